From an optimization exercise on the open Yosys and OpenROAD flow, aimed at small area and a short achievable clock period; shortcuts taken in it are not production practice. In this exercise RTL edits were held to simulation tests only and were not proved equivalent to the original. Runs are listed by start time; runs that overlapped did not see each other's results, and the first one shown may already differ from the original design. The series may have gaps, and a smaller design here may also do less where the tests do not look.

### flow/run.sh
#!/bin/bash
# synth_recipe.tcl (not shown) runs the flow's synth.tcl, then flattens the netlist and writes it again
# the make line also repeats each setting of config.mk as NAME=value (left out here)
make -C /OpenROAD-flow-scripts/flow DESIGN_CONFIG=/design/flow/config.mk WORK_HOME=/design/flow/orfs CLKGATE_MAP_FILE= SYNTH_SCRIPT=/design/flow/synth_recipe.tcl finish
### flow/config.mk
export PLATFORM = sky130hd
export DESIGN_NAME = processor
export DESIGN_NICKNAME = processor
export VERILOG_FILES = /design/flow/design.v
export SDC_FILE = /design/flow/constraint.sdc
export NUM_CORES = 4
export LEC_CHECK = 0
export CAP_MARGIN = 20
export CORE_MARGIN = 2
export CORE_UTILIZATION = 40
export SLEW_MARGIN = 20
### flow/constraint.sdc
create_clock -name core_clock -period 42.0 [get_ports {clk}]
set_input_delay 8.4000 -clock core_clock [delete_from_list [all_inputs] [get_ports {clk}]]
set_output_delay 8.4000 -clock core_clock [all_outputs]
set_load 0.01 [all_outputs]
### flow/design.v
module processor(clk, rst, i_dataValid, i_packet,
                 o_answer);
                 input clk; 
                 input rst;
                 input i_dataValid;
                 input [31:0] i_packet;
                 output reg [31:0] o_answer;
                 localparam p_initSum = 32'd50;
                 wire iw_direction;
                 wire [30:0] iw_val;
                 assign iw_direction = i_packet[31];
                 assign iw_val = i_packet[30:0];
                 reg signed [31:0] ir_counter;
                 reg signed [31:0] ir_newCounter;
                 reg [31:0] ir_zerosInStep;
                 reg signed [32:0] ir_numA, ir_numB;
                 always @(*) begin 
                    if (!iw_direction) begin
                        ir_newCounter = ir_counter - iw_val;
                        ir_numA = {ir_counter[31], ir_counter} - 33'sd1;
                        ir_numB = {ir_newCounter[31], ir_newCounter} - 33'sd1;
                        ir_zerosInStep = ((ir_numA - (ir_numA[32] ? 33'sd99 : 33'sd0)) / 33'sd100)
                                       - ((ir_numB - (ir_numB[32] ? 33'sd99 : 33'sd0)) / 33'sd100);
                    end else begin
                        ir_newCounter = ir_counter + iw_val;
                        ir_numA = {ir_newCounter[31], ir_newCounter};
                        ir_numB = {ir_counter[31], ir_counter};
                        ir_zerosInStep = ((ir_numA - (ir_numA[32] ? 33'sd99 : 33'sd0)) / 33'sd100)
                                       - ((ir_numB - (ir_numB[32] ? 33'sd99 : 33'sd0)) / 33'sd100);
                    end
                 end
                 always @(posedge clk) begin 
                    if (rst) begin 
                        ir_counter <= p_initSum;
                        o_answer <= 0;
                    end else if (i_dataValid) begin 
                        ir_counter <= ir_newCounter;
                        o_answer <= o_answer + ir_zerosInStep;
                    end
                 end
endmodule
==> results by group, run 1 <==
Layout
  – Layout Cells excl Fill: between 7000 and 8000
  – Number of nets in the layout: between 6000 and 7000
  – Share of layout cells above drive strength 1: between 10% and 20%
  – Relative area change from synthesis to final layout: 11.2%
  – Post-layout instance area: between 0.04 and 0.05 mm²

GRT
  – Maximum number of pins on one net before global-route repair: 70
  – Overall overflow remaining after global route: 0
  – Via count of the first global-routing pass: about 46000
  – First-pass GRT wire length: 258000 µm
  – All-layer global routing usage: about 28%
  – Number of antenna violations at the first check in global routing: 0

Drt
  – Final wirelength: 169000 µm
  – Routed Antenna Nets: 0
  – Number of DRC markers after the initial detailed-route iteration: between 5000 and 6000
  – Routed via count: between 50000 and 60000
  – Average routed wire per standard cell: ~21 µm
  – Count of TritonRoute iterations in the first routing pass: 8
  – Drt via density: approximately 6.5
  – DRC: 0

Clock network
  – Clock Tree Buf Depth: 2
  – Count of clock tree sinks: 64
  – Clock tree from TritonCTS: done
  – Clock transition at the registers of the reported paths: around 0.060 ns
  – Root buffer cell: clkbuf_16
  – H-tree Lvls: 3
  – Total CTS buffers: 9
  – Worst-Skew Late Latency: 0.36 ns

Placed design
  – Dpl cells: 7921
  – Final HPWL from detailed placement: 137000 µm
  – Final GP Congestion: between 1 and 1.5
  – # port buffers: 66
  – Post-Place Cell Area: ~0.047 mm²

Timing
  – Worst setup skew after layout: about 0.0085 ns
  – Setup Viol. Count Final: 0
  – Sum Neg Setup Slack: 0 ns
  – Worst slew margin: roughly 24%
  – Final hold violation count: 0
  – Max Slew Vio Count: 0
  – Final worst-path cycle share: a little over nine tenths
  – Worst hold margin: between 0.5 and 0.6 ns
  – Highest attainable clock frequency: ~0.025 GHz
  – Slew at the pin closest to its max-slew limit: 1.13 ns
  – Min Clock Period, post-route: roughly 40 ns

Logic synthesis
  – Most common flop cell mapped by yosys: dfxtp_1
  – Sequential share of the synthesized area: 2.95%
  – Synthesized instance count: around 6400
  – Fraction of registers with async set or reset after synthesis: 0%
  – EDFF count, synth: 0
  – Unique masters post-synth: between 150 and 200
  – Flops & latches, synth: 64
  – Post-synthesis area per instance: approximately 6.7 µm²
  – Total standard cell area after synthesis: about 0.043 mm²
  – Synth warnings: 1

Die
  – Initial Utilization: between 40 and 50%
  – Die span in x: ~330 µm
  – Standard cell core area: approximately 0.11 mm²
  – Vert. Die Dim: 333 µm
  – Full die area: 0.111 mm²
  – Cell row count: 120
  – Total I/O pin count: 67

Hold path
  – Type of the most critical hold path: reg2reg

Outcome
  – Status: timing/DRC/antenna clean

Worst setup path
  – Worst path arrival time: just over 40 ns
  – Setup slack of the most critical reg-to-reg path: roughly 7.2 ns
  – Crit path max fanout: 13
  – Sort of element at the start of the critical path: primary input
  – Slowest CP cell: xnor2_1
  – Max stage delay on crit path: ~0.63 ns
  – Kind of end point of the critical path: flop
  – Critical setup path kind: in2reg
  – Required time at the worst-slack endpoint: 42.29 ns

Job
  – Max-capacitance violation count: 0
[worst paths after layout]
kind,start,to,cells after the start
min,o_answer[9],o_answer[9],2
max,i_packet[8],o_answer[31],147
min reg2reg,o_answer[9],o_answer[9],2
max reg2reg,ir_counter[0],o_answer[31],129
[metrics by stage]
step | util [%] | setup slack [ns]
6_report | 45.0 | 1.94
5_1_grt | 45.0 | -0.121
4_1_cts | 43.7 | 0.777
3_5_place_dp | 43.4 | 0.641
3_3_place_gp | 43.4 | 0.882
2_1_floorplan | - | 4.27
[logic make-up (layout without fill, tap and decap cells)]
kind of cell             Yosys count  after routing  synth area share, %
buffers and inverters            472            613                 4.67
XOR/XNOR                         648            648                 13.5
AO/OA/AOI/OAI                   2377           2377                 39.5
flip-flops                        64             64                 2.95
AND/OR/NAND/NOR                 2496           2496                 29.2
adder cells (fa/ha/maj)          218            218                 6.30
multiplexers                     159            159                 3.87
other                              0              2                    0
[what timing repair did]
item	in CTS	in global routing
buffers inserted	0	41
hold buffers	0	0
setup endpoints to repair	0	14
resized for setup	0	194
[state kept, by name, indices dropped and copies added, names as in the netlist]
register / count
o_answer: 32
ir_counter: 32
[final cells by class]
cell class / count / area (µm²)
inverter: 234 / 882
antenna: 2 / 5.00
clock buffer: 10 / 239
clock inverter: 6 / 73.8
multi-input combinational: 5898 / 41200
tap: 1403 / 1760
sequential: 64 / 1280
timing repair buffer: 363 / 2880
fill: 11200 / 59100
[Yosys cell counts, types with 64 or more instances]
library cell | number | area (µm²)
nor3_1 | 229 | 1150
a211oi_1 | 118 | 886
and2_1 | 130 | 813
a31oi_1 | 131 | 820
dfxtp_1 | 64 | 1280
mux2i_1 | 107 | 1070
clkbuf_1 | 124 | 465
nand4_1 | 88 | 551
nor2_1 | 637 | 2390
inv_1 | 226 | 848
ha_1 | 184 | 2300
a21oi_1 | 455 | 2280
a21o_1 | 106 | 796
o21ai_0 | 346 | 1730
nand3_1 | 233 | 1170
o21a_1 | 96 | 721
and3_1 | 106 | 663
or3_1 | 84 | 526
o211ai_1 | 95 | 713
xor2_1 | 176 | 1540
xnor2_1 | 453 | 3970
o21ai_1 | 70 | 350
nor4_1 | 68 | 425
o31ai_1 | 93 | 698
nand2_1 | 527 | 1980
[critical path, delay by kind of cell]
family                     cells  cell delay [ns]
buffers and inverters         14             2.52
and+or+nand+nor               48             9.84
adders and majority gates      7             2.27
AOI/OAI and AO/OA             74            16.19
xor gates and xnor gates       4             1.10
[metal layers]
metal  share of wire [%]  track usage, %  vias up
met3                 7.0            3.14      336
met5                   0               0        -
met4                 5.1            13.3        0
li1                    -               -    24900
met2                  44            44.5     2062
met1                  44            38.4    24500
[cell usage in the layout, fill, tap and decap left out, types with 127 or more instances in the layout]
cell type,count
nor2_1,629
nand2_1,526
xnor2_1,445
a21oi_1,441
o21ai_0,339
buf_4,296
nand3_1,227
inv_1,224
nor3_1,217
ha_1,174
xor2_1,173
and2_1,129
a31oi_1,127
Power of run 1 is not shown: default switching activity piles up to over one toggle a cycle in this logic, so the estimate is an artifact.
==> run 2, diff against run 1 <==
==> flow/design.v (replaced) <==
module processor(clk, rst, i_dataValid, i_packet, o_answer);
  input clk;
  input rst;
  input i_dataValid;
  input [31:0] i_packet;
  output reg [31:0] o_answer;
  reg [6:0] rf;
  reg f;
  wire g = i_dataValid & ~rst;             
  wire dir = i_packet[31];
  wire [30:0] v = i_packet[30:0] & {31{g}};
  wire [31:0] a = o_answer & {32{~rst}};
  wire [6:0] rneg = (rf == 7'd0) ? 7'd0 : 7'd100 - rf;
  wire [6:0] rin = (dir ^ f) ? rneg : rf;
  wire [9:0] c0 = v[11:2];
  wire [9:0] c1 = v[21:12];
  wire [8:0] c2 = v[30:22];
  wire [9:0] c1n = ~c1;
  wire [8:0] c2n = ~c2;
  wire [2:0] uq = v[1:0] + rin[1:0];
  wire cc = uq[2];
  wire ns_1, nc_2;
  fa uns_1 (.a(c0[1]), .b(c1n[1]), .c(c2[1]), .s(ns_1), .co(nc_2));
  wire ns_3, nc_4;
  ha uns_3 (.a(c0[2]), .b(c1n[2]), .s(ns_3), .co(nc_4));
  wire ns_5, nc_6;
  fa uns_5 (.a(c0[0]), .b(c1n[0]), .c(c2[0]), .s(ns_5), .co(nc_6));
  wire ns_7, nc_8;
  fa uns_7 (.a(ns_1), .b(rin[3]), .c(c0[8]), .s(ns_7), .co(nc_8));
  wire ns_9, nc_10;
  fa uns_9 (.a(c0[7]), .b(c1n[8]), .c(c1n[7]), .s(ns_9), .co(nc_10));
  wire ns_11, nc_12;
  fa uns_11 (.a(ns_3), .b(c2[2]), .c(rin[4]), .s(ns_11), .co(nc_12));
  wire ns_13, nc_14;
  fa uns_13 (.a(c0[9]), .b(c0[8]), .c(c1n[9]), .s(ns_13), .co(nc_14));
  wire ns_15, nc_16;
  ha uns_15 (.a(c1n[8]), .b(c2[8]), .s(ns_15), .co(nc_16));
  wire ns_17, nc_18;
  fa uns_17 (.a(c0[3]), .b(c1n[3]), .c(c2[3]), .s(ns_17), .co(nc_18));
  wire ns_19, nc_20;
  fa uns_19 (.a(rin[5]), .b(c0[9]), .c(c1n[9]), .s(ns_19), .co(nc_20));
  wire ns_21, nc_22;
  fa uns_21 (.a(ns_5), .b(rin[2]), .c(cc), .s(ns_21), .co(nc_22));
  wire ns_23, nc_24;
  fa uns_23 (.a(ns_7), .b(ns_9), .c(c2[8]), .s(ns_23), .co(nc_24));
  wire ns_25, nc_26;
  ha uns_25 (.a(c2[7]), .b(1'b1), .s(ns_25), .co(nc_26));
  wire ns_27, nc_28;
  fa uns_27 (.a(ns_11), .b(ns_13), .c(ns_15), .s(ns_27), .co(nc_28));
  wire ns_29, nc_30;
  fa uns_29 (.a(nc_2), .b(nc_8), .c(nc_10), .s(ns_29), .co(nc_30));
  wire ns_31, nc_32;
  fa uns_31 (.a(ns_17), .b(ns_19), .c(nc_4), .s(ns_31), .co(nc_32));
  wire ns_33, nc_34;
  fa uns_33 (.a(nc_12), .b(nc_14), .c(nc_16), .s(ns_33), .co(nc_34));
  wire ns_35, nc_36;
  fa uns_35 (.a(c0[4]), .b(c1n[4]), .c(c2[4]), .s(ns_35), .co(nc_36));
  wire ns_37, nc_38;
  fa uns_37 (.a(rin[6]), .b(nc_18), .c(nc_20), .s(ns_37), .co(nc_38));
  wire ns_39, nc_40;
  ha uns_39 (.a(c0[5]), .b(c1n[5]), .s(ns_39), .co(nc_40));
  wire ns_41, nc_42;
  ha uns_41 (.a(ns_21), .b(c0[7]), .s(ns_41), .co(nc_42));
  wire ns_43, nc_44;
  fa uns_43 (.a(ns_23), .b(ns_25), .c(nc_6), .s(ns_43), .co(nc_44));
  wire ns_45, nc_46;
  fa uns_45 (.a(ns_27), .b(ns_29), .c(nc_24), .s(ns_45), .co(nc_46));
  wire ns_47, nc_48;
  fa uns_47 (.a(ns_31), .b(ns_33), .c(nc_28), .s(ns_47), .co(nc_48));
  wire ns_49, nc_50;
  fa uns_49 (.a(ns_35), .b(ns_37), .c(nc_32), .s(ns_49), .co(nc_50));
  wire ns_51, nc_52;
  fa uns_51 (.a(ns_39), .b(c2[5]), .c(nc_36), .s(ns_51), .co(nc_52));
  wire ns_53, nc_54;
  fa uns_53 (.a(c0[6]), .b(c1n[6]), .c(c2[6]), .s(ns_53), .co(nc_54));
  wire ns_55, nc_56;
  ha uns_55 (.a(ns_41), .b(c1n[7]), .s(ns_55), .co(nc_56));
  wire ns_57, nc_58;
  fa uns_57 (.a(ns_43), .b(nc_22), .c(nc_42), .s(ns_57), .co(nc_58));
  wire ns_59, nc_60;
  fa uns_59 (.a(ns_45), .b(nc_26), .c(nc_44), .s(ns_59), .co(nc_60));
  wire ns_61, nc_62;
  fa uns_61 (.a(ns_47), .b(nc_30), .c(nc_46), .s(ns_61), .co(nc_62));
  wire ns_63, nc_64;
  fa uns_63 (.a(ns_49), .b(nc_34), .c(nc_48), .s(ns_63), .co(nc_64));
  wire ns_65, nc_66;
  fa uns_65 (.a(ns_51), .b(nc_38), .c(nc_50), .s(ns_65), .co(nc_66));
  wire ns_67, nc_68;
  fa uns_67 (.a(ns_53), .b(nc_40), .c(nc_52), .s(ns_67), .co(nc_68));
  wire [8:0] fp;
  wire ng_69 = ns_55 & c2[7];
  wire np_78 = ns_55 ^ c2[7];
  wire ng_70 = ns_57 & nc_56;
  wire np_79 = ns_57 ^ nc_56;
  wire ng_71 = ns_59 & nc_58;
  wire np_80 = ns_59 ^ nc_58;
  wire ng_72 = ns_61 & nc_60;
  wire np_81 = ns_61 ^ nc_60;
  wire ng_73 = ns_63 & nc_62;
  wire np_82 = ns_63 ^ nc_62;
  wire ng_74 = ns_65 & nc_64;
  wire np_83 = ns_65 ^ nc_64;
  wire ng_75 = ns_67 & nc_66;
  wire np_84 = ns_67 ^ nc_66;
  wire ng_76 = nc_54 & nc_68;
  wire np_85 = nc_54 ^ nc_68;
  wire ng_77 = 1'b0 & 1'b0;
  wire np_86 = 1'b0 ^ 1'b0;
  wire nG_87 = ng_70 | (np_79 & ng_69);
  wire nP_88 = np_79 & np_78;
  wire nG_89 = ng_72 | (np_81 & ng_71);
  wire nP_90 = np_81 & np_80;
  wire nG_91 = ng_74 | (np_83 & ng_73);
  wire nP_92 = np_83 & np_82;
  wire nG_93 = ng_76 | (np_85 & ng_75);
  wire nP_94 = np_85 & np_84;
  wire nG_95 = ng_71 | (np_80 & nG_87);
  wire nP_96 = np_80 & nP_88;
  wire nG_97 = nG_89 | (nP_90 & nG_87);
  wire nP_98 = nP_90 & nP_88;
  wire nG_99 = ng_75 | (np_84 & nG_91);
  wire nP_100 = np_84 & nP_92;
  wire nG_101 = nG_93 | (nP_94 & nG_91);
  wire nP_102 = nP_94 & nP_92;
  wire nG_103 = ng_73 | (np_82 & nG_97);
  wire nP_104 = np_82 & nP_98;
  wire nG_105 = nG_91 | (nP_92 & nG_97);
  wire nP_106 = nP_92 & nP_98;
  wire nG_107 = nG_99 | (nP_100 & nG_97);
  wire nP_108 = nP_100 & nP_98;
  wire nG_109 = nG_101 | (nP_102 & nG_97);
  wire nP_110 = nP_102 & nP_98;
  wire nG_111 = ng_77 | (np_86 & nG_109);
  wire nP_112 = np_86 & nP_110;
  assign fp[0] = np_78;
  assign fp[1] = np_79 ^ ng_69;
  assign fp[2] = np_80 ^ nG_87;
  assign fp[3] = np_81 ^ nG_95;
  assign fp[4] = np_82 ^ nG_97;
  assign fp[5] = np_83 ^ nG_103;
  assign fp[6] = np_84 ^ nG_105;
  assign fp[7] = np_85 ^ nG_107;
  assign fp[8] = np_86 ^ nG_109;
  wire [7:0] gg = {fp[8:5], 3'd0} - {4'd0, fp[8:5]} + {3'd0, fp[4:0]};
  wire [2:0] qg = gg / 8'd25;
  wire [4:0] rg = gg % 8'd25;
  wire [6:0] m = {rg, uq[1:0]};
  wire ns_113, nc_114;
  ha uns_113 (.a(a[2]), .b(c0[9]), .s(ns_113), .co(nc_114));
  wire ns_115, nc_116;
  ha uns_115 (.a(a[3]), .b(c0[8]), .s(ns_115), .co(nc_116));
  wire ns_117, nc_118;
  fa uns_117 (.a(a[0]), .b(c0[7]), .c(c1n[7]), .s(ns_117), .co(nc_118));
  wire ns_119, nc_120;
  fa uns_119 (.a(a[1]), .b(c0[8]), .c(c1n[8]), .s(ns_119), .co(nc_120));
  wire ns_121, nc_122;
  ha uns_121 (.a(c2[8]), .b(fp[6]), .s(ns_121), .co(nc_122));
  wire ns_123, nc_124;
  fa uns_123 (.a(ns_113), .b(c0[7]), .c(c1n[9]), .s(ns_123), .co(nc_124));
  wire ns_125, nc_126;
  fa uns_125 (.a(c1n[7]), .b(c2[7]), .c(fp[7]), .s(ns_125), .co(nc_126));
  wire ns_127, nc_128;
  ha uns_127 (.a(qg[2]), .b(c1[2]), .s(ns_127), .co(nc_128));
  wire ns_129, nc_130;
  fa uns_129 (.a(ns_115), .b(c1n[8]), .c(c2[8]), .s(ns_129), .co(nc_130));
  wire ns_131, nc_132;
  fa uns_131 (.a(fp[8]), .b(c1[3]), .c(c1[0]), .s(ns_131), .co(nc_132));
  wire ns_133, nc_134;
  fa uns_133 (.a(c2n[0]), .b(c2n[3]), .c(nc_114), .s(ns_133), .co(nc_134));
  wire ns_135, nc_136;
  fa uns_135 (.a(a[4]), .b(c0[9]), .c(c1n[9]), .s(ns_135), .co(nc_136));
  wire ns_137, nc_138;
  fa uns_137 (.a(c1[4]), .b(c1[1]), .c(c2n[1]), .s(ns_137), .co(nc_138));
  wire ns_139, nc_140;
  ha uns_139 (.a(c2n[4]), .b(nc_116), .s(ns_139), .co(nc_140));
  wire ns_141, nc_142;
  fa uns_141 (.a(a[5]), .b(c1[5]), .c(c1[2]), .s(ns_141), .co(nc_142));
  wire ns_143, nc_144;
  fa uns_143 (.a(c1[0]), .b(c2n[0]), .c(c2n[2]), .s(ns_143), .co(nc_144));
  wire ns_145, nc_146;
  fa uns_145 (.a(a[6]), .b(c1[6]), .c(c1[3]), .s(ns_145), .co(nc_146));
  wire ns_147, nc_148;
  ha uns_147 (.a(c1[1]), .b(c2n[1]), .s(ns_147), .co(nc_148));
  wire ns_149, nc_150;
  fa uns_149 (.a(a[7]), .b(c1[7]), .c(c1[4]), .s(ns_149), .co(nc_150));
  wire ns_151, nc_152;
  ha uns_151 (.a(c1[2]), .b(c2n[2]), .s(ns_151), .co(nc_152));
  wire ns_153, nc_154;
  fa uns_153 (.a(a[8]), .b(c1[8]), .c(c1[5]), .s(ns_153), .co(nc_154));
  wire ns_155, nc_156;
  ha uns_155 (.a(c1[3]), .b(c2n[3]), .s(ns_155), .co(nc_156));
  wire ns_157, nc_158;
  fa uns_157 (.a(a[9]), .b(c1[9]), .c(c1[6]), .s(ns_157), .co(nc_158));
  wire ns_159, nc_160;
  ha uns_159 (.a(c1[4]), .b(c2n[4]), .s(ns_159), .co(nc_160));
  wire ns_161, nc_162;
  fa uns_161 (.a(a[10]), .b(c1[7]), .c(c1[5]), .s(ns_161), .co(nc_162));
  wire ns_163, nc_164;
  ha uns_163 (.a(c2[0]), .b(c2n[5]), .s(ns_163), .co(nc_164));
  wire ns_165, nc_166;
  fa uns_165 (.a(a[11]), .b(c1[8]), .c(c1[6]), .s(ns_165), .co(nc_166));
  wire ns_167, nc_168;
  ha uns_167 (.a(c2[1]), .b(c2n[6]), .s(ns_167), .co(nc_168));
  wire ns_169, nc_170;
  ha uns_169 (.a(a[12]), .b(c1[9]), .s(ns_169), .co(nc_170));
  wire ns_171, nc_172;
  ha uns_171 (.a(a[13]), .b(c1[8]), .s(ns_171), .co(nc_172));
  wire ns_173, nc_174;
  fa uns_173 (.a(ns_117), .b(c2[7]), .c(fp[5]), .s(ns_173), .co(nc_174));
  wire ns_175, nc_176;
  fa uns_175 (.a(ns_119), .b(ns_121), .c(qg[1]), .s(ns_175), .co(nc_176));
  wire ns_177, nc_178;
  ha uns_177 (.a(c1[1]), .b(c2n[1]), .s(ns_177), .co(nc_178));
  wire ns_179, nc_180;
  fa uns_179 (.a(ns_123), .b(ns_125), .c(ns_127), .s(ns_179), .co(nc_180));
  wire ns_181, nc_182;
  fa uns_181 (.a(c2n[2]), .b(nc_120), .c(nc_122), .s(ns_181), .co(nc_182));
  wire ns_183, nc_184;
  fa uns_183 (.a(ns_129), .b(ns_131), .c(ns_133), .s(ns_183), .co(nc_184));
  wire ns_185, nc_186;
  fa uns_185 (.a(nc_124), .b(nc_126), .c(nc_128), .s(ns_185), .co(nc_186));
  wire ns_187, nc_188;
  fa uns_187 (.a(ns_135), .b(ns_137), .c(ns_139), .s(ns_187), .co(nc_188));
  wire ns_189, nc_190;
  fa uns_189 (.a(nc_130), .b(nc_132), .c(nc_134), .s(ns_189), .co(nc_190));
  wire ns_191, nc_192;
  fa uns_191 (.a(ns_141), .b(ns_143), .c(c2n[5]), .s(ns_191), .co(nc_192));
  wire ns_193, nc_194;
  fa uns_193 (.a(nc_136), .b(nc_138), .c(nc_140), .s(ns_193), .co(nc_194));
  wire ns_195, nc_196;
  fa uns_195 (.a(ns_145), .b(ns_147), .c(c2n[3]), .s(ns_195), .co(nc_196));
  wire ns_197, nc_198;
  fa uns_197 (.a(c2n[6]), .b(nc_142), .c(nc_144), .s(ns_197), .co(nc_198));
  wire ns_199, nc_200;
  fa uns_199 (.a(ns_149), .b(ns_151), .c(c2n[4]), .s(ns_199), .co(nc_200));
  wire ns_201, nc_202;
  fa uns_201 (.a(c2n[7]), .b(nc_146), .c(nc_148), .s(ns_201), .co(nc_202));
  wire ns_203, nc_204;
  fa uns_203 (.a(ns_153), .b(ns_155), .c(c2n[5]), .s(ns_203), .co(nc_204));
  wire ns_205, nc_206;
  fa uns_205 (.a(c2n[8]), .b(nc_150), .c(nc_152), .s(ns_205), .co(nc_206));
  wire ns_207, nc_208;
  fa uns_207 (.a(ns_157), .b(ns_159), .c(c2n[6]), .s(ns_207), .co(nc_208));
  wire ns_209, nc_210;
  fa uns_209 (.a(1'b1), .b(nc_154), .c(nc_156), .s(ns_209), .co(nc_210));
  wire ns_211, nc_212;
  fa uns_211 (.a(ns_161), .b(ns_163), .c(c2n[7]), .s(ns_211), .co(nc_212));
  wire ns_213, nc_214;
  fa uns_213 (.a(1'b1), .b(nc_158), .c(nc_160), .s(ns_213), .co(nc_214));
  wire ns_215, nc_216;
  fa uns_215 (.a(ns_165), .b(ns_167), .c(c2n[8]), .s(ns_215), .co(nc_216));
  wire ns_217, nc_218;
  fa uns_217 (.a(1'b1), .b(nc_162), .c(nc_164), .s(ns_217), .co(nc_218));
  wire ns_219, nc_220;
  fa uns_219 (.a(ns_169), .b(c1[7]), .c(c2[2]), .s(ns_219), .co(nc_220));
  wire ns_221, nc_222;
  fa uns_221 (.a(c2n[7]), .b(nc_166), .c(nc_168), .s(ns_221), .co(nc_222));
  wire ns_223, nc_224;
  fa uns_223 (.a(ns_171), .b(c2[0]), .c(c2[3]), .s(ns_223), .co(nc_224));
  wire ns_225, nc_226;
  fa uns_225 (.a(c2n[8]), .b(1'b1), .c(nc_170), .s(ns_225), .co(nc_226));
  wire ns_227, nc_228;
  fa uns_227 (.a(a[14]), .b(c1[9]), .c(c2[1]), .s(ns_227), .co(nc_228));
  wire ns_229, nc_230;
  ha uns_229 (.a(c2[4]), .b(nc_172), .s(ns_229), .co(nc_230));
  wire ns_231, nc_232;
  fa uns_231 (.a(a[15]), .b(c2[0]), .c(c2[2]), .s(ns_231), .co(nc_232));
  wire ns_233, nc_234;
  ha uns_233 (.a(c2[5]), .b(1'b1), .s(ns_233), .co(nc_234));
  wire ns_235, nc_236;
  fa uns_235 (.a(a[16]), .b(c2[1]), .c(c2[3]), .s(ns_235), .co(nc_236));
  wire ns_237, nc_238;
  ha uns_237 (.a(c2[6]), .b(1'b1), .s(ns_237), .co(nc_238));
  wire ns_239, nc_240;
  fa uns_239 (.a(a[17]), .b(c2[2]), .c(c2[4]), .s(ns_239), .co(nc_240));
  wire ns_241, nc_242;
  ha uns_241 (.a(c2[7]), .b(1'b1), .s(ns_241), .co(nc_242));
  wire ns_243, nc_244;
  fa uns_243 (.a(a[18]), .b(c2[3]), .c(c2[5]), .s(ns_243), .co(nc_244));
  wire ns_245, nc_246;
  ha uns_245 (.a(c2[8]), .b(1'b1), .s(ns_245), .co(nc_246));
  wire ns_247, nc_248;
  fa uns_247 (.a(a[19]), .b(c2[4]), .c(c2[6]), .s(ns_247), .co(nc_248));
  wire ns_249, nc_250;
  ha uns_249 (.a(a[20]), .b(c2[5]), .s(ns_249), .co(nc_250));
  wire ns_251, nc_252;
  ha uns_251 (.a(a[21]), .b(c2[6]), .s(ns_251), .co(nc_252));
  wire ns_253, nc_254;
  ha uns_253 (.a(ns_173), .b(qg[0]), .s(ns_253), .co(nc_254));
  wire ns_255, nc_256;
  fa uns_255 (.a(ns_175), .b(ns_177), .c(nc_118), .s(ns_255), .co(nc_256));
  wire ns_257, nc_258;
  fa uns_257 (.a(ns_179), .b(ns_181), .c(nc_176), .s(ns_257), .co(nc_258));
  wire ns_259, nc_260;
  fa uns_259 (.a(ns_183), .b(ns_185), .c(nc_180), .s(ns_259), .co(nc_260));
  wire ns_261, nc_262;
  fa uns_261 (.a(ns_187), .b(ns_189), .c(nc_184), .s(ns_261), .co(nc_262));
  wire ns_263, nc_264;
  fa uns_263 (.a(ns_191), .b(ns_193), .c(nc_188), .s(ns_263), .co(nc_264));
  wire ns_265, nc_266;
  fa uns_265 (.a(ns_195), .b(ns_197), .c(nc_192), .s(ns_265), .co(nc_266));
  wire ns_267, nc_268;
  fa uns_267 (.a(ns_199), .b(ns_201), .c(nc_196), .s(ns_267), .co(nc_268));
  wire ns_269, nc_270;
  fa uns_269 (.a(ns_203), .b(ns_205), .c(nc_200), .s(ns_269), .co(nc_270));
  wire ns_271, nc_272;
  fa uns_271 (.a(ns_207), .b(ns_209), .c(nc_204), .s(ns_271), .co(nc_272));
  wire ns_273, nc_274;
  fa uns_273 (.a(ns_211), .b(ns_213), .c(nc_208), .s(ns_273), .co(nc_274));
  wire ns_275, nc_276;
  fa uns_275 (.a(ns_215), .b(ns_217), .c(nc_212), .s(ns_275), .co(nc_276));
  wire ns_277, nc_278;
  fa uns_277 (.a(ns_219), .b(ns_221), .c(nc_216), .s(ns_277), .co(nc_278));
  wire ns_279, nc_280;
  fa uns_279 (.a(ns_223), .b(ns_225), .c(nc_220), .s(ns_279), .co(nc_280));
  wire ns_281, nc_282;
  fa uns_281 (.a(ns_227), .b(ns_229), .c(nc_224), .s(ns_281), .co(nc_282));
  wire ns_283, nc_284;
  fa uns_283 (.a(ns_231), .b(ns_233), .c(nc_228), .s(ns_283), .co(nc_284));
  wire ns_285, nc_286;
  fa uns_285 (.a(ns_235), .b(ns_237), .c(nc_232), .s(ns_285), .co(nc_286));
  wire ns_287, nc_288;
  fa uns_287 (.a(ns_239), .b(ns_241), .c(nc_236), .s(ns_287), .co(nc_288));
  wire ns_289, nc_290;
  fa uns_289 (.a(ns_243), .b(ns_245), .c(nc_240), .s(ns_289), .co(nc_290));
  wire ns_291, nc_292;
  fa uns_291 (.a(ns_247), .b(1'b1), .c(nc_244), .s(ns_291), .co(nc_292));
  wire ns_293, nc_294;
  fa uns_293 (.a(ns_249), .b(c2[7]), .c(1'b1), .s(ns_293), .co(nc_294));
  wire ns_295, nc_296;
  fa uns_295 (.a(ns_251), .b(c2[8]), .c(1'b1), .s(ns_295), .co(nc_296));
  wire ns_297, nc_298;
  fa uns_297 (.a(a[22]), .b(c2[7]), .c(1'b1), .s(ns_297), .co(nc_298));
  wire ns_299, nc_300;
  ha uns_299 (.a(a[23]), .b(c2[8]), .s(ns_299), .co(nc_300));
  wire ns_301, nc_302;
  ha uns_301 (.a(ns_253), .b(c1[0]), .s(ns_301), .co(nc_302));
  wire ns_303, nc_304;
  fa uns_303 (.a(ns_255), .b(nc_174), .c(nc_254), .s(ns_303), .co(nc_304));
  wire ns_305, nc_306;
  fa uns_305 (.a(ns_257), .b(nc_178), .c(nc_256), .s(ns_305), .co(nc_306));
  wire ns_307, nc_308;
  fa uns_307 (.a(ns_259), .b(nc_182), .c(nc_258), .s(ns_307), .co(nc_308));
  wire ns_309, nc_310;
  fa uns_309 (.a(ns_261), .b(nc_186), .c(nc_260), .s(ns_309), .co(nc_310));
  wire ns_311, nc_312;
  fa uns_311 (.a(ns_263), .b(nc_190), .c(nc_262), .s(ns_311), .co(nc_312));
  wire ns_313, nc_314;
  fa uns_313 (.a(ns_265), .b(nc_194), .c(nc_264), .s(ns_313), .co(nc_314));
  wire ns_315, nc_316;
  fa uns_315 (.a(ns_267), .b(nc_198), .c(nc_266), .s(ns_315), .co(nc_316));
  wire ns_317, nc_318;
  fa uns_317 (.a(ns_269), .b(nc_202), .c(nc_268), .s(ns_317), .co(nc_318));
  wire ns_319, nc_320;
  fa uns_319 (.a(ns_271), .b(nc_206), .c(nc_270), .s(ns_319), .co(nc_320));
  wire ns_321, nc_322;
  fa uns_321 (.a(ns_273), .b(nc_210), .c(nc_272), .s(ns_321), .co(nc_322));
  wire ns_323, nc_324;
  fa uns_323 (.a(ns_275), .b(nc_214), .c(nc_274), .s(ns_323), .co(nc_324));
  wire ns_325, nc_326;
  fa uns_325 (.a(ns_277), .b(nc_218), .c(nc_276), .s(ns_325), .co(nc_326));
  wire ns_327, nc_328;
  fa uns_327 (.a(ns_279), .b(nc_222), .c(nc_278), .s(ns_327), .co(nc_328));
  wire ns_329, nc_330;
  fa uns_329 (.a(ns_281), .b(nc_226), .c(nc_280), .s(ns_329), .co(nc_330));
  wire ns_331, nc_332;
  fa uns_331 (.a(ns_283), .b(nc_230), .c(nc_282), .s(ns_331), .co(nc_332));
  wire ns_333, nc_334;
  fa uns_333 (.a(ns_285), .b(nc_234), .c(nc_284), .s(ns_333), .co(nc_334));
  wire ns_335, nc_336;
  fa uns_335 (.a(ns_287), .b(nc_238), .c(nc_286), .s(ns_335), .co(nc_336));
  wire ns_337, nc_338;
  fa uns_337 (.a(ns_289), .b(nc_242), .c(nc_288), .s(ns_337), .co(nc_338));
  wire ns_339, nc_340;
  fa uns_339 (.a(ns_291), .b(nc_246), .c(nc_290), .s(ns_339), .co(nc_340));
  wire ns_341, nc_342;
  fa uns_341 (.a(ns_293), .b(nc_248), .c(nc_292), .s(ns_341), .co(nc_342));
  wire ns_343, nc_344;
  fa uns_343 (.a(ns_295), .b(nc_250), .c(nc_294), .s(ns_343), .co(nc_344));
  wire ns_345, nc_346;
  fa uns_345 (.a(ns_297), .b(nc_252), .c(nc_296), .s(ns_345), .co(nc_346));
  wire ns_347, nc_348;
  fa uns_347 (.a(ns_299), .b(1'b1), .c(nc_298), .s(ns_347), .co(nc_348));
  wire ns_349, nc_350;
  fa uns_349 (.a(a[24]), .b(1'b1), .c(nc_300), .s(ns_349), .co(nc_350));
  wire ns_351, nc_352;
  ha uns_351 (.a(a[25]), .b(1'b1), .s(ns_351), .co(nc_352));
  wire ns_353, nc_354;
  ha uns_353 (.a(a[26]), .b(1'b1), .s(ns_353), .co(nc_354));
  wire ns_355, nc_356;
  ha uns_355 (.a(a[27]), .b(1'b1), .s(ns_355), .co(nc_356));
  wire ns_357, nc_358;
  ha uns_357 (.a(a[28]), .b(1'b1), .s(ns_357), .co(nc_358));
  wire ns_359, nc_360;
  ha uns_359 (.a(a[29]), .b(1'b1), .s(ns_359), .co(nc_360));
  wire ns_361, nc_362;
  ha uns_361 (.a(a[30]), .b(1'b1), .s(ns_361), .co(nc_362));
  wire ns_363, nc_364;
  ha uns_363 (.a(a[31]), .b(1'b1), .s(ns_363), .co(nc_364));
  wire [31:0] sum;
  wire ng_365 = ns_301 & c2n[0];
  wire np_397 = ns_301 ^ c2n[0];
  wire ng_366 = ns_303 & nc_302;
  wire np_398 = ns_303 ^ nc_302;
  wire ng_367 = ns_305 & nc_304;
  wire np_399 = ns_305 ^ nc_304;
  wire ng_368 = ns_307 & nc_306;
  wire np_400 = ns_307 ^ nc_306;
  wire ng_369 = ns_309 & nc_308;
  wire np_401 = ns_309 ^ nc_308;
  wire ng_370 = ns_311 & nc_310;
  wire np_402 = ns_311 ^ nc_310;
  wire ng_371 = ns_313 & nc_312;
  wire np_403 = ns_313 ^ nc_312;
  wire ng_372 = ns_315 & nc_314;
  wire np_404 = ns_315 ^ nc_314;
  wire ng_373 = ns_317 & nc_316;
  wire np_405 = ns_317 ^ nc_316;
  wire ng_374 = ns_319 & nc_318;
  wire np_406 = ns_319 ^ nc_318;
  wire ng_375 = ns_321 & nc_320;
  wire np_407 = ns_321 ^ nc_320;
  wire ng_376 = ns_323 & nc_322;
  wire np_408 = ns_323 ^ nc_322;
  wire ng_377 = ns_325 & nc_324;
  wire np_409 = ns_325 ^ nc_324;
  wire ng_378 = ns_327 & nc_326;
  wire np_410 = ns_327 ^ nc_326;
  wire ng_379 = ns_329 & nc_328;
  wire np_411 = ns_329 ^ nc_328;
  wire ng_380 = ns_331 & nc_330;
  wire np_412 = ns_331 ^ nc_330;
  wire ng_381 = ns_333 & nc_332;
  wire np_413 = ns_333 ^ nc_332;
  wire ng_382 = ns_335 & nc_334;
  wire np_414 = ns_335 ^ nc_334;
  wire ng_383 = ns_337 & nc_336;
  wire np_415 = ns_337 ^ nc_336;
  wire ng_384 = ns_339 & nc_338;
  wire np_416 = ns_339 ^ nc_338;
  wire ng_385 = ns_341 & nc_340;
  wire np_417 = ns_341 ^ nc_340;
  wire ng_386 = ns_343 & nc_342;
  wire np_418 = ns_343 ^ nc_342;
  wire ng_387 = ns_345 & nc_344;
  wire np_419 = ns_345 ^ nc_344;
  wire ng_388 = ns_347 & nc_346;
  wire np_420 = ns_347 ^ nc_346;
  wire ng_389 = ns_349 & nc_348;
  wire np_421 = ns_349 ^ nc_348;
  wire ng_390 = ns_351 & nc_350;
  wire np_422 = ns_351 ^ nc_350;
  wire ng_391 = ns_353 & nc_352;
  wire np_423 = ns_353 ^ nc_352;
  wire ng_392 = ns_355 & nc_354;
  wire np_424 = ns_355 ^ nc_354;
  wire ng_393 = ns_357 & nc_356;
  wire np_425 = ns_357 ^ nc_356;
  wire ng_394 = ns_359 & nc_358;
  wire np_426 = ns_359 ^ nc_358;
  wire ng_395 = ns_361 & nc_360;
  wire np_427 = ns_361 ^ nc_360;
  wire ng_396 = ns_363 & nc_362;
  wire np_428 = ns_363 ^ nc_362;
  wire nG_429 = ng_366 | (np_398 & ng_365);
  wire nP_430 = np_398 & np_397;
  wire nG_431 = ng_368 | (np_400 & ng_367);
  wire nP_432 = np_400 & np_399;
  wire nG_433 = ng_370 | (np_402 & ng_369);
  wire nP_434 = np_402 & np_401;
  wire nG_435 = ng_372 | (np_404 & ng_371);
  wire nP_436 = np_404 & np_403;
  wire nG_437 = ng_374 | (np_406 & ng_373);
  wire nP_438 = np_406 & np_405;
  wire nG_439 = ng_376 | (np_408 & ng_375);
  wire nP_440 = np_408 & np_407;
  wire nG_441 = ng_378 | (np_410 & ng_377);
  wire nP_442 = np_410 & np_409;
  wire nG_443 = ng_380 | (np_412 & ng_379);
  wire nP_444 = np_412 & np_411;
  wire nG_445 = ng_382 | (np_414 & ng_381);
  wire nP_446 = np_414 & np_413;
  wire nG_447 = ng_384 | (np_416 & ng_383);
  wire nP_448 = np_416 & np_415;
  wire nG_449 = ng_386 | (np_418 & ng_385);
  wire nP_450 = np_418 & np_417;
  wire nG_451 = ng_388 | (np_420 & ng_387);
  wire nP_452 = np_420 & np_419;
  wire nG_453 = ng_390 | (np_422 & ng_389);
  wire nP_454 = np_422 & np_421;
  wire nG_455 = ng_392 | (np_424 & ng_391);
  wire nP_456 = np_424 & np_423;
  wire nG_457 = ng_394 | (np_426 & ng_393);
  wire nP_458 = np_426 & np_425;
  wire nG_459 = ng_396 | (np_428 & ng_395);
  wire nP_460 = np_428 & np_427;
  wire nG_461 = ng_367 | (np_399 & nG_429);
  wire nP_462 = np_399 & nP_430;
  wire nG_463 = nG_431 | (nP_432 & nG_429);
  wire nP_464 = nP_432 & nP_430;
  wire nG_465 = ng_371 | (np_403 & nG_433);
  wire nP_466 = np_403 & nP_434;
  wire nG_467 = nG_435 | (nP_436 & nG_433);
  wire nP_468 = nP_436 & nP_434;
  wire nG_469 = ng_375 | (np_407 & nG_437);
  wire nP_470 = np_407 & nP_438;
  wire nG_471 = nG_439 | (nP_440 & nG_437);
  wire nP_472 = nP_440 & nP_438;
  wire nG_473 = ng_379 | (np_411 & nG_441);
  wire nP_474 = np_411 & nP_442;
  wire nG_475 = nG_443 | (nP_444 & nG_441);
  wire nP_476 = nP_444 & nP_442;
  wire nG_477 = ng_383 | (np_415 & nG_445);
  wire nP_478 = np_415 & nP_446;
  wire nG_479 = nG_447 | (nP_448 & nG_445);
  wire nP_480 = nP_448 & nP_446;
  wire nG_481 = ng_387 | (np_419 & nG_449);
  wire nP_482 = np_419 & nP_450;
  wire nG_483 = nG_451 | (nP_452 & nG_449);
  wire nP_484 = nP_452 & nP_450;
  wire nG_485 = ng_391 | (np_423 & nG_453);
  wire nP_486 = np_423 & nP_454;
  wire nG_487 = nG_455 | (nP_456 & nG_453);
  wire nP_488 = nP_456 & nP_454;
  wire nG_489 = ng_395 | (np_427 & nG_457);
  wire nP_490 = np_427 & nP_458;
  wire nG_491 = nG_459 | (nP_460 & nG_457);
  wire nP_492 = nP_460 & nP_458;
  wire nG_493 = ng_369 | (np_401 & nG_463);
  wire nP_494 = np_401 & nP_464;
  wire nG_495 = nG_433 | (nP_434 & nG_463);
  wire nP_496 = nP_434 & nP_464;
  wire nG_497 = nG_465 | (nP_466 & nG_463);
  wire nP_498 = nP_466 & nP_464;
  wire nG_499 = nG_467 | (nP_468 & nG_463);
  wire nP_500 = nP_468 & nP_464;
  wire nG_501 = ng_377 | (np_409 & nG_471);
  wire nP_502 = np_409 & nP_472;
  wire nG_503 = nG_441 | (nP_442 & nG_471);
  wire nP_504 = nP_442 & nP_472;
  wire nG_505 = nG_473 | (nP_474 & nG_471);
  wire nP_506 = nP_474 & nP_472;
  wire nG_507 = nG_475 | (nP_476 & nG_471);
  wire nP_508 = nP_476 & nP_472;
  wire nG_509 = ng_385 | (np_417 & nG_479);
  wire nP_510 = np_417 & nP_480;
  wire nG_511 = nG_449 | (nP_450 & nG_479);
  wire nP_512 = nP_450 & nP_480;
  wire nG_513 = nG_481 | (nP_482 & nG_479);
  wire nP_514 = nP_482 & nP_480;
  wire nG_515 = nG_483 | (nP_484 & nG_479);
  wire nP_516 = nP_484 & nP_480;
  wire nG_517 = ng_393 | (np_425 & nG_487);
  wire nP_518 = np_425 & nP_488;
  wire nG_519 = nG_457 | (nP_458 & nG_487);
  wire nP_520 = nP_458 & nP_488;
  wire nG_521 = nG_489 | (nP_490 & nG_487);
  wire nP_522 = nP_490 & nP_488;
  wire nG_523 = nG_491 | (nP_492 & nG_487);
  wire nP_524 = nP_492 & nP_488;
  wire nG_525 = ng_373 | (np_405 & nG_499);
  wire nP_526 = np_405 & nP_500;
  wire nG_527 = nG_437 | (nP_438 & nG_499);
  wire nP_528 = nP_438 & nP_500;
  wire nG_529 = nG_469 | (nP_470 & nG_499);
  wire nP_530 = nP_470 & nP_500;
  wire nG_531 = nG_471 | (nP_472 & nG_499);
  wire nP_532 = nP_472 & nP_500;
  wire nG_533 = nG_501 | (nP_502 & nG_499);
  wire nP_534 = nP_502 & nP_500;
  wire nG_535 = nG_503 | (nP_504 & nG_499);
  wire nP_536 = nP_504 & nP_500;
  wire nG_537 = nG_505 | (nP_506 & nG_499);
  wire nP_538 = nP_506 & nP_500;
  wire nG_539 = nG_507 | (nP_508 & nG_499);
  wire nP_540 = nP_508 & nP_500;
  wire nG_541 = ng_389 | (np_421 & nG_515);
  wire nP_542 = np_421 & nP_516;
  wire nG_543 = nG_453 | (nP_454 & nG_515);
  wire nP_544 = nP_454 & nP_516;
  wire nG_545 = nG_485 | (nP_486 & nG_515);
  wire nP_546 = nP_486 & nP_516;
  wire nG_547 = nG_487 | (nP_488 & nG_515);
  wire nP_548 = nP_488 & nP_516;
  wire nG_549 = nG_517 | (nP_518 & nG_515);
  wire nP_550 = nP_518 & nP_516;
  wire nG_551 = nG_519 | (nP_520 & nG_515);
  wire nP_552 = nP_520 & nP_516;
  wire nG_553 = nG_521 | (nP_522 & nG_515);
  wire nP_554 = nP_522 & nP_516;
  wire nG_555 = nG_523 | (nP_524 & nG_515);
  wire nP_556 = nP_524 & nP_516;
  wire nG_557 = ng_381 | (np_413 & nG_539);
  wire nP_558 = np_413 & nP_540;
  wire nG_559 = nG_445 | (nP_446 & nG_539);
  wire nP_560 = nP_446 & nP_540;
  wire nG_561 = nG_477 | (nP_478 & nG_539);
  wire nP_562 = nP_478 & nP_540;
  wire nG_563 = nG_479 | (nP_480 & nG_539);
  wire nP_564 = nP_480 & nP_540;
  wire nG_565 = nG_509 | (nP_510 & nG_539);
  wire nP_566 = nP_510 & nP_540;
  wire nG_567 = nG_511 | (nP_512 & nG_539);
  wire nP_568 = nP_512 & nP_540;
  wire nG_569 = nG_513 | (nP_514 & nG_539);
  wire nP_570 = nP_514 & nP_540;
  wire nG_571 = nG_515 | (nP_516 & nG_539);
  wire nP_572 = nP_516 & nP_540;
  wire nG_573 = nG_541 | (nP_542 & nG_539);
  wire nP_574 = nP_542 & nP_540;
  wire nG_575 = nG_543 | (nP_544 & nG_539);
  wire nP_576 = nP_544 & nP_540;
  wire nG_577 = nG_545 | (nP_546 & nG_539);
  wire nP_578 = nP_546 & nP_540;
  wire nG_579 = nG_547 | (nP_548 & nG_539);
  wire nP_580 = nP_548 & nP_540;
  wire nG_581 = nG_549 | (nP_550 & nG_539);
  wire nP_582 = nP_550 & nP_540;
  wire nG_583 = nG_551 | (nP_552 & nG_539);
  wire nP_584 = nP_552 & nP_540;
  wire nG_585 = nG_553 | (nP_554 & nG_539);
  wire nP_586 = nP_554 & nP_540;
  wire nG_587 = nG_555 | (nP_556 & nG_539);
  wire nP_588 = nP_556 & nP_540;
  assign sum[0] = np_397;
  assign sum[1] = np_398 ^ ng_365;
  assign sum[2] = np_399 ^ nG_429;
  assign sum[3] = np_400 ^ nG_461;
  assign sum[4] = np_401 ^ nG_463;
  assign sum[5] = np_402 ^ nG_493;
  assign sum[6] = np_403 ^ nG_495;
  assign sum[7] = np_404 ^ nG_497;
  assign sum[8] = np_405 ^ nG_499;
  assign sum[9] = np_406 ^ nG_525;
  assign sum[10] = np_407 ^ nG_527;
  assign sum[11] = np_408 ^ nG_529;
  assign sum[12] = np_409 ^ nG_531;
  assign sum[13] = np_410 ^ nG_533;
  assign sum[14] = np_411 ^ nG_535;
  assign sum[15] = np_412 ^ nG_537;
  assign sum[16] = np_413 ^ nG_539;
  assign sum[17] = np_414 ^ nG_557;
  assign sum[18] = np_415 ^ nG_559;
  assign sum[19] = np_416 ^ nG_561;
  assign sum[20] = np_417 ^ nG_563;
  assign sum[21] = np_418 ^ nG_565;
  assign sum[22] = np_419 ^ nG_567;
  assign sum[23] = np_420 ^ nG_569;
  assign sum[24] = np_421 ^ nG_571;
  assign sum[25] = np_422 ^ nG_573;
  assign sum[26] = np_423 ^ nG_575;
  assign sum[27] = np_424 ^ nG_577;
  assign sum[28] = np_425 ^ nG_579;
  assign sum[29] = np_426 ^ nG_581;
  assign sum[30] = np_427 ^ nG_583;
  assign sum[31] = np_428 ^ nG_585;
  always @(posedge clk) begin
    o_answer <= sum;
    rf <= rst ? 7'd50 : m;
    f <= dir;
  end
endmodule
module fa(input a, input b, input c, output s, output co);
  assign s = a ^ b ^ c;
  assign co = (a & b) | (a & c) | (b & c);
endmodule
module ha(input a, input b, output s, output co);
  assign s = a ^ b;
  assign co = a & b;
endmodule
--- a/flow/config.mk
+++ b/flow/config.mk
@@ -7,5 +7,6 @@
 export LEC_CHECK = 0
 export CAP_MARGIN = 20
 export CORE_MARGIN = 2
-export CORE_UTILIZATION = 40
+export CORE_UTILIZATION = 60
 export SLEW_MARGIN = 20
+export SYNTH_HIERARCHICAL = 1
==> run 2 against run 1 <==
Compared with the run above: critical path type unchanged; utilization increased by 25 points; highest routed layer unchanged; hold slack improved by 0.33 ns; flip-flop and latch count decreased by 24; die area decreased by 88%.
==> results by group, run 2 <==
Timing
  – Final worst-path cycle share: ~55%
  – Max Slew Vio Count: 0
  – Setup Viol. Count Final: 0
  – RSZ-0062 raised after global routing: no
  – Slew at the pin closest to its max-slew limit: ~0.94 ns
  – Min Clock Period, post-route: about 23 ns
  – Highest attainable clock frequency: approximately 0.043 GHz
  – Final hold violation count: 0
  – Worst slew margin: 37.2%
  – Sum Neg Setup Slack: 0 ns
  – Worst setup skew after layout: between 0.006 and 0.007 ns

Drt
  – DRC: 0
  – Routed Antenna Nets: 0
  – Drt via density: roughly 5.7
  – Routed via count: ~5300
  – Final wirelength: around 16000 µm
  – Number of DRC markers after the initial detailed-route iteration: 312
  – Average routed wire per standard cell: 17.5 µm
  – Count of TritonRoute iterations in the first routing pass: 4

Logic synthesis
  – Most frequent cell after synthesis: fa_1
  – Most common flop cell mapped by yosys: dfxtp_1
  – Total standard cell area after synthesis: ~0.0073 mm²
  – Post-synthesis area per instance: around 10 µm²
  – Top area cells in the synthesized netlist: fa_1, ha_1, dfxtp_1, nor2b_1, inv_1
  – Most common library cells after synthesis: fa_1, ha_1, inv_1
  – Fraction of registers with async set or reset after synthesis: 0%
  – Unique masters post-synth: 77
  – EDFF count, synth: 0
  – Synth warnings: 7
  – Top-area cell type share of the netlist area: ~36%
  – Flops & latches, synth: 40
  – Synthesized instance count: between 700 and 800
  – Yosys top cell by area: fa_1
  – Sequential share of the synthesized area: between 10% and 20%

Die
  – Initial Utilization: 61.0%
  – Vert. Die Dim: between 100 and 150 µm
  – Full die area: roughly 0.013 mm²
  – Total I/O pin count: 67
  – Cell row count: 40
  – Standard cell core area: 0.0120 mm²
  – Die span in x: between 100 and 150 µm

Clock network
  – Clock transition at the registers of the reported paths: roughly 0.060 ns
  – Post-cts sizing count: 0
  – Setup Buffers After CTS: 0
  – Clock tree from TritonCTS: done
  – Count of clock tree sinks: 40
  – Worst-Skew Late Latency: about 0.31 ns
  – Cts hold-fix bufs: 0
  – Root buffer cell: clkbuf_16
  – Clock Tree Buf Depth: 2
  – H-tree Lvls: 2
  – Total CTS buffers: 5

GRT
  – Maximum number of pins on one net before global-route repair: 39
  – Met1 demand-to-capacity share in global routing: between 30 and 40%
  – Via count of the first global-routing pass: around 5700
  – Number of antenna violations at the first check in global routing: 0
  – Met3 Resource Use GR: around 5.0%
  – Global routing met2 resource utilization: between 40% and 50%
  – Overall overflow remaining after global route: 0
  – Busiest metal layer after global routing: met2
  – First-pass GRT wire length: between 20000 and 30000 µm
  – All-layer global routing usage: between 20 and 30%

Worst setup path
  – Slowest CP cell: xor2_1
  – Worst path arrival time: about 23 ns
  – Crit path max fanout: 38
  – Cell with the most instances on the worst path: fa_1
  – Crit path buffers/inverters: 7
  – Cell class contributing the biggest share of worst-path delay: adder cells
  – Max stage delay on crit path: between 0.7 and 0.8 ns
  – Required time at the worst-slack endpoint: ~42 ns
  – Kind of end point of the critical path: flop
  – Sort of element at the start of the critical path: primary input
  – Critical setup path kind: in2reg

Layout
  – Flip-flop count of the largest register, all copies and words added: 32
  – Relative area change from synthesis to final layout: 14.1%
  – Most common library cell in the layout ignoring fill and taps: fa_1
  – FILL cells: 932
  – Top Registers: o_answer x32, rf x7, f x1
  – Share of layout cells above drive strength 1: about 5.2%
  – Register with the most flip-flops: o_answer
  – Number of nets in the layout: between 1000 and 1500
  – Diode insertion count for antenna repair: 0
  – Commonest cells after routing, fill and taps aside: fa_1, ha_1, inv_1, clkdlybuf4s50_1

Outcome
  – Status: timing/DRC/antenna clean

Hold path
  – Type of the most critical hold path: reg2reg

Placed design
  – Final GP Congestion: 0.889
  – Final HPWL from detailed placement: 14200 µm
  – # port buffers: 66

Job
  – Max-capacitance violation count: 0
## run 2: changes by cell type in the layout (fill, tap and decap cells not counted), sizes merged, moves of 297 or more
cell,change
a21oi,-453
buf,-297
nand2,-488
nor2,-608
o21ai,-410
xnor2,-443
## run 2: tightest hold or removal path: cells and delay by family (launching register included)
family,cells,cell delay (ns)
AO/OA/AOI/OAI,1,0.17
adder cells (fa/ha/maj),1,0.14
buffers and inverters,1,0.07
flip-flops,1,0.34
AND/OR/NAND/NOR,1,0.11
## run 2: routing by layer
layer / vias up / wire, µm
met5: - / 0
met4: 0 / 287
met3: 16 / 813
met2: 119 / 7920
met1: 2646 / 7420
li1: 2533 / -
## run 2: path summary, 6_finish.rpt
check,startpoint,end,slack [ns],depth (start not counted)
worst max-delay path,rst,o_answer[31],18.81,57
worst min-delay path,rf[0],rf[0],0.87,4
worst max register to register,f,o_answer[31],27.42,52
worst min register to register,rf[0],rf[0],0.87,4
## run 2: cell type report
| cell class | instances | area [µm²] | area share (%) |
|---|---|---|---|
| Clock buffer | 5 | 125 | 1.50 |
| Tap cell | 147 | 184 | 2.21 |
| Timing Repair Buffer | 68 | 676 | 8.11 |
| Clock inverter | 3 | 23.8 | 0.285 |
| Sequential cell | 40 | 801 | 9.61 |
| Multi-Input combinational cell | 603 | 6250 | 75.0 |
| Inverter | 71 | 269 | 3.23 |
## run 2: per-stage QoR
stage / hold WS, ns / instances / setup slack (ns) / utilization (%) / instance area [µm²]
floorplan: 0.735 / 729 / 20.61 / - / 7380
global placement: 0.800 / 929 / 18.95 / 68.4 / 8180
detailed placement: 0.872 / 929 / 18.52 / 68.4 / 8180
CTS: 0.887 / 937 / 18.81 / 69.6 / 8330
global route: 0.940 / 937 / 17.78 / 69.6 / 8330
finish: 0.867 / 937 / 18.81 / 69.6 / 8330
## run 2: logic make-up (layout without fill, tap and decap cells)
group / after synthesis / in the layout / share of synthesized area (%)
adder cells (fa/ha/maj): 223 / 223 / 51.9
AND/OR/NAND/NOR: 197 / 197 / 14.3
AO/OA/AOI/OAI: 117 / 117 / 12.4
buffers and inverters: 86 / 147 / 4.51
flip-flops: 40 / 40 / 11.0
XOR/XNOR: 38 / 38 / 4.66
multiplexers: 6 / 6 / 1.18
other: 1 / 22 / 0.0514
## run 2: per-module statistics from Yosys, one instance, submodules excluded
module / times used / flops+latches / area, µm² / cells
ha: 37 / 0 / 12.5 / 1
processor: 1 / 40 / 4370 / 548
fa: 123 / 0 / 20.0 / 1
Power of run 2 is left out for the same reason.
## Run 3: large edit since run 2, in outline
flow/design.v: 670 -> 855 lines; modules unchanged: 2
  processor: edited, 662 -> 838 lines, shown in part
  ao21: new, 3 lines
  an2: new, 3 lines
  xr2: new, 3 lines
==> module processor, changes in run 3, first 38 of 1426 lines <==
@@ -17,643 +17,819 @@
   wire [8:0] c2 = v[30:22];
   wire [9:0] c1n = ~c1;
   wire [8:0] c2n = ~c2;
-  wire [2:0] uq = v[1:0] + rin[1:0];
+  wire [2:0] uq = {1'b0, v[1:0]} + {1'b0, rin[1:0]};
   wire cc = uq[2];
   wire ns_1, nc_2;
-  fa uns_1 (.a(c0[1]), .b(c1n[1]), .c(c2[1]), .s(ns_1), .co(nc_2));
+  fa uns_1 (.a(c0[0]), .b(c1n[0]), .c(c2[0]), .s(ns_1), .co(nc_2));
   wire ns_3, nc_4;
-  ha uns_3 (.a(c0[2]), .b(c1n[2]), .s(ns_3), .co(nc_4));
+  fa uns_3 (.a(c0[7]), .b(c1n[7]), .c(c2[7]), .s(ns_3), .co(nc_4));
   wire ns_5, nc_6;
-  fa uns_5 (.a(c0[0]), .b(c1n[0]), .c(c2[0]), .s(ns_5), .co(nc_6));
-  wire ns_7, nc_8;
-  fa uns_7 (.a(ns_1), .b(rin[3]), .c(c0[8]), .s(ns_7), .co(nc_8));
+  fa uns_5 (.a(rin[2]), .b(cc), .c(ns_1), .s(ns_5), .co(nc_6));
+  wire ns_7 = ~(c0[1] ^ c1n[1]);
+  wire nc_8 = c0[1] | c1n[1];
   wire ns_9, nc_10;
-  fa uns_9 (.a(c0[7]), .b(c1n[8]), .c(c1n[7]), .s(ns_9), .co(nc_10));
+  fa uns_9 (.a(c2[1]), .b(c0[8]), .c(c0[7]), .s(ns_9), .co(nc_10));
   wire ns_11, nc_12;
-  fa uns_11 (.a(ns_3), .b(c2[2]), .c(rin[4]), .s(ns_11), .co(nc_12));
+  fa uns_11 (.a(c1n[8]), .b(c1n[7]), .c(c2[8]), .s(ns_11), .co(nc_12));
   wire ns_13, nc_14;
-  fa uns_13 (.a(c0[9]), .b(c0[8]), .c(c1n[9]), .s(ns_13), .co(nc_14));
+  fa uns_13 (.a(c2[7]), .b(rin[3]), .c(ns_7), .s(ns_13), .co(nc_14));
   wire ns_15, nc_16;
-  ha uns_15 (.a(c1n[8]), .b(c2[8]), .s(ns_15), .co(nc_16));
+  fa uns_15 (.a(nc_2), .b(nc_4), .c(ns_9), .s(ns_15), .co(nc_16));
   wire ns_17, nc_18;
-  fa uns_17 (.a(c0[3]), .b(c1n[3]), .c(c2[3]), .s(ns_17), .co(nc_18));
+  fa uns_17 (.a(ns_11), .b(ns_13), .c(nc_6), .s(ns_17), .co(nc_18));
   wire ns_19, nc_20;
-  fa uns_19 (.a(rin[5]), .b(c0[9]), .c(c1n[9]), .s(ns_19), .co(nc_20));
+  fa uns_19 (.a(c0[2]), .b(c1n[2]), .c(c2[2]), .s(ns_19), .co(nc_20));
==> module ao21 as of run 3 <==
module ao21(input a, input b, input c, output y);
  assign y = a | (b & c);
endmodule
==> module an2 as of run 3 <==
module an2(input a, input b, output y);
  assign y = a & b;
endmodule
==> module xr2 as of run 3 <==
module xr2(input a, input b, output y);
  assign y = a ^ b;
endmodule
==> run 3 against run 2 <==
Compared with the run above: flip-flop and latch count stayed put; register-to-register slack gained 6.5 ns; global-route usage decreased by 0.37 points; via count is 2.9% lower; still clean; critical endpoint unchanged; first-iteration DRC count up 5.8%; die area shrank 2.8%.
==> results by group, run 3 <==
Layout
  – Top Registers: o_answer x32, rf x7, f x1
  – Flip-flop count of the largest register, all copies and words added: 32
  – Number of nets in the layout: slightly above 1000
  – Register with the most flip-flops: o_answer
  – Diode insertion count for antenna repair: 0
  – Commonest cells after routing, fill and taps aside: fa_1, ha_1, a21o_1, inv_1, and2_1
  – Most common library cell in the layout ignoring fill and taps: fa_1
  – Multi-input gate area: roughly 0.0060 mm²
  – FILL cells: about 920
  – Sequential standard cell area: 801 µm²
  – Share of layout cells above drive strength 1: ~3%
  – Relative area change from synthesis to final layout: 13.5%
  – Post-layout instance area: a little over 0.008 mm²

Logic synthesis
  – Most frequent cell after synthesis: fa_1
  – Multiplexer fraction of the synthesized cell area: 1.11%
  – Most common library cells after synthesis: fa_1, ha_1, a21o_1
  – Total standard cell area after synthesis: ~0.0071 mm²
  – Top-area cell type share of the netlist area: a little under a third
  – Fraction of registers with async set or reset after synthesis: 0%
  – Yosys top cell by area: fa_1
  – Synthesized instance count: about 700
  – Flops & latches, synth: 40
  – Sequential share of the synthesized area: 11.3%
  – Area share of fa/ha/maj cells after synthesis: 47.7%
  – Largest family of logic cells by synthesized area: adder cells
  – Synth warnings: 7
  – Post-synthesis share of cell area spent on and, or, nand and nor gates: around 15%
  – Unique masters post-synth: 46
  – Xor/xnor cell area share of the yosys netlist: between 6 and 7%
  – Post-synthesis area per instance: between 9 and 10 µm²
  – EDFF count, synth: 0
  – Compound-Gate Fraction of Synth Area: between 10% and 20%
  – Most common flop cell mapped by yosys: dfxtp_1
  – Top area cells in the synthesized netlist: fa_1, ha_1, dfxtp_1, a21o_1, and2_1

Die
  – Standard cell core area: about 0.011 mm²
  – Initial Utilization: between 60% and 70%
  – Vert. Die Dim: between 100 and 150 µm
  – Cell row count: 39
  – Die span in x: between 100 and 150 µm
  – Total I/O pin count: 67
  – Full die area: roughly 0.013 mm²

Clock network
  – Setup Buffers After CTS: 0
  – H-tree Lvls: 2
  – Cts hold-fix bufs: 0
  – Clock Tree Buf Depth: 2
  – Clock transition at the registers of the reported paths: roughly 0.060 ns
  – Root buffer cell: clkbuf_16
  – Count of clock tree sinks: 40
  – Worst-Skew Late Latency: 0.30 ns
  – Post-cts sizing count: 0
  – Total CTS buffers: 5
  – Clock tree from TritonCTS: done

Outcome
  – Status: timing/DRC/antenna clean

Worst setup path
  – Timing startpoint of the critical path: rst
  – FF-to-FF path depth: 29
  – Terminus of the critical flop-to-flop path: o_answer[31]
  – Required time at the worst-slack endpoint: 42.23 ns
  – Worst path arrival time: about 18 ns
  – Worst flop-to-flop path startpoint: f
  – Kind of end point of the critical path: flop
  – Sort of element at the start of the critical path: primary input
  – Critical setup path kind: in2reg
  – End of the critical path: o_answer[31]
  – Crit path max fanout: 40
  – Setup slack of the most critical reg-to-reg path: roughly 34 ns

Timing
  – Slew at the pin closest to its max-slew limit: just over 1 ns
  – Sum Neg Setup Slack: 0 ns
  – Worst slew margin: a little under a third
  – Final worst-path cycle share: 41.6%
  – Min Clock Period, post-route: between 15 and 20 ns
  – Final hold violation count: 0
  – Max Slew Vio Count: 0
  – Setup Viol. Count Final: 0
  – Highest attainable clock frequency: about 0.057 GHz
  – Worst setup skew after layout: 0.00673 ns
  – RSZ-0062 raised after global routing: no

Drt
  – DRC: 0
  – Routed via count: 5159
  – Count of TritonRoute iterations in the first routing pass: 4
  – Routed Antenna Nets: 0
  – Number of DRC markers after the initial detailed-route iteration: between 300 and 400
  – Drt via density: approximately 5.6
  – Final wirelength: between 15000 and 20000 µm
  – Average routed wire per standard cell: around 18 µm

Placed design
  – Final HPWL from detailed placement: approximately 14000 µm
  – Final GP Congestion: 0.884
  – Post-Place Cell Area: around 0.008 mm²
  – # port buffers: 66

GRT
  – Via count of the first global-routing pass: between 5000 and 6000
  – Busiest metal layer after global routing: met2
  – Global routing met2 resource utilization: between 40% and 50%
  – First-pass GRT wire length: about 27000 µm
  – Met3 Resource Use GR: 4.55%
  – Met1 demand-to-capacity share in global routing: a little over a third
  – Maximum number of pins on one net before global-route repair: between 40 and 50
  – Overall overflow remaining after global route: 0
  – All-layer global routing usage: a little over a quarter
  – Number of antenna violations at the first check in global routing: 0

Hold path
  – Type of the most critical hold path: reg2reg
  – Start point of the worst hold path: o_answer[31]

Job
  – Max-capacitance violation count: 0
[run 3: cell types whose count changed after synthesis, moves of 20 or more]
cell      before  now
a21o_1         7   95
and2_1        17   67
xor2_1        13   42
nor2b_1       43   18
fa_1         133  109
nand2b_1       8   29
nor2_1        38   18
[run 3: kinds of logic after synthesis]
kind of cell | count (synthesis)
buffers and inverters | 86
muxes | 6
AOI/OAI and AO/OA | 147
and+or+nand+nor | 184
adders and majority gates | 205
xor gates and xnor gates | 49
DFF | 40
[run 3: worst min-delay path by stage]
stage / end / slack [ns] / cells after the start
6_report: o_answer[31] / 0.66 / 3
5_1_grt: o_answer[31] / 0.69 / 3
4_1_cts: o_answer[31] / 0.64 / 3
3_5_place_dp: o_answer[31] / 0.63 / 3
3_3_place_gp: o_answer[31] / 0.59 / 3
2_1_floorplan: o_answer[31] / 0.62 / 3
[run 3: critical path, cell delays in order]
cell and delay (ns):
clkdlybuf4s50_1 0.40, buf_4 0.25, nor2b_2 0.84, nand2_1 0.42, inv_1 0.29, fa_1 0.45, fa_1 0.40, fa_1 0.42
fa_1 0.44, ha_1 0.34, and2_1 0.17, a21o_1 0.23, a21o_1 0.18, xor2_1 0.58, inv_1 0.30, ha_1 0.49
nand2b_1 0.20, a21oi_1 0.10, a211oi_1 0.25, a21oi_1 0.09, ha_1 0.33, nor2b_1 0.04, o21ai_0 0.13, a21oi_1 0.19
nor2_2 0.46, a21o_1 0.86, a21o_1 0.23, xor2_1 0.14
[run 3: modules after synthesis, one instance, submodules excluded]
module     cells inside  times used
processor           363           1
ha                    1          62
fa                    1         107
an2                   1          55
xr2                   1          39
ao21                  1          91
[run 3: layout make-up]
type / count / share of cell area [%]
repair buffers: 69 / 8.49
flip-flops and latches: 40 / 9.95
multi-input cells: 591 / 74.0
clock inverters: 3 / 0.529
inverters: 70 / 3.27
well taps: 143 / 2.22
clock buffers: 5 / 1.56
[run 3: stage by stage]
| step | util [%] | worst slack, ns | hold slack, ns | instances |
|---|---|---|---|---|
| after floorplan | - | 26.71 | 0.620 | 717 |
| after global placement | 68.7 | 24.71 | 0.593 | 913 |
| after detailed placement | 68.7 | 24.35 | 0.631 | 913 |
| after CTS | 70.2 | 24.65 | 0.643 | 921 |
| after global routing | 70.2 | 23.85 | 0.690 | 921 |
| final | 70.2 | 24.55 | 0.662 | 921 |
[run 3: layer usage]
metal,share of wire [%],vias up,routed length [µm]
met3,3.8,38,616
met5,0,-,0
li1,-,2485,-
met4,3.8,0,614
met1,44,2511,7120
met2,48,125,7830
Power of run 3 is left out for the same reason.
==> run 4, diff against run 3 <==
==> flow/flow/run.sh (new file) <==
#!/bin/bash
# Standard layout, with plain buf_1 cells (instead of the default delay buffers) as the
# buffers that every input and output port gets.
set -euo pipefail
export BUFFER_PORTS_ARGS="-buffer_cell sky130_fd_sc_hd__buf_1"
bash standard.sh > standard.log 2>&1
==> flow/standard.sh (new file) <==
#!/bin/bash
# synth_recipe.tcl (not shown) runs the flow's synth.tcl, then flattens the netlist and writes it again
# the make line also repeats each setting of config.mk as NAME=value (left out here)
make -C /OpenROAD-flow-scripts/flow DESIGN_CONFIG=/design/flow/config.mk WORK_HOME=/design/flow/orfs CLKGATE_MAP_FILE= SYNTH_SCRIPT=/design/flow/synth_recipe.tcl "${@:-finish}"
removed: flow/run.sh
==> run 4 against run 3 <==
Compared with the run above: clock-buffer cell count did not move; clock skew rose by 0.0056 ns; flip-flop and latch count did not move; die area did not move; critical path type unchanged; still clean; first-iteration DRC count fell by 15%; synthesized cell count did not move; cell count did not move; highest routed layer unchanged; cell area fell by 5.1%; critical endpoint is now o_answer[11].
==> results by group, run 4 <==
Die
  – Standard cell core area: between 0.01 and 0.015 mm²
  – Vert. Die Dim: between 100 and 150 µm
  – Initial Utilization: 61.8%
  – Cell row count: 39
  – Total I/O pin count: 67
  – Full die area: 0.0127 mm²
  – Die span in x: about 110 µm

Worst setup path
  – Critical setup path kind: in2reg
  – Kind of end point of the critical path: flop
  – Required time at the worst-slack endpoint: roughly 42 ns
  – Crit path max fanout: 40
  – Worst flop-to-flop path startpoint: f
  – Setup slack of the most critical reg-to-reg path: approximately 34 ns
  – Sort of element at the start of the critical path: primary input
  – Terminus of the critical flop-to-flop path: o_answer[11]
  – Worst path arrival time: 17.17 ns
  – FF-to-FF path depth: 26

GRT
  – All-layer global routing usage: approximately 27%
  – Number of antenna violations at the first check in global routing: 0
  – Maximum number of pins on one net before global-route repair: roughly 40
  – Via count of the first global-routing pass: between 5000 and 6000
  – First-pass GRT wire length: 27100 µm
  – Overall overflow remaining after global route: 0

Clock network
  – Cts hold-fix bufs: 0
  – Count of clock tree sinks: 40
  – Total CTS buffers: 5
  – Post-cts sizing count: 0
  – Setup Buffers After CTS: 0
  – Clock tree from TritonCTS: done
  – Worst-Skew Late Latency: ~0.30 ns
  – Clock Tree Buf Depth: 2
  – H-tree Lvls: 2
  – Root buffer cell: clkbuf_16
  – Clock transition at the registers of the reported paths: 0.07 ns

Drt
  – DRC: 0
  – Number of DRC markers after the initial detailed-route iteration: between 200 and 300
  – Routed via count: roughly 5100
  – Count of TritonRoute iterations in the first routing pass: 6
  – Drt via density: roughly 5.5
  – Routed Antenna Nets: 0
  – Average routed wire per standard cell: approximately 17 µm
  – Final wirelength: around 16000 µm

Logic synthesis
  – Post-synthesis area per instance: between 9 and 10 µm²
  – Fraction of registers with async set or reset after synthesis: 0%
  – Top area cells in the synthesized netlist: fa_1, ha_1, dfxtp_1, a21o_1, and2_1
  – Unique masters post-synth: 46
  – Synth warnings: 7
  – Yosys top cell by area: fa_1
  – Synthesized instance count: approximately 700
  – Top-area cell type share of the netlist area: between 30% and 40%
  – Flops & latches, synth: 40
  – Most frequent cell after synthesis: fa_1
  – EDFF count, synth: 0
  – Sequential share of the synthesized area: between 10% and 20%
  – Most common library cells after synthesis: fa_1, ha_1, a21o_1
  – Most common flop cell mapped by yosys: dfxtp_1
  – Total standard cell area after synthesis: a little over 0.007 mm²

Outcome
  – Status: timing/DRC/antenna clean

Timing
  – Sum Neg Setup Slack: 0 ns
  – Min Clock Period, post-route: around 17 ns
  – Setup Viol. Count Final: 0
  – Final worst-path cycle share: between 40% and 50%
  – Worst slew margin: 33.4%
  – RSZ-0062 raised after global routing: no
  – Max Slew Vio Count: 0
  – Highest attainable clock frequency: between 0.05 and 0.06 GHz
  – Final hold violation count: 0
  – Worst setup skew after layout: 0.0123 ns
  – Slew at the pin closest to its max-slew limit: 0.995 ns

Layout
  – FILL cells: about 960
  – Top Registers: o_answer x32, rf x7, f x1
  – Multi-input gate area: just under 0.006 mm²
  – Share of layout cells above drive strength 1: under 10%
  – Number of nets in the layout: between 1000 and 1500
  – Diode insertion count for antenna repair: 0
  – Most common library cell in the layout ignoring fill and taps: fa_1
  – Commonest cells after routing, fill and taps aside: fa_1, ha_1, a21o_1, inv_1, and2_1
  – Relative area change from synthesis to final layout: 7.73%
  – Flip-flop count of the largest register, all copies and words added: 32
  – Register with the most flip-flops: o_answer
  – Sequential standard cell area: around 800 µm²

Hold path
  – Type of the most critical hold path: reg2reg
  – Endpoint of the worst hold-timing path: o_answer[31]
  – Worst Hold Path Cells: 3
  – Start point of the worst hold path: o_answer[31]

Job
  – Max-capacitance violation count: 0

Placed design
  – # port buffers: 66
  – Final GP Congestion: roughly 0.94
  – Final HPWL from detailed placement: approximately 14000 µm
-- run 4: cell counts after synthesis --
Identical to the previous run, type by type.
-- run 4: worst max-delay path, cell delays in order --
cell and delay [ns]:
buf_1 0.07, buf_4 0.25, nor2b_2 0.82, nand2_1 0.43, inv_1 0.43, fa_1 0.26
fa_1 0.43, fa_1 0.40, fa_1 0.44, ha_1 0.35, and2_1 0.17, a21o_1 0.23
a21o_1 0.19, xor2_1 0.61, inv_1 0.29, ha_1 0.47, nand2b_1 0.22, a21oi_1 0.11
a211oi_1 0.21, a21oi_1 0.07, ha_1 0.32, nor2b_1 0.04, o21ai_0 0.14, a21oi_1 0.19
nor2_2 0.41, a21o_1 0.83, a21o_1 0.22, xor2_1 0.16
-- run 4: final cells by class --
type / instances / area share [%]
clock inverters: 3 / 0.606
multi-input cells: 591 / 77.9
inverters: 70 / 3.44
clock buffers: 5 / 1.64
repair buffers: 69 / 3.54
well taps: 143 / 2.34
flip-flops and latches: 40 / 10.5
-- run 4: cell families after synthesis --
family,count (synthesis),synth area share [%]
AO/OA/AOI/OAI,147,14.5
XOR/XNOR,49,6.05
adder cells (fa/ha/maj),205,47.7
buffers and inverters,86,4.77
flip-flops,40,11.3
multiplexers,6,1.11
AND/OR/NAND/NOR,184,14.5
-- run 4: metal layers --
layer / wire (µm) / GRT usage [%]
met1: 7050 / 36.0
met5: 0 / 0
met4: 454 / 8.86
met3: 609 / 4.66
met2: 7790 / 45.9
-- run 4: per-module statistics from Yosys (local to each module, per instance) --
module,flops+latches,cells inside,cell area [µm²]
an2,0,1,6.26
ao21,0,1,7.51
fa,0,1,20.0
ha,0,1,12.5
processor,40,363,2800
xr2,0,1,8.76
-- run 4: worst max-delay path by stage --
stage	start	end	slack [ns]	cells after the start
final	rst	o_answer[11]	25.06	28
after floorplan	i_dataValid	o_answer[10]	26.71	24
after global routing	rst	o_answer[11]	24.27	26
after global placement	rst	o_answer[24]	25.00	27
after CTS	rst	o_answer[11]	25.02	28
after detailed placement	rst	o_answer[11]	24.72	27
-- run 4: metrics by stage --
step                instance area, µm²  util (%)  hold WS, ns  setup WS (ns)  cells
floorplan                         7090         -        0.620          26.71    717
global placement                  7460      65.1        0.592          25.00    913
detailed placement                7460      65.1        0.607          24.72    913
CTS                               7640      66.6        0.619          25.02    921
global route                      7640      66.6        0.645          24.27    921
finish                            7640      66.6        0.614          25.06    921
Power of run 4 is left out for the same reason.
==> run 5, diff against run 4 <==
==> flow/flow/run.sh (replaced) <==
#!/bin/bash
# Standard layout, with plain buf_1 cells as the buffers that every input and output port gets,
# and timing repair asked to keep 28 ns of setup slack (a 14 ns path) so that the resizer
# buffers and sizes the critical path instead of leaving minimum-size gates on it.
set -euo pipefail
export BUFFER_PORTS_ARGS="-buffer_cell sky130_fd_sc_hd__buf_1"
export SETUP_SLACK_MARGIN=28
bash standard.sh > standard.log 2>&1
==> run 5 against run 4 <==
Compared with the run above: cell count up 7.8%; clock skew down 0.0033 ns; non-clock buffer count up 67; flip-flop and latch count unchanged; via count up 13%; global-route usage up 5.5 points; synthesized cell count unchanged; die area unchanged; hold slack better by 0.022 ns; first-iteration DRC count up 19%; still clean on timing, DRC and antenna; cell area up 18%; clock-buffer cell count unchanged.
==> results by group, run 5 <==
Layout
  – Register with the most flip-flops: o_answer
  – Multi-input gate area: around 0.0066 mm²
  – Sequential standard cell area: between 800 and 900 µm²
  – Top Registers: o_answer x32, rf x7, f x1
  – Layout Cells excl Fill: around 990
  – Share of layout cells above drive strength 1: approximately 22%
  – FILL cells: 757
  – Diode insertion count for antenna repair: 0
  – Number of nets in the layout: between 1000 and 1500
  – Flip-flop count of the largest register, all copies and words added: 32
  – Commonest cells after routing, fill and taps aside: fa_1, a21o_1, ha_1, buf_1, and2_1
  – Relative area change from synthesis to final layout: 27.1%
  – Most common library cell in the layout ignoring fill and taps: fa_1

Placed design
  – Worst slack, placed: roughly 26 ns
  – Final HPWL from detailed placement: ~14000 µm
  – # port buffers: 66
  – Final GP Congestion: ~0.91
  – Dpl cells: roughly 910

Die
  – Die span in x: between 100 and 150 µm
  – Total I/O pin count: between 60 and 70
  – Initial Utilization: 61.8%
  – Vert. Die Dim: about 110 µm
  – Cell row count: 39
  – Full die area: approximately 0.013 mm²
  – Standard cell core area: 0.0115 mm²

Logic synthesis
  – Unique masters post-synth: 46
  – Top area cells in the synthesized netlist: fa_1, ha_1, dfxtp_1, a21o_1, and2_1
  – Most common flop cell mapped by yosys: dfxtp_1
  – Fraction of registers with async set or reset after synthesis: 0%
  – Total standard cell area after synthesis: approximately 0.0071 mm²
  – Most common library cells after synthesis: fa_1, ha_1, a21o_1
  – Flops & latches, synth: 40
  – Sequential share of the synthesized area: approximately 11%
  – Post-synthesis area per instance: 9.89 µm²
  – Yosys top cell by area: fa_1
  – Top-area cell type share of the netlist area: approximately 31%
  – Synth warnings: 7
  – Most frequent cell after synthesis: fa_1
  – EDFF count, synth: 0
  – Synthesized instance count: slightly above 700

Worst setup path
  – Max stage delay on crit path: approximately 0.57 ns
  – Crit path max fanout: 7
  – Critical setup path kind: in2reg
  – FF-to-FF path depth: 27
  – Required time at the worst-slack endpoint: 42.19 ns
  – Worst path arrival time: 14.58 ns
  – Setup slack of the most critical reg-to-reg path: 35.58 ns
  – Slowest CP cell: fa_2
  – Terminus of the critical flop-to-flop path: o_answer[9]
  – Kind of end point of the critical path: flop
  – Sort of element at the start of the critical path: primary input
  – Worst flop-to-flop path startpoint: rf[0]

Timing
  – RSZ-0062 raised after global routing: yes
  – Worst setup skew after layout: a little over 0.009 ns
  – Final hold violation count: 0
  – Highest attainable clock frequency: 0.0695 GHz
  – Max Slew Vio Count: 0
  – Min Clock Period, post-route: 14.39 ns
  – Final worst-path cycle share: 34.3%
  – Setup Viol. Count Final: 0
  – Final worst-path setup slack: between 20 and 30 ns
  – Worst slew margin: a little under two thirds
  – Sum Neg Setup Slack: 0 ns
  – Slew at the pin closest to its max-slew limit: between 0.5 and 0.6 ns

GRT
  – Maximum number of pins on one net before global-route repair: 30
  – All-layer global routing usage: between 30% and 40%
  – Overall overflow remaining after global route: 0
  – Number of antenna violations at the first check in global routing: 0
  – First-pass GRT wire length: 31800 µm
  – Via count of the first global-routing pass: around 6000

Clock network
  – Clock tree from TritonCTS: done
  – H-tree Lvls: 2
  – Clock Tree Buf Depth: 2
  – Count of clock tree sinks: 40
  – Clock transition at the registers of the reported paths: ~0.070 ns
  – Cts hold-fix bufs: 0
  – Root buffer cell: clkbuf_16
  – Worst-Skew Late Latency: 0.31 ns
  – Total CTS buffers: 5

Drt
  – Routed via count: 5736
  – DRC: 0
  – Average routed wire per standard cell: 20.0 µm
  – Final wirelength: 19800 µm
  – Routed Antenna Nets: 0
  – Drt via density: 5.78
  – Count of TritonRoute iterations in the first routing pass: 5
  – Number of DRC markers after the initial detailed-route iteration: approximately 330

Outcome
  – Status: timing/DRC/antenna clean

Job
  – Max-capacitance violation count: 0

Hold path
  – Endpoint of the worst hold-timing path: o_answer[31]
  – Start point of the worst hold path: o_answer[31]
  – Worst Hold Path Cells: 3
  – Type of the most critical hold path: reg2reg
==> run 5: cell counts after synthesis <==
No cell type changed its count.
==> run 5: worst max-delay path by stage <==
| stage | start | to | slack [ns] | cells after the start |
|---|---|---|---|---|
| 5_1_grt | rst | o_answer[9] | 27.45 | 30 |
| 3_5_place_dp | rst | o_answer[26] | 25.96 | 26 |
| 2_1_floorplan | i_dataValid | o_answer[10] | 27.75 | 24 |
| 3_3_place_gp | rst | o_answer[23] | 26.07 | 26 |
| 4_1_cts | rst | o_answer[9] | 27.71 | 31 |
| 6_report | rst | o_answer[9] | 27.61 | 31 |
==> run 5: repair_timing <==
action / in CTS / in global routing
cloned: 10 / 0
resized for setup: 67 / 30
endpoints found under the setup margin: 37 / 37
pin swaps: 55 / 28
buffers inserted: 47 / 16
==> run 5: stage by stage <==
stage               util, %  instance area [µm²]  hold slack, ns
finish                 78.5                 9010           0.636
global route           78.5                 9010           0.662
CTS                    76.4                 8760           0.619
detailed placement     67.6                 7760           0.608
global placement       67.6                 7760           0.591
floorplan                 -                 7450           0.624
==> run 5: cells by family (layout without fill, tap and decap cells) <==
kind of cell | Yosys count | count (layout) | share of synthesized area, %
XOR/XNOR | 49 | 50 | 6.05
buffers and inverters | 86 | 214 | 4.77
multiplexers | 6 | 6 | 1.11
flip-flops | 40 | 40 | 11.3
adder cells (fa/ha/maj) | 205 | 205 | 47.7
AO/OA/AOI/OAI | 147 | 150 | 14.5
AND/OR/NAND/NOR | 184 | 185 | 14.5
==> run 5: layer usage <==
layer / global-route usage, % / share of wire, %
met3: 7.28 / 6.7
met4: 12.6 / 4.3
met5: 0 / 0
met1: 42.6 / 40
met2: 53.8 / 48
==> run 5: final cells by class <==
| class | count | share of cell area (%) |
|---|---|---|
| inverters | 70 | 3.24 |
| clock buffers | 5 | 1.39 |
| repair buffers | 136 | 10.8 |
| flip-flops and latches | 40 | 8.89 |
| clock inverters | 3 | 0.514 |
| multi-input cells | 596 | 73.2 |
| well taps | 143 | 1.99 |
==> run 5: Yosys stat by module (local to each module, per instance) <==
module,cell area [µm²],cells inside,times used,flip-flops and latches
an2,6.26,1,55,0
xr2,8.76,1,39,0
processor,2800,363,1,40
fa,20.0,1,107,0
ao21,7.51,1,91,0
ha,12.5,1,62,0
==> run 5: worst max-delay path, delay by kind of cell <==
kind	cells	cell delay [ns]
AO/OA/AOI/OAI	10	1.85
buffers and inverters	7	0.81
adder cells (fa/ha/maj)	7	2.36
XOR/XNOR	2	0.43
AND/OR/NAND/NOR	5	0.68
Power of run 5 is left out for the same reason.
==> run 6, diff against run 5 <==
--- a/flow/design.v
+++ b/flow/design.v
@@ -6,10 +6,14 @@
   output reg [31:0] o_answer;
   reg [6:0] rf;
   reg f;
-  wire g = i_dataValid & ~rst;             
   wire dir = i_packet[31];
-  wire [30:0] v = i_packet[30:0] & {31{g}};
-  wire [31:0] a = o_answer & {32{~rst}};
+  wire [30:0] v;
+  gate8 ug0 (.d(i_packet[7:0]), .vld(i_dataValid), .rst(rst), .q(v[7:0]));
+  gate8 ug1 (.d(i_packet[15:8]), .vld(i_dataValid), .rst(rst), .q(v[15:8]));
+  gate8 ug2 (.d(i_packet[23:16]), .vld(i_dataValid), .rst(rst), .q(v[23:16]));
+  gate8 ug3 (.d({1'b0, i_packet[30:24]}), .vld(i_dataValid), .rst(rst), .q({nc_unused, v[30:24]}));
+  wire nc_unused;
+  wire [31:0] a = o_answer;
   wire [6:0] rneg = (rf == 7'd0) ? 7'd0 : 7'd100 - rf;
   wire [6:0] rin = (dir ^ f) ? rneg : rf;
   wire [9:0] c0 = v[11:2];
@@ -160,42 +164,8 @@
   wire no_109;
   xr2 uno_109 (.a(np_78), .b(nG_99), .y(no_109));
   wire [8:0] fp = {nG_101, no_109, no_108, no_107, no_106, no_105, no_104, no_103, np_64};
-  wire [4:0] fF = fp[8:4];
-  reg [4:0] qf, rr, th;
-  always @(*) begin
-    case (fF)
-      5'd0: begin qf = 5'd0; rr = 5'd0; th = 5'd25; end
-      5'd1: begin qf = 5'd0; rr = 5'd16; th = 5'd9; end
-      5'd2: begin qf = 5'd1; rr = 5'd7; th = 5'd18; end
-      5'd3: begin qf = 5'd1; rr = 5'd23; th = 5'd2; end
-      5'd4: begin qf = 5'd2; rr = 5'd14; th = 5'd11; end
-      5'd5: begin qf = 5'd3; rr = 5'd5; th = 5'd20; end
-      5'd6: begin qf = 5'd3; rr = 5'd21; th = 5'd4; end
-      5'd7: begin qf = 5'd4; rr = 5'd12; th = 5'd13; end
-      5'd8: begin qf = 5'd5; rr = 5'd3; th = 5'd22; end
-      5'd9: begin qf = 5'd5; rr = 5'd19; th = 5'd6; end
-      5'd10: begin qf = 5'd6; rr = 5'd10; th = 5'd15; end
-      5'd11: begin qf = 5'd7; rr = 5'd1; th = 5'd24; end
-      5'd12: begin qf = 5'd7; rr = 5'd17; th = 5'd8; end
-      5'd13: begin qf = 5'd8; rr = 5'd8; th = 5'd17; end
-      5'd14: begin qf = 5'd8; rr = 5'd24; th = 5'd1; end
-      5'd15: begin qf = 5'd9; rr = 5'd15; th = 5'd10; end
-      5'd16: begin qf = 5'd10; rr = 5'd6; th = 5'd19; end
-      5'd17: begin qf = 5'd10; rr = 5'd22; th = 5'd3; end
-      5'd18: begin qf = 5'd11; rr = 5'd13; th = 5'd12; end
-      5'd19: begin qf = 5'd12; rr = 5'd4; th = 5'd21; end
-      5'd20: begin qf = 5'd12; rr = 5'd20; th = 5'd5; end
-      5'd21: begin qf = 5'd13; rr = 5'd11; th = 5'd14; end
-      5'd22: begin qf = 5'd14; rr = 5'd2; th = 5'd23; end
-      5'd23: begin qf = 5'd14; rr = 5'd18; th = 5'd7; end
-      5'd24: begin qf = 5'd15; rr = 5'd9; th = 5'd16; end
-      5'd25: begin qf = 5'd16; rr = 5'd0; th = 5'd25; end
-      5'd26: begin qf = 5'd16; rr = 5'd16; th = 5'd9; end
-      5'd27: begin qf = 5'd17; rr = 5'd7; th = 5'd18; end
-      5'd28: begin qf = 5'd17; rr = 5'd23; th = 5'd2; end
-      default: begin qf = 5'd0; rr = 5'd0; th = 5'd0; end
-    endcase
-  end
+  wire [4:0] qf, rr, th;
+  ftab utab (.f(fp[8:4]), .qf(qf), .rr(rr), .th(th));
   wire [5:0] s = {1'b0, rr} + {2'b0, fp[3:0]};
   wire k = {1'b0, fp[3:0]} >= th;        
   wire [4:0] ry = k ? s[4:0] + 5'd7 : s[4:0];
@@ -831,11 +801,32 @@
   ao21 unG_572 (.a(nG_495), .b(nP_496), .c(nG_380), .y(nG_572));
   wire [31:0] sum = {no_571, no_569, no_567, no_565, no_563, no_561, no_559, no_557, no_555, no_553, no_551, no_549, no_547, no_545, no_543, no_541, no_539, no_537, no_535, no_533, no_531, no_529, no_527, no_525, no_523, no_521, no_379, no_377, no_375, no_373, no_371, no_369};
   always @(posedge clk) begin
-    o_answer <= sum;
+    o_answer <= rst ? 32'd0 : sum;
     rf <= rst ? 7'd50 : m;
     f <= dir;
   end
 endmodule
+module ftab(input [4:0] f, output [4:0] qf, output [4:0] rr, output [4:0] th);
+  assign qf[0] = (f == 5'd2) | (f == 5'd3) | (f == 5'd5) | (f == 5'd6) | (f == 5'd8) | (f == 5'd9) | (f == 5'd11) | (f == 5'd12) | (f == 5'd15) | (f == 5'd18) | (f == 5'd21) | (f == 5'd24) | (f == 5'd27) | (f == 5'd28) | (f == 5'd30) | (f == 5'd31);
+  assign qf[1] = (f == 5'd4) | (f == 5'd5) | (f == 5'd6) | (f == 5'd10) | (f == 5'd11) | (f == 5'd12) | (f == 5'd16) | (f == 5'd17) | (f == 5'd18) | (f == 5'd22) | (f == 5'd23) | (f == 5'd24) | (f == 5'd29) | (f == 5'd30) | (f == 5'd31);
+  assign qf[2] = (f == 5'd7) | (f == 5'd8) | (f == 5'd9) | (f == 5'd10) | (f == 5'd11) | (f == 5'd12) | (f == 5'd19) | (f == 5'd20) | (f == 5'd21) | (f == 5'd22) | (f == 5'd23) | (f == 5'd24);
+  assign qf[3] = (f == 5'd13) | (f == 5'd14) | (f == 5'd15) | (f == 5'd16) | (f == 5'd17) | (f == 5'd18) | (f == 5'd19) | (f == 5'd20) | (f == 5'd21) | (f == 5'd22) | (f == 5'd23) | (f == 5'd24);
+  assign qf[4] = (f == 5'd25) | (f == 5'd26) | (f == 5'd27) | (f == 5'd28) | (f == 5'd29) | (f == 5'd30) | (f == 5'd31);
+  assign rr[0] = (f == 5'd2) | (f == 5'd3) | (f == 5'd5) | (f == 5'd6) | (f == 5'd8) | (f == 5'd9) | (f == 5'd11) | (f == 5'd12) | (f == 5'd15) | (f == 5'd18) | (f == 5'd21) | (f == 5'd24) | (f == 5'd27) | (f == 5'd28) | (f == 5'd30) | (f == 5'd31);
+  assign rr[1] = (f == 5'd2) | (f == 5'd3) | (f == 5'd4) | (f == 5'd8) | (f == 5'd9) | (f == 5'd10) | (f == 5'd15) | (f == 5'd16) | (f == 5'd17) | (f == 5'd21) | (f == 5'd22) | (f == 5'd23) | (f == 5'd27) | (f == 5'd28) | (f == 5'd29);
+  assign rr[2] = (f == 5'd2) | (f == 5'd3) | (f == 5'd4) | (f == 5'd5) | (f == 5'd6) | (f == 5'd7) | (f == 5'd15) | (f == 5'd16) | (f == 5'd17) | (f == 5'd18) | (f == 5'd19) | (f == 5'd20) | (f == 5'd27) | (f == 5'd28) | (f == 5'd29) | (f == 5'd30) | (f == 5'd31);
+  assign rr[3] = (f == 5'd4) | (f == 5'd7) | (f == 5'd10) | (f == 5'd13) | (f == 5'd14) | (f == 5'd15) | (f == 5'd18) | (f == 5'd21) | (f == 5'd24) | (f == 5'd29);
+  assign rr[4] = (f == 5'd1) | (f == 5'd3) | (f == 5'd6) | (f == 5'd9) | (f == 5'd12) | (f == 5'd14) | (f == 5'd17) | (f == 5'd20) | (f == 5'd23) | (f == 5'd26) | (f == 5'd28) | (f == 5'd31);
+  assign th[0] = (f == 5'd0) | (f == 5'd1) | (f == 5'd4) | (f == 5'd7) | (f == 5'd10) | (f == 5'd13) | (f == 5'd14) | (f == 5'd16) | (f == 5'd17) | (f == 5'd19) | (f == 5'd20) | (f == 5'd22) | (f == 5'd23) | (f == 5'd25) | (f == 5'd26) | (f == 5'd29);
+  assign th[1] = (f == 5'd2) | (f == 5'd3) | (f == 5'd4) | (f == 5'd8) | (f == 5'd9) | (f == 5'd10) | (f == 5'd15) | (f == 5'd16) | (f == 5'd17) | (f == 5'd21) | (f == 5'd22) | (f == 5'd23) | (f == 5'd27) | (f == 5'd28) | (f == 5'd29);
+  assign th[2] = (f == 5'd5) | (f == 5'd6) | (f == 5'd7) | (f == 5'd8) | (f == 5'd9) | (f == 5'd10) | (f == 5'd18) | (f == 5'd19) | (f == 5'd20) | (f == 5'd21) | (f == 5'd22) | (f == 5'd23) | (f == 5'd30) | (f == 5'd31);
+  assign th[3] = (f == 5'd0) | (f == 5'd1) | (f == 5'd4) | (f == 5'd7) | (f == 5'd10) | (f == 5'd11) | (f == 5'd12) | (f == 5'd15) | (f == 5'd18) | (f == 5'd21) | (f == 5'd25) | (f == 5'd26) | (f == 5'd29);
+  assign th[4] = (f == 5'd0) | (f == 5'd2) | (f == 5'd5) | (f == 5'd8) | (f == 5'd11) | (f == 5'd13) | (f == 5'd16) | (f == 5'd19) | (f == 5'd22) | (f == 5'd24) | (f == 5'd25) | (f == 5'd27) | (f == 5'd30);
+endmodule
+module gate8(input [7:0] d, input vld, input rst, output [7:0] q);
+  wire g = vld & ~rst;
+  assign q = d & {8{g}};
+endmodule
 module fa(input a, input b, input c, output s, output co);
   assign s = a ^ b ^ c;
   assign co = (a & b) | (a & c) | (b & c);
==> flow/flow/run.sh (replaced) <==
#!/bin/bash
# Standard layout, with plain buf_1 cells (instead of the default delay buffers) as the
# buffers that every input and output port gets.
set -euo pipefail
export BUFFER_PORTS_ARGS="-buffer_cell sky130_fd_sc_hd__buf_1"
bash standard.sh > standard.log 2>&1
==> run 6 against run 5 <==
Compared with the run above: cell count fell by 6.9%; non-clock buffer count decreased by 65; critical path depth down 8; clock-buffer cell count did not move; clock skew fell by 0.0051 ns; flip-flop and latch count unchanged; wire length decreased by 20%; utilization fell by 13 points; cell area down 14%; fmax is 11% lower; first-iteration DRC count down 12%; critical path type unchanged.
==> results by group, run 6 <==
Drt
  – Routed Antenna Nets: 0
  – Number of DRC markers after the initial detailed-route iteration: 295
  – Final wirelength: 16000 µm
  – Count of TritonRoute iterations in the first routing pass: 4
  – Routed via count: a little over 5000
  – Drt via density: 5.58
  – Average routed wire per standard cell: approximately 17 µm
  – DRC: 0

Timing
  – Worst slew margin: 28.6%
  – Slew at the pin closest to its max-slew limit: roughly 1.1 ns
  – Worst setup skew after layout: 0.00391 ns
  – Final hold violation count: 0
  – Min Clock Period, post-route: 16.20 ns
  – Highest attainable clock frequency: 0.0617 GHz
  – Max Slew Vio Count: 0
  – Final worst-path cycle share: roughly 39%
  – RSZ-0062 raised after global routing: no
  – Sum Neg Setup Slack: 0 ns
  – Setup Viol. Count Final: 0

Placed design
  – Final HPWL from detailed placement: approximately 13000 µm
  – Final GP Congestion: approximately 0.84
  – # port buffers: 66

Worst setup path
  – Cell class contributing the biggest share of worst-path delay: adder cells
  – Worst path arrival time: 16.44 ns
  – Required time at the worst-slack endpoint: roughly 42 ns
  – Worst-path cell chain: buf_1 -> and3b_1 -> inv_1 -> fa_1 -> fa_1 -> fa_1 -> fa_1 -> fa_1 -> ha_1 -> and2_1 -> and2_1 -> a21o_1 -> maj3_2 -> or3b_1 -> and3_1 -> ha_1 -> nor2b_1 -> o21ai_1 -> a22o_1 -> a21o_1 -> a21o_1 -> xor2_1 -> nor2b_1
  – Terminus of the critical flop-to-flop path: o_answer[19]
  – Crit path buffers/inverters: 2
  – Timing startpoint of the critical path: i_dataValid
  – End of the critical path: o_answer[19]
  – Worst flop-to-flop path startpoint: f
  – Sort of element at the start of the critical path: primary input
  – Setup slack of the most critical reg-to-reg path: approximately 34 ns
  – Slowest CP cell: a21o_1
  – Crit path max fanout: 31
  – Kind of end point of the critical path: flop
  – Cell with the most instances on the worst path: fa_1
  – FF-to-FF path depth: 28
  – Critical setup path kind: in2reg
  – Critical path depth: 23
  – Max stage delay on crit path: around 0.86 ns

Die
  – Initial Utilization: approximately three fifths
  – Full die area: approximately 0.013 mm²
  – Total I/O pin count: 67
  – Die span in x: around 110 µm
  – Cell row count: 40
  – Vert. Die Dim: approximately 110 µm
  – Standard cell core area: about 0.012 mm²

Logic synthesis
  – Synthesized instance count: ~700
  – Post-synthesis area per instance: 10.1 µm²
  – Synth warnings: 7
  – Total standard cell area after synthesis: slightly above 0.007 mm²

Layout
  – Commonest cells after routing, fill and taps aside: fa_1, a21o_1, ha_1, inv_1, buf_1
  – Most common library cell in the layout ignoring fill and taps: fa_1
  – Top Registers: o_answer x32, rf x7, f x1
  – Register with the most flip-flops: o_answer
  – Share of layout cells above drive strength 1: 3.47%
  – Relative area change from synthesis to final layout: 7.43%
  – Diode insertion count for antenna repair: 0
  – Flip-flop count of the largest register, all copies and words added: 32
  – Number of nets in the layout: 1008

Outcome
  – Status: timing/DRC/antenna clean

GRT
  – Number of antenna violations at the first check in global routing: 0
  – First-pass GRT wire length: about 28000 µm
  – Overall overflow remaining after global route: 0
  – All-layer global routing usage: between 20 and 30%
  – Maximum number of pins on one net before global-route repair: between 70 and 80
  – Via count of the first global-routing pass: roughly 5500

Clock network
  – Clock transition at the registers of the reported paths: approximately 0.07 ns
  – Clock tree from TritonCTS: done
  – Clock Tree Buf Depth: 2
  – Cts hold-fix bufs: 0
  – Post-cts sizing count: 0
  – Root buffer cell: clkbuf_16
  – H-tree Lvls: 2
  – Setup Buffers After CTS: 0
  – Total CTS buffers: 5
  – Worst-Skew Late Latency: about 0.30 ns
  – Count of clock tree sinks: 40

Job
  – Max-capacitance violation count: 0

Hold path
  – Type of the most critical hold path: reg2reg
  – Start point of the worst hold path: o_answer[31]
-- run 6: cell count changes in the layout (fill, tap and decap cells not counted), sizes merged, moves of 5 or more --
| cell | before | now |
|---|---|---|
| nor2 | 20 | 12 |
| ha | 96 | 88 |
| a21oi | 23 | 12 |
| buf | 134 | 70 |
| nor2b | 19 | 37 |
| nand2 | 35 | 11 |
| inv | 70 | 81 |
| and3 | 1 | 6 |
| and3b | 0 | 32 |
| nand2b | 29 | 5 |
| and2 | 67 | 55 |
-- run 6: worst min-delay path by stage --
| stage | slack (ns) | to | depth (start not counted) |
|---|---|---|---|
| after floorplan | 0.69 | rf[0] | 4 |
| after global placement | 0.68 | o_answer[31] | 4 |
| after detailed placement | 0.70 | o_answer[31] | 4 |
| after CTS | 0.72 | o_answer[31] | 4 |
| after global routing | 0.78 | o_answer[31] | 4 |
| final | 0.71 | o_answer[31] | 4 |
-- run 6: area by class of cell --
type,count,area [µm²]
multi-input cells,578,6000
inverters,80,300
flip-flops and latches,40,801
clock inverters,3,46.3
well taps,147,184
repair buffers,71,287
fillers,1004,4120
clock buffers,5,125
-- run 6: per-stage QoR --
stage               setup WS, ns  cell area [µm²]  utilization [%]  hold slack (ns)  instances
finish                     25.80             7740             65.3            0.707        924
global route               25.22             7740             65.3            0.778        924
CTS                        25.89             7740             65.3            0.716        924
detailed placement         25.62             7570             63.9            0.700        916
global placement           25.81             7570             63.9            0.680        916
floorplan                  27.36             7210                -            0.690        717
-- run 6: metal layers --
| layer | up-vias | GRT usage [%] | wire [µm] |
|---|---|---|---|
| li1 | 2515 | - | - |
| met1 | 2559 | 37.9 | 7480 |
| met2 | 70 | 45.9 | 7800 |
| met3 | 16 | 4.09 | 480 |
| met4 | 0 | 5.45 | 190 |
| met5 | - | 0 | 0 |
-- run 6: worst min-delay path, delay by kind of cell, from the launching register on --
kind | cells | cell delay, ns
flops | 1 | 0.32
simple gates | 1 | 0.12
fa+ha+maj | 1 | 0.12
xor+xnor | 1 | 0.05
buf+inv | 1 | 0.05
Power of run 6 is left out for the same reason.
==> run 7: too many edits to list; what changed since run 6 <==
flow/design.v: 846 -> 823 lines; modules unchanged: 6
  processor: edited, 808 -> 789 lines, shown in part
  ftab: edited, 17 -> 7 lines
  xn2: new, 3 lines
  or2m: new, 3 lines
==> module processor, changes in run 7, first 51 of 1270 lines <==
@@ -4,7 +4,8 @@
   input i_dataValid;
   input [31:0] i_packet;
   output reg [31:0] o_answer;
-  reg [6:0] rf;
+  reg [8:0] fpr;
+  reg [1:0] uqr;
   reg f;
   wire dir = i_packet[31];
   wire [30:0] v;
@@ -14,6 +15,11 @@
   gate8 ug3 (.d({1'b0, i_packet[30:24]}), .vld(i_dataValid), .rst(rst), .q({nc_unused, v[30:24]}));
   wire nc_unused;
   wire [31:0] a = o_answer;
+  wire [4:0] rr;
+  ftab utab (.f(fpr[8:4]), .rr(rr));
+  wire [5:0] s = {1'b0, rr} + {2'b0, fpr[3:0]};
+  wire [4:0] ry = (s >= 6'd25) ? s[4:0] + 5'd7 : s[4:0];
+  wire [6:0] rf = {ry, uqr};
   wire [6:0] rneg = (rf == 7'd0) ? 7'd0 : 7'd100 - rf;
   wire [6:0] rin = (dir ^ f) ? rneg : rf;
   wire [9:0] c0 = v[11:2];
@@ -29,8 +35,9 @@
   fa uns_3 (.a(c0[7]), .b(c1n[7]), .c(c2[7]), .s(ns_3), .co(nc_4));
   wire ns_5, nc_6;
   fa uns_5 (.a(rin[2]), .b(cc), .c(ns_1), .s(ns_5), .co(nc_6));
-  wire ns_7 = ~(c0[1] ^ c1n[1]);
-  wire nc_8 = c0[1] | c1n[1];
+  wire ns_7, nc_8;
+  xn2 uns_7 (.a(c0[1]), .b(c1n[1]), .y(ns_7));
+  or2m unc_8 (.a(c0[1]), .b(c1n[1]), .y(nc_8));
   wire ns_9, nc_10;
   fa uns_9 (.a(c2[1]), .b(c0[8]), .c(c0[7]), .s(ns_9), .co(nc_10));
   wire ns_11, nc_12;
@@ -101,54 +108,30 @@
   ha unp_76 (.a(nc_58), .b(ns_61), .s(np_76), .co(ng_75));
   wire ng_77, np_78;
   ha unp_78 (.a(nc_60), .b(nc_62), .s(np_78), .co(ng_77));
-  wire nG_79;
-  ao21 unG_79 (.a(ng_65), .b(np_66), .c(ng_63), .y(nG_79));
-  wire nP_80;
-  an2 unP_80 (.a(np_66), .b(np_64), .y(nP_80));
-  wire nG_81;
-  ao21 unG_81 (.a(ng_69), .b(np_70), .c(ng_67), .y(nG_81));
-  wire nP_82;
-  an2 unP_82 (.a(np_70), .b(np_68), .y(nP_82));
-  wire nG_83;
-  ao21 unG_83 (.a(ng_73), .b(np_74), .c(ng_71), .y(nG_83));
-  wire nP_84;
-  an2 unP_84 (.a(np_74), .b(np_72), .y(nP_84));
-  wire nG_85;
==> module ftab as of run 7 <==
module ftab(input [4:0] f, output [4:0] rr);
  assign rr[0] = (f == 5'd2) | (f == 5'd3) | (f == 5'd5) | (f == 5'd6) | (f == 5'd8) | (f == 5'd9) | (f == 5'd11) | (f == 5'd12) | (f == 5'd15) | (f == 5'd18) | (f == 5'd21) | (f == 5'd24) | (f == 5'd27) | (f == 5'd28) | (f == 5'd30) | (f == 5'd31);
  assign rr[1] = (f == 5'd2) | (f == 5'd3) | (f == 5'd4) | (f == 5'd8) | (f == 5'd9) | (f == 5'd10) | (f == 5'd15) | (f == 5'd16) | (f == 5'd17) | (f == 5'd21) | (f == 5'd22) | (f == 5'd23) | (f == 5'd27) | (f == 5'd28) | (f == 5'd29);
  assign rr[2] = (f == 5'd2) | (f == 5'd3) | (f == 5'd4) | (f == 5'd5) | (f == 5'd6) | (f == 5'd7) | (f == 5'd15) | (f == 5'd16) | (f == 5'd17) | (f == 5'd18) | (f == 5'd19) | (f == 5'd20) | (f == 5'd27) | (f == 5'd28) | (f == 5'd29) | (f == 5'd30) | (f == 5'd31);
  assign rr[3] = (f == 5'd4) | (f == 5'd7) | (f == 5'd10) | (f == 5'd13) | (f == 5'd14) | (f == 5'd15) | (f == 5'd18) | (f == 5'd21) | (f == 5'd24) | (f == 5'd29);
  assign rr[4] = (f == 5'd1) | (f == 5'd3) | (f == 5'd6) | (f == 5'd9) | (f == 5'd12) | (f == 5'd14) | (f == 5'd17) | (f == 5'd20) | (f == 5'd23) | (f == 5'd26) | (f == 5'd28) | (f == 5'd31);
endmodule
==> module xn2 as of run 7 <==
module xn2(input a, input b, output y);
  assign y = ~(a ^ b);
endmodule
==> module or2m as of run 7 <==
module or2m(input a, input b, output y);
  assign y = a | b;
endmodule
==> run 7 against run 6 <==
Compared with the run above: die area shrank 0.63%; cell count down 9.0%; largest cell class unchanged; synthesized area shrank 0.66%; global-route usage is 0.17 points higher; register-to-register slack got worse by 2.3 ns; utilization up 1.5 points; setup slack better by 0.61 ns; wire length up 0.13%; clock skew is 0.0066 ns higher; via count decreased by 4.8%; sequential share of layout area rose by 1.1 points.
==> results by group, run 7 <==
Timing
  – Final worst-path cycle share: between 30% and 40%
  – Worst setup skew after layout: between 0.01 and 0.015 ns
  – Setup Viol. Count Final: 0
  – Slew at the pin closest to its max-slew limit: 0.656 ns
  – Max Slew Vio Count: 0
  – Final hold violation count: 0
  – Highest attainable clock frequency: between 0.06 and 0.07 GHz
  – Sum Neg Setup Slack: 0 ns
  – Worst hold margin: around 0.73 ns
  – Min Clock Period, post-route: 15.59 ns
  – Worst slew margin: between 50% and 60%
  – RSZ-0062 raised after global routing: no

Clock network
  – Clock Tree Buf Depth: 2
  – Clock transition at the registers of the reported paths: about 0.070 ns
  – Clock tree from TritonCTS: done
  – Setup Buffers After CTS: 0
  – Root buffer cell: clkbuf_16
  – Count of clock tree sinks: between 40 and 50
  – H-tree Lvls: 2
  – Total CTS buffers: 5
  – Cts hold-fix bufs: 0
  – Post-cts sizing count: 0
  – Worst-Skew Late Latency: roughly 0.31 ns

Placed design
  – Final GP Congestion: about 0.9
  – Final HPWL from detailed placement: approximately 13000 µm
  – Post-Place Cell Area: 0.00752 mm²
  – Dpl cells: about 830
  – # port buffers: 66

Layout
  – Most common library cell in the layout ignoring fill and taps: fa_1
  – Post-layout instance area: slightly below 0.008 mm²
  – Diode insertion count for antenna repair: 0
  – Commonest cells after routing, fill and taps aside: fa_1, ha_1, buf_1, xor2_1, dfxtp_1
  – Share of layout cells above drive strength 1: slightly above 5%
  – Register with the most flip-flops: o_answer
  – Layout Cells excl Fill: around 840
  – Top Registers: o_answer x32, fpr x9, uqr x2
  – Flip-flop count of the largest register, all copies and words added: 32
  – Relative area change from synthesis to final layout: 7.46%
  – Number of nets in the layout: between 900 and 1000

Worst setup path
  – Critical path depth: 25
  – Sort of element at the start of the critical path: primary input
  – Timing startpoint of the critical path: i_packet[31]
  – Kind of end point of the critical path: flop
  – End of the critical path: o_answer[31]
  – Crit path buffers/inverters: 1
  – Worst path arrival time: 15.77 ns
  – Critical setup path kind: in2reg
  – Required time at the worst-slack endpoint: ~42 ns
  – FF-to-FF path depth: 33
  – Max stage delay on crit path: 0.51 ns
  – Cell class contributing the biggest share of worst-path delay: adder cells
  – Setup slack of the most critical reg-to-reg path: 31.81 ns
  – Crit path max fanout: 8
  – Worst flop-to-flop path startpoint: fpr[5]
  – Slowest CP cell: fa_1
  – Terminus of the critical flop-to-flop path: o_answer[31]
  – Cell with the most instances on the worst path: fa_1

Drt
  – Routed Antenna Nets: 0
  – Final wirelength: between 15000 and 20000 µm
  – Drt via density: just under 6
  – Number of DRC markers after the initial detailed-route iteration: between 200 and 300
  – Routed via count: around 5000
  – DRC: 0
  – Count of TritonRoute iterations in the first routing pass: 15
  – Average routed wire per standard cell: approximately 19 µm

GRT
  – All-layer global routing usage: 27.4%
  – Via count of the first global-routing pass: 5247
  – Number of antenna violations at the first check in global routing: 0
  – Maximum number of pins on one net before global-route repair: 55
  – First-pass GRT wire length: around 27000 µm
  – Overall overflow remaining after global route: 0

Die
  – Initial Utilization: around 62%
  – Total I/O pin count: between 60 and 70
  – Standard cell core area: around 0.012 mm²
  – Vert. Die Dim: between 100 and 150 µm
  – Cell row count: 39
  – Die span in x: 113 µm
  – Full die area: approximately 0.013 mm²

Job
  – Max-capacitance violation count: 0

Hold path
  – Type of the most critical hold path: reg2reg

Logic synthesis
  – Total standard cell area after synthesis: a little over 0.007 mm²
  – Post-synthesis area per instance: roughly 11 µm²
  – Synthesized instance count: 633
  – Synth warnings: 7

Outcome
  – Status: timing/DRC/antenna clean
[run 7: changes by cell type in the layout (fill, tap and decap cells not counted), sizes merged, moves of 6 or more]
cell / previous run / this run
fa: 109 / 131
and2: 55 / 7
or2: 2 / 25
xnor2: 6 / 19
a21o: 96 / 35
nand2: 11 / 17
inv: 81 / 36
ha: 88 / 79
nor2: 12 / 4
[run 7: layout make-up]
cell class	count	area [µm²]
Multi-Input combinational cell	543	6070
Fill cell	927	3820
Sequential cell	44	881
Timing Repair Buffer	68	264
Tap cell	143	179
Inverter	35	131
Clock buffer	5	125
Clock inverter	3	46.3
[run 7: tightest hold or removal path, cell delays in order, from the launching register on]
cell	delay [ns]
dfxtp_1	0.34
and2_1	0.13
ha_1	0.11
nor2b_1	0.11
[run 7: how the worst min path moves through the flow]
| stage | startpoint | end | slack (ns) | cells past startpoint |
|---|---|---|---|---|
| finish | uqr[0] | uqr[0] | 0.73 | 3 |
| global route | o_answer[31] | o_answer[31] | 0.79 | 4 |
| global placement | uqr[0] | uqr[0] | 0.67 | 3 |
| CTS | uqr[0] | uqr[0] | 0.74 | 3 |
| detailed placement | uqr[0] | uqr[0] | 0.71 | 3 |
| floorplan | uqr[0] | uqr[0] | 0.65 | 3 |
[run 7: routing by layer]
| layer | vias up | GRT usage [%] | part of all wire [%] |
|---|---|---|---|
| met1 | 2490 | 37.7 | 46 |
| met5 | - | 0 | 0 |
| met4 | 0 | 6.26 | 1.5 |
| met3 | 15 | 6.05 | 5.0 |
| met2 | 97 | 44.9 | 47 |
| li1 | 2312 | - | - |
[run 7: stage by stage]
stage,setup WS [ns],util [%]
floorplan,26.89,-
global placement,26.21,65.3
detailed placement,26.07,65.3
CTS,26.38,66.8
global route,25.95,66.8
finish,26.41,66.8
Power of run 7 is left out for the same reason.
==> run 8, diff against run 7 <==
==> flow/flow/run.sh (replaced) <==
#!/bin/bash
# Standard layout, with plain buf_1 cells as the buffers that every input and output port gets,
# and timing repair asked to keep 27 ns of setup slack (a 15 ns path) so that the resizer
# buffers and sizes the critical path instead of leaving minimum-size gates on it.
set -euo pipefail
export BUFFER_PORTS_ARGS="-buffer_cell sky130_fd_sc_hd__buf_1"
export SETUP_SLACK_MARGIN=27
bash standard.sh > standard.log 2>&1
==> run 8 against run 7 <==
Compared with the run above: cell area up 3.7%; utilization up 2.5 points; synthesized cell count unchanged; largest cell class unchanged.
==> results by group, run 8 <==
GRT
  – Number of antenna violations at the first check in global routing: 0
  – All-layer global routing usage: approximately 28%
  – Overall overflow remaining after global route: 0
  – Maximum number of pins on one net before global-route repair: between 40 and 50
  – Via count of the first global-routing pass: between 5000 and 6000
  – First-pass GRT wire length: 27300 µm

Layout
  – Register with the most flip-flops: o_answer
  – Commonest cells after routing, fill and taps aside: fa_1, ha_1, buf_1, dfxtp_1
  – Flip-flop count of the largest register, all copies and words added: 32
  – Most common library cell in the layout ignoring fill and taps: fa_1
  – Diode insertion count for antenna repair: 0
  – Share of layout cells above drive strength 1: approximately 11%
  – Relative area change from synthesis to final layout: 11.4%
  – Number of nets in the layout: approximately 950
  – Post-layout instance area: between 0.007 and 0.008 mm²
  – Top Registers: o_answer x32, fpr x9, uqr x2

Drt
  – Drt via density: approximately 5.8
  – Average routed wire per standard cell: about 19 µm
  – Count of TritonRoute iterations in the first routing pass: 21
  – Routed via count: roughly 5000
  – DRC: 0
  – Final wirelength: about 16000 µm
  – Routed Antenna Nets: 0
  – Number of DRC markers after the initial detailed-route iteration: slightly above 200

Timing
  – Highest attainable clock frequency: slightly below 0.07 GHz
  – Sum Neg Setup Slack: 0 ns
  – Setup Viol. Count Final: 0
  – Max Slew Vio Count: 0
  – Worst slew margin: between 50% and 60%
  – Final hold violation count: 0
  – Final worst-path cycle share: 35.3%
  – Worst setup skew after layout: 0.00611 ns
  – Slew at the pin closest to its max-slew limit: 0.616 ns
  – Min Clock Period, post-route: approximately 15 ns
  – RSZ-0062 raised after global routing: yes

Job
  – Max-capacitance violation count: 0

Worst setup path
  – Cell class contributing the biggest share of worst-path delay: adder cells
  – Sort of element at the start of the critical path: primary input
  – Kind of end point of the critical path: flop
  – Max stage delay on crit path: 0.57 ns
  – FF-to-FF path depth: 33
  – Crit path buffers/inverters: 1
  – Crit path max fanout: 3
  – Setup slack of the most critical reg-to-reg path: around 32 ns
  – Critical setup path kind: in2reg
  – Worst path arrival time: roughly 15 ns
  – Required time at the worst-slack endpoint: ~42 ns
  – Worst flop-to-flop path startpoint: fpr[5]
  – Cell with the most instances on the worst path: ha_4
  – Slowest CP cell: fa_1
  – Terminus of the critical flop-to-flop path: o_answer[31]

Clock network
  – Clock Tree Buf Depth: 2
  – Worst-Skew Late Latency: between 0.3 and 0.4 ns
  – Clock transition at the registers of the reported paths: ~0.070 ns
  – Total CTS buffers: 5
  – H-tree Lvls: 2
  – Cts hold-fix bufs: 0
  – Root buffer cell: clkbuf_16
  – Clock tree from TritonCTS: done
  – Count of clock tree sinks: between 40 and 50

Logic synthesis
  – Synthesized instance count: between 600 and 700
  – Synth warnings: 7
  – Post-synthesis area per instance: roughly 11 µm²
  – Total standard cell area after synthesis: a little over 0.007 mm²

Die
  – Standard cell core area: around 0.012 mm²
  – Cell row count: 39
  – Full die area: roughly 0.013 mm²
  – Initial Utilization: slightly above 60%
  – Die span in x: 113 µm
  – Vert. Die Dim: between 100 and 150 µm
  – Total I/O pin count: between 60 and 70

Hold path
  – Type of the most critical hold path: reg2reg
  – Worst Hold Path Cells: 4
  – Start point of the worst hold path: o_answer[31]
  – Endpoint of the worst hold-timing path: o_answer[31]

Outcome
  – Status: timing/DRC/antenna clean

Placed design
  – Final GP Congestion: 0.906
  – # port buffers: 66
  – Final HPWL from detailed placement: about 14000 µm
  – Post-Place Cell Area: about 0.0075 mm²
run 8: layout make-up:
class / count / area (µm²)
multi-input cells: 543 / 6200
clock buffers: 5 / 125
well taps: 143 / 179
repair buffers: 80 / 418
fillers: 897 / 3540
flip-flops and latches: 44 / 881
inverters: 35 / 131
clock inverters: 3 / 46.3
run 8: routing by layer:
metal	share of wire, %	global-route usage (%)
met1	46	38.9
met2	48	45.4
met3	5.0	5.25
met4	1.2	5.37
met5	0	0
run 8: worst max-delay path by stage:
stage,cells after the start,startpoint,slack (ns),endpoint
5_1_grt,25,i_packet[31],26.94,o_answer[31]
6_report,25,i_packet[31],27.17,o_answer[31]
3_3_place_gp,21,i_dataValid,25.97,o_answer[31]
4_1_cts,21,rst,27.01,o_answer[31]
3_5_place_dp,21,i_dataValid,25.89,o_answer[31]
2_1_floorplan,24,i_packet[31],27.01,o_answer[31]
run 8: metrics by stage:
stage / hold slack, ns / std cells / util [%] / setup WS, ns
2_1_floorplan: 0.646 / 633 / - / 27.01
3_3_place_gp: 0.676 / 832 / 65.3 / 25.97
3_5_place_dp: 0.677 / 832 / 65.3 / 25.89
4_1_cts: 0.699 / 843 / 67.5 / 27.01
5_1_grt: 0.743 / 853 / 69.3 / 26.94
6_report: 0.704 / 853 / 69.3 / 27.17
run 8: repair_timing:
item	CTS	global route
pin swaps	5	26
gates cloned	0	1
setup endpoints to repair	28	15
setup buffers	3	9
resized for setup	17	29
hold endpoints to repair	0	0
run 8: worst min-delay path: stages, from the launching register on:
cell     delay, ns
dfxtp_1       0.31
inv_1         0.05
ha_1          0.12
xor2_1        0.06
nor2b_1       0.12
Power of run 8 is left out for the same reason.
==> run 9, diff against run 8 <==
--- a/flow/design.v
+++ b/flow/design.v
@@ -4,24 +4,25 @@
   input i_dataValid;
   input [31:0] i_packet;
   output reg [31:0] o_answer;
-  reg [8:0] fpr;
-  reg [1:0] uqr;
+  reg [6:0] rf;
   reg f;
   wire dir = i_packet[31];
   wire [30:0] v;
-  gate8 ug0 (.d(i_packet[7:0]), .vld(i_dataValid), .rst(rst), .q(v[7:0]));
-  gate8 ug1 (.d(i_packet[15:8]), .vld(i_dataValid), .rst(rst), .q(v[15:8]));
-  gate8 ug2 (.d(i_packet[23:16]), .vld(i_dataValid), .rst(rst), .q(v[23:16]));
-  gate8 ug3 (.d({1'b0, i_packet[30:24]}), .vld(i_dataValid), .rst(rst), .q({nc_unused, v[30:24]}));
+  wire [3:0] g;
+  gctl uc0 (.vld(i_dataValid), .rst(rst), .g(g[0]));
+  gctl uc1 (.vld(i_dataValid), .rst(rst), .g(g[1]));
+  gctl uc2 (.vld(i_dataValid), .rst(rst), .g(g[2]));
+  gctl uc3 (.vld(i_dataValid), .rst(rst), .g(g[3]));
+  gate8 ug0 (.d(i_packet[7:0]), .g(g[0]), .q(v[7:0]));
+  gate8 ug1 (.d(i_packet[15:8]), .g(g[1]), .q(v[15:8]));
+  gate8 ug2 (.d(i_packet[23:16]), .g(g[2]), .q(v[23:16]));
+  gate8 ug3 (.d({1'b0, i_packet[30:24]}), .g(g[3]), .q({nc_unused, v[30:24]}));
   wire nc_unused;
   wire [31:0] a = o_answer;
-  wire [4:0] rr;
-  ftab utab (.f(fpr[8:4]), .rr(rr));
-  wire [5:0] s = {1'b0, rr} + {2'b0, fpr[3:0]};
-  wire [4:0] ry = (s >= 6'd25) ? s[4:0] + 5'd7 : s[4:0];
-  wire [6:0] rf = {ry, uqr};
   wire [6:0] rneg = (rf == 7'd0) ? 7'd0 : 7'd100 - rf;
-  wire [6:0] rin = (dir ^ f) ? rneg : rf;
+  wire [6:0] rin1 = f ? rf : rneg;        
+  wire [6:0] rin0 = f ? rneg : rf;        
+  wire [6:0] rin = dir ? rin1 : rin0;
   wire [9:0] c0 = v[11:2];
   wire [9:0] c1 = v[21:12];
   wire [8:0] c2 = v[30:22];
@@ -147,6 +148,11 @@
   wire no_109;
   xr2 uno_109 (.a(np_78), .b(nG_99), .y(no_109));
   wire [8:0] fp = {nG_101, no_109, no_108, no_107, no_106, no_105, no_104, no_103, np_64};
+  wire [4:0] rr;
+  ftab utab (.f(fp[8:4]), .rr(rr));
+  wire [5:0] s = {1'b0, rr} + {2'b0, fp[3:0]};
+  wire [4:0] ry = (s >= 6'd25) ? s[4:0] + 5'd7 : s[4:0];
+  wire [6:0] m = {ry, uq[1:0]};
   wire ns_110, nc_111;
   fa uns_110 (.a(ns_3), .b(ns_5), .c(ns_41), .s(ns_110), .co(nc_111));
   wire ns_112, nc_113;
@@ -782,8 +788,7 @@
   wire [31:0] sum = {no_694, no_693, no_692, no_691, no_690, no_689, no_688, no_687, no_686, no_685, no_684, no_683, no_682, no_681, no_680, no_679, no_678, no_677, no_676, no_675, no_674, no_673, no_672, no_671, no_670, no_669, no_668, no_667, no_666, no_665, no_664, no_663};
   always @(posedge clk) begin
     o_answer <= rst ? 32'd0 : sum;
-    fpr <= rst ? 9'd12 : fp;               
-    uqr <= rst ? 2'd2 : uq[1:0];
+    rf <= rst ? 7'd50 : m;
     f <= dir;
   end
 endmodule
@@ -794,8 +799,10 @@
   assign rr[3] = (f == 5'd4) | (f == 5'd7) | (f == 5'd10) | (f == 5'd13) | (f == 5'd14) | (f == 5'd15) | (f == 5'd18) | (f == 5'd21) | (f == 5'd24) | (f == 5'd29);
   assign rr[4] = (f == 5'd1) | (f == 5'd3) | (f == 5'd6) | (f == 5'd9) | (f == 5'd12) | (f == 5'd14) | (f == 5'd17) | (f == 5'd20) | (f == 5'd23) | (f == 5'd26) | (f == 5'd28) | (f == 5'd31);
 endmodule
-module gate8(input [7:0] d, input vld, input rst, output [7:0] q);
-  wire g = vld & ~rst;
+module gctl(input vld, input rst, output g);
+  assign g = vld & ~rst;
+endmodule
+module gate8(input [7:0] d, input g, output [7:0] q);
   assign q = d & {8{g}};
 endmodule
 module fa(input a, input b, input c, output s, output co);
==> flow/flow/run.sh (replaced) <==
#!/bin/bash
# Standard layout, with plain buf_1 cells (instead of the default delay buffers) as the
# buffers that every input and output port gets.
set -euo pipefail
export BUFFER_PORTS_ARGS="-buffer_cell sky130_fd_sc_hd__buf_1"
bash standard.sh > standard.log 2>&1
==> run 9 against run 8 <==
Compared with the run above: non-clock buffer count down 13; global-route usage down 1.1 points; sequential share of layout area is 0.35 points lower; die area decreased by 2.5%; clock-buffer cell count unchanged; via count shrank 2.2%; critical path depth is 2 higher; register-to-register slack gained 1.6 ns; critical path type unchanged; largest cell class unchanged; synthesized cell count is 1.7% higher.
==> results by group, run 9 <==
Drt
  – DRC: 0
  – Average routed wire per standard cell: approximately 18 µm
  – Routed via count: 4866
  – Number of DRC markers after the initial detailed-route iteration: roughly 330
  – Routed Antenna Nets: 0
  – Count of TritonRoute iterations in the first routing pass: 5
  – Final wirelength: roughly 15000 µm
  – Drt via density: around 5.7

Worst setup path
  – Worst flop-to-flop path startpoint: f
  – Cell class contributing the biggest share of worst-path delay: adder cells
  – Required time at the worst-slack endpoint: ~42 ns
  – Crit path max fanout: 43
  – Cell with the most instances on the worst path: fa_1
  – Terminus of the critical flop-to-flop path: rf[3]
  – Worst path arrival time: about 16 ns
  – Max stage delay on crit path: just over 0.8 ns
  – Setup slack of the most critical reg-to-reg path: ~34 ns
  – Kind of end point of the critical path: flop
  – Crit path buffers/inverters: 4
  – Slowest CP cell: xor2_1
  – FF-to-FF path depth: 28
  – Critical setup path kind: in2reg
  – Sort of element at the start of the critical path: primary input

Die
  – Full die area: 0.0125 mm²
  – Die span in x: between 100 and 150 µm
  – Total I/O pin count: 67
  – Cell row count: 39
  – Vert. Die Dim: around 110 µm
  – Standard cell core area: ~0.011 mm²
  – Initial Utilization: 61.3%

Layout
  – Commonest cells after routing, fill and taps aside: fa_1, ha_1, buf_1, inv_1
  – Diode insertion count for antenna repair: 0
  – Post-layout instance area: approximately 0.0075 mm²
  – Relative area change from synthesis to final layout: 7.39%
  – Number of nets in the layout: 951
  – Final design utilization: approximately 66%
  – Top Registers: o_answer x32, rf x7, f x1
  – Register with the most flip-flops: o_answer
  – Share of layout cells above drive strength 1: 3.96%
  – Most common library cell in the layout ignoring fill and taps: fa_1
  – Flip-flop count of the largest register, all copies and words added: 32

Timing
  – Setup Viol. Count Final: 0
  – Min Clock Period, post-route: 16.15 ns
  – Sum Neg Setup Slack: 0 ns
  – Slew at the pin closest to its max-slew limit: 1.01 ns
  – Max Slew Vio Count: 0
  – Worst setup skew after layout: between 0.01 and 0.015 ns
  – Final worst-path cycle share: around two fifths
  – Worst slew margin: between 30% and 40%
  – Final worst-path setup slack: ~26 ns
  – RSZ-0062 raised after global routing: no
  – Final hold violation count: 0
  – Highest attainable clock frequency: around 0.062 GHz

Logic synthesis
  – Synth warnings: 7
  – Post-synthesis area per instance: ~11 µm²
  – Synthesized instance count: between 600 and 700
  – Total standard cell area after synthesis: approximately 0.0070 mm²

Clock network
  – Root buffer cell: clkbuf_16
  – Post-cts sizing count: 0
  – Clock Tree Buf Depth: 2
  – Total CTS buffers: 5
  – Worst-Skew Late Latency: around 0.30 ns
  – Clock transition at the registers of the reported paths: 0.07 ns
  – Cts hold-fix bufs: 0
  – Clock tree from TritonCTS: done
  – H-tree Lvls: 2
  – Count of clock tree sinks: 40
  – Setup Buffers After CTS: 0

Placed design
  – Final GP Congestion: roughly 0.9
  – Worst slack, placed: ~25 ns
  – Post-Place Cell Area: about 0.0073 mm²
  – # port buffers: 66
  – Final HPWL from detailed placement: ~13000 µm

GRT
  – Overall overflow remaining after global route: 0
  – Number of antenna violations at the first check in global routing: 0
  – Via count of the first global-routing pass: between 5000 and 6000
  – All-layer global routing usage: between 20% and 30%
  – First-pass GRT wire length: ~26000 µm
  – Maximum number of pins on one net before global-route repair: 44

Outcome
  – Status: timing/DRC/antenna clean

Hold path
  – Type of the most critical hold path: reg2reg
  – Endpoint of the worst hold-timing path: o_answer[31]
  – Start point of the worst hold path: o_answer[31]
  – Worst Hold Path Cells: 4

Job
  – Max-capacitance violation count: 0
-- run 9: worst min-delay path, delay by kind of cell (launching register included) --
| kind | cells | cell delay [ns] |
|---|---|---|
| xor gates and xnor gates | 1 | 0.06 |
| adders and majority gates | 1 | 0.12 |
| buffers and inverters | 1 | 0.05 |
| DFF | 1 | 0.32 |
| and+or+nand+nor | 1 | 0.12 |
-- run 9: routing by layer --
metal  GRT usage, %  vias to the layer above  share of wire (%)
li1               -                     2301                  -
met1           36.7                     2407                 45
met2           43.2                      138                 47
met3           5.88                       20                5.6
met4           6.26                        0                1.8
met5              0                        -                  0
-- run 9: final cells by class --
type / count / area [µm²]
Clock buffer: 5 / 125
Clock inverter: 3 / 23.8
Fill cell: 931 / 3880
Inverter: 41 / 154
Multi-Input combinational cell: 551 / 5950
Sequential cell: 40 / 801
Tap cell: 143 / 179
Timing Repair Buffer: 67 / 256
-- run 9: through the flow --
step           hold slack [ns]  instances
2_1_floorplan            0.684        644
3_3_place_gp             0.680        842
3_5_place_dp             0.703        842
4_1_cts                  0.719        850
5_1_grt                  0.761        850
6_report                 0.708        850
-- run 9: how the worst max path moves through the flow --
stage                     slack [ns]        start     to  cells after the start
after floorplan                27.07  i_dataValid  rf[4]                     27
after global placement         25.83          rst  rf[4]                     27
after detailed placement       25.40          rst  rf[4]                     27
after CTS                      25.69          rst  rf[3]                     27
after global routing           25.33          rst  rf[2]                     27
final                          25.85          rst  rf[3]                     27
Power of run 9 is left out for the same reason.
==> run 10, diff against run 9 <==
==> flow/flow/run.sh (replaced) <==
#!/bin/bash
# Standard layout, with plain buf_1 cells as the buffers that every input and output port gets,
# and timing repair asked to keep 27 ns of setup slack (a 15 ns path) so that the resizer
# buffers and sizes the critical path instead of leaving minimum-size gates on it.
set -euo pipefail
export BUFFER_PORTS_ARGS="-buffer_cell sky130_fd_sc_hd__buf_1"
export SETUP_SLACK_MARGIN=27
bash standard.sh > standard.log 2>&1
==> run 10 against run 9 <==
Compared with the run above: flip-flop and latch count unchanged; setup slack gained 1.3 ns; utilization grew 3.8 points; largest cell class unchanged; non-clock buffer count is 22 higher; hold slack about the same; synthesized cell count did not move; synthesized area is the same; critical path depth increased by 2; first-iteration DRC count grew 2.4%; fmax grew 8.8%; die area stayed put; via count up 3.1%.
==> results by group, run 10 <==
Outcome
  – Status: timing/DRC/antenna clean

Logic synthesis
  – Post-synthesis area per instance: between 10 and 15 µm²
  – Synthesized instance count: between 600 and 700
  – Total standard cell area after synthesis: between 0.006 and 0.007 mm²
  – Synth warnings: 7

Clock network
  – Clock tree from TritonCTS: done
  – Count of clock tree sinks: 40
  – H-tree Lvls: 2
  – Clock Tree Buf Depth: 2
  – Clock transition at the registers of the reported paths: 0.07 ns
  – Root buffer cell: clkbuf_16
  – Total CTS buffers: 5
  – Worst-Skew Late Latency: 0.30 ns

Layout
  – Commonest cells after routing, fill and taps aside: fa_1, ha_1, buf_1, dfxtp_1, inv_1
  – Register with the most flip-flops: o_answer
  – Most common library cell in the layout ignoring fill and taps: fa_1
  – Number of nets in the layout: a little under 1000
  – FILL cells: around 900
  – Flip-flop count of the largest register, all copies and words added: 32
  – Relative area change from synthesis to final layout: 13.5%
  – Diode insertion count for antenna repair: 0
  – Share of layout cells above drive strength 1: between 10% and 20%
  – Top Registers: o_answer x32, rf x7, f x1

Placed design
  – Final GP Congestion: 0.874
  – Final HPWL from detailed placement: 13100 µm
  – # port buffers: 66

Worst setup path
  – Setup slack of the most critical reg-to-reg path: approximately 35 ns
  – Required time at the worst-slack endpoint: around 42 ns
  – Sort of element at the start of the critical path: primary input
  – FF-to-FF path depth: 30
  – Terminus of the critical flop-to-flop path: rf[2]
  – Critical setup path kind: in2reg
  – Crit path max fanout: 8
  – Worst flop-to-flop path startpoint: rf[4]
  – Kind of end point of the critical path: flop
  – Worst path arrival time: 15.03 ns
  – Max stage delay on crit path: 0.58 ns
  – Slowest CP cell: fa_2
  – Cell with the most instances on the worst path: fa_2

Drt
  – Drt via density: ~5.8
  – Final wirelength: about 16000 µm
  – Count of TritonRoute iterations in the first routing pass: 6
  – DRC: 0
  – Number of DRC markers after the initial detailed-route iteration: 339
  – Routed via count: between 5000 and 6000
  – Routed Antenna Nets: 0
  – Average routed wire per standard cell: 18.5 µm

Hold path
  – Start point of the worst hold path: o_answer[31]
  – Type of the most critical hold path: reg2reg
  – Worst Hold Path Cells: 4
  – Endpoint of the worst hold-timing path: o_answer[31]

Job
  – Max-capacitance violation count: 0

GRT
  – Via count of the first global-routing pass: 5206
  – First-pass GRT wire length: 26100 µm
  – Maximum number of pins on one net before global-route repair: 44
  – Number of antenna violations at the first check in global routing: 0
  – Overall overflow remaining after global route: 0
  – All-layer global routing usage: between 20% and 30%

Timing
  – Worst setup skew after layout: around 0.013 ns
  – Slew at the pin closest to its max-slew limit: ~0.88 ns
  – Setup Viol. Count Final: 0
  – Max Slew Vio Count: 0
  – Sum Neg Setup Slack: 0 ns
  – Min Clock Period, post-route: around 15 ns
  – Final hold violation count: 0
  – Final worst-path cycle share: between 30% and 40%
  – Worst slew margin: about two fifths
  – Worst hold margin: 0.709 ns
  – Highest attainable clock frequency: around 0.067 GHz
  – RSZ-0062 raised after global routing: no

Die
  – Standard cell core area: around 0.011 mm²
  – Cell row count: 39
  – Full die area: between 0.01 and 0.015 mm²
  – Die span in x: 112 µm
  – Total I/O pin count: 67
  – Vert. Die Dim: between 100 and 150 µm
  – Initial Utilization: around three fifths
==> run 10: final cells by class <==
| class | count | area, µm² | share of cell area [%] |
|---|---|---|---|
| clock buffers | 5 | 125 | 1.58 |
| flip-flops and latches | 40 | 801 | 10.1 |
| multi-input cells | 551 | 6150 | 77.7 |
| well taps | 143 | 179 | 2.26 |
| repair buffers | 89 | 472 | 5.96 |
| clock inverters | 3 | 23.8 | 0.300 |
| inverters | 41 | 161 | 2.04 |
==> run 10: worst max-delay path by stage <==
stage	from	slack, ns	end
6_report	rst	27.15	rf[2]
5_1_grt	rst	26.92	rf[2]
4_1_cts	rst	27.02	rf[3]
3_5_place_dp	rst	25.40	rf[4]
3_3_place_gp	rst	25.83	rf[4]
2_1_floorplan	i_dataValid	27.07	rf[4]
==> run 10: worst max-delay path: cells and delay by family <==
kind            cells  cell delay (ns)
compound gates      8             1.79
xor+xnor            1             0.17
fa+ha+maj           9             3.31
buf+inv             6             0.80
simple gates        5             0.53
==> run 10: metal layers <==
metal  vias to the layer above  GRT usage [%]  wire length [µm]
met4                         0           6.75               273
met2                       129           43.8              7770
met1                      2534           36.8              7270
li1                       2335              -                 -
met3                        18           6.10               861
met5                         -              0                 0
==> run 10: stage by stage <==
step | util, % | setup slack (ns) | cell area, µm² | cells
after global placement | 64.4 | 25.83 | 7320 | 842
after CTS | 67.3 | 27.02 | 7650 | 859
final | 69.6 | 27.15 | 7920 | 872
after detailed placement | 64.5 | 25.40 | 7330 | 842
after floorplan | - | 27.07 | 6970 | 644
after global routing | 69.6 | 26.92 | 7920 | 872
==> run 10: what timing repair did <==
action | CTS | global route
resized for setup | 30 | 34
setup buffers | 9 | 11
cloned | 0 | 2
pin swaps | 10 | 13
hold buffers | 0 | 0
setup endpoints to repair | 6 | 13
Power of run 10 is left out for the same reason.
==> run 11, diff against run 10 <==
==> flow/flow/run.sh (replaced) <==
#!/bin/bash
# Standard layout, with plain buf_1 cells as the buffers that every input and output port gets,
# and timing repair asked to keep 25 ns of setup slack (a 17 ns path) so that the resizer
# buffers and sizes the critical path instead of leaving minimum-size gates on it.
set -euo pipefail
export BUFFER_PORTS_ARGS="-buffer_cell sky130_fd_sc_hd__buf_1"
export SETUP_SLACK_MARGIN=25
bash standard.sh > standard.log 2>&1
==> run 11 against run 10 <==
Compared with the run above: critical endpoint is now rf[3]; fmax is 8.1% lower; cell area is 5.4% lower; synthesized cell count stayed put; sequential share of layout area is 0.58 points higher; setup slack worse by 1.3 ns; largest cell class unchanged; highest routed layer unchanged.
==> results by group, run 11 <==
Outcome
  – Status: timing/DRC/antenna clean

Worst setup path
  – Slowest CP cell: xor2_1
  – Worst flop-to-flop path startpoint: f
  – Terminus of the critical flop-to-flop path: rf[3]
  – End of the critical path: rf[3]
  – Crit path max fanout: between 40 and 50
  – Worst path arrival time: between 15 and 20 ns
  – Critical setup path kind: in2reg
  – Max stage delay on crit path: 0.81 ns
  – Setup slack of the most critical reg-to-reg path: ~34 ns
  – Sort of element at the start of the critical path: primary input
  – Required time at the worst-slack endpoint: about 42 ns
  – Crit path buffers/inverters: 4
  – Cell with the most instances on the worst path: fa_1
  – Timing startpoint of the critical path: rst
  – FF-to-FF path depth: 28
  – Critical path depth: 27
  – Cell class contributing the biggest share of worst-path delay: adder cells
  – Kind of end point of the critical path: flop

GRT
  – Number of antenna violations at the first check in global routing: 0
  – Maximum number of pins on one net before global-route repair: 44
  – All-layer global routing usage: roughly a quarter
  – Via count of the first global-routing pass: around 5100
  – Overall overflow remaining after global route: 0
  – First-pass GRT wire length: 25700 µm

Clock network
  – Post-cts sizing count: 0
  – Total CTS buffers: 5
  – Root buffer cell: clkbuf_16
  – Clock tree from TritonCTS: done
  – Setup Buffers After CTS: 0
  – Count of clock tree sinks: 40
  – Cts hold-fix bufs: 0
  – Clock Tree Buf Depth: 2
  – Clock transition at the registers of the reported paths: around 0.070 ns
  – Worst-Skew Late Latency: 0.30 ns
  – H-tree Lvls: 2

Placed design
  – # port buffers: 66
  – Final HPWL from detailed placement: roughly 13000 µm
  – Final GP Congestion: slightly below 0.9

Hold path
  – Type of the most critical hold path: reg2reg

Logic synthesis
  – Post-synthesis area per instance: roughly 11 µm²
  – Synth warnings: 7
  – Total standard cell area after synthesis: 0.00697 mm²
  – Synthesized instance count: approximately 640

Timing
  – Min Clock Period, post-route: 16.15 ns
  – Final hold violation count: 0
  – Final worst-path cycle share: approximately 38%
  – Worst slew margin: approximately 32%
  – Max Slew Vio Count: 0
  – Sum Neg Setup Slack: 0 ns
  – Highest attainable clock frequency: 0.0619 GHz
  – Worst setup skew after layout: around 0.012 ns
  – Slew at the pin closest to its max-slew limit: slightly above 1 ns
  – RSZ-0062 raised after global routing: no
  – Setup Viol. Count Final: 0

Layout
  – Commonest cells after routing, fill and taps aside: fa_1, ha_1, buf_1, inv_1
  – Top Registers: o_answer x32, rf x7, f x1
  – Number of nets in the layout: 951
  – Diode insertion count for antenna repair: 0
  – Relative area change from synthesis to final layout: 7.39%
  – Register with the most flip-flops: o_answer
  – Share of layout cells above drive strength 1: ~4.0%
  – Most common library cell in the layout ignoring fill and taps: fa_1
  – Flip-flop count of the largest register, all copies and words added: 32
  – FILL cells: a little over 900

Drt
  – Number of DRC markers after the initial detailed-route iteration: around 330
  – Routed via count: approximately 4900
  – Count of TritonRoute iterations in the first routing pass: 5
  – Drt via density: approximately 5.7
  – Routed Antenna Nets: 0
  – DRC: 0
  – Final wirelength: between 15000 and 20000 µm
  – Average routed wire per standard cell: 17.9 µm

Job
  – Max-capacitance violation count: 0

Die
  – Initial Utilization: 61.3%
  – Vert. Die Dim: approximately 110 µm
  – Cell row count: 39
  – Die span in x: around 110 µm
  – Standard cell core area: around 0.011 mm²
  – Total I/O pin count: 67
  – Full die area: 0.0125 mm²
## run 11: cell count changes in the layout (fill, tap and decap cells not counted), sizes merged
cell / change
buf: -19
inv: +2
clkbuf: -3
clkinvlp: -2
## run 11: area by class of cell
class                   instances  area, µm²  share of cell area, %
multi-input cells             551       5950                   79.4
flip-flops and latches         40        801                   10.7
repair buffers                 67        256                   3.43
well taps                     143        179                   2.39
inverters                      41        154                   2.06
clock buffers                   5        125                   1.67
clock inverters                 3       23.8                  0.317
## run 11: worst min-delay path by stage
stage / from / to / slack [ns] / depth (start not counted)
floorplan: rf[0] / rf[0] / 0.68 / 4
global placement: o_answer[31] / o_answer[31] / 0.68 / 4
detailed placement: o_answer[31] / o_answer[31] / 0.70 / 4
CTS: o_answer[31] / o_answer[31] / 0.72 / 4
global route: o_answer[31] / o_answer[31] / 0.76 / 4
finish: o_answer[31] / o_answer[31] / 0.71 / 4
## run 11: worst register-to-register path: cells and delay by family, from the launching register on
kind	cells	cell delay [ns]
buffers and inverters	1	0.07
DFF	1	0.34
muxes	1	0.19
and+or+nand+nor	8	0.94
AOI/OAI and AO/OA	7	1.90
adders and majority gates	9	3.24
xor gates and xnor gates	2	1.31
## run 11: through the flow
step / cells / setup slack (ns) / utilization (%) / instance area, µm² / hold WS (ns)
finish: 850 / 25.85 / 65.9 / 7490 / 0.708
global route: 850 / 25.33 / 65.9 / 7490 / 0.761
CTS: 850 / 25.69 / 65.8 / 7480 / 0.719
detailed placement: 842 / 25.40 / 64.5 / 7330 / 0.703
global placement: 842 / 25.83 / 64.4 / 7320 / 0.680
floorplan: 644 / 27.07 / - / 6970 / 0.684
## run 11: metal layers
| layer | routed length (µm) | global-route usage, % |
|---|---|---|
| met2 | 7220 | 43.2 |
| met4 | 277 | 6.26 |
| met3 | 856 | 5.88 |
| met5 | 0 | 0 |
| met1 | 6870 | 36.7 |
Power of run 11 is left out for the same reason.
==> run 12, diff against run 11 <==
==> flow/flow/run.sh (replaced) <==
#!/bin/bash
# Standard layout, with plain buf_1 cells as the buffers that every input and output port gets,
# and timing repair asked to keep 29 ns of setup slack (a 13 ns path) so that the resizer
# buffers and sizes the critical path instead of leaving minimum-size gates on it.
set -euo pipefail
export BUFFER_PORTS_ARGS="-buffer_cell sky130_fd_sc_hd__buf_1"
export SETUP_SLACK_MARGIN=29
bash standard.sh > standard.log 2>&1
==> run 12 against run 11 <==
Compared with the run above: critical path type unchanged; wire length increased by 20%; setup slack improved by 1.7 ns; non-clock buffer count increased by 73; largest cell class unchanged; sequential share of layout area decreased by 1.6 points; via count increased by 8.5%; first-iteration DRC count increased by 4.8%.
==> results by group, run 12 <==
Worst setup path
  – Max stage delay on crit path: between 0.5 and 0.6 ns
  – Slowest CP cell: fa_2
  – Worst path arrival time: around 15 ns
  – Timing startpoint of the critical path: rst
  – Cell class contributing the biggest share of worst-path delay: adder cells
  – Kind of end point of the critical path: flop
  – Cell with the most instances on the worst path: fa_2
  – Crit path max fanout: 7
  – Crit path buffers/inverters: 5
  – Sort of element at the start of the critical path: primary input
  – Critical setup path kind: in2reg
  – Worst flop-to-flop path startpoint: rf[1]
  – Required time at the worst-slack endpoint: between 40 and 50 ns

Drt
  – Routed via count: between 5000 and 6000
  – Met1 routed wirelength after detailed routing: between 7000 and 8000 µm
  – Drt via density: approximately 5.7
  – Number of DRC markers after the initial detailed-route iteration: ~350
  – Met2 layer wire length in the routed design: between 9000 and 10000 µm
  – Final wirelength: between 15000 and 20000 µm
  – Routed Antenna Nets: 0
  – Uppermost layer routed: met4
  – Average routed wire per standard cell: roughly 20 µm
  – Met3 layer wire length in the routed design: about 810 µm
  – Count of TritonRoute iterations in the first routing pass: 4
  – DRC: 0

Clock network
  – Worst-Skew Late Latency: about 0.29 ns
  – Root buffer cell: clkbuf_16
  – Total CTS buffers: 5
  – Clock tree from TritonCTS: done
  – H-tree Lvls: 2
  – Clock Tree Buf Depth: 2
  – Clock transition at the registers of the reported paths: ~0.060 ns
  – Count of clock tree sinks: 40
  – Cts hold-fix bufs: 0

Timing
  – Worst setup skew after layout: 0.00648 ns
  – Min Clock Period, post-route: 14.49 ns
  – Sum Neg Setup Slack: 0 ns
  – Worst slew margin: 51.3%
  – Setup Viol. Count Final: 0
  – Final worst-path cycle share: 34.5%
  – Max Slew Vio Count: 0
  – Final hold violation count: 0
  – Slew at the pin closest to its max-slew limit: around 0.72 ns
  – Highest attainable clock frequency: about 0.07 GHz
  – RSZ-0062 raised after global routing: yes

Logic synthesis
  – Synth warnings: 7
  – Synthesized instance count: roughly 640
  – Total standard cell area after synthesis: around 0.007 mm²
  – Post-synthesis area per instance: between 10 and 15 µm²

Die
  – Die span in x: 112 µm
  – Initial Utilization: between 60% and 70%
  – Full die area: ~0.013 mm²
  – Standard cell core area: ~0.011 mm²
  – Cell row count: 39
  – Vert. Die Dim: 112 µm
  – Total I/O pin count: 67

Layout
  – Commonest cells after routing, fill and taps aside: fa_1, ha_1, buf_1, buf_4, dfxtp_1
  – Diode insertion count for antenna repair: 0
  – Number of nets in the layout: about 1000
  – Flip-flop count of the largest register, all copies and words added: 32
  – Top Registers: o_answer x32, rf x7, f x1
  – Register with the most flip-flops: o_answer
  – Share of layout cells above drive strength 1: 25.9%
  – Relative area change from synthesis to final layout: 26.0%
  – Most common library cell in the layout ignoring fill and taps: fa_1

Placed design
  – Final HPWL from detailed placement: ~13000 µm
  – # port buffers: 66
  – Final GP Congestion: 0.883

GRT
  – Number of antenna violations at the first check in global routing: 0
  – Maximum number of pins on one net before global-route repair: 22
  – Via count of the first global-routing pass: 5828
  – Overall overflow remaining after global route: 0
  – All-layer global routing usage: 30.1%
  – First-pass GRT wire length: 29100 µm

Hold path
  – Type of the most critical hold path: reg2reg
  – Start point of the worst hold path: o_answer[31]

Outcome
  – Status: timing/DRC/antenna clean

Job
  – Max-capacitance violation count: 0
==> run 12: cell type report <==
class	count	area [µm²]
clock buffers	6	139
clock inverters	2	38.8
fillers	751	2590
inverters	41	165
multi-input cells	551	6520
flip-flops and latches	40	801
well taps	143	179
repair buffers	140	946
==> run 12: through the flow <==
| stage | util (%) | std cells | worst slack, ns | hold WS [ns] | instance area, µm² |
|---|---|---|---|---|---|
| finish | 77.3 | 923 | 27.51 | 0.709 | 8780 |
| detailed placement | 66.3 | 842 | 26.20 | 0.698 | 7540 |
| floorplan | - | 644 | 27.73 | 0.684 | 7180 |
| global route | 77.3 | 923 | 27.36 | 0.764 | 8780 |
| global placement | 66.2 | 842 | 26.44 | 0.679 | 7530 |
| CTS | 72.8 | 892 | 27.57 | 0.710 | 8280 |
==> run 12: layer usage <==
| metal | up-vias | GRT usage (%) |
|---|---|---|
| li1 | 2434 | - |
| met1 | 2656 | 40.2 |
| met2 | 150 | 49.7 |
| met3 | 38 | 5.50 |
| met4 | 0 | 10.6 |
| met5 | - | 0 |
==> run 12: final timing paths <==
check                               endpoint  slack (ns)  depth (start not counted)
worst max-delay path                   rf[4]       27.51                         29
worst min register to register  o_answer[31]        0.71                          4
worst min-delay path            o_answer[31]        0.71                          4
worst max register to register         rf[4]       35.38                         31
==> run 12: timing repair <==
action                                  in CTS  in global routing
pin swaps                                   35                 41
hold endpoints to repair                     0                  0
buffers inserted                            40                 31
resized for setup                           49                 60
cloned                                       2                  0
endpoints found under the setup margin      37                 37
==> run 12: tightest hold or removal path: cells and delay by family, from the launching register on <==
| kind | cells | cell delay, ns |
|---|---|---|
| XOR/XNOR | 1 | 0.06 |
| adder cells (fa/ha/maj) | 1 | 0.13 |
| buffers and inverters | 1 | 0.05 |
| flip-flops | 1 | 0.31 |
| AND/OR/NAND/NOR | 1 | 0.12 |
Power of run 12 is left out for the same reason.
==> run 13, diff against run 12 <==
==> flow/flow/run.sh (replaced) <==
#!/bin/bash
# Standard layout, with plain buf_1 cells as the buffers that every input and output port gets,
# and timing repair asked to keep 27 ns of setup slack (a 15 ns path) so that the resizer
# buffers and sizes the critical path instead of leaving minimum-size gates on it.
set -euo pipefail
export BUFFER_PORTS_ARGS="-buffer_cell sky130_fd_sc_hd__buf_1"
export SETUP_SLACK_MARGIN=27
bash standard.sh > standard.log 2>&1
--- a/flow/config.mk
+++ b/flow/config.mk
@@ -7,6 +7,6 @@
 export LEC_CHECK = 0
 export CAP_MARGIN = 20
 export CORE_MARGIN = 2
-export CORE_UTILIZATION = 60
+export CORE_UTILIZATION = 75
 export SLEW_MARGIN = 20
 export SYNTH_HIERARCHICAL = 1
==> run 13 against run 12 <==
Compared with the run above: cell area fell by 11%; utilization is 8.5 points higher; synthesized cell count unchanged; non-clock buffer count is 52 lower; flip-flop and latch count unchanged; register-to-register slack worse by 0.55 ns; hold slack improved by 0.0078 ns; sequential share of layout area grew 1.1 points; critical endpoint unchanged.
==> results by group, run 13 <==
Outcome
  – Status: timing/DRC/antenna clean

Placed design
  – Final GP Congestion: 0.986
  – # port buffers: 66
  – Final HPWL from detailed placement: approximately 13000 µm

Layout
  – Most common library cell in the layout ignoring fill and taps: fa_1
  – Flip-flop count of the largest register, all copies and words added: 32
  – Top Registers: o_answer x32, rf x7, f x1
  – Diode insertion count for antenna repair: 0
  – Share of layout cells above drive strength 1: 12.9%
  – Commonest cells after routing, fill and taps aside: fa_1, ha_1, buf_1, dfxtp_1, inv_1
  – Register with the most flip-flops: o_answer
  – Relative area change from synthesis to final layout: 12.0%
  – Number of nets in the layout: slightly below 1000

Clock network
  – Total CTS buffers: 5
  – Worst-Skew Late Latency: approximately 0.31 ns
  – Clock Tree Buf Depth: 2
  – Count of clock tree sinks: 40
  – H-tree Lvls: 2
  – Clock transition at the registers of the reported paths: 0.10 ns
  – Root buffer cell: clkbuf_8
  – Clock tree from TritonCTS: done

Drt
  – Count of TritonRoute iterations in the first routing pass: 5
  – Final wirelength: ~17000 µm
  – Routed via count: 5233
  – Average routed wire per standard cell: just over 20 µm
  – Routed Antenna Nets: 0
  – DRC: 0
  – Number of DRC markers after the initial detailed-route iteration: 332
  – Drt via density: about 6.2

Worst setup path
  – Terminus of the critical flop-to-flop path: rf[4]
  – Max stage delay on crit path: roughly 0.57 ns
  – Kind of end point of the critical path: flop
  – Timing startpoint of the critical path: rst
  – Slowest CP cell: fa_2
  – Worst path arrival time: 15.16 ns
  – Sort of element at the start of the critical path: primary input
  – Crit path max fanout: 19
  – Crit path buffers/inverters: 4
  – Worst flop-to-flop path startpoint: rf[4]
  – Critical path depth: 25
  – Setup slack of the most critical reg-to-reg path: 34.83 ns
  – FF-to-FF path depth: 26
  – Cell with the most instances on the worst path: fa_2
  – Required time at the worst-slack endpoint: about 42 ns
  – End of the critical path: rf[4]
  – Critical setup path kind: in2reg
  – Cell class contributing the biggest share of worst-path delay: adder cells

Job
  – Max-capacitance violation count: 0

Die
  – Standard cell core area: slightly above 0.009 mm²
  – Initial Utilization: approximately 77%
  – Cell row count: 35
  – Full die area: ~0.010 mm²
  – Total I/O pin count: 67
  – Die span in x: between 100 and 150 µm
  – Vert. Die Dim: 100 µm

GRT
  – All-layer global routing usage: 34.4%
  – Via count of the first global-routing pass: ~5400
  – Overall overflow remaining after global route: 0
  – Number of antenna violations at the first check in global routing: 0
  – First-pass GRT wire length: 26400 µm
  – Maximum number of pins on one net before global-route repair: 44

Logic synthesis
  – Total standard cell area after synthesis: approximately 0.0070 mm²
  – Synthesized instance count: 644
  – Synth warnings: 7
  – Post-synthesis area per instance: 10.8 µm²

Timing
  – Final hold violation count: 0
  – Highest attainable clock frequency: 0.0669 GHz
  – Worst setup skew after layout: around 0.014 ns
  – RSZ-0062 raised after global routing: no
  – Max Slew Vio Count: 0
  – Sum Neg Setup Slack: 0 ns
  – Worst slew margin: 40.9%
  – Slew at the pin closest to its max-slew limit: approximately 0.9 ns
  – Setup Viol. Count Final: 0
  – Min Clock Period, post-route: between 10 and 15 ns
  – Final worst-path cycle share: approximately 36%

Hold path
  – Type of the most critical hold path: reg2reg
run 13: cell count changes in the layout (fill, tap and decap cells not counted), sizes merged:
cell / previous run / this run
buf: 137 / 85
bufbuf: 2 / 0
clkbuf: 7 / 8
clkinv: 1 / 0
clkinvlp: 1 / 3
run 13: per-stage QoR:
| stage | setup slack [ns] | hold WS, ns | util (%) | cell area [µm²] | cells |
|---|---|---|---|---|---|
| 2_1_floorplan | 27.07 | 0.684 | - | 6970 | 644 |
| 6_report | 27.05 | 0.717 | 85.7 | 7810 | 839 |
| 4_1_cts | 27.01 | 0.721 | 83.0 | 7560 | 826 |
| 3_5_place_dp | 25.47 | 0.702 | 80.0 | 7280 | 810 |
| 3_3_place_gp | 25.89 | 0.678 | 80.0 | 7280 | 810 |
| 5_1_grt | 26.86 | 0.781 | 85.7 | 7810 | 839 |
run 13: worst min path at each step:
stage	cells after the start	slack (ns)	endpoint	startpoint
finish	4	0.72	o_answer[31]	o_answer[31]
global route	4	0.78	o_answer[31]	o_answer[31]
CTS	4	0.72	o_answer[31]	o_answer[31]
floorplan	4	0.68	rf[0]	rf[0]
global placement	4	0.68	o_answer[31]	o_answer[31]
detailed placement	4	0.70	o_answer[31]	o_answer[31]
run 13: repair_timing:
item,in CTS,in global routing
gates cloned,0,2
pin swaps,8,12
hold buffers,0,0
gates resized for setup,30,35
endpoints found under the setup margin,6,10
setup buffers,8,11
run 13: final cells by class:
cell class	instances	area, µm²
Multi-Input combinational cell	551	6130
Inverter	41	161
Clock inverter	3	46.3
Sequential cell	40	801
Tap cell	111	139
Timing Repair Buffer	88	463
Clock buffer	5	68.8
Fill cell	511	1300
run 13: layer usage:
layer | vias to the layer above | global-route usage, % | wire length (µm)
li1 | 2332 | - | -
met1 | 2622 | 45.3 | 6910
met2 | 230 | 59.2 | 8680
met3 | 49 | 4.87 | 1070
met4 | 0 | 11.2 | 518
met5 | - | 0 | 0
run 13: tightest hold or removal path: stages, from the launching register on:
cell and delay (ns):
dfxtp_1 0.33, inv_1 0.05, ha_1 0.13, xor2_1 0.05
nor2b_1 0.11
Power of run 13 is left out for the same reason.
==> run 14, diff against run 13 <==
==> flow/flow/run.sh (replaced) <==
#!/bin/bash
# Standard layout, with plain buf_1 cells as the buffers that every input and output port gets,
# and timing repair asked to keep 26 ns of setup slack (a 16 ns path) so that the resizer
# buffers and sizes the critical path instead of leaving minimum-size gates on it.
set -euo pipefail
export BUFFER_PORTS_ARGS="-buffer_cell sky130_fd_sc_hd__buf_1"
export SETUP_SLACK_MARGIN=26
bash standard.sh > standard.log 2>&1
--- a/flow/config.mk
+++ b/flow/config.mk
@@ -7,6 +7,6 @@
 export LEC_CHECK = 0
 export CAP_MARGIN = 20
 export CORE_MARGIN = 2
-export CORE_UTILIZATION = 75
+export CORE_UTILIZATION = 60
 export SLEW_MARGIN = 20
 export SYNTH_HIERARCHICAL = 1
==> run 14 against run 13 <==
Compared with the run above: still clean; cell count grew 1.3%; utilization down 20 points; sequential share of layout area up 0.38 points; clock skew fell by 0.0017 ns; critical path depth rose by 2; setup slack got worse by 0.59 ns; wire length fell by 11%; synthesized area stayed put; clock-buffer cell count unchanged; hold slack got worse by 0.0083 ns; fmax decreased by 3.8%; largest cell class unchanged.
==> results by group, run 14 <==
Layout
  – Commonest cells after routing, fill and taps aside: fa_1, ha_1, buf_1, inv_1, dfxtp_1
  – FILL cells: 930
  – Layout Cells excl Fill: between 800 and 900
  – Top Registers: o_answer x32, rf x7, f x1
  – Share of layout cells above drive strength 1: roughly 4.8%
  – Diode insertion count for antenna repair: 0
  – Number of nets in the layout: roughly 950
  – Most common library cell in the layout ignoring fill and taps: fa_1
  – Register with the most flip-flops: o_answer
  – Relative area change from synthesis to final layout: 7.97%
  – Flip-flop count of the largest register, all copies and words added: 32

Timing
  – Slew at the pin closest to its max-slew limit: approximately 0.86 ns
  – Final worst-path cycle share: a little under two fifths
  – Final hold violation count: 0
  – Max Slew Vio Count: 0
  – Setup Viol. Count Final: 0
  – Sum Neg Setup Slack: 0 ns
  – Worst setup skew after layout: around 0.012 ns
  – Worst slew margin: 42.5%
  – Min Clock Period, post-route: 15.55 ns
  – RSZ-0062 raised after global routing: no
  – Highest attainable clock frequency: around 0.064 GHz

Drt
  – Routed via count: around 4900
  – DRC: 0
  – Routed Antenna Nets: 0
  – Drt via density: roughly 5.7
  – Final wirelength: ~15000 µm
  – Average routed wire per standard cell: between 15 and 20 µm
  – Number of DRC markers after the initial detailed-route iteration: 292
  – Count of TritonRoute iterations in the first routing pass: 5

Placed design
  – # port buffers: 66
  – Final HPWL from detailed placement: 13100 µm
  – Dpl cells: around 840
  – Final GP Congestion: between 0.8 and 0.9

Worst setup path
  – Setup slack of the most critical reg-to-reg path: about 34 ns
  – Cell class contributing the biggest share of worst-path delay: adder cells
  – Crit path max fanout: between 40 and 50
  – Cell with the most instances on the worst path: fa_1
  – Critical setup path kind: in2reg
  – Sort of element at the start of the critical path: primary input
  – Worst path arrival time: 15.72 ns
  – Crit path buffers/inverters: 3
  – Slowest CP cell: fa_1
  – Max stage delay on crit path: 0.66 ns
  – Kind of end point of the critical path: flop
  – Required time at the worst-slack endpoint: around 42 ns

Die
  – Die span in x: ~110 µm
  – Cell row count: 39
  – Initial Utilization: between 60% and 70%
  – Vert. Die Dim: roughly 110 µm
  – Full die area: 0.0125 mm²
  – Total I/O pin count: 67
  – Standard cell core area: 0.0114 mm²

Outcome
  – Status: timing/DRC/antenna clean

Logic synthesis
  – Synthesized instance count: around 640
  – Post-synthesis area per instance: between 10 and 15 µm²
  – Total standard cell area after synthesis: between 0.006 and 0.007 mm²
  – Synth warnings: 7

Clock network
  – Count of clock tree sinks: 40
  – Clock tree from TritonCTS: done
  – Clock Tree Buf Depth: 2
  – Setup Buffers After CTS: 0
  – Worst-Skew Late Latency: around 0.3 ns
  – Clock transition at the registers of the reported paths: roughly 0.07 ns
  – H-tree Lvls: 2
  – Cts hold-fix bufs: 0
  – Root buffer cell: clkbuf_16
  – Total CTS buffers: 5

GRT
  – Maximum number of pins on one net before global-route repair: 44
  – All-layer global routing usage: 26.5%
  – Overall overflow remaining after global route: 0
  – Via count of the first global-routing pass: ~5000
  – First-pass GRT wire length: 25700 µm
  – Number of antenna violations at the first check in global routing: 0

Hold path
  – Type of the most critical hold path: reg2reg

Job
  – Max-capacitance violation count: 0
-- run 14: cell count changes in the layout (fill, tap and decap cells not counted), moves of 4 or more --
| cell | before | now |
|---|---|---|
| fa_2 | 9 | 0 |
| buf_4 | 19 | 0 |
| fa_1 | 122 | 131 |
| a21o_4 | 4 | 0 |
| ha_1 | 75 | 79 |
| and2_4 | 5 | 0 |
| and2_1 | 19 | 32 |
| clkbuf_8 | 5 | 0 |
| ha_2 | 4 | 0 |
| and2_2 | 10 | 2 |
-- run 14: worst paths after layout --
path | cells past startpoint | start | end
setup reg to reg | 29 | f | rf[3]
hold / removal | 4 | o_answer[31] | o_answer[31]
setup / recovery | 27 | rst | rf[3]
hold reg to reg | 4 | o_answer[31] | o_answer[31]
-- run 14: tightest hold or removal path: cells and delay by family (launching register included) --
kind | cells | cell delay, ns
XOR/XNOR | 1 | 0.06
adder cells (fa/ha/maj) | 1 | 0.12
buffers and inverters | 1 | 0.05
flip-flops | 1 | 0.32
AND/OR/NAND/NOR | 1 | 0.12
-- run 14: metrics by stage --
stage / worst slack [ns] / area, µm² / hold WS, ns / utilization (%)
finish: 26.45 / 7530 / 0.709 / 66.2
CTS: 26.01 / 7510 / 0.719 / 66.0
global route: 26.05 / 7530 / 0.761 / 66.2
detailed placement: 25.40 / 7330 / 0.703 / 64.5
global placement: 25.83 / 7320 / 0.680 / 64.4
floorplan: 27.07 / 6970 / 0.684 / -
-- run 14: layout make-up --
| cell class | count | area (µm²) | area share [%] |
|---|---|---|---|
| clock buffer | 5 | 125 | 1.66 |
| inverter | 41 | 154 | 2.04 |
| multi-input combinational | 551 | 5990 | 79.5 |
| timing repair buffer | 67 | 260 | 3.46 |
| tap | 143 | 179 | 2.38 |
| clock inverter | 3 | 23.8 | 0.316 |
| sequential | 40 | 801 | 10.6 |
-- run 14: what timing repair did --
action | in CTS | in global routing
resized for setup | 3 | 7
pin swaps | 0 | 0
endpoints found under the setup margin | 3 | 4
-- run 14: layer usage --
| layer | global-route usage, % | vias to the layer above | wire length (µm) |
|---|---|---|---|
| met2 | 43.2 | 136 | 7300 |
| met1 | 36.7 | 2421 | 6800 |
| li1 | - | 2299 | - |
| met4 | 6.26 | 0 | 274 |
| met3 | 5.88 | 18 | 894 |
| met5 | 0 | - | 0 |
Power of run 14 is left out for the same reason.
==> run 15, diff against run 14 <==
==> flow/design.v (replaced) <==
module processor(clk, rst, i_dataValid, i_packet, o_answer);
  input clk;
  input rst;
  input i_dataValid;
  input [31:0] i_packet;
  output reg [31:0] o_answer;
  reg [6:0] rf;
  reg f;
  wire dir = i_packet[31];
  wire [30:0] v;
  wire [3:0] g;
  gctl uc0 (.vld(i_dataValid), .rst(rst), .g(g[0]));
  gctl uc1 (.vld(i_dataValid), .rst(rst), .g(g[1]));
  gctl uc2 (.vld(i_dataValid), .rst(rst), .g(g[2]));
  gctl uc3 (.vld(i_dataValid), .rst(rst), .g(g[3]));
  gate8 ug0 (.d(i_packet[7:0]), .g(g[0]), .q(v[7:0]));
  gate8 ug1 (.d(i_packet[15:8]), .g(g[1]), .q(v[15:8]));
  gate8 ug2 (.d(i_packet[23:16]), .g(g[2]), .q(v[23:16]));
  gate8 ug3 (.d({1'b0, i_packet[30:24]}), .g(g[3]), .q({nc_unused, v[30:24]}));
  wire nc_unused;
  wire [31:0] a = o_answer;
  wire [6:0] rneg = (rf == 7'd0) ? 7'd0 : 7'd100 - rf;
  wire [6:0] rin1 = f ? rf : rneg;        
  wire [6:0] rin0 = f ? rneg : rf;        
  wire [6:0] rin = dir ? rin1 : rin0;
  wire [9:0] c0 = v[11:2];
  wire [9:0] c1 = v[21:12];
  wire [8:0] c2 = v[30:22];
  wire [9:0] c1n = ~c1;
  wire [8:0] c2n = ~c2;
  wire [2:0] uq = {1'b0, v[1:0]} + {1'b0, rin[1:0]};
  wire cc = uq[2];
  wire ns_1, nc_2;
  fa uns_1 (.a(c0[0]), .b(c1n[0]), .c(c2[0]), .s(ns_1), .co(nc_2));
  wire ns_3, nc_4;
  fa uns_3 (.a(c0[7]), .b(c1n[7]), .c(c2[7]), .s(ns_3), .co(nc_4));
  wire ns_5, nc_6;
  fa uns_5 (.a(rin[2]), .b(cc), .c(ns_1), .s(ns_5), .co(nc_6));
  wire ns_7, nc_8;
  xn2 uns_7 (.a(c0[1]), .b(c1n[1]), .y(ns_7));
  or2m unc_8 (.a(c0[1]), .b(c1n[1]), .y(nc_8));
  wire ns_9, nc_10;
  fa uns_9 (.a(c2[1]), .b(c0[8]), .c(c0[7]), .s(ns_9), .co(nc_10));
  wire ns_11, nc_12;
  fa uns_11 (.a(c1n[8]), .b(c1n[7]), .c(c2[8]), .s(ns_11), .co(nc_12));
  wire ns_13, nc_14;
  fa uns_13 (.a(c2[7]), .b(rin[3]), .c(ns_7), .s(ns_13), .co(nc_14));
  wire ns_15, nc_16;
  fa uns_15 (.a(nc_2), .b(nc_4), .c(ns_9), .s(ns_15), .co(nc_16));
  wire ns_17, nc_18;
  fa uns_17 (.a(ns_11), .b(ns_13), .c(nc_6), .s(ns_17), .co(nc_18));
  wire ns_19, nc_20;
  fa uns_19 (.a(c0[2]), .b(c1n[2]), .c(c2[2]), .s(ns_19), .co(nc_20));
  wire ns_21, nc_22;
  fa uns_21 (.a(c0[9]), .b(c0[8]), .c(c1n[9]), .s(ns_21), .co(nc_22));
  wire ns_23, nc_24;
  fa uns_23 (.a(c1n[8]), .b(c2[8]), .c(rin[4]), .s(ns_23), .co(nc_24));
  wire ns_25, nc_26;
  fa uns_25 (.a(nc_8), .b(nc_10), .c(nc_12), .s(ns_25), .co(nc_26));
  wire ns_27, nc_28;
  fa uns_27 (.a(ns_19), .b(ns_21), .c(ns_23), .s(ns_27), .co(nc_28));
  wire ns_29, nc_30;
  fa uns_29 (.a(nc_14), .b(nc_16), .c(ns_25), .s(ns_29), .co(nc_30));
  wire ns_31, nc_32;
  ha uns_31 (.a(ns_27), .b(nc_18), .s(ns_31), .co(nc_32));
  wire ns_33, nc_34;
  fa uns_33 (.a(c0[3]), .b(c1n[3]), .c(c2[3]), .s(ns_33), .co(nc_34));
  wire ns_35, nc_36;
  fa uns_35 (.a(c0[9]), .b(c1n[9]), .c(rin[5]), .s(ns_35), .co(nc_36));
  wire ns_37, nc_38;
  fa uns_37 (.a(nc_20), .b(nc_22), .c(ns_33), .s(ns_37), .co(nc_38));
  wire ns_39, nc_40;
  fa uns_39 (.a(nc_24), .b(ns_35), .c(nc_26), .s(ns_39), .co(nc_40));
  wire ns_41, nc_42;
  fa uns_41 (.a(ns_37), .b(nc_28), .c(nc_30), .s(ns_41), .co(nc_42));
  wire ns_43, nc_44;
  ha uns_43 (.a(ns_39), .b(nc_32), .s(ns_43), .co(nc_44));
  wire ns_45, nc_46;
  fa uns_45 (.a(c0[4]), .b(c1n[4]), .c(c2[4]), .s(ns_45), .co(nc_46));
  wire ns_47, nc_48;
  fa uns_47 (.a(rin[6]), .b(nc_34), .c(ns_45), .s(ns_47), .co(nc_48));
  wire ns_49, nc_50;
  fa uns_49 (.a(nc_36), .b(nc_38), .c(ns_47), .s(ns_49), .co(nc_50));
  wire ns_51, nc_52;
  fa uns_51 (.a(nc_40), .b(ns_49), .c(nc_42), .s(ns_51), .co(nc_52));
  wire ns_53, nc_54;
  fa uns_53 (.a(c0[5]), .b(c1n[5]), .c(c2[5]), .s(ns_53), .co(nc_54));
  wire ns_55, nc_56;
  fa uns_55 (.a(nc_46), .b(ns_53), .c(nc_48), .s(ns_55), .co(nc_56));
  wire ns_57, nc_58;
  ha uns_57 (.a(nc_50), .b(ns_55), .s(ns_57), .co(nc_58));
  wire ns_59, nc_60;
  fa uns_59 (.a(c0[6]), .b(c1n[6]), .c(c2[6]), .s(ns_59), .co(nc_60));
  wire ns_61, nc_62;
  fa uns_61 (.a(nc_54), .b(ns_59), .c(nc_56), .s(ns_61), .co(nc_62));
  wire ng_63, np_64;
  ha unp_64 (.a(ns_3), .b(ns_5), .s(np_64), .co(ng_63));
  wire ng_65, np_66;
  ha unp_66 (.a(ns_15), .b(ns_17), .s(np_66), .co(ng_65));
  wire ng_67, np_68;
  ha unp_68 (.a(ns_29), .b(ns_31), .s(np_68), .co(ng_67));
  wire ng_69, np_70;
  ha unp_70 (.a(ns_41), .b(ns_43), .s(np_70), .co(ng_69));
  wire ng_71, np_72;
  ha unp_72 (.a(nc_44), .b(ns_51), .s(np_72), .co(ng_71));
  wire ng_73, np_74;
  ha unp_74 (.a(ns_57), .b(nc_52), .s(np_74), .co(ng_73));
  wire ng_75, np_76;
  ha unp_76 (.a(nc_58), .b(ns_61), .s(np_76), .co(ng_75));
  wire ng_77, np_78;
  ha unp_78 (.a(nc_60), .b(nc_62), .s(np_78), .co(ng_77));
  wire nG_79 = ng_65 | (np_66 & ng_63);
  wire nP_80 = np_66 & np_64;
  wire nG_81 = ng_69 | (np_70 & ng_67);
  wire nP_82 = np_70 & np_68;
  wire nG_83 = ng_73 | (np_74 & ng_71);
  wire nP_84 = np_74 & np_72;
  wire nG_85 = ng_77 | (np_78 & ng_75);
  wire nP_86 = np_78 & np_76;
  wire nG_87 = ng_67 | (np_68 & nG_79);
  wire nP_88 = np_68 & nP_80;
  wire nG_89 = nG_81 | (nP_82 & nG_79);
  wire nP_90 = nP_82 & nP_80;
  wire nG_91 = ng_75 | (np_76 & nG_83);
  wire nP_92 = np_76 & nP_84;
  wire nG_93 = nG_85 | (nP_86 & nG_83);
  wire nP_94 = nP_86 & nP_84;
  wire nG_95 = ng_71 | (np_72 & nG_89);
  wire nP_96 = np_72 & nP_90;
  wire nG_97 = nG_83 | (nP_84 & nG_89);
  wire nP_98 = nP_84 & nP_90;
  wire nG_99 = nG_91 | (nP_92 & nG_89);
  wire nP_100 = nP_92 & nP_90;
  wire nG_101 = nG_93 | (nP_94 & nG_89);
  wire nP_102 = nP_94 & nP_90;
  wire no_103;
  xr2 uno_103 (.a(np_66), .b(ng_63), .y(no_103));
  wire no_104;
  xr2 uno_104 (.a(np_68), .b(nG_79), .y(no_104));
  wire no_105;
  xr2 uno_105 (.a(np_70), .b(nG_87), .y(no_105));
  wire no_106;
  xr2 uno_106 (.a(np_72), .b(nG_89), .y(no_106));
  wire no_107;
  xr2 uno_107 (.a(np_74), .b(nG_95), .y(no_107));
  wire no_108;
  xr2 uno_108 (.a(np_76), .b(nG_97), .y(no_108));
  wire no_109;
  xr2 uno_109 (.a(np_78), .b(nG_99), .y(no_109));
  wire [8:0] fp = {nG_101, no_109, no_108, no_107, no_106, no_105, no_104, no_103, np_64};
  wire [4:0] rr;
  ftab utab (.f(fp[8:4]), .rr(rr));
  wire [5:0] s = {1'b0, rr} + {2'b0, fp[3:0]};
  wire [4:0] ry = (s >= 6'd25) ? s[4:0] + 5'd7 : s[4:0];
  wire [6:0] m = {ry, uq[1:0]};
  wire ns_110 = ~no_103;
  wire ns_111, nc_112;
  fa uns_111 (.a(np_64), .b(no_103), .c(no_104), .s(ns_111), .co(nc_112));
  wire ns_113, nc_114;
  fa uns_113 (.a(no_103), .b(no_105), .c(nc_112), .s(ns_113), .co(nc_114));
  wire ns_115, nc_116;
  fa uns_115 (.a(no_104), .b(no_106), .c(nc_114), .s(ns_115), .co(nc_116));
  wire ns_117, nc_118;
  fa uns_117 (.a(no_105), .b(no_107), .c(nG_101), .s(ns_117), .co(nc_118));
  wire ns_119, nc_120;
  ha uns_119 (.a(no_106), .b(no_108), .s(ns_119), .co(nc_120));
  wire ns_121, nc_122;
  fa uns_121 (.a(a[0]), .b(c1[0]), .c(c2n[0]), .s(ns_121), .co(nc_122));
  wire ns_123, nc_124;
  fa uns_123 (.a(c0[7]), .b(c1n[7]), .c(c2[7]), .s(ns_123), .co(nc_124));
  wire ns_125, nc_126;
  fa uns_125 (.a(ns_121), .b(ns_123), .c(no_107), .s(ns_125), .co(nc_126));
  wire ns_127, nc_128;
  ha uns_127 (.a(no_109), .b(nc_120), .s(ns_127), .co(nc_128));
  wire ns_129, nc_130;
  fa uns_129 (.a(a[1]), .b(c1[1]), .c(c2n[1]), .s(ns_129), .co(nc_130));
  wire ns_131, nc_132;
  fa uns_131 (.a(c0[8]), .b(c1n[8]), .c(c2[8]), .s(ns_131), .co(nc_132));
  wire ns_133, nc_134;
  fa uns_133 (.a(nc_122), .b(nc_124), .c(ns_129), .s(ns_133), .co(nc_134));
  wire ns_135, nc_136;
  fa uns_135 (.a(ns_131), .b(ns_133), .c(nG_101), .s(ns_135), .co(nc_136));
  wire ns_137, nc_138;
  fa uns_137 (.a(no_108), .b(nc_126), .c(nc_128), .s(ns_137), .co(nc_138));
  wire ns_139, nc_140;
  fa uns_139 (.a(a[2]), .b(c1[2]), .c(c2n[2]), .s(ns_139), .co(nc_140));
  wire ns_141, nc_142;
  fa uns_141 (.a(c0[9]), .b(c0[7]), .c(c1n[9]), .s(ns_141), .co(nc_142));
  wire ns_143, nc_144;
  fa uns_143 (.a(c1n[7]), .b(c2[7]), .c(nc_130), .s(ns_143), .co(nc_144));
  wire ns_145, nc_146;
  fa uns_145 (.a(nc_132), .b(ns_139), .c(ns_141), .s(ns_145), .co(nc_146));
  wire ns_147, nc_148;
  fa uns_147 (.a(nc_134), .b(ns_143), .c(ns_145), .s(ns_147), .co(nc_148));
  wire ns_149, nc_150;
  fa uns_149 (.a(ns_147), .b(no_109), .c(nc_136), .s(ns_149), .co(nc_150));
  wire ns_151, nc_152;
  fa uns_151 (.a(a[3]), .b(c1[3]), .c(c1[0]), .s(ns_151), .co(nc_152));
  wire ns_153, nc_154;
  fa uns_153 (.a(c2n[0]), .b(c2n[3]), .c(c0[8]), .s(ns_153), .co(nc_154));
  wire ns_155, nc_156;
  fa uns_155 (.a(c1n[8]), .b(c2[8]), .c(nc_140), .s(ns_155), .co(nc_156));
  wire ns_157, nc_158;
  fa uns_157 (.a(nc_142), .b(ns_151), .c(ns_153), .s(ns_157), .co(nc_158));
  wire ns_159, nc_160;
  fa uns_159 (.a(nc_144), .b(nc_146), .c(ns_155), .s(ns_159), .co(nc_160));
  wire ns_161, nc_162;
  fa uns_161 (.a(ns_157), .b(nc_148), .c(ns_159), .s(ns_161), .co(nc_162));
  wire ns_163, nc_164;
  ha uns_163 (.a(ns_161), .b(nG_101), .s(ns_163), .co(nc_164));
  wire ns_165, nc_166;
  fa uns_165 (.a(a[4]), .b(c1[4]), .c(c1[1]), .s(ns_165), .co(nc_166));
  wire ns_167, nc_168;
  fa uns_167 (.a(c2n[1]), .b(c2n[4]), .c(c0[9]), .s(ns_167), .co(nc_168));
  wire ns_169, nc_170;
  fa uns_169 (.a(c1n[9]), .b(nc_152), .c(nc_154), .s(ns_169), .co(nc_170));
  wire ns_171, nc_172;
  fa uns_171 (.a(ns_165), .b(ns_167), .c(nc_156), .s(ns_171), .co(nc_172));
  wire ns_173, nc_174;
  fa uns_173 (.a(nc_158), .b(ns_169), .c(nc_160), .s(ns_173), .co(nc_174));
  wire ns_175, nc_176;
  fa uns_175 (.a(ns_171), .b(nc_162), .c(ns_173), .s(ns_175), .co(nc_176));
  wire ns_177, nc_178;
  fa uns_177 (.a(a[5]), .b(c1[5]), .c(c1[2]), .s(ns_177), .co(nc_178));
  wire ns_179, nc_180;
  fa uns_179 (.a(c1[0]), .b(c2n[0]), .c(c2n[2]), .s(ns_179), .co(nc_180));
  wire ns_181, nc_182;
  fa uns_181 (.a(c2n[5]), .b(nc_166), .c(nc_168), .s(ns_181), .co(nc_182));
  wire ns_183, nc_184;
  fa uns_183 (.a(ns_177), .b(ns_179), .c(nc_170), .s(ns_183), .co(nc_184));
  wire ns_185, nc_186;
  fa uns_185 (.a(ns_181), .b(nc_172), .c(ns_183), .s(ns_185), .co(nc_186));
  wire ns_187, nc_188;
  ha uns_187 (.a(nc_174), .b(ns_185), .s(ns_187), .co(nc_188));
  wire ns_189, nc_190;
  fa uns_189 (.a(a[6]), .b(c1[6]), .c(c1[3]), .s(ns_189), .co(nc_190));
  wire ns_191, nc_192;
  fa uns_191 (.a(c1[1]), .b(c2n[1]), .c(c2n[3]), .s(ns_191), .co(nc_192));
  wire ns_193, nc_194;
  fa uns_193 (.a(c2n[6]), .b(nc_178), .c(nc_180), .s(ns_193), .co(nc_194));
  wire ns_195, nc_196;
  fa uns_195 (.a(ns_189), .b(ns_191), .c(nc_182), .s(ns_195), .co(nc_196));
  wire ns_197, nc_198;
  fa uns_197 (.a(ns_193), .b(nc_184), .c(ns_195), .s(ns_197), .co(nc_198));
  wire ns_199, nc_200;
  ha uns_199 (.a(nc_186), .b(ns_197), .s(ns_199), .co(nc_200));
  wire ns_201, nc_202;
  fa uns_201 (.a(a[7]), .b(c1[7]), .c(c1[4]), .s(ns_201), .co(nc_202));
  wire ns_203, nc_204;
  fa uns_203 (.a(c1[2]), .b(c2n[2]), .c(c2n[4]), .s(ns_203), .co(nc_204));
  wire ns_205, nc_206;
  fa uns_205 (.a(c2n[7]), .b(nc_190), .c(nc_192), .s(ns_205), .co(nc_206));
  wire ns_207, nc_208;
  fa uns_207 (.a(ns_201), .b(ns_203), .c(nc_194), .s(ns_207), .co(nc_208));
  wire ns_209, nc_210;
  fa uns_209 (.a(ns_205), .b(nc_196), .c(ns_207), .s(ns_209), .co(nc_210));
  wire ns_211, nc_212;
  ha uns_211 (.a(nc_198), .b(ns_209), .s(ns_211), .co(nc_212));
  wire ns_213, nc_214;
  fa uns_213 (.a(a[8]), .b(c1[8]), .c(c1[5]), .s(ns_213), .co(nc_214));
  wire ns_215, nc_216;
  fa uns_215 (.a(c1[3]), .b(c2n[3]), .c(c2n[5]), .s(ns_215), .co(nc_216));
  wire ns_217, nc_218;
  fa uns_217 (.a(c2n[8]), .b(nc_202), .c(nc_204), .s(ns_217), .co(nc_218));
  wire ns_219, nc_220;
  fa uns_219 (.a(ns_213), .b(ns_215), .c(nc_206), .s(ns_219), .co(nc_220));
  wire ns_221, nc_222;
  fa uns_221 (.a(ns_217), .b(nc_208), .c(ns_219), .s(ns_221), .co(nc_222));
  wire ns_223, nc_224;
  ha uns_223 (.a(nc_210), .b(ns_221), .s(ns_223), .co(nc_224));
  wire ns_225, nc_226;
  xn2 uns_225 (.a(a[9]), .b(c1[9]), .y(ns_225));
  or2m unc_226 (.a(a[9]), .b(c1[9]), .y(nc_226));
  wire ns_227, nc_228;
  fa uns_227 (.a(c1[6]), .b(c1[4]), .c(c2n[4]), .s(ns_227), .co(nc_228));
  wire ns_229, nc_230;
  fa uns_229 (.a(c2n[6]), .b(ns_225), .c(nc_214), .s(ns_229), .co(nc_230));
  wire ns_231, nc_232;
  fa uns_231 (.a(nc_216), .b(ns_227), .c(nc_218), .s(ns_231), .co(nc_232));
  wire ns_233, nc_234;
  fa uns_233 (.a(ns_229), .b(nc_220), .c(ns_231), .s(ns_233), .co(nc_234));
  wire ns_235, nc_236;
  ha uns_235 (.a(nc_222), .b(ns_233), .s(ns_235), .co(nc_236));
  wire ns_237, nc_238;
  xn2 uns_237 (.a(a[10]), .b(c1[7]), .y(ns_237));
  or2m unc_238 (.a(a[10]), .b(c1[7]), .y(nc_238));
  wire ns_239, nc_240;
  fa uns_239 (.a(c1[5]), .b(c2[0]), .c(c2n[5]), .s(ns_239), .co(nc_240));
  wire ns_241, nc_242;
  fa uns_241 (.a(c2n[7]), .b(nc_226), .c(ns_237), .s(ns_241), .co(nc_242));
  wire ns_243, nc_244;
  fa uns_243 (.a(nc_228), .b(ns_239), .c(ns_241), .s(ns_243), .co(nc_244));
  wire ns_245, nc_246;
  fa uns_245 (.a(nc_230), .b(ns_243), .c(nc_232), .s(ns_245), .co(nc_246));
  wire ns_247, nc_248;
  ha uns_247 (.a(nc_234), .b(ns_245), .s(ns_247), .co(nc_248));
  wire ns_249, nc_250;
  xn2 uns_249 (.a(a[11]), .b(c1[8]), .y(ns_249));
  or2m unc_250 (.a(a[11]), .b(c1[8]), .y(nc_250));
  wire ns_251, nc_252;
  fa uns_251 (.a(c1[6]), .b(c2[1]), .c(c2n[6]), .s(ns_251), .co(nc_252));
  wire ns_253, nc_254;
  fa uns_253 (.a(c2n[8]), .b(nc_238), .c(ns_249), .s(ns_253), .co(nc_254));
  wire ns_255, nc_256;
  fa uns_255 (.a(nc_240), .b(ns_251), .c(nc_242), .s(ns_255), .co(nc_256));
  wire ns_257, nc_258;
  fa uns_257 (.a(ns_253), .b(nc_244), .c(ns_255), .s(ns_257), .co(nc_258));
  wire ns_259, nc_260;
  ha uns_259 (.a(ns_257), .b(nc_246), .s(ns_259), .co(nc_260));
  wire ns_261, nc_262;
  fa uns_261 (.a(a[12]), .b(c1[9]), .c(c1[7]), .s(ns_261), .co(nc_262));
  wire ns_263, nc_264;
  fa uns_263 (.a(c2[2]), .b(c2n[7]), .c(nc_250), .s(ns_263), .co(nc_264));
  wire ns_265, nc_266;
  fa uns_265 (.a(nc_252), .b(ns_261), .c(nc_254), .s(ns_265), .co(nc_266));
  wire ns_267, nc_268;
  fa uns_267 (.a(ns_263), .b(nc_256), .c(ns_265), .s(ns_267), .co(nc_268));
  wire ns_269, nc_270;
  ha uns_269 (.a(nc_258), .b(ns_267), .s(ns_269), .co(nc_270));
  wire ns_271, nc_272;
  xn2 uns_271 (.a(a[13]), .b(c1[8]), .y(ns_271));
  or2m unc_272 (.a(a[13]), .b(c1[8]), .y(nc_272));
  wire ns_273, nc_274;
  fa uns_273 (.a(c2[0]), .b(c2[3]), .c(c2n[8]), .s(ns_273), .co(nc_274));
  wire ns_275, nc_276;
  fa uns_275 (.a(ns_271), .b(nc_262), .c(ns_273), .s(ns_275), .co(nc_276));
  wire ns_277, nc_278;
  fa uns_277 (.a(nc_264), .b(ns_275), .c(nc_266), .s(ns_277), .co(nc_278));
  wire ns_279, nc_280;
  ha uns_279 (.a(nc_268), .b(ns_277), .s(ns_279), .co(nc_280));
  wire ns_281, nc_282;
  fa uns_281 (.a(a[14]), .b(c1[9]), .c(c2[1]), .s(ns_281), .co(nc_282));
  wire ns_283, nc_284;
  fa uns_283 (.a(c2[4]), .b(nc_272), .c(nc_274), .s(ns_283), .co(nc_284));
  wire ns_285, nc_286;
  fa uns_285 (.a(ns_281), .b(nc_276), .c(ns_283), .s(ns_285), .co(nc_286));
  wire ns_287, nc_288;
  ha uns_287 (.a(ns_285), .b(nc_278), .s(ns_287), .co(nc_288));
  wire ns_289, nc_290;
  xn2 uns_289 (.a(a[15]), .b(c2[0]), .y(ns_289));
  or2m unc_290 (.a(a[15]), .b(c2[0]), .y(nc_290));
  wire ns_291, nc_292;
  fa uns_291 (.a(c2[2]), .b(c2[5]), .c(ns_289), .s(ns_291), .co(nc_292));
  wire ns_293, nc_294;
  fa uns_293 (.a(nc_282), .b(ns_291), .c(nc_284), .s(ns_293), .co(nc_294));
  wire ns_295, nc_296;
  ha uns_295 (.a(nc_286), .b(ns_293), .s(ns_295), .co(nc_296));
  wire ns_297, nc_298;
  xn2 uns_297 (.a(a[16]), .b(c2[1]), .y(ns_297));
  or2m unc_298 (.a(a[16]), .b(c2[1]), .y(nc_298));
  wire ns_299, nc_300;
  fa uns_299 (.a(c2[3]), .b(c2[6]), .c(nc_290), .s(ns_299), .co(nc_300));
  wire ns_301, nc_302;
  fa uns_301 (.a(ns_297), .b(nc_292), .c(ns_299), .s(ns_301), .co(nc_302));
  wire ns_303, nc_304;
  ha uns_303 (.a(ns_301), .b(nc_294), .s(ns_303), .co(nc_304));
  wire ns_305, nc_306;
  xn2 uns_305 (.a(a[17]), .b(c2[2]), .y(ns_305));
  or2m unc_306 (.a(a[17]), .b(c2[2]), .y(nc_306));
  wire ns_307, nc_308;
  fa uns_307 (.a(c2[4]), .b(c2[7]), .c(nc_298), .s(ns_307), .co(nc_308));
  wire ns_309, nc_310;
  fa uns_309 (.a(ns_305), .b(nc_300), .c(ns_307), .s(ns_309), .co(nc_310));
  wire ns_311, nc_312;
  ha uns_311 (.a(nc_302), .b(ns_309), .s(ns_311), .co(nc_312));
  wire ns_313, nc_314;
  xn2 uns_313 (.a(a[18]), .b(c2[3]), .y(ns_313));
  or2m unc_314 (.a(a[18]), .b(c2[3]), .y(nc_314));
  wire ns_315, nc_316;
  fa uns_315 (.a(c2[5]), .b(c2[8]), .c(nc_306), .s(ns_315), .co(nc_316));
  wire ns_317, nc_318;
  fa uns_317 (.a(ns_313), .b(nc_308), .c(ns_315), .s(ns_317), .co(nc_318));
  wire ns_319, nc_320;
  ha uns_319 (.a(nc_310), .b(ns_317), .s(ns_319), .co(nc_320));
  wire ns_321, nc_322;
  xn2 uns_321 (.a(a[19]), .b(c2[4]), .y(ns_321));
  or2m unc_322 (.a(a[19]), .b(c2[4]), .y(nc_322));
  wire ns_323, nc_324;
  fa uns_323 (.a(c2[6]), .b(nc_314), .c(ns_321), .s(ns_323), .co(nc_324));
  wire ns_325, nc_326;
  fa uns_325 (.a(nc_316), .b(ns_323), .c(nc_318), .s(ns_325), .co(nc_326));
  wire ns_327, nc_328;
  xn2 uns_327 (.a(a[20]), .b(c2[5]), .y(ns_327));
  or2m unc_328 (.a(a[20]), .b(c2[5]), .y(nc_328));
  wire ns_329, nc_330;
  fa uns_329 (.a(c2[7]), .b(nc_322), .c(ns_327), .s(ns_329), .co(nc_330));
  wire ns_331, nc_332;
  ha uns_331 (.a(nc_324), .b(ns_329), .s(ns_331), .co(nc_332));
  wire ns_333, nc_334;
  xn2 uns_333 (.a(a[21]), .b(c2[6]), .y(ns_333));
  or2m unc_334 (.a(a[21]), .b(c2[6]), .y(nc_334));
  wire ns_335, nc_336;
  fa uns_335 (.a(c2[8]), .b(nc_328), .c(ns_333), .s(ns_335), .co(nc_336));
  wire ns_337, nc_338;
  ha uns_337 (.a(nc_330), .b(ns_335), .s(ns_337), .co(nc_338));
  wire ns_339, nc_340;
  xn2 uns_339 (.a(a[22]), .b(c2[7]), .y(ns_339));
  or2m unc_340 (.a(a[22]), .b(c2[7]), .y(nc_340));
  wire ns_341, nc_342;
  fa uns_341 (.a(nc_334), .b(ns_339), .c(nc_336), .s(ns_341), .co(nc_342));
  wire ns_343, nc_344;
  xn2 uns_343 (.a(a[23]), .b(c2[8]), .y(ns_343));
  or2m unc_344 (.a(a[23]), .b(c2[8]), .y(nc_344));
  wire ns_345, nc_346;
  ha uns_345 (.a(nc_340), .b(ns_343), .s(ns_345), .co(nc_346));
  wire ns_347, nc_348;
  xn2 uns_347 (.a(a[24]), .b(nc_344), .y(ns_347));
  or2m unc_348 (.a(a[24]), .b(nc_344), .y(nc_348));
  wire ns_349 = ~a[25];
  wire ns_350 = ~a[26];
  wire ns_351 = ~a[27];
  wire ns_352 = ~a[28];
  wire ns_353 = ~a[29];
  wire ns_354 = ~a[30];
  wire ns_355 = ~a[31];
  wire ng_356, np_357;
  ha unp_357 (.a(np_64), .b(no_105), .s(np_357), .co(ng_356));
  wire ng_358, np_359;
  ha unp_359 (.a(ns_110), .b(no_106), .s(np_359), .co(ng_358));
  wire ng_360, np_361;
  ha unp_361 (.a(ns_111), .b(no_107), .s(np_361), .co(ng_360));
  wire ng_362, np_363;
  ha unp_363 (.a(ns_113), .b(no_108), .s(np_363), .co(ng_362));
  wire ng_364, np_365;
  ha unp_365 (.a(no_109), .b(ns_115), .s(np_365), .co(ng_364));
  wire ng_366, np_367;
  ha unp_367 (.a(nc_116), .b(ns_117), .s(np_367), .co(ng_366));
  wire ng_368, np_369;
  ha unp_369 (.a(ns_119), .b(nc_118), .s(np_369), .co(ng_368));
  wire ng_370, np_371;
  ha unp_371 (.a(ns_125), .b(ns_127), .s(np_371), .co(ng_370));
  wire ng_372, np_373;
  ha unp_373 (.a(ns_135), .b(ns_137), .s(np_373), .co(ng_372));
  wire ng_374, np_375;
  ha unp_375 (.a(nc_138), .b(ns_149), .s(np_375), .co(ng_374));
  wire ng_376, np_377;
  ha unp_377 (.a(ns_163), .b(nc_150), .s(np_377), .co(ng_376));
  wire ng_378, np_379;
  ha unp_379 (.a(ns_175), .b(nc_164), .s(np_379), .co(ng_378));
  wire ng_380, np_381;
  ha unp_381 (.a(ns_187), .b(nc_176), .s(np_381), .co(ng_380));
  wire ng_382, np_383;
  ha unp_383 (.a(nc_188), .b(ns_199), .s(np_383), .co(ng_382));
  wire ng_384, np_385;
  ha unp_385 (.a(nc_200), .b(ns_211), .s(np_385), .co(ng_384));
  wire ng_386, np_387;
  ha unp_387 (.a(nc_212), .b(ns_223), .s(np_387), .co(ng_386));
  wire ng_388, np_389;
  ha unp_389 (.a(nc_224), .b(ns_235), .s(np_389), .co(ng_388));
  wire ng_390, np_391;
  ha unp_391 (.a(ns_247), .b(nc_236), .s(np_391), .co(ng_390));
  wire ng_392, np_393;
  ha unp_393 (.a(nc_248), .b(ns_259), .s(np_393), .co(ng_392));
  wire ng_394, np_395;
  ha unp_395 (.a(ns_269), .b(nc_260), .s(np_395), .co(ng_394));
  wire ng_396, np_397;
  ha unp_397 (.a(nc_270), .b(ns_279), .s(np_397), .co(ng_396));
  wire ng_398, np_399;
  ha unp_399 (.a(ns_287), .b(nc_280), .s(np_399), .co(ng_398));
  wire ng_400, np_401;
  ha unp_401 (.a(ns_295), .b(nc_288), .s(np_401), .co(ng_400));
  wire ng_402, np_403;
  ha unp_403 (.a(nc_296), .b(ns_303), .s(np_403), .co(ng_402));
  wire ng_404, np_405;
  ha unp_405 (.a(ns_311), .b(nc_304), .s(np_405), .co(ng_404));
  wire ng_406, np_407;
  ha unp_407 (.a(nc_312), .b(ns_319), .s(np_407), .co(ng_406));
  wire ng_408, np_409;
  ha unp_409 (.a(nc_320), .b(ns_325), .s(np_409), .co(ng_408));
  wire ng_410, np_411;
  ha unp_411 (.a(ns_331), .b(nc_326), .s(np_411), .co(ng_410));
  wire ng_412, np_413;
  ha unp_413 (.a(nc_332), .b(ns_337), .s(np_413), .co(ng_412));
  wire ng_414, np_415;
  ha unp_415 (.a(nc_338), .b(ns_341), .s(np_415), .co(ng_414));
  wire ng_416, np_417;
  ha unp_417 (.a(ns_345), .b(nc_342), .s(np_417), .co(ng_416));
  wire ng_418, np_419;
  ha unp_419 (.a(ns_347), .b(nc_346), .s(np_419), .co(ng_418));
  wire ng_420, np_421;
  ha unp_421 (.a(ns_349), .b(nc_348), .s(np_421), .co(ng_420));
  wire ng_422, np_423;
  ha unp_423 (.a(a[25]), .b(ns_350), .s(np_423), .co(ng_422));
  wire ng_424, np_425;
  ha unp_425 (.a(a[26]), .b(ns_351), .s(np_425), .co(ng_424));
  wire ng_426, np_427;
  ha unp_427 (.a(a[27]), .b(ns_352), .s(np_427), .co(ng_426));
  wire ng_428, np_429;
  ha unp_429 (.a(a[28]), .b(ns_353), .s(np_429), .co(ng_428));
  wire ng_430, np_431;
  ha unp_431 (.a(a[29]), .b(ns_354), .s(np_431), .co(ng_430));
  wire ng_432, np_433;
  ha unp_433 (.a(a[30]), .b(ns_355), .s(np_433), .co(ng_432));
  wire nG_434 = ng_358 | (np_359 & ng_356);
  wire nP_435 = np_359 & np_357;
  wire nG_436 = ng_362 | (np_363 & ng_360);
  wire nP_437 = np_363 & np_361;
  wire nG_438 = ng_366 | (np_367 & ng_364);
  wire nP_439 = np_367 & np_365;
  wire nG_440 = ng_370 | (np_371 & ng_368);
  wire nP_441 = np_371 & np_369;
  wire nG_442 = ng_374 | (np_375 & ng_372);
  wire nP_443 = np_375 & np_373;
  wire nG_444 = ng_378 | (np_379 & ng_376);
  wire nP_445 = np_379 & np_377;
  wire nG_446 = ng_382 | (np_383 & ng_380);
  wire nP_447 = np_383 & np_381;
  wire nG_448 = ng_386 | (np_387 & ng_384);
  wire nP_449 = np_387 & np_385;
  wire nG_450 = ng_390 | (np_391 & ng_388);
  wire nP_451 = np_391 & np_389;
  wire nG_452 = ng_394 | (np_395 & ng_392);
  wire nP_453 = np_395 & np_393;
  wire nG_454 = ng_398 | (np_399 & ng_396);
  wire nP_455 = np_399 & np_397;
  wire nG_456 = ng_402 | (np_403 & ng_400);
  wire nP_457 = np_403 & np_401;
  wire nG_458 = ng_406 | (np_407 & ng_404);
  wire nP_459 = np_407 & np_405;
  wire nG_460 = ng_410 | (np_411 & ng_408);
  wire nP_461 = np_411 & np_409;
  wire nG_462 = ng_414 | (np_415 & ng_412);
  wire nP_463 = np_415 & np_413;
  wire nG_464 = ng_418 | (np_419 & ng_416);
  wire nP_465 = np_419 & np_417;
  wire nG_466 = ng_422 | (np_423 & ng_420);
  wire nP_467 = np_423 & np_421;
  wire nG_468 = ng_426 | (np_427 & ng_424);
  wire nP_469 = np_427 & np_425;
  wire nG_470 = ng_430 | (np_431 & ng_428);
  wire nP_471 = np_431 & np_429;
  wire nG_472 = ng_360 | (np_361 & nG_434);
  wire nP_473 = np_361 & nP_435;
  wire nG_474 = nG_436 | (nP_437 & nG_434);
  wire nP_475 = nP_437 & nP_435;
  wire nG_476 = ng_368 | (np_369 & nG_438);
  wire nP_477 = np_369 & nP_439;
  wire nG_478 = nG_440 | (nP_441 & nG_438);
  wire nP_479 = nP_441 & nP_439;
  wire nG_480 = ng_376 | (np_377 & nG_442);
  wire nP_481 = np_377 & nP_443;
  wire nG_482 = nG_444 | (nP_445 & nG_442);
  wire nP_483 = nP_445 & nP_443;
  wire nG_484 = ng_384 | (np_385 & nG_446);
  wire nP_485 = np_385 & nP_447;
  wire nG_486 = nG_448 | (nP_449 & nG_446);
  wire nP_487 = nP_449 & nP_447;
  wire nG_488 = ng_392 | (np_393 & nG_450);
  wire nP_489 = np_393 & nP_451;
  wire nG_490 = nG_452 | (nP_453 & nG_450);
  wire nP_491 = nP_453 & nP_451;
  wire nG_492 = ng_400 | (np_401 & nG_454);
  wire nP_493 = np_401 & nP_455;
  wire nG_494 = nG_456 | (nP_457 & nG_454);
  wire nP_495 = nP_457 & nP_455;
  wire nG_496 = ng_408 | (np_409 & nG_458);
  wire nP_497 = np_409 & nP_459;
  wire nG_498 = nG_460 | (nP_461 & nG_458);
  wire nP_499 = nP_461 & nP_459;
  wire nG_500 = ng_416 | (np_417 & nG_462);
  wire nP_501 = np_417 & nP_463;
  wire nG_502 = nG_464 | (nP_465 & nG_462);
  wire nP_503 = nP_465 & nP_463;
  wire nG_504 = ng_424 | (np_425 & nG_466);
  wire nP_505 = np_425 & nP_467;
  wire nG_506 = nG_468 | (nP_469 & nG_466);
  wire nP_507 = nP_469 & nP_467;
  wire nG_508 = ng_432 | (np_433 & nG_470);
  wire nP_509 = np_433 & nP_471;
  wire nG_510 = ng_364 | (np_365 & nG_474);
  wire nP_511 = np_365 & nP_475;
  wire nG_512 = nG_438 | (nP_439 & nG_474);
  wire nP_513 = nP_439 & nP_475;
  wire nG_514 = nG_476 | (nP_477 & nG_474);
  wire nP_515 = nP_477 & nP_475;
  wire nG_516 = nG_478 | (nP_479 & nG_474);
  wire nP_517 = nP_479 & nP_475;
  wire nG_518 = ng_380 | (np_381 & nG_482);
  wire nP_519 = np_381 & nP_483;
  wire nG_520 = nG_446 | (nP_447 & nG_482);
  wire nP_521 = nP_447 & nP_483;
  wire nG_522 = nG_484 | (nP_485 & nG_482);
  wire nP_523 = nP_485 & nP_483;
  wire nG_524 = nG_486 | (nP_487 & nG_482);
  wire nP_525 = nP_487 & nP_483;
  wire nG_526 = ng_396 | (np_397 & nG_490);
  wire nP_527 = np_397 & nP_491;
  wire nG_528 = nG_454 | (nP_455 & nG_490);
  wire nP_529 = nP_455 & nP_491;
  wire nG_530 = nG_492 | (nP_493 & nG_490);
  wire nP_531 = nP_493 & nP_491;
  wire nG_532 = nG_494 | (nP_495 & nG_490);
  wire nP_533 = nP_495 & nP_491;
  wire nG_534 = ng_412 | (np_413 & nG_498);
  wire nP_535 = np_413 & nP_499;
  wire nG_536 = nG_462 | (nP_463 & nG_498);
  wire nP_537 = nP_463 & nP_499;
  wire nG_538 = nG_500 | (nP_501 & nG_498);
  wire nP_539 = nP_501 & nP_499;
  wire nG_540 = nG_502 | (nP_503 & nG_498);
  wire nP_541 = nP_503 & nP_499;
  wire nG_542 = ng_428 | (np_429 & nG_506);
  wire nP_543 = np_429 & nP_507;
  wire nG_544 = nG_470 | (nP_471 & nG_506);
  wire nP_545 = nP_471 & nP_507;
  wire nG_546 = nG_508 | (nP_509 & nG_506);
  wire nP_547 = nP_509 & nP_507;
  wire nG_548 = ng_372 | (np_373 & nG_516);
  wire nP_549 = np_373 & nP_517;
  wire nG_550 = nG_442 | (nP_443 & nG_516);
  wire nP_551 = nP_443 & nP_517;
  wire nG_552 = nG_480 | (nP_481 & nG_516);
  wire nP_553 = nP_481 & nP_517;
  wire nG_554 = nG_482 | (nP_483 & nG_516);
  wire nP_555 = nP_483 & nP_517;
  wire nG_556 = nG_518 | (nP_519 & nG_516);
  wire nP_557 = nP_519 & nP_517;
  wire nG_558 = nG_520 | (nP_521 & nG_516);
  wire nP_559 = nP_521 & nP_517;
  wire nG_560 = nG_522 | (nP_523 & nG_516);
  wire nP_561 = nP_523 & nP_517;
  wire nG_562 = nG_524 | (nP_525 & nG_516);
  wire nP_563 = nP_525 & nP_517;
  wire nG_564 = ng_404 | (np_405 & nG_532);
  wire nP_565 = np_405 & nP_533;
  wire nG_566 = nG_458 | (nP_459 & nG_532);
  wire nP_567 = nP_459 & nP_533;
  wire nG_568 = nG_496 | (nP_497 & nG_532);
  wire nP_569 = nP_497 & nP_533;
  wire nG_570 = nG_498 | (nP_499 & nG_532);
  wire nP_571 = nP_499 & nP_533;
  wire nG_572 = nG_534 | (nP_535 & nG_532);
  wire nP_573 = nP_535 & nP_533;
  wire nG_574 = nG_536 | (nP_537 & nG_532);
  wire nP_575 = nP_537 & nP_533;
  wire nG_576 = nG_538 | (nP_539 & nG_532);
  wire nP_577 = nP_539 & nP_533;
  wire nG_578 = nG_540 | (nP_541 & nG_532);
  wire nP_579 = nP_541 & nP_533;
  wire nG_580 = ng_388 | (np_389 & nG_562);
  wire nP_581 = np_389 & nP_563;
  wire nG_582 = nG_450 | (nP_451 & nG_562);
  wire nP_583 = nP_451 & nP_563;
  wire nG_584 = nG_488 | (nP_489 & nG_562);
  wire nP_585 = nP_489 & nP_563;
  wire nG_586 = nG_490 | (nP_491 & nG_562);
  wire nP_587 = nP_491 & nP_563;
  wire nG_588 = nG_526 | (nP_527 & nG_562);
  wire nP_589 = nP_527 & nP_563;
  wire nG_590 = nG_528 | (nP_529 & nG_562);
  wire nP_591 = nP_529 & nP_563;
  wire nG_592 = nG_530 | (nP_531 & nG_562);
  wire nP_593 = nP_531 & nP_563;
  wire nG_594 = nG_532 | (nP_533 & nG_562);
  wire nP_595 = nP_533 & nP_563;
  wire nG_596 = nG_564 | (nP_565 & nG_562);
  wire nP_597 = nP_565 & nP_563;
  wire nG_598 = nG_566 | (nP_567 & nG_562);
  wire nP_599 = nP_567 & nP_563;
  wire nG_600 = nG_568 | (nP_569 & nG_562);
  wire nP_601 = nP_569 & nP_563;
  wire nG_602 = nG_570 | (nP_571 & nG_562);
  wire nP_603 = nP_571 & nP_563;
  wire nG_604 = nG_572 | (nP_573 & nG_562);
  wire nP_605 = nP_573 & nP_563;
  wire nG_606 = nG_574 | (nP_575 & nG_562);
  wire nP_607 = nP_575 & nP_563;
  wire nG_608 = nG_576 | (nP_577 & nG_562);
  wire nP_609 = nP_577 & nP_563;
  wire nG_610 = nG_578 | (nP_579 & nG_562);
  wire nP_611 = nP_579 & nP_563;
  wire nG_612 = ng_420 | (np_421 & nG_610);
  wire nP_613 = np_421 & nP_611;
  wire nG_614 = nG_466 | (nP_467 & nG_610);
  wire nP_615 = nP_467 & nP_611;
  wire nG_616 = nG_504 | (nP_505 & nG_610);
  wire nP_617 = nP_505 & nP_611;
  wire nG_618 = nG_506 | (nP_507 & nG_610);
  wire nP_619 = nP_507 & nP_611;
  wire nG_620 = nG_542 | (nP_543 & nG_610);
  wire nP_621 = nP_543 & nP_611;
  wire nG_622 = nG_544 | (nP_545 & nG_610);
  wire nP_623 = nP_545 & nP_611;
  wire nG_624 = nG_546 | (nP_547 & nG_610);
  wire nP_625 = nP_547 & nP_611;
  wire no_626;
  xr2 uno_626 (.a(np_371), .b(nG_514), .y(no_626));
  wire no_627;
  xr2 uno_627 (.a(np_373), .b(nG_516), .y(no_627));
  wire no_628;
  xr2 uno_628 (.a(np_375), .b(nG_548), .y(no_628));
  wire no_629;
  xr2 uno_629 (.a(np_377), .b(nG_550), .y(no_629));
  wire no_630;
  xr2 uno_630 (.a(np_379), .b(nG_552), .y(no_630));
  wire no_631;
  xr2 uno_631 (.a(np_381), .b(nG_554), .y(no_631));
  wire no_632;
  xr2 uno_632 (.a(np_383), .b(nG_556), .y(no_632));
  wire no_633;
  xr2 uno_633 (.a(np_385), .b(nG_558), .y(no_633));
  wire no_634;
  xr2 uno_634 (.a(np_387), .b(nG_560), .y(no_634));
  wire no_635;
  xr2 uno_635 (.a(np_389), .b(nG_562), .y(no_635));
  wire no_636;
  xr2 uno_636 (.a(np_391), .b(nG_580), .y(no_636));
  wire no_637;
  xr2 uno_637 (.a(np_393), .b(nG_582), .y(no_637));
  wire no_638;
  xr2 uno_638 (.a(np_395), .b(nG_584), .y(no_638));
  wire no_639;
  xr2 uno_639 (.a(np_397), .b(nG_586), .y(no_639));
  wire no_640;
  xr2 uno_640 (.a(np_399), .b(nG_588), .y(no_640));
  wire no_641;
  xr2 uno_641 (.a(np_401), .b(nG_590), .y(no_641));
  wire no_642;
  xr2 uno_642 (.a(np_403), .b(nG_592), .y(no_642));
  wire no_643;
  xr2 uno_643 (.a(np_405), .b(nG_594), .y(no_643));
  wire no_644;
  xr2 uno_644 (.a(np_407), .b(nG_596), .y(no_644));
  wire no_645;
  xr2 uno_645 (.a(np_409), .b(nG_598), .y(no_645));
  wire no_646;
  xr2 uno_646 (.a(np_411), .b(nG_600), .y(no_646));
  wire no_647;
  xr2 uno_647 (.a(np_413), .b(nG_602), .y(no_647));
  wire no_648;
  xr2 uno_648 (.a(np_415), .b(nG_604), .y(no_648));
  wire no_649;
  xr2 uno_649 (.a(np_417), .b(nG_606), .y(no_649));
  wire no_650;
  xr2 uno_650 (.a(np_419), .b(nG_608), .y(no_650));
  wire no_651;
  xr2 uno_651 (.a(np_421), .b(nG_610), .y(no_651));
  wire no_652;
  xr2 uno_652 (.a(np_423), .b(nG_612), .y(no_652));
  wire no_653;
  xr2 uno_653 (.a(np_425), .b(nG_614), .y(no_653));
  wire no_654;
  xr2 uno_654 (.a(np_427), .b(nG_616), .y(no_654));
  wire no_655;
  xr2 uno_655 (.a(np_429), .b(nG_618), .y(no_655));
  wire no_656;
  xr2 uno_656 (.a(np_431), .b(nG_620), .y(no_656));
  wire no_657;
  xr2 uno_657 (.a(np_433), .b(nG_622), .y(no_657));
  wire [31:0] sum = {no_657, no_656, no_655, no_654, no_653, no_652, no_651, no_650, no_649, no_648, no_647, no_646, no_645, no_644, no_643, no_642, no_641, no_640, no_639, no_638, no_637, no_636, no_635, no_634, no_633, no_632, no_631, no_630, no_629, no_628, no_627, no_626};
  always @(posedge clk) begin
    o_answer <= rst ? 32'd0 : sum;
    rf <= rst ? 7'd50 : m;
    f <= dir;
  end
endmodule
module ftab(input [4:0] f, output [4:0] rr);
  assign rr[0] = (f == 5'd2) | (f == 5'd3) | (f == 5'd5) | (f == 5'd6) | (f == 5'd8) | (f == 5'd9) | (f == 5'd11) | (f == 5'd12) | (f == 5'd15) | (f == 5'd18) | (f == 5'd21) | (f == 5'd24) | (f == 5'd27) | (f == 5'd28) | (f == 5'd30) | (f == 5'd31);
  assign rr[1] = (f == 5'd2) | (f == 5'd3) | (f == 5'd4) | (f == 5'd8) | (f == 5'd9) | (f == 5'd10) | (f == 5'd15) | (f == 5'd16) | (f == 5'd17) | (f == 5'd21) | (f == 5'd22) | (f == 5'd23) | (f == 5'd27) | (f == 5'd28) | (f == 5'd29);
  assign rr[2] = (f == 5'd2) | (f == 5'd3) | (f == 5'd4) | (f == 5'd5) | (f == 5'd6) | (f == 5'd7) | (f == 5'd15) | (f == 5'd16) | (f == 5'd17) | (f == 5'd18) | (f == 5'd19) | (f == 5'd20) | (f == 5'd27) | (f == 5'd28) | (f == 5'd29) | (f == 5'd30) | (f == 5'd31);
  assign rr[3] = (f == 5'd4) | (f == 5'd7) | (f == 5'd10) | (f == 5'd13) | (f == 5'd14) | (f == 5'd15) | (f == 5'd18) | (f == 5'd21) | (f == 5'd24) | (f == 5'd29);
  assign rr[4] = (f == 5'd1) | (f == 5'd3) | (f == 5'd6) | (f == 5'd9) | (f == 5'd12) | (f == 5'd14) | (f == 5'd17) | (f == 5'd20) | (f == 5'd23) | (f == 5'd26) | (f == 5'd28) | (f == 5'd31);
endmodule
module gctl(input vld, input rst, output g);
  assign g = vld & ~rst;
endmodule
module gate8(input [7:0] d, input g, output [7:0] q);
  assign q = d & {8{g}};
endmodule
module fa(input a, input b, input c, output s, output co);
  assign s = a ^ b ^ c;
  assign co = (a & b) | (a & c) | (b & c);
endmodule
module ao21(input a, input b, input c, output y);
  assign y = a | (b & c);
endmodule
module xn2(input a, input b, output y);
  assign y = ~(a ^ b);
endmodule
module or2m(input a, input b, output y);
  assign y = a | b;
endmodule
module an2(input a, input b, output y);
  assign y = a & b;
endmodule
module xr2(input a, input b, output y);
  assign y = a ^ b;
endmodule
module ha(input a, input b, output s, output co);
  assign s = a ^ b;
  assign co = a & b;
endmodule
==> run 15 against run 14 <==
Compared with the run above: clock-buffer cell count is the same; still clean; flip-flop and latch count unchanged; cell count is 1.8% lower; via count fell by 2.6%; wire length fell by 3.1%; critical endpoint is now rf[4]; sequential share of layout area up 0.60 points; largest cell class unchanged; fmax down 0.15%.
==> results by group, run 15 <==
Drt
  – Routed Antenna Nets: 0
  – Final wirelength: 14800 µm
  – DRC: 0
  – Average routed wire per standard cell: 17.7 µm
  – Number of DRC markers after the initial detailed-route iteration: ~310
  – Routed via count: roughly 4700
  – Count of TritonRoute iterations in the first routing pass: 5
  – Drt via density: approximately 5.7

Timing
  – Worst slew margin: between 50% and 60%
  – Final worst-path cycle share: 37.1%
  – Min Clock Period, post-route: 15.57 ns
  – Sum Neg Setup Slack: 0 ns
  – Final hold violation count: 0
  – Slew at the pin closest to its max-slew limit: 0.692 ns
  – RSZ-0062 raised after global routing: no
  – Setup Viol. Count Final: 0
  – Worst setup skew after layout: ~0.019 ns
  – Max Slew Vio Count: 0
  – Highest attainable clock frequency: roughly 0.064 GHz

Layout
  – Register with the most flip-flops: o_answer
  – Share of layout cells above drive strength 1: about 5.5%
  – Number of nets in the layout: about 920
  – Top Registers: o_answer x32, rf x7, f x1
  – Most common library cell in the layout ignoring fill and taps: fa_1
  – Relative area change from synthesis to final layout: 7.62%
  – Commonest cells after routing, fill and taps aside: fa_1, ha_1, buf_1, inv_1, xor2_1
  – Post-layout instance area: 0.00713 mm²
  – Flip-flop count of the largest register, all copies and words added: 32
  – Diode insertion count for antenna repair: 0

Logic synthesis
  – Post-synthesis area per instance: about 11 µm²
  – Total standard cell area after synthesis: ~0.0066 mm²
  – Synthesized instance count: ~630
  – Synth warnings: 7

Die
  – Initial Utilization: about three fifths
  – Standard cell core area: ~0.011 mm²
  – Full die area: 0.0119 mm²
  – Vert. Die Dim: roughly 110 µm
  – Die span in x: 109 µm
  – Cell row count: 38
  – Total I/O pin count: 67

Placed design
  – # port buffers: 66
  – Final GP Congestion: just over 0.9
  – Post-Place Cell Area: roughly 0.0070 mm²
  – Final HPWL from detailed placement: between 10000 and 15000 µm

GRT
  – Number of antenna violations at the first check in global routing: 0
  – First-pass GRT wire length: 24000 µm
  – Overall overflow remaining after global route: 0
  – Maximum number of pins on one net before global-route repair: 44
  – Via count of the first global-routing pass: 4935
  – All-layer global routing usage: a little over a quarter

Job
  – Max-capacitance violation count: 0

Worst setup path
  – Kind of end point of the critical path: flop
  – Sort of element at the start of the critical path: primary input
  – Worst path arrival time: approximately 16 ns
  – Required time at the worst-slack endpoint: 42.20 ns
  – Crit path max fanout: 43
  – Critical setup path kind: in2reg

Clock network
  – Count of clock tree sinks: 40
  – Worst-Skew Late Latency: 0.34 ns
  – Clock tree from TritonCTS: done
  – Clock transition at the registers of the reported paths: approximately 0.1 ns
  – Total CTS buffers: 5
  – H-tree Lvls: 2
  – Clock Tree Buf Depth: 2
  – Root buffer cell: clkbuf_8
  – Setup Buffers After CTS: 0

Outcome
  – Status: timing/DRC/antenna clean

Hold path
  – Type of the most critical hold path: reg2reg
==> run 15: area by class of cell <==
type	count	area (µm²)
well taps	140	175
flip-flops and latches	40	801
inverters	41	154
multi-input cells	534	5610
clock buffers	5	68.8
repair buffers	72	298
fillers	890	3670
clock inverters	3	23.8
==> run 15: final timing paths <==
check / cells after the start / from / slack [ns] / to
setup reg to reg: 29 / f / 34.46 / rf[4]
hold reg to reg: 4 / o_answer[31] / 0.71 / o_answer[31]
setup / recovery: 28 / rst / 26.43 / rf[4]
hold / removal: 4 / o_answer[31] / 0.71 / o_answer[31]
==> run 15: critical path, cell delays in order <==
cell	delay [ns]
clkbuf_2	0.08
buf_6	0.22
nor2b_4	0.21
and2_2	0.28
inv_1	0.18
fa_1	0.46
fa_1	0.46
fa_1	0.39
fa_1	0.40
fa_1	0.45
ha_1	0.32
a21o_1	0.19
a21o_1	0.20
a21o_1	0.20
a21o_2	0.35
maj3_2	0.35
nor3b_1	0.17
a221o_1	0.15
ha_1	0.18
inv_1	0.06
fa_1	0.56
ha_1	0.21
nand2_1	0.11
nor2_2	0.13
nor3_1	0.08
a221o_1	0.39
and3_1	0.21
or3_1	0.36
==> run 15: what timing repair did <==
item                                    in CTS  in global routing
hold buffers                                 0                  0
endpoints found under the hold margin        0                  0
endpoints found under the setup margin       0                 22
resized for setup                            0                  7
==> run 15: routing by layer <==
layer	vias up	global-route usage [%]	part of all wire, %
met5	-	0	0
met4	0	8.97	2.4
met3	24	5.38	4.2
met2	116	46.2	50
met1	2367	34.8	44
li1	2242	-	-
==> run 15: stage by stage <==
stage / std cells / hold slack, ns / setup WS, ns / util (%)
6_report: 835 / 0.707 / 26.43 / 66.0
5_1_grt: 835 / 0.745 / 26.04 / 66.0
4_1_cts: 835 / 0.712 / 26.04 / 65.8
3_5_place_dp: 827 / 0.695 / 25.68 / 65.0
3_3_place_gp: 827 / 0.679 / 25.90 / 65.0
2_1_floorplan: 626 / 0.684 / 26.90 / -
Power of run 15 is left out for the same reason.
==> run 16, diff against run 15 <==
==> flow/flow/run.sh (replaced) <==
#!/bin/bash
# Standard layout, with plain buf_1 cells as the buffers that every input and output port gets,
# and timing repair asked to keep 27 ns of setup slack (a 15 ns path) so that the resizer
# buffers and sizes the critical path instead of leaving minimum-size gates on it.
set -euo pipefail
export BUFFER_PORTS_ARGS="-buffer_cell sky130_fd_sc_hd__buf_1"
export SETUP_SLACK_MARGIN=27
bash standard.sh > standard.log 2>&1
==> run 16 against run 15 <==
Compared with the run above: synthesized cell count is the same; cell area grew 9.3%; sequential share of layout area shrank 0.96 points; flip-flop and latch count is the same; critical path depth unchanged; critical path type unchanged; highest routed layer unchanged.
==> results by group, run 16 <==
Timing
  – Final worst-path setup slack: ~27 ns
  – Final hold violation count: 0
  – Setup Viol. Count Final: 0
  – Slew at the pin closest to its max-slew limit: roughly 0.74 ns
  – Min Clock Period, post-route: ~15 ns
  – Sum Neg Setup Slack: 0 ns
  – RSZ-0062 raised after global routing: yes
  – Final worst-path cycle share: 35.4%
  – Highest attainable clock frequency: about 0.067 GHz
  – Worst setup skew after layout: 0.0103 ns
  – Max Slew Vio Count: 0
  – Worst slew margin: 50.3%

Drt
  – Count of TritonRoute iterations in the first routing pass: 4
  – Routed via count: between 4000 and 5000
  – Drt via density: between 5 and 6
  – Routed Antenna Nets: 0
  – DRC: 0
  – Number of DRC markers after the initial detailed-route iteration: 290
  – Final wirelength: between 15000 and 20000 µm
  – Average routed wire per standard cell: 18.4 µm

Placed design
  – # port buffers: 66
  – Final HPWL from detailed placement: 12300 µm
  – Worst slack, placed: approximately 26 ns
  – Final GP Congestion: between 0.9 and 1

GRT
  – Via count of the first global-routing pass: about 5000
  – First-pass GRT wire length: 25600 µm
  – Overall overflow remaining after global route: 0
  – Maximum number of pins on one net before global-route repair: 23
  – All-layer global routing usage: 28.9%
  – Number of antenna violations at the first check in global routing: 0

Layout
  – Register with the most flip-flops: o_answer
  – Top Registers: o_answer x32, rf x7, f x1
  – Diode insertion count for antenna repair: 0
  – Multi-input gate area: 0.00594 mm²
  – Commonest cells after routing, fill and taps aside: fa_1, ha_1, buf_1, dfxtp_1
  – Share of layout cells above drive strength 1: between 15 and 20%
  – Relative area change from synthesis to final layout: 17.6%
  – Flip-flop count of the largest register, all copies and words added: 32
  – Number of nets in the layout: around 950
  – Sequential standard cell area: ~800 µm²
  – Most common library cell in the layout ignoring fill and taps: fa_1
  – FILL cells: around 830

Worst setup path
  – Required time at the worst-slack endpoint: about 42 ns
  – Worst path arrival time: between 15 and 20 ns
  – Critical setup path kind: in2reg
  – Sort of element at the start of the critical path: primary input
  – Crit path max fanout: 7
  – Kind of end point of the critical path: flop

Job
  – Max-capacitance violation count: 0

Logic synthesis
  – Total standard cell area after synthesis: 0.00662 mm²
  – Synth warnings: 7
  – Synthesized instance count: between 600 and 700
  – Post-synthesis area per instance: roughly 11 µm²

Clock network
  – H-tree Lvls: 2
  – Clock Tree Buf Depth: 2
  – Cts hold-fix bufs: 0
  – Count of clock tree sinks: 40
  – Worst-Skew Late Latency: about 0.32 ns
  – Clock tree from TritonCTS: done
  – Root buffer cell: clkbuf_8
  – Clock transition at the registers of the reported paths: 0.09 ns
  – Total CTS buffers: 5

Die
  – Full die area: roughly 0.012 mm²
  – Initial Utilization: a little over 60%
  – Total I/O pin count: 67
  – Cell row count: 38
  – Standard cell core area: between 0.01 and 0.015 mm²
  – Die span in x: ~110 µm
  – Vert. Die Dim: 109 µm

Outcome
  – Status: timing/DRC/antenna clean

Hold path
  – Type of the most critical hold path: reg2reg
## run 16: worst max-delay path: stages
cell	delay, ns
buf_8	0.10
buf_12	0.13
nor2b_4	0.15
and2_4	0.18
clkinvlp_4	0.16
fa_2	0.42
fa_1	0.49
fa_2	0.39
fa_2	0.37
fa_1	0.53
ha_4	0.21
a21o_1	0.17
a21o_1	0.18
a21o_1	0.22
a21o_4	0.28
fa_2	0.38
fa_2	0.58
ha_4	0.23
a21oi_4	0.15
o21ai_4	0.10
a21oi_2	0.20
o31ai_4	0.13
buf_6	0.15
a21o_1	0.17
a21o_1	0.17
a21o_1	0.16
xor2_1	0.15
nor2b_1	0.13
## run 16: through the flow
step,instances,area [µm²],hold WS (ns),util (%)
after floorplan,626,6650,0.684,-
after global placement,825,7030,0.681,65.1
after detailed placement,825,7030,0.717,65.1
after CTS,850,7420,0.739,68.8
after global routing,866,7790,0.800,72.2
final,866,7790,0.737,72.2
## run 16: final timing paths
path | from | to | slack (ns) | cells past startpoint
worst max-delay path | rst | o_answer[12] | 27.11 | 28
worst min-delay path | o_answer[31] | o_answer[31] | 0.74 | 4
worst max register to register | rf[0] | o_answer[12] | 35.01 | 30
worst min register to register | o_answer[31] | o_answer[31] | 0.74 | 4
## run 16: repair_timing
action                                  CTS  global route
pin swaps                                12            39
gates cloned                              2             0
endpoints found under the setup margin   35            22
buffers inserted                         15            16
endpoints found under the hold margin     0             0
gates resized for setup                  37            52
## run 16: area by class of cell
cell class / instances / share of cell area [%]
clock buffer: 5 / 0.884
sequential: 40 / 10.3
clock inverter: 3 / 0.305
tap: 140 / 2.25
multi-input combinational: 534 / 76.3
inverter: 41 / 2.07
timing repair buffer: 103 / 7.89
## run 16: per-layer routing
| metal | track usage (%) | vias to the layer above | wire length, µm |
|---|---|---|---|
| li1 | - | 2312 | - |
| met1 | 39.2 | 2457 | 7000 |
| met2 | 48.2 | 113 | 7780 |
| met3 | 5.56 | 22 | 784 |
| met4 | 6.78 | 0 | 355 |
| met5 | 0 | - | 0 |
Power of run 16 is left out for the same reason.
==> run 17, diff against run 16 <==
==> flow/design.v (replaced) <==
module processor(clk, rst, i_dataValid, i_packet, o_answer);
  input clk;
  input rst;
  input i_dataValid;
  input [31:0] i_packet;
  output reg [31:0] o_answer;
  reg [6:0] rf;
  reg f;
  wire dir = i_packet[31];
  wire [30:0] v;
  wire [3:0] g;
  gctl uc0 (.vld(i_dataValid), .rst(rst), .g(g[0]));
  gctl uc1 (.vld(i_dataValid), .rst(rst), .g(g[1]));
  gctl uc2 (.vld(i_dataValid), .rst(rst), .g(g[2]));
  gctl uc3 (.vld(i_dataValid), .rst(rst), .g(g[3]));
  gate8 ug0 (.d(i_packet[7:0]), .g(g[0]), .q(v[7:0]));
  gate8 ug1 (.d(i_packet[15:8]), .g(g[1]), .q(v[15:8]));
  gate8 ug2 (.d(i_packet[23:16]), .g(g[2]), .q(v[23:16]));
  gate8 ug3 (.d({1'b0, i_packet[30:24]}), .g(g[3]), .q({nc_unused, v[30:24]}));
  wire nc_unused;
  wire [31:0] a = o_answer;
  wire [6:0] rneg = (rf == 7'd0) ? 7'd0 : 7'd100 - rf;
  wire [6:0] rin1 = f ? rf : rneg;        
  wire [6:0] rin0 = f ? rneg : rf;        
  wire [6:0] rin = dir ? rin1 : rin0;
  wire [9:0] c0 = v[11:2];
  wire [9:0] c1 = v[21:12];
  wire [8:0] c2 = v[30:22];
  wire [9:0] c1n = ~c1;
  wire [8:0] c2n = ~c2;
  wire [2:0] uq = {1'b0, v[1:0]} + {1'b0, rin[1:0]};
  wire cc = uq[2];
  wire ns_1, nc_2;
  fa uns_1 (.a(c0[0]), .b(c1n[0]), .c(c2[0]), .s(ns_1), .co(nc_2));
  wire ns_3, nc_4;
  fa uns_3 (.a(c0[7]), .b(c1n[7]), .c(c2[7]), .s(ns_3), .co(nc_4));
  wire ns_5, nc_6;
  fa uns_5 (.a(rin[2]), .b(cc), .c(ns_1), .s(ns_5), .co(nc_6));
  wire ns_7, nc_8;
  xn2 uns_7 (.a(c0[1]), .b(c1n[1]), .y(ns_7));
  or2m unc_8 (.a(c0[1]), .b(c1n[1]), .y(nc_8));
  wire ns_9, nc_10;
  fa uns_9 (.a(c2[1]), .b(c0[8]), .c(c0[7]), .s(ns_9), .co(nc_10));
  wire ns_11, nc_12;
  fa uns_11 (.a(c1n[8]), .b(c1n[7]), .c(c2[8]), .s(ns_11), .co(nc_12));
  wire ns_13, nc_14;
  fa uns_13 (.a(c2[7]), .b(rin[3]), .c(ns_7), .s(ns_13), .co(nc_14));
  wire ns_15, nc_16;
  fa uns_15 (.a(nc_2), .b(nc_4), .c(ns_9), .s(ns_15), .co(nc_16));
  wire ns_17, nc_18;
  fa uns_17 (.a(ns_11), .b(ns_13), .c(nc_6), .s(ns_17), .co(nc_18));
  wire ns_19, nc_20;
  fa uns_19 (.a(c0[2]), .b(c1n[2]), .c(c2[2]), .s(ns_19), .co(nc_20));
  wire ns_21, nc_22;
  fa uns_21 (.a(c0[9]), .b(c0[8]), .c(c1n[9]), .s(ns_21), .co(nc_22));
  wire ns_23, nc_24;
  fa uns_23 (.a(c1n[8]), .b(c2[8]), .c(rin[4]), .s(ns_23), .co(nc_24));
  wire ns_25, nc_26;
  fa uns_25 (.a(nc_8), .b(nc_10), .c(nc_12), .s(ns_25), .co(nc_26));
  wire ns_27, nc_28;
  fa uns_27 (.a(ns_19), .b(ns_21), .c(ns_23), .s(ns_27), .co(nc_28));
  wire ns_29, nc_30;
  fa uns_29 (.a(nc_14), .b(nc_16), .c(ns_25), .s(ns_29), .co(nc_30));
  wire ns_31, nc_32;
  ha uns_31 (.a(ns_27), .b(nc_18), .s(ns_31), .co(nc_32));
  wire ns_33, nc_34;
  fa uns_33 (.a(c0[3]), .b(c1n[3]), .c(c2[3]), .s(ns_33), .co(nc_34));
  wire ns_35, nc_36;
  fa uns_35 (.a(c0[9]), .b(c1n[9]), .c(rin[5]), .s(ns_35), .co(nc_36));
  wire ns_37, nc_38;
  fa uns_37 (.a(nc_20), .b(nc_22), .c(ns_33), .s(ns_37), .co(nc_38));
  wire ns_39, nc_40;
  fa uns_39 (.a(nc_24), .b(ns_35), .c(nc_26), .s(ns_39), .co(nc_40));
  wire ns_41, nc_42;
  fa uns_41 (.a(ns_37), .b(nc_28), .c(nc_30), .s(ns_41), .co(nc_42));
  wire ns_43, nc_44;
  ha uns_43 (.a(ns_39), .b(nc_32), .s(ns_43), .co(nc_44));
  wire ns_45, nc_46;
  fa uns_45 (.a(c0[4]), .b(c1n[4]), .c(c2[4]), .s(ns_45), .co(nc_46));
  wire ns_47, nc_48;
  fa uns_47 (.a(rin[6]), .b(nc_34), .c(ns_45), .s(ns_47), .co(nc_48));
  wire ns_49, nc_50;
  fa uns_49 (.a(nc_36), .b(nc_38), .c(ns_47), .s(ns_49), .co(nc_50));
  wire ns_51, nc_52;
  fa uns_51 (.a(nc_40), .b(ns_49), .c(nc_42), .s(ns_51), .co(nc_52));
  wire ns_53, nc_54;
  fa uns_53 (.a(c0[5]), .b(c1n[5]), .c(c2[5]), .s(ns_53), .co(nc_54));
  wire ns_55, nc_56;
  fa uns_55 (.a(nc_46), .b(ns_53), .c(nc_48), .s(ns_55), .co(nc_56));
  wire ns_57, nc_58;
  ha uns_57 (.a(nc_50), .b(ns_55), .s(ns_57), .co(nc_58));
  wire ns_59, nc_60;
  fa uns_59 (.a(c0[6]), .b(c1n[6]), .c(c2[6]), .s(ns_59), .co(nc_60));
  wire ns_61, nc_62;
  fa uns_61 (.a(nc_54), .b(ns_59), .c(nc_56), .s(ns_61), .co(nc_62));
  wire ng_63, np_64;
  ha unp_64 (.a(ns_3), .b(ns_5), .s(np_64), .co(ng_63));
  wire ng_65, np_66;
  ha unp_66 (.a(ns_15), .b(ns_17), .s(np_66), .co(ng_65));
  wire ng_67, np_68;
  ha unp_68 (.a(ns_29), .b(ns_31), .s(np_68), .co(ng_67));
  wire ng_69, np_70;
  ha unp_70 (.a(ns_41), .b(ns_43), .s(np_70), .co(ng_69));
  wire ng_71, np_72;
  ha unp_72 (.a(nc_44), .b(ns_51), .s(np_72), .co(ng_71));
  wire ng_73, np_74;
  ha unp_74 (.a(ns_57), .b(nc_52), .s(np_74), .co(ng_73));
  wire ng_75, np_76;
  ha unp_76 (.a(nc_58), .b(ns_61), .s(np_76), .co(ng_75));
  wire ng_77, np_78;
  ha unp_78 (.a(nc_60), .b(nc_62), .s(np_78), .co(ng_77));
  wire nG_79 = ng_65 | (np_66 & ng_63);
  wire nP_80 = np_66 & np_64;
  wire nG_81 = ng_69 | (np_70 & ng_67);
  wire nP_82 = np_70 & np_68;
  wire nG_83 = ng_73 | (np_74 & ng_71);
  wire nP_84 = np_74 & np_72;
  wire nG_85 = ng_77 | (np_78 & ng_75);
  wire nP_86 = np_78 & np_76;
  wire nG_87 = ng_67 | (np_68 & nG_79);
  wire nP_88 = np_68 & nP_80;
  wire nG_89 = nG_81 | (nP_82 & nG_79);
  wire nP_90 = nP_82 & nP_80;
  wire nG_91 = ng_75 | (np_76 & nG_83);
  wire nP_92 = np_76 & nP_84;
  wire nG_93 = nG_85 | (nP_86 & nG_83);
  wire nP_94 = nP_86 & nP_84;
  wire nG_95 = ng_71 | (np_72 & nG_89);
  wire nP_96 = np_72 & nP_90;
  wire nG_97 = nG_83 | (nP_84 & nG_89);
  wire nP_98 = nP_84 & nP_90;
  wire nG_99 = nG_91 | (nP_92 & nG_89);
  wire nP_100 = nP_92 & nP_90;
  wire nG_101 = nG_93 | (nP_94 & nG_89);
  wire nP_102 = nP_94 & nP_90;
  wire no_103;
  xr2 uno_103 (.a(np_66), .b(ng_63), .y(no_103));
  wire no_104;
  xr2 uno_104 (.a(np_68), .b(nG_79), .y(no_104));
  wire no_105;
  xr2 uno_105 (.a(np_70), .b(nG_87), .y(no_105));
  wire no_106;
  xr2 uno_106 (.a(np_72), .b(nG_89), .y(no_106));
  wire no_107;
  xr2 uno_107 (.a(np_74), .b(nG_95), .y(no_107));
  wire no_108;
  xr2 uno_108 (.a(np_76), .b(nG_97), .y(no_108));
  wire no_109;
  xr2 uno_109 (.a(np_78), .b(nG_99), .y(no_109));
  wire [8:0] fp = {nG_101, no_109, no_108, no_107, no_106, no_105, no_104, no_103, np_64};
  wire [4:0] rr;
  ftab utab (.f(fp[8:4]), .rr(rr));
  wire [5:0] s = {1'b0, rr} + {2'b0, fp[3:0]};
  wire [4:0] ry = (s >= 6'd25) ? s[4:0] + 5'd7 : s[4:0];
  wire [6:0] m = {ry, uq[1:0]};
  wire ng_110, np_111;
  ha unp_111 (.a(c1[0]), .b(c2n[0]), .s(np_111), .co(ng_110));
  wire ng_112, np_113;
  ha unp_113 (.a(c1[1]), .b(c2n[1]), .s(np_113), .co(ng_112));
  wire ng_114, np_115;
  ha unp_115 (.a(c1[2]), .b(c2n[2]), .s(np_115), .co(ng_114));
  wire ng_116, np_117;
  ha unp_117 (.a(c1[3]), .b(c2n[3]), .s(np_117), .co(ng_116));
  wire ng_118, np_119;
  ha unp_119 (.a(c1[4]), .b(c2n[4]), .s(np_119), .co(ng_118));
  wire ng_120, np_121;
  ha unp_121 (.a(c1[5]), .b(c2n[5]), .s(np_121), .co(ng_120));
  wire ng_122, np_123;
  ha unp_123 (.a(c1[6]), .b(c2n[6]), .s(np_123), .co(ng_122));
  wire ng_124, np_125;
  ha unp_125 (.a(c1[7]), .b(c2n[7]), .s(np_125), .co(ng_124));
  wire ng_126, np_127;
  ha unp_127 (.a(c1[8]), .b(c2n[8]), .s(np_127), .co(ng_126));
  wire nG_128 = ng_112 | (np_113 & ng_110);
  wire nP_129 = np_113 & np_111;
  wire nG_130 = ng_116 | (np_117 & ng_114);
  wire nP_131 = np_117 & np_115;
  wire nG_132 = ng_120 | (np_121 & ng_118);
  wire nP_133 = np_121 & np_119;
  wire nG_134 = ng_124 | (np_125 & ng_122);
  wire nP_135 = np_125 & np_123;
  wire nG_136 = c1[9] & ng_126;
  wire nP_137 = c1[9] & np_127;
  wire nG_138 = ng_114 | (np_115 & nG_128);
  wire nP_139 = np_115 & nP_129;
  wire nG_140 = nG_130 | (nP_131 & nG_128);
  wire nP_141 = nP_131 & nP_129;
  wire nG_142 = ng_122 | (np_123 & nG_132);
  wire nP_143 = np_123 & nP_133;
  wire nG_144 = nG_134 | (nP_135 & nG_132);
  wire nP_145 = nP_135 & nP_133;
  wire nG_146 = ng_118 | (np_119 & nG_140);
  wire nP_147 = np_119 & nP_141;
  wire nG_148 = nG_132 | (nP_133 & nG_140);
  wire nP_149 = nP_133 & nP_141;
  wire nG_150 = nG_142 | (nP_143 & nG_140);
  wire nP_151 = nP_143 & nP_141;
  wire nG_152 = nG_144 | (nP_145 & nG_140);
  wire nP_153 = nP_145 & nP_141;
  wire nG_154 = ng_126 | (np_127 & nG_152);
  wire nP_155 = np_127 & nP_153;
  wire nG_156 = nG_136 | (nP_137 & nG_152);
  wire nP_157 = nP_137 & nP_153;
  wire no_158 = ~np_111;
  wire nG_159 = ng_110 | np_111;
  wire no_160;
  xr2 uno_160 (.a(np_113), .b(nG_159), .y(no_160));
  wire nG_161 = nG_128 | nP_129;
  wire no_162;
  xr2 uno_162 (.a(np_115), .b(nG_161), .y(no_162));
  wire nG_163 = nG_138 | nP_139;
  wire no_164;
  xr2 uno_164 (.a(np_117), .b(nG_163), .y(no_164));
  wire nG_165 = nG_140 | nP_141;
  wire no_166;
  xr2 uno_166 (.a(np_119), .b(nG_165), .y(no_166));
  wire nG_167 = nG_146 | nP_147;
  wire no_168;
  xr2 uno_168 (.a(np_121), .b(nG_167), .y(no_168));
  wire nG_169 = nG_148 | nP_149;
  wire no_170;
  xr2 uno_170 (.a(np_123), .b(nG_169), .y(no_170));
  wire nG_171 = nG_150 | nP_151;
  wire no_172;
  xr2 uno_172 (.a(np_125), .b(nG_171), .y(no_172));
  wire nG_173 = nG_152 | nP_153;
  wire no_174;
  xr2 uno_174 (.a(np_127), .b(nG_173), .y(no_174));
  wire nG_175 = nG_154 | nP_155;
  wire no_176;
  xr2 uno_176 (.a(c1[9]), .b(nG_175), .y(no_176));
  wire nG_177 = nG_156 | nP_157;
  wire ns_178 = ~no_103;
  wire ns_179, nc_180;
  fa uns_179 (.a(np_64), .b(no_103), .c(no_104), .s(ns_179), .co(nc_180));
  wire ns_181, nc_182;
  fa uns_181 (.a(no_103), .b(no_105), .c(nc_180), .s(ns_181), .co(nc_182));
  wire ns_183, nc_184;
  fa uns_183 (.a(no_104), .b(no_106), .c(nc_182), .s(ns_183), .co(nc_184));
  wire ns_185, nc_186;
  fa uns_185 (.a(no_105), .b(no_107), .c(nG_101), .s(ns_185), .co(nc_186));
  wire ns_187, nc_188;
  ha uns_187 (.a(no_106), .b(no_108), .s(ns_187), .co(nc_188));
  wire ns_189, nc_190;
  xn2 uns_189 (.a(a[0]), .b(c0[7]), .y(ns_189));
  or2m unc_190 (.a(a[0]), .b(c0[7]), .y(nc_190));
  wire ns_191, nc_192;
  fa uns_191 (.a(c1n[7]), .b(c2[7]), .c(ns_189), .s(ns_191), .co(nc_192));
  wire ns_193, nc_194;
  fa uns_193 (.a(no_158), .b(ns_191), .c(no_107), .s(ns_193), .co(nc_194));
  wire ns_195, nc_196;
  ha uns_195 (.a(no_109), .b(nc_188), .s(ns_195), .co(nc_196));
  wire ns_197, nc_198;
  xn2 uns_197 (.a(a[1]), .b(c0[8]), .y(ns_197));
  or2m unc_198 (.a(a[1]), .b(c0[8]), .y(nc_198));
  wire ns_199, nc_200;
  fa uns_199 (.a(c1n[8]), .b(c2[8]), .c(nc_190), .s(ns_199), .co(nc_200));
  wire ns_201, nc_202;
  fa uns_201 (.a(ns_197), .b(no_160), .c(nc_192), .s(ns_201), .co(nc_202));
  wire ns_203, nc_204;
  fa uns_203 (.a(ns_199), .b(ns_201), .c(nG_101), .s(ns_203), .co(nc_204));
  wire ns_205, nc_206;
  fa uns_205 (.a(no_108), .b(nc_194), .c(nc_196), .s(ns_205), .co(nc_206));
  wire ns_207, nc_208;
  xn2 uns_207 (.a(a[2]), .b(c0[9]), .y(ns_207));
  or2m unc_208 (.a(a[2]), .b(c0[9]), .y(nc_208));
  wire ns_209, nc_210;
  fa uns_209 (.a(c0[7]), .b(c1n[9]), .c(c1n[7]), .s(ns_209), .co(nc_210));
  wire ns_211, nc_212;
  fa uns_211 (.a(c2[7]), .b(nc_198), .c(ns_207), .s(ns_211), .co(nc_212));
  wire ns_213, nc_214;
  fa uns_213 (.a(ns_209), .b(nc_200), .c(ns_211), .s(ns_213), .co(nc_214));
  wire ns_215, nc_216;
  fa uns_215 (.a(no_162), .b(nc_202), .c(ns_213), .s(ns_215), .co(nc_216));
  wire ns_217, nc_218;
  fa uns_217 (.a(ns_215), .b(no_109), .c(nc_204), .s(ns_217), .co(nc_218));
  wire ns_219, nc_220;
  fa uns_219 (.a(a[3]), .b(c0[8]), .c(c1n[8]), .s(ns_219), .co(nc_220));
  wire ns_221, nc_222;
  fa uns_221 (.a(c2[8]), .b(nc_208), .c(no_158), .s(ns_221), .co(nc_222));
  wire ns_223, nc_224;
  fa uns_223 (.a(nc_210), .b(ns_219), .c(nc_212), .s(ns_223), .co(nc_224));
  wire ns_225, nc_226;
  fa uns_225 (.a(ns_221), .b(no_164), .c(nc_214), .s(ns_225), .co(nc_226));
  wire ns_227, nc_228;
  fa uns_227 (.a(ns_223), .b(nc_216), .c(ns_225), .s(ns_227), .co(nc_228));
  wire ns_229, nc_230;
  ha uns_229 (.a(ns_227), .b(nG_101), .s(ns_229), .co(nc_230));
  wire ns_231, nc_232;
  xn2 uns_231 (.a(a[4]), .b(c0[9]), .y(ns_231));
  or2m unc_232 (.a(a[4]), .b(c0[9]), .y(nc_232));
  wire ns_233, nc_234;
  fa uns_233 (.a(c1n[9]), .b(ns_231), .c(nc_220), .s(ns_233), .co(nc_234));
  wire ns_235, nc_236;
  fa uns_235 (.a(no_160), .b(nc_222), .c(ns_233), .s(ns_235), .co(nc_236));
  wire ns_237, nc_238;
  fa uns_237 (.a(no_166), .b(nc_224), .c(ns_235), .s(ns_237), .co(nc_238));
  wire ns_239, nc_240;
  fa uns_239 (.a(nc_226), .b(ns_237), .c(nc_228), .s(ns_239), .co(nc_240));
  wire ns_241, nc_242;
  fa uns_241 (.a(a[5]), .b(nc_232), .c(no_158), .s(ns_241), .co(nc_242));
  wire ns_243, nc_244;
  fa uns_243 (.a(no_162), .b(nc_234), .c(ns_241), .s(ns_243), .co(nc_244));
  wire ns_245, nc_246;
  fa uns_245 (.a(no_168), .b(nc_236), .c(ns_243), .s(ns_245), .co(nc_246));
  wire ns_247, nc_248;
  ha uns_247 (.a(nc_238), .b(ns_245), .s(ns_247), .co(nc_248));
  wire ns_249, nc_250;
  xn2 uns_249 (.a(a[6]), .b(no_160), .y(ns_249));
  or2m unc_250 (.a(a[6]), .b(no_160), .y(nc_250));
  wire ns_251, nc_252;
  fa uns_251 (.a(nc_242), .b(ns_249), .c(no_164), .s(ns_251), .co(nc_252));
  wire ns_253, nc_254;
  fa uns_253 (.a(no_170), .b(nc_244), .c(ns_251), .s(ns_253), .co(nc_254));
  wire ns_255, nc_256;
  ha uns_255 (.a(nc_246), .b(ns_253), .s(ns_255), .co(nc_256));
  wire ns_257, nc_258;
  xn2 uns_257 (.a(a[7]), .b(no_162), .y(ns_257));
  or2m unc_258 (.a(a[7]), .b(no_162), .y(nc_258));
  wire ns_259, nc_260;
  fa uns_259 (.a(nc_250), .b(no_166), .c(ns_257), .s(ns_259), .co(nc_260));
  wire ns_261, nc_262;
  fa uns_261 (.a(no_172), .b(nc_252), .c(ns_259), .s(ns_261), .co(nc_262));
  wire ns_263, nc_264;
  ha uns_263 (.a(nc_254), .b(ns_261), .s(ns_263), .co(nc_264));
  wire ns_265, nc_266;
  xn2 uns_265 (.a(a[8]), .b(no_164), .y(ns_265));
  or2m unc_266 (.a(a[8]), .b(no_164), .y(nc_266));
  wire ns_267, nc_268;
  fa uns_267 (.a(nc_258), .b(no_174), .c(no_168), .s(ns_267), .co(nc_268));
  wire ns_269, nc_270;
  fa uns_269 (.a(ns_265), .b(nc_260), .c(ns_267), .s(ns_269), .co(nc_270));
  wire ns_271, nc_272;
  ha uns_271 (.a(nc_262), .b(ns_269), .s(ns_271), .co(nc_272));
  wire ns_273, nc_274;
  fa uns_273 (.a(a[9]), .b(no_166), .c(no_170), .s(ns_273), .co(nc_274));
  wire ns_275, nc_276;
  fa uns_275 (.a(nc_266), .b(no_176), .c(nc_268), .s(ns_275), .co(nc_276));
  wire ns_277, nc_278;
  fa uns_277 (.a(ns_273), .b(nc_270), .c(ns_275), .s(ns_277), .co(nc_278));
  wire ns_279, nc_280;
  xn2 uns_279 (.a(a[10]), .b(c2[0]), .y(ns_279));
  or2m unc_280 (.a(a[10]), .b(c2[0]), .y(nc_280));
  wire ns_281, nc_282;
  fa uns_281 (.a(ns_279), .b(nG_177), .c(no_172), .s(ns_281), .co(nc_282));
  wire ns_283, nc_284;
  fa uns_283 (.a(no_168), .b(nc_274), .c(ns_281), .s(ns_283), .co(nc_284));
  wire ns_285, nc_286;
  ha uns_285 (.a(nc_276), .b(ns_283), .s(ns_285), .co(nc_286));
  wire ns_287, nc_288;
  xn2 uns_287 (.a(a[11]), .b(c2[1]), .y(ns_287));
  or2m unc_288 (.a(a[11]), .b(c2[1]), .y(nc_288));
  wire ns_289, nc_290;
  fa uns_289 (.a(nc_280), .b(ns_287), .c(no_174), .s(ns_289), .co(nc_290));
  wire ns_291, nc_292;
  fa uns_291 (.a(no_170), .b(nc_282), .c(ns_289), .s(ns_291), .co(nc_292));
  wire ns_293, nc_294;
  ha uns_293 (.a(nc_284), .b(ns_291), .s(ns_293), .co(nc_294));
  wire ns_295, nc_296;
  fa uns_295 (.a(a[12]), .b(c2[2]), .c(nc_288), .s(ns_295), .co(nc_296));
  wire ns_297, nc_298;
  fa uns_297 (.a(ns_295), .b(no_172), .c(no_176), .s(ns_297), .co(nc_298));
  wire ns_299, nc_300;
  fa uns_299 (.a(nc_290), .b(ns_297), .c(nc_292), .s(ns_299), .co(nc_300));
  wire ns_301, nc_302;
  xn2 uns_301 (.a(a[13]), .b(c2[0]), .y(ns_301));
  or2m unc_302 (.a(a[13]), .b(c2[0]), .y(nc_302));
  wire ns_303, nc_304;
  fa uns_303 (.a(c2[3]), .b(ns_301), .c(nc_296), .s(ns_303), .co(nc_304));
  wire ns_305, nc_306;
  fa uns_305 (.a(ns_303), .b(nG_177), .c(no_174), .s(ns_305), .co(nc_306));
  wire ns_307, nc_308;
  ha uns_307 (.a(ns_305), .b(nc_298), .s(ns_307), .co(nc_308));
  wire ns_309, nc_310;
  fa uns_309 (.a(a[14]), .b(c2[1]), .c(c2[4]), .s(ns_309), .co(nc_310));
  wire ns_311, nc_312;
  fa uns_311 (.a(nc_302), .b(ns_309), .c(nc_304), .s(ns_311), .co(nc_312));
  wire ns_313, nc_314;
  fa uns_313 (.a(no_176), .b(ns_311), .c(nc_306), .s(ns_313), .co(nc_314));
  wire ns_315, nc_316;
  xn2 uns_315 (.a(a[15]), .b(c2[0]), .y(ns_315));
  or2m unc_316 (.a(a[15]), .b(c2[0]), .y(nc_316));
  wire ns_317, nc_318;
  fa uns_317 (.a(c2[2]), .b(c2[5]), .c(ns_315), .s(ns_317), .co(nc_318));
  wire ns_319, nc_320;
  fa uns_319 (.a(nc_310), .b(ns_317), .c(nG_177), .s(ns_319), .co(nc_320));
  wire ns_321, nc_322;
  ha uns_321 (.a(nc_312), .b(ns_319), .s(ns_321), .co(nc_322));
  wire ns_323, nc_324;
  xn2 uns_323 (.a(a[16]), .b(c2[1]), .y(ns_323));
  or2m unc_324 (.a(a[16]), .b(c2[1]), .y(nc_324));
  wire ns_325, nc_326;
  fa uns_325 (.a(c2[3]), .b(c2[6]), .c(nc_316), .s(ns_325), .co(nc_326));
  wire ns_327, nc_328;
  fa uns_327 (.a(ns_323), .b(nc_318), .c(ns_325), .s(ns_327), .co(nc_328));
  wire ns_329, nc_330;
  ha uns_329 (.a(ns_327), .b(nc_320), .s(ns_329), .co(nc_330));
  wire ns_331, nc_332;
  xn2 uns_331 (.a(a[17]), .b(c2[2]), .y(ns_331));
  or2m unc_332 (.a(a[17]), .b(c2[2]), .y(nc_332));
  wire ns_333, nc_334;
  fa uns_333 (.a(c2[4]), .b(c2[7]), .c(nc_324), .s(ns_333), .co(nc_334));
  wire ns_335, nc_336;
  fa uns_335 (.a(ns_331), .b(nc_326), .c(ns_333), .s(ns_335), .co(nc_336));
  wire ns_337, nc_338;
  ha uns_337 (.a(nc_328), .b(ns_335), .s(ns_337), .co(nc_338));
  wire ns_339, nc_340;
  xn2 uns_339 (.a(a[18]), .b(c2[3]), .y(ns_339));
  or2m unc_340 (.a(a[18]), .b(c2[3]), .y(nc_340));
  wire ns_341, nc_342;
  fa uns_341 (.a(c2[5]), .b(c2[8]), .c(nc_332), .s(ns_341), .co(nc_342));
  wire ns_343, nc_344;
  fa uns_343 (.a(ns_339), .b(nc_334), .c(ns_341), .s(ns_343), .co(nc_344));
  wire ns_345, nc_346;
  ha uns_345 (.a(nc_336), .b(ns_343), .s(ns_345), .co(nc_346));
  wire ns_347, nc_348;
  xn2 uns_347 (.a(a[19]), .b(c2[4]), .y(ns_347));
  or2m unc_348 (.a(a[19]), .b(c2[4]), .y(nc_348));
  wire ns_349, nc_350;
  fa uns_349 (.a(c2[6]), .b(nc_340), .c(ns_347), .s(ns_349), .co(nc_350));
  wire ns_351, nc_352;
  fa uns_351 (.a(nc_342), .b(ns_349), .c(nc_344), .s(ns_351), .co(nc_352));
  wire ns_353, nc_354;
  xn2 uns_353 (.a(a[20]), .b(c2[5]), .y(ns_353));
  or2m unc_354 (.a(a[20]), .b(c2[5]), .y(nc_354));
  wire ns_355, nc_356;
  fa uns_355 (.a(c2[7]), .b(nc_348), .c(ns_353), .s(ns_355), .co(nc_356));
  wire ns_357, nc_358;
  ha uns_357 (.a(nc_350), .b(ns_355), .s(ns_357), .co(nc_358));
  wire ns_359, nc_360;
  xn2 uns_359 (.a(a[21]), .b(c2[6]), .y(ns_359));
  or2m unc_360 (.a(a[21]), .b(c2[6]), .y(nc_360));
  wire ns_361, nc_362;
  fa uns_361 (.a(c2[8]), .b(nc_354), .c(ns_359), .s(ns_361), .co(nc_362));
  wire ns_363, nc_364;
  ha uns_363 (.a(nc_356), .b(ns_361), .s(ns_363), .co(nc_364));
  wire ns_365, nc_366;
  xn2 uns_365 (.a(a[22]), .b(c2[7]), .y(ns_365));
  or2m unc_366 (.a(a[22]), .b(c2[7]), .y(nc_366));
  wire ns_367, nc_368;
  fa uns_367 (.a(nc_360), .b(ns_365), .c(nc_362), .s(ns_367), .co(nc_368));
  wire ns_369, nc_370;
  xn2 uns_369 (.a(a[23]), .b(c2[8]), .y(ns_369));
  or2m unc_370 (.a(a[23]), .b(c2[8]), .y(nc_370));
  wire ns_371, nc_372;
  ha uns_371 (.a(nc_366), .b(ns_369), .s(ns_371), .co(nc_372));
  wire ns_373, nc_374;
  xn2 uns_373 (.a(a[24]), .b(nc_370), .y(ns_373));
  or2m unc_374 (.a(a[24]), .b(nc_370), .y(nc_374));
  wire ns_375 = ~a[25];
  wire ns_376 = ~a[26];
  wire ns_377 = ~a[27];
  wire ns_378 = ~a[28];
  wire ns_379 = ~a[29];
  wire ns_380 = ~a[30];
  wire ns_381 = ~a[31];
  wire ng_382, np_383;
  ha unp_383 (.a(np_64), .b(no_105), .s(np_383), .co(ng_382));
  wire ng_384, np_385;
  ha unp_385 (.a(ns_178), .b(no_106), .s(np_385), .co(ng_384));
  wire ng_386, np_387;
  ha unp_387 (.a(ns_179), .b(no_107), .s(np_387), .co(ng_386));
  wire ng_388, np_389;
  ha unp_389 (.a(ns_181), .b(no_108), .s(np_389), .co(ng_388));
  wire ng_390, np_391;
  ha unp_391 (.a(no_109), .b(ns_183), .s(np_391), .co(ng_390));
  wire ng_392, np_393;
  ha unp_393 (.a(nc_184), .b(ns_185), .s(np_393), .co(ng_392));
  wire ng_394, np_395;
  ha unp_395 (.a(ns_187), .b(nc_186), .s(np_395), .co(ng_394));
  wire ng_396, np_397;
  ha unp_397 (.a(ns_193), .b(ns_195), .s(np_397), .co(ng_396));
  wire ng_398, np_399;
  ha unp_399 (.a(ns_203), .b(ns_205), .s(np_399), .co(ng_398));
  wire ng_400, np_401;
  ha unp_401 (.a(nc_206), .b(ns_217), .s(np_401), .co(ng_400));
  wire ng_402, np_403;
  ha unp_403 (.a(ns_229), .b(nc_218), .s(np_403), .co(ng_402));
  wire ng_404, np_405;
  ha unp_405 (.a(ns_239), .b(nc_230), .s(np_405), .co(ng_404));
  wire ng_406, np_407;
  ha unp_407 (.a(ns_247), .b(nc_240), .s(np_407), .co(ng_406));
  wire ng_408, np_409;
  ha unp_409 (.a(nc_248), .b(ns_255), .s(np_409), .co(ng_408));
  wire ng_410, np_411;
  ha unp_411 (.a(nc_256), .b(ns_263), .s(np_411), .co(ng_410));
  wire ng_412, np_413;
  ha unp_413 (.a(nc_264), .b(ns_271), .s(np_413), .co(ng_412));
  wire ng_414, np_415;
  ha unp_415 (.a(nc_272), .b(ns_277), .s(np_415), .co(ng_414));
  wire ng_416, np_417;
  ha unp_417 (.a(ns_285), .b(nc_278), .s(np_417), .co(ng_416));
  wire ng_418, np_419;
  ha unp_419 (.a(nc_286), .b(ns_293), .s(np_419), .co(ng_418));
  wire ng_420, np_421;
  ha unp_421 (.a(nc_294), .b(ns_299), .s(np_421), .co(ng_420));
  wire ng_422, np_423;
  ha unp_423 (.a(ns_307), .b(nc_300), .s(np_423), .co(ng_422));
  wire ng_424, np_425;
  ha unp_425 (.a(nc_308), .b(ns_313), .s(np_425), .co(ng_424));
  wire ng_426, np_427;
  ha unp_427 (.a(ns_321), .b(nc_314), .s(np_427), .co(ng_426));
  wire ng_428, np_429;
  ha unp_429 (.a(nc_322), .b(ns_329), .s(np_429), .co(ng_428));
  wire ng_430, np_431;
  ha unp_431 (.a(ns_337), .b(nc_330), .s(np_431), .co(ng_430));
  wire ng_432, np_433;
  ha unp_433 (.a(nc_338), .b(ns_345), .s(np_433), .co(ng_432));
  wire ng_434, np_435;
  ha unp_435 (.a(nc_346), .b(ns_351), .s(np_435), .co(ng_434));
  wire ng_436, np_437;
  ha unp_437 (.a(ns_357), .b(nc_352), .s(np_437), .co(ng_436));
  wire ng_438, np_439;
  ha unp_439 (.a(nc_358), .b(ns_363), .s(np_439), .co(ng_438));
  wire ng_440, np_441;
  ha unp_441 (.a(nc_364), .b(ns_367), .s(np_441), .co(ng_440));
  wire ng_442, np_443;
  ha unp_443 (.a(ns_371), .b(nc_368), .s(np_443), .co(ng_442));
  wire ng_444, np_445;
  ha unp_445 (.a(ns_373), .b(nc_372), .s(np_445), .co(ng_444));
  wire ng_446, np_447;
  ha unp_447 (.a(ns_375), .b(nc_374), .s(np_447), .co(ng_446));
  wire ng_448, np_449;
  ha unp_449 (.a(a[25]), .b(ns_376), .s(np_449), .co(ng_448));
  wire ng_450, np_451;
  ha unp_451 (.a(a[26]), .b(ns_377), .s(np_451), .co(ng_450));
  wire ng_452, np_453;
  ha unp_453 (.a(a[27]), .b(ns_378), .s(np_453), .co(ng_452));
  wire ng_454, np_455;
  ha unp_455 (.a(a[28]), .b(ns_379), .s(np_455), .co(ng_454));
  wire ng_456, np_457;
  ha unp_457 (.a(a[29]), .b(ns_380), .s(np_457), .co(ng_456));
  wire ng_458, np_459;
  ha unp_459 (.a(a[30]), .b(ns_381), .s(np_459), .co(ng_458));
  wire nG_460 = ng_384 | (np_385 & ng_382);
  wire nP_461 = np_385 & np_383;
  wire nG_462 = ng_388 | (np_389 & ng_386);
  wire nP_463 = np_389 & np_387;
  wire nG_464 = ng_392 | (np_393 & ng_390);
  wire nP_465 = np_393 & np_391;
  wire nG_466 = ng_396 | (np_397 & ng_394);
  wire nP_467 = np_397 & np_395;
  wire nG_468 = ng_400 | (np_401 & ng_398);
  wire nP_469 = np_401 & np_399;
  wire nG_470 = ng_404 | (np_405 & ng_402);
  wire nP_471 = np_405 & np_403;
  wire nG_472 = ng_408 | (np_409 & ng_406);
  wire nP_473 = np_409 & np_407;
  wire nG_474 = ng_412 | (np_413 & ng_410);
  wire nP_475 = np_413 & np_411;
  wire nG_476 = ng_416 | (np_417 & ng_414);
  wire nP_477 = np_417 & np_415;
  wire nG_478 = ng_420 | (np_421 & ng_418);
  wire nP_479 = np_421 & np_419;
  wire nG_480 = ng_424 | (np_425 & ng_422);
  wire nP_481 = np_425 & np_423;
  wire nG_482 = ng_428 | (np_429 & ng_426);
  wire nP_483 = np_429 & np_427;
  wire nG_484 = ng_432 | (np_433 & ng_430);
  wire nP_485 = np_433 & np_431;
  wire nG_486 = ng_436 | (np_437 & ng_434);
  wire nP_487 = np_437 & np_435;
  wire nG_488 = ng_440 | (np_441 & ng_438);
  wire nP_489 = np_441 & np_439;
  wire nG_490 = ng_444 | (np_445 & ng_442);
  wire nP_491 = np_445 & np_443;
  wire nG_492 = ng_448 | (np_449 & ng_446);
  wire nP_493 = np_449 & np_447;
  wire nG_494 = ng_452 | (np_453 & ng_450);
  wire nP_495 = np_453 & np_451;
  wire nG_496 = ng_456 | (np_457 & ng_454);
  wire nP_497 = np_457 & np_455;
  wire nG_498 = ng_386 | (np_387 & nG_460);
  wire nP_499 = np_387 & nP_461;
  wire nG_500 = nG_462 | (nP_463 & nG_460);
  wire nP_501 = nP_463 & nP_461;
  wire nG_502 = ng_394 | (np_395 & nG_464);
  wire nP_503 = np_395 & nP_465;
  wire nG_504 = nG_466 | (nP_467 & nG_464);
  wire nP_505 = nP_467 & nP_465;
  wire nG_506 = ng_402 | (np_403 & nG_468);
  wire nP_507 = np_403 & nP_469;
  wire nG_508 = nG_470 | (nP_471 & nG_468);
  wire nP_509 = nP_471 & nP_469;
  wire nG_510 = ng_410 | (np_411 & nG_472);
  wire nP_511 = np_411 & nP_473;
  wire nG_512 = nG_474 | (nP_475 & nG_472);
  wire nP_513 = nP_475 & nP_473;
  wire nG_514 = ng_418 | (np_419 & nG_476);
  wire nP_515 = np_419 & nP_477;
  wire nG_516 = nG_478 | (nP_479 & nG_476);
  wire nP_517 = nP_479 & nP_477;
  wire nG_518 = ng_426 | (np_427 & nG_480);
  wire nP_519 = np_427 & nP_481;
  wire nG_520 = nG_482 | (nP_483 & nG_480);
  wire nP_521 = nP_483 & nP_481;
  wire nG_522 = ng_434 | (np_435 & nG_484);
  wire nP_523 = np_435 & nP_485;
  wire nG_524 = nG_486 | (nP_487 & nG_484);
  wire nP_525 = nP_487 & nP_485;
  wire nG_526 = ng_442 | (np_443 & nG_488);
  wire nP_527 = np_443 & nP_489;
  wire nG_528 = nG_490 | (nP_491 & nG_488);
  wire nP_529 = nP_491 & nP_489;
  wire nG_530 = ng_450 | (np_451 & nG_492);
  wire nP_531 = np_451 & nP_493;
  wire nG_532 = nG_494 | (nP_495 & nG_492);
  wire nP_533 = nP_495 & nP_493;
  wire nG_534 = ng_458 | (np_459 & nG_496);
  wire nP_535 = np_459 & nP_497;
  wire nG_536 = ng_390 | (np_391 & nG_500);
  wire nP_537 = np_391 & nP_501;
  wire nG_538 = nG_464 | (nP_465 & nG_500);
  wire nP_539 = nP_465 & nP_501;
  wire nG_540 = nG_502 | (nP_503 & nG_500);
  wire nP_541 = nP_503 & nP_501;
  wire nG_542 = nG_504 | (nP_505 & nG_500);
  wire nP_543 = nP_505 & nP_501;
  wire nG_544 = ng_406 | (np_407 & nG_508);
  wire nP_545 = np_407 & nP_509;
  wire nG_546 = nG_472 | (nP_473 & nG_508);
  wire nP_547 = nP_473 & nP_509;
  wire nG_548 = nG_510 | (nP_511 & nG_508);
  wire nP_549 = nP_511 & nP_509;
  wire nG_550 = nG_512 | (nP_513 & nG_508);
  wire nP_551 = nP_513 & nP_509;
  wire nG_552 = ng_422 | (np_423 & nG_516);
  wire nP_553 = np_423 & nP_517;
  wire nG_554 = nG_480 | (nP_481 & nG_516);
  wire nP_555 = nP_481 & nP_517;
  wire nG_556 = nG_518 | (nP_519 & nG_516);
  wire nP_557 = nP_519 & nP_517;
  wire nG_558 = nG_520 | (nP_521 & nG_516);
  wire nP_559 = nP_521 & nP_517;
  wire nG_560 = ng_438 | (np_439 & nG_524);
  wire nP_561 = np_439 & nP_525;
  wire nG_562 = nG_488 | (nP_489 & nG_524);
  wire nP_563 = nP_489 & nP_525;
  wire nG_564 = nG_526 | (nP_527 & nG_524);
  wire nP_565 = nP_527 & nP_525;
  wire nG_566 = nG_528 | (nP_529 & nG_524);
  wire nP_567 = nP_529 & nP_525;
  wire nG_568 = ng_454 | (np_455 & nG_532);
  wire nP_569 = np_455 & nP_533;
  wire nG_570 = nG_496 | (nP_497 & nG_532);
  wire nP_571 = nP_497 & nP_533;
  wire nG_572 = nG_534 | (nP_535 & nG_532);
  wire nP_573 = nP_535 & nP_533;
  wire nG_574 = ng_398 | (np_399 & nG_542);
  wire nP_575 = np_399 & nP_543;
  wire nG_576 = nG_468 | (nP_469 & nG_542);
  wire nP_577 = nP_469 & nP_543;
  wire nG_578 = nG_506 | (nP_507 & nG_542);
  wire nP_579 = nP_507 & nP_543;
  wire nG_580 = nG_508 | (nP_509 & nG_542);
  wire nP_581 = nP_509 & nP_543;
  wire nG_582 = nG_544 | (nP_545 & nG_542);
  wire nP_583 = nP_545 & nP_543;
  wire nG_584 = nG_546 | (nP_547 & nG_542);
  wire nP_585 = nP_547 & nP_543;
  wire nG_586 = nG_548 | (nP_549 & nG_542);
  wire nP_587 = nP_549 & nP_543;
  wire nG_588 = nG_550 | (nP_551 & nG_542);
  wire nP_589 = nP_551 & nP_543;
  wire nG_590 = ng_430 | (np_431 & nG_558);
  wire nP_591 = np_431 & nP_559;
  wire nG_592 = nG_484 | (nP_485 & nG_558);
  wire nP_593 = nP_485 & nP_559;
  wire nG_594 = nG_522 | (nP_523 & nG_558);
  wire nP_595 = nP_523 & nP_559;
  wire nG_596 = nG_524 | (nP_525 & nG_558);
  wire nP_597 = nP_525 & nP_559;
  wire nG_598 = nG_560 | (nP_561 & nG_558);
  wire nP_599 = nP_561 & nP_559;
  wire nG_600 = nG_562 | (nP_563 & nG_558);
  wire nP_601 = nP_563 & nP_559;
  wire nG_602 = nG_564 | (nP_565 & nG_558);
  wire nP_603 = nP_565 & nP_559;
  wire nG_604 = nG_566 | (nP_567 & nG_558);
  wire nP_605 = nP_567 & nP_559;
  wire nG_606 = ng_414 | (np_415 & nG_588);
  wire nP_607 = np_415 & nP_589;
  wire nG_608 = nG_476 | (nP_477 & nG_588);
  wire nP_609 = nP_477 & nP_589;
  wire nG_610 = nG_514 | (nP_515 & nG_588);
  wire nP_611 = nP_515 & nP_589;
  wire nG_612 = nG_516 | (nP_517 & nG_588);
  wire nP_613 = nP_517 & nP_589;
  wire nG_614 = nG_552 | (nP_553 & nG_588);
  wire nP_615 = nP_553 & nP_589;
  wire nG_616 = nG_554 | (nP_555 & nG_588);
  wire nP_617 = nP_555 & nP_589;
  wire nG_618 = nG_556 | (nP_557 & nG_588);
  wire nP_619 = nP_557 & nP_589;
  wire nG_620 = nG_558 | (nP_559 & nG_588);
  wire nP_621 = nP_559 & nP_589;
  wire nG_622 = nG_590 | (nP_591 & nG_588);
  wire nP_623 = nP_591 & nP_589;
  wire nG_624 = nG_592 | (nP_593 & nG_588);
  wire nP_625 = nP_593 & nP_589;
  wire nG_626 = nG_594 | (nP_595 & nG_588);
  wire nP_627 = nP_595 & nP_589;
  wire nG_628 = nG_596 | (nP_597 & nG_588);
  wire nP_629 = nP_597 & nP_589;
  wire nG_630 = nG_598 | (nP_599 & nG_588);
  wire nP_631 = nP_599 & nP_589;
  wire nG_632 = nG_600 | (nP_601 & nG_588);
  wire nP_633 = nP_601 & nP_589;
  wire nG_634 = nG_602 | (nP_603 & nG_588);
  wire nP_635 = nP_603 & nP_589;
  wire nG_636 = nG_604 | (nP_605 & nG_588);
  wire nP_637 = nP_605 & nP_589;
  wire nG_638 = ng_446 | (np_447 & nG_636);
  wire nP_639 = np_447 & nP_637;
  wire nG_640 = nG_492 | (nP_493 & nG_636);
  wire nP_641 = nP_493 & nP_637;
  wire nG_642 = nG_530 | (nP_531 & nG_636);
  wire nP_643 = nP_531 & nP_637;
  wire nG_644 = nG_532 | (nP_533 & nG_636);
  wire nP_645 = nP_533 & nP_637;
  wire nG_646 = nG_568 | (nP_569 & nG_636);
  wire nP_647 = nP_569 & nP_637;
  wire nG_648 = nG_570 | (nP_571 & nG_636);
  wire nP_649 = nP_571 & nP_637;
  wire nG_650 = nG_572 | (nP_573 & nG_636);
  wire nP_651 = nP_573 & nP_637;
  wire no_652;
  xr2 uno_652 (.a(np_397), .b(nG_540), .y(no_652));
  wire no_653;
  xr2 uno_653 (.a(np_399), .b(nG_542), .y(no_653));
  wire no_654;
  xr2 uno_654 (.a(np_401), .b(nG_574), .y(no_654));
  wire no_655;
  xr2 uno_655 (.a(np_403), .b(nG_576), .y(no_655));
  wire no_656;
  xr2 uno_656 (.a(np_405), .b(nG_578), .y(no_656));
  wire no_657;
  xr2 uno_657 (.a(np_407), .b(nG_580), .y(no_657));
  wire no_658;
  xr2 uno_658 (.a(np_409), .b(nG_582), .y(no_658));
  wire no_659;
  xr2 uno_659 (.a(np_411), .b(nG_584), .y(no_659));
  wire no_660;
  xr2 uno_660 (.a(np_413), .b(nG_586), .y(no_660));
  wire no_661;
  xr2 uno_661 (.a(np_415), .b(nG_588), .y(no_661));
  wire no_662;
  xr2 uno_662 (.a(np_417), .b(nG_606), .y(no_662));
  wire no_663;
  xr2 uno_663 (.a(np_419), .b(nG_608), .y(no_663));
  wire no_664;
  xr2 uno_664 (.a(np_421), .b(nG_610), .y(no_664));
  wire no_665;
  xr2 uno_665 (.a(np_423), .b(nG_612), .y(no_665));
  wire no_666;
  xr2 uno_666 (.a(np_425), .b(nG_614), .y(no_666));
  wire no_667;
  xr2 uno_667 (.a(np_427), .b(nG_616), .y(no_667));
  wire no_668;
  xr2 uno_668 (.a(np_429), .b(nG_618), .y(no_668));
  wire no_669;
  xr2 uno_669 (.a(np_431), .b(nG_620), .y(no_669));
  wire no_670;
  xr2 uno_670 (.a(np_433), .b(nG_622), .y(no_670));
  wire no_671;
  xr2 uno_671 (.a(np_435), .b(nG_624), .y(no_671));
  wire no_672;
  xr2 uno_672 (.a(np_437), .b(nG_626), .y(no_672));
  wire no_673;
  xr2 uno_673 (.a(np_439), .b(nG_628), .y(no_673));
  wire no_674;
  xr2 uno_674 (.a(np_441), .b(nG_630), .y(no_674));
  wire no_675;
  xr2 uno_675 (.a(np_443), .b(nG_632), .y(no_675));
  wire no_676;
  xr2 uno_676 (.a(np_445), .b(nG_634), .y(no_676));
  wire no_677;
  xr2 uno_677 (.a(np_447), .b(nG_636), .y(no_677));
  wire no_678;
  xr2 uno_678 (.a(np_449), .b(nG_638), .y(no_678));
  wire no_679;
  xr2 uno_679 (.a(np_451), .b(nG_640), .y(no_679));
  wire no_680;
  xr2 uno_680 (.a(np_453), .b(nG_642), .y(no_680));
  wire no_681;
  xr2 uno_681 (.a(np_455), .b(nG_644), .y(no_681));
  wire no_682;
  xr2 uno_682 (.a(np_457), .b(nG_646), .y(no_682));
  wire no_683;
  xr2 uno_683 (.a(np_459), .b(nG_648), .y(no_683));
  wire [31:0] sum = {no_683, no_682, no_681, no_680, no_679, no_678, no_677, no_676, no_675, no_674, no_673, no_672, no_671, no_670, no_669, no_668, no_667, no_666, no_665, no_664, no_663, no_662, no_661, no_660, no_659, no_658, no_657, no_656, no_655, no_654, no_653, no_652};
  always @(posedge clk) begin
    o_answer <= rst ? 32'd0 : sum;
    rf <= rst ? 7'd50 : m;
    f <= dir;
  end
endmodule
module ftab(input [4:0] f, output [4:0] rr);
  assign rr[0] = (f == 5'd2) | (f == 5'd3) | (f == 5'd5) | (f == 5'd6) | (f == 5'd8) | (f == 5'd9) | (f == 5'd11) | (f == 5'd12) | (f == 5'd15) | (f == 5'd18) | (f == 5'd21) | (f == 5'd24) | (f == 5'd27) | (f == 5'd28) | (f == 5'd30) | (f == 5'd31);
  assign rr[1] = (f == 5'd2) | (f == 5'd3) | (f == 5'd4) | (f == 5'd8) | (f == 5'd9) | (f == 5'd10) | (f == 5'd15) | (f == 5'd16) | (f == 5'd17) | (f == 5'd21) | (f == 5'd22) | (f == 5'd23) | (f == 5'd27) | (f == 5'd28) | (f == 5'd29);
  assign rr[2] = (f == 5'd2) | (f == 5'd3) | (f == 5'd4) | (f == 5'd5) | (f == 5'd6) | (f == 5'd7) | (f == 5'd15) | (f == 5'd16) | (f == 5'd17) | (f == 5'd18) | (f == 5'd19) | (f == 5'd20) | (f == 5'd27) | (f == 5'd28) | (f == 5'd29) | (f == 5'd30) | (f == 5'd31);
  assign rr[3] = (f == 5'd4) | (f == 5'd7) | (f == 5'd10) | (f == 5'd13) | (f == 5'd14) | (f == 5'd15) | (f == 5'd18) | (f == 5'd21) | (f == 5'd24) | (f == 5'd29);
  assign rr[4] = (f == 5'd1) | (f == 5'd3) | (f == 5'd6) | (f == 5'd9) | (f == 5'd12) | (f == 5'd14) | (f == 5'd17) | (f == 5'd20) | (f == 5'd23) | (f == 5'd26) | (f == 5'd28) | (f == 5'd31);
endmodule
module gctl(input vld, input rst, output g);
  assign g = vld & ~rst;
endmodule
module gate8(input [7:0] d, input g, output [7:0] q);
  assign q = d & {8{g}};
endmodule
module fa(input a, input b, input c, output s, output co);
  assign s = a ^ b ^ c;
  assign co = (a & b) | (a & c) | (b & c);
endmodule
module ao21(input a, input b, input c, output y);
  assign y = a | (b & c);
endmodule
module xn2(input a, input b, output y);
  assign y = ~(a ^ b);
endmodule
module or2m(input a, input b, output y);
  assign y = a | b;
endmodule
module an2(input a, input b, output y);
  assign y = a & b;
endmodule
module xr2(input a, input b, output y);
  assign y = a ^ b;
endmodule
module ha(input a, input b, output s, output co);
  assign s = a ^ b;
  assign co = a & b;
endmodule
==> flow/flow/run.sh (replaced) <==
#!/bin/bash
# Standard layout, with plain buf_1 cells as the buffers that every input and output port gets,
# and timing repair asked to keep 26 ns of setup slack (a 16 ns path) so that the resizer
# buffers and sizes the critical path instead of leaving minimum-size gates on it.
set -euo pipefail
export BUFFER_PORTS_ARGS="-buffer_cell sky130_fd_sc_hd__buf_1"
export SETUP_SLACK_MARGIN=26
bash standard.sh > standard.log 2>&1
==> run 17 against run 16 <==
Compared with the run above: synthesized area decreased by 4.0%; first-iteration DRC count down 17%; flip-flop and latch count is the same; setup slack lost 0.80 ns; sequential share of layout area increased by 1.3 points; die area down 3.9%; clock-buffer cell count grew 1; global-route usage shrank 2.5 points; cell count down 4.3%; via count fell by 6.7%; cell area down 11%; fmax decreased by 5.1%.
==> results by group, run 17 <==
Hold path
  – Endpoint of the worst hold-timing path: o_answer[31]
  – Start point of the worst hold path: o_answer[31]
  – Worst Hold Path Cells: 4
  – Type of the most critical hold path: reg2reg

Logic synthesis
  – Total standard cell area after synthesis: roughly 0.0064 mm²
  – Post-synthesis area per instance: approximately 10 µm²
  – Synth warnings: 7
  – Synthesized instance count: 622

GRT
  – Maximum number of pins on one net before global-route repair: 44
  – All-layer global routing usage: around a quarter
  – Overall overflow remaining after global route: 0
  – Number of antenna violations at the first check in global routing: 0
  – Via count of the first global-routing pass: approximately 4900
  – First-pass GRT wire length: between 20000 and 25000 µm

Timing
  – Max Slew Vio Count: 0
  – Min Clock Period, post-route: between 15 and 20 ns
  – RSZ-0062 raised after global routing: no
  – Setup Viol. Count Final: 0
  – Highest attainable clock frequency: about 0.064 GHz
  – Final worst-path cycle share: ~37%
  – Final hold violation count: 0
  – Worst setup skew after layout: 0.00532 ns
  – Slew at the pin closest to its max-slew limit: between 0.6 and 0.7 ns
  – Sum Neg Setup Slack: 0 ns
  – Worst slew margin: 58.4%

Clock network
  – Clock transition at the registers of the reported paths: approximately 0.08 ns
  – Worst-Skew Late Latency: 0.31 ns
  – Clock Tree Buf Depth: 2
  – Count of clock tree sinks: 40
  – Cts hold-fix bufs: 0
  – H-tree Lvls: 2
  – Root buffer cell: clkbuf_8
  – Clock tree from TritonCTS: done
  – Total CTS buffers: 5

Layout
  – Register with the most flip-flops: o_answer
  – Diode insertion count for antenna repair: 0
  – Final design utilization: between 60% and 70%
  – Flip-flop count of the largest register, all copies and words added: 32
  – Multi-input gate area: between 0.005 and 0.006 mm²
  – Commonest cells after routing, fill and taps aside: fa_1, ha_1, buf_1, xor2_1, inv_1
  – FILL cells: about 870
  – Relative area change from synthesis to final layout: 8.74%
  – Sequential standard cell area: roughly 800 µm²
  – Share of layout cells above drive strength 1: under 10%
  – Top Registers: o_answer x32, rf x7, f x1
  – Most common library cell in the layout ignoring fill and taps: fa_1
  – Number of nets in the layout: around 900

Worst setup path
  – Terminus of the critical flop-to-flop path: o_answer[31]
  – Critical setup path kind: in2reg
  – Setup slack of the most critical reg-to-reg path: around 34 ns
  – Sort of element at the start of the critical path: primary input
  – FF-to-FF path depth: 29
  – Worst flop-to-flop path startpoint: rf[4]
  – Kind of end point of the critical path: flop
  – Worst path arrival time: 15.88 ns
  – Crit path max fanout: 43
  – Required time at the worst-slack endpoint: between 40 and 50 ns

Drt
  – Routed via count: between 4000 and 5000
  – Routed Antenna Nets: 0
  – Number of DRC markers after the initial detailed-route iteration: 242
  – Drt via density: approximately 5.5
  – DRC: 0
  – Final wirelength: 13700 µm
  – Count of TritonRoute iterations in the first routing pass: 4
  – Average routed wire per standard cell: 16.5 µm

Placed design
  – # port buffers: 66
  – Final HPWL from detailed placement: ~12000 µm
  – Final GP Congestion: a little under 0.9

Die
  – Standard cell core area: between 0.01 and 0.015 mm²
  – Vert. Die Dim: roughly 110 µm
  – Full die area: 0.0114 mm²
  – Die span in x: roughly 110 µm
  – Total I/O pin count: 67
  – Initial Utilization: about three fifths
  – Cell row count: 37

Outcome
  – Status: timing/DRC/antenna clean

Job
  – Max-capacitance violation count: 0
-- run 17: critical path, cell delays in order --
cell and delay (ns):
clkbuf_2 0.09, buf_8 0.29, nor2b_4 0.10, and2_1 0.28, fa_1 0.47, fa_1 0.46
fa_1 0.41, fa_1 0.38, fa_1 0.44, ha_1 0.31, a21o_1 0.19, a21o_1 0.20
a21o_1 0.21, a21o_4 0.30, fa_1 0.40, fa_1 0.44, ha_1 0.36, a21oi_1 0.17
o21ai_0 0.12, a221oi_1 0.32, a21bo_4 0.31, a31o_2 0.27, a31o_2 0.28, a31oi_2 0.23
o21ai_0 0.14, xor2_1 0.17, nor2b_1 0.12
-- run 17: per-layer routing --
metal	global-route usage, %	up-vias	share of wire [%]
met1	35.4	2259	46
li1	-	2224	-
met3	3.83	16	2.5
met4	6.96	0	1.8
met2	45.1	76	50
met5	0	-	0
-- run 17: how the worst max path moves through the flow --
stage	from	endpoint	slack, ns
after floorplan	i_packet[31]	o_answer[31]	26.58
after global placement	rst	o_answer[31]	25.70
after detailed placement	rst	o_answer[31]	25.52
after CTS	rst	o_answer[31]	26.00
after global routing	rst	o_answer[31]	26.01
final	rst	o_answer[31]	26.32
-- run 17: per-stage QoR --
step | area (µm²) | worst slack [ns] | std cells | hold WS, ns
after floorplan | 6350 | 26.58 | 622 | 0.684
after global placement | 6730 | 25.70 | 818 | 0.687
after detailed placement | 6730 | 25.52 | 818 | 0.690
after CTS | 6850 | 26.00 | 826 | 0.702
after global routing | 6910 | 26.01 | 829 | 0.759
final | 6910 | 26.32 | 829 | 0.696
-- run 17: cell type report --
class,instances,share of cell area (%)
clock buffer,6,1.05
clock inverter,2,0.507
inverter,46,2.50
multi-input combinational,525,77.3
sequential,40,11.6
tap,136,2.46
timing repair buffer,74,4.58
-- run 17: repair_timing --
action,CTS,global route
setup endpoints to repair,3,14
buffers inserted,0,3
pin swaps,0,1
cloned,0,0
resized for setup,4,12
Power of run 17 is left out for the same reason.
==> run 18, diff against run 17 <==
==> flow/flow/run.sh (replaced) <==
#!/bin/bash
# Standard layout, with plain buf_1 cells (instead of the default delay buffers) as the
# buffers that every input and output port gets.
set -euo pipefail
export BUFFER_PORTS_ARGS="-buffer_cell sky130_fd_sc_hd__buf_1"
bash standard.sh > standard.log 2>&1
==> run 18 against run 17 <==
Compared with the run above: largest cell class unchanged; clock skew down 0.00067 ns; clock-buffer cell count unchanged; wire length down 0.30%; highest routed layer unchanged; first-iteration DRC count down 12%; utilization down 0.69 points.
==> results by group, run 18 <==
GRT
  – Via count of the first global-routing pass: 4859
  – All-layer global routing usage: 26.4%
  – Maximum number of pins on one net before global-route repair: 44
  – Overall overflow remaining after global route: 0
  – Number of antenna violations at the first check in global routing: 0
  – First-pass GRT wire length: ~23000 µm

Layout
  – Top Registers: o_answer x32, rf x7, f x1
  – Commonest cells after routing, fill and taps aside: fa_1, ha_1, buf_1, xor2_1, inv_1
  – Diode insertion count for antenna repair: 0
  – FILL cells: about 880
  – Register with the most flip-flops: o_answer
  – Share of layout cells above drive strength 1: around 4.6%
  – Relative area change from synthesis to final layout: 7.62%
  – Most common library cell in the layout ignoring fill and taps: fa_1
  – Number of nets in the layout: around 900
  – Flip-flop count of the largest register, all copies and words added: 32

Worst setup path
  – Critical setup path kind: in2reg
  – Crit path max fanout: 43
  – Sort of element at the start of the critical path: primary input
  – Worst path arrival time: about 16 ns
  – Required time at the worst-slack endpoint: ~42 ns
  – Kind of end point of the critical path: flop

Logic synthesis
  – Total standard cell area after synthesis: 0.00635 mm²
  – Synth warnings: 7
  – Synthesized instance count: slightly above 600
  – Post-synthesis area per instance: about 10 µm²

Timing
  – Sum Neg Setup Slack: 0 ns
  – Min Clock Period, post-route: 16.12 ns
  – Worst setup skew after layout: approximately 0.0047 ns
  – Final hold violation count: 0
  – Setup Viol. Count Final: 0
  – Final worst-path cycle share: about two fifths
  – Worst slew margin: ~57%
  – Max Slew Vio Count: 0
  – RSZ-0062 raised after global routing: no
  – Slew at the pin closest to its max-slew limit: around 0.64 ns
  – Highest attainable clock frequency: 0.0620 GHz

Clock network
  – H-tree Lvls: 2
  – Cts hold-fix bufs: 0
  – Worst-Skew Late Latency: 0.31 ns
  – Clock transition at the registers of the reported paths: approximately 0.080 ns
  – Setup Buffers After CTS: 0
  – Total CTS buffers: 5
  – Clock Tree Buf Depth: 2
  – Root buffer cell: clkbuf_8
  – Clock tree from TritonCTS: done
  – Count of clock tree sinks: 40
  – Post-cts sizing count: 0

Placed design
  – # port buffers: between 60 and 70
  – Final HPWL from detailed placement: 11600 µm
  – Final GP Congestion: between 0.8 and 0.9

Die
  – Initial Utilization: between 60% and 70%
  – Die span in x: about 110 µm
  – Standard cell core area: roughly 0.010 mm²
  – Total I/O pin count: 67
  – Cell row count: 37
  – Vert. Die Dim: ~110 µm
  – Full die area: roughly 0.011 mm²

Drt
  – Routed Antenna Nets: 0
  – Count of TritonRoute iterations in the first routing pass: 4
  – Number of DRC markers after the initial detailed-route iteration: ~210
  – Drt via density: 5.53
  – Routed via count: roughly 4600
  – Final wirelength: around 14000 µm
  – DRC: 0
  – Average routed wire per standard cell: approximately 16 µm

Outcome
  – Status: timing/DRC/antenna clean

Job
  – Max-capacitance violation count: 0

Hold path
  – Type of the most critical hold path: reg2reg
run 18: cell types whose count changed in the layout (fill, tap and decap cells not counted), sizes merged:
| cell | previous run | this run |
|---|---|---|
| buf | 73 | 70 |
run 18: worst paths after layout:
| path | startpoint | endpoint | slack, ns | depth (start not counted) |
|---|---|---|---|---|
| worst max register to register | f | o_answer[31] | 33.79 | 29 |
| worst max-delay path | rst | o_answer[31] | 25.88 | 27 |
| worst min-delay path | o_answer[31] | o_answer[31] | 0.70 | 4 |
| worst min register to register | o_answer[31] | o_answer[31] | 0.70 | 4 |
run 18: layer usage:
layer,track usage (%),share of wire [%],wire (µm)
met4,6.96,1.8,240
met3,3.83,3.5,478
met1,35.4,45,6110
met5,0,0,0
met2,45.1,50,6790
run 18: critical path, stage by stage:
cell      delay [ns]
clkbuf_2        0.08
buf_4           0.29
nor2b_4         0.24
and2_1          0.41
fa_1            0.49
fa_1            0.40
fa_1            0.41
fa_1            0.38
fa_1            0.44
ha_1            0.31
a21o_1          0.19
a21o_1          0.20
a21o_1          0.20
a21o_1          0.41
fa_1            0.48
fa_1            0.44
ha_1            0.35
a21oi_1         0.16
o21ai_0         0.12
a221oi_1        0.28
a21bo_2         0.34
a31o_2          0.28
a31o_2          0.27
a31oi_1         0.25
o21ai_0         0.16
xor2_1          0.17
nor2b_1         0.12
run 18: stage by stage:
step / utilization, % / hold slack, ns / setup WS, ns / area [µm²] / instances
2_1_floorplan: - / 0.684 / 26.58 / 6350 / 622
3_3_place_gp: 65.2 / 0.687 / 25.70 / 6730 / 818
3_5_place_dp: 65.2 / 0.690 / 25.52 / 6730 / 818
4_1_cts: 66.2 / 0.702 / 25.85 / 6840 / 826
5_1_grt: 66.2 / 0.759 / 25.42 / 6840 / 826
6_report: 66.2 / 0.695 / 25.88 / 6840 / 826
run 18: final cells by class:
| type | count | area, µm² | area share [%] |
|---|---|---|---|
| clock buffers | 6 | 72.6 | 1.06 |
| clock inverters | 2 | 35.0 | 0.512 |
| inverters | 46 | 173 | 2.52 |
| multi-input cells | 525 | 5300 | 77.5 |
| flip-flops and latches | 40 | 801 | 11.7 |
| well taps | 136 | 170 | 2.49 |
| repair buffers | 71 | 287 | 4.19 |
Power of run 18 is left out for the same reason.
==> run 19, diff against run 18 <==
--- a/flow/design.v
+++ b/flow/design.v
@@ -7,17 +7,7 @@
   reg [6:0] rf;
   reg f;
   wire dir = i_packet[31];
-  wire [30:0] v;
-  wire [3:0] g;
-  gctl uc0 (.vld(i_dataValid), .rst(rst), .g(g[0]));
-  gctl uc1 (.vld(i_dataValid), .rst(rst), .g(g[1]));
-  gctl uc2 (.vld(i_dataValid), .rst(rst), .g(g[2]));
-  gctl uc3 (.vld(i_dataValid), .rst(rst), .g(g[3]));
-  gate8 ug0 (.d(i_packet[7:0]), .g(g[0]), .q(v[7:0]));
-  gate8 ug1 (.d(i_packet[15:8]), .g(g[1]), .q(v[15:8]));
-  gate8 ug2 (.d(i_packet[23:16]), .g(g[2]), .q(v[23:16]));
-  gate8 ug3 (.d({1'b0, i_packet[30:24]}), .g(g[3]), .q({nc_unused, v[30:24]}));
-  wire nc_unused;
+  wire [30:0] v = i_packet[30:0];
   wire [31:0] a = o_answer;
   wire [6:0] rneg = (rf == 7'd0) ? 7'd0 : 7'd100 - rf;
   wire [6:0] rin1 = f ? rf : rneg;        
@@ -790,9 +780,14 @@
   xr2 uno_683 (.a(np_459), .b(nG_648), .y(no_683));
   wire [31:0] sum = {no_683, no_682, no_681, no_680, no_679, no_678, no_677, no_676, no_675, no_674, no_673, no_672, no_671, no_670, no_669, no_668, no_667, no_666, no_665, no_664, no_663, no_662, no_661, no_660, no_659, no_658, no_657, no_656, no_655, no_654, no_653, no_652};
   always @(posedge clk) begin
-    o_answer <= rst ? 32'd0 : sum;
-    rf <= rst ? 7'd50 : m;
-    f <= dir;
+    if (rst) begin
+      o_answer <= 32'd0;
+      rf <= 7'd50;
+    end else if (i_dataValid) begin
+      o_answer <= sum;
+      rf <= m;
+      f <= dir;
+    end
   end
 endmodule
 module ftab(input [4:0] f, output [4:0] rr);
==> flow/flow/run.sh (replaced) <==
#!/bin/bash
# Standard layout, with plain buf_1 cells as the buffers that every input and output port gets,
# and timing repair asked to keep 26 ns of setup slack (a 16 ns path) so that the resizer
# buffers and sizes the critical path instead of leaving minimum-size gates on it.
set -euo pipefail
export BUFFER_PORTS_ARGS="-buffer_cell sky130_fd_sc_hd__buf_1"
export SETUP_SLACK_MARGIN=26
bash standard.sh > standard.log 2>&1
==> run 19 against run 18 <==
Compared with the run above: fmax rose by 3.8%; die area rose by 6.1%; critical path depth rose by 3; synthesized area rose by 6.3%; utilization rose by 0.65 points; global-route usage rose by 0.56 points; critical endpoint is now o_answer[19]; setup slack improved by 0.59 ns; sequential share of layout area fell by 0.63 points; via count rose by 11%; non-clock buffer count rose by 3; critical path type unchanged; largest cell class unchanged.
==> results by group, run 19 <==
Placed design
  – Post-Place Cell Area: between 0.007 and 0.008 mm²
  – Worst slack, placed: 25.76 ns
  – Dpl cells: about 900
  – Final HPWL from detailed placement: roughly 12000 µm
  – Final GP Congestion: about 0.85
  – # port buffers: 66

Logic synthesis
  – Flops & latches, synth: 40
  – Post-synthesis area per instance: 9.96 µm²
  – Total standard cell area after synthesis: 0.00676 mm²
  – Synth warnings: 7
  – Most common library cells after synthesis: fa_1, ha_1, nor2_1
  – Sequential share of the synthesized area: 12.0%
  – Most common flop cell mapped by yosys: dfxtp_1
  – Top-area cell type share of the netlist area: 26.7%
  – EDFF count, synth: 1
  – Top area cells in the synthesized netlist: fa_1, ha_1, dfxtp_1, xor2_1, mux2i_1
  – Fraction of registers with async set or reset after synthesis: 0%
  – Most frequent cell after synthesis: fa_1
  – Unique masters post-synth: between 60 and 70
  – Yosys top cell by area: fa_1
  – Synthesized instance count: 678

Drt
  – Average routed wire per standard cell: between 15 and 20 µm
  – Drt via density: 5.76
  – Routed Antenna Nets: 0
  – Routed via count: between 5000 and 6000
  – Final wirelength: between 15000 and 20000 µm
  – Count of TritonRoute iterations in the first routing pass: 4
  – Number of DRC markers after the initial detailed-route iteration: approximately 280
  – DRC: 0

Layout
  – Relative area change from synthesis to final layout: 8.30%
  – Commonest cells after routing, fill and taps aside: fa_1, ha_1, buf_1, nor2_1, xor2_1
  – Flip-flop count of the largest register, all copies and words added: 32
  – Top Registers: o_answer x32, rf x7, f x1
  – Most common library cell in the layout ignoring fill and taps: fa_1
  – Post-layout instance area: roughly 0.0073 mm²
  – Diode insertion count for antenna repair: 0
  – Layout Cells excl Fill: a little under 900
  – Register with the most flip-flops: o_answer
  – Number of nets in the layout: approximately 950
  – Share of layout cells above drive strength 1: about 7%

Timing
  – Final worst-path cycle share: a little under two fifths
  – Worst slew margin: 34.1%
  – Final hold violation count: 0
  – Sum Neg Setup Slack: 0 ns
  – Final worst-path setup slack: ~26 ns
  – Worst setup skew after layout: approximately 0.0063 ns
  – Setup Viol. Count Final: 0
  – Max Slew Vio Count: 0
  – Highest attainable clock frequency: around 0.064 GHz
  – Slew at the pin closest to its max-slew limit: 0.989 ns
  – RSZ-0062 raised after global routing: no
  – Min Clock Period, post-route: approximately 16 ns

Worst setup path
  – Required time at the worst-slack endpoint: between 40 and 50 ns
  – Kind of end point of the critical path: flop
  – Slowest CP cell: fa_1
  – Max stage delay on crit path: 0.44 ns
  – Crit path buffers/inverters: 1
  – Cell with the most instances on the worst path: a21o_1
  – Critical setup path kind: in2reg
  – Cell class contributing the biggest share of worst-path delay: adder cells
  – Crit path max fanout: 17
  – Sort of element at the start of the critical path: primary input
  – Worst path arrival time: ~16 ns

Clock network
  – Count of clock tree sinks: 40
  – Clock tree from TritonCTS: done
  – Cts hold-fix bufs: 0
  – Total CTS buffers: 5
  – Root buffer cell: clkbuf_16
  – Worst-Skew Late Latency: around 0.3 ns
  – H-tree Lvls: 2
  – Clock transition at the registers of the reported paths: 0.06 ns
  – Clock Tree Buf Depth: 2

Die
  – Total I/O pin count: 67
  – Die span in x: 110 µm
  – Standard cell core area: about 0.011 mm²
  – Full die area: ~0.012 mm²
  – Initial Utilization: about three fifths
  – Vert. Die Dim: about 110 µm
  – Cell row count: 38

Job
  – Max-capacitance violation count: 0

GRT
  – All-layer global routing usage: 27.0%
  – Maximum number of pins on one net before global-route repair: around 50
  – Overall overflow remaining after global route: 0
  – Number of antenna violations at the first check in global routing: 0
  – Via count of the first global-routing pass: between 5000 and 6000
  – First-pass GRT wire length: 24800 µm

Hold path
  – Type of the most critical hold path: reg2reg

Outcome
  – Status: timing/DRC/antenna clean
==> run 19: cell types whose count changed in the layout (fill, tap and decap cells not counted), sizes merged, moves of 4 or more <==
cell   change
a21o      -15
a21oi      +5
and2      -28
mux2i     +34
nand2      +4
nor2      +45
nor2b     -33
nor3       +6
o21a       +5
o21ai      +7
o31ai      +5
or2        +4
==> run 19: modules after synthesis, one instance, submodules excluded <==
module,copies in the design,area (µm²)
or2m,21,6.26
ftab,1,342
ha,76,12.5
fa,88,20.0
xn2,21,8.76
xr2,48,8.76
processor,1,2970
==> run 19: cell type report <==
cell class	count	area, µm²
Clock buffer	7	153
Fill cell	927	3620
Inverter	44	165
Multi-Input combinational cell	578	5700
Sequential cell	40	811
Tap cell	140	175
Timing Repair Buffer	74	310
==> run 19: final timing paths <==
check             slack, ns      endpoint          from  cells past startpoint
hold / removal         0.53         rf[0]         rf[0]                      2
hold reg to reg        0.53         rf[0]         rf[0]                      2
setup / recovery      26.47  o_answer[19]  i_packet[31]                     30
setup reg to reg      34.31  o_answer[19]             f                     29
==> run 19: stage by stage <==
stage / utilization (%) / hold slack, ns
2_1_floorplan: - / 0.478
3_3_place_gp: 65.0 / 0.503
3_5_place_dp: 65.0 / 0.514
6_report: 66.9 / 0.527
4_1_cts: 66.4 / 0.529
5_1_grt: 66.9 / 0.559
==> run 19: timing repair <==
| item | 4_1_cts | 5_1_grt |
|---|---|---|
| setup buffers | 0 | 2 |
| resized for setup | 0 | 7 |
| endpoints found under the setup margin | 0 | 23 |
==> run 19: per-layer routing <==
metal	up-vias	global-route usage (%)	part of all wire, %
li1	2455	-	-
met1	2520	37.6	48
met2	99	44.8	47
met3	13	3.35	3.8
met4	0	6.61	1.3
met5	-	0	0
==> run 19: logic make-up after synthesis <==
family / after synthesis / share of synthesized area, %
adder cells (fa/ha/maj): 176 / 42.6
AND/OR/NAND/NOR: 168 / 13.0
AO/OA/AOI/OAI: 121 / 13.0
XOR/XNOR: 77 / 9.98
buffers and inverters: 60 / 4.13
flip-flops: 40 / 12.0
multiplexers: 36 / 5.33
==> run 19: worst min-delay path: stages (launching register included) <==
cell and delay [ns]:
dfxtp_1 0.34, mux2i_1 0.08, nor2_1 0.07
Power of run 19 is left out for the same reason.
==> run 20, diff against run 19 <==
--- a/flow/design.v
+++ b/flow/design.v
@@ -7,7 +7,17 @@
   reg [6:0] rf;
   reg f;
   wire dir = i_packet[31];
-  wire [30:0] v = i_packet[30:0];
+  wire [30:0] v;
+  wire [3:0] g;
+  gctl uc0 (.vld(i_dataValid), .rst(rst), .g(g[0]));
+  gctl uc1 (.vld(i_dataValid), .rst(rst), .g(g[1]));
+  gctl uc2 (.vld(i_dataValid), .rst(rst), .g(g[2]));
+  gctl uc3 (.vld(i_dataValid), .rst(rst), .g(g[3]));
+  gate8 ug0 (.d(i_packet[7:0]), .g(g[0]), .q(v[7:0]));
+  gate8 ug1 (.d(i_packet[15:8]), .g(g[1]), .q(v[15:8]));
+  gate8 ug2 (.d(i_packet[23:16]), .g(g[2]), .q(v[23:16]));
+  gate8 ug3 (.d({1'b0, i_packet[30:24]}), .g(g[3]), .q({nc_unused, v[30:24]}));
+  wire nc_unused;
   wire [31:0] a = o_answer;
   wire [6:0] rneg = (rf == 7'd0) ? 7'd0 : 7'd100 - rf;
   wire [6:0] rin1 = f ? rf : rneg;        
@@ -780,14 +790,9 @@
   xr2 uno_683 (.a(np_459), .b(nG_648), .y(no_683));
   wire [31:0] sum = {no_683, no_682, no_681, no_680, no_679, no_678, no_677, no_676, no_675, no_674, no_673, no_672, no_671, no_670, no_669, no_668, no_667, no_666, no_665, no_664, no_663, no_662, no_661, no_660, no_659, no_658, no_657, no_656, no_655, no_654, no_653, no_652};
   always @(posedge clk) begin
-    if (rst) begin
-      o_answer <= 32'd0;
-      rf <= 7'd50;
-    end else if (i_dataValid) begin
-      o_answer <= sum;
-      rf <= m;
-      f <= dir;
-    end
+    o_answer <= rst ? 32'd0 : sum;
+    rf <= rst ? 7'd50 : m;
+    f <= dir;
   end
 endmodule
 module ftab(input [4:0] f, output [4:0] rr);
--- a/flow/config.mk
+++ b/flow/config.mk
@@ -7,6 +7,6 @@
 export LEC_CHECK = 0
 export CAP_MARGIN = 20
 export CORE_MARGIN = 2
-export CORE_UTILIZATION = 60
+export CORE_UTILIZATION = 70
 export SLEW_MARGIN = 20
 export SYNTH_HIERARCHICAL = 1
==> run 20 against run 19 <==
Compared with the run above: still clean on timing, DRC and antenna; clock skew increased by 0.0024 ns; clock-buffer cell count decreased by 2; global-route usage increased by 3.0 points; first-iteration DRC count decreased by 47%; via count decreased by 8.6%; critical path type unchanged; critical endpoint is now o_answer[31]; largest cell class unchanged.
==> results by group, run 20 <==
Outcome
  – Status: timing/DRC/antenna clean

Worst setup path
  – Worst path arrival time: 15.92 ns
  – Cell with the most instances on the worst path: fa_1
  – Cell class contributing the biggest share of worst-path delay: adder cells
  – Max stage delay on crit path: around 0.48 ns
  – Kind of end point of the critical path: flop
  – Required time at the worst-slack endpoint: 42.18 ns
  – Slowest CP cell: fa_1
  – Crit path buffers/inverters: 2
  – Sort of element at the start of the critical path: primary input
  – Crit path max fanout: between 40 and 50
  – Critical path depth: 27
  – FF-to-FF path depth: 29
  – Critical setup path kind: in2reg

Die
  – Total I/O pin count: between 60 and 70
  – Cell row count: 34
  – Standard cell core area: a little under 0.009 mm²
  – Initial Utilization: slightly above 70%
  – Vert. Die Dim: between 90 and 100 µm
  – Full die area: approximately 0.01 mm²
  – Die span in x: ~99 µm

Drt
  – Drt via density: 5.81
  – Average routed wire per standard cell: ~17 µm
  – DRC: 0
  – Count of TritonRoute iterations in the first routing pass: 4
  – Number of DRC markers after the initial detailed-route iteration: ~150
  – Routed via count: between 4000 and 5000
  – Final wirelength: ~14000 µm
  – Routed Antenna Nets: 0

Layout
  – Flip-flop count of the largest register, all copies and words added: 32
  – Register with the most flip-flops: o_answer
  – Final design utilization: 79.0%
  – Relative area change from synthesis to final layout: 8.92%
  – Most common library cell in the layout ignoring fill and taps: fa_1
  – Diode insertion count for antenna repair: 0
  – Multi-input gate area: 0.00535 mm²
  – Top Registers: o_answer x32, rf x7, f x1
  – Post-layout instance area: slightly below 0.007 mm²
  – Number of nets in the layout: 900
  – Share of layout cells above drive strength 1: under 10%
  – Sequential standard cell area: 801 µm²
  – Commonest cells after routing, fill and taps aside: fa_1, ha_1, buf_1, xor2_1, inv_1
  – FILL cells: 597

Timing
  – Final worst-path setup slack: 26.26 ns
  – Highest attainable clock frequency: ~0.064 GHz
  – Worst slew margin: 60.6%
  – Min Clock Period, post-route: 15.74 ns
  – Final worst-path cycle share: a little under two fifths
  – RSZ-0062 raised after global routing: no
  – Final hold violation count: 0
  – Slew at the pin closest to its max-slew limit: between 0.5 and 0.6 ns
  – Max Slew Vio Count: 0
  – Sum Neg Setup Slack: 0 ns
  – Setup Viol. Count Final: 0
  – Worst setup skew after layout: about 0.0087 ns

GRT
  – Number of antenna violations at the first check in global routing: 0
  – Maximum number of pins on one net before global-route repair: 44
  – Via count of the first global-routing pass: around 5000
  – All-layer global routing usage: 30.0%
  – Overall overflow remaining after global route: 0
  – First-pass GRT wire length: between 20000 and 25000 µm

Placed design
  – Worst slack, placed: 25.45 ns
  – Post-Place Cell Area: 0.00670 mm²
  – Final GP Congestion: 0.897
  – Final HPWL from detailed placement: roughly 11000 µm
  – # port buffers: 66

Clock network
  – H-tree Lvls: 2
  – Root buffer cell: clkbuf_8
  – Cts hold-fix bufs: 0
  – Count of clock tree sinks: 40
  – Clock transition at the registers of the reported paths: 0.08 ns
  – Worst-Skew Late Latency: 0.30 ns
  – Clock tree from TritonCTS: done
  – Clock Tree Buf Depth: 2
  – Total CTS buffers: 5

Logic synthesis
  – Total standard cell area after synthesis: roughly 0.0064 mm²
  – Synth warnings: 7
  – Post-synthesis area per instance: slightly above 10 µm²
  – Synthesized instance count: approximately 620

Job
  – Max-capacitance violation count: 0

Hold path
  – Worst Hold Path Cells: 4
  – Type of the most critical hold path: reg2reg
[run 20: path summary, 6_finish.rpt]
path	slack, ns	from	end
worst max-delay path	26.26	rst	o_answer[31]
worst min-delay path	0.72	o_answer[31]	o_answer[31]
worst max register to register	34.16	rf[4]	o_answer[31]
worst min register to register	0.72	o_answer[31]	o_answer[31]
[run 20: stage by stage]
stage          hold WS (ns)  instances
4_1_cts               0.717        798
3_3_place_gp          0.686        790
6_report              0.715        800
5_1_grt               0.765        800
3_5_place_dp          0.705        790
2_1_floorplan         0.684        622
[run 20: layer usage]
layer / wire length, µm / track usage [%]
met1: 5760 / 37.8
met2: 6830 / 51.2
met3: 701 / 5.69
met4: 464 / 11.9
met5: 0 / 0
[run 20: cell type report]
cell class / instances / area share, %
timing repair buffer: 73 / 4.46
tap: 108 / 1.95
inverter: 46 / 2.49
multi-input combinational: 525 / 77.2
clock inverter: 3 / 1.30
sequential: 40 / 11.6
clock buffer: 5 / 0.994
[run 20: worst min-delay path, stage by stage, from the launching register on]
cell and delay (ns):
dfxtp_1 0.32, inv_1 0.05, ha_1 0.13, xor2_1 0.06
nor2b_1 0.12
[run 20: what timing repair did]
item	CTS	global route
resized for setup	6	12
pin swaps	0	1
buffers inserted	0	2
setup endpoints to repair	5	7
Power of run 20 is left out for the same reason.
==> run 21, diff against run 20 <==
==> flow/design.v (replaced) <==
module processor(clk, rst, i_dataValid, i_packet, o_answer);
  input clk;
  input rst;
  input i_dataValid;
  input [31:0] i_packet;
  output reg [31:0] o_answer;
  reg [6:0] rf;
  reg f;
  wire dir = i_packet[31];
  wire [30:0] v;
  wire [3:0] g;
  gctl uc0 (.vld(i_dataValid), .rst(rst), .g(g[0]));
  gctl uc1 (.vld(i_dataValid), .rst(rst), .g(g[1]));
  gctl uc2 (.vld(i_dataValid), .rst(rst), .g(g[2]));
  gctl uc3 (.vld(i_dataValid), .rst(rst), .g(g[3]));
  gate8 ug0 (.d(i_packet[7:0]), .g(g[0]), .q(v[7:0]));
  gate8 ug1 (.d(i_packet[15:8]), .g(g[1]), .q(v[15:8]));
  gate8 ug2 (.d(i_packet[23:16]), .g(g[2]), .q(v[23:16]));
  gate8 ug3 (.d({1'b0, i_packet[30:24]}), .g(g[3]), .q({nc_unused, v[30:24]}));
  wire nc_unused;
  wire [31:0] a = o_answer;
  wire [6:0] rneg = (rf == 7'd0) ? 7'd0 : 7'd100 - rf;
  wire [6:0] rin1 = f ? rf : rneg;        
  wire [6:0] rin0 = f ? rneg : rf;        
  wire [6:0] rin = dir ? rin1 : rin0;
  wire [9:0] c0 = v[11:2];
  wire [9:0] c1 = v[21:12];
  wire [8:0] c2 = v[30:22];
  wire [9:0] c1n = ~c1;
  wire [8:0] c2n = ~c2;
  wire [2:0] uq = {1'b0, v[1:0]} + {1'b0, rin[1:0]};
  wire cc = uq[2];
  wire ns_1, nc_2;
  fa uns_1 (.a(c0[7]), .b(c1n[7]), .c(c2[7]), .s(ns_1), .co(nc_2));
  wire ns_3, nc_4;
  fa uns_3 (.a(c0[8]), .b(c1n[8]), .c(c2[8]), .s(ns_3), .co(nc_4));
  wire ns_5, nc_6;
  ha uns_5 (.a(nc_2), .b(ns_3), .s(ns_5), .co(nc_6));
  wire ns_7, nc_8;
  fa uns_7 (.a(c0[9]), .b(c1n[9]), .c(nc_4), .s(ns_7), .co(nc_8));
  wire ns_9, nc_10;
  ha uns_9 (.a(nc_6), .b(ns_7), .s(ns_9), .co(nc_10));
  wire ns_11, nc_12;
  ha uns_11 (.a(nc_8), .b(nc_10), .s(ns_11), .co(nc_12));
  wire ns_13, nc_14;
  fa uns_13 (.a(c0[0]), .b(c1n[0]), .c(c2[0]), .s(ns_13), .co(nc_14));
  wire ns_15, nc_16;
  fa uns_15 (.a(rin[2]), .b(cc), .c(ns_1), .s(ns_15), .co(nc_16));
  wire ns_17, nc_18;
  xn2 uns_17 (.a(c0[1]), .b(c1n[1]), .y(ns_17));
  or2m unc_18 (.a(c0[1]), .b(c1n[1]), .y(nc_18));
  wire ns_19, nc_20;
  fa uns_19 (.a(c2[1]), .b(rin[3]), .c(ns_17), .s(ns_19), .co(nc_20));
  wire ns_21, nc_22;
  fa uns_21 (.a(nc_14), .b(ns_1), .c(ns_19), .s(ns_21), .co(nc_22));
  wire ns_23, nc_24;
  ha uns_23 (.a(ns_5), .b(nc_16), .s(ns_23), .co(nc_24));
  wire ns_25, nc_26;
  fa uns_25 (.a(c0[2]), .b(c1n[2]), .c(c2[2]), .s(ns_25), .co(nc_26));
  wire ns_27, nc_28;
  fa uns_27 (.a(rin[4]), .b(nc_18), .c(ns_25), .s(ns_27), .co(nc_28));
  wire ns_29, nc_30;
  fa uns_29 (.a(nc_20), .b(ns_5), .c(ns_27), .s(ns_29), .co(nc_30));
  wire ns_31, nc_32;
  fa uns_31 (.a(nc_22), .b(nc_24), .c(ns_9), .s(ns_31), .co(nc_32));
  wire ns_33, nc_34;
  fa uns_33 (.a(c0[3]), .b(c1n[3]), .c(c2[3]), .s(ns_33), .co(nc_34));
  wire ns_35, nc_36;
  fa uns_35 (.a(rin[5]), .b(nc_26), .c(ns_33), .s(ns_35), .co(nc_36));
  wire ns_37, nc_38;
  fa uns_37 (.a(nc_28), .b(ns_35), .c(ns_9), .s(ns_37), .co(nc_38));
  wire ns_39, nc_40;
  fa uns_39 (.a(nc_30), .b(ns_11), .c(nc_32), .s(ns_39), .co(nc_40));
  wire ns_41, nc_42;
  fa uns_41 (.a(c0[4]), .b(c1n[4]), .c(c2[4]), .s(ns_41), .co(nc_42));
  wire ns_43, nc_44;
  fa uns_43 (.a(rin[6]), .b(nc_34), .c(ns_41), .s(ns_43), .co(nc_44));
  wire ns_45, nc_46;
  fa uns_45 (.a(nc_36), .b(ns_43), .c(nc_12), .s(ns_45), .co(nc_46));
  wire ns_47, nc_48;
  fa uns_47 (.a(ns_11), .b(nc_38), .c(ns_45), .s(ns_47), .co(nc_48));
  wire ns_49, nc_50;
  fa uns_49 (.a(c0[5]), .b(c1n[5]), .c(c2[5]), .s(ns_49), .co(nc_50));
  wire ns_51, nc_52;
  fa uns_51 (.a(nc_42), .b(ns_49), .c(nc_44), .s(ns_51), .co(nc_52));
  wire ns_53, nc_54;
  fa uns_53 (.a(nc_12), .b(ns_51), .c(nc_46), .s(ns_53), .co(nc_54));
  wire ns_55, nc_56;
  fa uns_55 (.a(c0[6]), .b(c1n[6]), .c(c2[6]), .s(ns_55), .co(nc_56));
  wire ns_57, nc_58;
  fa uns_57 (.a(nc_50), .b(ns_55), .c(nc_52), .s(ns_57), .co(nc_58));
  wire ng_59, np_60;
  ha unp_60 (.a(ns_13), .b(ns_15), .s(np_60), .co(ng_59));
  wire ng_61, np_62;
  ha unp_62 (.a(ns_21), .b(ns_23), .s(np_62), .co(ng_61));
  wire ng_63, np_64;
  ha unp_64 (.a(ns_29), .b(ns_31), .s(np_64), .co(ng_63));
  wire ng_65, np_66;
  ha unp_66 (.a(ns_37), .b(ns_39), .s(np_66), .co(ng_65));
  wire ng_67, np_68;
  ha unp_68 (.a(nc_40), .b(ns_47), .s(np_68), .co(ng_67));
  wire ng_69, np_70;
  ha unp_70 (.a(nc_48), .b(ns_53), .s(np_70), .co(ng_69));
  wire ng_71, np_72;
  ha unp_72 (.a(ns_57), .b(nc_54), .s(np_72), .co(ng_71));
  wire ng_73, np_74;
  ha unp_74 (.a(nc_56), .b(nc_58), .s(np_74), .co(ng_73));
  wire nG_75 = ng_61 | (np_62 & ng_59);
  wire nP_76 = np_62 & np_60;
  wire nG_77 = ng_65 | (np_66 & ng_63);
  wire nP_78 = np_66 & np_64;
  wire nG_79 = ng_69 | (np_70 & ng_67);
  wire nP_80 = np_70 & np_68;
  wire nG_81 = ng_73 | (np_74 & ng_71);
  wire nP_82 = np_74 & np_72;
  wire nG_83 = ng_63 | (np_64 & nG_75);
  wire nP_84 = np_64 & nP_76;
  wire nG_85 = nG_77 | (nP_78 & nG_75);
  wire nP_86 = nP_78 & nP_76;
  wire nG_87 = ng_71 | (np_72 & nG_79);
  wire nP_88 = np_72 & nP_80;
  wire nG_89 = nG_81 | (nP_82 & nG_79);
  wire nP_90 = nP_82 & nP_80;
  wire nG_91 = ng_67 | (np_68 & nG_85);
  wire nP_92 = np_68 & nP_86;
  wire nG_93 = nG_79 | (nP_80 & nG_85);
  wire nP_94 = nP_80 & nP_86;
  wire nG_95 = nG_87 | (nP_88 & nG_85);
  wire nP_96 = nP_88 & nP_86;
  wire nG_97 = nG_89 | (nP_90 & nG_85);
  wire nP_98 = nP_90 & nP_86;
  wire no_99;
  xr2 uno_99 (.a(np_62), .b(ng_59), .y(no_99));
  wire no_100;
  xr2 uno_100 (.a(np_64), .b(nG_75), .y(no_100));
  wire no_101;
  xr2 uno_101 (.a(np_66), .b(nG_83), .y(no_101));
  wire no_102;
  xr2 uno_102 (.a(np_68), .b(nG_85), .y(no_102));
  wire no_103;
  xr2 uno_103 (.a(np_70), .b(nG_91), .y(no_103));
  wire no_104;
  xr2 uno_104 (.a(np_72), .b(nG_93), .y(no_104));
  wire no_105;
  xr2 uno_105 (.a(np_74), .b(nG_95), .y(no_105));
  wire [8:0] fp = {nG_97, no_105, no_104, no_103, no_102, no_101, no_100, no_99, np_60};
  wire [4:0] rr;
  ftab utab (.f(fp[8:4]), .rr(rr));
  wire [5:0] s = {1'b0, rr} + {2'b0, fp[3:0]};
  wire [4:0] ry = (s >= 6'd25) ? s[4:0] + 5'd7 : s[4:0];
  wire [6:0] m = {ry, uq[1:0]};
  wire ng_106, np_107;
  ha unp_107 (.a(c1[0]), .b(c2n[0]), .s(np_107), .co(ng_106));
  wire ng_108, np_109;
  ha unp_109 (.a(c1[1]), .b(c2n[1]), .s(np_109), .co(ng_108));
  wire ng_110, np_111;
  ha unp_111 (.a(c1[2]), .b(c2n[2]), .s(np_111), .co(ng_110));
  wire ng_112, np_113;
  ha unp_113 (.a(c1[3]), .b(c2n[3]), .s(np_113), .co(ng_112));
  wire ng_114, np_115;
  ha unp_115 (.a(c1[4]), .b(c2n[4]), .s(np_115), .co(ng_114));
  wire ng_116, np_117;
  ha unp_117 (.a(c1[5]), .b(c2n[5]), .s(np_117), .co(ng_116));
  wire ng_118, np_119;
  ha unp_119 (.a(c1[6]), .b(c2n[6]), .s(np_119), .co(ng_118));
  wire ng_120, np_121;
  ha unp_121 (.a(c1[7]), .b(c2n[7]), .s(np_121), .co(ng_120));
  wire ng_122, np_123;
  ha unp_123 (.a(c1[8]), .b(c2n[8]), .s(np_123), .co(ng_122));
  wire nG_124 = ng_108 | (np_109 & ng_106);
  wire nP_125 = np_109 & np_107;
  wire nG_126 = ng_112 | (np_113 & ng_110);
  wire nP_127 = np_113 & np_111;
  wire nG_128 = ng_116 | (np_117 & ng_114);
  wire nP_129 = np_117 & np_115;
  wire nG_130 = ng_120 | (np_121 & ng_118);
  wire nP_131 = np_121 & np_119;
  wire nG_132 = c1[9] & ng_122;
  wire nP_133 = c1[9] & np_123;
  wire nG_134 = ng_110 | (np_111 & nG_124);
  wire nP_135 = np_111 & nP_125;
  wire nG_136 = nG_126 | (nP_127 & nG_124);
  wire nP_137 = nP_127 & nP_125;
  wire nG_138 = ng_118 | (np_119 & nG_128);
  wire nP_139 = np_119 & nP_129;
  wire nG_140 = nG_130 | (nP_131 & nG_128);
  wire nP_141 = nP_131 & nP_129;
  wire nG_142 = ng_114 | (np_115 & nG_136);
  wire nP_143 = np_115 & nP_137;
  wire nG_144 = nG_128 | (nP_129 & nG_136);
  wire nP_145 = nP_129 & nP_137;
  wire nG_146 = nG_138 | (nP_139 & nG_136);
  wire nP_147 = nP_139 & nP_137;
  wire nG_148 = nG_140 | (nP_141 & nG_136);
  wire nP_149 = nP_141 & nP_137;
  wire nG_150 = ng_122 | (np_123 & nG_148);
  wire nP_151 = np_123 & nP_149;
  wire nG_152 = nG_132 | (nP_133 & nG_148);
  wire nP_153 = nP_133 & nP_149;
  wire no_154 = ~np_107;
  wire nG_155 = ng_106 | np_107;
  wire no_156;
  xr2 uno_156 (.a(np_109), .b(nG_155), .y(no_156));
  wire nG_157 = nG_124 | nP_125;
  wire no_158;
  xr2 uno_158 (.a(np_111), .b(nG_157), .y(no_158));
  wire nG_159 = nG_134 | nP_135;
  wire no_160;
  xr2 uno_160 (.a(np_113), .b(nG_159), .y(no_160));
  wire nG_161 = nG_136 | nP_137;
  wire no_162;
  xr2 uno_162 (.a(np_115), .b(nG_161), .y(no_162));
  wire nG_163 = nG_142 | nP_143;
  wire no_164;
  xr2 uno_164 (.a(np_117), .b(nG_163), .y(no_164));
  wire nG_165 = nG_144 | nP_145;
  wire no_166;
  xr2 uno_166 (.a(np_119), .b(nG_165), .y(no_166));
  wire nG_167 = nG_146 | nP_147;
  wire no_168;
  xr2 uno_168 (.a(np_121), .b(nG_167), .y(no_168));
  wire nG_169 = nG_148 | nP_149;
  wire no_170;
  xr2 uno_170 (.a(np_123), .b(nG_169), .y(no_170));
  wire nG_171 = nG_150 | nP_151;
  wire no_172;
  xr2 uno_172 (.a(c1[9]), .b(nG_171), .y(no_172));
  wire nG_173 = nG_152 | nP_153;
  wire ns_174 = ~no_99;
  wire ns_175, nc_176;
  fa uns_175 (.a(np_60), .b(no_99), .c(no_100), .s(ns_175), .co(nc_176));
  wire ns_177, nc_178;
  fa uns_177 (.a(no_99), .b(no_101), .c(nc_176), .s(ns_177), .co(nc_178));
  wire ns_179, nc_180;
  fa uns_179 (.a(no_100), .b(no_102), .c(nc_178), .s(ns_179), .co(nc_180));
  wire ns_181, nc_182;
  fa uns_181 (.a(no_101), .b(nG_97), .c(no_103), .s(ns_181), .co(nc_182));
  wire ns_183, nc_184;
  ha uns_183 (.a(no_102), .b(no_104), .s(ns_183), .co(nc_184));
  wire ns_185, nc_186;
  xn2 uns_185 (.a(a[0]), .b(no_154), .y(ns_185));
  or2m unc_186 (.a(a[0]), .b(no_154), .y(nc_186));
  wire ns_187, nc_188;
  fa uns_187 (.a(ns_1), .b(ns_185), .c(no_103), .s(ns_187), .co(nc_188));
  wire ns_189, nc_190;
  ha uns_189 (.a(no_105), .b(nc_184), .s(ns_189), .co(nc_190));
  wire ns_191, nc_192;
  xn2 uns_191 (.a(a[1]), .b(nc_186), .y(ns_191));
  or2m unc_192 (.a(a[1]), .b(nc_186), .y(nc_192));
  wire ns_193, nc_194;
  fa uns_193 (.a(no_156), .b(ns_5), .c(ns_191), .s(ns_193), .co(nc_194));
  wire ns_195, nc_196;
  fa uns_195 (.a(ns_193), .b(nG_97), .c(no_104), .s(ns_195), .co(nc_196));
  wire ns_197, nc_198;
  ha uns_197 (.a(nc_188), .b(nc_190), .s(ns_197), .co(nc_198));
  wire ns_199, nc_200;
  xn2 uns_199 (.a(a[2]), .b(ns_1), .y(ns_199));
  or2m unc_200 (.a(a[2]), .b(ns_1), .y(nc_200));
  wire ns_201, nc_202;
  fa uns_201 (.a(ns_199), .b(nc_192), .c(no_158), .s(ns_201), .co(nc_202));
  wire ns_203, nc_204;
  fa uns_203 (.a(ns_9), .b(nc_194), .c(ns_201), .s(ns_203), .co(nc_204));
  wire ns_205, nc_206;
  fa uns_205 (.a(ns_203), .b(no_105), .c(nc_196), .s(ns_205), .co(nc_206));
  wire ns_207, nc_208;
  fa uns_207 (.a(a[3]), .b(no_154), .c(nc_200), .s(ns_207), .co(nc_208));
  wire ns_209, nc_210;
  fa uns_209 (.a(ns_5), .b(no_160), .c(ns_207), .s(ns_209), .co(nc_210));
  wire ns_211, nc_212;
  fa uns_211 (.a(nc_202), .b(ns_11), .c(ns_209), .s(ns_211), .co(nc_212));
  wire ns_213, nc_214;
  fa uns_213 (.a(nc_204), .b(ns_211), .c(nG_97), .s(ns_213), .co(nc_214));
  wire ns_215, nc_216;
  xn2 uns_215 (.a(a[4]), .b(no_156), .y(ns_215));
  or2m unc_216 (.a(a[4]), .b(no_156), .y(nc_216));
  wire ns_217, nc_218;
  fa uns_217 (.a(ns_215), .b(no_162), .c(nc_208), .s(ns_217), .co(nc_218));
  wire ns_219, nc_220;
  fa uns_219 (.a(ns_9), .b(nc_12), .c(nc_210), .s(ns_219), .co(nc_220));
  wire ns_221, nc_222;
  fa uns_221 (.a(ns_217), .b(nc_212), .c(ns_219), .s(ns_221), .co(nc_222));
  wire ns_223, nc_224;
  fa uns_223 (.a(a[5]), .b(no_154), .c(no_158), .s(ns_223), .co(nc_224));
  wire ns_225, nc_226;
  fa uns_225 (.a(nc_216), .b(no_164), .c(ns_223), .s(ns_225), .co(nc_226));
  wire ns_227, nc_228;
  fa uns_227 (.a(ns_11), .b(nc_218), .c(ns_225), .s(ns_227), .co(nc_228));
  wire ns_229, nc_230;
  ha uns_229 (.a(nc_220), .b(ns_227), .s(ns_229), .co(nc_230));
  wire ns_231, nc_232;
  xn2 uns_231 (.a(a[6]), .b(no_156), .y(ns_231));
  or2m unc_232 (.a(a[6]), .b(no_156), .y(nc_232));
  wire ns_233, nc_234;
  fa uns_233 (.a(ns_231), .b(no_160), .c(no_166), .s(ns_233), .co(nc_234));
  wire ns_235, nc_236;
  fa uns_235 (.a(nc_224), .b(nc_12), .c(ns_233), .s(ns_235), .co(nc_236));
  wire ns_237, nc_238;
  fa uns_237 (.a(nc_226), .b(ns_235), .c(nc_228), .s(ns_237), .co(nc_238));
  wire ns_239, nc_240;
  xn2 uns_239 (.a(a[7]), .b(no_158), .y(ns_239));
  or2m unc_240 (.a(a[7]), .b(no_158), .y(nc_240));
  wire ns_241, nc_242;
  fa uns_241 (.a(nc_232), .b(no_162), .c(ns_239), .s(ns_241), .co(nc_242));
  wire ns_243, nc_244;
  fa uns_243 (.a(no_168), .b(ns_241), .c(nc_234), .s(ns_243), .co(nc_244));
  wire ns_245, nc_246;
  ha uns_245 (.a(nc_236), .b(ns_243), .s(ns_245), .co(nc_246));
  wire ns_247, nc_248;
  xn2 uns_247 (.a(a[8]), .b(no_160), .y(ns_247));
  or2m unc_248 (.a(a[8]), .b(no_160), .y(nc_248));
  wire ns_249, nc_250;
  fa uns_249 (.a(nc_240), .b(no_170), .c(no_164), .s(ns_249), .co(nc_250));
  wire ns_251, nc_252;
  fa uns_251 (.a(ns_247), .b(nc_242), .c(ns_249), .s(ns_251), .co(nc_252));
  wire ns_253, nc_254;
  ha uns_253 (.a(nc_244), .b(ns_251), .s(ns_253), .co(nc_254));
  wire ns_255, nc_256;
  fa uns_255 (.a(a[9]), .b(no_162), .c(no_166), .s(ns_255), .co(nc_256));
  wire ns_257, nc_258;
  fa uns_257 (.a(nc_248), .b(no_172), .c(nc_250), .s(ns_257), .co(nc_258));
  wire ns_259, nc_260;
  fa uns_259 (.a(ns_255), .b(nc_252), .c(ns_257), .s(ns_259), .co(nc_260));
  wire ns_261, nc_262;
  xn2 uns_261 (.a(a[10]), .b(c2[0]), .y(ns_261));
  or2m unc_262 (.a(a[10]), .b(c2[0]), .y(nc_262));
  wire ns_263, nc_264;
  fa uns_263 (.a(ns_261), .b(nG_173), .c(no_168), .s(ns_263), .co(nc_264));
  wire ns_265, nc_266;
  fa uns_265 (.a(no_164), .b(nc_256), .c(ns_263), .s(ns_265), .co(nc_266));
  wire ns_267, nc_268;
  ha uns_267 (.a(nc_258), .b(ns_265), .s(ns_267), .co(nc_268));
  wire ns_269, nc_270;
  xn2 uns_269 (.a(a[11]), .b(c2[1]), .y(ns_269));
  or2m unc_270 (.a(a[11]), .b(c2[1]), .y(nc_270));
  wire ns_271, nc_272;
  fa uns_271 (.a(nc_262), .b(ns_269), .c(no_170), .s(ns_271), .co(nc_272));
  wire ns_273, nc_274;
  fa uns_273 (.a(no_166), .b(nc_264), .c(ns_271), .s(ns_273), .co(nc_274));
  wire ns_275, nc_276;
  ha uns_275 (.a(nc_266), .b(ns_273), .s(ns_275), .co(nc_276));
  wire ns_277, nc_278;
  fa uns_277 (.a(a[12]), .b(c2[2]), .c(nc_270), .s(ns_277), .co(nc_278));
  wire ns_279, nc_280;
  fa uns_279 (.a(ns_277), .b(no_168), .c(no_172), .s(ns_279), .co(nc_280));
  wire ns_281, nc_282;
  fa uns_281 (.a(nc_272), .b(ns_279), .c(nc_274), .s(ns_281), .co(nc_282));
  wire ns_283, nc_284;
  xn2 uns_283 (.a(a[13]), .b(c2[0]), .y(ns_283));
  or2m unc_284 (.a(a[13]), .b(c2[0]), .y(nc_284));
  wire ns_285, nc_286;
  fa uns_285 (.a(c2[3]), .b(ns_283), .c(nc_278), .s(ns_285), .co(nc_286));
  wire ns_287, nc_288;
  fa uns_287 (.a(ns_285), .b(nG_173), .c(no_170), .s(ns_287), .co(nc_288));
  wire ns_289, nc_290;
  ha uns_289 (.a(ns_287), .b(nc_280), .s(ns_289), .co(nc_290));
  wire ns_291, nc_292;
  fa uns_291 (.a(a[14]), .b(c2[1]), .c(c2[4]), .s(ns_291), .co(nc_292));
  wire ns_293, nc_294;
  fa uns_293 (.a(nc_284), .b(ns_291), .c(nc_286), .s(ns_293), .co(nc_294));
  wire ns_295, nc_296;
  fa uns_295 (.a(no_172), .b(ns_293), .c(nc_288), .s(ns_295), .co(nc_296));
  wire ns_297, nc_298;
  xn2 uns_297 (.a(a[15]), .b(c2[0]), .y(ns_297));
  or2m unc_298 (.a(a[15]), .b(c2[0]), .y(nc_298));
  wire ns_299, nc_300;
  fa uns_299 (.a(c2[2]), .b(c2[5]), .c(ns_297), .s(ns_299), .co(nc_300));
  wire ns_301, nc_302;
  fa uns_301 (.a(nc_292), .b(ns_299), .c(nG_173), .s(ns_301), .co(nc_302));
  wire ns_303, nc_304;
  ha uns_303 (.a(nc_294), .b(ns_301), .s(ns_303), .co(nc_304));
  wire ns_305, nc_306;
  xn2 uns_305 (.a(a[16]), .b(c2[1]), .y(ns_305));
  or2m unc_306 (.a(a[16]), .b(c2[1]), .y(nc_306));
  wire ns_307, nc_308;
  fa uns_307 (.a(c2[3]), .b(c2[6]), .c(nc_298), .s(ns_307), .co(nc_308));
  wire ns_309, nc_310;
  fa uns_309 (.a(ns_305), .b(nc_300), .c(ns_307), .s(ns_309), .co(nc_310));
  wire ns_311, nc_312;
  ha uns_311 (.a(ns_309), .b(nc_302), .s(ns_311), .co(nc_312));
  wire ns_313, nc_314;
  xn2 uns_313 (.a(a[17]), .b(c2[2]), .y(ns_313));
  or2m unc_314 (.a(a[17]), .b(c2[2]), .y(nc_314));
  wire ns_315, nc_316;
  fa uns_315 (.a(c2[4]), .b(c2[7]), .c(nc_306), .s(ns_315), .co(nc_316));
  wire ns_317, nc_318;
  fa uns_317 (.a(ns_313), .b(nc_308), .c(ns_315), .s(ns_317), .co(nc_318));
  wire ns_319, nc_320;
  ha uns_319 (.a(nc_310), .b(ns_317), .s(ns_319), .co(nc_320));
  wire ns_321, nc_322;
  xn2 uns_321 (.a(a[18]), .b(c2[3]), .y(ns_321));
  or2m unc_322 (.a(a[18]), .b(c2[3]), .y(nc_322));
  wire ns_323, nc_324;
  fa uns_323 (.a(c2[5]), .b(c2[8]), .c(nc_314), .s(ns_323), .co(nc_324));
  wire ns_325, nc_326;
  fa uns_325 (.a(ns_321), .b(nc_316), .c(ns_323), .s(ns_325), .co(nc_326));
  wire ns_327, nc_328;
  ha uns_327 (.a(nc_318), .b(ns_325), .s(ns_327), .co(nc_328));
  wire ns_329, nc_330;
  xn2 uns_329 (.a(a[19]), .b(c2[4]), .y(ns_329));
  or2m unc_330 (.a(a[19]), .b(c2[4]), .y(nc_330));
  wire ns_331, nc_332;
  fa uns_331 (.a(c2[6]), .b(nc_322), .c(ns_329), .s(ns_331), .co(nc_332));
  wire ns_333, nc_334;
  fa uns_333 (.a(nc_324), .b(ns_331), .c(nc_326), .s(ns_333), .co(nc_334));
  wire ns_335, nc_336;
  xn2 uns_335 (.a(a[20]), .b(c2[5]), .y(ns_335));
  or2m unc_336 (.a(a[20]), .b(c2[5]), .y(nc_336));
  wire ns_337, nc_338;
  fa uns_337 (.a(c2[7]), .b(nc_330), .c(ns_335), .s(ns_337), .co(nc_338));
  wire ns_339, nc_340;
  ha uns_339 (.a(nc_332), .b(ns_337), .s(ns_339), .co(nc_340));
  wire ns_341, nc_342;
  xn2 uns_341 (.a(a[21]), .b(c2[6]), .y(ns_341));
  or2m unc_342 (.a(a[21]), .b(c2[6]), .y(nc_342));
  wire ns_343, nc_344;
  fa uns_343 (.a(c2[8]), .b(nc_336), .c(ns_341), .s(ns_343), .co(nc_344));
  wire ns_345, nc_346;
  ha uns_345 (.a(nc_338), .b(ns_343), .s(ns_345), .co(nc_346));
  wire ns_347, nc_348;
  xn2 uns_347 (.a(a[22]), .b(c2[7]), .y(ns_347));
  or2m unc_348 (.a(a[22]), .b(c2[7]), .y(nc_348));
  wire ns_349, nc_350;
  fa uns_349 (.a(nc_342), .b(ns_347), .c(nc_344), .s(ns_349), .co(nc_350));
  wire ns_351, nc_352;
  xn2 uns_351 (.a(a[23]), .b(c2[8]), .y(ns_351));
  or2m unc_352 (.a(a[23]), .b(c2[8]), .y(nc_352));
  wire ns_353, nc_354;
  ha uns_353 (.a(nc_348), .b(ns_351), .s(ns_353), .co(nc_354));
  wire ns_355, nc_356;
  xn2 uns_355 (.a(a[24]), .b(nc_352), .y(ns_355));
  or2m unc_356 (.a(a[24]), .b(nc_352), .y(nc_356));
  wire ns_357 = ~a[25];
  wire ns_358 = ~a[26];
  wire ns_359 = ~a[27];
  wire ns_360 = ~a[28];
  wire ns_361 = ~a[29];
  wire ns_362 = ~a[30];
  wire ns_363 = ~a[31];
  wire ng_364, np_365;
  ha unp_365 (.a(np_60), .b(no_101), .s(np_365), .co(ng_364));
  wire ng_366, np_367;
  ha unp_367 (.a(ns_174), .b(no_102), .s(np_367), .co(ng_366));
  wire ng_368, np_369;
  ha unp_369 (.a(ns_175), .b(no_103), .s(np_369), .co(ng_368));
  wire ng_370, np_371;
  ha unp_371 (.a(ns_177), .b(no_104), .s(np_371), .co(ng_370));
  wire ng_372, np_373;
  ha unp_373 (.a(no_105), .b(ns_179), .s(np_373), .co(ng_372));
  wire ng_374, np_375;
  ha unp_375 (.a(nc_180), .b(ns_181), .s(np_375), .co(ng_374));
  wire ng_376, np_377;
  ha unp_377 (.a(ns_183), .b(nc_182), .s(np_377), .co(ng_376));
  wire ng_378, np_379;
  ha unp_379 (.a(ns_187), .b(ns_189), .s(np_379), .co(ng_378));
  wire ng_380, np_381;
  ha unp_381 (.a(ns_195), .b(ns_197), .s(np_381), .co(ng_380));
  wire ng_382, np_383;
  ha unp_383 (.a(nc_198), .b(ns_205), .s(np_383), .co(ng_382));
  wire ng_384, np_385;
  ha unp_385 (.a(ns_213), .b(nc_206), .s(np_385), .co(ng_384));
  wire ng_386, np_387;
  ha unp_387 (.a(ns_221), .b(nc_214), .s(np_387), .co(ng_386));
  wire ng_388, np_389;
  ha unp_389 (.a(nc_222), .b(ns_229), .s(np_389), .co(ng_388));
  wire ng_390, np_391;
  ha unp_391 (.a(nc_230), .b(ns_237), .s(np_391), .co(ng_390));
  wire ng_392, np_393;
  ha unp_393 (.a(ns_245), .b(nc_238), .s(np_393), .co(ng_392));
  wire ng_394, np_395;
  ha unp_395 (.a(nc_246), .b(ns_253), .s(np_395), .co(ng_394));
  wire ng_396, np_397;
  ha unp_397 (.a(nc_254), .b(ns_259), .s(np_397), .co(ng_396));
  wire ng_398, np_399;
  ha unp_399 (.a(ns_267), .b(nc_260), .s(np_399), .co(ng_398));
  wire ng_400, np_401;
  ha unp_401 (.a(nc_268), .b(ns_275), .s(np_401), .co(ng_400));
  wire ng_402, np_403;
  ha unp_403 (.a(nc_276), .b(ns_281), .s(np_403), .co(ng_402));
  wire ng_404, np_405;
  ha unp_405 (.a(ns_289), .b(nc_282), .s(np_405), .co(ng_404));
  wire ng_406, np_407;
  ha unp_407 (.a(nc_290), .b(ns_295), .s(np_407), .co(ng_406));
  wire ng_408, np_409;
  ha unp_409 (.a(ns_303), .b(nc_296), .s(np_409), .co(ng_408));
  wire ng_410, np_411;
  ha unp_411 (.a(nc_304), .b(ns_311), .s(np_411), .co(ng_410));
  wire ng_412, np_413;
  ha unp_413 (.a(ns_319), .b(nc_312), .s(np_413), .co(ng_412));
  wire ng_414, np_415;
  ha unp_415 (.a(nc_320), .b(ns_327), .s(np_415), .co(ng_414));
  wire ng_416, np_417;
  ha unp_417 (.a(nc_328), .b(ns_333), .s(np_417), .co(ng_416));
  wire ng_418, np_419;
  ha unp_419 (.a(ns_339), .b(nc_334), .s(np_419), .co(ng_418));
  wire ng_420, np_421;
  ha unp_421 (.a(nc_340), .b(ns_345), .s(np_421), .co(ng_420));
  wire ng_422, np_423;
  ha unp_423 (.a(nc_346), .b(ns_349), .s(np_423), .co(ng_422));
  wire ng_424, np_425;
  ha unp_425 (.a(ns_353), .b(nc_350), .s(np_425), .co(ng_424));
  wire ng_426, np_427;
  ha unp_427 (.a(ns_355), .b(nc_354), .s(np_427), .co(ng_426));
  wire ng_428, np_429;
  ha unp_429 (.a(ns_357), .b(nc_356), .s(np_429), .co(ng_428));
  wire ng_430, np_431;
  ha unp_431 (.a(a[25]), .b(ns_358), .s(np_431), .co(ng_430));
  wire ng_432, np_433;
  ha unp_433 (.a(a[26]), .b(ns_359), .s(np_433), .co(ng_432));
  wire ng_434, np_435;
  ha unp_435 (.a(a[27]), .b(ns_360), .s(np_435), .co(ng_434));
  wire ng_436, np_437;
  ha unp_437 (.a(a[28]), .b(ns_361), .s(np_437), .co(ng_436));
  wire ng_438, np_439;
  ha unp_439 (.a(a[29]), .b(ns_362), .s(np_439), .co(ng_438));
  wire ng_440, np_441;
  ha unp_441 (.a(a[30]), .b(ns_363), .s(np_441), .co(ng_440));
  wire nG_442 = ng_366 | (np_367 & ng_364);
  wire nP_443 = np_367 & np_365;
  wire nG_444 = ng_370 | (np_371 & ng_368);
  wire nP_445 = np_371 & np_369;
  wire nG_446 = ng_374 | (np_375 & ng_372);
  wire nP_447 = np_375 & np_373;
  wire nG_448 = ng_378 | (np_379 & ng_376);
  wire nP_449 = np_379 & np_377;
  wire nG_450 = ng_382 | (np_383 & ng_380);
  wire nP_451 = np_383 & np_381;
  wire nG_452 = ng_386 | (np_387 & ng_384);
  wire nP_453 = np_387 & np_385;
  wire nG_454 = ng_390 | (np_391 & ng_388);
  wire nP_455 = np_391 & np_389;
  wire nG_456 = ng_394 | (np_395 & ng_392);
  wire nP_457 = np_395 & np_393;
  wire nG_458 = ng_398 | (np_399 & ng_396);
  wire nP_459 = np_399 & np_397;
  wire nG_460 = ng_402 | (np_403 & ng_400);
  wire nP_461 = np_403 & np_401;
  wire nG_462 = ng_406 | (np_407 & ng_404);
  wire nP_463 = np_407 & np_405;
  wire nG_464 = ng_410 | (np_411 & ng_408);
  wire nP_465 = np_411 & np_409;
  wire nG_466 = ng_414 | (np_415 & ng_412);
  wire nP_467 = np_415 & np_413;
  wire nG_468 = ng_418 | (np_419 & ng_416);
  wire nP_469 = np_419 & np_417;
  wire nG_470 = ng_422 | (np_423 & ng_420);
  wire nP_471 = np_423 & np_421;
  wire nG_472 = ng_426 | (np_427 & ng_424);
  wire nP_473 = np_427 & np_425;
  wire nG_474 = ng_430 | (np_431 & ng_428);
  wire nP_475 = np_431 & np_429;
  wire nG_476 = ng_434 | (np_435 & ng_432);
  wire nP_477 = np_435 & np_433;
  wire nG_478 = ng_438 | (np_439 & ng_436);
  wire nP_479 = np_439 & np_437;
  wire nG_480 = ng_368 | (np_369 & nG_442);
  wire nP_481 = np_369 & nP_443;
  wire nG_482 = nG_444 | (nP_445 & nG_442);
  wire nP_483 = nP_445 & nP_443;
  wire nG_484 = ng_376 | (np_377 & nG_446);
  wire nP_485 = np_377 & nP_447;
  wire nG_486 = nG_448 | (nP_449 & nG_446);
  wire nP_487 = nP_449 & nP_447;
  wire nG_488 = ng_384 | (np_385 & nG_450);
  wire nP_489 = np_385 & nP_451;
  wire nG_490 = nG_452 | (nP_453 & nG_450);
  wire nP_491 = nP_453 & nP_451;
  wire nG_492 = ng_392 | (np_393 & nG_454);
  wire nP_493 = np_393 & nP_455;
  wire nG_494 = nG_456 | (nP_457 & nG_454);
  wire nP_495 = nP_457 & nP_455;
  wire nG_496 = ng_400 | (np_401 & nG_458);
  wire nP_497 = np_401 & nP_459;
  wire nG_498 = nG_460 | (nP_461 & nG_458);
  wire nP_499 = nP_461 & nP_459;
  wire nG_500 = ng_408 | (np_409 & nG_462);
  wire nP_501 = np_409 & nP_463;
  wire nG_502 = nG_464 | (nP_465 & nG_462);
  wire nP_503 = nP_465 & nP_463;
  wire nG_504 = ng_416 | (np_417 & nG_466);
  wire nP_505 = np_417 & nP_467;
  wire nG_506 = nG_468 | (nP_469 & nG_466);
  wire nP_507 = nP_469 & nP_467;
  wire nG_508 = ng_424 | (np_425 & nG_470);
  wire nP_509 = np_425 & nP_471;
  wire nG_510 = nG_472 | (nP_473 & nG_470);
  wire nP_511 = nP_473 & nP_471;
  wire nG_512 = ng_432 | (np_433 & nG_474);
  wire nP_513 = np_433 & nP_475;
  wire nG_514 = nG_476 | (nP_477 & nG_474);
  wire nP_515 = nP_477 & nP_475;
  wire nG_516 = ng_440 | (np_441 & nG_478);
  wire nP_517 = np_441 & nP_479;
  wire nG_518 = ng_372 | (np_373 & nG_482);
  wire nP_519 = np_373 & nP_483;
  wire nG_520 = nG_446 | (nP_447 & nG_482);
  wire nP_521 = nP_447 & nP_483;
  wire nG_522 = nG_484 | (nP_485 & nG_482);
  wire nP_523 = nP_485 & nP_483;
  wire nG_524 = nG_486 | (nP_487 & nG_482);
  wire nP_525 = nP_487 & nP_483;
  wire nG_526 = ng_388 | (np_389 & nG_490);
  wire nP_527 = np_389 & nP_491;
  wire nG_528 = nG_454 | (nP_455 & nG_490);
  wire nP_529 = nP_455 & nP_491;
  wire nG_530 = nG_492 | (nP_493 & nG_490);
  wire nP_531 = nP_493 & nP_491;
  wire nG_532 = nG_494 | (nP_495 & nG_490);
  wire nP_533 = nP_495 & nP_491;
  wire nG_534 = ng_404 | (np_405 & nG_498);
  wire nP_535 = np_405 & nP_499;
  wire nG_536 = nG_462 | (nP_463 & nG_498);
  wire nP_537 = nP_463 & nP_499;
  wire nG_538 = nG_500 | (nP_501 & nG_498);
  wire nP_539 = nP_501 & nP_499;
  wire nG_540 = nG_502 | (nP_503 & nG_498);
  wire nP_541 = nP_503 & nP_499;
  wire nG_542 = ng_420 | (np_421 & nG_506);
  wire nP_543 = np_421 & nP_507;
  wire nG_544 = nG_470 | (nP_471 & nG_506);
  wire nP_545 = nP_471 & nP_507;
  wire nG_546 = nG_508 | (nP_509 & nG_506);
  wire nP_547 = nP_509 & nP_507;
  wire nG_548 = nG_510 | (nP_511 & nG_506);
  wire nP_549 = nP_511 & nP_507;
  wire nG_550 = ng_436 | (np_437 & nG_514);
  wire nP_551 = np_437 & nP_515;
  wire nG_552 = nG_478 | (nP_479 & nG_514);
  wire nP_553 = nP_479 & nP_515;
  wire nG_554 = nG_516 | (nP_517 & nG_514);
  wire nP_555 = nP_517 & nP_515;
  wire nG_556 = ng_380 | (np_381 & nG_524);
  wire nP_557 = np_381 & nP_525;
  wire nG_558 = nG_450 | (nP_451 & nG_524);
  wire nP_559 = nP_451 & nP_525;
  wire nG_560 = nG_488 | (nP_489 & nG_524);
  wire nP_561 = nP_489 & nP_525;
  wire nG_562 = nG_490 | (nP_491 & nG_524);
  wire nP_563 = nP_491 & nP_525;
  wire nG_564 = nG_526 | (nP_527 & nG_524);
  wire nP_565 = nP_527 & nP_525;
  wire nG_566 = nG_528 | (nP_529 & nG_524);
  wire nP_567 = nP_529 & nP_525;
  wire nG_568 = nG_530 | (nP_531 & nG_524);
  wire nP_569 = nP_531 & nP_525;
  wire nG_570 = nG_532 | (nP_533 & nG_524);
  wire nP_571 = nP_533 & nP_525;
  wire nG_572 = ng_412 | (np_413 & nG_540);
  wire nP_573 = np_413 & nP_541;
  wire nG_574 = nG_466 | (nP_467 & nG_540);
  wire nP_575 = nP_467 & nP_541;
  wire nG_576 = nG_504 | (nP_505 & nG_540);
  wire nP_577 = nP_505 & nP_541;
  wire nG_578 = nG_506 | (nP_507 & nG_540);
  wire nP_579 = nP_507 & nP_541;
  wire nG_580 = nG_542 | (nP_543 & nG_540);
  wire nP_581 = nP_543 & nP_541;
  wire nG_582 = nG_544 | (nP_545 & nG_540);
  wire nP_583 = nP_545 & nP_541;
  wire nG_584 = nG_546 | (nP_547 & nG_540);
  wire nP_585 = nP_547 & nP_541;
  wire nG_586 = nG_548 | (nP_549 & nG_540);
  wire nP_587 = nP_549 & nP_541;
  wire nG_588 = ng_396 | (np_397 & nG_570);
  wire nP_589 = np_397 & nP_571;
  wire nG_590 = nG_458 | (nP_459 & nG_570);
  wire nP_591 = nP_459 & nP_571;
  wire nG_592 = nG_496 | (nP_497 & nG_570);
  wire nP_593 = nP_497 & nP_571;
  wire nG_594 = nG_498 | (nP_499 & nG_570);
  wire nP_595 = nP_499 & nP_571;
  wire nG_596 = nG_534 | (nP_535 & nG_570);
  wire nP_597 = nP_535 & nP_571;
  wire nG_598 = nG_536 | (nP_537 & nG_570);
  wire nP_599 = nP_537 & nP_571;
  wire nG_600 = nG_538 | (nP_539 & nG_570);
  wire nP_601 = nP_539 & nP_571;
  wire nG_602 = nG_540 | (nP_541 & nG_570);
  wire nP_603 = nP_541 & nP_571;
  wire nG_604 = nG_572 | (nP_573 & nG_570);
  wire nP_605 = nP_573 & nP_571;
  wire nG_606 = nG_574 | (nP_575 & nG_570);
  wire nP_607 = nP_575 & nP_571;
  wire nG_608 = nG_576 | (nP_577 & nG_570);
  wire nP_609 = nP_577 & nP_571;
  wire nG_610 = nG_578 | (nP_579 & nG_570);
  wire nP_611 = nP_579 & nP_571;
  wire nG_612 = nG_580 | (nP_581 & nG_570);
  wire nP_613 = nP_581 & nP_571;
  wire nG_614 = nG_582 | (nP_583 & nG_570);
  wire nP_615 = nP_583 & nP_571;
  wire nG_616 = nG_584 | (nP_585 & nG_570);
  wire nP_617 = nP_585 & nP_571;
  wire nG_618 = nG_586 | (nP_587 & nG_570);
  wire nP_619 = nP_587 & nP_571;
  wire nG_620 = ng_428 | (np_429 & nG_618);
  wire nP_621 = np_429 & nP_619;
  wire nG_622 = nG_474 | (nP_475 & nG_618);
  wire nP_623 = nP_475 & nP_619;
  wire nG_624 = nG_512 | (nP_513 & nG_618);
  wire nP_625 = nP_513 & nP_619;
  wire nG_626 = nG_514 | (nP_515 & nG_618);
  wire nP_627 = nP_515 & nP_619;
  wire nG_628 = nG_550 | (nP_551 & nG_618);
  wire nP_629 = nP_551 & nP_619;
  wire nG_630 = nG_552 | (nP_553 & nG_618);
  wire nP_631 = nP_553 & nP_619;
  wire nG_632 = nG_554 | (nP_555 & nG_618);
  wire nP_633 = nP_555 & nP_619;
  wire no_634;
  xr2 uno_634 (.a(np_379), .b(nG_522), .y(no_634));
  wire no_635;
  xr2 uno_635 (.a(np_381), .b(nG_524), .y(no_635));
  wire no_636;
  xr2 uno_636 (.a(np_383), .b(nG_556), .y(no_636));
  wire no_637;
  xr2 uno_637 (.a(np_385), .b(nG_558), .y(no_637));
  wire no_638;
  xr2 uno_638 (.a(np_387), .b(nG_560), .y(no_638));
  wire no_639;
  xr2 uno_639 (.a(np_389), .b(nG_562), .y(no_639));
  wire no_640;
  xr2 uno_640 (.a(np_391), .b(nG_564), .y(no_640));
  wire no_641;
  xr2 uno_641 (.a(np_393), .b(nG_566), .y(no_641));
  wire no_642;
  xr2 uno_642 (.a(np_395), .b(nG_568), .y(no_642));
  wire no_643;
  xr2 uno_643 (.a(np_397), .b(nG_570), .y(no_643));
  wire no_644;
  xr2 uno_644 (.a(np_399), .b(nG_588), .y(no_644));
  wire no_645;
  xr2 uno_645 (.a(np_401), .b(nG_590), .y(no_645));
  wire no_646;
  xr2 uno_646 (.a(np_403), .b(nG_592), .y(no_646));
  wire no_647;
  xr2 uno_647 (.a(np_405), .b(nG_594), .y(no_647));
  wire no_648;
  xr2 uno_648 (.a(np_407), .b(nG_596), .y(no_648));
  wire no_649;
  xr2 uno_649 (.a(np_409), .b(nG_598), .y(no_649));
  wire no_650;
  xr2 uno_650 (.a(np_411), .b(nG_600), .y(no_650));
  wire no_651;
  xr2 uno_651 (.a(np_413), .b(nG_602), .y(no_651));
  wire no_652;
  xr2 uno_652 (.a(np_415), .b(nG_604), .y(no_652));
  wire no_653;
  xr2 uno_653 (.a(np_417), .b(nG_606), .y(no_653));
  wire no_654;
  xr2 uno_654 (.a(np_419), .b(nG_608), .y(no_654));
  wire no_655;
  xr2 uno_655 (.a(np_421), .b(nG_610), .y(no_655));
  wire no_656;
  xr2 uno_656 (.a(np_423), .b(nG_612), .y(no_656));
  wire no_657;
  xr2 uno_657 (.a(np_425), .b(nG_614), .y(no_657));
  wire no_658;
  xr2 uno_658 (.a(np_427), .b(nG_616), .y(no_658));
  wire no_659;
  xr2 uno_659 (.a(np_429), .b(nG_618), .y(no_659));
  wire no_660;
  xr2 uno_660 (.a(np_431), .b(nG_620), .y(no_660));
  wire no_661;
  xr2 uno_661 (.a(np_433), .b(nG_622), .y(no_661));
  wire no_662;
  xr2 uno_662 (.a(np_435), .b(nG_624), .y(no_662));
  wire no_663;
  xr2 uno_663 (.a(np_437), .b(nG_626), .y(no_663));
  wire no_664;
  xr2 uno_664 (.a(np_439), .b(nG_628), .y(no_664));
  wire no_665;
  xr2 uno_665 (.a(np_441), .b(nG_630), .y(no_665));
  wire [31:0] sum = {no_665, no_664, no_663, no_662, no_661, no_660, no_659, no_658, no_657, no_656, no_655, no_654, no_653, no_652, no_651, no_650, no_649, no_648, no_647, no_646, no_645, no_644, no_643, no_642, no_641, no_640, no_639, no_638, no_637, no_636, no_635, no_634};
  always @(posedge clk) begin
    o_answer <= rst ? 32'd0 : sum;
    rf <= rst ? 7'd50 : m;
    f <= dir;
  end
endmodule
module ftab(input [4:0] f, output [4:0] rr);
  assign rr[0] = (f == 5'd2) | (f == 5'd3) | (f == 5'd5) | (f == 5'd6) | (f == 5'd8) | (f == 5'd9) | (f == 5'd11) | (f == 5'd12) | (f == 5'd15) | (f == 5'd18) | (f == 5'd21) | (f == 5'd24) | (f == 5'd27) | (f == 5'd28) | (f == 5'd30) | (f == 5'd31);
  assign rr[1] = (f == 5'd2) | (f == 5'd3) | (f == 5'd4) | (f == 5'd8) | (f == 5'd9) | (f == 5'd10) | (f == 5'd15) | (f == 5'd16) | (f == 5'd17) | (f == 5'd21) | (f == 5'd22) | (f == 5'd23) | (f == 5'd27) | (f == 5'd28) | (f == 5'd29);
  assign rr[2] = (f == 5'd2) | (f == 5'd3) | (f == 5'd4) | (f == 5'd5) | (f == 5'd6) | (f == 5'd7) | (f == 5'd15) | (f == 5'd16) | (f == 5'd17) | (f == 5'd18) | (f == 5'd19) | (f == 5'd20) | (f == 5'd27) | (f == 5'd28) | (f == 5'd29) | (f == 5'd30) | (f == 5'd31);
  assign rr[3] = (f == 5'd4) | (f == 5'd7) | (f == 5'd10) | (f == 5'd13) | (f == 5'd14) | (f == 5'd15) | (f == 5'd18) | (f == 5'd21) | (f == 5'd24) | (f == 5'd29);
  assign rr[4] = (f == 5'd1) | (f == 5'd3) | (f == 5'd6) | (f == 5'd9) | (f == 5'd12) | (f == 5'd14) | (f == 5'd17) | (f == 5'd20) | (f == 5'd23) | (f == 5'd26) | (f == 5'd28) | (f == 5'd31);
endmodule
module gctl(input vld, input rst, output g);
  assign g = vld & ~rst;
endmodule
module gate8(input [7:0] d, input g, output [7:0] q);
  assign q = d & {8{g}};
endmodule
module fa(input a, input b, input c, output s, output co);
  assign s = a ^ b ^ c;
  assign co = (a & b) | (a & c) | (b & c);
endmodule
module ao21(input a, input b, input c, output y);
  assign y = a | (b & c);
endmodule
module xn2(input a, input b, output y);
  assign y = ~(a ^ b);
endmodule
module or2m(input a, input b, output y);
  assign y = a | b;
endmodule
module an2(input a, input b, output y);
  assign y = a & b;
endmodule
module xr2(input a, input b, output y);
  assign y = a ^ b;
endmodule
module ha(input a, input b, output s, output co);
  assign s = a ^ b;
  assign co = a & b;
endmodule
--- a/flow/config.mk
+++ b/flow/config.mk
@@ -7,6 +7,6 @@
 export LEC_CHECK = 0
 export CAP_MARGIN = 20
 export CORE_MARGIN = 2
-export CORE_UTILIZATION = 70
+export CORE_UTILIZATION = 60
 export SLEW_MARGIN = 20
 export SYNTH_HIERARCHICAL = 1
==> run 21 against run 20 <==
Compared with the run above: still clean; utilization decreased by 12 points; setup slack improved by 0.097 ns; flip-flop and latch count unchanged.
==> results by group, run 21 <==
Layout
  – Share of layout cells above drive strength 1: under 10%
  – Top Registers: o_answer x32, rf x7, f x1
  – Number of nets in the layout: around 900
  – Diode insertion count for antenna repair: 0
  – Relative area change from synthesis to final layout: 9.85%
  – Flip-flop count of the largest register, all copies and words added: 32
  – Sequential standard cell area: ~800 µm²
  – Multi-input gate area: around 0.0052 mm²
  – FILL cells: between 800 and 900
  – Register with the most flip-flops: o_answer
  – Most common library cell in the layout ignoring fill and taps: ha_1
  – Commonest cells after routing, fill and taps aside: ha_1, fa_1, buf_1, xor2_1, inv_1

Clock network
  – Worst-Skew Late Latency: around 0.32 ns
  – Root buffer cell: clkbuf_8
  – Cts hold-fix bufs: 0
  – H-tree Lvls: 2
  – Clock tree from TritonCTS: done
  – Count of clock tree sinks: 40
  – Clock Tree Buf Depth: 2
  – Total CTS buffers: 5
  – Clock transition at the registers of the reported paths: roughly 0.08 ns

Drt
  – Drt via density: ~5.5
  – Number of DRC markers after the initial detailed-route iteration: between 100 and 150
  – Routed Antenna Nets: 0
  – DRC: 0
  – Count of TritonRoute iterations in the first routing pass: 6
  – Routed via count: 4538
  – Average routed wire per standard cell: around 16 µm
  – Final wirelength: roughly 13000 µm

Logic synthesis
  – Total standard cell area after synthesis: between 0.006 and 0.007 mm²
  – Synthesized instance count: between 600 and 700
  – Synth warnings: 7
  – Post-synthesis area per instance: between 10 and 15 µm²

GRT
  – Maximum number of pins on one net before global-route repair: 44
  – All-layer global routing usage: around a quarter
  – Via count of the first global-routing pass: about 4800
  – First-pass GRT wire length: ~23000 µm
  – Overall overflow remaining after global route: 0
  – Number of antenna violations at the first check in global routing: 0

Job
  – Max-capacitance violation count: 0

Worst setup path
  – Slowest CP cell: fa_1
  – Required time at the worst-slack endpoint: 42.20 ns
  – Cell with the most instances on the worst path: a21o_1
  – Crit path max fanout: 43
  – Worst path arrival time: 15.84 ns
  – Max stage delay on crit path: 0.52 ns
  – Sort of element at the start of the critical path: primary input
  – Kind of end point of the critical path: flop
  – Critical setup path kind: in2reg

Timing
  – Setup Viol. Count Final: 0
  – Final worst-path cycle share: 37.2%
  – Final hold violation count: 0
  – Highest attainable clock frequency: between 0.06 and 0.07 GHz
  – Max Slew Vio Count: 0
  – Worst setup skew after layout: 0.0156 ns
  – Worst slew margin: 53.5%
  – Min Clock Period, post-route: 15.64 ns
  – Slew at the pin closest to its max-slew limit: roughly 0.70 ns
  – RSZ-0062 raised after global routing: no
  – Sum Neg Setup Slack: 0 ns

Placed design
  – # port buffers: 66
  – Final HPWL from detailed placement: about 11000 µm
  – Final GP Congestion: 0.932

Die
  – Full die area: about 0.011 mm²
  – Vert. Die Dim: 105 µm
  – Cell row count: 37
  – Total I/O pin count: 67
  – Initial Utilization: between 60% and 70%
  – Standard cell core area: 0.0101 mm²
  – Die span in x: between 100 and 150 µm

Outcome
  – Status: timing/DRC/antenna clean

Hold path
  – Type of the most critical hold path: reg2reg
==> run 21: layout make-up <==
class                      instances  share of cell area, %
multi-input combinational        516                   76.4
sequential                        40                   11.8
timing repair buffer              77                   5.07
inverter                          46                   2.55
tap                              136                   2.51
clock buffer                       5                   1.01
clock inverter                     3                  0.627
==> run 21: metal layers <==
layer  global-route usage [%]  vias to the layer above  routed length, µm
li1                         -                     2200                  -
met3                     2.84                       17                362
met1                     33.4                     2241               5930
met4                     6.76                        0                231
met2                     45.9                       80               6800
met5                        0                        -                  0
==> run 21: worst paths after layout <==
path                start      endpoint  slack, ns  depth (start not counted)
max reg2reg         rf[4]  o_answer[31]      34.17                         29
max                   rst  o_answer[31]      26.36                         30
min          o_answer[31]  o_answer[31]       0.72                          4
min reg2reg  o_answer[31]  o_answer[31]       0.72                          4
==> run 21: what timing repair did <==
action,4_1_cts,5_1_grt
pin swaps,1,2
buffers inserted,1,6
resized for setup,6,10
setup endpoints to repair,6,13
cloned,0,0
==> run 21: through the flow <==
stage               util [%]  hold WS [ns]  instances  setup WS (ns)  area [µm²]
detailed placement      64.5         0.716        808          25.39        6540
global placement        64.5         0.686        808          25.58        6540
floorplan                  -         0.684        613          26.35        6170
CTS                     65.9         0.730        817          26.06        6690
finish                  66.9         0.719        823          26.36        6780
global route            66.9         0.743        823          25.99        6780
==> run 21: critical path: cells and delay by family <==
kind / cells / cell delay (ns)
adders and majority gates: 5 / 1.98
AOI/OAI and AO/OA: 16 / 3.50
and+or+nand+nor: 4 / 0.99
buffers and inverters: 3 / 0.38
xor gates and xnor gates: 2 / 0.60
Power of run 21 is left out for the same reason.
==> run 22, diff against run 21 <==
==> flow/flow/run.sh (replaced) <==
#!/bin/bash
# Standard layout, with plain buf_1 cells (instead of the default delay buffers) as the
# buffers that every input and output port gets.
set -euo pipefail
export BUFFER_PORTS_ARGS="-buffer_cell sky130_fd_sc_hd__buf_1"
bash standard.sh > standard.log 2>&1
==> run 22 against run 21 <==
Compared with the run above: synthesized area unchanged; still clean on timing, DRC and antenna; critical path depth unchanged; cell count decreased by 0.85%; setup slack got worse by 0.69 ns; critical endpoint unchanged; global-route usage about the same; sequential share of layout area increased by 0.21 points; first-iteration DRC count increased by 0.82%; clock-buffer cell count unchanged; largest cell class unchanged.
==> results by group, run 22 <==
Layout
  – Top Registers: o_answer x32, rf x7, f x1
  – Register with the most flip-flops: o_answer
  – Share of layout cells above drive strength 1: about 4.9%
  – Layout Cells excl Fill: between 800 and 900
  – Flip-flop count of the largest register, all copies and words added: 32
  – Number of nets in the layout: about 900
  – Relative area change from synthesis to final layout: 7.90%
  – Commonest cells after routing, fill and taps aside: ha_1, fa_1, buf_1, xor2_1, inv_1
  – Post-layout instance area: ~0.0067 mm²
  – Most common library cell in the layout ignoring fill and taps: ha_1
  – FILL cells: between 800 and 900
  – Diode insertion count for antenna repair: 0

Timing
  – Min Clock Period, post-route: 16.33 ns
  – Slew at the pin closest to its max-slew limit: around 0.70 ns
  – Worst slew margin: 53.0%
  – Sum Neg Setup Slack: 0 ns
  – Worst setup skew after layout: roughly 0.016 ns
  – RSZ-0062 raised after global routing: no
  – Highest attainable clock frequency: 0.0612 GHz
  – Final hold violation count: 0
  – Setup Viol. Count Final: 0
  – Max Slew Vio Count: 0
  – Final worst-path cycle share: between 30% and 40%

Placed design
  – # port buffers: 66
  – Dpl cells: roughly 800
  – Post-Place Cell Area: ~0.0065 mm²
  – Final GP Congestion: between 0.9 and 1
  – Final HPWL from detailed placement: 11200 µm

Drt
  – Routed Antenna Nets: 0
  – Number of DRC markers after the initial detailed-route iteration: 123
  – Count of TritonRoute iterations in the first routing pass: 4
  – DRC: 0
  – Average routed wire per standard cell: ~16 µm
  – Final wirelength: around 13000 µm
  – Routed via count: 4500
  – Drt via density: around 5.5

Worst setup path
  – Setup slack of the most critical reg-to-reg path: approximately 34 ns
  – Terminus of the critical flop-to-flop path: o_answer[31]
  – FF-to-FF path depth: 29
  – Crit path max fanout: 17
  – Worst path arrival time: about 17 ns
  – Kind of end point of the critical path: flop
  – Required time at the worst-slack endpoint: around 42 ns
  – Sort of element at the start of the critical path: primary input
  – Max stage delay on crit path: 0.51 ns
  – Critical setup path kind: in2reg
  – Cell with the most instances on the worst path: fa_1
  – Slowest CP cell: fa_1
  – Worst flop-to-flop path startpoint: f

GRT
  – Via count of the first global-routing pass: around 4800
  – Overall overflow remaining after global route: 0
  – First-pass GRT wire length: between 20000 and 25000 µm
  – All-layer global routing usage: roughly 26%
  – Number of antenna violations at the first check in global routing: 0
  – Maximum number of pins on one net before global-route repair: 44

Logic synthesis
  – Synth warnings: 7
  – Total standard cell area after synthesis: about 0.0062 mm²
  – Post-synthesis area per instance: between 10 and 15 µm²
  – Synthesized instance count: approximately 600

Clock network
  – Count of clock tree sinks: 40
  – Setup Buffers After CTS: 0
  – Post-cts sizing count: 0
  – Cts hold-fix bufs: 0
  – Root buffer cell: clkbuf_8
  – Clock Tree Buf Depth: 2
  – H-tree Lvls: 2
  – Clock tree from TritonCTS: done
  – Worst-Skew Late Latency: roughly 0.32 ns
  – Clock transition at the registers of the reported paths: approximately 0.080 ns
  – Total CTS buffers: 5

Die
  – Full die area: roughly 0.011 mm²
  – Standard cell core area: between 0.01 and 0.015 mm²
  – Die span in x: between 100 and 150 µm
  – Vert. Die Dim: roughly 110 µm
  – Total I/O pin count: 67
  – Cell row count: 37
  – Initial Utilization: about three fifths

Hold path
  – Endpoint of the worst hold-timing path: o_answer[31]
  – Start point of the worst hold path: o_answer[31]
  – Worst Hold Path Cells: 4
  – Type of the most critical hold path: reg2reg

Outcome
  – Status: timing/DRC/antenna clean

Job
  – Max-capacitance violation count: 0
-- run 22: worst max path at each step --
stage	startpoint	end	slack, ns	cells after the start
finish	i_packet[31]	o_answer[31]	25.67	30
global route	i_packet[31]	o_answer[31]	25.17	30
CTS	i_packet[31]	o_answer[31]	25.70	30
detailed placement	rst	o_answer[31]	25.39	28
global placement	rst	o_answer[31]	25.58	28
floorplan	i_packet[31]	o_answer[31]	26.35	29
-- run 22: routing by layer --
layer | part of all wire, % | track usage [%]
met4 | 1.8 | 6.76
met2 | 51 | 45.6
met5 | 0 | 0
met1 | 45 | 33.5
met3 | 2.3 | 2.84
-- run 22: layout make-up --
cell class	count	area (µm²)	share of cell area (%)
clock inverters	3	42.5	0.638
multi-input cells	516	5130	77.0
clock buffers	5	68.8	1.03
inverters	46	173	2.59
well taps	136	170	2.55
flip-flops and latches	40	801	12.0
repair buffers	70	279	4.19
-- run 22: per-stage QoR --
| stage | hold WS [ns] | worst slack [ns] | utilization, % |
|---|---|---|---|
| floorplan | 0.684 | 26.35 | - |
| global placement | 0.686 | 25.58 | 64.5 |
| detailed placement | 0.716 | 25.39 | 64.5 |
| CTS | 0.730 | 25.70 | 65.6 |
| global route | 0.743 | 25.17 | 65.7 |
| finish | 0.718 | 25.67 | 65.7 |
-- run 22: worst max-delay path, delay by kind of cell --
family                   cells  cell delay (ns)
AND/OR/NAND/NOR              4             0.58
AO/OA/AOI/OAI               13             3.07
buffers and inverters        1             0.11
adder cells (fa/ha/maj)     10             3.68
XOR/XNOR                     2             0.63
Power of run 22 is left out for the same reason.
==> run 23, diff against run 22 <==
--- a/flow/design.v
+++ b/flow/design.v
@@ -145,7 +145,12 @@
   xr2 uno_105 (.a(np_74), .b(nG_95), .y(no_105));
   wire [8:0] fp = {nG_97, no_105, no_104, no_103, no_102, no_101, no_100, no_99, np_60};
   wire [4:0] rr;
-  ftab utab (.f(fp[8:4]), .rr(rr));
+  wire [4:0] fpf = fp[8:4];
+  assign rr[0] = (fpf == 5'd2) | (fpf == 5'd3) | (fpf == 5'd5) | (fpf == 5'd6) | (fpf == 5'd8) | (fpf == 5'd9) | (fpf == 5'd11) | (fpf == 5'd12) | (fpf == 5'd15) | (fpf == 5'd18) | (fpf == 5'd21) | (fpf == 5'd24) | (fpf == 5'd27) | (fpf == 5'd28) | (fpf == 5'd30) | (fpf == 5'd31);
+  assign rr[1] = (fpf == 5'd2) | (fpf == 5'd3) | (fpf == 5'd4) | (fpf == 5'd8) | (fpf == 5'd9) | (fpf == 5'd10) | (fpf == 5'd15) | (fpf == 5'd16) | (fpf == 5'd17) | (fpf == 5'd21) | (fpf == 5'd22) | (fpf == 5'd23) | (fpf == 5'd27) | (fpf == 5'd28) | (fpf == 5'd29);
+  assign rr[2] = (fpf == 5'd2) | (fpf == 5'd3) | (fpf == 5'd4) | (fpf == 5'd5) | (fpf == 5'd6) | (fpf == 5'd7) | (fpf == 5'd15) | (fpf == 5'd16) | (fpf == 5'd17) | (fpf == 5'd18) | (fpf == 5'd19) | (fpf == 5'd20) | (fpf == 5'd27) | (fpf == 5'd28) | (fpf == 5'd29) | (fpf == 5'd30) | (fpf == 5'd31);
+  assign rr[3] = (fpf == 5'd4) | (fpf == 5'd7) | (fpf == 5'd10) | (fpf == 5'd13) | (fpf == 5'd14) | (fpf == 5'd15) | (fpf == 5'd18) | (fpf == 5'd21) | (fpf == 5'd24) | (fpf == 5'd29);
+  assign rr[4] = (fpf == 5'd1) | (fpf == 5'd3) | (fpf == 5'd6) | (fpf == 5'd9) | (fpf == 5'd12) | (fpf == 5'd14) | (fpf == 5'd17) | (fpf == 5'd20) | (fpf == 5'd23) | (fpf == 5'd26) | (fpf == 5'd28) | (fpf == 5'd31);
   wire [5:0] s = {1'b0, rr} + {2'b0, fp[3:0]};
   wire [4:0] ry = (s >= 6'd25) ? s[4:0] + 5'd7 : s[4:0];
   wire [6:0] m = {ry, uq[1:0]};
@@ -777,13 +782,6 @@
     f <= dir;
   end
 endmodule
-module ftab(input [4:0] f, output [4:0] rr);
-  assign rr[0] = (f == 5'd2) | (f == 5'd3) | (f == 5'd5) | (f == 5'd6) | (f == 5'd8) | (f == 5'd9) | (f == 5'd11) | (f == 5'd12) | (f == 5'd15) | (f == 5'd18) | (f == 5'd21) | (f == 5'd24) | (f == 5'd27) | (f == 5'd28) | (f == 5'd30) | (f == 5'd31);
-  assign rr[1] = (f == 5'd2) | (f == 5'd3) | (f == 5'd4) | (f == 5'd8) | (f == 5'd9) | (f == 5'd10) | (f == 5'd15) | (f == 5'd16) | (f == 5'd17) | (f == 5'd21) | (f == 5'd22) | (f == 5'd23) | (f == 5'd27) | (f == 5'd28) | (f == 5'd29);
-  assign rr[2] = (f == 5'd2) | (f == 5'd3) | (f == 5'd4) | (f == 5'd5) | (f == 5'd6) | (f == 5'd7) | (f == 5'd15) | (f == 5'd16) | (f == 5'd17) | (f == 5'd18) | (f == 5'd19) | (f == 5'd20) | (f == 5'd27) | (f == 5'd28) | (f == 5'd29) | (f == 5'd30) | (f == 5'd31);
-  assign rr[3] = (f == 5'd4) | (f == 5'd7) | (f == 5'd10) | (f == 5'd13) | (f == 5'd14) | (f == 5'd15) | (f == 5'd18) | (f == 5'd21) | (f == 5'd24) | (f == 5'd29);
-  assign rr[4] = (f == 5'd1) | (f == 5'd3) | (f == 5'd6) | (f == 5'd9) | (f == 5'd12) | (f == 5'd14) | (f == 5'd17) | (f == 5'd20) | (f == 5'd23) | (f == 5'd26) | (f == 5'd28) | (f == 5'd31);
-endmodule
 module gctl(input vld, input rst, output g);
   assign g = vld & ~rst;
 endmodule
==> flow/flow/run.sh (replaced) <==
#!/bin/bash
# Standard layout, with plain buf_1 cells as the buffers that every input and output port gets,
# and timing repair asked to keep 26 ns of setup slack (a 16 ns path) so that the resizer
# buffers and sizes the critical path instead of leaving minimum-size gates on it.
set -euo pipefail
export BUFFER_PORTS_ARGS="-buffer_cell sky130_fd_sc_hd__buf_1"
export SETUP_SLACK_MARGIN=26
bash standard.sh > standard.log 2>&1
==> run 23 against run 22 <==
Compared with the run above: hold slack better by 0.017 ns; clock-buffer cell count up 1; global-route usage up 1.1 points; highest routed layer unchanged; register-to-register slack better by 0.85 ns; critical path type unchanged; clock skew down 0.0071 ns; utilization up 1.7 points; critical path depth down 1; synthesized area up 4.6%; cell count up 5.1%; largest cell class unchanged; wire length up 6.9%.
==> results by group, run 23 <==
Outcome
  – Status: timing/DRC/antenna clean

Placed design
  – Final GP Congestion: a little under 0.9
  – # port buffers: 66
  – Dpl cells: 850
  – Final HPWL from detailed placement: about 12000 µm

Clock network
  – Cts hold-fix bufs: 0
  – Count of clock tree sinks: 40
  – Total CTS buffers: 5
  – Worst-Skew Late Latency: a little over 0.3 ns
  – Clock transition at the registers of the reported paths: 0.08 ns
  – H-tree Lvls: 2
  – Clock tree from TritonCTS: done
  – Setup Buffers After CTS: 0
  – Root buffer cell: clkbuf_8
  – Clock Tree Buf Depth: 2

GRT
  – Via count of the first global-routing pass: ~5000
  – Number of antenna violations at the first check in global routing: 0
  – Maximum number of pins on one net before global-route repair: 47
  – All-layer global routing usage: between 20% and 30%
  – Overall overflow remaining after global route: 0
  – First-pass GRT wire length: approximately 24000 µm

Timing
  – Worst slew margin: 53.1%
  – Final hold violation count: 0
  – RSZ-0062 raised after global routing: no
  – Min Clock Period, post-route: around 16 ns
  – Worst setup skew after layout: between 0.008 and 0.009 ns
  – Setup Viol. Count Final: 0
  – Sum Neg Setup Slack: 0 ns
  – Slew at the pin closest to its max-slew limit: around 0.70 ns
  – Max Slew Vio Count: 0
  – Highest attainable clock frequency: 0.0641 GHz
  – Final worst-path cycle share: a little under two fifths

Logic synthesis
  – Synth warnings: 7
  – Synthesized instance count: approximately 660
  – Post-synthesis area per instance: between 9 and 10 µm²
  – Total standard cell area after synthesis: 0.00646 mm²

Drt
  – Routed Antenna Nets: 0
  – Final wirelength: approximately 14000 µm
  – DRC: 0
  – Drt via density: between 5 and 6
  – Count of TritonRoute iterations in the first routing pass: 5
  – Number of DRC markers after the initial detailed-route iteration: 240
  – Routed via count: between 4000 and 5000
  – Average routed wire per standard cell: between 15 and 20 µm

Layout
  – Most common library cell in the layout ignoring fill and taps: ha_1
  – Commonest cells after routing, fill and taps aside: ha_1, fa_1, buf_1, xor2_1, inv_1
  – Register with the most flip-flops: o_answer
  – Diode insertion count for antenna repair: 0
  – Multi-input gate area: ~0.0054 mm²
  – Share of layout cells above drive strength 1: between 5 and 6%
  – Layout Cells excl Fill: approximately 860
  – Relative area change from synthesis to final layout: 8.15%
  – Flip-flop count of the largest register, all copies and words added: 32
  – Sequential standard cell area: ~800 µm²
  – Number of nets in the layout: a little over 900
  – FILL cells: 870
  – Top Registers: o_answer x32, rf x7, f x1

Die
  – Standard cell core area: about 0.010 mm²
  – Die span in x: 108 µm
  – Vert. Die Dim: 108 µm
  – Total I/O pin count: between 60 and 70
  – Initial Utilization: between 60 and 70%
  – Full die area: 0.0116 mm²
  – Cell row count: 37

Worst setup path
  – Max stage delay on crit path: ~0.50 ns
  – Sort of element at the start of the critical path: primary input
  – Slowest CP cell: fa_1
  – Critical setup path kind: in2reg
  – Cell with the most instances on the worst path: fa_1
  – Kind of end point of the critical path: flop
  – Required time at the worst-slack endpoint: between 40 and 50 ns
  – Crit path max fanout: 46
  – Worst path arrival time: ~16 ns

Hold path
  – Type of the most critical hold path: reg2reg

Job
  – Max-capacitance violation count: 0
-- run 23: cell types whose count changed in the layout (fill, tap and decap cells not counted), moves of 5 or more --
cell and delta:
a21o_1 -5, xnor2_1 -5, a21oi_1 +7, nor3_1 +8
nor4_1 +7, o21ai_0 +5
-- run 23: critical path: cells and delay by family --
family | cells | cell delay [ns]
AOI/OAI and AO/OA | 8 | 1.74
buffers and inverters | 3 | 0.55
and+or+nand+nor | 6 | 0.99
adders and majority gates | 10 | 3.77
xor gates and xnor gates | 2 | 0.30
-- run 23: per-layer routing --
metal | share of wire [%] | GRT usage [%] | wire, µm
met5 | 0 | 0 | 0
met3 | 3.6 | 2.97 | 505
met1 | 45 | 36.4 | 6410
met4 | 2.7 | 8.70 | 375
met2 | 48 | 45.1 | 6840
-- run 23: path summary, 6_finish.rpt --
path	startpoint	endpoint	slack, ns	depth (start not counted)
worst max register to register	f	o_answer[31]	34.41	29
worst max-delay path	rst	o_answer[31]	26.41	29
worst min-delay path	o_answer[31]	o_answer[31]	0.73	4
worst min register to register	o_answer[31]	o_answer[31]	0.73	4
-- run 23: area by class of cell --
class | instances | share of cell area, %
clock buffers | 6 | 1.18
clock inverters | 2 | 0.555
inverters | 48 | 2.58
multi-input cells | 555 | 77.5
flip-flops and latches | 40 | 11.5
well taps | 136 | 2.44
repair buffers | 71 | 4.28
-- run 23: per-stage QoR --
stage / cell area, µm² / setup slack, ns / util, % / hold WS, ns
after floorplan: 6460 / 26.93 / - / 0.709
after global placement: 6850 / 25.96 / 66.1 / 0.685
after detailed placement: 6850 / 25.76 / 66.1 / 0.738
after CTS: 6970 / 26.06 / 67.2 / 0.755
after global routing: 6990 / 26.03 / 67.4 / 0.777
final: 6990 / 26.41 / 67.4 / 0.735
-- run 23: timing repair --
action,CTS,global route
hold endpoints to repair,0,0
gates resized for setup,0,5
setup endpoints to repair,0,19
Power of run 23 is left out for the same reason.
==> run 24, diff against run 23 <==
==> flow/flow/run.sh (replaced) <==
#!/bin/bash
# Standard layout, with plain buf_1 cells as the buffers that every input and output port gets,
# and timing repair asked to keep 27 ns of setup slack (a 15 ns path) so that the resizer
# buffers and sizes the critical path instead of leaving minimum-size gates on it.
set -euo pipefail
export BUFFER_PORTS_ARGS="-buffer_cell sky130_fd_sc_hd__buf_1"
export SETUP_SLACK_MARGIN=27
bash standard.sh > standard.log 2>&1
==> run 24 against run 23 <==
Compared with the run above: non-clock buffer count rose by 42; die area unchanged; fmax up 4.7%; flip-flop and latch count did not move; cell count grew 4.9%; wire length rose by 14%; hold slack got worse by 0.038 ns; still clean; global-route usage increased by 2.0 points; via count rose by 3.9%; critical path depth grew 1; synthesized cell count unchanged; sequential share of layout area fell by 1.1 points.
==> results by group, run 24 <==
Outcome
  – Status: timing/DRC/antenna clean

Drt
  – Average routed wire per standard cell: about 18 µm
  – Uppermost layer routed: met4
  – Count of TritonRoute iterations in the first routing pass: 5
  – Routed via count: between 5000 and 6000
  – Met3 layer wire length in the routed design: 673 µm
  – Final wirelength: about 16000 µm
  – DRC: 0
  – Routed Antenna Nets: 0
  – Number of DRC markers after the initial detailed-route iteration: approximately 190
  – Drt via density: ~5.7
  – Met1 routed wirelength after detailed routing: between 6000 and 7000 µm
  – Met2 layer wire length in the routed design: around 8000 µm

Timing
  – Final hold violation count: 0
  – Setup Viol. Count Final: 0
  – Sum Neg Setup Slack: 0 ns
  – Highest attainable clock frequency: 0.0671 GHz
  – Worst setup skew after layout: between 0.006 and 0.007 ns
  – RSZ-0062 raised after global routing: yes
  – Worst slew margin: between 50% and 60%
  – Final worst-path cycle share: 35.5%
  – Max Slew Vio Count: 0
  – Min Clock Period, post-route: 14.90 ns
  – Slew at the pin closest to its max-slew limit: 0.659 ns

GRT
  – Maximum number of pins on one net before global-route repair: 27
  – First-pass GRT wire length: 25600 µm
  – All-layer global routing usage: ~29%
  – Number of antenna violations at the first check in global routing: 0
  – Overall overflow remaining after global route: 0
  – Via count of the first global-routing pass: roughly 5200

Layout
  – Relative area change from synthesis to final layout: 19.3%
  – Flip-flop count of the largest register, all copies and words added: 32
  – Final design utilization: about three quarters
  – Number of nets in the layout: between 900 and 1000
  – Most common library cell in the layout ignoring fill and taps: ha_1
  – Commonest cells after routing, fill and taps aside: ha_1, fa_1, buf_1, inv_1, xor2_1
  – Diode insertion count for antenna repair: 0
  – Top Registers: o_answer x32, rf x7, f x1
  – Register with the most flip-flops: o_answer
  – Share of layout cells above drive strength 1: between 10% and 20%

Logic synthesis
  – Synthesized instance count: 658
  – Total standard cell area after synthesis: approximately 0.0065 mm²
  – Synth warnings: 7
  – Post-synthesis area per instance: around 9.8 µm²

Worst setup path
  – Sort of element at the start of the critical path: primary input
  – Worst path arrival time: around 15 ns
  – Crit path max fanout: 4
  – Slowest CP cell: fa_1
  – Cell with the most instances on the worst path: fa_1
  – Critical setup path kind: in2reg
  – Max stage delay on crit path: between 0.4 and 0.5 ns
  – Kind of end point of the critical path: flop
  – Required time at the worst-slack endpoint: between 40 and 50 ns

Clock network
  – Count of clock tree sinks: 40
  – Clock tree from TritonCTS: done
  – Total CTS buffers: 5
  – Clock Tree Buf Depth: 2
  – H-tree Lvls: 2
  – Cts hold-fix bufs: 0
  – Clock transition at the registers of the reported paths: roughly 0.080 ns
  – Worst-Skew Late Latency: 0.31 ns
  – Root buffer cell: clkbuf_8

Die
  – Standard cell core area: 0.0104 mm²
  – Full die area: around 0.012 mm²
  – Cell row count: 37
  – Initial Utilization: between 60% and 70%
  – Die span in x: approximately 110 µm
  – Total I/O pin count: between 60 and 70
  – Vert. Die Dim: roughly 110 µm

Placed design
  – Final GP Congestion: roughly 0.87
  – # port buffers: 66
  – Final HPWL from detailed placement: around 12000 µm

Hold path
  – Type of the most critical hold path: reg2reg

Job
  – Max-capacitance violation count: 0
==> run 24: cell types whose count changed in the layout (fill, tap and decap cells not counted), sizes merged <==
cell and change:
bufbuf +2, buf +40
==> run 24: per-layer routing <==
layer	vias up	GRT usage, %
met4	0	9.34
met1	2494	38.4
met3	26	4.18
li1	2455	-
met2	126	48.4
met5	-	0
==> run 24: layout make-up <==
cell class,count,area (µm²)
Multi-Input combinational cell,555,5710
Fill cell,786,2660
Sequential cell,40,801
Timing Repair Buffer,113,733
Inverter,48,185
Tap cell,136,170
Clock buffer,6,72.6
Clock inverter,2,35.0
==> run 24: worst paths after layout <==
kind                     start            to  slack, ns  cells after the start
hold / removal    o_answer[31]  o_answer[31]       0.70                      4
hold reg to reg   o_answer[31]  o_answer[31]       0.70                      4
setup reg to reg         rf[3]  o_answer[31]      34.95                     28
setup / recovery           rst  o_answer[31]      27.10                     30
==> run 24: critical path: cells and delay by family <==
| family | cells | cell delay (ns) |
|---|---|---|
| AOI/OAI and AO/OA | 7 | 1.37 |
| xor gates and xnor gates | 2 | 0.34 |
| adders and majority gates | 10 | 3.45 |
| buffers and inverters | 4 | 0.40 |
| and+or+nand+nor | 7 | 1.12 |
==> run 24: timing repair <==
| item | 4_1_cts | 5_1_grt |
|---|---|---|
| resized for setup | 39 | 44 |
| setup buffers | 22 | 16 |
| setup endpoints to repair | 30 | 28 |
| pin swaps | 17 | 33 |
| gates cloned | 3 | 1 |
==> run 24: per-stage QoR <==
stage	setup WS, ns	cells	hold WS [ns]	cell area, µm²
2_1_floorplan	27.03	658	0.709	6480
3_3_place_gp	26.13	850	0.685	6870
3_5_place_dp	25.95	850	0.689	6870
4_1_cts	26.98	883	0.702	7410
5_1_grt	26.85	900	0.764	7710
6_report	27.10	900	0.697	7710
Power of run 24 is left out for the same reason.
==> run 25, diff against run 24 <==
--- a/flow/design.v
+++ b/flow/design.v
@@ -145,12 +145,7 @@
   xr2 uno_105 (.a(np_74), .b(nG_95), .y(no_105));
   wire [8:0] fp = {nG_97, no_105, no_104, no_103, no_102, no_101, no_100, no_99, np_60};
   wire [4:0] rr;
-  wire [4:0] fpf = fp[8:4];
-  assign rr[0] = (fpf == 5'd2) | (fpf == 5'd3) | (fpf == 5'd5) | (fpf == 5'd6) | (fpf == 5'd8) | (fpf == 5'd9) | (fpf == 5'd11) | (fpf == 5'd12) | (fpf == 5'd15) | (fpf == 5'd18) | (fpf == 5'd21) | (fpf == 5'd24) | (fpf == 5'd27) | (fpf == 5'd28) | (fpf == 5'd30) | (fpf == 5'd31);
-  assign rr[1] = (fpf == 5'd2) | (fpf == 5'd3) | (fpf == 5'd4) | (fpf == 5'd8) | (fpf == 5'd9) | (fpf == 5'd10) | (fpf == 5'd15) | (fpf == 5'd16) | (fpf == 5'd17) | (fpf == 5'd21) | (fpf == 5'd22) | (fpf == 5'd23) | (fpf == 5'd27) | (fpf == 5'd28) | (fpf == 5'd29);
-  assign rr[2] = (fpf == 5'd2) | (fpf == 5'd3) | (fpf == 5'd4) | (fpf == 5'd5) | (fpf == 5'd6) | (fpf == 5'd7) | (fpf == 5'd15) | (fpf == 5'd16) | (fpf == 5'd17) | (fpf == 5'd18) | (fpf == 5'd19) | (fpf == 5'd20) | (fpf == 5'd27) | (fpf == 5'd28) | (fpf == 5'd29) | (fpf == 5'd30) | (fpf == 5'd31);
-  assign rr[3] = (fpf == 5'd4) | (fpf == 5'd7) | (fpf == 5'd10) | (fpf == 5'd13) | (fpf == 5'd14) | (fpf == 5'd15) | (fpf == 5'd18) | (fpf == 5'd21) | (fpf == 5'd24) | (fpf == 5'd29);
-  assign rr[4] = (fpf == 5'd1) | (fpf == 5'd3) | (fpf == 5'd6) | (fpf == 5'd9) | (fpf == 5'd12) | (fpf == 5'd14) | (fpf == 5'd17) | (fpf == 5'd20) | (fpf == 5'd23) | (fpf == 5'd26) | (fpf == 5'd28) | (fpf == 5'd31);
+  ftab utab (.f(fp[8:4]), .rr(rr));
   wire [5:0] s = {1'b0, rr} + {2'b0, fp[3:0]};
   wire [4:0] ry = (s >= 6'd25) ? s[4:0] + 5'd7 : s[4:0];
   wire [6:0] m = {ry, uq[1:0]};
@@ -172,36 +167,66 @@
   ha unp_121 (.a(c1[7]), .b(c2n[7]), .s(np_121), .co(ng_120));
   wire ng_122, np_123;
   ha unp_123 (.a(c1[8]), .b(c2n[8]), .s(np_123), .co(ng_122));
-  wire nG_124 = ng_108 | (np_109 & ng_106);
-  wire nP_125 = np_109 & np_107;
-  wire nG_126 = ng_112 | (np_113 & ng_110);
-  wire nP_127 = np_113 & np_111;
-  wire nG_128 = ng_116 | (np_117 & ng_114);
-  wire nP_129 = np_117 & np_115;
-  wire nG_130 = ng_120 | (np_121 & ng_118);
-  wire nP_131 = np_121 & np_119;
-  wire nG_132 = c1[9] & ng_122;
-  wire nP_133 = c1[9] & np_123;
-  wire nG_134 = ng_110 | (np_111 & nG_124);
-  wire nP_135 = np_111 & nP_125;
-  wire nG_136 = nG_126 | (nP_127 & nG_124);
-  wire nP_137 = nP_127 & nP_125;
-  wire nG_138 = ng_118 | (np_119 & nG_128);
-  wire nP_139 = np_119 & nP_129;
-  wire nG_140 = nG_130 | (nP_131 & nG_128);
-  wire nP_141 = nP_131 & nP_129;
-  wire nG_142 = ng_114 | (np_115 & nG_136);
-  wire nP_143 = np_115 & nP_137;
-  wire nG_144 = nG_128 | (nP_129 & nG_136);
-  wire nP_145 = nP_129 & nP_137;
-  wire nG_146 = nG_138 | (nP_139 & nG_136);
-  wire nP_147 = nP_139 & nP_137;
-  wire nG_148 = nG_140 | (nP_141 & nG_136);
-  wire nP_149 = nP_141 & nP_137;
-  wire nG_150 = ng_122 | (np_123 & nG_148);
-  wire nP_151 = np_123 & nP_149;
-  wire nG_152 = nG_132 | (nP_133 & nG_148);
-  wire nP_153 = nP_133 & nP_149;
+  wire nG_124;
+  ao21 unG_124 (.a(ng_108), .b(np_109), .c(ng_106), .y(nG_124));
+  wire nP_125;
+  an2 unP_125 (.a(np_109), .b(np_107), .y(nP_125));
+  wire nG_126;
+  ao21 unG_126 (.a(ng_112), .b(np_113), .c(ng_110), .y(nG_126));
+  wire nP_127;
+  an2 unP_127 (.a(np_113), .b(np_111), .y(nP_127));
+  wire nG_128;
+  ao21 unG_128 (.a(ng_116), .b(np_117), .c(ng_114), .y(nG_128));
+  wire nP_129;
+  an2 unP_129 (.a(np_117), .b(np_115), .y(nP_129));
+  wire nG_130;
+  ao21 unG_130 (.a(ng_120), .b(np_121), .c(ng_118), .y(nG_130));
+  wire nP_131;
+  an2 unP_131 (.a(np_121), .b(np_119), .y(nP_131));
+  wire nG_132;
+  an2 unG_132 (.a(c1[9]), .b(ng_122), .y(nG_132));
+  wire nP_133;
+  an2 unP_133 (.a(c1[9]), .b(np_123), .y(nP_133));
+  wire nG_134;
+  ao21 unG_134 (.a(ng_110), .b(np_111), .c(nG_124), .y(nG_134));
+  wire nP_135;
+  an2 unP_135 (.a(np_111), .b(nP_125), .y(nP_135));
+  wire nG_136;
+  ao21 unG_136 (.a(nG_126), .b(nP_127), .c(nG_124), .y(nG_136));
+  wire nP_137;
+  an2 unP_137 (.a(nP_127), .b(nP_125), .y(nP_137));
+  wire nG_138;
+  ao21 unG_138 (.a(ng_118), .b(np_119), .c(nG_128), .y(nG_138));
+  wire nP_139;
+  an2 unP_139 (.a(np_119), .b(nP_129), .y(nP_139));
+  wire nG_140;
+  ao21 unG_140 (.a(nG_130), .b(nP_131), .c(nG_128), .y(nG_140));
+  wire nP_141;
+  an2 unP_141 (.a(nP_131), .b(nP_129), .y(nP_141));
+  wire nG_142;
+  ao21 unG_142 (.a(ng_114), .b(np_115), .c(nG_136), .y(nG_142));
+  wire nP_143;
+  an2 unP_143 (.a(np_115), .b(nP_137), .y(nP_143));
+  wire nG_144;
+  ao21 unG_144 (.a(nG_128), .b(nP_129), .c(nG_136), .y(nG_144));
+  wire nP_145;
+  an2 unP_145 (.a(nP_129), .b(nP_137), .y(nP_145));
+  wire nG_146;
+  ao21 unG_146 (.a(nG_138), .b(nP_139), .c(nG_136), .y(nG_146));
+  wire nP_147;
+  an2 unP_147 (.a(nP_139), .b(nP_137), .y(nP_147));
+  wire nG_148;
+  ao21 unG_148 (.a(nG_140), .b(nP_141), .c(nG_136), .y(nG_148));
+  wire nP_149;
+  an2 unP_149 (.a(nP_141), .b(nP_137), .y(nP_149));
+  wire nG_150;
+  ao21 unG_150 (.a(ng_122), .b(np_123), .c(nG_148), .y(nG_150));
+  wire nP_151;
+  an2 unP_151 (.a(np_123), .b(nP_149), .y(nP_151));
+  wire nG_152;
+  ao21 unG_152 (.a(nG_132), .b(nP_133), .c(nG_148), .y(nG_152));
+  wire nP_153;
+  an2 unP_153 (.a(nP_133), .b(nP_149), .y(nP_153));
   wire no_154 = ~np_107;
   wire nG_155 = ng_106 | np_107;
   wire no_156;
@@ -782,6 +807,13 @@
     f <= dir;
   end
 endmodule
+module ftab(input [4:0] f, output [4:0] rr);
+  assign rr[0] = (f == 5'd2) | (f == 5'd3) | (f == 5'd5) | (f == 5'd6) | (f == 5'd8) | (f == 5'd9) | (f == 5'd11) | (f == 5'd12) | (f == 5'd15) | (f == 5'd18) | (f == 5'd21) | (f == 5'd24) | (f == 5'd27) | (f == 5'd28) | (f == 5'd30) | (f == 5'd31);
+  assign rr[1] = (f == 5'd2) | (f == 5'd3) | (f == 5'd4) | (f == 5'd8) | (f == 5'd9) | (f == 5'd10) | (f == 5'd15) | (f == 5'd16) | (f == 5'd17) | (f == 5'd21) | (f == 5'd22) | (f == 5'd23) | (f == 5'd27) | (f == 5'd28) | (f == 5'd29);
+  assign rr[2] = (f == 5'd2) | (f == 5'd3) | (f == 5'd4) | (f == 5'd5) | (f == 5'd6) | (f == 5'd7) | (f == 5'd15) | (f == 5'd16) | (f == 5'd17) | (f == 5'd18) | (f == 5'd19) | (f == 5'd20) | (f == 5'd27) | (f == 5'd28) | (f == 5'd29) | (f == 5'd30) | (f == 5'd31);
+  assign rr[3] = (f == 5'd4) | (f == 5'd7) | (f == 5'd10) | (f == 5'd13) | (f == 5'd14) | (f == 5'd15) | (f == 5'd18) | (f == 5'd21) | (f == 5'd24) | (f == 5'd29);
+  assign rr[4] = (f == 5'd1) | (f == 5'd3) | (f == 5'd6) | (f == 5'd9) | (f == 5'd12) | (f == 5'd14) | (f == 5'd17) | (f == 5'd20) | (f == 5'd23) | (f == 5'd26) | (f == 5'd28) | (f == 5'd31);
+endmodule
 module gctl(input vld, input rst, output g);
   assign g = vld & ~rst;
 endmodule
==> flow/flow/run.sh (replaced) <==
#!/bin/bash
# Standard layout, with plain buf_1 cells as the buffers that every input and output port gets,
# and timing repair asked to keep 26 ns of setup slack (a 16 ns path) so that the resizer
# buffers and sizes the critical path instead of leaving minimum-size gates on it.
set -euo pipefail
export BUFFER_PORTS_ARGS="-buffer_cell sky130_fd_sc_hd__buf_1"
export SETUP_SLACK_MARGIN=26
bash standard.sh > standard.log 2>&1
==> run 25 against run 24 <==
Compared with the run above: flip-flop and latch count unchanged; sequential share of layout area up 1.1 points; hold slack improved by 0.015 ns; clock-buffer cell count down 1; utilization decreased by 6.8 points.
==> results by group, run 25 <==
Placed design
  – Worst slack, placed: approximately 25 ns
  – Final HPWL from detailed placement: about 12000 µm
  – Final GP Congestion: about 0.8
  – # port buffers: 66

Clock network
  – Root buffer cell: clkbuf_8
  – Count of clock tree sinks: 40
  – Worst-Skew Late Latency: 0.31 ns
  – Clock Tree Buf Depth: 2
  – Clock tree from TritonCTS: done
  – H-tree Lvls: 2
  – Clock transition at the registers of the reported paths: roughly 0.090 ns
  – Total CTS buffers: 5

Worst setup path
  – Required time at the worst-slack endpoint: 42.20 ns
  – Sort of element at the start of the critical path: primary input
  – Terminus of the critical flop-to-flop path: o_answer[31]
  – Timing startpoint of the critical path: rst
  – End of the critical path: o_answer[31]
  – Setup slack of the most critical reg-to-reg path: between 30 and 40 ns
  – Crit path max fanout: 43
  – Worst path arrival time: around 16 ns
  – Kind of end point of the critical path: flop
  – Worst flop-to-flop path startpoint: rf[4]
  – FF-to-FF path depth: 28
  – Critical setup path kind: in2reg

Die
  – Cell row count: 37
  – Vert. Die Dim: ~110 µm
  – Full die area: approximately 0.012 mm²
  – Total I/O pin count: 67
  – Die span in x: 108 µm
  – Initial Utilization: 62.3%
  – Standard cell core area: just over 0.01 mm²

GRT
  – Maximum number of pins on one net before global-route repair: 44
  – Number of antenna violations at the first check in global routing: 0
  – Overall overflow remaining after global route: 0
  – Via count of the first global-routing pass: ~5100
  – All-layer global routing usage: about a quarter
  – First-pass GRT wire length: 23900 µm

Drt
  – Average routed wire per standard cell: 16.4 µm
  – Final wirelength: between 10000 and 15000 µm
  – DRC: 0
  – Drt via density: approximately 5.5
  – Number of DRC markers after the initial detailed-route iteration: 290
  – Count of TritonRoute iterations in the first routing pass: 4
  – Routed via count: roughly 4800
  – Routed Antenna Nets: 0

Layout
  – Commonest cells after routing, fill and taps aside: ha_1, fa_1, buf_1, xor2_1, and2_1
  – Flip-flop count of the largest register, all copies and words added: 32
  – Share of layout cells above drive strength 1: about 6.3%
  – Number of nets in the layout: between 900 and 1000
  – Register with the most flip-flops: o_answer
  – Relative area change from synthesis to final layout: 8.35%
  – Top Registers: o_answer x32, rf x7, f x1
  – Diode insertion count for antenna repair: 0
  – Most common library cell in the layout ignoring fill and taps: ha_1

Logic synthesis
  – Total standard cell area after synthesis: approximately 0.0065 mm²
  – Synth warnings: 7
  – Synthesized instance count: around 660
  – Post-synthesis area per instance: 9.80 µm²

Timing
  – Max Slew Vio Count: 0
  – Final worst-path cycle share: between 30% and 40%
  – RSZ-0062 raised after global routing: no
  – Min Clock Period, post-route: roughly 16 ns
  – Sum Neg Setup Slack: 0 ns
  – Highest attainable clock frequency: 0.0639 GHz
  – Final hold violation count: 0
  – Worst setup skew after layout: just over 0.009 ns
  – Slew at the pin closest to its max-slew limit: 0.688 ns
  – Worst slew margin: between 50% and 60%
  – Final worst-path setup slack: between 20 and 30 ns
  – Setup Viol. Count Final: 0

Hold path
  – Type of the most critical hold path: reg2reg

Outcome
  – Status: timing/DRC/antenna clean

Job
  – Max-capacitance violation count: 0
[run 25: area by class of cell]
type | instances | area (µm²)
fill | 857 | 3370
sequential | 40 | 801
clock buffer | 5 | 68.8
inverter | 42 | 158
clock inverter | 3 | 46.3
multi-input combinational | 565 | 5460
timing repair buffer | 71 | 295
tap | 136 | 170
[run 25: critical path: stages]
cell and delay, ns:
clkbuf_8 0.24, nor2b_4 0.21, and2_1 0.18, inv_1 0.06, fa_1 0.41, fa_1 0.46
ha_1 0.43, fa_1 0.44, fa_1 0.44, ha_1 0.32, a21o_1 0.20, a21o_1 0.20
a21o_1 0.20, a21o_1 0.21, a21o_4 0.30, fa_1 0.43, fa_1 0.44, ha_1 0.34
a21oi_1 0.17, o21ai_1 0.15, and3_1 0.21, o311a_1 0.32, a211o_1 0.28, a31o_1 0.27
a31o_1 0.24, xor2_1 0.15, nor2b_1 0.12
[run 25: through the flow]
stage | instance area [µm²] | instances | util, % | hold slack (ns)
global route | 7000 | 862 | 67.5 | 0.770
detailed placement | 6820 | 852 | 65.7 | 0.698
CTS | 6950 | 860 | 67.0 | 0.717
finish | 7000 | 862 | 67.5 | 0.712
global placement | 6820 | 852 | 65.7 | 0.687
floorplan | 6460 | 659 | - | 0.684
[run 25: routing by layer]
layer  GRT usage [%]  vias up  routed length, µm
li1                -     2375                  -
met1            34.1     2297               6330
met2            47.3       76               7120
met3            3.45       22                349
met4            7.88        0                345
met5               0        -                  0
[run 25: worst min-delay path by stage]
stage	endpoint	start	slack, ns	cells past startpoint
2_1_floorplan	rf[0]	rf[0]	0.68	4
3_3_place_gp	o_answer[31]	o_answer[31]	0.69	4
3_5_place_dp	o_answer[31]	o_answer[31]	0.70	4
4_1_cts	o_answer[31]	o_answer[31]	0.72	4
5_1_grt	o_answer[31]	o_answer[30]	0.77	3
6_report	o_answer[31]	o_answer[31]	0.71	4
[run 25: timing repair]
item                                    in CTS  in global routing
hold buffers                                 0                  0
setup buffers                                0                  2
resized for setup                            5                  5
cloned                                       0                  0
pin swaps                                    0                  1
endpoints found under the setup margin      24                 16
Power of run 25 is left out for the same reason.
==> run 26, diff against run 25 <==
==> flow/flow/run.sh (replaced) <==
#!/bin/bash
# Standard layout, with plain buf_1 cells (instead of the default delay buffers) as the
# buffers that every input and output port gets.
set -euo pipefail
export BUFFER_PORTS_ARGS="-buffer_cell sky130_fd_sc_hd__buf_1"
bash standard.sh > standard.log 2>&1
==> run 26 against run 25 <==
Compared with the run above: still clean; register-to-register slack lost 0.45 ns; synthesized cell count unchanged; via count increased by 0.92%; flip-flop and latch count unchanged; wire length about the same; clock-buffer cell count did not move; setup slack worse by 0.83 ns; critical path depth fell by 1; first-iteration DRC count down 1.0%; synthesized area unchanged; non-clock buffer count shrank 2; critical endpoint unchanged; largest cell class unchanged.
==> results by group, run 26 <==
Clock network
  – H-tree Lvls: 2
  – Root buffer cell: clkbuf_8
  – Post-cts sizing count: 0
  – Clock tree from TritonCTS: done
  – Total CTS buffers: 5
  – Clock Tree Buf Depth: 2
  – Setup Buffers After CTS: 0
  – Cts hold-fix bufs: 0
  – Worst-Skew Late Latency: ~0.31 ns
  – Clock transition at the registers of the reported paths: 0.09 ns
  – Count of clock tree sinks: 40

Timing
  – RSZ-0062 raised after global routing: no
  – Max Slew Vio Count: 0
  – Min Clock Period, post-route: 16.48 ns
  – Slew at the pin closest to its max-slew limit: 1.02 ns
  – Final worst-path cycle share: 39.2%
  – Final hold violation count: 0
  – Highest attainable clock frequency: about 0.06 GHz
  – Setup Viol. Count Final: 0
  – Worst slew margin: between 30% and 40%
  – Worst setup skew after layout: roughly 0.01 ns
  – Sum Neg Setup Slack: 0 ns

Logic synthesis
  – Total standard cell area after synthesis: roughly 0.0065 mm²
  – Synthesized instance count: between 600 and 700
  – Post-synthesis area per instance: ~9.8 µm²
  – Synth warnings: 7

Hold path
  – Type of the most critical hold path: reg2reg

Layout
  – Share of layout cells above drive strength 1: between 5 and 6%
  – Top Registers: o_answer x32, rf x7, f x1
  – FILL cells: slightly below 900
  – Flip-flop count of the largest register, all copies and words added: 32
  – Final design utilization: 66.9%
  – Register with the most flip-flops: o_answer
  – Number of nets in the layout: ~900
  – Relative area change from synthesis to final layout: 7.44%
  – Diode insertion count for antenna repair: 0
  – Most common library cell in the layout ignoring fill and taps: ha_1
  – Commonest cells after routing, fill and taps aside: ha_1, fa_1, buf_1, xor2_1, and2_1
  – Post-layout instance area: approximately 0.0069 mm²

GRT
  – Maximum number of pins on one net before global-route repair: 44
  – First-pass GRT wire length: ~24000 µm
  – Overall overflow remaining after global route: 0
  – Number of antenna violations at the first check in global routing: 0
  – Via count of the first global-routing pass: slightly above 5000
  – All-layer global routing usage: 26.8%

Drt
  – Routed via count: just under 5000
  – Routed Antenna Nets: 0
  – Drt via density: approximately 5.6
  – Count of TritonRoute iterations in the first routing pass: 4
  – Number of DRC markers after the initial detailed-route iteration: approximately 290
  – Average routed wire per standard cell: between 15 and 20 µm
  – DRC: 0
  – Final wirelength: between 10000 and 15000 µm

Worst setup path
  – Sort of element at the start of the critical path: primary input
  – Kind of end point of the critical path: flop
  – Terminus of the critical flop-to-flop path: o_answer[31]
  – End of the critical path: o_answer[31]
  – Timing startpoint of the critical path: rst
  – Required time at the worst-slack endpoint: 42.17 ns
  – FF-to-FF path depth: 28
  – Setup slack of the most critical reg-to-reg path: around 34 ns
  – Worst flop-to-flop path startpoint: f
  – Crit path max fanout: 43
  – Critical setup path kind: in2reg
  – Worst path arrival time: 16.64 ns

Placed design
  – Final HPWL from detailed placement: about 12000 µm
  – # port buffers: 66
  – Final GP Congestion: just over 0.8
  – Post-Place Cell Area: between 0.006 and 0.007 mm²

Die
  – Cell row count: 37
  – Total I/O pin count: 67
  – Full die area: about 0.012 mm²
  – Standard cell core area: just over 0.01 mm²
  – Vert. Die Dim: between 100 and 150 µm
  – Initial Utilization: approximately 62%
  – Die span in x: between 100 and 150 µm

Outcome
  – Status: timing/DRC/antenna clean

Job
  – Max-capacitance violation count: 0
==> run 26: changes by cell type in the layout (fill, tap and decap cells not counted), sizes merged <==
cell | previous run | this run
buf | 70 | 68
==> run 26: how the worst min path moves through the flow <==
stage                 start      endpoint  depth (start not counted)
6_report       o_answer[31]  o_answer[31]                          4
5_1_grt        o_answer[30]  o_answer[31]                          3
4_1_cts        o_answer[31]  o_answer[31]                          4
3_5_place_dp   o_answer[31]  o_answer[31]                          4
3_3_place_gp   o_answer[31]  o_answer[31]                          4
2_1_floorplan         rf[0]         rf[0]                          4
==> run 26: critical path, cell delays in order <==
cell	delay [ns]
clkbuf_2	0.55
nor2b_4	0.33
and2_1	0.38
fa_1	0.63
fa_1	0.44
ha_1	0.21
fa_1	0.42
fa_1	0.44
ha_1	0.32
a21o_1	0.20
a21o_1	0.20
a21o_1	0.20
a21o_1	0.20
a21o_1	0.42
fa_1	0.52
fa_1	0.44
ha_1	0.34
a21oi_1	0.16
o21ai_0	0.21
and3_1	0.25
o311a_1	0.32
a211o_1	0.28
a31o_1	0.27
a31o_1	0.24
xor2_1	0.15
nor2b_1	0.12
==> run 26: layout make-up <==
cell class                      count  area [µm²]  area share (%)
Sequential cell                    40         801            11.5
Tap cell                          136         170            2.45
Multi-Input combinational cell    565        5430            78.2
Timing Repair Buffer               69         272            3.91
Clock inverter                      3        46.3           0.667
Clock buffer                        5        68.8           0.992
Inverter                           42         158            2.27
==> run 26: metrics by stage <==
step	hold WS, ns	std cells	worst slack [ns]
global placement	0.687	852	25.35
global route	0.770	860	25.05
floorplan	0.684	659	26.55
detailed placement	0.698	852	25.10
CTS	0.717	860	25.46
finish	0.711	860	25.52
==> run 26: layer usage <==
layer / up-vias / GRT usage [%] / wire length, µm
met4: 0 / 7.88 / 369
met3: 24 / 3.45 / 386
li1: 2372 / - / -
met1: 2336 / 34.2 / 6270
met2: 82 / 47.3 / 7130
met5: - / 0 / 0
Power of run 26 is left out for the same reason.
==> run 27, diff against run 26 <==
==> flow/design.v: back to that of run 21 <==
==> flow/flow/run.sh (replaced) <==
#!/bin/bash
# Standard layout, with plain buf_1 cells as the buffers that every input and output port gets,
# and timing repair asked to keep 26.5 ns of setup slack (a 15.5 ns path) so that the resizer
# buffers and sizes the critical path instead of leaving minimum-size gates on it.
set -euo pipefail
export BUFFER_PORTS_ARGS="-buffer_cell sky130_fd_sc_hd__buf_1"
export SETUP_SLACK_MARGIN=26.5
bash standard.sh > standard.log 2>&1
==> run 27 against run 26 <==
Compared with the run above: global-route usage shrank 0.11 points; critical path type unchanged; register-to-register slack improved by 0.66 ns; cell count fell by 4.1%; highest routed layer unchanged; flip-flop and latch count unchanged; clock-buffer cell count unchanged; cell area increased by 0.23%; synthesized area fell by 4.4%; setup slack improved by 1.1 ns; critical path depth grew 2; first-iteration DRC count is 30% lower; still clean on timing, DRC and antenna.
==> results by group, run 27 <==
Outcome
  – Status: timing/DRC/antenna clean

Placed design
  – # port buffers: 66
  – Final GP Congestion: ~1
  – Dpl cells: 807
  – Final HPWL from detailed placement: approximately 11000 µm

Timing
  – Sum Neg Setup Slack: 0 ns
  – Worst slew margin: approximately half
  – Min Clock Period, post-route: around 15 ns
  – Worst setup skew after layout: 0.0214 ns
  – Setup Viol. Count Final: 0
  – Final hold violation count: 0
  – Worst hold margin: between 0.6 and 0.7 ns
  – Highest attainable clock frequency: between 0.06 and 0.07 GHz
  – Max Slew Vio Count: 0
  – RSZ-0062 raised after global routing: no
  – Final worst-path cycle share: 36.5%
  – Slew at the pin closest to its max-slew limit: around 0.74 ns

Layout
  – Register with the most flip-flops: o_answer
  – Relative area change from synthesis to final layout: 12.7%
  – Final design utilization: about two thirds
  – Layout Cells excl Fill: ~830
  – Most common library cell in the layout ignoring fill and taps: ha_1
  – Share of layout cells above drive strength 1: 9.88%
  – Flip-flop count of the largest register, all copies and words added: 32
  – Commonest cells after routing, fill and taps aside: ha_1, fa_1, buf_1, xor2_1, inv_1
  – Number of nets in the layout: about 890
  – Top Registers: o_answer x32, rf x7, f x1

Clock network
  – Clock tree from TritonCTS: done
  – H-tree Lvls: 2
  – Clock Tree Buf Depth: 2
  – Cts hold-fix bufs: 0
  – Worst-Skew Late Latency: approximately 0.33 ns
  – Count of clock tree sinks: 40
  – Root buffer cell: clkbuf_8
  – Total CTS buffers: 5
  – Clock transition at the registers of the reported paths: 0.09 ns

Die
  – Full die area: 0.0111 mm²
  – Cell row count: 37
  – Vert. Die Dim: between 100 and 150 µm
  – Initial Utilization: between 60% and 70%
  – Standard cell core area: 0.0101 mm²
  – Die span in x: ~110 µm
  – Total I/O pin count: 67

Worst setup path
  – Required time at the worst-slack endpoint: around 42 ns
  – Slowest CP cell: fa_1
  – Max stage delay on crit path: roughly 0.6 ns
  – Crit path max fanout: 6
  – Kind of end point of the critical path: flop
  – Critical setup path kind: in2reg
  – Worst path arrival time: roughly 16 ns
  – Cell with the most instances on the worst path: a21o_1
  – Sort of element at the start of the critical path: primary input

GRT
  – Overall overflow remaining after global route: 0
  – First-pass GRT wire length: about 23000 µm
  – Maximum number of pins on one net before global-route repair: 44
  – Via count of the first global-routing pass: roughly 4900
  – Number of antenna violations at the first check in global routing: 1
  – All-layer global routing usage: between 20% and 30%

Drt
  – Routed Antenna Nets: 0
  – Count of TritonRoute iterations in the first routing pass: 4
  – Average routed wire per standard cell: roughly 17 µm
  – Number of DRC markers after the initial detailed-route iteration: 200
  – Final wirelength: between 10000 and 15000 µm
  – Drt via density: 5.52
  – DRC: 0
  – Routed via count: about 4600

Logic synthesis
  – Synthesized instance count: between 600 and 700
  – Total standard cell area after synthesis: a little over 0.006 mm²
  – Synth warnings: 7
  – Post-synthesis area per instance: between 10 and 15 µm²

Hold path
  – Type of the most critical hold path: reg2reg

Job
  – Max-capacitance violation count: 0
==> run 27: cell type report <==
class                           instances  area (µm²)
Fill cell                             847        3180
Tap cell                              136         170
Clock buffer                            5        68.8
Antenna cell                            1        2.50
Timing Repair Buffer                   78         365
Inverter                               46         173
Clock inverter                          3        46.3
Sequential cell                        40         801
Multi-Input combinational cell        516        5330
==> run 27: stage by stage <==
stage	setup slack (ns)	area [µm²]
final	26.66	6960
after CTS	26.54	6770
after detailed placement	25.16	6560
after floorplan	26.55	6190
after global placement	25.38	6560
after global routing	26.45	6950
==> run 27: critical path, delay by kind of cell <==
| family | cells | cell delay [ns] |
|---|---|---|
| fa+ha+maj | 9 | 3.59 |
| simple gates | 3 | 0.42 |
| buf+inv | 2 | 0.27 |
| xor+xnor | 1 | 0.15 |
| compound gates | 13 | 2.71 |
==> run 27: path summary, 6_finish.rpt <==
path         slack (ns)      endpoint  cells after the start    startpoint
min                0.70  o_answer[31]                      4  o_answer[31]
max reg2reg       34.40  o_answer[20]                     29         rf[4]
max               26.66  o_answer[20]                     28   i_dataValid
min reg2reg        0.70  o_answer[31]                      4  o_answer[31]
==> run 27: repair_timing <==
item | 4_1_cts | 5_1_grt
setup buffers | 4 | 4
gates resized for setup | 16 | 25
cloned | 0 | 1
endpoints found under the setup margin | 30 | 14
pin swaps | 1 | 12
==> run 27: metal layers <==
layer | wire length, µm | part of all wire (%) | GRT usage, % | up-vias
li1 | - | - | - | 2206
met1 | 6340 | 45 | 34.4 | 2228
met2 | 6850 | 48 | 45.0 | 87
met3 | 512 | 3.6 | 4.45 | 31
met4 | 438 | 3.1 | 10.1 | 0
met5 | 0 | 0 | 0 | -
Power of run 27 is left out for the same reason.
==> run 28, diff against run 27 <==
--- a/flow/design.v
+++ b/flow/design.v
@@ -18,7 +18,7 @@
   gate8 ug2 (.d(i_packet[23:16]), .g(g[2]), .q(v[23:16]));
   gate8 ug3 (.d({1'b0, i_packet[30:24]}), .g(g[3]), .q({nc_unused, v[30:24]}));
   wire nc_unused;
-  wire [31:0] a = o_answer;
+  wire [31:0] a = o_answer & {32{~rst}};    
   wire [6:0] rneg = (rf == 7'd0) ? 7'd0 : 7'd100 - rf;
   wire [6:0] rin1 = f ? rf : rneg;        
   wire [6:0] rin0 = f ? rneg : rf;        
@@ -772,7 +772,7 @@
   xr2 uno_665 (.a(np_441), .b(nG_630), .y(no_665));
   wire [31:0] sum = {no_665, no_664, no_663, no_662, no_661, no_660, no_659, no_658, no_657, no_656, no_655, no_654, no_653, no_652, no_651, no_650, no_649, no_648, no_647, no_646, no_645, no_644, no_643, no_642, no_641, no_640, no_639, no_638, no_637, no_636, no_635, no_634};
   always @(posedge clk) begin
-    o_answer <= rst ? 32'd0 : sum;
+    o_answer <= sum;
     rf <= rst ? 7'd50 : m;
     f <= dir;
   end
==> flow/flow/run.sh (replaced) <==
#!/bin/bash
# Standard layout, with plain buf_1 cells as the buffers that every input and output port gets,
# and timing repair asked to keep 26 ns of setup slack (a 16 ns path) so that the resizer
# buffers and sizes the critical path instead of leaving minimum-size gates on it.
set -euo pipefail
export BUFFER_PORTS_ARGS="-buffer_cell sky130_fd_sc_hd__buf_1"
export SETUP_SLACK_MARGIN=26
bash standard.sh > standard.log 2>&1
==> run 28 against run 27 <==
Compared with the run above: clock skew shrank 0.017 ns; clock-buffer cell count grew 1; flip-flop and latch count unchanged; global-route usage is essentially flat; synthesized area rose by 0.93%; sequential share of layout area grew 0.36 points; non-clock buffer count decreased by 6; register-to-register slack lost 0.22 ns; first-iteration DRC count up 46%; critical path type unchanged; critical endpoint is now o_answer[23]; largest cell class unchanged.
==> results by group, run 28 <==
Clock network
  – Root buffer cell: clkbuf_8
  – Clock tree from TritonCTS: done
  – Total CTS buffers: 5
  – Count of clock tree sinks: 40
  – Clock Tree Buf Depth: 2
  – Worst-Skew Late Latency: approximately 0.32 ns
  – Clock transition at the registers of the reported paths: approximately 0.090 ns
  – H-tree Lvls: 2

GRT
  – Overall overflow remaining after global route: 0
  – Maximum number of pins on one net before global-route repair: 44
  – All-layer global routing usage: 26.7%
  – First-pass GRT wire length: 23200 µm
  – Via count of the first global-routing pass: around 4800
  – Number of antenna violations at the first check in global routing: 0

Layout
  – Top Registers: o_answer x32, rf x7, f x1
  – Share of layout cells above drive strength 1: 6.53%
  – Number of nets in the layout: roughly 890
  – Diode insertion count for antenna repair: 0
  – FILL cells: about 880
  – Post-layout instance area: between 0.006 and 0.007 mm²
  – Multi-input gate area: roughly 0.0052 mm²
  – Most common library cell in the layout ignoring fill and taps: ha_1
  – Commonest cells after routing, fill and taps aside: ha_1, fa_1, buf_1, xor2_1, dfxtp_1
  – Flip-flop count of the largest register, all copies and words added: 32
  – Relative area change from synthesis to final layout: 8.27%
  – Sequential standard cell area: between 800 and 900 µm²
  – Register with the most flip-flops: o_answer

Drt
  – Routed Antenna Nets: 0
  – Count of TritonRoute iterations in the first routing pass: 4
  – Average routed wire per standard cell: roughly 17 µm
  – Routed via count: about 4600
  – Drt via density: approximately 5.5
  – Final wirelength: approximately 14000 µm
  – DRC: 0
  – Number of DRC markers after the initial detailed-route iteration: roughly 300

Worst setup path
  – Timing startpoint of the critical path: rst
  – Worst path arrival time: ~16 ns
  – Crit path max fanout: between 40 and 50
  – Required time at the worst-slack endpoint: 42.25 ns
  – Worst flop-to-flop path startpoint: rf[0]
  – Sort of element at the start of the critical path: primary input
  – Kind of end point of the critical path: flop
  – Setup slack of the most critical reg-to-reg path: approximately 34 ns
  – Terminus of the critical flop-to-flop path: o_answer[23]
  – End of the critical path: o_answer[23]
  – FF-to-FF path depth: 28
  – Critical setup path kind: in2reg

Logic synthesis
  – Total standard cell area after synthesis: 0.00623 mm²
  – Synth warnings: 7
  – Synthesized instance count: 620
  – Post-synthesis area per instance: 10.1 µm²

Die
  – Standard cell core area: ~0.010 mm²
  – Vert. Die Dim: ~110 µm
  – Die span in x: 106 µm
  – Initial Utilization: 61.2%
  – Total I/O pin count: 67
  – Full die area: 0.0112 mm²
  – Cell row count: 37

Placed design
  – Final HPWL from detailed placement: between 10000 and 15000 µm
  – Post-Place Cell Area: between 0.006 and 0.007 mm²
  – Final GP Congestion: around 0.84
  – # port buffers: between 60 and 70

Timing
  – Final worst-path cycle share: about 37%
  – Final hold violation count: 0
  – Slew at the pin closest to its max-slew limit: slightly above 0.7 ns
  – Highest attainable clock frequency: roughly 0.064 GHz
  – RSZ-0062 raised after global routing: no
  – Worst slew margin: 51.0%
  – Max Slew Vio Count: 0
  – Setup Viol. Count Final: 0
  – Sum Neg Setup Slack: 0 ns
  – Worst hold margin: ~0.6 ns
  – Worst setup skew after layout: between 0.004 and 0.005 ns
  – Min Clock Period, post-route: between 15 and 20 ns

Job
  – Max-capacitance violation count: 0

Outcome
  – Status: timing/DRC/antenna clean

Hold path
  – Type of the most critical hold path: reg2reg
==> run 28: repair_timing <==
action / CTS / global route
resized for setup: 1 / 11
gates cloned: 0 / 0
setup endpoints to repair: 5 / 14
hold buffers: 0 / 0
setup buffers: 0 / 1
==> run 28: final cells by class <==
type	count	share of cell area [%]
multi-input combinational	529	77.6
sequential	40	11.9
timing repair buffer	72	4.45
tap	136	2.52
inverter	40	2.23
clock buffer	6	1.22
clock inverter	2	0.148
==> run 28: how the worst min path moves through the flow <==
| stage | start | to | slack [ns] | cells past startpoint |
|---|---|---|---|---|
| 2_1_floorplan | o_answer[31] | o_answer[31] | 0.62 | 3 |
| 4_1_cts | o_answer[31] | o_answer[31] | 0.62 | 3 |
| 3_3_place_gp | o_answer[31] | o_answer[31] | 0.59 | 3 |
| 5_1_grt | o_answer[31] | o_answer[31] | 0.64 | 3 |
| 3_5_place_dp | o_answer[31] | o_answer[31] | 0.61 | 3 |
| 6_report | o_answer[31] | o_answer[31] | 0.61 | 3 |
==> run 28: metal layers <==
| layer | track usage (%) | wire (µm) | part of all wire [%] |
|---|---|---|---|
| met5 | 0 | 0 | 0 |
| met3 | 3.92 | 410 | 2.9 |
| met2 | 46.7 | 7080 | 51 |
| met1 | 34.6 | 6250 | 45 |
| met4 | 7.61 | 249 | 1.8 |
==> run 28: metrics by stage <==
| stage | setup slack (ns) | std cells | util, % |
|---|---|---|---|
| 2_1_floorplan | 26.85 | 620 | - |
| 5_1_grt | 26.00 | 825 | 66.3 |
| 3_3_place_gp | 25.83 | 816 | 64.9 |
| 4_1_cts | 26.03 | 824 | 65.8 |
| 6_report | 26.38 | 825 | 66.3 |
| 3_5_place_dp | 25.62 | 816 | 64.9 |
==> run 28: worst max-delay path, cell delays in order <==
cell      delay, ns
clkbuf_2       0.08
clkbuf_8       0.25
nor2b_4        0.19
and2_1         0.17
inv_1          0.06
fa_1           0.42
fa_1           0.50
ha_2           0.33
fa_1           0.40
fa_1           0.44
ha_1           0.32
a21o_1         0.19
a21o_1         0.20
a21o_1         0.19
a21o_1         0.21
a21o_4         0.30
fa_1           0.43
fa_1           0.47
ha_1           0.36
a21oi_1        0.08
o21ai_0        0.31
a21o_1         0.25
a21oi_4        0.10
o31ai_2        0.60
a211o_1        0.27
a31o_1         0.18
xor2_1         0.14
Power of run 28 is left out for the same reason.
==> run 29, diff against run 28 <==
==> flow/flow/run.sh (replaced) <==
#!/bin/bash
# Standard layout, with plain buf_1 cells as the buffers that every input and output port gets,
# and timing repair asked to keep 26.5 ns of setup slack (a 15.5 ns path) so that the resizer
# buffers and sizes the critical path instead of leaving minimum-size gates on it.
set -euo pipefail
export BUFFER_PORTS_ARGS="-buffer_cell sky130_fd_sc_hd__buf_1"
export SETUP_SLACK_MARGIN=26.5
bash standard.sh > standard.log 2>&1
==> run 29 against run 28 <==
Compared with the run above: utilization up 2.9 points; register-to-register slack gained 0.26 ns; still clean on timing, DRC and antenna; first-iteration DRC count down 15%.
==> results by group, run 29 <==
Outcome
  – Status: timing/DRC/antenna clean

Timing
  – Final worst-path cycle share: a little over a third
  – Worst slew margin: between 50% and 60%
  – Min Clock Period, post-route: about 15 ns
  – Slew at the pin closest to its max-slew limit: about 0.63 ns
  – Max Slew Vio Count: 0
  – Final hold violation count: 0
  – Setup Viol. Count Final: 0
  – Worst setup skew after layout: around 0.0048 ns
  – Sum Neg Setup Slack: 0 ns
  – Highest attainable clock frequency: ~0.066 GHz
  – RSZ-0062 raised after global routing: no

GRT
  – All-layer global routing usage: a little over a quarter
  – Met1 demand-to-capacity share in global routing: about 35%
  – Busiest metal layer after global routing: met2
  – Met3 Resource Use GR: between 4 and 5%
  – Maximum number of pins on one net before global-route repair: 44
  – Global routing met2 resource utilization: a little under half
  – Via count of the first global-routing pass: 4801
  – Overall overflow remaining after global route: 0
  – First-pass GRT wire length: 23300 µm
  – Number of antenna violations at the first check in global routing: 0

Layout
  – Number of nets in the layout: approximately 900
  – Layout Cells excl Fill: 840
  – Relative area change from synthesis to final layout: 13.0%
  – Flip-flop count of the largest register, all copies and words added: 32
  – Top Registers: o_answer x32, rf x7, f x1
  – Commonest cells after routing, fill and taps aside: fa_1, ha_1, buf_1, xor2_1, dfxtp_1
  – Share of layout cells above drive strength 1: 10.8%
  – Diode insertion count for antenna repair: 0
  – Register with the most flip-flops: o_answer

Worst setup path
  – Sort of element at the start of the critical path: primary input
  – Cell class contributing the biggest share of worst-path delay: adder cells
  – Slowest CP cell: fa_1
  – Worst path arrival time: between 15 and 20 ns
  – Critical setup path kind: in2reg
  – Crit path max fanout: 11
  – Max stage delay on crit path: 0.60 ns
  – Setup slack of the most critical reg-to-reg path: between 30 and 40 ns
  – Required time at the worst-slack endpoint: approximately 42 ns
  – Crit path buffers/inverters: 3
  – Cell with the most instances on the worst path: fa_1
  – Kind of end point of the critical path: flop

Die
  – Standard cell core area: 0.0102 mm²
  – Initial Utilization: about three fifths
  – Vert. Die Dim: about 110 µm
  – Die span in x: ~110 µm
  – Total I/O pin count: 67
  – Full die area: 0.0112 mm²
  – Cell row count: 37

Drt
  – Final wirelength: roughly 15000 µm
  – Average routed wire per standard cell: between 15 and 20 µm
  – DRC: 0
  – Count of TritonRoute iterations in the first routing pass: 4
  – Number of DRC markers after the initial detailed-route iteration: around 250
  – Drt via density: around 5.6
  – Routed Antenna Nets: 0
  – Routed via count: around 4700

Placed design
  – Final GP Congestion: roughly 0.84
  – # port buffers: 66
  – Final HPWL from detailed placement: 11800 µm
  – Dpl cells: approximately 800

Logic synthesis
  – Synth warnings: 7
  – Synthesized instance count: slightly above 600
  – Total standard cell area after synthesis: between 0.006 and 0.007 mm²
  – Post-synthesis area per instance: about 10 µm²

Clock network
  – Total CTS buffers: 5
  – Count of clock tree sinks: 40
  – Clock Tree Buf Depth: 2
  – Clock transition at the registers of the reported paths: 0.09 ns
  – Clock tree from TritonCTS: done
  – Worst-Skew Late Latency: 0.32 ns
  – Root buffer cell: clkbuf_8
  – H-tree Lvls: 2
  – Cts hold-fix bufs: 0

Job
  – Max-capacitance violation count: 0

Hold path
  – Type of the most critical hold path: reg2reg
## run 29: worst paths after layout
| path | from | end | cells after the start |
|---|---|---|---|
| min reg2reg | o_answer[31] | o_answer[31] | 3 |
| max reg2reg | rf[0] | o_answer[30] | 30 |
| max | rst | o_answer[30] | 29 |
| min | o_answer[31] | o_answer[31] | 3 |
## run 29: through the flow
| stage | hold slack [ns] | cell area [µm²] | setup slack [ns] | utilization, % |
|---|---|---|---|---|
| 2_1_floorplan | 0.621 | 6230 | 26.85 | - |
| 3_3_place_gp | 0.595 | 6610 | 25.83 | 64.9 |
| 3_5_place_dp | 0.605 | 6610 | 25.62 | 64.9 |
| 4_1_cts | 0.618 | 6770 | 26.52 | 66.4 |
| 5_1_grt | 0.638 | 7040 | 26.48 | 69.1 |
| 6_report | 0.609 | 7040 | 26.74 | 69.1 |
## run 29: timing repair
item	CTS	global route
cloned	0	3
pin swaps	1	8
buffers inserted	2	11
setup endpoints to repair	22	16
resized for setup	13	25
## run 29: final cells by class
type	instances	area [µm²]
multi-input combinational	530	5380
fill	857	3140
sequential	40	801
timing repair buffer	86	453
tap	136	170
inverter	40	150
clock buffer	6	82.6
clock inverter	2	10.0
## run 29: worst register-to-register path: cells and delay by family (launching register included)
family	cells	cell delay, ns
compound gates	13	2.60
xor+xnor	1	0.16
flops	1	0.32
simple gates	4	0.42
fa+ha+maj	11	3.87
buf+inv	1	0.07
## run 29: metal layers
metal,part of all wire (%),vias to the layer above
li1,-,2277
met4,1.9,0
met5,0,-
met3,3.6,21
met1,44,2302
met2,51,87
Power of run 29 is left out for the same reason.
==> run 30, diff against run 29 <==
==> flow/flow/run.sh (replaced) <==
#!/bin/bash
# Standard layout, with plain buf_1 cells as the buffers that every input and output port gets,
# and timing repair asked to keep 27 ns of setup slack (a 15 ns path) so that the resizer
# buffers and sizes the critical path instead of leaving minimum-size gates on it.
set -euo pipefail
export BUFFER_PORTS_ARGS="-buffer_cell sky130_fd_sc_hd__buf_1"
export SETUP_SLACK_MARGIN=27
bash standard.sh > standard.log 2>&1
==> run 30 against run 29 <==
Compared with the run above: global-route usage increased by 2.0 points; first-iteration DRC count decreased by 17%; non-clock buffer count is 35 higher; sequential share of layout area shrank 0.79 points; utilization rose by 5.1 points; clock skew is essentially flat.
==> results by group, run 30 <==
Outcome
  – Status: timing/DRC/antenna clean

Layout
  – Most common library cell in the layout ignoring fill and taps: ha_1
  – Register with the most flip-flops: o_answer
  – Number of nets in the layout: around 940
  – FILL cells: around 750
  – Flip-flop count of the largest register, all copies and words added: 32
  – Relative area change from synthesis to final layout: 21.4%
  – Commonest cells after routing, fill and taps aside: ha_1, fa_1, buf_1, buf_4, xor2_1
  – Diode insertion count for antenna repair: 0
  – Top Registers: o_answer x32, rf x7, f x1
  – Share of layout cells above drive strength 1: approximately 20%

Die
  – Full die area: around 0.011 mm²
  – Cell row count: 37
  – Standard cell core area: ~0.01 mm²
  – Die span in x: 106 µm
  – Vert. Die Dim: roughly 110 µm
  – Total I/O pin count: 67
  – Initial Utilization: about three fifths

Worst setup path
  – Kind of end point of the critical path: flop
  – Setup slack of the most critical reg-to-reg path: approximately 35 ns
  – Cell with the most instances on the worst path: ha_4
  – Worst flop-to-flop path startpoint: rf[1]
  – Terminus of the critical flop-to-flop path: rf[4]
  – Crit path buffers/inverters: 5
  – Crit path max fanout: 6
  – Critical setup path kind: in2reg
  – Cell class contributing the biggest share of worst-path delay: adder cells
  – Required time at the worst-slack endpoint: around 42 ns
  – FF-to-FF path depth: 33
  – Worst path arrival time: 15.13 ns
  – Max stage delay on crit path: 0.59 ns
  – Slowest CP cell: fa_2
  – Sort of element at the start of the critical path: primary input

Logic synthesis
  – Synth warnings: 7
  – Total standard cell area after synthesis: 0.00623 mm²
  – Post-synthesis area per instance: about 10 µm²
  – Synthesized instance count: between 600 and 700

GRT
  – Overall overflow remaining after global route: 0
  – First-pass GRT wire length: 25100 µm
  – Number of antenna violations at the first check in global routing: 0
  – Via count of the first global-routing pass: between 5000 and 6000
  – Maximum number of pins on one net before global-route repair: 23
  – All-layer global routing usage: ~29%

Timing
  – Min Clock Period, post-route: roughly 15 ns
  – Final worst-path cycle share: a little over a third
  – Sum Neg Setup Slack: 0 ns
  – Worst slew margin: roughly 55%
  – Final hold violation count: 0
  – Setup Viol. Count Final: 0
  – Highest attainable clock frequency: between 0.06 and 0.07 GHz
  – Max Slew Vio Count: 0
  – Worst setup skew after layout: 0.00505 ns
  – RSZ-0062 raised after global routing: yes
  – Slew at the pin closest to its max-slew limit: between 0.6 and 0.7 ns

Hold path
  – Start point of the worst hold path: o_answer[31]
  – Worst Hold Path Cells: 3
  – Endpoint of the worst hold-timing path: o_answer[31]
  – Type of the most critical hold path: reg2reg

Drt
  – Number of DRC markers after the initial detailed-route iteration: roughly 200
  – Final wirelength: about 15000 µm
  – Average routed wire per standard cell: ~18 µm
  – Routed Antenna Nets: 0
  – DRC: 0
  – Drt via density: 5.55
  – Routed via count: slightly below 5000
  – Count of TritonRoute iterations in the first routing pass: 4

Clock network
  – Count of clock tree sinks: 40
  – Root buffer cell: clkbuf_8
  – H-tree Lvls: 2
  – Cts hold-fix bufs: 0
  – Total CTS buffers: 5
  – Clock tree from TritonCTS: done
  – Worst-Skew Late Latency: approximately 0.31 ns
  – Clock Tree Buf Depth: 2
  – Clock transition at the registers of the reported paths: 0.09 ns

Placed design
  – Final GP Congestion: 0.833
  – Final HPWL from detailed placement: around 12000 µm
  – # port buffers: between 60 and 70

Job
  – Max-capacitance violation count: 0
## run 30: timing repair
action / 4_1_cts / 5_1_grt
setup endpoints to repair: 27 / 21
gates cloned: 2 / 0
gates resized for setup: 56 / 25
hold endpoints to repair: 0 / 0
pin swaps: 40 / 39
buffers inserted: 34 / 14
## run 30: layer usage
layer / up-vias / global-route usage [%] / share of wire, % / wire length (µm)
met5: - / 0 / 0 / 0
met4: 0 / 10.9 / 3.4 / 514
met3: 37 / 4.97 / 3.3 / 503
met2: 96 / 50.2 / 51 / 7830
met1: 2373 / 35.7 / 42 / 6490
li1: 2341 / - / - / -
## run 30: stage by stage
step | std cells | cell area (µm²) | setup WS (ns) | hold WS (ns) | util, %
2_1_floorplan | 620 | 6270 | 27.02 | 0.621 | -
3_3_place_gp | 816 | 6650 | 26.02 | 0.594 | 65.3
3_5_place_dp | 816 | 6650 | 25.79 | 0.648 | 65.3
4_1_cts | 860 | 7350 | 27.00 | 0.665 | 72.2
5_1_grt | 874 | 7570 | 26.86 | 0.699 | 74.3
6_report | 874 | 7570 | 27.08 | 0.653 | 74.3
## run 30: how the worst max path moves through the flow
stage / startpoint / to / cells after the start
final: rst / rf[4] / 32
after global routing: rst / rf[4] / 33
after floorplan: i_dataValid / o_answer[31] / 27
after CTS: rst / rf[4] / 32
after global placement: rst / o_answer[31] / 28
after detailed placement: rst / o_answer[31] / 28
## run 30: area by class of cell
| class | count | area [µm²] | share of cell area [%] |
|---|---|---|---|
| clock buffers | 5 | 68.8 | 0.910 |
| multi-input cells | 529 | 5560 | 73.5 |
| repair buffers | 121 | 767 | 10.1 |
| well taps | 136 | 170 | 2.25 |
| inverters | 40 | 150 | 1.98 |
| clock inverters | 3 | 46.3 | 0.612 |
| flip-flops and latches | 40 | 801 | 10.6 |
## run 30: tightest hold or removal path, delay by kind of cell (launching register included)
family | cells | cell delay, ns
xor+xnor | 1 | 0.06
fa+ha+maj | 1 | 0.14
flops | 1 | 0.32
simple gates | 1 | 0.09
Power of run 30 is left out for the same reason.
==> run 31, diff against run 30 <==
==> flow/flow/run.sh (replaced) <==
#!/bin/bash
# Standard layout, with plain buf_1 cells as the buffers that every input and output port gets,
# and timing repair asked to keep 25.5 ns of setup slack (a 16.5 ns path) so that the resizer
# buffers and sizes the critical path instead of leaving minimum-size gates on it.
set -euo pipefail
export BUFFER_PORTS_ARGS="-buffer_cell sky130_fd_sc_hd__buf_1"
export SETUP_SLACK_MARGIN=25.5
bash standard.sh > standard.log 2>&1
==> run 31 against run 30 <==
Compared with the run above: global-route usage shrank 2.0 points; via count shrank 5.9%; clock skew is essentially flat; non-clock buffer count shrank 50; register-to-register slack lost 0.79 ns; synthesized cell count is the same; first-iteration DRC count grew 17%; cell count shrank 5.7%; critical path type unchanged; largest cell class unchanged; highest routed layer unchanged.
==> results by group, run 31 <==
Worst setup path
  – Sort of element at the start of the critical path: primary input
  – Terminus of the critical flop-to-flop path: rf[4]
  – Max stage delay on crit path: roughly 0.65 ns
  – Setup slack of the most critical reg-to-reg path: about 34 ns
  – Worst flop-to-flop path startpoint: rf[0]
  – Critical setup path kind: in2reg
  – FF-to-FF path depth: 32
  – Worst path arrival time: 16.23 ns
  – Required time at the worst-slack endpoint: 42.22 ns
  – Kind of end point of the critical path: flop
  – Crit path max fanout: 43
  – Slowest CP cell: fa_1

Placed design
  – # port buffers: 66
  – Post-Place Cell Area: 0.00661 mm²
  – Final HPWL from detailed placement: about 12000 µm
  – Final GP Congestion: around 0.84

Layout
  – Number of nets in the layout: 887
  – Register with the most flip-flops: o_answer
  – Commonest cells after routing, fill and taps aside: ha_1, fa_1, buf_1, xor2_1, dfxtp_1
  – Top Registers: o_answer x32, rf x7, f x1
  – Post-layout instance area: roughly 0.0067 mm²
  – Share of layout cells above drive strength 1: roughly 5.2%
  – Relative area change from synthesis to final layout: 7.53%
  – FILL cells: roughly 890
  – Flip-flop count of the largest register, all copies and words added: 32
  – Most common library cell in the layout ignoring fill and taps: ha_1
  – Diode insertion count for antenna repair: 0

Drt
  – Count of TritonRoute iterations in the first routing pass: 4
  – Routed Antenna Nets: 0
  – DRC: 0
  – Final wirelength: 14000 µm
  – Number of DRC markers after the initial detailed-route iteration: 240
  – Routed via count: around 4600
  – Drt via density: 5.53
  – Average routed wire per standard cell: between 15 and 20 µm

Clock network
  – Setup Buffers After CTS: 0
  – Clock tree from TritonCTS: done
  – Total CTS buffers: 5
  – Cts hold-fix bufs: 0
  – Count of clock tree sinks: 40
  – Clock Tree Buf Depth: 2
  – H-tree Lvls: 2
  – Worst-Skew Late Latency: 0.32 ns
  – Clock transition at the registers of the reported paths: 0.09 ns
  – Post-cts sizing count: 0
  – Root buffer cell: clkbuf_8

Timing
  – Setup Viol. Count Final: 0
  – Highest attainable clock frequency: between 0.06 and 0.07 GHz
  – Sum Neg Setup Slack: 0 ns
  – Worst setup skew after layout: roughly 0.0046 ns
  – Min Clock Period, post-route: around 16 ns
  – Final worst-path cycle share: a little under two fifths
  – Max Slew Vio Count: 0
  – Worst slew margin: a little over 50%
  – Slew at the pin closest to its max-slew limit: ~0.7 ns
  – Final hold violation count: 0
  – RSZ-0062 raised after global routing: no

Die
  – Initial Utilization: between 60 and 70%
  – Die span in x: ~110 µm
  – Standard cell core area: 0.0102 mm²
  – Full die area: roughly 0.011 mm²
  – Cell row count: 37
  – Total I/O pin count: 67
  – Vert. Die Dim: 106 µm

GRT
  – First-pass GRT wire length: between 20000 and 25000 µm
  – Maximum number of pins on one net before global-route repair: 44
  – Number of antenna violations at the first check in global routing: 0
  – Overall overflow remaining after global route: 0
  – All-layer global routing usage: approximately a quarter
  – Via count of the first global-routing pass: between 4000 and 5000

Logic synthesis
  – Post-synthesis area per instance: between 10 and 15 µm²
  – Synth warnings: 7
  – Total standard cell area after synthesis: a little over 0.006 mm²
  – Synthesized instance count: 620

Job
  – Max-capacitance violation count: 0

Hold path
  – Type of the most critical hold path: reg2reg
  – Endpoint of the worst hold-timing path: o_answer[31]
  – Worst Hold Path Cells: 3
  – Start point of the worst hold path: o_answer[31]

Outcome
  – Status: timing/DRC/antenna clean
[run 31: changes by cell type in the layout (fill, tap and decap cells not counted), sizes merged]
| cell | delta |
|---|---|
| bufbuf | -2 |
| bufinv | -1 |
| inv | -1 |
| clkinv | +2 |
| clkinvlp | -1 |
| buf | -47 |
[run 31: per-layer routing]
layer,global-route usage [%],vias to the layer above,routed length (µm)
li1,-,2237,-
met1,34.5,2224,6230
met2,46.7,80,7080
met3,3.92,19,405
met4,7.61,0,249
met5,0,-,0
[run 31: how the worst max path moves through the flow]
stage / cells after the start / slack (ns) / to / start
finish: 30 / 25.99 / rf[4] / rst
global route: 28 / 25.55 / o_answer[31] / rst
CTS: 28 / 25.94 / o_answer[30] / rst
detailed placement: 28 / 25.62 / o_answer[30] / rst
global placement: 28 / 25.83 / o_answer[31] / rst
floorplan: 27 / 26.85 / o_answer[31] / i_packet[31]
[run 31: worst max-delay path, delay by kind of cell]
family / cells / cell delay (ns)
AOI/OAI and AO/OA: 7 / 1.86
xor gates and xnor gates: 2 / 0.46
adders and majority gates: 9 / 3.41
buffers and inverters: 3 / 0.41
muxes: 1 / 0.30
and+or+nand+nor: 8 / 1.39
[run 31: cell type report]
class | instances | area (µm²) | area share [%]
Inverter | 40 | 150 | 2.24
Sequential cell | 40 | 801 | 11.9
Clock buffer | 6 | 82.6 | 1.23
Multi-Input combinational cell | 529 | 5200 | 77.6
Timing Repair Buffer | 71 | 287 | 4.28
Tap cell | 136 | 170 | 2.54
Clock inverter | 2 | 10.0 | 0.149
[run 31: through the flow]
| step | worst slack (ns) | utilization (%) | hold slack, ns | std cells |
|---|---|---|---|---|
| after floorplan | 26.85 | - | 0.621 | 620 |
| after global placement | 25.83 | 64.9 | 0.595 | 816 |
| after detailed placement | 25.62 | 64.9 | 0.605 | 816 |
| after CTS | 25.94 | 65.8 | 0.618 | 824 |
| after global routing | 25.55 | 65.8 | 0.639 | 824 |
| final | 25.99 | 65.8 | 0.609 | 824 |
Power of run 31 is left out for the same reason.
==> run 32, diff against run 31 <==
==> flow/flow/run.sh (replaced) <==
#!/bin/bash
# Standard layout, with plain buf_1 cells (instead of the default delay buffers) as the
# buffers that every input and output port gets.
set -euo pipefail
export BUFFER_PORTS_ARGS="-buffer_cell sky130_fd_sc_hd__buf_1"
bash standard.sh > standard.log 2>&1
==> run 32 against run 31 <==
Compared with the run above: still clean on timing, DRC and antenna; cell area is the same; hold slack is the same; clock-buffer cell count is the same; clock skew is the same; synthesized area is the same; flip-flop and latch count is the same; sequential share of layout area is the same; critical path depth is the same; global-route usage is the same; cell count is the same; non-clock buffer count is the same; critical endpoint unchanged; highest routed layer unchanged.
==> results by group, run 32 <==
Drt
  – Number of DRC markers after the initial detailed-route iteration: 240
  – Average routed wire per standard cell: ~17 µm
  – Final wirelength: ~14000 µm
  – Routed Antenna Nets: 0
  – Drt via density: ~5.5
  – Uppermost layer routed: met4
  – Count of TritonRoute iterations in the first routing pass: 4
  – Met1 routed wirelength after detailed routing: between 6000 and 7000 µm
  – Routed via count: 4560
  – Met2 layer wire length in the routed design: 7080 µm
  – DRC: 0
  – Met3 layer wire length in the routed design: slightly above 400 µm

Clock network
  – Setup Buffers After CTS: 0
  – Clock transition at the registers of the reported paths: 0.09 ns
  – Clock Tree Buf Depth: 2
  – Worst-Skew Late Latency: about 0.32 ns
  – Clock tree from TritonCTS: done
  – H-tree Lvls: 2
  – Cts hold-fix bufs: 0
  – Total CTS buffers: 5
  – Root buffer cell: clkbuf_8
  – Count of clock tree sinks: 40
  – Post-cts sizing count: 0

Layout
  – Register with the most flip-flops: o_answer
  – Most common library cell in the layout ignoring fill and taps: ha_1
  – Share of layout cells above drive strength 1: 5.23%
  – Commonest cells after routing, fill and taps aside: ha_1, fa_1, buf_1, xor2_1, dfxtp_1
  – Top Registers: o_answer x32, rf x7, f x1
  – Diode insertion count for antenna repair: 0
  – Relative area change from synthesis to final layout: 7.53%
  – Flip-flop count of the largest register, all copies and words added: 32
  – Post-layout instance area: 0.00670 mm²
  – Layout Cells excl Fill: 824
  – Number of nets in the layout: 887

Die
  – Standard cell core area: 0.0102 mm²
  – Die span in x: 106 µm
  – Total I/O pin count: between 60 and 70
  – Cell row count: 37
  – Vert. Die Dim: about 110 µm
  – Full die area: approximately 0.011 mm²
  – Initial Utilization: between 60% and 70%

Timing
  – Slew at the pin closest to its max-slew limit: 0.719 ns
  – RSZ-0062 raised after global routing: no
  – Final worst-path cycle share: 38.1%
  – Highest attainable clock frequency: ~0.062 GHz
  – Worst setup skew after layout: 0.00465 ns
  – Worst hold margin: 0.609 ns
  – Final hold violation count: 0
  – Worst slew margin: 51.5%
  – Setup Viol. Count Final: 0
  – Sum Neg Setup Slack: 0 ns
  – Max Slew Vio Count: 0
  – Min Clock Period, post-route: about 16 ns

Worst setup path
  – Crit path max fanout: 43
  – Kind of end point of the critical path: flop
  – Worst path arrival time: ~16 ns
  – Critical setup path kind: in2reg
  – Max stage delay on crit path: around 0.65 ns
  – Sort of element at the start of the critical path: primary input
  – Slowest CP cell: fa_1
  – Required time at the worst-slack endpoint: 42.22 ns

GRT
  – First-pass GRT wire length: 23200 µm
  – All-layer global routing usage: 26.7%
  – Maximum number of pins on one net before global-route repair: 44
  – Overall overflow remaining after global route: 0
  – Number of antenna violations at the first check in global routing: 0
  – Via count of the first global-routing pass: between 4000 and 5000

Logic synthesis
  – Synth warnings: 7
  – Post-synthesis area per instance: approximately 10 µm²
  – Total standard cell area after synthesis: a little over 0.006 mm²
  – Synthesized instance count: a little over 600

Job
  – Max-capacitance violation count: 0

Placed design
  – # port buffers: 66
  – Post-Place Cell Area: about 0.0066 mm²
  – Final HPWL from detailed placement: 11800 µm
  – Dpl cells: just over 800
  – Final GP Congestion: approximately 0.84

Hold path
  – Type of the most critical hold path: reg2reg

Outcome
  – Status: timing/DRC/antenna clean
[run 32: per-layer routing]
metal	track usage, %	vias to the layer above
met2	46.7	80
li1	-	2237
met4	7.61	0
met3	3.92	19
met5	0	-
met1	34.5	2224
[run 32: critical path, delay by kind of cell]
kind | cells | cell delay (ns)
simple gates | 8 | 1.39
mux | 1 | 0.30
buf+inv | 3 | 0.41
fa+ha+maj | 9 | 3.41
xor+xnor | 2 | 0.46
compound gates | 7 | 1.86
[run 32: worst paths after layout]
| path | end | slack [ns] | cells after the start | startpoint |
|---|---|---|---|---|
| worst max-delay path | rf[4] | 25.99 | 30 | rst |
| worst min-delay path | o_answer[31] | 0.61 | 3 | o_answer[31] |
| worst max register to register | rf[4] | 33.99 | 32 | rf[0] |
| worst min register to register | o_answer[31] | 0.61 | 3 | o_answer[31] |
[run 32: area by class of cell]
cell class | count | area (µm²)
clock buffers | 6 | 82.6
well taps | 136 | 170
fillers | 892 | 3480
flip-flops and latches | 40 | 801
multi-input cells | 529 | 5200
inverters | 40 | 150
clock inverters | 2 | 10.0
repair buffers | 71 | 287
[run 32: through the flow]
stage | setup WS [ns] | utilization (%)
after floorplan | 26.85 | -
after global placement | 25.83 | 64.9
after detailed placement | 25.62 | 64.9
after CTS | 25.94 | 65.8
after global routing | 25.55 | 65.8
final | 25.99 | 65.8
Power of run 32 is left out for the same reason.

[separate check: timing with driven ports]
No port has a modelled driver above. Below, the same layouts with a new extraction and two added sets of constraints.
Step 1 (the two cells are an assumption about what drives the block):
set clk [get_ports {clk}]
set_driving_cell -lib_cell sky130_fd_sc_hd__clkbuf_16 $clk
set_driving_cell -lib_cell sky130_fd_sc_hd__buf_2 [delete_from_list [all_inputs] $clk]
Step 2 moves the port delays by t, midway between the first and last clock arrival at a register: inputs arrive t later, outputs are due t later. That takes back most of the time a late clock gives input paths.
Three values: ideal ports, drivers, drivers and shift; two values: the first two.
run	t, ns	slack for setup (ns)	hold slack, ns
run 1	0.428	1.937 / 1.980 / 1.552	0.534 / 0.534 / 0.534
run 2	0.343	18.805 / 18.823 / 18.481	0.867 / 0.867 / 0.867
run 3	0.340	24.548 / 24.568 / 24.229	0.662 / 0.662 / 0.662
run 4	0.338	25.060 / 25.079 / 24.741	0.614 / 0.614 / 0.614
run 5	0.346	27.613 / 27.615 / 27.270	0.636 / 0.636 / 0.636
run 6	0.337	25.799 / 25.809 / 25.472	0.707 / 0.707 / 0.707
run 7	0.349	26.409 / 26.426 / 26.077	0.735 / 0.735 / 0.735
run 8	0.342	27.171 / 27.175 / 26.833	0.704 / 0.704 / 0.704
run 9	0.338	25.854 / 25.876 / 25.538	0.708 / 0.708 / 0.708
run 10	0.339	27.155 / 27.179 / 26.840	0.709 / 0.709 / 0.709
run 11	0.338	25.854 / 25.876 / 25.538	0.708 / 0.708 / 0.708
run 12	0.333	27.513 / 27.515 / 27.183	0.709 / 0.709 / 0.709
run 13	0.339	27.046 / 27.062 / 26.723	0.717 / 0.717 / 0.717
run 14	0.338	26.454 / 26.473 / 26.135	0.709 / 0.709 / 0.709
run 15	0.363	26.430 / 26.444 / 26.080	0.707 / 0.707 / 0.707
run 16	0.353	27.114 / 27.108 / 26.755	0.737 / 0.737 / 0.737
run 17	0.345	26.318 / 26.328 / 25.984	0.696 / 0.696 / 0.696
run 18	0.344	25.877 / 25.889 / 25.546	0.695 / 0.695 / 0.695
run 19	0.338	26.471 / 26.488 / 26.150	0.527 / 0.527 / 0.527
run 20	0.330	26.261 / 26.273 / 25.944	0.715 / 0.715 / 0.715
run 21	0.349	26.359 / 26.373 / 26.024	0.719 / 0.719 / 0.719
run 22	0.347	25.672 / 25.683 / 25.336	0.718 / 0.718 / 0.718
run 23	0.343	26.411 / 26.413 / 26.070	0.735 / 0.735 / 0.735
run 24	0.349	27.105 / 27.102 / 26.753	0.697 / 0.697 / 0.697
run 25	0.340	26.357 / 26.362 / 26.023	0.712 / 0.712 / 0.712
run 26	0.340	25.525 / 25.538 / 25.198	0.711 / 0.711 / 0.711
run 27	0.355	26.663 / 26.601 / 26.246	0.697 / 0.697 / 0.697
run 28	0.353	26.381 / 26.395 / 26.041	0.609 / 0.609 / 0.609
run 29	0.353	26.745 / 26.758 / 26.405	0.609 / 0.609 / 0.609
run 30	0.343	27.076 / 27.068 / 26.726	0.653 / 0.653 / 0.653
run 31	0.353	25.985 / 25.998 / 25.645	0.609 / 0.609 / 0.609
run 32	0.353	25.985 / 25.998 / 25.645	0.609 / 0.609 / 0.609
After both steps setup and hold are still met in every run listed. The setup slack of run 27, which loses most, moves by -0.062 ns with the drivers and by -0.417 ns with both steps.
